From an optimization exercise on the open Yosys and OpenROAD flow, aimed at small area; shortcuts taken in it are not production practice. At most, simulation tests tie the RTL to the original design; equivalence was not proved. The runs stand in the order in which they began. Some may have run side by side, so a run need not build on the results above it, and the first need not be the original design. The series may have gaps, and a smaller design here may also do less where the tests do not look. No functional check of the RTL was part of run 7. In runs 8 to 27 the design's own scripts or RTL, not TritonCTS, make the clock network. The clock input has no modelled driver; a real chip could not lean on it and would need a root buffer or a full tree.

**design/flow/run.sh**
```bash
#!/bin/bash
# synth_recipe.tcl (not shown) runs the flow's synth.tcl, then flattens the netlist and writes it again
# the make line also repeats each setting of config.mk as NAME=value (left out here)
make -C /OpenROAD-flow-scripts/flow DESIGN_CONFIG=/design/flow/config.mk WORK_HOME=/design/flow/orfs CLKGATE_MAP_FILE= SYNTH_SCRIPT=/design/flow/synth_recipe.tcl finish
```
**design/flow/config.mk**
```make
export PLATFORM = sky130hd
export DESIGN_NAME = fpga_top
export DESIGN_NICKNAME = fpga_top
export VERILOG_FILES = /design/flow/design.v
export SDC_FILE = /design/flow/constraint.sdc
export NUM_CORES = 4
export LEC_CHECK = 0
export CAP_MARGIN = 20
export CORE_MARGIN = 2
export CORE_UTILIZATION = 40
export SLEW_MARGIN = 20
```
**design/flow/constraint.sdc**
```tcl
create_clock -name core_clock -period 10.0 [get_ports {CLOCK_50}]
set_input_delay 2.0000 -clock core_clock [delete_from_list [all_inputs] [get_ports {CLOCK_50}]]
set_output_delay 2.0000 -clock core_clock [all_outputs]
set_load 0.01 [all_outputs]
```
**design/flow/design.v**
```verilog
module fpga_top(SW, KEY, CLOCK_50, LEDR, HEX0, HEX1);
    input [9:0] SW;
    input [3:0] KEY;
    input CLOCK_50;
    output [9:0] LEDR;
    output [6:0] HEX0, HEX1;
    wire resetn;
    wire go;
    wire [7:0] data_result;
    assign go = ~KEY[1];
    assign resetn = KEY[0];
    wrapper u0(
        .clk(CLOCK_50),
        .resetn(resetn),
        .go(go),
        .data_in(SW[7:0]),
        .data_result(data_result)
    );
    assign LEDR[9:0] = {2'b00, data_result};
    hex_decoder H0(
        .hex_digit(data_result[3:0]), 
        .segments(HEX0)
        );
    hex_decoder H1(
        .hex_digit(data_result[7:4]), 
        .segments(HEX1)
        );
endmodule
module wrapper(
    input clk,
    input resetn,
    input go,
    input [7:0] data_in,
    output [7:0] data_result
    );
    wire ld_a, ld_b, ld_c, ld_x, ld_r;
    wire ld_alu_out;
    wire [1:0]  alu_select_a, alu_select_b;
    wire alu_op;
    control C0(
        .clk(clk),
        .resetn(resetn),
        .go(go),
        .ld_alu_out(ld_alu_out), 
        .ld_x(ld_x),
        .ld_a(ld_a),
        .ld_b(ld_b),
        .ld_c(ld_c), 
        .ld_r(ld_r), 
        .alu_select_a(alu_select_a),
        .alu_select_b(alu_select_b),
        .alu_op(alu_op)
    );
    datapath D0(
        .clk(clk),
        .resetn(resetn),
        .ld_alu_out(ld_alu_out), 
        .ld_x(ld_x),
        .ld_a(ld_a),
        .ld_b(ld_b),
        .ld_c(ld_c), 
        .ld_r(ld_r), 
        .alu_select_a(alu_select_a),
        .alu_select_b(alu_select_b),
        .alu_op(alu_op),
        .data_in(data_in),
        .data_result(data_result)
    );
 endmodule        
module control(
    input clk,
    input resetn,
    input go,
    output reg  ld_a, ld_b, ld_c, ld_x, ld_r,
    output reg  ld_alu_out,
    output reg [1:0]  alu_select_a, alu_select_b,
    output reg alu_op
    );
    reg [3:0] current_state, next_state; 
    localparam  S_LOAD_A        = 4'd0,
                S_LOAD_A_WAIT   = 4'd1,
                S_LOAD_B        = 4'd2,
                S_LOAD_B_WAIT   = 4'd3,
                S_LOAD_C        = 4'd4,
                S_LOAD_C_WAIT   = 4'd5,
                S_LOAD_X        = 4'd6,
                S_LOAD_X_WAIT   = 4'd7,
                S_CYCLE_0       = 4'd8,
                S_CYCLE_1       = 4'd9,
                S_CYCLE_2       = 4'd10,
		S_CYCLE_3       = 4'd11,
                S_CYCLE_4       = 4'd12;
    always@(*)
    begin: state_table 
            case (current_state)
                S_LOAD_A: next_state = go ? S_LOAD_A_WAIT : S_LOAD_A;  
                S_LOAD_A_WAIT: next_state = go ? S_LOAD_A_WAIT : S_LOAD_B;  
                S_LOAD_B: next_state = go ? S_LOAD_B_WAIT : S_LOAD_B;  
                S_LOAD_B_WAIT: next_state = go ? S_LOAD_B_WAIT : S_LOAD_C;  
                S_LOAD_C: next_state = go ? S_LOAD_C_WAIT : S_LOAD_C;  
                S_LOAD_C_WAIT: next_state = go ? S_LOAD_C_WAIT : S_LOAD_X;  
                S_LOAD_X: next_state = go ? S_LOAD_X_WAIT : S_LOAD_X;  
                S_LOAD_X_WAIT: next_state = go ? S_LOAD_X_WAIT : S_CYCLE_0;  
                S_CYCLE_0: next_state = S_CYCLE_1;
                S_CYCLE_1: next_state = S_CYCLE_2;
		S_CYCLE_2: next_state = S_CYCLE_3;
		S_CYCLE_3: next_state = S_CYCLE_4;
		S_CYCLE_4: next_state = S_LOAD_A;  
            default:     next_state = S_LOAD_A;
        endcase
    end  
    always @(*)
    begin: enable_signals
        ld_alu_out = 1'b0;
        ld_a = 1'b0;
        ld_b = 1'b0;
        ld_c = 1'b0;
        ld_x = 1'b0;
        ld_r = 1'b0;
        alu_select_a = 2'b00;
        alu_select_b = 2'b00;
        alu_op       = 1'b0;
        case (current_state)
            S_LOAD_A: begin
                ld_a = 1'b1;
                end
            S_LOAD_B: begin
                ld_b = 1'b1;
                end
            S_LOAD_C: begin
                ld_c = 1'b1;
                end
            S_LOAD_X: begin
                ld_x = 1'b1;
                end
            S_CYCLE_0: begin  
                ld_alu_out = 1'b1; ld_a = 1'b1;  
                alu_select_a = 2'b11;  
                alu_select_b = 2'b00;  
                alu_op = 1'b1;  
            end
	    S_CYCLE_1: begin  
                ld_alu_out = 1'b1; ld_a = 1'b1;  
                alu_select_a = 2'b11;  
                alu_select_b = 2'b00;  
                alu_op = 1'b1;  
            end
	    S_CYCLE_2: begin  
                ld_alu_out = 1'b1; ld_b = 1'b1;  
                alu_select_a = 2'b11;  
                alu_select_b = 2'b01;  
                alu_op = 1'b1;  
            end
	    S_CYCLE_3: begin  
                ld_alu_out = 1'b1; ld_b = 1'b1;  
                alu_select_a = 2'b00;  
                alu_select_b = 2'b01;  
                alu_op = 1'b0;  
            end
            S_CYCLE_4: begin 
                ld_r = 1'b1;  
                alu_select_a = 2'b01;  
                alu_select_b = 2'b10;  
                alu_op = 1'b0;  
            end
        endcase
    end  
    always@(posedge clk)
    begin: state_FFs
        if(!resetn)
            current_state <= S_LOAD_A;
        else
            current_state <= next_state;
    end  
endmodule
module datapath(
    input clk,
    input resetn,
    input [7:0] data_in,
    input ld_alu_out, 
    input ld_x, ld_a, ld_b, ld_c,
    input ld_r,
    input alu_op, 
    input [1:0] alu_select_a, alu_select_b,
    output reg [7:0] data_result
    );
    reg [7:0] a, b, c, x;
    reg [7:0] alu_out;
    reg [7:0] alu_a, alu_b;
    always @ (posedge clk) begin
        if (!resetn) begin
            a <= 8'd0; 
            b <= 8'd0; 
            c <= 8'd0; 
            x <= 8'd0; 
        end
        else begin
            if (ld_a)
                a <= ld_alu_out ? alu_out : data_in;  
            if (ld_b)
                b <= ld_alu_out ? alu_out : data_in;  
            if (ld_x)
                x <= data_in;
            if (ld_c)
                c <= data_in;
        end
    end
    always @ (posedge clk) begin
        if (!resetn) begin
            data_result <= 8'd0; 
        end
        else 
            if(ld_r)
                data_result <= alu_out;
    end
    always @(*)
    begin
        case (alu_select_a)
            2'd0:
                alu_a = a;
            2'd1:
                alu_a = b;
            2'd2:
                alu_a = c;
            2'd3:
                alu_a = x;
            default: alu_a = 8'd0;
        endcase
        case (alu_select_b)
            2'd0:
                alu_b = a;
            2'd1:
                alu_b = b;
            2'd2:
                alu_b = c;
            2'd3:
                alu_b = x;
            default: alu_b = 8'd0;
        endcase
    end
    always @(*)
    begin : ALU
        case (alu_op)
            0: begin
                   alu_out = alu_a + alu_b;  
               end
            1: begin
                   alu_out = alu_a * alu_b;  
               end
            default: alu_out = 8'd0;
        endcase
    end
endmodule
module hex_decoder(hex_digit, segments);
    input [3:0] hex_digit;
    output reg [6:0] segments;
    always @(*)
        case (hex_digit)
            4'h0: segments = 7'b100_0000;
            4'h1: segments = 7'b111_1001;
            4'h2: segments = 7'b010_0100;
            4'h3: segments = 7'b011_0000;
            4'h4: segments = 7'b001_1001;
            4'h5: segments = 7'b001_0010;
            4'h6: segments = 7'b000_0010;
            4'h7: segments = 7'b111_1000;
            4'h8: segments = 7'b000_0000;
            4'h9: segments = 7'b001_1000;
            4'hA: segments = 7'b000_1000;
            4'hB: segments = 7'b000_0011;
            4'hC: segments = 7'b100_0110;
            4'hD: segments = 7'b010_0001;
            4'hE: segments = 7'b000_0110;
            4'hF: segments = 7'b000_1110;   
            default: segments = 7'h7f;
        endcase
endmodule
```
==> results.txt, run 1 <==
Worst Hold Class=reg2reg; vias per cell=~5.2; Core Box Area=10900 um^2; CP Launch Point=u0.D0.alu_op; max_cap viols=0; Cell Area, Placed=between 4000 and 5000 um^2; Area Growth Syn to Fin=14.3%; CP Launch Type=register; number of antenna violations at the first check in global routing=0; via count=roughly 3400; Critical Path RT=around 10 ns; Gate Count Post-Synth=487; worst r2r src=u0.D0.alu_op; Max Slew Vio Count=0; PostCTS Resize Cnt=0; dominant cell type by area after synthesis=dfxtp_1; Diodes inserted=0; final non-filler cell total=649; Fin Setup TNS=0 ns; outcome=complete, no violations; synth cell count leaders=67 x dfxtp_1, 60 x nor2_1, 43 x inv_1; unrepaired setup endpoints after global routing=false; Critical Path, Cell by Cell=mux4_2 -> ha_1 -> inv_1 -> fa_1 -> inv_1 -> fa_1 -> ha_1 -> inv_1 -> fa_1 -> inv_1 -> ha_1 -> a21o_1 -> a21oi_1 -> xnor3_1 -> xnor3_1 -> mux2i_4 -> mux2i_4 -> mux2_2 -> o22ai_1; nets=roughly 570; first-pass GRT wire length=roughly 16000 um; Hold-fix buffers, CTS=0; CTS buffer count=9; CP Class=reg2reg; mean post-synth cell area=around 9.3 um^2; Post-synth EDFFs=0; share of cells above drive strength 1=0.102; 1st-pass router iterations=4; Worst setup EP type=register; Post-CTS Setup Bufs=0; port buffer count=32; final wirelength=about 9600 um; Final setup viols=0; Fillers=between 1000 and 1500; utilization after layout=0.474; post-placement cell count=approximately 640; H-tree level count=3; Die Y=111 um; slew at the pin closest to its max-slew limit=about 0.8 ns; R2R Setup Slk=between 3 and 4 ns; GRT Overall Usage=0.163; CTS Sinks=67; top post-synthesis cells by area=dfxtp_1 30%, ha_1 9.1%, mux2i_1 7.9%; root buffer cell=clkbuf_16; Synth async-reset ratio=0; number of global-route vias before repair=between 3000 and 4000; arrival time worst endpoint=6.30 ns; multi-input logic area=2900 um^2; family with the most delay on the worst path=adder cells; Rows=38; Max Fclk=approximately 160 MHz; slowest CP cell=dfxtp_1; sequential element share of the synthesized area=0.295; Antenna Nets Post-Route=0; Layout Skew=approximately 0.0029 ns; fin crit period=~6 ns; Clock Latency Late Sink=between 0.3 and 0.4 ns; Die X=111 um; post-synthesis cell area=about 4500 um^2; fin area=about 5200 um^2; largest net degree at the start of global routing=46; GP Congestion=around 0.85; Yosys top cell area share=0.295; Seq cells post-synth=67; Remaining DRCs=0; full die area=between 10000 and 15000 um^2; clk buf depth=2; Hold Startpoint=u0.D0.a[5]; DP HPWL=around 7200 um; initial drt markers=around 120; crit-path max FO=16; IO Count=39; TritonCTS clock tree=built; most common cell in the netlist=dfxtp_1; Crit path largest cell delay=0.83 ns; CP Buf/Inv Count=4; initial core utilization=0.415; Final Cycle Share=0.607; synth warn=3; post-synthesis cell type count=60; Slew headroom=0.472; crit-path most repeated cell=inv_1; Synth Flop Type=dfxtp_1; DR WL/cell=~15 um; clk slew on worst S/H paths=around 0.05 ns; GR Overflow Total=0; register area=1340 um^2; final hold violations=0
-- path summary, 6_finish.rpt --
path / endpoint / depth (start not counted)
setup / recovery: HEX1[4] / 19
hold / removal: u0.D0.a[5] / 2
setup reg to reg: HEX1[4] / 19
hold reg to reg: u0.D0.a[5] / 2
-- flip-flops by register name (all words and copies together) (netlist names), 2 cells and up --
register,cells
HEX0,7
u0.D0.alu_select_b,2
u0.D0.x,8
u0.D0.a,8
u0.C0.current_state,4
u0.D0.b,8
u0.D0.c,8
HEX1,7
u0.D0.data_result,8
-- logic make-up after synthesis --
group / count (synthesis) / share of synthesized area
compound gates: 81 / 0.120
other cells: 1 / 0.000826
fa+ha+maj: 46 / 0.146
mux: 56 / 0.174
xor+xnor: 22 / 0.0502
buf+inv: 70 / 0.0675
simple gates: 144 / 0.145
flops: 67 / 0.295
-- cell usage in the layout, fill, tap and decap left out, types with 7 or more instances in the layout --
cell	count
a21oi_1	24
and2_1	12
clkbuf_16	9
clkdlybuf4s50_1	32
dfxtp_1	67
fa_1	12
ha_1	33
inv_1	43
mux2i_1	36
mux4_2	15
nand2_1	42
nor2_1	60
o21ai_0	11
o22ai_1	7
xnor2_1	14
-- layout make-up --
class	instances	share of cell area
timing repair buffer	33	0.0632
multi-input combinational	351	0.558
inverter	44	0.0318
sequential	67	0.259
clock buffer	11	0.0468
tap	140	0.0338
clock inverter	3	0.00772
-- worst min-delay path, delay by kind of cell (launching register included) --
family          cells  cell delay (ns)
flops               1             0.31
simple gates        1             0.06
compound gates      1             0.06
-- metrics by stage --
stage | worst slack (ns) | hold slack (ns)
after floorplan | 4.76 | 0.454
after global placement | 3.92 | 0.470
after detailed placement | 3.92 | 0.483
after CTS | 3.86 | 0.493
after global routing | 3.52 | 0.536
final | 3.93 | 0.488
-- routing by layer --
layer,track usage,routed length [um],vias to the layer above,part of all wire
met5,0,0,-,0
li1,-,-,1705,-
met2,0.281,4760,40,0.50
met1,0.210,4490,1627,0.47
met4,0.0450,129,0,0.013
met3,0.0296,229,12,0.024
Power of run 1 is not shown: the default activity estimate is doubtful for this run.
==> inputs of run 2 (changes only) <==
==> design/flow/design.v (replaced) <==
module fpga_top(SW, KEY, CLOCK_50, LEDR, HEX0, HEX1);
    input [9:0] SW;
    input [3:0] KEY;
    input CLOCK_50;
    output [9:0] LEDR;
    output [6:0] HEX0, HEX1;
    wire resetn = KEY[0];
    wire go = ~KEY[1];
    wire [7:0] data_result;
    quad_core u0(
        .clk(CLOCK_50),
        .resetn(resetn),
        .go(go),
        .data_in(SW[7:0]),
        .data_result(data_result)
    );
    assign LEDR[9:0] = {2'b00, data_result};
    hex_decoder H0(.hex_digit(data_result[3:0]), .segments(HEX0));
    hex_decoder H1(.hex_digit(data_result[7:4]), .segments(HEX1));
endmodule
module quad_core(
    input clk,
    input resetn,
    input go,
    input [7:0] data_in,
    output reg [7:0] data_result
    );
    reg [3:0] state;
    wire advance = state[3] | (state[0] ^ go);
    wire last    = (state == 4'd12);
    always @(posedge clk) begin
        if (!resetn)
            state <= 4'd0;
        else if (advance)
            state <= last ? 4'd0 : state + 4'd1;
    end
    wire ld_a  = (state == 4'd0);
    wire ld_b  = (state == 4'd2);
    wire ld_c  = (state == 4'd4);
    wire ld_x  = (state == 4'd6) & go;
    reg [7:0] a, b, c;
    wire [7:0] b_next = (ld_b | ld_x) ? data_in : b;
    wire [7:0] k   = state[3] ? c : b;
    wire [7:0] mac = a * b_next + k;
    always @(posedge clk) begin
        if (ld_a)
            a <= data_in;
        else if (ld_x)
            a <= mac;
        b <= b_next;
        if (ld_c)
            c <= data_in;
    end
    always @(posedge clk) begin
        if (!resetn)
            data_result <= 8'd0;
        else if (last)
            data_result <= mac;
    end
endmodule
module hex_decoder(hex_digit, segments);
    input [3:0] hex_digit;
    output [6:0] segments;
    localparam [15:0] SEG0 = 16'h2812,
                      SEG1 = 16'hd860,
                      SEG2 = 16'hd004,
                      SEG3 = 16'h8692,
                      SEG4 = 16'h02ba,
                      SEG5 = 16'h208e,
                      SEG6 = 16'h1083;
    assign segments = {SEG6[hex_digit], SEG5[hex_digit], SEG4[hex_digit],
                       SEG3[hex_digit], SEG2[hex_digit], SEG1[hex_digit],
                       SEG0[hex_digit]};
endmodule
==> run 2 against run 1 <==
Setup slack worse by 1.3 ns; synthesized area is 33% lower; final cell count fell by 29%; critical path depth unchanged; sequential share of layout area shrank 0.99 points; routed wire length fell by 29%; fmax down 17%; count of clock-buffer cells in the layout down 5; synthesized cell count fell by 31%; clock skew grew 0.0045 ns; critical path type is now in2reg; largest cell class unchanged; highest routed layer unchanged.
==> results.txt, run 2 <==
GRT Overall Usage=0.172; first-pass GRT wire length=11400 um; Cell Area, Placed=between 3000 and 4000 um^2; clk slew on worst S/H paths=about 0.07 ns; clk buf depth=2; IO Count=39; CTS buffer count=5; Die X=between 90 and 100 um; Remaining DRCs=0; Worst Hold Class=reg2reg; Hold Startpoint=u0.b[7]; Hold-fix buffers, CTS=0; sequential element share of the synthesized area=0.288; synth warn=1; via count=~2400; most common cell after layout, fill and taps aside=nand2_1; post-synthesis cell type count=between 40 and 50; post-synthesis cell area=3060 um^2; top post-synthesis cells by area=edfxtp_1 16%, dfxtp_1 13%, ha_1 12%; H-tree level count=2; root buffer cell=clkbuf_8; R2R Setup Slk=4.20 ns; most common cell in the netlist=nand2_1; largest net degree at the start of global routing=22; Critical Path RT=around 10 ns; worst-case reg-to-reg path depth=20; worst r2r src=u0.state[0]; Rows=31; Final setup viols=0; Slew headroom=0.377; Max Slew Vio Count=0; most frequent cells in the layout=53 x nand2_1, 45 x inv_1, 32 x clkdlybuf4s50_1; unrepaired setup endpoints after global routing=false; fin crit period=7.35 ns; GP Congestion=0.820; port buffer count=32; hold depth=1; fin area=approximately 3500 um^2; Fillers=roughly 700; TritonCTS clock tree=built; CP Launch Type=primary input; initial core utilization=0.417; Diodes inserted=0; nets=approximately 430; Post-CTS Setup Bufs=0; 1st-pass router iterations=4; Post-synth EDFFs=16; CP Class=in2reg; Seq cells post-synth=36; register area=between 800 and 900 um^2; Fin Setup TNS=0 ns; Clock Latency Late Sink=0.29 ns; Area Growth Syn to Fin=15.8%; Critical Path, Cell by Cell=clkdlybuf4s50_1 -> nand2_4 -> nand2_2 -> nand2_1 -> nand2_1 -> nand2_1 -> fa_1 -> inv_1 -> fa_1 -> inv_1 -> fa_1 -> fa_1 -> inv_1 -> ha_1 -> a21oi_1 -> xnor3_1 -> xnor3_1 -> xnor3_1 -> o21ai_2; Core Box Area=7330 um^2; dominant cell type by area after synthesis=edfxtp_1; worst r2r dst=u0.a[7]; number of global-route vias before repair=2324; Max Fclk=136 MHz; PnR worst setup slack=2.65 ns; max_cap viols=0; Gate Count Post-Synth=around 330; multi-input logic area=1950 um^2; outcome=complete, no violations; Antenna Nets Post-Route=0; slew at the pin closest to its max-slew limit=between 0.9 and 1 ns; WHS Endpoint=u0.b[7]; DR WL/cell=roughly 15 um; initial drt markers=between 100 and 150; mean post-synth cell area=9.16 um^2; final wirelength=approximately 7000 um; Final Cycle Share=0.735; number of antenna violations at the first check in global routing=0; Yosys top cell area share=0.157; CTS Sinks=36; pre-CTS setup slack=about 2.3 ns; Die Y=91.5 um; full die area=between 8000 and 9000 um^2; final hold violations=0; vias per cell=between 5 and 6; slowest CP cell=clkdlybuf4s50_1; Synth Flop Type=dfxtp_1; Crit path largest cell delay=0.61 ns; arrival time worst endpoint=~7.4 ns; GR Overflow Total=0; crit-path most repeated cell=fa_1; PostCTS Resize Cnt=0; synth cell count leaders=53 x nand2_1, 45 x inv_1, 30 x ha_1; Layout Skew=about 0.0074 ns; crit-path max FO=9; DP HPWL=~5300 um; share of cells above drive strength 1=0.0658; Worst setup EP type=register; Synth async-reset ratio=0
==> run 2: cell count changes after synthesis, sizes merged, moves of 12 or more <==
cell and change:
a21oi -16, nand3 +12, dfxtp -47, edfxtp +16, mux2i -26, mux4 -16
nor2 -47
==> run 2: cell families after synthesis <==
| logic type | Yosys count | synth area share |
|---|---|---|
| AO/OA/AOI/OAI | 50 | 0.101 |
| XOR/XNOR | 15 | 0.0564 |
| adder cells (fa/ha/maj) | 48 | 0.240 |
| buffers and inverters | 57 | 0.0760 |
| flip-flops | 36 | 0.288 |
| multiplexers | 21 | 0.0724 |
| other | 1 | 0.00123 |
| AND/OR/NAND/NOR | 106 | 0.165 |
==> run 2: cell type report <==
class / instances / share of cell area
well taps: 99 / 0.0350
multi-input cells: 242 / 0.550
flip-flops and latches: 36 / 0.249
inverters: 45 / 0.0477
clock inverters: 2 / 0.00318
repair buffers: 34 / 0.0946
clock buffers: 6 / 0.0205
==> run 2: worst max path at each step <==
stage / start / endpoint / slack, ns / depth (start not counted)
6_report: KEY[1] / u0.a[7] / 2.65 / 19
5_1_grt: KEY[1] / u0.a[7] / 2.34 / 19
4_1_cts: KEY[1] / u0.a[7] / 2.61 / 19
3_5_place_dp: KEY[1] / u0.a[7] / 2.31 / 19
3_3_place_gp: KEY[1] / u0.a[7] / 2.40 / 19
2_1_floorplan: KEY[1] / u0.a[7] / 3.37 / 19
==> run 2: routing by layer <==
layer / GRT usage / up-vias / routed length (um)
met1: 0.247 / 1139 / 3340
met4: 0.0429 / 0 / 51
met3: 0.0274 / 4 / 277
met5: 0 / - / 0
met2: 0.268 / 44 / 3180
li1: - / 1165 / -
==> run 2: critical path, delay by kind of cell <==
kind,cells,cell delay (ns)
buffers and inverters,4,0.76
AO/OA/AOI/OAI,2,0.19
AND/OR/NAND/NOR,5,0.81
adder cells (fa/ha/maj),5,2.36
XOR/XNOR,3,1.24
==> run 2: metrics by stage <==
step           utilization  hold slack [ns]  std cells
2_1_floorplan            -            0.460        335
3_3_place_gp         0.472            0.484        456
3_5_place_dp         0.472            0.496        456
4_1_cts              0.483            0.514        464
5_1_grt              0.483            0.537        464
6_report             0.483            0.509        464
Power of run 2 is not shown: the default activity estimate is doubtful for this run.
==> inputs of run 3 (changes only) <==
--- a/design/flow/design.v
+++ b/design/flow/design.v
@@ -41,7 +41,8 @@
     reg [7:0] a, b, c;
     wire [7:0] b_next = (ld_b | ld_x) ? data_in : b;
     wire [7:0] k   = state[3] ? c : b;
-    wire [7:0] mac = a * b_next + k;
+    wire [7:0] mac;
+    mac8 M0(.m(a), .n(b_next), .k(k), .y(mac));
     always @(posedge clk) begin
         if (ld_a)
             a <= data_in;
@@ -72,3 +73,110 @@
                        SEG3[hex_digit], SEG2[hex_digit], SEG1[hex_digit],
                        SEG0[hex_digit]};
 endmodule
+module mac8(
+    input  [7:0] m,
+    input  [7:0] n,
+    input  [7:0] k,
+    output [7:0] y
+    );
+    wire pp0_0 = m[0] & n[0];
+    wire pp0_1 = m[1] & n[0];
+    wire pp0_2 = m[2] & n[0];
+    wire pp0_3 = m[3] & n[0];
+    wire pp0_4 = m[4] & n[0];
+    wire pp0_5 = m[5] & n[0];
+    wire pp0_6 = m[6] & n[0];
+    wire pp0_7 = m[7] & n[0];
+    wire pp1_0 = m[0] & n[1];
+    wire pp1_1 = m[1] & n[1];
+    wire pp1_2 = m[2] & n[1];
+    wire pp1_3 = m[3] & n[1];
+    wire pp1_4 = m[4] & n[1];
+    wire pp1_5 = m[5] & n[1];
+    wire pp1_6 = m[6] & n[1];
+    wire pp2_0 = m[0] & n[2];
+    wire pp2_1 = m[1] & n[2];
+    wire pp2_2 = m[2] & n[2];
+    wire pp2_3 = m[3] & n[2];
+    wire pp2_4 = m[4] & n[2];
+    wire pp2_5 = m[5] & n[2];
+    wire pp3_0 = m[0] & n[3];
+    wire pp3_1 = m[1] & n[3];
+    wire pp3_2 = m[2] & n[3];
+    wire pp3_3 = m[3] & n[3];
+    wire pp3_4 = m[4] & n[3];
+    wire pp4_0 = m[0] & n[4];
+    wire pp4_1 = m[1] & n[4];
+    wire pp4_2 = m[2] & n[4];
+    wire pp4_3 = m[3] & n[4];
+    wire pp5_0 = m[0] & n[5];
+    wire pp5_1 = m[1] & n[5];
+    wire pp5_2 = m[2] & n[5];
+    wire pp6_0 = m[0] & n[6];
+    wire pp6_1 = m[1] & n[6];
+    wire pp7_0 = m[0] & n[7];
+    wire s0 = pp0_0 ^ k[0];
+    wire c0 = pp0_0 & k[0];
+    assign y[0] = s0;
+    wire s1 = pp0_1 ^ pp1_0 ^ k[1];
+    wire c1 = (pp0_1 & pp1_0) | (pp0_1 & k[1]) | (pp1_0 & k[1]);
+    wire s2 = c0 ^ s1;
+    wire c2 = c0 & s1;
+    assign y[1] = s2;
+    wire s3 = pp0_2 ^ pp1_1 ^ pp2_0;
+    wire c3 = (pp0_2 & pp1_1) | (pp0_2 & pp2_0) | (pp1_1 & pp2_0);
+    wire s4 = k[2] ^ c1 ^ c2;
+    wire c4 = (k[2] & c1) | (k[2] & c2) | (c1 & c2);
+    wire s5 = s3 ^ s4;
+    wire c5 = s3 & s4;
+    assign y[2] = s5;
+    wire s6 = pp0_3 ^ pp1_2 ^ pp2_1;
+    wire c6 = (pp0_3 & pp1_2) | (pp0_3 & pp2_1) | (pp1_2 & pp2_1);
+    wire s7 = pp3_0 ^ k[3] ^ c3;
+    wire c7 = (pp3_0 & k[3]) | (pp3_0 & c3) | (k[3] & c3);
+    wire s8 = c4 ^ c5 ^ s6;
+    wire c8 = (c4 & c5) | (c4 & s6) | (c5 & s6);
+    wire s9 = s7 ^ s8;
+    wire c9 = s7 & s8;
+    assign y[3] = s9;
+    wire s10 = pp0_4 ^ pp1_3 ^ pp2_2;
+    wire c10 = (pp0_4 & pp1_3) | (pp0_4 & pp2_2) | (pp1_3 & pp2_2);
+    wire s11 = pp3_1 ^ pp4_0 ^ k[4];
+    wire c11 = (pp3_1 & pp4_0) | (pp3_1 & k[4]) | (pp4_0 & k[4]);
+    wire s12 = c6 ^ c7 ^ c8;
+    wire c12 = (c6 & c7) | (c6 & c8) | (c7 & c8);
+    wire s13 = c9 ^ s10 ^ s11;
+    wire c13 = (c9 & s10) | (c9 & s11) | (s10 & s11);
+    wire s14 = s12 ^ s13;
+    wire c14 = s12 & s13;
+    assign y[4] = s14;
+    wire s15 = pp0_5 ^ pp1_4 ^ pp2_3;
+    wire c15 = (pp0_5 & pp1_4) | (pp0_5 & pp2_3) | (pp1_4 & pp2_3);
+    wire s16 = pp3_2 ^ pp4_1 ^ pp5_0;
+    wire c16 = (pp3_2 & pp4_1) | (pp3_2 & pp5_0) | (pp4_1 & pp5_0);
+    wire s17 = k[5] ^ c10 ^ c11;
+    wire c17 = (k[5] & c10) | (k[5] & c11) | (c10 & c11);
+    wire s18 = c12 ^ c13 ^ c14;
+    wire c18 = (c12 & c13) | (c12 & c14) | (c13 & c14);
+    wire s19 = s15 ^ s16 ^ s17;
+    wire c19 = (s15 & s16) | (s15 & s17) | (s16 & s17);
+    wire s20 = s18 ^ s19;
+    wire c20 = s18 & s19;
+    assign y[5] = s20;
+    wire s21 = pp0_6 ^ pp1_5 ^ pp2_4;
+    wire c21 = (pp0_6 & pp1_5) | (pp0_6 & pp2_4) | (pp1_5 & pp2_4);
+    wire s22 = pp3_3 ^ pp4_2 ^ pp5_1;
+    wire c22 = (pp3_3 & pp4_2) | (pp3_3 & pp5_1) | (pp4_2 & pp5_1);
+    wire s23 = pp6_0 ^ k[6] ^ c15;
+    wire c23 = (pp6_0 & k[6]) | (pp6_0 & c15) | (k[6] & c15);
+    wire s24 = c16 ^ c17 ^ c18;
+    wire c24 = (c16 & c17) | (c16 & c18) | (c17 & c18);
+    wire s25 = c19 ^ c20 ^ s21;
+    wire c25 = (c19 & c20) | (c19 & s21) | (c20 & s21);
+    wire s26 = s22 ^ s23 ^ s24;
+    wire c26 = (s22 & s23) | (s22 & s24) | (s23 & s24);
+    wire s27 = s25 ^ s26;
+    wire c27 = s25 & s26;
+    assign y[6] = s27;
+    assign y[7] = pp0_7 ^ pp1_6 ^ pp2_5 ^ pp3_4 ^ pp4_3 ^ pp5_2 ^ pp6_1 ^ pp7_0 ^ k[7] ^ c21 ^ c22 ^ c23 ^ c24 ^ c25 ^ c26 ^ c27;
+endmodule
--- a/design/flow/config.mk
+++ b/design/flow/config.mk
@@ -5,6 +5,7 @@
 export SDC_FILE = /design/flow/constraint.sdc
 export NUM_CORES = 4
 export LEC_CHECK = 0
+export ABC_AREA = 1
 export CAP_MARGIN = 20
 export CORE_MARGIN = 2
 export CORE_UTILIZATION = 40
==> run 3 against run 2 <==
Still clean; global-route usage increased by 0.54 points; worst hold slack better by 0.011 ns; fmax fell by 15%; setup slack got worse by 1.3 ns; non-clock buffer count down 2; count of clock-buffer cells in the layout shrank 1; sequential share of layout area grew 0.50 points; die area decreased by 2.5%; synthesized area shrank 2.6%; flip-flop and latch count did not move; via count up 7.4%; critical path type unchanged; largest cell class unchanged.
==> results.txt, run 3 <==
outcome=complete, no violations; Die X=about 90 um; Synth Flop Type=dfxtp_1; Critical Path RT=10.04 ns; root buffer cell=clkbuf_8; 1st-pass router iterations=5; Slew headroom=0.420; Die Y=between 90 and 100 um; slew at the pin closest to its max-slew limit=a little under 0.9 ns; Hold-fix buffers, CTS=0; slowest CP cell=clkdlybuf4s50_1; Final Cycle Share=0.864; number of global-route vias before repair=~2500; fin crit period=~8.6 ns; family with the most delay on the worst path=adder cells; post-placement cell count=between 500 and 600; CP Class=in2reg; crit-path most repeated cell=inv_1; synth cell count leaders=80 x nand2_1, 79 x inv_1, 40 x nor2_1; Antenna Nets Post-Route=0; GR Overflow Total=0; Core Box Area=about 7300 um^2; first-pass GRT wire length=approximately 12000 um; GP Congestion=0.864; max_cap viols=0; Post-synth EDFFs=16; Max Slew Vio Count=0; full die area=8160 um^2; Seq cells post-synth=36; unrepaired setup endpoints after global routing=false; GRT Overall Usage=0.177; Worst Hold Class=reg2reg; arrival time worst endpoint=around 8.7 ns; Post-CTS Setup Bufs=0; Clock Latency Late Sink=roughly 0.29 ns; Synth async-reset ratio=0; post-synthesis cell type count=38; post-synthesis cell area=about 3000 um^2; Diodes inserted=0; final wirelength=between 6000 and 7000 um; TritonCTS clock tree=built; Crit path largest cell delay=0.54 ns; PostCTS Resize Cnt=0; final hold violations=0; IO Count=39; most common cell in the netlist=nand2_1; largest net degree at the start of global routing=17; top post-synthesis cells by area=edfxtp_1 16%, fa_1 14%, dfxtp_1 13%; Gate Count Post-Synth=388; final non-filler cell total=between 500 and 600; synth warn=1; Area Growth Syn to Fin=16.5%; Max Fclk=between 100 and 150 MHz; H-tree level count=2; vias per cell=4.85; Yosys top cell area share=0.161; pre-CTS setup slack=between 1 and 1.5 ns; Remaining DRCs=0; sequential element share of the synthesized area=0.296; Rows=31; initial drt markers=137; Layout Skew=0.00746 ns; Final setup viols=0; port buffer count=32; clk slew on worst S/H paths=0.07 ns; Fin Setup TNS=0 ns; DP HPWL=between 5000 and 6000 um; dominant cell type by area after synthesis=edfxtp_1; CP Buf/Inv Count=9; nets=about 480; PnR worst setup slack=about 1.4 ns; DR WL/cell=between 10 and 15 um; crit-path max FO=10; clk buf depth=2; mean post-synth cell area=roughly 7.7 um^2; share of cells above drive strength 1=0.0616; CP Launch Type=primary input; CTS buffer count=5; number of antenna violations at the first check in global routing=0; initial core utilization=0.411; CTS Sinks=36; utilization after layout=0.479; Worst setup EP type=register; most frequent cells in the layout=80 x nand2_1, 79 x inv_1, 40 x nor2_1; most common cell after layout, fill and taps aside=nand2_1; via count=between 2000 and 3000
[run 3: cell count changes after synthesis, sizes merged, moves of 5 or more]
cell,delta
nor2,+30
xnor2,-5
o21ai,+8
nand3,+15
inv,+36
mux2i,-11
nand2,+36
and2,-7
a31oi,-6
ha,-10
mux2,-9
nand2b,-6
[run 3: worst paths after layout]
kind                from      end  slack, ns  depth (start not counted)
min reg2reg      u0.b[7]  u0.b[7]       0.52                          2
max reg2reg  u0.state[3]  u0.a[7]       2.76                         33
min              u0.b[7]  u0.b[7]       0.52                          2
max               KEY[1]  u0.a[7]       1.36                         34
[run 3: logic make-up after synthesis]
group                      share of synthesized area
DFF                                            0.296
adders and majority gates                      0.225
AOI/OAI and AO/OA                             0.0865
and+or+nand+nor                                0.254
muxes                                        0.00336
xor gates and xnor gates                      0.0176
buffers and inverters                          0.116
other                                        0.00126
[run 3: worst reg2reg max path, delay by kind of cell, from the launching register on]
kind | cells | cell delay (ns)
and+or+nand+nor | 12 | 1.38
buffers and inverters | 8 | 0.52
xor gates and xnor gates | 1 | 0.22
adders and majority gates | 12 | 4.06
DFF | 1 | 0.82
[run 3: cell type report]
cell class                      count  area [um^2]
Sequential cell                    36          881
Fill cell                         741         3780
Tap cell                           99          124
Inverter                           81          304
Clock inverter                      3         18.8
Clock buffer                        5         68.8
Multi-Input combinational cell    265         1760
Timing Repair Buffer               32          320
[run 3: layer usage]
layer | routed length [um] | track usage
met4 | 93 | 0.0410
met3 | 307 | 0.0275
met5 | 0 | 0
met2 | 3280 | 0.297
met1 | 3190 | 0.241
[run 3: per-stage QoR]
stage | hold slack, ns | cell area, um^2
6_report | 0.520 | 3470
4_1_cts | 0.517 | 3470
3_3_place_gp | 0.501 | 3390
5_1_grt | 0.544 | 3470
2_1_floorplan | 0.480 | 2980
3_5_place_dp | 0.505 | 3390
Power of run 3 is not shown: the default activity estimate is doubtful for this run.
==> inputs of run 4 (changes only) <==
==> design/flow/design.v (replaced) <==
module fpga_top(SW, KEY, CLOCK_50, LEDR, HEX0, HEX1);
    input [9:0] SW;
    input [3:0] KEY;
    input CLOCK_50;
    output [9:0] LEDR;
    output [6:0] HEX0, HEX1;
    wire resetn = KEY[0];
    wire go = ~KEY[1];
    wire [7:0] data_result;
    quad_core u0(
        .clk(CLOCK_50),
        .resetn(resetn),
        .go(go),
        .data_in(SW[7:0]),
        .data_result(data_result)
    );
    assign LEDR[9:0] = {2'b00, data_result};
    hex_decoder H0(.hex_digit(data_result[3:0]), .segments(HEX0));
    hex_decoder H1(.hex_digit(data_result[7:4]), .segments(HEX1));
endmodule
module quad_core(
    input clk,
    input resetn,
    input go,
    input [7:0] data_in,
    output reg [7:0] data_result
    );
    reg [3:0] state;
    wire advance = state[3] | (state[0] ^ go);
    wire last    = (state == 4'd12);
    always @(posedge clk) begin
        if (!resetn)
            state <= 4'd0;
        else if (advance)
            state <= last ? 4'd0 : state + 4'd1;
    end
    wire ld_a  = (state == 4'd0);
    wire ld_b  = (state == 4'd2);
    wire ld_c  = (state == 4'd4);
    wire ld_x  = (state == 4'd6) & go;
    reg [7:0] a, b, c;
    wire       ld_bx  = ld_b | ld_x;
    wire [7:0] b_next = (data_in & {8{ld_bx}}) | (b & {8{~ld_bx}});
    wire [7:0] k   = state[3] ? c : b;
    wire [7:0] mac_n;
    wire [7:0] mac = ~mac_n;
    mac8 M0(.m(a), .n(b_next), .kn(~k), .yn(mac_n));
    always @(posedge clk) begin
        if (ld_a)
            a <= data_in;
        else if (ld_x)
            a <= mac;
        b <= b_next;
        if (ld_c)
            c <= data_in;
    end
    always @(posedge clk) begin
        if (!resetn)
            data_result <= 8'd0;
        else if (last)
            data_result <= mac;
    end
endmodule
module hex_decoder(hex_digit, segments);
    input [3:0] hex_digit;
    output [6:0] segments;
    localparam [15:0] SEG0 = 16'h2812,
                      SEG1 = 16'hd860,
                      SEG2 = 16'hd004,
                      SEG3 = 16'h8692,
                      SEG4 = 16'h02ba,
                      SEG5 = 16'h208e,
                      SEG6 = 16'h1083;
    assign segments = {SEG6[hex_digit], SEG5[hex_digit], SEG4[hex_digit],
                       SEG3[hex_digit], SEG2[hex_digit], SEG1[hex_digit],
                       SEG0[hex_digit]};
endmodule
module mac8(m, n, kn, yn);
    input [7:0] m, n, kn;
    output [7:0] yn;
    assign yn = ~(m * n + ~kn);
endmodule
==> design/flow/flow/run.sh (new file) <==
#!/bin/bash
# Layout flow: the standard flow, with the multiply-accumulate module
# mac8 taken from a hand-mapped cell netlist (flow/mac8_cells.v) instead of
# being synthesized, and without Yosys's full-adder extraction for the rest.
set -euo pipefail
here=$(pwd)
python3 - "$FLOW_DESIGN" flow/mac8_cells.v design_cells.v > swap_module.log 2>&1 <<'PY'
import re, sys
src = open(sys.argv[1]).read()
cells = open(sys.argv[2]).read()
m = re.search(r'^\s*module\s+mac8\b.*?^\s*endmodule\b', src, re.S | re.M)
assert m, "module mac8 not found"
src = src[:m.start()] + "\n" + cells + "\n" + src[m.end():]
open(sys.argv[3], 'w').write(src)
print("replaced mac8")
PY
bash standard.sh VERILOG_FILES="$here/design_cells.v" ADDER_MAP_FILE= finish > standard_flow.log 2>&1
==> design/flow/flow/mac8_cells.v (new file) <==
module mac8(m, n, kn, yn);
    input [7:0] m, n, kn;
    output [7:0] yn;
    wire ppn1;
    wire ppn3;
    wire ppn5;
    wire ppn7;
    wire ppn9;
    wire ppn11;
    wire ppn13;
    wire ppn15;
    wire ppn17;
    wire ppn19;
    wire ppn21;
    wire ppn23;
    wire ppn25;
    wire ppn27;
    wire ppn29;
    wire ppn31;
    wire ppn33;
    wire ppn35;
    wire ppn37;
    wire ppn39;
    wire ppn41;
    wire ppn43;
    wire ppn45;
    wire ppn47;
    wire ppn49;
    wire ppn51;
    wire ppn53;
    wire ppn55;
    wire ppn57;
    wire ppn59;
    wire ppn61;
    wire ppn63;
    wire ppn65;
    wire ppn67;
    wire ppn69;
    wire ppn71;
    wire s73;
    wire c74;
    wire s77;
    wire c78;
    wire s80;
    wire c81;
    wire s84;
    wire c85;
    wire s87;
    wire c88;
    wire s90;
    wire c91;
    wire s94;
    wire c95;
    wire s97;
    wire c98;
    wire s100;
    wire c101;
    wire s103;
    wire c104;
    wire s107;
    wire c108;
    wire s110;
    wire c111;
    wire s113;
    wire c114;
    wire s116;
    wire c117;
    wire s119;
    wire c120;
    wire s123;
    wire c124;
    wire s126;
    wire c127;
    wire s129;
    wire c130;
    wire s132;
    wire c133;
    wire s135;
    wire c136;
    wire s138;
    wire c139;
    wire s142;
    wire c143;
    wire s145;
    wire c146;
    wire s148;
    wire c149;
    wire s151;
    wire c152;
    wire s154;
    wire c155;
    wire s157;
    wire c158;
    wire s160;
    wire c161;
    wire x164;
    wire x166;
    wire x168;
    wire x170;
    wire x172;
    wire x174;
    wire x176;
    wire x178;
    wire x180;
    wire x182;
    wire x184;
    wire x186;
    wire x188;
    wire x190;
    sky130_fd_sc_hd__nand2_1 g2 (.A(m[0]), .B(n[0]), .Y(ppn1));
    sky130_fd_sc_hd__nand2_1 g4 (.A(m[1]), .B(n[0]), .Y(ppn3));
    sky130_fd_sc_hd__nand2_1 g6 (.A(m[2]), .B(n[0]), .Y(ppn5));
    sky130_fd_sc_hd__nand2_1 g8 (.A(m[3]), .B(n[0]), .Y(ppn7));
    sky130_fd_sc_hd__nand2_1 g10 (.A(m[4]), .B(n[0]), .Y(ppn9));
    sky130_fd_sc_hd__nand2_1 g12 (.A(m[5]), .B(n[0]), .Y(ppn11));
    sky130_fd_sc_hd__nand2_1 g14 (.A(m[6]), .B(n[0]), .Y(ppn13));
    sky130_fd_sc_hd__nand2_1 g16 (.A(m[7]), .B(n[0]), .Y(ppn15));
    sky130_fd_sc_hd__nand2_1 g18 (.A(m[0]), .B(n[1]), .Y(ppn17));
    sky130_fd_sc_hd__nand2_1 g20 (.A(m[1]), .B(n[1]), .Y(ppn19));
    sky130_fd_sc_hd__nand2_1 g22 (.A(m[2]), .B(n[1]), .Y(ppn21));
    sky130_fd_sc_hd__nand2_1 g24 (.A(m[3]), .B(n[1]), .Y(ppn23));
    sky130_fd_sc_hd__nand2_1 g26 (.A(m[4]), .B(n[1]), .Y(ppn25));
    sky130_fd_sc_hd__nand2_1 g28 (.A(m[5]), .B(n[1]), .Y(ppn27));
    sky130_fd_sc_hd__nand2_1 g30 (.A(m[6]), .B(n[1]), .Y(ppn29));
    sky130_fd_sc_hd__nand2_1 g32 (.A(m[0]), .B(n[2]), .Y(ppn31));
    sky130_fd_sc_hd__nand2_1 g34 (.A(m[1]), .B(n[2]), .Y(ppn33));
    sky130_fd_sc_hd__nand2_1 g36 (.A(m[2]), .B(n[2]), .Y(ppn35));
    sky130_fd_sc_hd__nand2_1 g38 (.A(m[3]), .B(n[2]), .Y(ppn37));
    sky130_fd_sc_hd__nand2_1 g40 (.A(m[4]), .B(n[2]), .Y(ppn39));
    sky130_fd_sc_hd__nand2_1 g42 (.A(m[5]), .B(n[2]), .Y(ppn41));
    sky130_fd_sc_hd__nand2_1 g44 (.A(m[0]), .B(n[3]), .Y(ppn43));
    sky130_fd_sc_hd__nand2_1 g46 (.A(m[1]), .B(n[3]), .Y(ppn45));
    sky130_fd_sc_hd__nand2_1 g48 (.A(m[2]), .B(n[3]), .Y(ppn47));
    sky130_fd_sc_hd__nand2_1 g50 (.A(m[3]), .B(n[3]), .Y(ppn49));
    sky130_fd_sc_hd__nand2_1 g52 (.A(m[4]), .B(n[3]), .Y(ppn51));
    sky130_fd_sc_hd__nand2_1 g54 (.A(m[0]), .B(n[4]), .Y(ppn53));
    sky130_fd_sc_hd__nand2_1 g56 (.A(m[1]), .B(n[4]), .Y(ppn55));
    sky130_fd_sc_hd__nand2_1 g58 (.A(m[2]), .B(n[4]), .Y(ppn57));
    sky130_fd_sc_hd__nand2_1 g60 (.A(m[3]), .B(n[4]), .Y(ppn59));
    sky130_fd_sc_hd__nand2_1 g62 (.A(m[0]), .B(n[5]), .Y(ppn61));
    sky130_fd_sc_hd__nand2_1 g64 (.A(m[1]), .B(n[5]), .Y(ppn63));
    sky130_fd_sc_hd__nand2_1 g66 (.A(m[2]), .B(n[5]), .Y(ppn65));
    sky130_fd_sc_hd__nand2_1 g68 (.A(m[0]), .B(n[6]), .Y(ppn67));
    sky130_fd_sc_hd__nand2_1 g70 (.A(m[1]), .B(n[6]), .Y(ppn69));
    sky130_fd_sc_hd__nand2_1 g72 (.A(m[0]), .B(n[7]), .Y(ppn71));
    sky130_fd_sc_hd__xnor2_1 g75 (.A(ppn1), .B(kn[0]), .Y(s73));
    sky130_fd_sc_hd__or2_1 g76 (.A(ppn1), .B(kn[0]), .X(c74));
    assign yn[0] = s73;
    sky130_fd_sc_hd__fa_1 g79 (.A(ppn3), .B(ppn17), .CIN(kn[1]), .COUT(c78), .SUM(s77));
    sky130_fd_sc_hd__xnor2_1 g82 (.A(c74), .B(s77), .Y(s80));
    sky130_fd_sc_hd__or2_1 g83 (.A(c74), .B(s77), .X(c81));
    assign yn[1] = s80;
    sky130_fd_sc_hd__fa_1 g86 (.A(ppn5), .B(ppn19), .CIN(ppn31), .COUT(c85), .SUM(s84));
    sky130_fd_sc_hd__fa_1 g89 (.A(kn[2]), .B(c78), .CIN(c81), .COUT(c88), .SUM(s87));
    sky130_fd_sc_hd__xnor2_1 g92 (.A(s84), .B(s87), .Y(s90));
    sky130_fd_sc_hd__or2_1 g93 (.A(s84), .B(s87), .X(c91));
    assign yn[2] = s90;
    sky130_fd_sc_hd__fa_1 g96 (.A(ppn7), .B(ppn21), .CIN(ppn33), .COUT(c95), .SUM(s94));
    sky130_fd_sc_hd__fa_1 g99 (.A(ppn43), .B(kn[3]), .CIN(c85), .COUT(c98), .SUM(s97));
    sky130_fd_sc_hd__fa_1 g102 (.A(c88), .B(c91), .CIN(s94), .COUT(c101), .SUM(s100));
    sky130_fd_sc_hd__xnor2_1 g105 (.A(s97), .B(s100), .Y(s103));
    sky130_fd_sc_hd__or2_1 g106 (.A(s97), .B(s100), .X(c104));
    assign yn[3] = s103;
    sky130_fd_sc_hd__fa_1 g109 (.A(ppn9), .B(ppn23), .CIN(ppn35), .COUT(c108), .SUM(s107));
    sky130_fd_sc_hd__fa_1 g112 (.A(ppn45), .B(ppn53), .CIN(kn[4]), .COUT(c111), .SUM(s110));
    sky130_fd_sc_hd__fa_1 g115 (.A(c95), .B(c98), .CIN(c101), .COUT(c114), .SUM(s113));
    sky130_fd_sc_hd__fa_1 g118 (.A(c104), .B(s107), .CIN(s110), .COUT(c117), .SUM(s116));
    sky130_fd_sc_hd__xnor2_1 g121 (.A(s113), .B(s116), .Y(s119));
    sky130_fd_sc_hd__or2_1 g122 (.A(s113), .B(s116), .X(c120));
    assign yn[4] = s119;
    sky130_fd_sc_hd__fa_1 g125 (.A(ppn11), .B(ppn25), .CIN(ppn37), .COUT(c124), .SUM(s123));
    sky130_fd_sc_hd__fa_1 g128 (.A(ppn47), .B(ppn55), .CIN(ppn61), .COUT(c127), .SUM(s126));
    sky130_fd_sc_hd__fa_1 g131 (.A(kn[5]), .B(c108), .CIN(c111), .COUT(c130), .SUM(s129));
    sky130_fd_sc_hd__fa_1 g134 (.A(c114), .B(c117), .CIN(c120), .COUT(c133), .SUM(s132));
    sky130_fd_sc_hd__fa_1 g137 (.A(s123), .B(s126), .CIN(s129), .COUT(c136), .SUM(s135));
    sky130_fd_sc_hd__xnor2_1 g140 (.A(s132), .B(s135), .Y(s138));
    sky130_fd_sc_hd__or2_1 g141 (.A(s132), .B(s135), .X(c139));
    assign yn[5] = s138;
    sky130_fd_sc_hd__fa_1 g144 (.A(ppn13), .B(ppn27), .CIN(ppn39), .COUT(c143), .SUM(s142));
    sky130_fd_sc_hd__fa_1 g147 (.A(ppn49), .B(ppn57), .CIN(ppn63), .COUT(c146), .SUM(s145));
    sky130_fd_sc_hd__fa_1 g150 (.A(ppn67), .B(kn[6]), .CIN(c124), .COUT(c149), .SUM(s148));
    sky130_fd_sc_hd__fa_1 g153 (.A(c127), .B(c130), .CIN(c133), .COUT(c152), .SUM(s151));
    sky130_fd_sc_hd__fa_1 g156 (.A(c136), .B(c139), .CIN(s142), .COUT(c155), .SUM(s154));
    sky130_fd_sc_hd__fa_1 g159 (.A(s145), .B(s148), .CIN(s151), .COUT(c158), .SUM(s157));
    sky130_fd_sc_hd__xnor2_1 g162 (.A(s154), .B(s157), .Y(s160));
    sky130_fd_sc_hd__or2_1 g163 (.A(s154), .B(s157), .X(c161));
    assign yn[6] = s160;
    sky130_fd_sc_hd__xor2_1 g165 (.A(ppn15), .B(ppn29), .X(x164));
    sky130_fd_sc_hd__xor2_1 g167 (.A(ppn41), .B(ppn51), .X(x166));
    sky130_fd_sc_hd__xor2_1 g169 (.A(ppn59), .B(ppn65), .X(x168));
    sky130_fd_sc_hd__xor2_1 g171 (.A(ppn69), .B(ppn71), .X(x170));
    sky130_fd_sc_hd__xor2_1 g173 (.A(kn[7]), .B(c143), .X(x172));
    sky130_fd_sc_hd__xor2_1 g175 (.A(c146), .B(c149), .X(x174));
    sky130_fd_sc_hd__xor2_1 g177 (.A(c152), .B(c155), .X(x176));
    sky130_fd_sc_hd__xor2_1 g179 (.A(c158), .B(c161), .X(x178));
    sky130_fd_sc_hd__xor2_1 g181 (.A(x164), .B(x166), .X(x180));
    sky130_fd_sc_hd__xor2_1 g183 (.A(x168), .B(x170), .X(x182));
    sky130_fd_sc_hd__xor2_1 g185 (.A(x172), .B(x174), .X(x184));
    sky130_fd_sc_hd__xor2_1 g187 (.A(x176), .B(x178), .X(x186));
    sky130_fd_sc_hd__xor2_1 g189 (.A(x180), .B(x182), .X(x188));
    sky130_fd_sc_hd__xor2_1 g191 (.A(x184), .B(x186), .X(x190));
    sky130_fd_sc_hd__xnor2_1 g192 (.A(x188), .B(x190), .Y(yn[7]));
endmodule
==> design/flow/standard.sh (new file) <==
#!/bin/bash
# synth_recipe.tcl (not shown) runs the flow's synth.tcl, then flattens the netlist and writes it again
# the make line also repeats each setting of config.mk as NAME=value (left out here)
make -C /OpenROAD-flow-scripts/flow DESIGN_CONFIG=/design/flow/config.mk WORK_HOME=/design/flow/orfs CLKGATE_MAP_FILE= SYNTH_SCRIPT=/design/flow/synth_recipe.tcl "${@:-finish}"
removed: design/flow/run.sh
==> run 4 against run 3 <==
Non-clock buffer count increased by 1; first-iteration DRC count shrank 51%; core utilization rose by 0.47 points; critical path type unchanged; final area down 11%.
==> results.txt, run 4 <==
outcome=complete, no violations; clk slew on worst S/H paths=0.07 ns; hold depth=2; post-synthesis cell area=between 2000 and 3000 um^2; worst-case reg-to-reg path depth=23; IO Count=39; Gate Count Post-Synth=326; Post-synth EDFFs=16; share of cells above drive strength 1=0.0532; most frequent cells in the layout=108 x nand2_1, 35 x nor2_1, 32 x clkdlybuf4s50_1; largest net degree at the start of global routing=18; first-pass GRT wire length=9430 um; hold slack=roughly 0.50 ns; GP Congestion=0.848; R2R Setup Slk=2.70 ns; PnR worst setup slack=~1.2 ns; number of antenna violations at the first check in global routing=0; DR WL/cell=about 13 um; crit-path max FO=10; Clock Latency Late Sink=between 0.2 and 0.3 ns; Hold-fix buffers, CTS=0; post-synthesis cell type count=29; worst r2r dst=u0.a[7]; CP Launch Type=primary input; fin area=a little over 3000 um^2; dominant cell type by area after synthesis=edfxtp_1; root buffer cell=clkbuf_8; H-tree level count=2; fin crit period=just under 9 ns; port buffer count=32; Rows=29; CTS Sinks=36; slew at the pin closest to its max-slew limit=a little under 0.7 ns; Remaining DRCs=0; Diodes inserted=0; Cell Area, Placed=between 3000 and 4000 um^2; Max Fclk=about 110 MHz; Fin Setup TNS=0 ns; crit path to=u0.a[7]; CP Class=in2reg; Area Growth Syn to Fin=15.9%; number of global-route vias before repair=a little under 2000; Seq cells post-synth=36; CP Launch Point=KEY[1]; Synth async-reset ratio=0; PostCTS Resize Cnt=0; GR Overflow Total=0; arrival time worst endpoint=approximately 9 ns; Max Slew Vio Count=0; 1st-pass router iterations=4; Yosys top cell area share=0.180; Worst setup EP type=register; Critical Path RT=10.02 ns; Slew headroom=0.541; full die area=7330 um^2; pre-CTS setup slack=0.874 ns; initial core utilization=0.417; via count=between 2000 and 2500; Post-CTS Setup Bufs=0; final hold violations=0; final wirelength=5440 um; nets=between 300 and 400; sequential element share of the synthesized area=0.331; max_cap viols=0; worst r2r src=u0.state[3]; vias per cell=roughly 4.9; Core Box Area=approximately 6400 um^2; synth cell count leaders=108 x nand2_1, 35 x nor2_1, 24 x nand3_1; mean post-synth cell area=a little over 8 um^2; Worst Hold Class=reg2reg; top post-synthesis cells by area=edfxtp_1 18%, fa_1 16%, nand2_1 15%; Antenna Nets Post-Route=0; unrepaired setup endpoints after global routing=false; Layout Skew=around 0.0071 ns; most common cell after layout, fill and taps aside=nand2_1; clk buf depth=2; Final Cycle Share=0.878; initial drt markers=67; GRT Overall Usage=0.160; Die X=85.6 um; synth warn=1; DP HPWL=~4300 um; Die Y=85.6 um; Synth Flop Type=dfxtp_1; TritonCTS clock tree=built; most common cell in the netlist=nand2_1; CTS buffer count=5; Final setup viols=0
==> run 4: cell count changes in the layout (fill, tap and decap cells not counted), moves of 4 or more <==
cell,change
mux2i_1,+7
nor2_1,-5
or2_1,+7
nand2_2,-6
o21ai_0,-19
nand2_1,+28
inv_1,-65
xnor2_1,+4
xor2_1,+12
ha_1,-20
==> run 4: worst min path at each step <==
stage / from / to / slack [ns]
after detailed placement: u0.b[7] / u0.b[7] / 0.49
after global placement: u0.b[7] / u0.b[7] / 0.49
final: u0.b[7] / u0.b[7] / 0.50
after floorplan: u0.b[7] / u0.b[7] / 0.47
after global routing: u0.b[6] / u0.b[6] / 0.54
after CTS: u0.b[7] / u0.b[7] / 0.50
==> run 4: worst max-delay path, cell delays in order <==
cell,delay (ns)
clkdlybuf4s50_1,0.45
nor2_2,0.14
nand3_2,0.24
nand2_4,0.19
nand2_1,0.06
nand2_1,0.25
nand2_1,0.13
fa_1,0.51
or2_1,0.24
fa_1,0.46
or2_1,0.24
fa_1,0.49
or2_1,0.25
fa_1,0.51
or2_1,0.24
fa_1,0.38
fa_1,0.53
fa_1,0.45
or2_1,0.24
xor2_1,0.17
xor2_1,0.18
xor2_1,0.19
xnor2_1,0.17
a21oi_1,0.09
==> run 4: layout make-up <==
| class | count | area (um^2) |
|---|---|---|
| fillers | 641 | 3300 |
| multi-input cells | 263 | 1640 |
| flip-flops and latches | 36 | 881 |
| repair buffers | 33 | 328 |
| well taps | 77 | 96.3 |
| clock buffers | 7 | 76.3 |
| inverters | 17 | 63.8 |
| clock inverters | 1 | 5.00 |
==> run 4: stage by stage <==
| stage | instances | utilization |
|---|---|---|
| 6_report | 434 | 0.484 |
| 5_1_grt | 434 | 0.484 |
| 4_1_cts | 434 | 0.484 |
| 3_5_place_dp | 426 | 0.471 |
| 3_3_place_gp | 426 | 0.471 |
| 2_1_floorplan | 327 | - |
==> run 4: cell families (layout without fill, tap and decap cells) <==
kind of cell,after synthesis,after routing,share of synthesized area
compound gates,25,25,0.0516
xor+xnor,22,22,0.0723
fa+ha+maj,21,21,0.158
buf+inv,28,58,0.0563
flops,36,36,0.331
mux,8,8,0.0300
other cells,1,2,0.00141
simple gates,185,185,0.300
==> run 4: metal layers <==
metal  vias up  wire [um]  GRT usage  share of wire
met3         5        262     0.0298          0.048
met5         -          0          0              0
met4         0         51     0.0390         0.0094
li1       1101          -          -              -
met2        54       2460      0.261           0.45
met1       976       2660      0.222           0.49
Power of run 4 is not shown: the default activity estimate is doubtful for this run.
==> inputs of run 5 (changes only) <==
==> design/flow/flow/run.sh (replaced) <==
#!/bin/bash
# Layout flow: the standard flow (standard.sh) with three changes to
# synthesis only:
#  - module mac8 (the multiply-accumulate array) is taken from the
#    hand-mapped cell netlist flow/mac8_cells.v instead of being synthesized;
#  - Yosys's full-adder extraction is off for the rest (ADDER_MAP_FILE=);
#  - ABC maps with flow/abc_area_deep.script (area-oriented, no upsizing).
# Registers are inferred from the RTL exactly as in the standard synthesis.
set -euo pipefail
here=$(pwd)
python3 - "$FLOW_DESIGN" flow/mac8_cells.v design_cells.v > swap_module.log 2>&1 <<'PY'
import re, sys
src = open(sys.argv[1]).read()
cells = open(sys.argv[2]).read()
m = re.search(r'^\s*module\s+mac8\b.*?^\s*endmodule\b', src, re.S | re.M)
assert m, "module mac8 not found"
src = src[:m.start()] + "\n" + cells + "\n" + src[m.end():]
open(sys.argv[3], 'w').write(src)
print("replaced mac8")
PY
cp flow/abc_area_deep.script abc_area_deep.script
{
  head -n 1 synth_recipe.tcl
  cat <<TCL
proc abc {args} {
  set i [lsearch -exact \$args -script]
  if {\$i >= 0} { set args [lreplace \$args [expr {\$i+1}] [expr {\$i+1}] $here/abc_area_deep.script] }
  set j [lsearch -exact \$args -D]
  if {\$j >= 0} { set args [lreplace \$args \$j [expr {\$j+1}]] }
  yosys abc {*}\$args
}
TCL
  tail -n +2 synth_recipe.tcl
} > my_synth.tcl
bash standard.sh VERILOG_FILES="$here/design_cells.v" ADDER_MAP_FILE= SYNTH_SCRIPT="$here/my_synth.tcl" finish > standard_flow.log 2>&1
==> design/flow/flow/abc_area_deep.script (new file) <==
strash
&get -n
&deepsyn -T 30
&put
dch
map -a
topo
==> run 5 against run 4 <==
Setup slack worse by 0.13 ns; clock skew down 0.0032 ns; non-clock buffer count up 3; core utilization up 3.6 points; worst hold slack worse by 0.0022 ns; register-to-register slack better by 0.06 ns; synthesized cell count down 25%; highest routed layer unchanged; synthesized area down 12%; critical endpoint unchanged; fmax down 1.4%; final cell count down 17%.
==> results.txt, run 5 <==
clk buf depth=2; H-tree level count=2; post-synthesis cell area=between 2000 and 2500 um^2; top post-synthesis cells by area=edfxtp_1 21%, fa_1 18%, dfxtp_1 17%; hold slack=~0.5 ns; Seq cells post-synth=36; initial core utilization=0.420; arrival time worst endpoint=8.93 ns; CTS buffer count=5; Die X=~80 um; PostCTS Resize Cnt=0; Yosys top cell area share=0.205; Remaining DRCs=0; DR WL/cell=approximately 14 um; Synth async-reset ratio=0; final wirelength=around 5100 um; number of global-route vias before repair=about 1800; final hold violations=0; Post-synth EDFFs=16; slew at the pin closest to its max-slew limit=~0.74 ns; Critical Path, Cell by Cell=clkdlybuf4s50_1 -> clkinv_1 -> o211ai_1 -> mux2_2 -> nand2_1 -> fa_1 -> or2_1 -> fa_1 -> or2_1 -> fa_1 -> or2_1 -> fa_1 -> or2_1 -> fa_1 -> fa_1 -> fa_1 -> or2_1 -> xor2_1 -> xor2_1 -> xor2_1 -> xnor2_1 -> a21oi_1; Gate Count Post-Synth=244; Max Fclk=~110 MHz; root buffer cell=clkbuf_8; Core Box Area=between 5000 and 6000 um^2; vias per cell=roughly 5; dominant cell type by area after synthesis=edfxtp_1; clk slew on worst S/H paths=approximately 0.070 ns; GP Congestion=around 0.76; crit-path max FO=8; most frequent cells in the layout=41 x nor2_1, 41 x nand2_1, 32 x clkdlybuf4s50_1; Fillers=roughly 530; synth warn=1; CP Launch Point=KEY[1]; nets=322; post-synthesis cell type count=23; Crit path largest cell delay=0.54 ns; Diodes inserted=0; CTS Sinks=36; initial drt markers=65; DP HPWL=a little under 4000 um; Hold-fix buffers, CTS=0; fin crit period=around 9 ns; Slew headroom=0.503; Hold Startpoint=u0.state[2]; via count=between 1500 and 2000; slowest CP cell=fa_1; Final Cycle Share=0.891; Rows=27; GRT Overall Usage=0.180; largest net degree at the start of global routing=18; full die area=6480 um^2; share of cells above drive strength 1=0.0801; Clock Latency Late Sink=slightly below 0.3 ns; outcome=complete, no violations; sequential element share of the synthesized area=0.376; CP Class=in2reg; crit-path most repeated cell=fa_1; Max Slew Vio Count=0; Synth Flop Type=dfxtp_1; Worst setup EP type=register; number of antenna violations at the first check in global routing=0; Critical Path RT=~10 ns; TritonCTS clock tree=built; Worst Hold Class=reg2reg; first-pass GRT wire length=8560 um; CP Launch Type=primary input; port buffer count=32; IO Count=39; synth cell count leaders=41 x nand2_1, 41 x nor2_1, 21 x fa_1; GR Overflow Total=0; mean post-synth cell area=9.59 um^2; Final setup viols=0; max_cap viols=0; Layout Skew=just under 0.004 ns; Die Y=80.5 um; Post-CTS Setup Bufs=0; Area Growth Syn to Fin=23.8%; Antenna Nets Post-Route=0; worst r2r src=u0.state[2]; Fin Setup TNS=0 ns; 1st-pass router iterations=4; unrepaired setup endpoints after global routing=false
[run 5: area by class of cell]
cell class	count	area [um^2]	area share
Timing Repair Buffer	36	350	0.121
Inverter	16	60.1	0.0207
Tap cell	72	90.1	0.0311
Multi-Input combinational cell	191	1400	0.481
Clock buffer	8	121	0.0419
Sequential cell	36	881	0.304
[run 5: worst paths after layout]
check	end	slack (ns)	cells after the start
max	u0.a[7]	1.09	22
min	u0.state[3]	0.49	1
max reg2reg	u0.a[7]	2.76	21
min reg2reg	u0.state[3]	0.49	1
[run 5: cell families after synthesis]
logic type / Yosys count / share of synthesized area
compound gates: 34 / 0.0850
xor+xnor: 23 / 0.0861
fa+ha+maj: 21 / 0.180
buf+inv: 18 / 0.0321
flops: 36 / 0.376
mux: 17 / 0.0775
other cells: 1 / 0.00160
simple gates: 94 / 0.162
[run 5: stage by stage]
step | worst slack [ns] | utilization | cells | cell area [um^2]
global placement | 0.795 | 0.498 | 351 | 2780
CTS | 1.07 | 0.520 | 359 | 2900
global route | 0.790 | 0.520 | 359 | 2900
detailed placement | 0.773 | 0.498 | 351 | 2780
finish | 1.09 | 0.520 | 359 | 2900
floorplan | 1.55 | - | 245 | 2340
[run 5: critical path: cells and delay by family]
kind,cells,cell delay (ns)
and+or+nand+nor,6,1.34
xor gates and xnor gates,4,0.73
buffers and inverters,2,0.55
muxes,1,0.48
adders and majority gates,7,3.32
AOI/OAI and AO/OA,2,0.51
[run 5: layer usage]
layer	vias up	routed length (um)	part of all wire	track usage
li1	896	-	-	-
met1	853	2350	0.46	0.231
met2	52	2370	0.47	0.295
met3	9	245	0.048	0.0416
met4	0	101	0.020	0.0661
met5	-	0	0	0
Power of run 5 is not shown: the default activity estimate is doubtful for this run.
==> inputs of run 6 (changes only) <==
--- a/design/flow/flow/run.sh
+++ b/design/flow/flow/run.sh
@@ -32,4 +32,7 @@
 TCL
   tail -n +2 synth_recipe.tcl
 } > my_synth.tcl
-bash standard.sh VERILOG_FILES="$here/design_cells.v" ADDER_MAP_FILE= SYNTH_SCRIPT="$here/my_synth.tcl" finish > standard_flow.log 2>&1
+bash standard.sh VERILOG_FILES="$here/design_cells.v" ADDER_MAP_FILE= SYNTH_SCRIPT="$here/my_synth.tcl" \
+  BUFFER_PORTS_ARGS="-inputs -outputs -buffer_cell sky130_fd_sc_hd__buf_1" \
+  CTS_ARGS="-sink_clustering_enable -repair_clock_nets -dont_use_dummy_load -buf_list sky130_fd_sc_hd__clkbuf_8 -sink_clustering_size 40 -sink_clustering_max_diameter 200" \
+  finish > standard_flow.log 2>&1
==> run 6 against run 5 <==
Flip-flop and latch count unchanged; still clean on timing, DRC and antenna; largest cell class unchanged; non-clock buffer count unchanged; routed wire length down 2.1%; critical endpoint unchanged; final area down 8.7%.
==> results.txt, run 6 <==
outcome=complete, no violations; Die Y=roughly 80 um; Synth Area in Compound Gates=0.0850; GP Congestion=approximately 0.76; DP HPWL=between 3000 and 4000 um; IO Count=39; vias per cell=between 5 and 6; via count=between 1500 and 2000; synth warn=1; CP Launch Type=primary input; sequential element share of the synthesized area=0.376; post-synthesis simple-gate area fraction=0.162; arrival time worst endpoint=8.53 ns; Rows=27; unrepaired setup endpoints after global routing=false; Clock Latency Late Sink=0.30 ns; share of cells above drive strength 1=0.0704; Gate Count Post-Synth=roughly 240; adder-cell share of the synthesized area=0.180; synth cell count leaders=41 x nand2_1, 41 x nor2_1, 21 x fa_1; post-synthesis xor/xnor area fraction=0.0861; Worst setup EP type=register; Crit path largest cell delay=roughly 0.53 ns; slew at the pin closest to its max-slew limit=~0.70 ns; nets=between 300 and 400; Critical Path RT=10.02 ns; GR Overflow Total=0; final hold violations=0; top post-synthesis cells by area=edfxtp_1 21%, fa_1 18%, dfxtp_1 17%; dominant cell type by area after synthesis=edfxtp_1; largest family of logic cells by synthesized area=adder cells; Critical Path, Cell by Cell=buf_1 -> clkinv_1 -> o211ai_1 -> mux2_2 -> nand2_1 -> fa_1 -> or2_1 -> fa_1 -> or2_1 -> fa_1 -> or2_1 -> fa_1 -> or2_1 -> fa_1 -> fa_1 -> fa_1 -> or2_1 -> xor2_1 -> xor2_1 -> xor2_1 -> xnor2_1 -> a21oi_1; CP Class=in2reg; clk buf depth=2; Yosys top cell area share=0.205; GRT Overall Usage=0.173; clk slew on worst S/H paths=roughly 0.080 ns; largest net degree at the start of global routing=18; Remaining DRCs=0; TritonCTS clock tree=built; final wirelength=4960 um; DR WL/cell=approximately 14 um; CTS buffer count=5; Area Growth Syn to Fin=13.0%; crit-path max FO=8; Final Cycle Share=0.851; Post-CTS Setup Bufs=0; CTS Sinks=36; Fillers=~550; Post-synth EDFFs=16; Synth Flop Type=dfxtp_1; Cell Area, Placed=around 2600 um^2; post-synthesis cell area=between 2000 and 2500 um^2; 1st-pass router iterations=4; Max Slew Vio Count=0; mux share of post-synthesis cell area=0.0775; Max Fclk=118 MHz; post-synthesis cell type count=23; full die area=~6500 um^2; port buffer count=32; initial drt markers=130; root buffer cell=clkbuf_8; slowest CP cell=fa_1; Seq cells post-synth=36; Final setup viols=0; first-pass GRT wire length=8430 um; H-tree level count=2; Layout Skew=0.0232 ns; number of antenna violations at the first check in global routing=0; post-placement cell count=~350; Slew headroom=0.529; Core Box Area=approximately 5600 um^2; final non-filler cell total=356; Fin Setup TNS=0 ns; max_cap viols=0; Diodes inserted=0; number of global-route vias before repair=1726; Synth async-reset ratio=0; most frequent cells in the layout=41 x nor2_1, 41 x nand2_1, 32 x buf_1; Die X=between 80 and 90 um; mean post-synth cell area=between 9 and 10 um^2; fin area=2650 um^2; Hold-fix buffers, CTS=0; Antenna Nets Post-Route=0; Worst Hold Class=reg2reg; crit-path most repeated cell=fa_1; initial core utilization=0.420; fin crit period=about 8.5 ns; PostCTS Resize Cnt=0
[run 6: logic make-up after synthesis]
group,after synthesis
AND/OR/NAND/NOR,94
multiplexers,17
other,1
flip-flops,36
AO/OA/AOI/OAI,34
buffers and inverters,18
adder cells (fa/ha/maj),21
XOR/XNOR,23
[run 6: area by class of cell]
cell class / count / area, um^2 / area share
Tap cell: 72 / 90.1 / 0.0341
Inverter: 16 / 60.1 / 0.0227
Timing Repair Buffer: 36 / 150 / 0.0568
Multi-Input combinational cell: 191 / 1400 / 0.527
Sequential cell: 36 / 881 / 0.333
Clock buffer: 5 / 68.8 / 0.0260
[run 6: worst paths after layout]
| path | end | slack (ns) | cells past startpoint | startpoint |
|---|---|---|---|---|
| worst min register to register | u0.state[3] | 0.48 | 1 | u0.state[2] |
| worst max-delay path | u0.a[7] | 1.49 | 22 | KEY[1] |
| worst min-delay path | u0.state[3] | 0.48 | 1 | u0.state[2] |
| worst max register to register | u0.a[7] | 2.80 | 21 | u0.state[2] |
[run 6: worst max-delay path, delay by kind of cell]
kind                       cells  cell delay [ns]
AOI/OAI and AO/OA              2             0.51
adders and majority gates      7             3.28
muxes                          1             0.47
buffers and inverters          2             0.18
and+or+nand+nor                6             1.34
xor gates and xnor gates       4             0.74
[run 6: metal layers]
| metal | GRT usage | up-vias | wire length (um) |
|---|---|---|---|
| met2 | 0.280 | 53 | 2280 |
| li1 | - | 901 | - |
| met5 | 0 | - | 0 |
| met4 | 0.0559 | 0 | 53 |
| met3 | 0.0315 | 7 | 238 |
| met1 | 0.234 | 883 | 2380 |
[run 6: metrics by stage]
| stage | setup slack [ns] | hold slack, ns | utilization |
|---|---|---|---|
| floorplan | 1.55 | 0.439 | - |
| global placement | 1.20 | 0.461 | 0.462 |
| detailed placement | 1.18 | 0.456 | 0.462 |
| CTS | 1.46 | 0.478 | 0.475 |
| global route | 1.15 | 0.544 | 0.475 |
| finish | 1.49 | 0.479 | 0.475 |
Power of run 6 is not shown: the default activity estimate is doubtful for this run.
==> inputs of run 7 (changes only) <==
==> design/flow/design.v (replaced) <==
module fpga_top(SW, KEY, CLOCK_50, LEDR, HEX0, HEX1);
    input [9:0] SW;
    input [3:0] KEY;
    input CLOCK_50;
    output [9:0] LEDR;
    output [6:0] HEX0, HEX1;
    wire [7:0] data_result;
    quad_core u0(
        .clk(CLOCK_50),
        .resetn(KEY[0]),
        .go_n(KEY[1]),
        .data_in(SW[7:0]),
        .data_result(data_result)
    );
    assign LEDR[9:0] = {2'b00, data_result};
    hex_decoder H0(.hex_digit(data_result[3:0]), .segments(HEX0));
    hex_decoder H1(.hex_digit(data_result[7:4]), .segments(HEX1));
endmodule
module quad_core(
    input clk,
    input resetn,
    input go_n,
    input [7:0] data_in,
    output reg [7:0] data_result
    );
    reg [3:0] state;
    reg [7:0] a, b, c;
    wire [3:0] state_next;
    wire ld_a, a_en, bx, bx_n, c_en, ks, ks_n, lr_n, hr;
    ctrl C0(
        .state(state), .go_n(go_n), .resetn(resetn),
        .state_next(state_next),
        .ld_a(ld_a), .a_en(a_en), .bx(bx), .bx_n(bx_n), .c_en(c_en),
        .ks(ks), .ks_n(ks_n), .lr_n(lr_n), .hr(hr)
    );
    wire [7:0] mac_n;      
    wire [7:0] a_d, b_next, k_n, r_d;
    dsel S0(
        .data_in(data_in), .a(a), .b(b), .c(c), .r(data_result), .mac_n(mac_n),
        .ld_a(ld_a), .bx(bx), .bx_n(bx_n), .ks(ks), .ks_n(ks_n),
        .lr_n(lr_n), .hr(hr),
        .a_d(a_d), .b_next(b_next), .k_n(k_n), .r_d(r_d)
    );
    mac8 M0(.m(a), .n(b_next), .kn(k_n), .yn(mac_n));
    always @(posedge clk) begin
        state <= state_next;
        if (a_en)
            a <= a_d;
        b <= b_next;
        if (c_en)
            c <= data_in;
        data_result <= r_d;
    end
endmodule
module ctrl(
    input  [3:0] state,
    input        go_n,
    input        resetn,
    output [3:0] state_next,
    output       ld_a,       
    output       a_en,       
    output       bx,         
    output       bx_n,
    output       c_en,       
    output       ks,         
    output       ks_n,
    output       lr_n,       
    output       hr          
    );
    wire go      = ~go_n;
    wire advance = state[3] | (state[0] ^ go);
    wire last    = (state == 4'd12);
    wire ld_x    = (state == 4'd6) & go;
    assign state_next = (!resetn || (advance && last)) ? 4'd0 :
                        advance ? state + 4'd1 : state;
    assign ld_a = (state == 4'd0);
    assign a_en = ld_a | ld_x;
    assign bx   = (state == 4'd2) | ld_x;
    assign bx_n = ~bx;
    assign c_en = (state == 4'd4);
    assign ks   = state[3];
    assign ks_n = ~state[3];
    assign lr_n = ~(last & resetn);
    assign hr   = ~last & resetn;
endmodule
module dsel(
    input  [7:0] data_in, a, b, c, r, mac_n,
    input        ld_a, bx, bx_n, ks, ks_n, lr_n, hr,
    output [7:0] a_d, b_next, k_n, r_d
    );
    assign a_d    = (data_in & {8{ld_a}}) | (~mac_n & {8{~ld_a}});
    assign b_next = (data_in & {8{bx}}) | (b & {8{bx_n}});
    assign k_n    = ~((c & {8{ks}}) | (b & {8{ks_n}}));
    assign r_d    = (~mac_n & {8{~lr_n}}) | (r & {8{hr}});
endmodule
module mac8(m, n, kn, yn);
    input [7:0] m, n, kn;
    output [7:0] yn;
    assign yn = ~(m * n + ~kn);
endmodule
module hex_decoder(hex_digit, segments);
    input [3:0] hex_digit;
    output [6:0] segments;
    localparam [15:0] SEG0 = 16'h2812,
                      SEG1 = 16'hd860,
                      SEG2 = 16'hd004,
                      SEG3 = 16'h8692,
                      SEG4 = 16'h02ba,
                      SEG5 = 16'h208e,
                      SEG6 = 16'h1083;
    assign segments = {SEG6[hex_digit], SEG5[hex_digit], SEG4[hex_digit],
                       SEG3[hex_digit], SEG2[hex_digit], SEG1[hex_digit],
                       SEG0[hex_digit]};
endmodule
==> design/flow/flow/run.sh (replaced) <==
#!/bin/bash
# Layout flow: the standard flow (standard.sh) with these changes:
#  - synthesis: the purely combinational modules of the design (mac8, dsel,
#    ctrl, hex_decoder) are taken from the hand-mapped cell netlists in
#    flow/cells.v instead of being synthesized from their RTL bodies; the
#    registers stay in the RTL and are inferred as in the standard synthesis.
#    Yosys's full-adder extraction is off and ABC uses an area script.
#  - ports are buffered with sky130_fd_sc_hd__buf_1.
#  - clock tree: no dummy loads, clkbuf_8 only.
set -euo pipefail
here=$(pwd)
python3 - "$FLOW_DESIGN" flow/cells.v design_cells.v > swap_modules.log 2>&1 <<'PY'
import re, sys
src = open(sys.argv[1]).read()
cells = open(sys.argv[2]).read()
for m in re.finditer(r'^\s*module\s+(\w+)\b.*?^\s*endmodule\b', cells, re.S | re.M):
    name = m.group(1)
    mm = re.search(r'^\s*module\s+' + name + r'\b.*?^\s*endmodule\b', src, re.S | re.M)
    assert mm, "module %s not found" % name
    src = src[:mm.start()] + "\n" + m.group(0) + "\n" + src[mm.end():]
    print("replaced", name)
open(sys.argv[3], 'w').write(src)
PY
cp flow/abc_area_deep.script abc_area_deep.script
{
  head -n 1 synth_recipe.tcl
  cat <<TCL
proc abc {args} {
  set i [lsearch -exact \$args -script]
  if {\$i >= 0} { set args [lreplace \$args [expr {\$i+1}] [expr {\$i+1}] $here/abc_area_deep.script] }
  set j [lsearch -exact \$args -D]
  if {\$j >= 0} { set args [lreplace \$args \$j [expr {\$j+1}]] }
  yosys abc {*}\$args
}
TCL
  tail -n +2 synth_recipe.tcl
} > my_synth.tcl
bash standard.sh VERILOG_FILES="$here/design_cells.v" ADDER_MAP_FILE= SYNTH_SCRIPT="$here/my_synth.tcl" \
  BUFFER_PORTS_ARGS="-inputs -outputs -buffer_cell sky130_fd_sc_hd__buf_1" \
  CTS_ARGS="-sink_clustering_enable -repair_clock_nets -dont_use_dummy_load -buf_list sky130_fd_sc_hd__clkbuf_8" \
  finish > standard_flow.log 2>&1
==> design/flow/flow/cells.v (new file) <==
module mac8(m, n, kn, yn);
    input [7:0] m, n, kn;
    output [7:0] yn;
    wire ppn1;
    wire ppn3;
    wire ppn5;
    wire ppn7;
    wire ppn9;
    wire ppn11;
    wire ppn13;
    wire ppn15;
    wire ppn17;
    wire ppn19;
    wire ppn21;
    wire ppn23;
    wire ppn25;
    wire ppn27;
    wire ppn29;
    wire ppn31;
    wire ppn33;
    wire ppn35;
    wire ppn37;
    wire ppn39;
    wire ppn41;
    wire ppn43;
    wire ppn45;
    wire ppn47;
    wire ppn49;
    wire ppn51;
    wire ppn53;
    wire ppn55;
    wire ppn57;
    wire ppn59;
    wire ppn61;
    wire ppn63;
    wire ppn65;
    wire ppn67;
    wire ppn69;
    wire ppn71;
    wire s73;
    wire c74;
    wire s77;
    wire c78;
    wire s80;
    wire c81;
    wire s84;
    wire c85;
    wire s87;
    wire c88;
    wire s90;
    wire c91;
    wire s94;
    wire c95;
    wire s97;
    wire c98;
    wire s100;
    wire c101;
    wire s103;
    wire c104;
    wire s107;
    wire c108;
    wire s110;
    wire c111;
    wire s113;
    wire c114;
    wire s116;
    wire c117;
    wire s119;
    wire c120;
    wire s123;
    wire c124;
    wire s126;
    wire c127;
    wire s129;
    wire c130;
    wire s132;
    wire c133;
    wire s135;
    wire c136;
    wire s138;
    wire c139;
    wire s142;
    wire c143;
    wire s145;
    wire c146;
    wire s148;
    wire c149;
    wire s151;
    wire c152;
    wire s154;
    wire c155;
    wire s157;
    wire c158;
    wire s160;
    wire c161;
    wire x164;
    wire x166;
    wire x168;
    wire x170;
    wire x172;
    wire x174;
    wire x176;
    wire x178;
    wire x180;
    wire x182;
    wire x184;
    wire x186;
    wire x188;
    wire x190;
    sky130_fd_sc_hd__nand2_1 g2 (.A(m[0]), .B(n[0]), .Y(ppn1));
    sky130_fd_sc_hd__nand2_1 g4 (.A(m[1]), .B(n[0]), .Y(ppn3));
    sky130_fd_sc_hd__nand2_1 g6 (.A(m[2]), .B(n[0]), .Y(ppn5));
    sky130_fd_sc_hd__nand2_1 g8 (.A(m[3]), .B(n[0]), .Y(ppn7));
    sky130_fd_sc_hd__nand2_1 g10 (.A(m[4]), .B(n[0]), .Y(ppn9));
    sky130_fd_sc_hd__nand2_1 g12 (.A(m[5]), .B(n[0]), .Y(ppn11));
    sky130_fd_sc_hd__nand2_1 g14 (.A(m[6]), .B(n[0]), .Y(ppn13));
    sky130_fd_sc_hd__nand2_1 g16 (.A(m[7]), .B(n[0]), .Y(ppn15));
    sky130_fd_sc_hd__nand2_1 g18 (.A(m[0]), .B(n[1]), .Y(ppn17));
    sky130_fd_sc_hd__nand2_1 g20 (.A(m[1]), .B(n[1]), .Y(ppn19));
    sky130_fd_sc_hd__nand2_1 g22 (.A(m[2]), .B(n[1]), .Y(ppn21));
    sky130_fd_sc_hd__nand2_1 g24 (.A(m[3]), .B(n[1]), .Y(ppn23));
    sky130_fd_sc_hd__nand2_1 g26 (.A(m[4]), .B(n[1]), .Y(ppn25));
    sky130_fd_sc_hd__nand2_1 g28 (.A(m[5]), .B(n[1]), .Y(ppn27));
    sky130_fd_sc_hd__nand2_1 g30 (.A(m[6]), .B(n[1]), .Y(ppn29));
    sky130_fd_sc_hd__nand2_1 g32 (.A(m[0]), .B(n[2]), .Y(ppn31));
    sky130_fd_sc_hd__nand2_1 g34 (.A(m[1]), .B(n[2]), .Y(ppn33));
    sky130_fd_sc_hd__nand2_1 g36 (.A(m[2]), .B(n[2]), .Y(ppn35));
    sky130_fd_sc_hd__nand2_1 g38 (.A(m[3]), .B(n[2]), .Y(ppn37));
    sky130_fd_sc_hd__nand2_1 g40 (.A(m[4]), .B(n[2]), .Y(ppn39));
    sky130_fd_sc_hd__nand2_1 g42 (.A(m[5]), .B(n[2]), .Y(ppn41));
    sky130_fd_sc_hd__nand2_1 g44 (.A(m[0]), .B(n[3]), .Y(ppn43));
    sky130_fd_sc_hd__nand2_1 g46 (.A(m[1]), .B(n[3]), .Y(ppn45));
    sky130_fd_sc_hd__nand2_1 g48 (.A(m[2]), .B(n[3]), .Y(ppn47));
    sky130_fd_sc_hd__nand2_1 g50 (.A(m[3]), .B(n[3]), .Y(ppn49));
    sky130_fd_sc_hd__nand2_1 g52 (.A(m[4]), .B(n[3]), .Y(ppn51));
    sky130_fd_sc_hd__nand2_1 g54 (.A(m[0]), .B(n[4]), .Y(ppn53));
    sky130_fd_sc_hd__nand2_1 g56 (.A(m[1]), .B(n[4]), .Y(ppn55));
    sky130_fd_sc_hd__nand2_1 g58 (.A(m[2]), .B(n[4]), .Y(ppn57));
    sky130_fd_sc_hd__nand2_1 g60 (.A(m[3]), .B(n[4]), .Y(ppn59));
    sky130_fd_sc_hd__nand2_1 g62 (.A(m[0]), .B(n[5]), .Y(ppn61));
    sky130_fd_sc_hd__nand2_1 g64 (.A(m[1]), .B(n[5]), .Y(ppn63));
    sky130_fd_sc_hd__nand2_1 g66 (.A(m[2]), .B(n[5]), .Y(ppn65));
    sky130_fd_sc_hd__nand2_1 g68 (.A(m[0]), .B(n[6]), .Y(ppn67));
    sky130_fd_sc_hd__nand2_1 g70 (.A(m[1]), .B(n[6]), .Y(ppn69));
    sky130_fd_sc_hd__nand2_1 g72 (.A(m[0]), .B(n[7]), .Y(ppn71));
    sky130_fd_sc_hd__xnor2_1 g75 (.A(ppn1), .B(kn[0]), .Y(s73));
    sky130_fd_sc_hd__or2_1 g76 (.A(ppn1), .B(kn[0]), .X(c74));
    assign yn[0] = s73;
    sky130_fd_sc_hd__fa_1 g79 (.A(ppn3), .B(ppn17), .CIN(kn[1]), .COUT(c78), .SUM(s77));
    sky130_fd_sc_hd__xnor2_1 g82 (.A(c74), .B(s77), .Y(s80));
    sky130_fd_sc_hd__or2_1 g83 (.A(c74), .B(s77), .X(c81));
    assign yn[1] = s80;
    sky130_fd_sc_hd__fa_1 g86 (.A(ppn5), .B(ppn19), .CIN(ppn31), .COUT(c85), .SUM(s84));
    sky130_fd_sc_hd__fa_1 g89 (.A(kn[2]), .B(c78), .CIN(c81), .COUT(c88), .SUM(s87));
    sky130_fd_sc_hd__xnor2_1 g92 (.A(s84), .B(s87), .Y(s90));
    sky130_fd_sc_hd__or2_1 g93 (.A(s84), .B(s87), .X(c91));
    assign yn[2] = s90;
    sky130_fd_sc_hd__fa_1 g96 (.A(ppn7), .B(ppn21), .CIN(ppn33), .COUT(c95), .SUM(s94));
    sky130_fd_sc_hd__fa_1 g99 (.A(ppn43), .B(kn[3]), .CIN(c85), .COUT(c98), .SUM(s97));
    sky130_fd_sc_hd__fa_1 g102 (.A(c88), .B(c91), .CIN(s94), .COUT(c101), .SUM(s100));
    sky130_fd_sc_hd__xnor2_1 g105 (.A(s97), .B(s100), .Y(s103));
    sky130_fd_sc_hd__or2_1 g106 (.A(s97), .B(s100), .X(c104));
    assign yn[3] = s103;
    sky130_fd_sc_hd__fa_1 g109 (.A(ppn9), .B(ppn23), .CIN(ppn35), .COUT(c108), .SUM(s107));
    sky130_fd_sc_hd__fa_1 g112 (.A(ppn45), .B(ppn53), .CIN(kn[4]), .COUT(c111), .SUM(s110));
    sky130_fd_sc_hd__fa_1 g115 (.A(c95), .B(c98), .CIN(c101), .COUT(c114), .SUM(s113));
    sky130_fd_sc_hd__fa_1 g118 (.A(c104), .B(s107), .CIN(s110), .COUT(c117), .SUM(s116));
    sky130_fd_sc_hd__xnor2_1 g121 (.A(s113), .B(s116), .Y(s119));
    sky130_fd_sc_hd__or2_1 g122 (.A(s113), .B(s116), .X(c120));
    assign yn[4] = s119;
    sky130_fd_sc_hd__fa_1 g125 (.A(ppn11), .B(ppn25), .CIN(ppn37), .COUT(c124), .SUM(s123));
    sky130_fd_sc_hd__fa_1 g128 (.A(ppn47), .B(ppn55), .CIN(ppn61), .COUT(c127), .SUM(s126));
    sky130_fd_sc_hd__fa_1 g131 (.A(kn[5]), .B(c108), .CIN(c111), .COUT(c130), .SUM(s129));
    sky130_fd_sc_hd__fa_1 g134 (.A(c114), .B(c117), .CIN(c120), .COUT(c133), .SUM(s132));
    sky130_fd_sc_hd__fa_1 g137 (.A(s123), .B(s126), .CIN(s129), .COUT(c136), .SUM(s135));
    sky130_fd_sc_hd__xnor2_1 g140 (.A(s132), .B(s135), .Y(s138));
    sky130_fd_sc_hd__or2_1 g141 (.A(s132), .B(s135), .X(c139));
    assign yn[5] = s138;
    sky130_fd_sc_hd__fa_1 g144 (.A(ppn13), .B(ppn27), .CIN(ppn39), .COUT(c143), .SUM(s142));
    sky130_fd_sc_hd__fa_1 g147 (.A(ppn49), .B(ppn57), .CIN(ppn63), .COUT(c146), .SUM(s145));
    sky130_fd_sc_hd__fa_1 g150 (.A(ppn67), .B(kn[6]), .CIN(c124), .COUT(c149), .SUM(s148));
    sky130_fd_sc_hd__fa_1 g153 (.A(c127), .B(c130), .CIN(c133), .COUT(c152), .SUM(s151));
    sky130_fd_sc_hd__fa_1 g156 (.A(c136), .B(c139), .CIN(s142), .COUT(c155), .SUM(s154));
    sky130_fd_sc_hd__fa_1 g159 (.A(s145), .B(s148), .CIN(s151), .COUT(c158), .SUM(s157));
    sky130_fd_sc_hd__xnor2_1 g162 (.A(s154), .B(s157), .Y(s160));
    sky130_fd_sc_hd__or2_1 g163 (.A(s154), .B(s157), .X(c161));
    assign yn[6] = s160;
    sky130_fd_sc_hd__xor2_1 g165 (.A(ppn15), .B(ppn29), .X(x164));
    sky130_fd_sc_hd__xor2_1 g167 (.A(ppn41), .B(ppn51), .X(x166));
    sky130_fd_sc_hd__xor2_1 g169 (.A(ppn59), .B(ppn65), .X(x168));
    sky130_fd_sc_hd__xor2_1 g171 (.A(ppn69), .B(ppn71), .X(x170));
    sky130_fd_sc_hd__xor2_1 g173 (.A(kn[7]), .B(c143), .X(x172));
    sky130_fd_sc_hd__xor2_1 g175 (.A(c146), .B(c149), .X(x174));
    sky130_fd_sc_hd__xor2_1 g177 (.A(c152), .B(c155), .X(x176));
    sky130_fd_sc_hd__xor2_1 g179 (.A(c158), .B(c161), .X(x178));
    sky130_fd_sc_hd__xor2_1 g181 (.A(x164), .B(x166), .X(x180));
    sky130_fd_sc_hd__xor2_1 g183 (.A(x168), .B(x170), .X(x182));
    sky130_fd_sc_hd__xor2_1 g185 (.A(x172), .B(x174), .X(x184));
    sky130_fd_sc_hd__xor2_1 g187 (.A(x176), .B(x178), .X(x186));
    sky130_fd_sc_hd__xor2_1 g189 (.A(x180), .B(x182), .X(x188));
    sky130_fd_sc_hd__xor2_1 g191 (.A(x184), .B(x186), .X(x190));
    sky130_fd_sc_hd__xnor2_1 g192 (.A(x188), .B(x190), .Y(yn[7]));
endmodule
module dsel(data_in, a, b, c, r, mac_n, ld_a, bx, bx_n, ks, ks_n, lr_n, hr, a_d, b_next, k_n, r_d);
    input [7:0] data_in, a, b, c, r, mac_n;
    input ld_a, bx, bx_n, ks, ks_n, lr_n, hr;
    output [7:0] a_d, b_next, k_n, r_d;
    sky130_fd_sc_hd__a2bb2o_1 ga0 (.A1_N(ld_a), .A2_N(mac_n[0]), .B1(ld_a), .B2(data_in[0]), .X(a_d[0]));
    sky130_fd_sc_hd__a22o_1 gb0 (.A1(data_in[0]), .A2(bx), .B1(b[0]), .B2(bx_n), .X(b_next[0]));
    sky130_fd_sc_hd__a22oi_1 gk0 (.A1(c[0]), .A2(ks), .B1(b[0]), .B2(ks_n), .Y(k_n[0]));
    sky130_fd_sc_hd__a2bb2o_1 gr0 (.A1_N(lr_n), .A2_N(mac_n[0]), .B1(r[0]), .B2(hr), .X(r_d[0]));
    sky130_fd_sc_hd__a2bb2o_1 ga1 (.A1_N(ld_a), .A2_N(mac_n[1]), .B1(ld_a), .B2(data_in[1]), .X(a_d[1]));
    sky130_fd_sc_hd__a22o_1 gb1 (.A1(data_in[1]), .A2(bx), .B1(b[1]), .B2(bx_n), .X(b_next[1]));
    sky130_fd_sc_hd__a22oi_1 gk1 (.A1(c[1]), .A2(ks), .B1(b[1]), .B2(ks_n), .Y(k_n[1]));
    sky130_fd_sc_hd__a2bb2o_1 gr1 (.A1_N(lr_n), .A2_N(mac_n[1]), .B1(r[1]), .B2(hr), .X(r_d[1]));
    sky130_fd_sc_hd__a2bb2o_1 ga2 (.A1_N(ld_a), .A2_N(mac_n[2]), .B1(ld_a), .B2(data_in[2]), .X(a_d[2]));
    sky130_fd_sc_hd__a22o_1 gb2 (.A1(data_in[2]), .A2(bx), .B1(b[2]), .B2(bx_n), .X(b_next[2]));
    sky130_fd_sc_hd__a22oi_1 gk2 (.A1(c[2]), .A2(ks), .B1(b[2]), .B2(ks_n), .Y(k_n[2]));
    sky130_fd_sc_hd__a2bb2o_1 gr2 (.A1_N(lr_n), .A2_N(mac_n[2]), .B1(r[2]), .B2(hr), .X(r_d[2]));
    sky130_fd_sc_hd__a2bb2o_1 ga3 (.A1_N(ld_a), .A2_N(mac_n[3]), .B1(ld_a), .B2(data_in[3]), .X(a_d[3]));
    sky130_fd_sc_hd__a22o_1 gb3 (.A1(data_in[3]), .A2(bx), .B1(b[3]), .B2(bx_n), .X(b_next[3]));
    sky130_fd_sc_hd__a22oi_1 gk3 (.A1(c[3]), .A2(ks), .B1(b[3]), .B2(ks_n), .Y(k_n[3]));
    sky130_fd_sc_hd__a2bb2o_1 gr3 (.A1_N(lr_n), .A2_N(mac_n[3]), .B1(r[3]), .B2(hr), .X(r_d[3]));
    sky130_fd_sc_hd__a2bb2o_1 ga4 (.A1_N(ld_a), .A2_N(mac_n[4]), .B1(ld_a), .B2(data_in[4]), .X(a_d[4]));
    sky130_fd_sc_hd__a22o_1 gb4 (.A1(data_in[4]), .A2(bx), .B1(b[4]), .B2(bx_n), .X(b_next[4]));
    sky130_fd_sc_hd__a22oi_1 gk4 (.A1(c[4]), .A2(ks), .B1(b[4]), .B2(ks_n), .Y(k_n[4]));
    sky130_fd_sc_hd__a2bb2o_1 gr4 (.A1_N(lr_n), .A2_N(mac_n[4]), .B1(r[4]), .B2(hr), .X(r_d[4]));
    sky130_fd_sc_hd__a2bb2o_1 ga5 (.A1_N(ld_a), .A2_N(mac_n[5]), .B1(ld_a), .B2(data_in[5]), .X(a_d[5]));
    sky130_fd_sc_hd__a22o_1 gb5 (.A1(data_in[5]), .A2(bx), .B1(b[5]), .B2(bx_n), .X(b_next[5]));
    sky130_fd_sc_hd__a22oi_1 gk5 (.A1(c[5]), .A2(ks), .B1(b[5]), .B2(ks_n), .Y(k_n[5]));
    sky130_fd_sc_hd__a2bb2o_1 gr5 (.A1_N(lr_n), .A2_N(mac_n[5]), .B1(r[5]), .B2(hr), .X(r_d[5]));
    sky130_fd_sc_hd__a2bb2o_1 ga6 (.A1_N(ld_a), .A2_N(mac_n[6]), .B1(ld_a), .B2(data_in[6]), .X(a_d[6]));
    sky130_fd_sc_hd__a22o_1 gb6 (.A1(data_in[6]), .A2(bx), .B1(b[6]), .B2(bx_n), .X(b_next[6]));
    sky130_fd_sc_hd__a22oi_1 gk6 (.A1(c[6]), .A2(ks), .B1(b[6]), .B2(ks_n), .Y(k_n[6]));
    sky130_fd_sc_hd__a2bb2o_1 gr6 (.A1_N(lr_n), .A2_N(mac_n[6]), .B1(r[6]), .B2(hr), .X(r_d[6]));
    sky130_fd_sc_hd__a2bb2o_1 ga7 (.A1_N(ld_a), .A2_N(mac_n[7]), .B1(ld_a), .B2(data_in[7]), .X(a_d[7]));
    sky130_fd_sc_hd__a22o_1 gb7 (.A1(data_in[7]), .A2(bx), .B1(b[7]), .B2(bx_n), .X(b_next[7]));
    sky130_fd_sc_hd__a22oi_1 gk7 (.A1(c[7]), .A2(ks), .B1(b[7]), .B2(ks_n), .Y(k_n[7]));
    sky130_fd_sc_hd__a2bb2o_1 gr7 (.A1_N(lr_n), .A2_N(mac_n[7]), .B1(r[7]), .B2(hr), .X(r_d[7]));
endmodule

module ctrl(state, go_n, resetn, state_next, ld_a, a_en, bx, bx_n, c_en, ks, ks_n, lr_n, hr);
  input [3:0] state;
  wire [3:0] state;
  input go_n;
  wire go_n;
  input resetn;
  wire resetn;
  output [3:0] state_next;
  wire [3:0] state_next;
  output ld_a;
  wire ld_a;
  output a_en;
  wire a_en;
  output bx;
  wire bx;
  output bx_n;
  wire bx_n;
  output c_en;
  wire c_en;
  output ks;
  wire ks;
  output ks_n;
  wire ks_n;
  output lr_n;
  wire lr_n;
  output hr;
  wire hr;
  wire _00_;
  wire _01_;
  wire _02_;
  wire _03_;
  wire _04_;
  wire _05_;
  wire _06_;
  wire _07_;
  wire _08_;
  wire _09_;
  wire _10_;
  wire _11_;
  wire _12_;
  wire _13_;
  wire _14_;
  wire _15_;
  wire _16_;
  sky130_fd_sc_hd__clkinv_1 _17_ (
    .A(state[3]),
    .Y(ks_n)
  );
  sky130_fd_sc_hd__clkinv_1 _18_ (
    .A(state[2]),
    .Y(_00_)
  );
  sky130_fd_sc_hd__clkinv_1 _19_ (
    .A(state[0]),
    .Y(_01_)
  );
  sky130_fd_sc_hd__nor2_1 _20_ (
    .A(state[3]),
    .B(go_n),
    .Y(_02_)
  );
  sky130_fd_sc_hd__nor2_1 _21_ (
    .A(_01_),
    .B(_02_),
    .Y(_03_)
  );
  sky130_fd_sc_hd__nand2_1 _22_ (
    .A(_03_),
    .B(state[1]),
    .Y(_04_)
  );
  sky130_fd_sc_hd__clkinv_1 _23_ (
    .A(_04_),
    .Y(_05_)
  );
  sky130_fd_sc_hd__clkinv_1 _24_ (
    .A(resetn),
    .Y(_06_)
  );
  sky130_fd_sc_hd__nor2_1 _25_ (
    .A(_00_),
    .B(_06_),
    .Y(_07_)
  );
  sky130_fd_sc_hd__nand2_1 _26_ (
    .A(_05_),
    .B(_07_),
    .Y(_08_)
  );
  sky130_fd_sc_hd__nor2_1 _27_ (
    .A(state[0]),
    .B(ks_n),
    .Y(_09_)
  );
  sky130_fd_sc_hd__clkinv_1 _28_ (
    .A(state[1]),
    .Y(_10_)
  );
  sky130_fd_sc_hd__a31oi_1 _29_ (
    .A1(_09_),
    .A2(_10_),
    .A3(state[2]),
    .B1(_06_),
    .Y(hr)
  );
  sky130_fd_sc_hd__nand2_1 _30_ (
    .A(_08_),
    .B(hr),
    .Y(_11_)
  );
  sky130_fd_sc_hd__a21oi_1 _31_ (
    .A1(_00_),
    .A2(_04_),
    .B1(_11_),
    .Y(state_next[2])
  );
  sky130_fd_sc_hd__o21ai_0 _32_ (
    .A1(state[1]),
    .A2(_03_),
    .B1(resetn),
    .Y(_12_)
  );
  sky130_fd_sc_hd__nor2_1 _33_ (
    .A(_12_),
    .B(_05_),
    .Y(state_next[1])
  );
  sky130_fd_sc_hd__o21a_1 _34_ (
    .A1(_02_),
    .A2(_09_),
    .B1(hr),
    .X(state_next[0])
  );
  sky130_fd_sc_hd__nand3_1 _35_ (
    .A(_07_),
    .B(_09_),
    .C(_10_),
    .Y(lr_n)
  );
  sky130_fd_sc_hd__nor2_1 _36_ (
    .A(state[3]),
    .B(state[0]),
    .Y(_13_)
  );
  sky130_fd_sc_hd__nand2_1 _37_ (
    .A(_13_),
    .B(_10_),
    .Y(_14_)
  );
  sky130_fd_sc_hd__nor2_1 _38_ (
    .A(_00_),
    .B(_14_),
    .Y(c_en)
  );
  sky130_fd_sc_hd__clkinv_1 _39_ (
    .A(go_n),
    .Y(_15_)
  );
  sky130_fd_sc_hd__o211ai_1 _40_ (
    .A1(_15_),
    .A2(_00_),
    .B1(state[1]),
    .C1(_13_),
    .Y(bx_n)
  );
  sky130_fd_sc_hd__clkinv_1 _41_ (
    .A(bx_n),
    .Y(bx)
  );
  sky130_fd_sc_hd__nor2_1 _42_ (
    .A(state[2]),
    .B(_14_),
    .Y(ld_a)
  );
  sky130_fd_sc_hd__o21bai_1 _43_ (
    .A1(_00_),
    .A2(bx_n),
    .B1_N(ld_a),
    .Y(a_en)
  );
  sky130_fd_sc_hd__nand3_1 _44_ (
    .A(_08_),
    .B(state[3]),
    .C(hr),
    .Y(_16_)
  );
  sky130_fd_sc_hd__o21ai_0 _45_ (
    .A1(state[3]),
    .A2(_08_),
    .B1(_16_),
    .Y(state_next[3])
  );
  assign ks = state[3];
endmodule

module hex_decoder(hex_digit, segments);
  input [3:0] hex_digit;
  wire [3:0] hex_digit;
  output [6:0] segments;
  wire [6:0] segments;
  wire _00_;
  wire _01_;
  wire _02_;
  wire _03_;
  wire _04_;
  wire _05_;
  wire _06_;
  wire _07_;
  wire _08_;
  wire _09_;
  wire _10_;
  wire _11_;
  wire _12_;
  wire _13_;
  wire _14_;
  wire _15_;
  wire _16_;
  wire _17_;
  wire _18_;
  wire _19_;
  wire _20_;
  sky130_fd_sc_hd__clkinv_1 _21_ (
    .A(hex_digit[2]),
    .Y(_00_)
  );
  sky130_fd_sc_hd__nor2_1 _22_ (
    .A(hex_digit[1]),
    .B(_00_),
    .Y(_01_)
  );
  sky130_fd_sc_hd__clkinv_1 _23_ (
    .A(hex_digit[3]),
    .Y(_02_)
  );
  sky130_fd_sc_hd__nand2_1 _24_ (
    .A(_01_),
    .B(_02_),
    .Y(_03_)
  );
  sky130_fd_sc_hd__clkinv_1 _25_ (
    .A(hex_digit[1]),
    .Y(_04_)
  );
  sky130_fd_sc_hd__nor2_1 _26_ (
    .A(hex_digit[2]),
    .B(_04_),
    .Y(_05_)
  );
  sky130_fd_sc_hd__o22ai_1 _27_ (
    .A1(hex_digit[0]),
    .A2(_02_),
    .B1(_01_),
    .B2(_05_),
    .Y(_06_)
  );
  sky130_fd_sc_hd__clkinv_1 _28_ (
    .A(_06_),
    .Y(_07_)
  );
  sky130_fd_sc_hd__o22ai_1 _29_ (
    .A1(hex_digit[0]),
    .A2(_03_),
    .B1(hex_digit[2]),
    .B2(_07_),
    .Y(_08_)
  );
  sky130_fd_sc_hd__clkinv_1 _30_ (
    .A(hex_digit[0]),
    .Y(_09_)
  );
  sky130_fd_sc_hd__a21oi_1 _31_ (
    .A1(_09_),
    .A2(hex_digit[2]),
    .B1(hex_digit[3]),
    .Y(_10_)
  );
  sky130_fd_sc_hd__clkinv_1 _32_ (
    .A(_10_),
    .Y(_11_)
  );
  sky130_fd_sc_hd__clkinv_1 _33_ (
    .A(_01_),
    .Y(_12_)
  );
  sky130_fd_sc_hd__nor2_1 _34_ (
    .A(hex_digit[0]),
    .B(_05_),
    .Y(_13_)
  );
  sky130_fd_sc_hd__a21oi_1 _35_ (
    .A1(_11_),
    .A2(_12_),
    .B1(_13_),
    .Y(_14_)
  );
  sky130_fd_sc_hd__nand2_1 _36_ (
    .A(_14_),
    .B(_03_),
    .Y(_15_)
  );
  sky130_fd_sc_hd__clkinv_1 _37_ (
    .A(_15_),
    .Y(segments[5])
  );
  sky130_fd_sc_hd__nor2_1 _38_ (
    .A(_08_),
    .B(segments[5]),
    .Y(segments[1])
  );
  sky130_fd_sc_hd__nor2_1 _39_ (
    .A(_00_),
    .B(_02_),
    .Y(_16_)
  );
  sky130_fd_sc_hd__a21oi_1 _40_ (
    .A1(hex_digit[1]),
    .A2(hex_digit[3]),
    .B1(_09_),
    .Y(_17_)
  );
  sky130_fd_sc_hd__nor2_1 _41_ (
    .A(_01_),
    .B(_17_),
    .Y(_18_)
  );
  sky130_fd_sc_hd__nor2_1 _42_ (
    .A(_16_),
    .B(_18_),
    .Y(segments[4])
  );
  sky130_fd_sc_hd__o22ai_1 _43_ (
    .A1(hex_digit[0]),
    .A2(_03_),
    .B1(_13_),
    .B2(_07_),
    .Y(segments[3])
  );
  sky130_fd_sc_hd__a21oi_1 _44_ (
    .A1(_12_),
    .A2(_11_),
    .B1(_07_),
    .Y(segments[6])
  );
  sky130_fd_sc_hd__nor2_1 _45_ (
    .A(_16_),
    .B(segments[5]),
    .Y(_19_)
  );
  sky130_fd_sc_hd__nor2_1 _46_ (
    .A(_17_),
    .B(_19_),
    .Y(segments[2])
  );
  sky130_fd_sc_hd__nand2_1 _47_ (
    .A(_08_),
    .B(_14_),
    .Y(_20_)
  );
  sky130_fd_sc_hd__o21ai_0 _48_ (
    .A1(_10_),
    .A2(_06_),
    .B1(_20_),
    .Y(segments[0])
  );
endmodule
removed: design/flow/flow/mac8_cells.v
==> run 7 against run 6 <==
First-iteration DRC count down 63%; critical path type unchanged; die area up 0.31%; register-to-register slack worse by 0.47 ns; core utilization down 0.38 points; global-route usage down 0.51 points; still clean; critical endpoint unchanged; count of clock-buffer cells in the layout unchanged; critical path depth up 2; final area down 0.80%; setup slack worse by 0.36 ns.
==> results.txt, run 7 <==
share of cells above drive strength 1=0.0215; crit-path max FO=10; Antenna Nets Post-Route=0; Max Fclk=approximately 110 MHz; arrival time worst endpoint=roughly 8.9 ns; top post-synthesis cells by area=edfxtp_1 20%, fa_1 18%, dfxtp_1 17%; Final Cycle Share=0.887; dominant cell type by area after synthesis=edfxtp_1; Synth Flop Type=dfxtp_1; DR WL/cell=14.1 um; fin crit period=slightly below 9 ns; DP HPWL=about 4000 um; vias per cell=~5.1; via count=1788; Gate Count Post-Synth=approximately 240; clk slew on worst S/H paths=0.07 ns; multi-input logic area=approximately 1400 um^2; largest net degree at the start of global routing=18; most common cell in the netlist=nand2_1; Fin Setup TNS=0 ns; Max Slew Vio Count=0; port buffer count=32; Seq cells post-synth=36; unrepaired setup endpoints after global routing=false; Area Growth Syn to Fin=11.7%; most common cell after layout, fill and taps aside=nand2_1; post-synthesis cell type count=22; synth cell count leaders=46 x nand2_1, 26 x nor2_1, 24 x clkinv_1; Final setup viols=0; PostCTS Resize Cnt=0; post-synthesis cell area=between 2000 and 2500 um^2; Layout Skew=around 0.013 ns; Critical Path RT=around 10 ns; register area=a little under 900 um^2; Clock Latency Late Sink=roughly 0.29 ns; GP Congestion=roughly 0.84; number of antenna violations at the first check in global routing=0; H-tree level count=2; Worst Hold Class=reg2reg; max_cap viols=0; Synth async-reset ratio=0; slew at the pin closest to its max-slew limit=about 0.86 ns; sequential element share of the synthesized area=0.375; CTS buffer count=5; Die Y=a little over 80 um; most frequent cells in the layout=46 x nand2_1, 32 x buf_1, 26 x nor2_1; Remaining DRCs=0; initial core utilization=0.421; Rows=27; Core Box Area=5570 um^2; first-pass GRT wire length=approximately 8200 um; number of global-route vias before repair=1620; Post-CTS Setup Bufs=0; outcome=complete, no violations; nets=~320; final hold violations=0; Post-synth EDFFs=16; mean post-synth cell area=between 9 and 10 um^2; CP Class=in2reg; full die area=about 6500 um^2; synth warn=1; Slew headroom=0.424; Worst setup EP type=register; 1st-pass router iterations=5; CTS Sinks=36; Diodes inserted=0; Yosys top cell area share=0.205; Fillers=around 550; GRT Overall Usage=0.168; root buffer cell=clkbuf_8; GR Overflow Total=0; CP Launch Type=primary input; final wirelength=slightly below 5000 um; TritonCTS clock tree=built; clk buf depth=2; Hold-fix buffers, CTS=0; initial drt markers=between 40 and 50; IO Count=39; Die X=80.6 um
-- run 7: cell count changes in the layout (fill, tap and decap cells not counted), sizes merged, moves of 2 or more --
cell	delta
a2bb2o	+16
a21oi	-4
o22ai	-4
a22oi	+8
mux2	-9
nor4	-2
buf	-3
mux2i	-8
nand2	+5
nor2	-15
a22o	+8
o21ai	-2
clkinv	+8
-- run 7: area by class of cell --
class                   instances  area share
inverters                      24      0.0343
flip-flops and latches         36       0.336
clock buffers                   5      0.0262
multi-input cells             181       0.521
repair buffers                 33      0.0486
well taps                      72      0.0343
-- run 7: cells by family (layout without fill, tap and decap cells) --
| kind of cell | count (synthesis) | in the layout | synth area share |
|---|---|---|---|
| adders and majority gates | 21 | 21 | 0.179 |
| DFF | 36 | 36 | 0.375 |
| buffers and inverters | 26 | 62 | 0.0448 |
| other | 1 | 2 | 0.00160 |
| AOI/OAI and AO/OA | 55 | 55 | 0.180 |
| and+or+nand+nor | 81 | 81 | 0.138 |
| xor gates and xnor gates | 22 | 22 | 0.0820 |
-- run 7: routing by layer --
metal  track usage  vias to the layer above  share of wire
met5             0                        -              0
met4        0.0407                        0         0.0067
met3        0.0337                        5          0.059
met2         0.244                       55           0.43
met1         0.255                      826           0.51
li1              -                      902              -
-- run 7: worst max-delay path, stage by stage --
cell	delay, ns
buf_1	0.10
clkinv_1	0.07
o211ai_1	0.17
buf_4	0.20
clkinv_1	0.24
a22o_1	0.45
nand2_1	0.16
fa_1	0.42
or2_1	0.24
fa_1	0.47
or2_1	0.25
fa_1	0.48
or2_1	0.25
fa_1	0.51
or2_1	0.24
fa_1	0.39
fa_1	0.51
fa_1	0.44
or2_1	0.24
xor2_1	0.17
xor2_1	0.20
xor2_1	0.20
xnor2_1	0.20
a2bb2o_1	0.31
-- run 7: metrics by stage --
stage / utilization / hold WS [ns] / setup slack (ns) / instance area (um^2) / cells
2_1_floorplan: - / 0.464 / 1.20 / 2350 / 243
3_3_place_gp: 0.458 / 0.496 / 0.876 / 2550 / 346
3_5_place_dp: 0.458 / 0.501 / 0.852 / 2550 / 346
4_1_cts: 0.471 / 0.520 / 1.14 / 2620 / 351
5_1_grt: 0.471 / 0.550 / 0.706 / 2620 / 351
6_report: 0.471 / 0.516 / 1.13 / 2620 / 351
-- run 7: path summary, 6_finish.rpt --
| path | start | endpoint | slack (ns) | cells past startpoint |
|---|---|---|---|---|
| max reg2reg | u0.state[3] | u0.a[7] | 2.33 | 23 |
| min reg2reg | u0.b[7] | u0.b[7] | 0.52 | 1 |
| min | u0.b[7] | u0.b[7] | 0.52 | 1 |
| max | KEY[1] | u0.a[7] | 1.13 | 24 |
Power of run 7 is not shown: the default activity estimate is doubtful for this run.
==> inputs of run 8 (changes only) <==
--- a/design/flow/design.v
+++ b/design/flow/design.v
@@ -26,26 +26,25 @@
     reg [3:0] state;
     reg [7:0] a, b, c;
     wire [3:0] state_next;
-    wire ld_a, a_en, bx, bx_n, c_en, ks, ks_n, lr_n, hr;
+    wire ld_a, ldx_n, a_hold, bx, bx_n, c_en, ks, ks_n, lr_n, hr;
     ctrl C0(
         .state(state), .go_n(go_n), .resetn(resetn),
         .state_next(state_next),
-        .ld_a(ld_a), .a_en(a_en), .bx(bx), .bx_n(bx_n), .c_en(c_en),
+        .ld_a(ld_a), .ldx_n(ldx_n), .a_hold(a_hold), .bx(bx), .bx_n(bx_n), .c_en(c_en),
         .ks(ks), .ks_n(ks_n), .lr_n(lr_n), .hr(hr)
     );
     wire [7:0] mac_n;      
     wire [7:0] a_d, b_next, k_n, r_d;
     dsel S0(
         .data_in(data_in), .a(a), .b(b), .c(c), .r(data_result), .mac_n(mac_n),
-        .ld_a(ld_a), .bx(bx), .bx_n(bx_n), .ks(ks), .ks_n(ks_n),
+        .ld_a(ld_a), .ldx_n(ldx_n), .a_hold(a_hold), .bx(bx), .bx_n(bx_n), .ks(ks), .ks_n(ks_n),
         .lr_n(lr_n), .hr(hr),
         .a_d(a_d), .b_next(b_next), .k_n(k_n), .r_d(r_d)
     );
     mac8 M0(.m(a), .n(b_next), .kn(k_n), .yn(mac_n));
     always @(posedge clk) begin
         state <= state_next;
-        if (a_en)
-            a <= a_d;
+        a <= a_d;
         b <= b_next;
         if (c_en)
             c <= data_in;
@@ -58,7 +57,8 @@
     input        resetn,
     output [3:0] state_next,
     output       ld_a,       
-    output       a_en,       
+    output       ldx_n,      
+    output       a_hold,     
     output       bx,         
     output       bx_n,
     output       c_en,       
@@ -74,7 +74,8 @@
     assign state_next = (!resetn || (advance && last)) ? 4'd0 :
                         advance ? state + 4'd1 : state;
     assign ld_a = (state == 4'd0);
-    assign a_en = ld_a | ld_x;
+    assign ldx_n  = ~ld_x;
+    assign a_hold = ~ld_a & ~ld_x;
     assign bx   = (state == 4'd2) | ld_x;
     assign bx_n = ~bx;
     assign c_en = (state == 4'd4);
@@ -85,10 +86,10 @@
 endmodule
 module dsel(
     input  [7:0] data_in, a, b, c, r, mac_n,
-    input        ld_a, bx, bx_n, ks, ks_n, lr_n, hr,
+    input        ld_a, ldx_n, a_hold, bx, bx_n, ks, ks_n, lr_n, hr,
     output [7:0] a_d, b_next, k_n, r_d
     );
-    assign a_d    = (data_in & {8{ld_a}}) | (~mac_n & {8{~ld_a}});
+    assign a_d    = (data_in & {8{ld_a}}) | (a & {8{a_hold}}) | (~mac_n & {8{~ldx_n}});
     assign b_next = (data_in & {8{bx}}) | (b & {8{bx_n}});
     assign k_n    = ~((c & {8{ks}}) | (b & {8{ks_n}}));
     assign r_d    = (~mac_n & {8{~lr_n}}) | (r & {8{hr}});
--- a/design/flow/flow/run.sh
+++ b/design/flow/flow/run.sh
@@ -6,7 +6,8 @@
 #    registers stay in the RTL and are inferred as in the standard synthesis.
 #    Yosys's full-adder extraction is off and ABC uses an area script.
 #  - ports are buffered with sky130_fd_sc_hd__buf_1.
-#  - clock tree: no dummy loads, clkbuf_8 only.
+#  - clock tree: a single clkbuf_16 driven by the clock port drives every
+#    register clock pin (flow/one_buf.tcl, run in place of TritonCTS).
 set -euo pipefail
 here=$(pwd)
 python3 - "$FLOW_DESIGN" flow/cells.v design_cells.v > swap_modules.log 2>&1 <<'PY'
@@ -35,7 +36,8 @@
 TCL
   tail -n +2 synth_recipe.tcl
 } > my_synth.tcl
+export ONE_CLKBUF=sky130_fd_sc_hd__clkbuf_16
 bash standard.sh VERILOG_FILES="$here/design_cells.v" ADDER_MAP_FILE= SYNTH_SCRIPT="$here/my_synth.tcl" \
   BUFFER_PORTS_ARGS="-inputs -outputs -buffer_cell sky130_fd_sc_hd__buf_1" \
-  CTS_ARGS="-sink_clustering_enable -repair_clock_nets -dont_use_dummy_load -buf_list sky130_fd_sc_hd__clkbuf_8" \
+  PRE_CTS_TCL="$here/flow/one_buf.tcl" \
   finish > standard_flow.log 2>&1
--- a/design/flow/flow/cells.v
+++ b/design/flow/flow/cells.v
@@ -201,45 +201,54 @@
     sky130_fd_sc_hd__xor2_1 g191 (.A(x184), .B(x186), .X(x190));
     sky130_fd_sc_hd__xnor2_1 g192 (.A(x188), .B(x190), .Y(yn[7]));
 endmodule
-module dsel(data_in, a, b, c, r, mac_n, ld_a, bx, bx_n, ks, ks_n, lr_n, hr, a_d, b_next, k_n, r_d);
+module dsel(data_in, a, b, c, r, mac_n, ld_a, ldx_n, a_hold, bx, bx_n, ks, ks_n, lr_n, hr, a_d, b_next, k_n, r_d);
     input [7:0] data_in, a, b, c, r, mac_n;
-    input ld_a, bx, bx_n, ks, ks_n, lr_n, hr;
+    input ld_a, ldx_n, a_hold, bx, bx_n, ks, ks_n, lr_n, hr;
     output [7:0] a_d, b_next, k_n, r_d;
-    sky130_fd_sc_hd__a2bb2o_1 ga0 (.A1_N(ld_a), .A2_N(mac_n[0]), .B1(ld_a), .B2(data_in[0]), .X(a_d[0]));
+    wire [7:0] at;
+    sky130_fd_sc_hd__nor2_1 gt0 (.A(ldx_n), .B(mac_n[0]), .Y(at[0]));
+    sky130_fd_sc_hd__a221o_1 ga0 (.A1(ld_a), .A2(data_in[0]), .B1(a_hold), .B2(a[0]), .C1(at[0]), .X(a_d[0]));
     sky130_fd_sc_hd__a22o_1 gb0 (.A1(data_in[0]), .A2(bx), .B1(b[0]), .B2(bx_n), .X(b_next[0]));
     sky130_fd_sc_hd__a22oi_1 gk0 (.A1(c[0]), .A2(ks), .B1(b[0]), .B2(ks_n), .Y(k_n[0]));
     sky130_fd_sc_hd__a2bb2o_1 gr0 (.A1_N(lr_n), .A2_N(mac_n[0]), .B1(r[0]), .B2(hr), .X(r_d[0]));
-    sky130_fd_sc_hd__a2bb2o_1 ga1 (.A1_N(ld_a), .A2_N(mac_n[1]), .B1(ld_a), .B2(data_in[1]), .X(a_d[1]));
+    sky130_fd_sc_hd__nor2_1 gt1 (.A(ldx_n), .B(mac_n[1]), .Y(at[1]));
+    sky130_fd_sc_hd__a221o_1 ga1 (.A1(ld_a), .A2(data_in[1]), .B1(a_hold), .B2(a[1]), .C1(at[1]), .X(a_d[1]));
     sky130_fd_sc_hd__a22o_1 gb1 (.A1(data_in[1]), .A2(bx), .B1(b[1]), .B2(bx_n), .X(b_next[1]));
     sky130_fd_sc_hd__a22oi_1 gk1 (.A1(c[1]), .A2(ks), .B1(b[1]), .B2(ks_n), .Y(k_n[1]));
     sky130_fd_sc_hd__a2bb2o_1 gr1 (.A1_N(lr_n), .A2_N(mac_n[1]), .B1(r[1]), .B2(hr), .X(r_d[1]));
-    sky130_fd_sc_hd__a2bb2o_1 ga2 (.A1_N(ld_a), .A2_N(mac_n[2]), .B1(ld_a), .B2(data_in[2]), .X(a_d[2]));
+    sky130_fd_sc_hd__nor2_1 gt2 (.A(ldx_n), .B(mac_n[2]), .Y(at[2]));
+    sky130_fd_sc_hd__a221o_1 ga2 (.A1(ld_a), .A2(data_in[2]), .B1(a_hold), .B2(a[2]), .C1(at[2]), .X(a_d[2]));
     sky130_fd_sc_hd__a22o_1 gb2 (.A1(data_in[2]), .A2(bx), .B1(b[2]), .B2(bx_n), .X(b_next[2]));
     sky130_fd_sc_hd__a22oi_1 gk2 (.A1(c[2]), .A2(ks), .B1(b[2]), .B2(ks_n), .Y(k_n[2]));
     sky130_fd_sc_hd__a2bb2o_1 gr2 (.A1_N(lr_n), .A2_N(mac_n[2]), .B1(r[2]), .B2(hr), .X(r_d[2]));
-    sky130_fd_sc_hd__a2bb2o_1 ga3 (.A1_N(ld_a), .A2_N(mac_n[3]), .B1(ld_a), .B2(data_in[3]), .X(a_d[3]));
+    sky130_fd_sc_hd__nor2_1 gt3 (.A(ldx_n), .B(mac_n[3]), .Y(at[3]));
+    sky130_fd_sc_hd__a221o_1 ga3 (.A1(ld_a), .A2(data_in[3]), .B1(a_hold), .B2(a[3]), .C1(at[3]), .X(a_d[3]));
     sky130_fd_sc_hd__a22o_1 gb3 (.A1(data_in[3]), .A2(bx), .B1(b[3]), .B2(bx_n), .X(b_next[3]));
     sky130_fd_sc_hd__a22oi_1 gk3 (.A1(c[3]), .A2(ks), .B1(b[3]), .B2(ks_n), .Y(k_n[3]));
     sky130_fd_sc_hd__a2bb2o_1 gr3 (.A1_N(lr_n), .A2_N(mac_n[3]), .B1(r[3]), .B2(hr), .X(r_d[3]));
-    sky130_fd_sc_hd__a2bb2o_1 ga4 (.A1_N(ld_a), .A2_N(mac_n[4]), .B1(ld_a), .B2(data_in[4]), .X(a_d[4]));
+    sky130_fd_sc_hd__nor2_1 gt4 (.A(ldx_n), .B(mac_n[4]), .Y(at[4]));
+    sky130_fd_sc_hd__a221o_1 ga4 (.A1(ld_a), .A2(data_in[4]), .B1(a_hold), .B2(a[4]), .C1(at[4]), .X(a_d[4]));
     sky130_fd_sc_hd__a22o_1 gb4 (.A1(data_in[4]), .A2(bx), .B1(b[4]), .B2(bx_n), .X(b_next[4]));
     sky130_fd_sc_hd__a22oi_1 gk4 (.A1(c[4]), .A2(ks), .B1(b[4]), .B2(ks_n), .Y(k_n[4]));
     sky130_fd_sc_hd__a2bb2o_1 gr4 (.A1_N(lr_n), .A2_N(mac_n[4]), .B1(r[4]), .B2(hr), .X(r_d[4]));
-    sky130_fd_sc_hd__a2bb2o_1 ga5 (.A1_N(ld_a), .A2_N(mac_n[5]), .B1(ld_a), .B2(data_in[5]), .X(a_d[5]));
+    sky130_fd_sc_hd__nor2_1 gt5 (.A(ldx_n), .B(mac_n[5]), .Y(at[5]));
+    sky130_fd_sc_hd__a221o_1 ga5 (.A1(ld_a), .A2(data_in[5]), .B1(a_hold), .B2(a[5]), .C1(at[5]), .X(a_d[5]));
     sky130_fd_sc_hd__a22o_1 gb5 (.A1(data_in[5]), .A2(bx), .B1(b[5]), .B2(bx_n), .X(b_next[5]));
     sky130_fd_sc_hd__a22oi_1 gk5 (.A1(c[5]), .A2(ks), .B1(b[5]), .B2(ks_n), .Y(k_n[5]));
     sky130_fd_sc_hd__a2bb2o_1 gr5 (.A1_N(lr_n), .A2_N(mac_n[5]), .B1(r[5]), .B2(hr), .X(r_d[5]));
-    sky130_fd_sc_hd__a2bb2o_1 ga6 (.A1_N(ld_a), .A2_N(mac_n[6]), .B1(ld_a), .B2(data_in[6]), .X(a_d[6]));
+    sky130_fd_sc_hd__nor2_1 gt6 (.A(ldx_n), .B(mac_n[6]), .Y(at[6]));
+    sky130_fd_sc_hd__a221o_1 ga6 (.A1(ld_a), .A2(data_in[6]), .B1(a_hold), .B2(a[6]), .C1(at[6]), .X(a_d[6]));
     sky130_fd_sc_hd__a22o_1 gb6 (.A1(data_in[6]), .A2(bx), .B1(b[6]), .B2(bx_n), .X(b_next[6]));
     sky130_fd_sc_hd__a22oi_1 gk6 (.A1(c[6]), .A2(ks), .B1(b[6]), .B2(ks_n), .Y(k_n[6]));
     sky130_fd_sc_hd__a2bb2o_1 gr6 (.A1_N(lr_n), .A2_N(mac_n[6]), .B1(r[6]), .B2(hr), .X(r_d[6]));
-    sky130_fd_sc_hd__a2bb2o_1 ga7 (.A1_N(ld_a), .A2_N(mac_n[7]), .B1(ld_a), .B2(data_in[7]), .X(a_d[7]));
+    sky130_fd_sc_hd__nor2_1 gt7 (.A(ldx_n), .B(mac_n[7]), .Y(at[7]));
+    sky130_fd_sc_hd__a221o_1 ga7 (.A1(ld_a), .A2(data_in[7]), .B1(a_hold), .B2(a[7]), .C1(at[7]), .X(a_d[7]));
     sky130_fd_sc_hd__a22o_1 gb7 (.A1(data_in[7]), .A2(bx), .B1(b[7]), .B2(bx_n), .X(b_next[7]));
     sky130_fd_sc_hd__a22oi_1 gk7 (.A1(c[7]), .A2(ks), .B1(b[7]), .B2(ks_n), .Y(k_n[7]));
     sky130_fd_sc_hd__a2bb2o_1 gr7 (.A1_N(lr_n), .A2_N(mac_n[7]), .B1(r[7]), .B2(hr), .X(r_d[7]));
 endmodule
 
-module ctrl(state, go_n, resetn, state_next, ld_a, a_en, bx, bx_n, c_en, ks, ks_n, lr_n, hr);
+module ctrl(state, go_n, resetn, state_next, ld_a, ldx_n, a_hold, bx, bx_n, c_en, ks, ks_n, lr_n, hr);
   input [3:0] state;
   wire [3:0] state;
   input go_n;
@@ -250,8 +259,10 @@
   wire [3:0] state_next;
   output ld_a;
   wire ld_a;
-  output a_en;
-  wire a_en;
+  output ldx_n;
+  wire ldx_n;
+  output a_hold;
+  wire a_hold;
   output bx;
   wire bx;
   output bx_n;
@@ -283,154 +294,163 @@
   wire _14_;
   wire _15_;
   wire _16_;
-  sky130_fd_sc_hd__clkinv_1 _17_ (
+  wire _17_;
+  sky130_fd_sc_hd__clkinv_1 _18_ (
     .A(state[3]),
     .Y(ks_n)
   );
-  sky130_fd_sc_hd__clkinv_1 _18_ (
-    .A(state[2]),
+  sky130_fd_sc_hd__clkinv_1 _19_ (
+    .A(state[1]),
     .Y(_00_)
   );
-  sky130_fd_sc_hd__clkinv_1 _19_ (
-    .A(state[0]),
+  sky130_fd_sc_hd__clkinv_1 _20_ (
+    .A(go_n),
     .Y(_01_)
   );
-  sky130_fd_sc_hd__nor2_1 _20_ (
-    .A(state[3]),
-    .B(go_n),
+  sky130_fd_sc_hd__nand2_1 _21_ (
+    .A(ks_n),
+    .B(_01_),
     .Y(_02_)
   );
-  sky130_fd_sc_hd__nor2_1 _21_ (
-    .A(_01_),
-    .B(_02_),
+  sky130_fd_sc_hd__nand2_1 _22_ (
+    .A(_02_),
+    .B(state[0]),
     .Y(_03_)
   );
-  sky130_fd_sc_hd__nand2_1 _22_ (
-    .A(_03_),
-    .B(state[1]),
+  sky130_fd_sc_hd__nor2_1 _23_ (
+    .A(_00_),
+    .B(_03_),
     .Y(_04_)
   );
-  sky130_fd_sc_hd__clkinv_1 _23_ (
+  sky130_fd_sc_hd__clkinv_1 _24_ (
     .A(_04_),
     .Y(_05_)
   );
-  sky130_fd_sc_hd__clkinv_1 _24_ (
-    .A(resetn),
+  sky130_fd_sc_hd__nand2_1 _25_ (
+    .A(_05_),
+    .B(resetn),
     .Y(_06_)
   );
-  sky130_fd_sc_hd__nor2_1 _25_ (
-    .A(_00_),
-    .B(_06_),
-    .Y(_07_)
+  sky130_fd_sc_hd__a21oi_1 _26_ (
+    .A1(_00_),
+    .A2(_03_),
+    .B1(_06_),
+    .Y(state_next[1])
   );
-  sky130_fd_sc_hd__nand2_1 _26_ (
-    .A(_05_),
-    .B(_07_),
-    .Y(_08_)
+  sky130_fd_sc_hd__clkinv_1 _27_ (
+    .A(state[2]),
+    .Y(_07_)
   );
-  sky130_fd_sc_hd__nor2_1 _27_ (
+  sky130_fd_sc_hd__or2_2 _28_ (
     .A(state[0]),
     .B(ks_n),
-    .Y(_09_)
+    .X(_08_)
   );
-  sky130_fd_sc_hd__clkinv_1 _28_ (
+  sky130_fd_sc_hd__nor3_1 _29_ (
     .A(state[1]),
-    .Y(_10_)
-  );
-  sky130_fd_sc_hd__a31oi_1 _29_ (
-    .A1(_09_),
-    .A2(_10_),
-    .A3(state[2]),
-    .B1(_06_),
-    .Y(hr)
+    .B(_07_),
+    .C(_08_),
+    .Y(_09_)
   );
   sky130_fd_sc_hd__nand2_1 _30_ (
-    .A(_08_),
-    .B(hr),
+    .A(_09_),
+    .B(resetn),
+    .Y(lr_n)
+  );
+  sky130_fd_sc_hd__clkinv_1 _31_ (
+    .A(_09_),
+    .Y(_10_)
+  );
+  sky130_fd_sc_hd__nand2_1 _32_ (
+    .A(_10_),
+    .B(resetn),
     .Y(_11_)
   );
-  sky130_fd_sc_hd__a21oi_1 _31_ (
-    .A1(_00_),
-    .A2(_04_),
+  sky130_fd_sc_hd__a21oi_1 _33_ (
+    .A1(_02_),
+    .A2(_08_),
     .B1(_11_),
-    .Y(state_next[2])
+    .Y(state_next[0])
   );
-  sky130_fd_sc_hd__o21ai_0 _32_ (
-    .A1(state[1]),
-    .A2(_03_),
-    .B1(resetn),
+  sky130_fd_sc_hd__nor2_1 _34_ (
+    .A(state[3]),
+    .B(state[0]),
     .Y(_12_)
   );
-  sky130_fd_sc_hd__nor2_1 _33_ (
+  sky130_fd_sc_hd__nand2_1 _35_ (
     .A(_12_),
-    .B(_05_),
-    .Y(state_next[1])
-  );
-  sky130_fd_sc_hd__o21a_1 _34_ (
-    .A1(_02_),
-    .A2(_09_),
-    .B1(hr),
-    .X(state_next[0])
-  );
-  sky130_fd_sc_hd__nand3_1 _35_ (
-    .A(_07_),
-    .B(_09_),
-    .C(_10_),
-    .Y(lr_n)
+    .B(_00_),
+    .Y(_13_)
   );
   sky130_fd_sc_hd__nor2_1 _36_ (
-    .A(state[3]),
-    .B(state[0]),
-    .Y(_13_)
+    .A(_07_),
+    .B(_13_),
+    .Y(c_en)
   );
-  sky130_fd_sc_hd__nand2_1 _37_ (
-    .A(_13_),
-    .B(_10_),
+  sky130_fd_sc_hd__clkinv_1 _37_ (
+    .A(_12_),
     .Y(_14_)
   );
   sky130_fd_sc_hd__nor2_1 _38_ (
+    .A(_01_),
+    .B(_07_),
+    .Y(_15_)
+  );
+  sky130_fd_sc_hd__nor3_1 _39_ (
     .A(_00_),
     .B(_14_),
-    .Y(c_en)
-  );
-  sky130_fd_sc_hd__clkinv_1 _39_ (
-    .A(go_n),
-    .Y(_15_)
+    .C(_15_),
+    .Y(bx)
   );
-  sky130_fd_sc_hd__o211ai_1 _40_ (
-    .A1(_15_),
-    .A2(_00_),
-    .B1(state[1]),
-    .C1(_13_),
-    .Y(bx_n)
+  sky130_fd_sc_hd__nand2_1 _40_ (
+    .A(bx),
+    .B(state[2]),
+    .Y(ldx_n)
   );
   sky130_fd_sc_hd__clkinv_1 _41_ (
-    .A(bx_n),
-    .Y(bx)
+    .A(bx),
+    .Y(bx_n)
   );
   sky130_fd_sc_hd__nor2_1 _42_ (
     .A(state[2]),
-    .B(_14_),
+    .B(_13_),
     .Y(ld_a)
   );
-  sky130_fd_sc_hd__o21bai_1 _43_ (
-    .A1(_00_),
-    .A2(bx_n),
-    .B1_N(ld_a),
-    .Y(a_en)
-  );
-  sky130_fd_sc_hd__nand3_1 _44_ (
-    .A(_08_),
-    .B(state[3]),
-    .C(hr),
-    .Y(_16_)
+  sky130_fd_sc_hd__a21oi_1 _43_ (
+    .A1(bx),
+    .A2(state[2]),
+    .B1(ld_a),
+    .Y(a_hold)
+  );
+  sky130_fd_sc_hd__clkinv_1 _44_ (
+    .A(_11_),
+    .Y(hr)
   );
   sky130_fd_sc_hd__o21ai_0 _45_ (
-    .A1(state[3]),
-    .A2(_08_),
-    .B1(_16_),
+    .A1(_07_),
+    .A2(_05_),
+    .B1(hr),
+    .Y(_16_)
+  );
+  sky130_fd_sc_hd__nand4_1 _46_ (
+    .A(_04_),
+    .B(ks_n),
+    .C(state[2]),
+    .D(resetn),
+    .Y(_17_)
+  );
+  sky130_fd_sc_hd__o21ai_0 _47_ (
+    .A1(ks_n),
+    .A2(_16_),
+    .B1(_17_),
     .Y(state_next[3])
   );
+  sky130_fd_sc_hd__a21oi_1 _48_ (
+    .A1(_07_),
+    .A2(_05_),
+    .B1(_16_),
+    .Y(state_next[2])
+  );
   assign ks = state[3];
 endmodule
 
==> design/flow/flow/one_buf.tcl (new file) <==
# Clock tree of a single buffer: the clock port drives one clock buffer,
# placed at the centroid of the registers, which drives every clock pin.
proc clock_tree_synthesis {args} {
  set buf_master $::env(ONE_CLKBUF)
  set block [ord::get_db_block]
  set db [ord::get_db]
  set master [$db findMaster $buf_master]
  set clk_port [$block findBTerm CLOCK_50]
  set clk_net [$clk_port getNet]
  set sinks {}
  set sx 0; set sy 0
  foreach it [$clk_net getITerms] {
    lappend sinks $it
    set inst [$it getInst]
    set bb [$inst getBBox]
    set sx [expr {$sx + ([$bb xMin] + [$bb xMax]) / 2}]
    set sy [expr {$sy + ([$bb yMin] + [$bb yMax]) / 2}]
  }
  set n [llength $sinks]
  puts "one-buffer clock tree: $n sinks, buffer $buf_master"
  set buf [odb::dbInst_create $block $master clkbuf_root]
  set new_net [odb::dbNet_create $block clknet_root]
  $new_net setSigType CLOCK
  $clk_net setSigType CLOCK
  foreach it $sinks {
    $it disconnect
    $it connect $new_net
  }
  [$buf findITerm A] connect $clk_net
  [$buf findITerm X] connect $new_net
  $buf setLocation [expr {$sx / $n}] [expr {$sy / $n}]
  $buf setPlacementStatus PLACED
}
==> run 8 against run 7 <==
Sequential share of layout area shrank 2.0 points; routed wire length is 1.2% higher; setup slack lost 0.11 ns; worst hold slack got worse by 0.0075 ns; clock skew shrank 0.0089 ns; register-to-register slack worse by 0.13 ns; flip-flop and latch count is the same; via count grew 3.1%; first-iteration DRC count is 50% higher; highest routed layer unchanged.
==> results.txt, run 8 <==
Seq cells post-synth=36; Critical Path RT=between 10 and 15 ns; Final setup viols=0; CP Launch Type=primary input; DR WL met3=between 200 and 300 um; GR Overflow Total=0; Remaining DRCs=0; DR WL/cell=about 14 um; Final Cycle Share=0.898; nets=324; DP HPWL=between 3000 and 4000 um; crit-path max FO=8; final non-filler cell total=approximately 360; post-placement cell count=~360; Slew headroom=0.489; port buffer count=32; final hold violations=0; Hold-fix buffers, CTS=0; IO Count=39; met2 wire length=2390 um; final wirelength=5000 um; Antenna Nets Post-Route=0; initial core utilization=0.415; Max Fclk=111 MHz; number of global-route vias before repair=1735; Die Y=approximately 80 um; largest net degree at the start of global routing=37; Gate Count Post-Synth=about 250; Die X=79.8 um; clk slew on worst S/H paths=0.13 ns; number of antenna violations at the first check in global routing=0; Rows=27; top post-synthesis cells by area=dfxtp_1 24%, fa_1 18%, edfxtp_1 10%; Core Box Area=5540 um^2; full die area=between 6000 and 7000 um^2; outcome=complete, no violations; dominant cell type by area after synthesis=dfxtp_1; most frequent cells in the layout=49 x nand2_1, 32 x buf_1, 31 x nor2_1; most common cell after layout, fill and taps aside=nand2_1; share of cells above drive strength 1=0.0140; mean post-synth cell area=9.13 um^2; GP Congestion=~0.8; synth warn=1; CP Class=in2reg; unrepaired setup endpoints after global routing=false; Clock Latency Late Sink=0.18 ns; first-pass GRT wire length=roughly 8600 um; initial drt markers=between 70 and 80; 1st-pass router iterations=4; met1 WL=between 2000 and 2500 um; arrival time worst endpoint=9.07 ns; Synth async-reset ratio=0; PostCTS Resize Cnt=0; via count=~1800; max_cap viols=0; Post-synth EDFFs=8; post-synthesis cell type count=21; sequential element share of the synthesized area=0.348; Yosys top cell area share=0.244; GRT Overall Usage=0.168; Worst Hold Class=reg2reg; most common cell in the netlist=nand2_1; post-synthesis cell area=2300 um^2; fin crit period=8.98 ns; Post-CTS Setup Bufs=0; synth cell count leaders=49 x nand2_1, 31 x nor2_1, 28 x dfxtp_1; Synth Flop Type=dfxtp_1; Area Growth Syn to Fin=10.4%; slew at the pin closest to its max-slew limit=approximately 0.76 ns; top routing layer in use=met4; vias per cell=approximately 5.2; Max Slew Vio Count=0; R2R Setup Slk=between 2 and 2.5 ns; Diodes inserted=0; Worst setup EP type=register; Fin Setup TNS=0 ns; Layout Skew=slightly above 0.004 ns
-- run 8: cell count changes in the layout (fill, tap and decap cells not counted), moves of 2 or more --
cell      delta
edfxtp_1     -8
a21oi_1      +3
a2bb2o_1     -8
nand3_1      -2
nand2_1      +3
nor3_1       +2
a221o_1      +8
nor2_1       +5
clkbuf_8     -5
dfxtp_1      +8
-- run 8: cell type report --
type / instances / area, um^2
well taps: 72 / 90.1
inverters: 25 / 93.8
multi-input cells: 190 / 1400
flip-flops and latches: 36 / 801
repair buffers: 34 / 135
plain buffers: 1 / 25.0
fillers: 572 / 3000
-- run 8: kinds of logic after synthesis --
| group | share of synthesized area |
|---|---|
| adders and majority gates | 0.183 |
| xor gates and xnor gates | 0.0837 |
| buffers and inverters | 0.0473 |
| DFF | 0.348 |
| AOI/OAI and AO/OA | 0.177 |
| other | 0.00163 |
| and+or+nand+nor | 0.159 |
-- run 8: worst max-delay path, cell delays in order --
cell      delay (ns)
buf_1           0.07
clkinv_1        0.05
nor2_1          0.04
nor3_1          0.29
buf_4           0.22
clkinv_1        0.23
a22o_1          0.40
nand2_1         0.14
fa_1            0.44
or2_1           0.24
fa_1            0.47
or2_1           0.24
fa_1            0.49
or2_1           0.26
fa_1            0.51
or2_1           0.24
fa_1            0.39
fa_1            0.51
fa_1            0.44
or2_1           0.23
xor2_1          0.16
xor2_1          0.19
xor2_1          0.25
xnor2_1         0.22
nor2_1          0.07
a221o_1         0.26
-- run 8: path summary, 6_finish.rpt --
path,cells past startpoint,endpoint,from
max,26,u0.a[7],KEY[1]
min,1,u0.a[7],u0.a[7]
max reg2reg,25,u0.a[7],u0.state[3]
min reg2reg,1,u0.a[7],u0.a[7]
-- run 8: metrics by stage --
stage / util / hold slack [ns] / cell area (um^2) / setup WS (ns)
floorplan: - / 0.455 / 2300 / 1.10
detailed placement: 0.454 / 0.474 / 2510 / 0.798
global route: 0.458 / 0.548 / 2540 / 0.565
CTS: 0.458 / 0.482 / 2540 / 0.762
global placement: 0.454 / 0.472 / 2510 / 0.818
finish: 0.458 / 0.509 / 2540 / 1.02
-- run 8: routing by layer --
layer | track usage | up-vias
met4 | 0.00847 | 0
li1 | - | 915
met1 | 0.243 | 882
met5 | 0 | -
met3 | 0.00679 | 2
met2 | 0.296 | 45
Power of run 8 is not shown: the default activity estimate is doubtful for this run.
==> inputs of run 9 (changes only) <==
--- a/design/flow/flow/run.sh
+++ b/design/flow/flow/run.sh
@@ -6,8 +6,9 @@
 #    registers stay in the RTL and are inferred as in the standard synthesis.
 #    Yosys's full-adder extraction is off and ABC uses an area script.
 #  - ports are buffered with sky130_fd_sc_hd__buf_1.
-#  - clock tree: a single clkbuf_16 driven by the clock port drives every
-#    register clock pin (flow/one_buf.tcl, run in place of TritonCTS).
+#  - clock tree: the clock port drives two clkbuf_8, each driving half of
+#    the register clock pins, grouped by position (flow/n_buf.tcl, run in
+#    place of TritonCTS).
 set -euo pipefail
 here=$(pwd)
 python3 - "$FLOW_DESIGN" flow/cells.v design_cells.v > swap_modules.log 2>&1 <<'PY'
@@ -36,8 +37,8 @@
 TCL
   tail -n +2 synth_recipe.tcl
 } > my_synth.tcl
-export ONE_CLKBUF=sky130_fd_sc_hd__clkbuf_16
+export CLKBUF_CELL=sky130_fd_sc_hd__clkbuf_8 CLKBUF_COUNT=2
 bash standard.sh VERILOG_FILES="$here/design_cells.v" ADDER_MAP_FILE= SYNTH_SCRIPT="$here/my_synth.tcl" \
   BUFFER_PORTS_ARGS="-inputs -outputs -buffer_cell sky130_fd_sc_hd__buf_1" \
-  PRE_CTS_TCL="$here/flow/one_buf.tcl" \
+  PRE_CTS_TCL="$here/flow/n_buf.tcl" \
   finish > standard_flow.log 2>&1
==> design/flow/flow/n_buf.tcl (new file) <==
# Clock tree of one level: the clock port drives CLKBUF_COUNT clock buffers
# (cell CLKBUF_CELL); the register clock pins are split into that many groups
# of near-equal size by position (k-means), and each group is driven by one
# buffer placed at the group's centroid. Used in place of TritonCTS.
proc clock_tree_synthesis {args} {
  set master_name $::env(CLKBUF_CELL)
  set nbuf $::env(CLKBUF_COUNT)
  set block [ord::get_db_block]
  set master [[ord::get_db] findMaster $master_name]
  set clk_net [[$block findBTerm CLOCK_50] getNet]
  set pts {}
  foreach it [$clk_net getITerms] {
    set bb [[$it getInst] getBBox]
    lappend pts [list $it [expr {([$bb xMin] + [$bb xMax]) / 2.0}] [expr {([$bb yMin] + [$bb yMax]) / 2.0}]]
  }
  set n [llength $pts]
  # seed centres along x, then balanced k-means (each group gets at most ceil(n/k))
  set sorted [lsort -real -index 1 $pts]
  set cap [expr {int(ceil(double($n) / $nbuf))}]
  set centres {}
  for {set g 0} {$g < $nbuf} {incr g} {
    set p [lindex $sorted [expr {int(($g + 0.5) * $n / $nbuf)}]]
    lappend centres [list [lindex $p 1] [lindex $p 2]]
  }
  for {set iter 0} {$iter < 20} {incr iter} {
    # assign greedily by distance, respecting capacity
    set pairs {}
    set i 0
    foreach p $pts {
      set g 0
      foreach c $centres {
        set d [expr {abs([lindex $p 1] - [lindex $c 0]) + abs([lindex $p 2] - [lindex $c 1])}]
        lappend pairs [list $d $i $g]
        incr g
      }
      incr i
    }
    set pairs [lsort -real -index 0 $pairs]
    set assign [lrepeat $n -1]
    set count [lrepeat $nbuf 0]
    foreach pr $pairs {
      lassign $pr d i g
      if {[lindex $assign $i] >= 0 || [lindex $count $g] >= $cap} continue
      lset assign $i $g
      lset count $g [expr {[lindex $count $g] + 1}]
    }
    set newc {}
    for {set g 0} {$g < $nbuf} {incr g} {
      set sx 0.0; set sy 0.0; set k 0
      for {set i 0} {$i < $n} {incr i} {
        if {[lindex $assign $i] == $g} {
          set p [lindex $pts $i]
          set sx [expr {$sx + [lindex $p 1]}]; set sy [expr {$sy + [lindex $p 2]}]; incr k
        }
      }
      if {$k > 0} { lappend newc [list [expr {$sx / $k}] [expr {$sy / $k}]] } else { lappend newc [lindex $centres $g] }
    }
    set centres $newc
  }
  $clk_net setSigType CLOCK
  for {set g 0} {$g < $nbuf} {incr g} {
    set buf [odb::dbInst_create $block $master clkbuf_$g]
    set net [odb::dbNet_create $block clknet_$g]
    $net setSigType CLOCK
    [$buf findITerm A] connect $clk_net
    [$buf findITerm X] connect $net
    set c [lindex $centres $g]
    $buf setLocation [expr {int([lindex $c 0])}] [expr {int([lindex $c 1])}]
    $buf setPlacementStatus PLACED
    set k 0
    for {set i 0} {$i < $n} {incr i} {
      if {[lindex $assign $i] == $g} {
        set it [lindex [lindex $pts $i] 0]
        $it disconnect
        $it connect $net
        incr k
      }
    }
    puts "clock buffer clkbuf_$g ($master_name) drives $k clock pins"
  }
}
removed: design/flow/flow/one_buf.tcl
==> run 9 against run 8 <==
Flip-flop and latch count unchanged; synthesized cell count unchanged; global-route usage increased by 0.19 points; highest routed layer unchanged.
==> results.txt, run 9 <==
Final Cycle Share=0.900; Gate Count Post-Synth=around 250; outcome=complete, no violations; DR WL/cell=14.0 um; Synth Flop Type=dfxtp_1; Remaining DRCs=0; number of antenna violations at the first check in global routing=0; GRT Overall Usage=0.170; dominant cell type by area after synthesis=dfxtp_1; mean post-synth cell area=around 9.1 um^2; most frequent cells in the layout=49 x nand2_1, 32 x buf_1, 31 x nor2_1; Post-CTS Setup Bufs=0; number of global-route vias before repair=1746; final hold violations=0; initial core utilization=0.415; nets=325; Die Y=between 70 and 80 um; Worst Hold Class=reg2reg; Seq cells post-synth=36; Final setup viols=0; PostCTS Resize Cnt=0; crit-path max FO=8; largest net degree at the start of global routing=19; Clock Latency Late Sink=approximately 0.17 ns; clk slew on worst S/H paths=around 0.12 ns; max_cap viols=0; sequential element share of the synthesized area=0.348; Synth async-reset ratio=0; port buffer count=32; most common cell in the netlist=nand2_1; Yosys top cell area share=0.244; DP HPWL=about 4000 um; initial drt markers=113; Diodes inserted=0; GP Congestion=between 0.8 and 0.9; synth warn=1; first-pass GRT wire length=8650 um; full die area=roughly 6400 um^2; Hold-fix buffers, CTS=0; CP Class=in2reg; share of cells above drive strength 1=0.0174; via count=around 1800; fin crit period=about 9 ns; post-synthesis cell area=approximately 2300 um^2; Layout Skew=0.00811 ns; Rows=27; Worst setup EP type=register; Post-synth EDFFs=8; vias per cell=5.10; Max Slew Vio Count=0; arrival time worst endpoint=between 9 and 10 ns; Area Growth Syn to Fin=10.5%; Die X=between 70 and 80 um; Core Box Area=between 5000 and 6000 um^2; unrepaired setup endpoints after global routing=false; IO Count=39; synth cell count leaders=49 x nand2_1, 31 x nor2_1, 28 x dfxtp_1; top post-synthesis cells by area=dfxtp_1 24%, fa_1 18%, edfxtp_1 10%; post-synthesis cell type count=21; final wirelength=5030 um; most common cell after layout, fill and taps aside=nand2_1; 1st-pass router iterations=4; Fin Setup TNS=0 ns; CP Launch Type=primary input; slew at the pin closest to its max-slew limit=between 0.7 and 0.8 ns; Max Fclk=between 100 and 150 MHz; GR Overflow Total=0; Slew headroom=0.471; Critical Path RT=between 10 and 15 ns; Antenna Nets Post-Route=0
==> run 9: critical path, cell delays in order <==
cell and delay (ns):
buf_1 0.07, clkinv_1 0.05, nor2_1 0.04, nor3_1 0.29, buf_4 0.22, clkinv_1 0.24, a22o_1 0.41, nand2_1 0.14
fa_1 0.44, or2_1 0.24, fa_1 0.47, or2_1 0.24, fa_1 0.49, or2_1 0.26, fa_1 0.51, or2_1 0.24
fa_1 0.39, fa_1 0.51, fa_1 0.44, or2_1 0.23, xor2_1 0.16, xor2_1 0.19, xor2_1 0.26, xnor2_1 0.22
nor2_1 0.07, a221o_1 0.26
==> run 9: routing by layer <==
metal | track usage | routed length [um]
met1 | 0.246 | 2380
met2 | 0.295 | 2340
met3 | 0.0102 | 272
met4 | 0.0102 | 41
met5 | 0 | 0
==> run 9: stage by stage <==
step	hold WS, ns	utilization	cells	worst slack, ns	area [um^2]
2_1_floorplan	0.455	-	253	1.10	2300
3_3_place_gp	0.472	0.454	357	0.818	2510
3_5_place_dp	0.474	0.454	357	0.798	2510
4_1_cts	0.482	0.459	359	0.762	2540
5_1_grt	0.545	0.459	359	0.541	2540
6_report	0.504	0.459	359	0.998	2540
==> run 9: final timing paths <==
check | to | from | cells past startpoint | slack, ns
worst max-delay path | u0.a[7] | KEY[1] | 26 | 1.0
worst min-delay path | u0.a[7] | u0.a[7] | 1 | 0.50
worst max register to register | u0.a[7] | u0.state[3] | 25 | 2.20
worst min register to register | u0.a[7] | u0.a[7] | 1 | 0.50
==> run 9: logic make-up (layout without fill, tap and decap cells) <==
group / Yosys count / after routing / synth area share
buffers and inverters: 27 / 61 / 0.0473
AND/OR/NAND/NOR: 91 / 91 / 0.159
flip-flops: 36 / 36 / 0.348
XOR/XNOR: 22 / 22 / 0.0837
adder cells (fa/ha/maj): 21 / 21 / 0.183
other: 1 / 2 / 0.00163
AO/OA/AOI/OAI: 54 / 54 / 0.177
==> run 9: final cells by class <==
class                   instances  area (um^2)
well taps                      72         90.1
inverters                      25         93.8
fillers                       571         3000
repair buffers                 34          135
plain buffers                   2         27.5
multi-input cells             190         1400
flip-flops and latches         36          801
Power of run 9 is not shown: the default activity estimate is doubtful for this run.
==> inputs of run 10 (changes only) <==
--- a/design/flow/config.mk
+++ b/design/flow/config.mk
@@ -8,5 +8,6 @@
 export ABC_AREA = 1
 export CAP_MARGIN = 20
 export CORE_MARGIN = 2
-export CORE_UTILIZATION = 40
+export CORE_UTILIZATION = 65
+export PLACE_DENSITY = 0.75
 export SLEW_MARGIN = 20
==> run 10 against run 9 <==
Still clean on timing, DRC and antenna; sequential share of layout area up 0.50 points; global-route usage up 9.0 points; final area down 1.6%; core utilization up 29 points; die area down 37%; register-to-register slack better by 0.15 ns; first-iteration DRC count down 15%; fmax up 1.6%; flip-flop and latch count unchanged; clock skew up 0.0051 ns; critical endpoint unchanged; highest routed layer unchanged.
==> results.txt, run 10 <==
Post-CTS Setup Bufs=0; worst r2r dst=u0.a[7]; post-synthesis simple-gate area fraction=0.159; number of antenna violations at the first check in global routing=0; Worst setup EP type=register; synth cell count leaders=49 x nand2_1, 31 x nor2_1, 28 x dfxtp_1; CP Launch Point=KEY[1]; Max Slew Vio Count=0; vias per cell=~5.6; Area Growth Syn to Fin=8.75%; nets=~320; post-synthesis cell area=roughly 2300 um^2; dominant cell type by area after synthesis=dfxtp_1; PostCTS Resize Cnt=0; GP Congestion=about 0.83; share of cells above drive strength 1=0.0140; Synth Flop Type=dfxtp_1; final hold violations=0; most common cell in the netlist=nand2_1; max_cap viols=0; Critical Path RT=slightly above 10 ns; number of global-route vias before repair=around 1900; DP HPWL=between 3000 and 4000 um; CP Launch Type=primary input; final wirelength=4790 um; Rows=21; Fin Setup TNS=0 ns; DR WL/cell=14.4 um; hold slack=about 0.5 ns; GRT Overall Usage=0.260; outcome=complete, no violations; Final setup viols=0; mean post-synth cell area=a little over 9 um^2; Layout Skew=approximately 0.013 ns; full die area=between 4000 and 5000 um^2; Post-synth EDFFs=8; post-synthesis xor/xnor area fraction=0.0837; GR Overflow Total=0; Slew headroom=0.421; port buffer count=32; Hold-fix buffers, CTS=0; most common cell after layout, fill and taps aside=nand2_1; crit path to=u0.a[7]; Diodes inserted=0; post-synthesis cell type count=21; Core Box Area=between 3000 and 4000 um^2; first-pass GRT wire length=8500 um; Die X=between 60 and 70 um; clk slew on worst S/H paths=between 0.1 and 0.15 ns; initial core utilization=0.684; unrepaired setup endpoints after global routing=false; R2R Setup Slk=2.35 ns; synth warn=1; IO Count=39; Fillers=277; largest family of logic cells by synthesized area=adder cells; worst r2r src=u0.state[3]; 1st-pass router iterations=4; initial drt markers=96; Seq cells post-synth=36; Max Fclk=113 MHz; Final Cycle Share=0.886; largest net degree at the start of global routing=19; Synth async-reset ratio=0; sequential element share of the synthesized area=0.348; crit-path max FO=11; adder-cell share of the synthesized area=0.183; CP Class=in2reg; slew at the pin closest to its max-slew limit=roughly 0.87 ns; via count=between 1500 and 2000; fin crit period=roughly 8.9 ns; Synth Area in Compound Gates=0.177; Gate Count Post-Synth=around 250; Worst Hold Class=reg2reg; Remaining DRCs=0; arrival time worst endpoint=8.91 ns; worst-case reg-to-reg path depth=25; mux share of post-synthesis cell area=0; top post-synthesis cells by area=dfxtp_1 24%, fa_1 18%, edfxtp_1 10%; most frequent cells in the layout=49 x nand2_1, 32 x buf_1, 31 x nor2_1; Antenna Nets Post-Route=0; Yosys top cell area share=0.244; Clock Latency Late Sink=between 0.15 and 0.2 ns; Die Y=between 60 and 70 um
[run 10: cell counts after synthesis]
Identical to the previous run, type by type.
[run 10: final cells by class]
class,instances,area [um^2],share of cell area
buffer,2,27.5,0.0110
multi-input combinational,190,1400,0.558
tap,46,57.6,0.0230
sequential,36,801,0.320
timing repair buffer,33,128,0.0510
inverter,25,93.8,0.0375
[run 10: critical path, cell delays in order]
cell      delay (ns)
buf_1           0.07
clkinv_1        0.04
nor2_1          0.04
nor3_1          0.13
buf_4           0.22
clkinv_1        0.25
a22o_1          0.39
nand2_1         0.14
fa_1            0.45
or2_1           0.24
fa_1            0.47
or2_1           0.25
fa_1            0.49
or2_1           0.25
fa_1            0.51
or2_1           0.24
fa_1            0.39
fa_1            0.51
fa_1            0.45
or2_1           0.24
xor2_1          0.17
xor2_1          0.21
xor2_1          0.19
xnor2_1         0.17
nor2_1          0.10
a221o_1         0.28
[run 10: metal layers]
metal,track usage,wire length [um],vias to the layer above,share of wire
met3,0.0125,313,2,0.065
li1,-,-,919,-
met2,0.466,2250,58,0.47
met4,0.0163,27,0,0.0056
met1,0.367,2200,865,0.46
met5,0,0,-,0
[run 10: cells by family after synthesis]
group	count (synthesis)
compound gates	54
xor+xnor	22
fa+ha+maj	21
buf+inv	27
flops	36
other cells	1
simple gates	91
[run 10: worst min path at each step]
stage,start,to,slack [ns],depth (start not counted)
after global placement,u0.a[7],u0.a[7],0.48,1
after CTS,u0.state[1],u0.state[1],0.49,2
after global routing,u0.state[1],u0.state[1],0.54,2
after detailed placement,u0.state[1],u0.state[1],0.49,2
after floorplan,u0.a[7],u0.a[7],0.45,1
final,u0.state[1],u0.state[1],0.50,2
[run 10: stage by stage]
step	cell area (um^2)	std cells	setup slack, ns	utilization
global route	2500	332	0.779	0.744
global placement	2470	330	1.11	0.736
finish	2500	332	1.14	0.744
floorplan	2300	253	1.10	-
CTS	2500	332	0.968	0.744
detailed placement	2470	330	1.00	0.736
Power of run 10 is not shown: the default activity estimate is doubtful for this run.
==> inputs of run 11 (changes only) <==
--- a/design/flow/config.mk
+++ b/design/flow/config.mk
@@ -8,6 +8,6 @@
 export ABC_AREA = 1
 export CAP_MARGIN = 20
 export CORE_MARGIN = 2
-export CORE_UTILIZATION = 65
-export PLACE_DENSITY = 0.75
+export CORE_UTILIZATION = 80
+export PLACE_DENSITY = 0.9
 export SLEW_MARGIN = 20
==> run 11 against run 10 <==
Critical endpoint unchanged; clock skew increased by 0.00097 ns; routed wire length increased by 21%; largest cell class unchanged; still clean on timing, DRC and antenna; synthesized area unchanged; final area decreased by 0.75%.
==> results.txt, run 11 <==
outcome=complete, no violations; Crit path largest cell delay=between 0.5 and 0.6 ns; post-synthesis cell type count=21; Slew headroom=0.525; Fillers=130; utilization after layout=0.908; worst r2r src=u0.state[3]; mean post-synth cell area=slightly above 9 um^2; final non-filler cell total=between 300 and 400; Synth Flop Type=dfxtp_1; via count=2102; initial core utilization=0.842; sequential element share of the synthesized area=0.348; WHS Endpoint=u0.a[7]; slowest CP cell=fa_1; Die Y=slightly below 60 um; Antenna Nets Post-Route=0; GP Congestion=just over 0.9; CP Launch Type=primary input; Post-CTS Setup Bufs=0; largest net degree at the start of global routing=19; Clock Latency Late Sink=around 0.17 ns; arrival time worst endpoint=slightly above 9 ns; number of antenna violations at the first check in global routing=0; Worst setup EP type=register; met2 Usage GRT=0.635; unrepaired setup endpoints after global routing=false; nets=roughly 320; synth cell count leaders=49 x nand2_1, 31 x nor2_1, 28 x dfxtp_1; Fin Setup TNS=0 ns; Remaining DRCs=0; Area Growth Syn to Fin=7.94%; hold depth=1; Die X=between 50 and 60 um; synth warn=1; most frequent cells in the layout=49 x nand2_1, 32 x buf_1, 31 x nor2_1; Yosys top cell area share=0.244; GR Overflow Total=0; Hold-fix buffers, CTS=0; pre-CTS setup slack=1.03 ns; final hold violations=0; max_cap viols=0; crit-path max FO=11; routing usage on met3=0.0491; Core Box Area=between 2000 and 3000 um^2; first-pass GRT wire length=about 9500 um; DR WL/cell=18.3 um; post-placement cell count=about 320; Seq cells post-synth=36; crit-path most repeated cell=fa_1; PnR worst setup slack=about 1 ns; full die area=around 3300 um^2; PostCTS Resize Cnt=0; 1st-pass router iterations=6; R2R Setup Slk=around 2.3 ns; most common cell in the netlist=nand2_1; fin crit period=9.00 ns; GRT met1 Usage=0.458; port buffer count=32; Diodes inserted=0; Max Fclk=~110 MHz; Gate Count Post-Synth=~250; initial drt markers=153; most common cell after layout, fill and taps aside=nand2_1; post-synthesis cell area=2300 um^2; Post-synth EDFFs=8; Final Cycle Share=0.900; final wirelength=about 5800 um; Worst Hold Class=reg2reg; Synth async-reset ratio=0; Final setup viols=0; share of cells above drive strength 1=0.0140; CP Class=in2reg; IO Count=39; number of global-route vias before repair=approximately 2000; Layout Skew=0.0142 ns; slew at the pin closest to its max-slew limit=0.712 ns; clk slew on worst S/H paths=0.11 ns; top post-synthesis cells by area=dfxtp_1 24%, fa_1 18%, edfxtp_1 10%; GRT Overall Usage=0.369; vias per cell=~6.6; Max Slew Vio Count=0; worst r2r dst=u0.a[7]; Hold Startpoint=u0.a[7]; Critical Path RT=about 10 ns; dominant cell type by area after synthesis=dfxtp_1; DP HPWL=4130 um; Rows=19; worst-case reg-to-reg path depth=25; GRT busiest layer=met2
run 11: area by class of cell:
class | count | area, um^2 | area share
Multi-Input combinational cell | 190 | 1400 | 0.562
Sequential cell | 36 | 801 | 0.322
Timing Repair Buffer | 33 | 128 | 0.0514
Inverter | 25 | 93.8 | 0.0378
Tap cell | 31 | 38.8 | 0.0156
Buffer | 2 | 27.5 | 0.0111
run 11: cell families after synthesis:
group | synth area share
buffers and inverters | 0.0473
other | 0.00163
and+or+nand+nor | 0.159
DFF | 0.348
AOI/OAI and AO/OA | 0.177
xor gates and xnor gates | 0.0837
adders and majority gates | 0.183
run 11: worst max path at each step:
stage | start | endpoint | slack [ns] | cells after the start
3_5_place_dp | KEY[1] | u0.a[7] | 1.03 | 26
3_3_place_gp | KEY[1] | u0.a[7] | 1.19 | 26
6_report | KEY[1] | u0.a[7] | 1.0 | 26
2_1_floorplan | KEY[1] | u0.a[7] | 1.10 | 24
4_1_cts | KEY[1] | u0.a[7] | 0.89 | 26
5_1_grt | KEY[1] | u0.a[7] | 0.77 | 26
run 11: metrics by stage:
| step | hold WS (ns) | cell area, um^2 |
|---|---|---|
| CTS | 0.480 | 2480 |
| global route | 0.518 | 2480 |
| global placement | 0.476 | 2460 |
| detailed placement | 0.478 | 2460 |
| floorplan | 0.455 | 2300 |
| finish | 0.511 | 2480 |
run 11: per-layer routing:
layer,vias up,share of wire
li1,920,-
met2,179,0.49
met3,36,0.12
met5,-,0
met1,967,0.34
met4,0,0.054
run 11: critical path: cells and delay by family:
family                     cells  cell delay (ns)
AOI/OAI and AO/OA              2             0.67
adders and majority gates      7             3.40
and+or+nand+nor                9             1.71
buffers and inverters          4             0.54
xor gates and xnor gates       4             0.73
Power of run 11 is not shown: the default activity estimate is doubtful for this run.
==> inputs of run 12 (changes only) <==
--- a/design/flow/design.v
+++ b/design/flow/design.v
@@ -37,7 +37,8 @@
     wire [7:0] a_d, b_next, k_n, r_d;
     dsel S0(
         .data_in(data_in), .a(a), .b(b), .c(c), .r(data_result), .mac_n(mac_n),
-        .ld_a(ld_a), .ldx_n(ldx_n), .a_hold(a_hold), .bx(bx), .bx_n(bx_n), .ks(ks), .ks_n(ks_n),
+        .ld_a(ld_a), .ldx_n(ldx_n), .a_hold(a_hold), .bx(bx), .bx_n(bx_n),
+        .ks(ks), .ks_n(ks_n),
         .lr_n(lr_n), .hr(hr),
         .a_d(a_d), .b_next(b_next), .k_n(k_n), .r_d(r_d)
     );
@@ -67,22 +68,22 @@
     output       lr_n,       
     output       hr          
     );
-    wire go      = ~go_n;
-    wire advance = state[3] | (state[0] ^ go);
-    wire last    = (state == 4'd12);
-    wire ld_x    = (state == 4'd6) & go;
-    assign state_next = (!resetn || (advance && last)) ? 4'd0 :
-                        advance ? state + 4'd1 : state;
-    assign ld_a = (state == 4'd0);
-    assign ldx_n  = ~ld_x;
-    assign a_hold = ~ld_a & ~ld_x;
-    assign bx   = (state == 4'd2) | ld_x;
-    assign bx_n = ~bx;
-    assign c_en = (state == 4'd4);
-    assign ks   = state[3];
-    assign ks_n = ~state[3];
-    assign lr_n = ~(last & resetn);
-    assign hr   = ~last & resetn;
+  wire go = ~go_n;
+  wire nx0_w = (~state[3] & go) | (~state[2] & state[3]) | (~state[1] & state[3]);
+  wire nx1_w = (state[0] & state[3]) | (~state[0] & state[1] & ~state[3]) | (state[0] & ~state[1] & ~go) | (state[0] & state[1] & go);
+  wire nx2_w = (state[2] & ~state[3]) | (state[0] & state[1] & state[3]) | (state[0] & state[1] & ~go);
+  wire nx3_w = (state[0] & state[3]) | (~state[1] & state[3]) | (state[0] & state[1] & state[2] & ~go);
+  wire ld_a_w = (~state[0] & ~state[1] & ~state[2]);
+  wire ldx_w = (~state[0] & state[1] & state[2] & ~state[3] & go);
+  wire bx_w = (~state[0] & state[1] & ~state[2]) | (~state[0] & state[1] & ~state[3] & go);
+  wire c_en_w = (~state[0] & ~state[1] & state[2] & ~state[3]);
+  wire last_w = (~state[0] & state[1] & state[3]);
+  wire ksr_w = (state[3]);
+  assign ld_a = ld_a_w; assign ldx_n = ~ldx_w; assign a_hold = ~ld_a_w & ~ldx_w;
+  assign bx = bx_w; assign bx_n = ~bx_w; assign c_en = c_en_w; assign ks = ksr_w; assign ks_n = ~ksr_w;
+  assign lr_n = ~(last_w & resetn); assign hr = ~last_w & resetn;
+  wire [3:0] nx = {nx3_w, nx2_w, nx1_w, nx0_w};
+  assign state_next = resetn ? nx : 4'd0;
 endmodule
 module dsel(
     input  [7:0] data_in, a, b, c, r, mac_n,
--- a/design/flow/flow/cells.v
+++ b/design/flow/flow/cells.v
@@ -289,168 +289,143 @@
   wire _09_;
   wire _10_;
   wire _11_;
-  wire _12_;
-  wire _13_;
-  wire _14_;
-  wire _15_;
-  wire _16_;
-  wire _17_;
-  sky130_fd_sc_hd__clkinv_1 _18_ (
+  sky130_fd_sc_hd__clkinv_1 _12_ (
     .A(state[3]),
     .Y(ks_n)
   );
-  sky130_fd_sc_hd__clkinv_1 _19_ (
-    .A(state[1]),
+  sky130_fd_sc_hd__clkinv_1 _13_ (
+    .A(resetn),
     .Y(_00_)
   );
-  sky130_fd_sc_hd__clkinv_1 _20_ (
-    .A(go_n),
+  sky130_fd_sc_hd__clkinv_1 _14_ (
+    .A(state[0]),
     .Y(_01_)
   );
-  sky130_fd_sc_hd__nand2_1 _21_ (
-    .A(ks_n),
-    .B(_01_),
+  sky130_fd_sc_hd__nor2_1 _15_ (
+    .A(state[3]),
+    .B(go_n),
     .Y(_02_)
   );
-  sky130_fd_sc_hd__nand2_1 _22_ (
-    .A(_02_),
-    .B(state[0]),
+  sky130_fd_sc_hd__nor2_1 _16_ (
+    .A(_01_),
+    .B(_02_),
     .Y(_03_)
   );
-  sky130_fd_sc_hd__nor2_1 _23_ (
-    .A(_00_),
-    .B(_03_),
+  sky130_fd_sc_hd__a22oi_1 _17_ (
+    .A1(state[2]),
+    .A2(ks_n),
+    .B1(_03_),
+    .B2(state[1]),
     .Y(_04_)
   );
-  sky130_fd_sc_hd__clkinv_1 _24_ (
-    .A(_04_),
+  sky130_fd_sc_hd__nor2_1 _18_ (
+    .A(_00_),
+    .B(_04_),
+    .Y(state_next[2])
+  );
+  sky130_fd_sc_hd__clkinv_1 _19_ (
+    .A(state[1]),
     .Y(_05_)
   );
-  sky130_fd_sc_hd__nand2_1 _25_ (
-    .A(_05_),
-    .B(resetn),
+  sky130_fd_sc_hd__nor4_1 _20_ (
+    .A(state[3]),
+    .B(_05_),
+    .C(_01_),
+    .D(_02_),
     .Y(_06_)
   );
-  sky130_fd_sc_hd__a21oi_1 _26_ (
-    .A1(_00_),
-    .A2(_03_),
-    .B1(_06_),
+  sky130_fd_sc_hd__a21oi_1 _21_ (
+    .A1(ks_n),
+    .A2(state[1]),
+    .B1(_03_),
+    .Y(_07_)
+  );
+  sky130_fd_sc_hd__nor3_1 _22_ (
+    .A(_00_),
+    .B(_06_),
+    .C(_07_),
     .Y(state_next[1])
   );
-  sky130_fd_sc_hd__clkinv_1 _27_ (
+  sky130_fd_sc_hd__clkinv_1 _23_ (
     .A(state[2]),
-    .Y(_07_)
-  );
-  sky130_fd_sc_hd__or2_2 _28_ (
-    .A(state[0]),
-    .B(ks_n),
-    .X(_08_)
+    .Y(_08_)
   );
-  sky130_fd_sc_hd__nor3_1 _29_ (
-    .A(state[1]),
-    .B(_07_),
-    .C(_08_),
+  sky130_fd_sc_hd__nor2_1 _24_ (
+    .A(_08_),
+    .B(_02_),
     .Y(_09_)
   );
-  sky130_fd_sc_hd__nand2_1 _30_ (
-    .A(_09_),
-    .B(resetn),
-    .Y(lr_n)
+  sky130_fd_sc_hd__a221oi_1 _25_ (
+    .A1(ks_n),
+    .A2(go_n),
+    .B1(_09_),
+    .B2(state[1]),
+    .C1(_00_),
+    .Y(state_next[0])
   );
-  sky130_fd_sc_hd__clkinv_1 _31_ (
-    .A(_09_),
+  sky130_fd_sc_hd__nor3_1 _26_ (
+    .A(state[0]),
+    .B(ks_n),
+    .C(_05_),
     .Y(_10_)
   );
-  sky130_fd_sc_hd__nand2_1 _32_ (
+  sky130_fd_sc_hd__nand2_1 _27_ (
     .A(_10_),
     .B(resetn),
-    .Y(_11_)
+    .Y(lr_n)
   );
-  sky130_fd_sc_hd__a21oi_1 _33_ (
-    .A1(_02_),
-    .A2(_08_),
-    .B1(_11_),
-    .Y(state_next[0])
+  sky130_fd_sc_hd__nor3_1 _28_ (
+    .A(state[2]),
+    .B(state[1]),
+    .C(state[0]),
+    .Y(ld_a)
   );
-  sky130_fd_sc_hd__nor2_1 _34_ (
+  sky130_fd_sc_hd__nor4_1 _29_ (
     .A(state[3]),
-    .B(state[0]),
-    .Y(_12_)
-  );
-  sky130_fd_sc_hd__nand2_1 _35_ (
-    .A(_12_),
-    .B(_00_),
-    .Y(_13_)
-  );
-  sky130_fd_sc_hd__nor2_1 _36_ (
-    .A(_07_),
-    .B(_13_),
+    .B(state[1]),
+    .C(state[0]),
+    .D(_08_),
     .Y(c_en)
   );
-  sky130_fd_sc_hd__clkinv_1 _37_ (
-    .A(_12_),
-    .Y(_14_)
+  sky130_fd_sc_hd__nor2_1 _30_ (
+    .A(_00_),
+    .B(_10_),
+    .Y(hr)
   );
-  sky130_fd_sc_hd__nor2_1 _38_ (
-    .A(_01_),
-    .B(_07_),
-    .Y(_15_)
+  sky130_fd_sc_hd__a31oi_1 _31_ (
+    .A1(_03_),
+    .A2(state[2]),
+    .A3(state[1]),
+    .B1(state[3]),
+    .Y(_11_)
   );
-  sky130_fd_sc_hd__nor3_1 _39_ (
+  sky130_fd_sc_hd__nor3_1 _32_ (
     .A(_00_),
-    .B(_14_),
-    .C(_15_),
+    .B(_10_),
+    .C(_11_),
+    .Y(state_next[3])
+  );
+  sky130_fd_sc_hd__nor3_1 _33_ (
+    .A(_05_),
+    .B(state[0]),
+    .C(_09_),
     .Y(bx)
   );
-  sky130_fd_sc_hd__nand2_1 _40_ (
+  sky130_fd_sc_hd__nand2_1 _34_ (
     .A(bx),
     .B(state[2]),
     .Y(ldx_n)
   );
-  sky130_fd_sc_hd__clkinv_1 _41_ (
+  sky130_fd_sc_hd__clkinv_1 _35_ (
     .A(bx),
     .Y(bx_n)
   );
-  sky130_fd_sc_hd__nor2_1 _42_ (
-    .A(state[2]),
-    .B(_13_),
-    .Y(ld_a)
-  );
-  sky130_fd_sc_hd__a21oi_1 _43_ (
+  sky130_fd_sc_hd__a21oi_1 _36_ (
     .A1(bx),
     .A2(state[2]),
     .B1(ld_a),
     .Y(a_hold)
   );
-  sky130_fd_sc_hd__clkinv_1 _44_ (
-    .A(_11_),
-    .Y(hr)
-  );
-  sky130_fd_sc_hd__o21ai_0 _45_ (
-    .A1(_07_),
-    .A2(_05_),
-    .B1(hr),
-    .Y(_16_)
-  );
-  sky130_fd_sc_hd__nand4_1 _46_ (
-    .A(_04_),
-    .B(ks_n),
-    .C(state[2]),
-    .D(resetn),
-    .Y(_17_)
-  );
-  sky130_fd_sc_hd__o21ai_0 _47_ (
-    .A1(ks_n),
-    .A2(_16_),
-    .B1(_17_),
-    .Y(state_next[3])
-  );
-  sky130_fd_sc_hd__a21oi_1 _48_ (
-    .A1(_07_),
-    .A2(_05_),
-    .B1(_16_),
-    .Y(state_next[2])
-  );
   assign ks = state[3];
 endmodule
 
@@ -473,154 +448,120 @@
   wire _11_;
   wire _12_;
   wire _13_;
-  wire _14_;
-  wire _15_;
-  wire _16_;
-  wire _17_;
-  wire _18_;
-  wire _19_;
-  wire _20_;
-  sky130_fd_sc_hd__clkinv_1 _21_ (
+  sky130_fd_sc_hd__clkinv_1 _14_ (
     .A(hex_digit[2]),
     .Y(_00_)
   );
-  sky130_fd_sc_hd__nor2_1 _22_ (
+  sky130_fd_sc_hd__nor3_1 _15_ (
     .A(hex_digit[1]),
-    .B(_00_),
+    .B(hex_digit[3]),
+    .C(_00_),
     .Y(_01_)
   );
-  sky130_fd_sc_hd__clkinv_1 _23_ (
-    .A(hex_digit[3]),
+  sky130_fd_sc_hd__clkinv_1 _16_ (
+    .A(hex_digit[1]),
     .Y(_02_)
   );
-  sky130_fd_sc_hd__nand2_1 _24_ (
-    .A(_01_),
+  sky130_fd_sc_hd__nor2_1 _17_ (
+    .A(hex_digit[2]),
     .B(_02_),
     .Y(_03_)
   );
-  sky130_fd_sc_hd__clkinv_1 _25_ (
-    .A(hex_digit[1]),
+  sky130_fd_sc_hd__nor2_1 _18_ (
+    .A(hex_digit[0]),
+    .B(_03_),
     .Y(_04_)
   );
-  sky130_fd_sc_hd__nor2_1 _26_ (
-    .A(hex_digit[2]),
-    .B(_04_),
+  sky130_fd_sc_hd__clkinv_1 _19_ (
+    .A(hex_digit[3]),
     .Y(_05_)
   );
-  sky130_fd_sc_hd__o22ai_1 _27_ (
-    .A1(hex_digit[0]),
-    .A2(_02_),
-    .B1(_01_),
-    .B2(_05_),
+  sky130_fd_sc_hd__nor2_1 _20_ (
+    .A(hex_digit[1]),
+    .B(_00_),
     .Y(_06_)
   );
-  sky130_fd_sc_hd__clkinv_1 _28_ (
-    .A(_06_),
+  sky130_fd_sc_hd__nor2_1 _21_ (
+    .A(_05_),
+    .B(_06_),
     .Y(_07_)
   );
-  sky130_fd_sc_hd__o22ai_1 _29_ (
+  sky130_fd_sc_hd__nor3_1 _22_ (
+    .A(_01_),
+    .B(_04_),
+    .C(_07_),
+    .Y(segments[5])
+  );
+  sky130_fd_sc_hd__o22ai_1 _23_ (
     .A1(hex_digit[0]),
-    .A2(_03_),
-    .B1(hex_digit[2]),
-    .B2(_07_),
+    .A2(_05_),
+    .B1(_06_),
+    .B2(_03_),
     .Y(_08_)
   );
-  sky130_fd_sc_hd__clkinv_1 _30_ (
-    .A(hex_digit[0]),
+  sky130_fd_sc_hd__clkinv_1 _24_ (
+    .A(_08_),
     .Y(_09_)
   );
-  sky130_fd_sc_hd__a21oi_1 _31_ (
-    .A1(_09_),
-    .A2(hex_digit[2]),
-    .B1(hex_digit[3]),
+  sky130_fd_sc_hd__clkinv_1 _25_ (
+    .A(hex_digit[0]),
     .Y(_10_)
   );
-  sky130_fd_sc_hd__clkinv_1 _32_ (
-    .A(_10_),
+  sky130_fd_sc_hd__nand2_1 _26_ (
+    .A(_01_),
+    .B(_10_),
     .Y(_11_)
   );
-  sky130_fd_sc_hd__clkinv_1 _33_ (
-    .A(_01_),
+  sky130_fd_sc_hd__o21ai_0 _27_ (
+    .A1(_04_),
+    .A2(_09_),
+    .B1(_11_),
+    .Y(segments[3])
+  );
+  sky130_fd_sc_hd__nand2_1 _28_ (
+    .A(segments[3]),
+    .B(_02_),
     .Y(_12_)
   );
-  sky130_fd_sc_hd__nor2_1 _34_ (
-    .A(hex_digit[0]),
-    .B(_05_),
+  sky130_fd_sc_hd__nor2_1 _29_ (
+    .A(_05_),
+    .B(_09_),
     .Y(_13_)
   );
-  sky130_fd_sc_hd__a21oi_1 _35_ (
-    .A1(_11_),
-    .A2(_12_),
+  sky130_fd_sc_hd__a21oi_1 _30_ (
+    .A1(_12_),
+    .A2(_05_),
     .B1(_13_),
-    .Y(_14_)
-  );
-  sky130_fd_sc_hd__nand2_1 _36_ (
-    .A(_14_),
-    .B(_03_),
-    .Y(_15_)
-  );
-  sky130_fd_sc_hd__clkinv_1 _37_ (
-    .A(_15_),
-    .Y(segments[5])
+    .Y(segments[0])
   );
-  sky130_fd_sc_hd__nor2_1 _38_ (
-    .A(_08_),
-    .B(segments[5]),
+  sky130_fd_sc_hd__a221oi_1 _31_ (
+    .A1(_10_),
+    .A2(_00_),
+    .B1(segments[3]),
+    .B2(_02_),
+    .C1(segments[5]),
     .Y(segments[1])
   );
-  sky130_fd_sc_hd__nor2_1 _39_ (
-    .A(_00_),
-    .B(_02_),
-    .Y(_16_)
-  );
-  sky130_fd_sc_hd__a21oi_1 _40_ (
-    .A1(hex_digit[1]),
-    .A2(hex_digit[3]),
-    .B1(_09_),
-    .Y(_17_)
-  );
-  sky130_fd_sc_hd__nor2_1 _41_ (
-    .A(_01_),
-    .B(_17_),
-    .Y(_18_)
-  );
-  sky130_fd_sc_hd__nor2_1 _42_ (
-    .A(_16_),
-    .B(_18_),
-    .Y(segments[4])
-  );
-  sky130_fd_sc_hd__o22ai_1 _43_ (
-    .A1(hex_digit[0]),
-    .A2(_03_),
-    .B1(_13_),
-    .B2(_07_),
-    .Y(segments[3])
-  );
-  sky130_fd_sc_hd__a21oi_1 _44_ (
-    .A1(_12_),
-    .A2(_11_),
+  sky130_fd_sc_hd__a311oi_1 _32_ (
+    .A1(_10_),
+    .A2(hex_digit[2]),
+    .A3(_05_),
     .B1(_07_),
+    .C1(_09_),
     .Y(segments[6])
   );
-  sky130_fd_sc_hd__nor2_1 _45_ (
-    .A(_16_),
-    .B(segments[5]),
-    .Y(_19_)
-  );
-  sky130_fd_sc_hd__nor2_1 _46_ (
-    .A(_17_),
-    .B(_19_),
-    .Y(segments[2])
-  );
-  sky130_fd_sc_hd__nand2_1 _47_ (
-    .A(_08_),
-    .B(_14_),
-    .Y(_20_)
+  sky130_fd_sc_hd__o21ai_0 _33_ (
+    .A1(_10_),
+    .A2(hex_digit[3]),
+    .B1(_12_),
+    .Y(segments[4])
   );
-  sky130_fd_sc_hd__o21ai_0 _48_ (
+  sky130_fd_sc_hd__a32o_1 _34_ (
     .A1(_10_),
-    .A2(_06_),
-    .B1(_20_),
-    .Y(segments[0])
+    .A2(_05_),
+    .A3(_03_),
+    .B1(_13_),
+    .B2(hex_digit[2]),
+    .X(segments[2])
   );
 endmodule
--- a/design/flow/config.mk
+++ b/design/flow/config.mk
@@ -8,6 +8,6 @@
 export ABC_AREA = 1
 export CAP_MARGIN = 20
 export CORE_MARGIN = 2
-export CORE_UTILIZATION = 80
-export PLACE_DENSITY = 0.9
+export CORE_UTILIZATION = 65
+export PLACE_DENSITY = 0.75
 export SLEW_MARGIN = 20
==> run 12 against run 11 <==
Critical path depth did not move; synthesized area is 1.8% lower; routed wire length decreased by 17%; register-to-register slack improved by 0.09 ns; highest routed layer unchanged; clock skew up 0.0043 ns; critical endpoint unchanged; flip-flop and latch count stayed put; core utilization decreased by 17 points; first-iteration DRC count is 39% lower; final cell count is 1.3% lower; die area rose by 19%; via count is 12% lower; fmax grew 0.83%.
==> results.txt, run 12 <==
R2R Setup Slk=around 2.4 ns; Diodes inserted=0; most common cell in the netlist=nand2_1; crit path to=u0.a[7]; Area Growth Syn to Fin=9.25%; arrival time worst endpoint=8.98 ns; Final setup viols=0; Post-CTS Setup Bufs=0; Critical Path RT=between 10 and 15 ns; Die Y=around 63 um; Layout Skew=0.0185 ns; sequential element share of the synthesized area=0.355; GP Congestion=slightly above 0.9; Slew headroom=0.272; max_cap viols=0; GR Overflow Total=0; Antenna Nets Post-Route=0; CP Launch Point=KEY[1]; initial core utilization=0.677; initial drt markers=between 90 and 100; slew at the pin closest to its max-slew limit=1.08 ns; worst-case reg-to-reg path depth=25; via count=around 1900; worst r2r dst=u0.a[7]; synth cell count leaders=42 x nand2_1, 28 x dfxtp_1, 23 x nor2_1; number of antenna violations at the first check in global routing=0; Max Slew Vio Count=0; share of cells above drive strength 1=0.0150; most common cell after layout, fill and taps aside=nand2_1; first-pass GRT wire length=between 8000 and 9000 um; Synth Flop Type=dfxtp_1; dominant cell type by area after synthesis=dfxtp_1; post-synthesis cell type count=24; Yosys top cell area share=0.248; outcome=complete, no violations; top post-synthesis cells by area=dfxtp_1 25%, fa_1 19%, edfxtp_1 11%; CP Launch Type=primary input; worst r2r src=u0.state[3]; IO Count=39; Core Box Area=roughly 3300 um^2; Die X=around 63 um; Worst Hold Class=reg2reg; Worst setup EP type=register; fin crit period=between 8 and 9 ns; Fillers=255; DP HPWL=~3700 um; full die area=just under 4000 um^2; unrepaired setup endpoints after global routing=false; Remaining DRCs=0; GRT Overall Usage=0.260; number of global-route vias before repair=between 1500 and 2000; CP Class=in2reg; most frequent cells in the layout=42 x nand2_1, 32 x buf_1, 28 x dfxtp_1; DR WL/cell=between 15 and 20 um; crit-path max FO=11; clk slew on worst S/H paths=roughly 0.10 ns; 1st-pass router iterations=8; nets=slightly above 300; port buffer count=32; mean post-synth cell area=just under 10 um^2; Fin Setup TNS=0 ns; Gate Count Post-Synth=232; Max Fclk=~110 MHz; final wirelength=4790 um; vias per cell=~5.9; post-synthesis cell area=2260 um^2; Synth async-reset ratio=0; Final Cycle Share=0.893; Seq cells post-synth=36; largest net degree at the start of global routing=19; synth warn=1; PostCTS Resize Cnt=0; final hold violations=0; Post-synth EDFFs=8; Rows=21; Hold-fix buffers, CTS=0; Clock Latency Late Sink=roughly 0.17 ns
[run 12: changes by cell type in the layout (fill, tap and decap cells not counted), sizes merged, moves of 2 or more]
cell / change
clkinv: -9
a21oi: -8
nor2: -8
nand2: -7
nor3: +7
o22ai: -4
a221oi: +3
a311oi: +2
a32o: +2
nor4: +2
[run 12: kinds of logic after synthesis]
group,count (synthesis),synth area share
AOI/OAI and AO/OA,51,0.186
xor gates and xnor gates,22,0.0853
adders and majority gates,21,0.186
buffers and inverters,18,0.0332
DFF,36,0.355
other,1,0.00166
and+or+nand+nor,83,0.153
[run 12: worst min path at each step]
| stage | start | endpoint | slack (ns) | cells past startpoint |
|---|---|---|---|---|
| final | u0.a[7] | u0.a[7] | 0.52 | 1 |
| after global routing | u0.a[7] | u0.a[7] | 0.54 | 1 |
| after CTS | u0.a[7] | u0.a[7] | 0.49 | 1 |
| after detailed placement | u0.a[7] | u0.a[7] | 0.48 | 1 |
| after global placement | u0.a[7] | u0.a[7] | 0.49 | 1 |
| after floorplan | u0.a[7] | u0.a[7] | 0.45 | 1 |
[run 12: metal layers]
layer	up-vias	GRT usage	part of all wire
met2	80	0.436	0.46
met1	878	0.387	0.46
met4	0	0.0278	0.0069
met3	5	0.0144	0.066
li1	894	-	-
met5	-	0	0
[run 12: final cells by class]
cell class                      instances  area [um^2]  area share
Multi-Input combinational cell        179         1390       0.562
Sequential cell                        36          801       0.325
Timing Repair Buffer                   34          135      0.0548
Inverter                               16         60.1      0.0243
Tap cell                               46         57.6      0.0233
Buffer                                  2         27.5      0.0112
[run 12: worst max-delay path, cell delays in order]
cell,delay (ns)
buf_1,0.08
nor2_1,0.16
nor2_1,0.09
nor3_1,0.14
buf_4,0.20
clkinv_1,0.21
a22o_1,0.38
nand2_1,0.15
fa_1,0.42
or2_1,0.24
fa_1,0.47
or2_1,0.24
fa_1,0.50
or2_1,0.25
fa_1,0.52
or2_1,0.25
fa_1,0.39
fa_1,0.51
fa_1,0.44
or2_1,0.23
xor2_1,0.16
xor2_1,0.20
xor2_1,0.19
xnor2_1,0.19
nor2_1,0.10
a221o_1,0.27
[run 12: stage by stage]
stage	utilization	setup slack, ns	cells	hold slack (ns)	cell area, um^2
after floorplan	-	0.960	233	0.455	2260
after global placement	0.731	1.01	311	0.487	2440
after detailed placement	0.731	0.938	311	0.483	2440
after CTS	0.739	0.910	313	0.492	2470
after global routing	0.739	0.625	313	0.535	2470
final	0.739	1.07	313	0.522	2470
Power of run 12 is not shown: the default activity estimate is doubtful for this run.
==> inputs of run 13 (changes only) <==
--- a/design/flow/config.mk
+++ b/design/flow/config.mk
@@ -6,8 +6,8 @@
 export NUM_CORES = 4
 export LEC_CHECK = 0
 export ABC_AREA = 1
-export CAP_MARGIN = 20
+export CAP_MARGIN = 0
 export CORE_MARGIN = 2
 export CORE_UTILIZATION = 65
 export PLACE_DENSITY = 0.75
-export SLEW_MARGIN = 20
+export SLEW_MARGIN = 0
==> run 13 against run 12 <==
Synthesized area unchanged; die area unchanged; sequential share of layout area unchanged; via count unchanged; critical path depth unchanged; first-iteration DRC count unchanged; final cell count unchanged; routed wire length unchanged; core utilization unchanged; clock skew unchanged; critical path type unchanged.
==> results.txt, run 13 <==
outcome=complete, no violations; number of antenna violations at the first check in global routing=0; Yosys top cell area share=0.248; GR Overflow Total=0; Worst setup EP type=register; Clock Latency Late Sink=0.17 ns; mean post-synth cell area=a little under 10 um^2; full die area=a little under 4000 um^2; Critical Path RT=around 10 ns; GRT Overall Usage=0.260; most common cell after layout, fill and taps aside=nand2_1; DP HPWL=about 3700 um; Synth async-reset ratio=0; register area=roughly 800 um^2; Seq cells post-synth=36; Hold-fix buffers, CTS=0; most frequent cells in the layout=42 x nand2_1, 32 x buf_1, 28 x dfxtp_1; fin crit period=8.93 ns; Area Growth Syn to Fin=9.25%; Worst Hold Class=reg2reg; initial core utilization=0.677; port buffer count=32; post-synthesis cell area=2260 um^2; dominant cell type by area after synthesis=dfxtp_1; Max Fclk=between 100 and 150 MHz; Die X=62.9 um; Post-synth EDFFs=8; nets=305; vias per cell=about 5.9; share of cells above drive strength 1=0.0150; max_cap viols=0; CP Class=in2reg; Gate Count Post-Synth=between 200 and 250; Final Cycle Share=0.893; final wirelength=4790 um; Remaining DRCs=0; Die Y=approximately 63 um; Antenna Nets Post-Route=0; synth warn=1; most common cell in the netlist=nand2_1; CP Launch Type=primary input; via count=1857; slew at the pin closest to its max-slew limit=approximately 1.1 ns; first-pass GRT wire length=approximately 8500 um; synth cell count leaders=42 x nand2_1, 28 x dfxtp_1, 23 x nor2_1; DR WL/cell=around 15 um; Core Box Area=3340 um^2; PostCTS Resize Cnt=0; IO Count=39; 1st-pass router iterations=8; clk slew on worst S/H paths=approximately 0.10 ns; Fillers=255; multi-input logic area=between 1000 and 1500 um^2; Synth Flop Type=dfxtp_1; Slew headroom=0.272; GP Congestion=0.916; utilization after layout=0.739; Max Slew Vio Count=0; number of global-route vias before repair=~1800; post-synthesis cell type count=24; Layout Skew=0.0185 ns; sequential element share of the synthesized area=0.355; Rows=21; crit-path max FO=11; largest net degree at the start of global routing=19; initial drt markers=94; top post-synthesis cells by area=dfxtp_1 25%, fa_1 19%, edfxtp_1 11%; Post-CTS Setup Bufs=0; unrepaired setup endpoints after global routing=false; Final setup viols=0; Diodes inserted=0; arrival time worst endpoint=8.98 ns; Fin Setup TNS=0 ns; final hold violations=0
## run 13: cell counts after synthesis
No cell type changed its count.
## run 13: logic make-up (layout without fill, tap and decap cells)
family                   Yosys count  after routing  share of synthesized area
other                              1              2                    0.00166
flip-flops                        36             36                      0.355
AND/OR/NAND/NOR                   83             83                      0.153
AO/OA/AOI/OAI                     51             51                      0.186
buffers and inverters             18             52                     0.0332
adder cells (fa/ha/maj)           21             21                      0.186
XOR/XNOR                          22             22                     0.0853
## run 13: area by class of cell
class | instances | area share
Inverter | 16 | 0.0243
Buffer | 2 | 0.0112
Tap cell | 46 | 0.0233
Timing Repair Buffer | 34 | 0.0548
Sequential cell | 36 | 0.325
Multi-Input combinational cell | 179 | 0.562
## run 13: critical path: stages
cell	delay, ns
buf_1	0.08
nor2_1	0.16
nor2_1	0.09
nor3_1	0.14
buf_4	0.20
clkinv_1	0.21
a22o_1	0.38
nand2_1	0.15
fa_1	0.42
or2_1	0.24
fa_1	0.47
or2_1	0.24
fa_1	0.50
or2_1	0.25
fa_1	0.52
or2_1	0.25
fa_1	0.39
fa_1	0.51
fa_1	0.44
or2_1	0.23
xor2_1	0.16
xor2_1	0.20
xor2_1	0.19
xnor2_1	0.19
nor2_1	0.10
a221o_1	0.27
## run 13: per-layer routing
layer  track usage  part of all wire  vias up
met5             0                 0        -
met4        0.0278            0.0069        0
met3        0.0144             0.066        5
met2         0.436              0.46       80
met1         0.387              0.46      878
li1              -                 -      894
## run 13: path summary, 6_finish.rpt
kind	start	cells past startpoint	slack [ns]	end
worst max-delay path	KEY[1]	26	1.07	u0.a[7]
worst min-delay path	u0.a[7]	1	0.52	u0.a[7]
worst max register to register	u0.state[3]	25	2.37	u0.a[7]
worst min register to register	u0.a[7]	1	0.52	u0.a[7]
## run 13: through the flow
stage,cells,instance area [um^2],setup slack (ns),hold WS [ns]
floorplan,233,2260,0.960,0.455
global placement,311,2440,1.01,0.487
detailed placement,311,2440,0.938,0.483
CTS,313,2470,0.910,0.492
global route,313,2470,0.625,0.535
finish,313,2470,1.07,0.522
Power of run 13 is not shown: the default activity estimate is doubtful for this run.
==> inputs of run 14 (changes only) <==
--- a/design/flow/config.mk
+++ b/design/flow/config.mk
@@ -6,8 +6,9 @@
 export NUM_CORES = 4
 export LEC_CHECK = 0
 export ABC_AREA = 1
-export CAP_MARGIN = 0
+export CAP_MARGIN = 20
 export CORE_MARGIN = 2
 export CORE_UTILIZATION = 65
+export GPL_TIMING_DRIVEN = 0
 export PLACE_DENSITY = 0.75
-export SLEW_MARGIN = 0
+export SLEW_MARGIN = 20
==> run 14 against run 13 <==
Final cell count increased by 0.32%; critical path depth decreased by 1; worst hold slack improved by 0.0047 ns; die area unchanged; critical path type unchanged.
==> results.txt, run 14 <==
outcome=complete, no violations; post-synthesis cell area=between 2000 and 2500 um^2; DR WL met3=around 330 um; unrepaired setup endpoints after global routing=false; share of cells above drive strength 1=0.0261; nets=about 300; clk slew on worst S/H paths=roughly 0.11 ns; Critical Path RT=around 10 ns; final non-filler cell total=between 300 and 400; most common cell after layout, fill and taps aside=nand2_1; Synth Flop Type=dfxtp_1; Post-CTS Setup Bufs=0; CP Class=in2reg; initial core utilization=0.677; post-placement cell count=about 310; initial drt markers=96; met1 WL=approximately 2100 um; synth cell count leaders=42 x nand2_1, 28 x dfxtp_1, 23 x nor2_1; number of antenna violations at the first check in global routing=0; Antenna Nets Post-Route=0; synth warn=1; max_cap viols=0; Die X=about 63 um; Rows=21; Layout Skew=around 0.010 ns; Area Growth Syn to Fin=10.1%; Clock Latency Late Sink=~0.17 ns; Post-synth EDFFs=8; post-synthesis cell type count=24; arrival time worst endpoint=around 9.4 ns; full die area=about 4000 um^2; Yosys top cell area share=0.248; port buffer count=32; 1st-pass router iterations=4; Max Slew Vio Count=0; slew at the pin closest to its max-slew limit=about 1.1 ns; Worst setup EP type=register; largest net degree at the start of global routing=19; fin crit period=9.32 ns; final hold violations=0; CP Launch Type=primary input; register area=about 800 um^2; PostCTS Resize Cnt=0; Hold-fix buffers, CTS=0; number of global-route vias before repair=~1800; first-pass GRT wire length=~8500 um; Remaining DRCs=0; hold slack=between 0.5 and 0.6 ns; GRT Overall Usage=0.263; mean post-synth cell area=around 9.7 um^2; dominant cell type by area after synthesis=dfxtp_1; GP Congestion=about 0.89; IO Count=39; Synth async-reset ratio=0; Final Cycle Share=0.932; multi-input logic area=roughly 1400 um^2; vias per cell=between 6 and 7; top routing layer in use=met4; Max Fclk=107 MHz; Core Box Area=3340 um^2; Fillers=roughly 270; Fin Setup TNS=0 ns; most frequent cells in the layout=42 x nand2_1, 32 x buf_1, 28 x dfxtp_1; via count=approximately 1900; sequential element share of the synthesized area=0.355; Die Y=62.9 um; Diodes inserted=0; met2 wire length=approximately 2200 um; GR Overflow Total=0; crit-path max FO=11; top post-synthesis cells by area=dfxtp_1 25%, fa_1 19%, edfxtp_1 11%; most common cell in the netlist=nand2_1; final wirelength=around 4800 um; Final setup viols=0; DP HPWL=3760 um; Seq cells post-synth=36; Gate Count Post-Synth=approximately 230; Slew headroom=0.267; Worst Hold Class=reg2reg; DR WL/cell=between 15 and 20 um
run 14: changes by cell type in the layout (fill, tap and decap cells not counted), sizes merged:
cell  previous run  this run
buf             34        35
run 14: through the flow:
step / utilization / setup WS (ns) / cell area, um^2
CTS: 0.744 / 0.0121 / 2480
detailed placement: 0.735 / 0.0208 / 2450
global route: 0.745 / 0.182 / 2490
floorplan: - / 0.960 / 2260
global placement: 0.731 / 0.143 / 2440
finish: 0.745 / 0.683 / 2490
run 14: cells by family after synthesis:
logic type	Yosys count	share of synthesized area
AND/OR/NAND/NOR	83	0.153
AO/OA/AOI/OAI	51	0.186
flip-flops	36	0.355
XOR/XNOR	22	0.0853
adder cells (fa/ha/maj)	21	0.186
buffers and inverters	18	0.0332
other	1	0.00166
run 14: final cells by class:
type	instances	share of cell area
plain buffers	4	0.0171
inverters	16	0.0242
multi-input cells	179	0.562
flip-flops and latches	36	0.322
well taps	46	0.0232
repair buffers	33	0.0513
run 14: final timing paths:
path	startpoint	end	slack, ns	cells past startpoint
worst max register to register	u0.state[3]	u0.a[7]	2.04	24
worst max-delay path	KEY[1]	u0.a[7]	0.68	25
worst min-delay path	u0.b[7]	u0.b[7]	0.53	1
worst min register to register	u0.b[7]	u0.b[7]	0.53	1
run 14: per-layer routing:
metal,up-vias,global-route usage
met5,-,0
met4,0,0.0417
met3,7,0.0126
met2,86,0.459
met1,903,0.371
li1,897,-
run 14: critical path, stage by stage:
cell and delay [ns]:
buf_1 0.08, nor2_1 0.16, nor2_1 0.09, nor3_2 0.51
clkinv_1 0.42, a22o_1 0.42, nand2_1 0.14, fa_1 0.46
or2_1 0.24, fa_1 0.46, or2_1 0.24, fa_1 0.49
or2_1 0.25, fa_1 0.51, or2_1 0.24, fa_1 0.38
fa_1 0.50, fa_1 0.44, or2_1 0.23, xor2_1 0.16
xor2_1 0.19, xor2_1 0.19, xnor2_1 0.19, nor2_1 0.09
a221o_1 0.29
Power of run 14 is not shown: the default activity estimate is doubtful for this run.
==> inputs of run 15 (changes only) <==
--- a/design/flow/flow/run.sh
+++ b/design/flow/flow/run.sh
@@ -38,7 +38,7 @@
   tail -n +2 synth_recipe.tcl
 } > my_synth.tcl
 export CLKBUF_CELL=sky130_fd_sc_hd__clkbuf_8 CLKBUF_COUNT=2
-bash standard.sh VERILOG_FILES="$here/design_cells.v" ADDER_MAP_FILE= SYNTH_SCRIPT="$here/my_synth.tcl" \
+bash standard.sh VERILOG_FILES="$here/design_cells.v" ADDER_MAP_FILE= SYNTH_INSBUF=0 SYNTH_SCRIPT="$here/my_synth.tcl" \
   BUFFER_PORTS_ARGS="-inputs -outputs -buffer_cell sky130_fd_sc_hd__buf_1" \
   PRE_CTS_TCL="$here/flow/n_buf.tcl" \
   finish > standard_flow.log 2>&1
--- a/design/flow/config.mk
+++ b/design/flow/config.mk
@@ -9,6 +9,5 @@
 export CAP_MARGIN = 20
 export CORE_MARGIN = 2
 export CORE_UTILIZATION = 65
-export GPL_TIMING_DRIVEN = 0
 export PLACE_DENSITY = 0.75
 export SLEW_MARGIN = 20
==> run 15 against run 14 <==
Flip-flop and latch count is the same; core utilization shrank 0.56 points; critical path depth grew 1; worst hold slack lost 0.025 ns; still clean; setup slack gained 0.45 ns; critical path type unchanged; first-iteration DRC count shrank 3.1%; clock skew is essentially flat; register-to-register slack gained 0.42 ns; critical endpoint unchanged.
==> results.txt, run 15 <==
most common cell after layout, fill and taps aside=nand2_1; number of antenna violations at the first check in global routing=0; clk slew on worst S/H paths=0.10 ns; GR Overflow Total=0; top post-synthesis cells by area=dfxtp_1 25%, fa_1 19%, edfxtp_1 11%; 1st-pass router iterations=4; outcome=complete, no violations; CP Class=in2reg; Die Y=around 63 um; port buffer count=32; Critical Path RT=approximately 10 ns; share of cells above drive strength 1=0.0150; Hold-fix buffers, CTS=0; GP Congestion=0.851; Core Box Area=about 3300 um^2; largest family of logic cells by synthesized area=compound AO/OA/AOI/OAI gates; PostCTS Resize Cnt=0; post-synthesis cell area=about 2200 um^2; largest net degree at the start of global routing=19; WHS Endpoint=u0.a[7]; dominant cell type by area after synthesis=dfxtp_1; synth warn=1; family with the most delay on the worst path=adder cells; slowest CP cell=fa_1; Worst setup EP type=register; crit-path most repeated cell=fa_1; sequential element share of the synthesized area=0.357; Final setup viols=0; arrival time worst endpoint=~9 ns; Post-CTS Setup Bufs=0; Yosys top cell area share=0.250; Rows=21; fin crit period=8.86 ns; most common cell in the netlist=nand2_1; final hold violations=0; CP Launch Type=primary input; slew at the pin closest to its max-slew limit=1.05 ns; CP Buf/Inv Count=3; R2R Setup Slk=~2.5 ns; via count=around 1900; hold depth=1; worst r2r src=u0.state[3]; worst-case reg-to-reg path depth=25; Diodes inserted=0; adder-cell share of the synthesized area=0.187; Post-synth EDFFs=8; unrepaired setup endpoints after global routing=false; initial core utilization=0.672; worst r2r dst=u0.a[7]; Seq cells post-synth=36; most frequent cells in the layout=42 x nand2_1, 32 x buf_1, 28 x dfxtp_1; mean post-synth cell area=between 9 and 10 um^2; Area Growth Syn to Fin=9.98%; GRT Overall Usage=0.265; post-synthesis simple-gate area fraction=0.154; number of global-route vias before repair=between 1500 and 2000; Antenna Nets Post-Route=0; Gate Count Post-Synth=230; full die area=approximately 3900 um^2; max_cap viols=0; Synth Area in Compound Gates=0.187; mux share of post-synthesis cell area=0; nets=approximately 300; Clock Latency Late Sink=around 0.16 ns; Synth async-reset ratio=0; Fillers=266; Die X=between 60 and 70 um; Cell Area, Placed=roughly 2400 um^2; initial drt markers=93; Max Slew Vio Count=0; DP HPWL=about 3800 um; first-pass GRT wire length=8450 um; Remaining DRCs=0; post-synthesis cell type count=23; synth cell count leaders=42 x nand2_1, 28 x dfxtp_1, 23 x nor2_1; Worst Hold Class=reg2reg; final wirelength=4790 um; post-synthesis xor/xnor area fraction=0.0859; IO Count=39; Layout Skew=~0.011 ns; Max Fclk=roughly 110 MHz; Crit path largest cell delay=~0.5 ns; Fin Setup TNS=0 ns; Synth Flop Type=dfxtp_1; Hold Startpoint=u0.a[7]; DR WL/cell=~15 um; vias per cell=around 6.0; crit-path max FO=11; Slew headroom=0.292; fin area=around 2500 um^2; Final Cycle Share=0.886
[run 15: changes by cell type in the layout (fill, tap and decap cells not counted)]
| cell | delta |
|---|---|
| buf_4 | -1 |
| nor3_1 | +1 |
| nor3_2 | -1 |
| nor4_1 | +1 |
| nor4_2 | -1 |
[run 15: per-stage QoR]
stage	util	hold WS [ns]	instances	setup WS [ns]
finish	0.739	0.502	313	1.14
detailed placement	0.731	0.467	311	0.976
CTS	0.739	0.478	313	0.931
floorplan	-	0.455	231	0.960
global placement	0.731	0.482	311	1.02
global route	0.739	0.529	313	0.660
[run 15: area by class of cell]
class	count	area (um^2)	share of cell area
flip-flops and latches	36	801	0.325
well taps	46	57.6	0.0233
multi-input cells	179	1390	0.562
plain buffers	2	27.5	0.0112
inverters	16	60.1	0.0243
repair buffers	34	135	0.0548
[run 15: worst max path at each step]
stage,start,end,cells after the start,slack (ns)
6_report,KEY[1],u0.a[7],26,1.14
5_1_grt,KEY[1],u0.a[7],26,0.66
4_1_cts,KEY[1],u0.a[7],26,0.93
3_5_place_dp,KEY[1],u0.a[7],26,0.98
3_3_place_gp,KEY[1],u0.a[7],26,1.02
2_1_floorplan,KEY[1],u0.a[7],24,0.96
[run 15: worst register-to-register path, stage by stage, from the launching register on]
cell and delay [ns]:
dfxtp_1 0.64, nor2_1 0.14, nor2_1 0.15, nor3_1 0.06
buf_4 0.17, clkinv_1 0.16, a22o_1 0.39, nand2_1 0.15
fa_1 0.51, or2_1 0.24, fa_1 0.47, or2_1 0.25
fa_1 0.50, or2_1 0.26, fa_1 0.50, or2_1 0.24
fa_1 0.38, fa_1 0.51, fa_1 0.43, or2_1 0.24
xor2_1 0.17, xor2_1 0.19, xor2_1 0.19, xnor2_1 0.16
nor2_1 0.07, a221o_1 0.26
[run 15: kinds of logic (layout without fill, tap and decap cells)]
| family | after synthesis | after routing |
|---|---|---|
| simple gates | 83 | 83 |
| compound gates | 51 | 51 |
| flops | 36 | 36 |
| xor+xnor | 22 | 22 |
| fa+ha+maj | 21 | 21 |
| buf+inv | 16 | 52 |
| other cells | 1 | 2 |
[run 15: layer usage]
metal | wire [um] | track usage | share of wire | up-vias
li1 | - | - | - | 895
met1 | 2160 | 0.398 | 0.45 | 888
met2 | 2200 | 0.445 | 0.46 | 81
met3 | 352 | 0.00721 | 0.074 | 8
met4 | 73 | 0.0389 | 0.015 | 0
met5 | 0 | 0 | 0 | -
Power of run 15 is not shown: the default activity estimate is doubtful for this run.
==> inputs of run 16 (changes only) <==
--- a/design/flow/config.mk
+++ b/design/flow/config.mk
@@ -9,5 +9,6 @@
 export CAP_MARGIN = 20
 export CORE_MARGIN = 2
 export CORE_UTILIZATION = 65
+export GPL_TIMING_DRIVEN = 0
 export PLACE_DENSITY = 0.75
 export SLEW_MARGIN = 20
==> run 16 against run 15 <==
Final cell count is 0.32% lower; die area unchanged; final area about the same; fmax decreased by 4.9%; critical path depth decreased by 1; global-route usage is 0.52 points higher; synthesized area unchanged; register-to-register slack got worse by 0.44 ns; flip-flop and latch count unchanged; worst hold slack better by 0.0094 ns; core utilization hardly changed; clock skew increased by 0.0051 ns; highest routed layer unchanged.
==> results.txt, run 16 <==
Rows=21; CP Class=in2reg; slew at the pin closest to its max-slew limit=around 1.1 ns; CP Launch Type=primary input; Synth async-reset ratio=0; CP Buf/Inv Count=2; Diodes inserted=0; post-synthesis cell type count=23; DP HPWL=3790 um; Slew headroom=0.284; synth cell count leaders=42 x nand2_1, 28 x dfxtp_1, 23 x nor2_1; nets=approximately 300; Fin Setup TNS=0 ns; full die area=3940 um^2; mean post-synth cell area=9.75 um^2; IO Count=39; DR WL/cell=roughly 16 um; Yosys top cell area share=0.250; Synth Flop Type=dfxtp_1; Layout Skew=around 0.016 ns; initial drt markers=125; Critical Path RT=~10 ns; initial core utilization=0.672; slowest CP cell=nor3_2; number of global-route vias before repair=around 1800; Seq cells post-synth=36; hold depth=1; family with the most delay on the worst path=adder cells; GP Congestion=between 0.8 and 0.9; worst r2r dst=u0.a[7]; max_cap viols=0; via count=1878; PostCTS Resize Cnt=0; final hold violations=0; Area Growth Syn to Fin=10.0%; number of antenna violations at the first check in global routing=0; Worst setup EP type=register; vias per cell=6.02; Post-CTS Setup Bufs=0; sequential element share of the synthesized area=0.357; Remaining DRCs=0; Max Fclk=107 MHz; worst r2r src=u0.state[3]; first-pass GRT wire length=8660 um; Max Slew Vio Count=0; Crit path largest cell delay=between 0.5 and 0.6 ns; dominant cell type by area after synthesis=dfxtp_1; clk slew on worst S/H paths=0.10 ns; crit-path most repeated cell=fa_1; final wirelength=around 4900 um; Worst Hold Class=reg2reg; Final setup viols=0; synth warn=1; fin crit period=approximately 9.3 ns; GRT Overall Usage=0.270; Clock Latency Late Sink=0.17 ns; unrepaired setup endpoints after global routing=false; Hold Startpoint=u0.a[7]; worst-case reg-to-reg path depth=24; Die X=~63 um; arrival time worst endpoint=9.37 ns; crit-path max FO=11; R2R Setup Slk=~2.0 ns; largest net degree at the start of global routing=19; port buffer count=32; Post-synth EDFFs=8; most common cell in the netlist=nand2_1; most frequent cells in the layout=42 x nand2_1, 32 x buf_1, 28 x dfxtp_1; top post-synthesis cells by area=dfxtp_1 25%, fa_1 19%, edfxtp_1 11%; most common cell after layout, fill and taps aside=nand2_1; Final Cycle Share=0.932; GR Overflow Total=0; post-synthesis cell area=between 2000 and 2500 um^2; Hold-fix buffers, CTS=0; WHS Endpoint=u0.a[7]; Gate Count Post-Synth=230; Core Box Area=~3300 um^2; share of cells above drive strength 1=0.0188; outcome=complete, no violations; Antenna Nets Post-Route=0; Die Y=around 63 um; 1st-pass router iterations=4
## run 16: cell counts after synthesis
No cell type changed its count.
## run 16: final cells by class
cell class	instances	area, um^2
multi-input combinational	179	1400
fill	289	868
sequential	36	801
timing repair buffer	33	125
inverter	16	60.1
tap	46	57.6
buffer	2	27.5
## run 16: kinds of logic after synthesis
kind of cell	after synthesis	share of synthesized area
AOI/OAI and AO/OA	51	0.187
DFF	36	0.357
buffers and inverters	16	0.0268
other	1	0.00167
and+or+nand+nor	83	0.154
xor gates and xnor gates	22	0.0859
adders and majority gates	21	0.187
## run 16: routing by layer
layer	up-vias	routed length, um	track usage
met3	2	177	0.00901
met2	55	2350	0.464
met5	-	0	0
li1	892	-	-
met1	929	2350	0.405
met4	0	16	0.0222
## run 16: worst max-delay path by stage
stage,from,end,slack (ns),depth (start not counted)
floorplan,KEY[1],u0.a[7],0.96,24
global placement,KEY[1],u0.a[7],0.16,25
detailed placement,KEY[1],u0.a[7],0.11,25
CTS,KEY[1],u0.a[7],0.09,25
global route,KEY[1],u0.a[7],0.22,25
finish,KEY[1],u0.a[7],0.68,25
## run 16: stage by stage
stage	utilization	cell area (um^2)	cells	worst slack (ns)	hold slack, ns
after detailed placement	0.730	2440	310	0.109	0.477
after global routing	0.740	2470	312	0.216	0.534
after floorplan	-	2250	231	0.960	0.455
final	0.740	2470	312	0.681	0.512
after global placement	0.727	2420	309	0.162	0.482
after CTS	0.738	2460	312	0.0881	0.484
Power of run 16 is not shown: the default activity estimate is doubtful for this run.
==> inputs of run 17 (changes only) <==
--- a/design/flow/design.v
+++ b/design/flow/design.v
@@ -26,29 +26,28 @@
     reg [3:0] state;
     reg [7:0] a, b, c;
     wire [3:0] state_next;
-    wire ld_a, ldx_n, a_hold, bx, bx_n, c_en, ks, ks_n, lr_n, hr;
+    wire ld_a, ldx_n, a_hold, bx, bx_n, c_en, c_en_n, ks, ks_n, lr_n, hr;
     ctrl C0(
         .state(state), .go_n(go_n), .resetn(resetn),
         .state_next(state_next),
-        .ld_a(ld_a), .ldx_n(ldx_n), .a_hold(a_hold), .bx(bx), .bx_n(bx_n), .c_en(c_en),
+        .ld_a(ld_a), .ldx_n(ldx_n), .a_hold(a_hold), .bx(bx), .bx_n(bx_n), .c_en(c_en), .c_en_n(c_en_n),
         .ks(ks), .ks_n(ks_n), .lr_n(lr_n), .hr(hr)
     );
     wire [7:0] mac_n;      
-    wire [7:0] a_d, b_next, k_n, r_d;
+    wire [7:0] a_d, b_next, c_d, k_n, r_d;
     dsel S0(
         .data_in(data_in), .a(a), .b(b), .c(c), .r(data_result), .mac_n(mac_n),
         .ld_a(ld_a), .ldx_n(ldx_n), .a_hold(a_hold), .bx(bx), .bx_n(bx_n),
-        .ks(ks), .ks_n(ks_n),
+        .c_en(c_en), .c_en_n(c_en_n), .ks(ks), .ks_n(ks_n),
         .lr_n(lr_n), .hr(hr),
-        .a_d(a_d), .b_next(b_next), .k_n(k_n), .r_d(r_d)
+        .a_d(a_d), .b_next(b_next), .c_d(c_d), .k_n(k_n), .r_d(r_d)
     );
     mac8 M0(.m(a), .n(b_next), .kn(k_n), .yn(mac_n));
     always @(posedge clk) begin
         state <= state_next;
         a <= a_d;
         b <= b_next;
-        if (c_en)
-            c <= data_in;
+        c <= c_d;
         data_result <= r_d;
     end
 endmodule
@@ -63,6 +62,7 @@
     output       bx,         
     output       bx_n,
     output       c_en,       
+    output       c_en_n,
     output       ks,         
     output       ks_n,
     output       lr_n,       
@@ -80,19 +80,20 @@
   wire last_w = (~state[0] & state[1] & state[3]);
   wire ksr_w = (state[3]);
   assign ld_a = ld_a_w; assign ldx_n = ~ldx_w; assign a_hold = ~ld_a_w & ~ldx_w;
-  assign bx = bx_w; assign bx_n = ~bx_w; assign c_en = c_en_w; assign ks = ksr_w; assign ks_n = ~ksr_w;
+  assign bx = bx_w; assign bx_n = ~bx_w; assign c_en = c_en_w; assign c_en_n = ~c_en_w; assign ks = ksr_w; assign ks_n = ~ksr_w;
   assign lr_n = ~(last_w & resetn); assign hr = ~last_w & resetn;
   wire [3:0] nx = {nx3_w, nx2_w, nx1_w, nx0_w};
   assign state_next = resetn ? nx : 4'd0;
 endmodule
 module dsel(
     input  [7:0] data_in, a, b, c, r, mac_n,
-    input        ld_a, ldx_n, a_hold, bx, bx_n, ks, ks_n, lr_n, hr,
-    output [7:0] a_d, b_next, k_n, r_d
+    input        ld_a, ldx_n, a_hold, bx, bx_n, c_en, c_en_n, ks, ks_n, lr_n, hr,
+    output [7:0] a_d, b_next, c_d, k_n, r_d
     );
     assign a_d    = (data_in & {8{ld_a}}) | (a & {8{a_hold}}) | (~mac_n & {8{~ldx_n}});
     assign b_next = (data_in & {8{bx}}) | (b & {8{bx_n}});
-    assign k_n    = ~((c & {8{ks}}) | (b & {8{ks_n}}));
+    assign c_d    = (data_in & {8{c_en}}) | (c & {8{c_en_n}});
+    assign k_n    = ~((c_d & {8{ks}}) | (b & {8{ks_n}}));
     assign r_d    = (~mac_n & {8{~lr_n}}) | (r & {8{hr}});
 endmodule
 module mac8(m, n, kn, yn);
--- a/design/flow/flow/run.sh
+++ b/design/flow/flow/run.sh
@@ -38,7 +38,7 @@
   tail -n +2 synth_recipe.tcl
 } > my_synth.tcl
 export CLKBUF_CELL=sky130_fd_sc_hd__clkbuf_8 CLKBUF_COUNT=2
-bash standard.sh VERILOG_FILES="$here/design_cells.v" ADDER_MAP_FILE= SYNTH_INSBUF=0 SYNTH_SCRIPT="$here/my_synth.tcl" \
+bash standard.sh VERILOG_FILES="$here/design_cells.v" ADDER_MAP_FILE= SYNTH_SCRIPT="$here/my_synth.tcl" \
   BUFFER_PORTS_ARGS="-inputs -outputs -buffer_cell sky130_fd_sc_hd__buf_1" \
   PRE_CTS_TCL="$here/flow/n_buf.tcl" \
   finish > standard_flow.log 2>&1
--- a/design/flow/flow/cells.v
+++ b/design/flow/flow/cells.v
@@ -201,54 +201,62 @@
     sky130_fd_sc_hd__xor2_1 g191 (.A(x184), .B(x186), .X(x190));
     sky130_fd_sc_hd__xnor2_1 g192 (.A(x188), .B(x190), .Y(yn[7]));
 endmodule
-module dsel(data_in, a, b, c, r, mac_n, ld_a, ldx_n, a_hold, bx, bx_n, ks, ks_n, lr_n, hr, a_d, b_next, k_n, r_d);
+module dsel(data_in, a, b, c, r, mac_n, ld_a, ldx_n, a_hold, bx, bx_n, c_en, c_en_n, ks, ks_n, lr_n, hr, a_d, b_next, c_d, k_n, r_d);
     input [7:0] data_in, a, b, c, r, mac_n;
-    input ld_a, ldx_n, a_hold, bx, bx_n, ks, ks_n, lr_n, hr;
-    output [7:0] a_d, b_next, k_n, r_d;
+    input ld_a, ldx_n, a_hold, bx, bx_n, c_en, c_en_n, ks, ks_n, lr_n, hr;
+    output [7:0] a_d, b_next, c_d, k_n, r_d;
     wire [7:0] at;
     sky130_fd_sc_hd__nor2_1 gt0 (.A(ldx_n), .B(mac_n[0]), .Y(at[0]));
     sky130_fd_sc_hd__a221o_1 ga0 (.A1(ld_a), .A2(data_in[0]), .B1(a_hold), .B2(a[0]), .C1(at[0]), .X(a_d[0]));
     sky130_fd_sc_hd__a22o_1 gb0 (.A1(data_in[0]), .A2(bx), .B1(b[0]), .B2(bx_n), .X(b_next[0]));
-    sky130_fd_sc_hd__a22oi_1 gk0 (.A1(c[0]), .A2(ks), .B1(b[0]), .B2(ks_n), .Y(k_n[0]));
+    sky130_fd_sc_hd__a22o_1 gc0 (.A1(data_in[0]), .A2(c_en), .B1(c[0]), .B2(c_en_n), .X(c_d[0]));
+    sky130_fd_sc_hd__a22oi_1 gk0 (.A1(c_d[0]), .A2(ks), .B1(b[0]), .B2(ks_n), .Y(k_n[0]));
     sky130_fd_sc_hd__a2bb2o_1 gr0 (.A1_N(lr_n), .A2_N(mac_n[0]), .B1(r[0]), .B2(hr), .X(r_d[0]));
     sky130_fd_sc_hd__nor2_1 gt1 (.A(ldx_n), .B(mac_n[1]), .Y(at[1]));
     sky130_fd_sc_hd__a221o_1 ga1 (.A1(ld_a), .A2(data_in[1]), .B1(a_hold), .B2(a[1]), .C1(at[1]), .X(a_d[1]));
     sky130_fd_sc_hd__a22o_1 gb1 (.A1(data_in[1]), .A2(bx), .B1(b[1]), .B2(bx_n), .X(b_next[1]));
-    sky130_fd_sc_hd__a22oi_1 gk1 (.A1(c[1]), .A2(ks), .B1(b[1]), .B2(ks_n), .Y(k_n[1]));
+    sky130_fd_sc_hd__a22o_1 gc1 (.A1(data_in[1]), .A2(c_en), .B1(c[1]), .B2(c_en_n), .X(c_d[1]));
+    sky130_fd_sc_hd__a22oi_1 gk1 (.A1(c_d[1]), .A2(ks), .B1(b[1]), .B2(ks_n), .Y(k_n[1]));
     sky130_fd_sc_hd__a2bb2o_1 gr1 (.A1_N(lr_n), .A2_N(mac_n[1]), .B1(r[1]), .B2(hr), .X(r_d[1]));
     sky130_fd_sc_hd__nor2_1 gt2 (.A(ldx_n), .B(mac_n[2]), .Y(at[2]));
     sky130_fd_sc_hd__a221o_1 ga2 (.A1(ld_a), .A2(data_in[2]), .B1(a_hold), .B2(a[2]), .C1(at[2]), .X(a_d[2]));
     sky130_fd_sc_hd__a22o_1 gb2 (.A1(data_in[2]), .A2(bx), .B1(b[2]), .B2(bx_n), .X(b_next[2]));
-    sky130_fd_sc_hd__a22oi_1 gk2 (.A1(c[2]), .A2(ks), .B1(b[2]), .B2(ks_n), .Y(k_n[2]));
+    sky130_fd_sc_hd__a22o_1 gc2 (.A1(data_in[2]), .A2(c_en), .B1(c[2]), .B2(c_en_n), .X(c_d[2]));
+    sky130_fd_sc_hd__a22oi_1 gk2 (.A1(c_d[2]), .A2(ks), .B1(b[2]), .B2(ks_n), .Y(k_n[2]));
     sky130_fd_sc_hd__a2bb2o_1 gr2 (.A1_N(lr_n), .A2_N(mac_n[2]), .B1(r[2]), .B2(hr), .X(r_d[2]));
     sky130_fd_sc_hd__nor2_1 gt3 (.A(ldx_n), .B(mac_n[3]), .Y(at[3]));
     sky130_fd_sc_hd__a221o_1 ga3 (.A1(ld_a), .A2(data_in[3]), .B1(a_hold), .B2(a[3]), .C1(at[3]), .X(a_d[3]));
     sky130_fd_sc_hd__a22o_1 gb3 (.A1(data_in[3]), .A2(bx), .B1(b[3]), .B2(bx_n), .X(b_next[3]));
-    sky130_fd_sc_hd__a22oi_1 gk3 (.A1(c[3]), .A2(ks), .B1(b[3]), .B2(ks_n), .Y(k_n[3]));
+    sky130_fd_sc_hd__a22o_1 gc3 (.A1(data_in[3]), .A2(c_en), .B1(c[3]), .B2(c_en_n), .X(c_d[3]));
+    sky130_fd_sc_hd__a22oi_1 gk3 (.A1(c_d[3]), .A2(ks), .B1(b[3]), .B2(ks_n), .Y(k_n[3]));
     sky130_fd_sc_hd__a2bb2o_1 gr3 (.A1_N(lr_n), .A2_N(mac_n[3]), .B1(r[3]), .B2(hr), .X(r_d[3]));
     sky130_fd_sc_hd__nor2_1 gt4 (.A(ldx_n), .B(mac_n[4]), .Y(at[4]));
     sky130_fd_sc_hd__a221o_1 ga4 (.A1(ld_a), .A2(data_in[4]), .B1(a_hold), .B2(a[4]), .C1(at[4]), .X(a_d[4]));
     sky130_fd_sc_hd__a22o_1 gb4 (.A1(data_in[4]), .A2(bx), .B1(b[4]), .B2(bx_n), .X(b_next[4]));
-    sky130_fd_sc_hd__a22oi_1 gk4 (.A1(c[4]), .A2(ks), .B1(b[4]), .B2(ks_n), .Y(k_n[4]));
+    sky130_fd_sc_hd__a22o_1 gc4 (.A1(data_in[4]), .A2(c_en), .B1(c[4]), .B2(c_en_n), .X(c_d[4]));
+    sky130_fd_sc_hd__a22oi_1 gk4 (.A1(c_d[4]), .A2(ks), .B1(b[4]), .B2(ks_n), .Y(k_n[4]));
     sky130_fd_sc_hd__a2bb2o_1 gr4 (.A1_N(lr_n), .A2_N(mac_n[4]), .B1(r[4]), .B2(hr), .X(r_d[4]));
     sky130_fd_sc_hd__nor2_1 gt5 (.A(ldx_n), .B(mac_n[5]), .Y(at[5]));
     sky130_fd_sc_hd__a221o_1 ga5 (.A1(ld_a), .A2(data_in[5]), .B1(a_hold), .B2(a[5]), .C1(at[5]), .X(a_d[5]));
     sky130_fd_sc_hd__a22o_1 gb5 (.A1(data_in[5]), .A2(bx), .B1(b[5]), .B2(bx_n), .X(b_next[5]));
-    sky130_fd_sc_hd__a22oi_1 gk5 (.A1(c[5]), .A2(ks), .B1(b[5]), .B2(ks_n), .Y(k_n[5]));
+    sky130_fd_sc_hd__a22o_1 gc5 (.A1(data_in[5]), .A2(c_en), .B1(c[5]), .B2(c_en_n), .X(c_d[5]));
+    sky130_fd_sc_hd__a22oi_1 gk5 (.A1(c_d[5]), .A2(ks), .B1(b[5]), .B2(ks_n), .Y(k_n[5]));
     sky130_fd_sc_hd__a2bb2o_1 gr5 (.A1_N(lr_n), .A2_N(mac_n[5]), .B1(r[5]), .B2(hr), .X(r_d[5]));
     sky130_fd_sc_hd__nor2_1 gt6 (.A(ldx_n), .B(mac_n[6]), .Y(at[6]));
     sky130_fd_sc_hd__a221o_1 ga6 (.A1(ld_a), .A2(data_in[6]), .B1(a_hold), .B2(a[6]), .C1(at[6]), .X(a_d[6]));
     sky130_fd_sc_hd__a22o_1 gb6 (.A1(data_in[6]), .A2(bx), .B1(b[6]), .B2(bx_n), .X(b_next[6]));
-    sky130_fd_sc_hd__a22oi_1 gk6 (.A1(c[6]), .A2(ks), .B1(b[6]), .B2(ks_n), .Y(k_n[6]));
+    sky130_fd_sc_hd__a22o_1 gc6 (.A1(data_in[6]), .A2(c_en), .B1(c[6]), .B2(c_en_n), .X(c_d[6]));
+    sky130_fd_sc_hd__a22oi_1 gk6 (.A1(c_d[6]), .A2(ks), .B1(b[6]), .B2(ks_n), .Y(k_n[6]));
     sky130_fd_sc_hd__a2bb2o_1 gr6 (.A1_N(lr_n), .A2_N(mac_n[6]), .B1(r[6]), .B2(hr), .X(r_d[6]));
     sky130_fd_sc_hd__nor2_1 gt7 (.A(ldx_n), .B(mac_n[7]), .Y(at[7]));
     sky130_fd_sc_hd__a221o_1 ga7 (.A1(ld_a), .A2(data_in[7]), .B1(a_hold), .B2(a[7]), .C1(at[7]), .X(a_d[7]));
     sky130_fd_sc_hd__a22o_1 gb7 (.A1(data_in[7]), .A2(bx), .B1(b[7]), .B2(bx_n), .X(b_next[7]));
-    sky130_fd_sc_hd__a22oi_1 gk7 (.A1(c[7]), .A2(ks), .B1(b[7]), .B2(ks_n), .Y(k_n[7]));
+    sky130_fd_sc_hd__a22o_1 gc7 (.A1(data_in[7]), .A2(c_en), .B1(c[7]), .B2(c_en_n), .X(c_d[7]));
+    sky130_fd_sc_hd__a22oi_1 gk7 (.A1(c_d[7]), .A2(ks), .B1(b[7]), .B2(ks_n), .Y(k_n[7]));
     sky130_fd_sc_hd__a2bb2o_1 gr7 (.A1_N(lr_n), .A2_N(mac_n[7]), .B1(r[7]), .B2(hr), .X(r_d[7]));
 endmodule
 
-module ctrl(state, go_n, resetn, state_next, ld_a, ldx_n, a_hold, bx, bx_n, c_en, ks, ks_n, lr_n, hr);
+module ctrl(state, go_n, resetn, state_next, ld_a, ldx_n, a_hold, bx, bx_n, c_en, c_en_n, ks, ks_n, lr_n, hr);
   input [3:0] state;
   wire [3:0] state;
   input go_n;
@@ -269,6 +277,8 @@
   wire bx_n;
   output c_en;
   wire c_en;
+  output c_en_n;
+  wire c_en_n;
   output ks;
   wire ks;
   output ks_n;
@@ -364,68 +374,72 @@
     .Y(state_next[0])
   );
   sky130_fd_sc_hd__nor3_1 _26_ (
+    .A(_05_),
+    .B(state[0]),
+    .C(_09_),
+    .Y(bx)
+  );
+  sky130_fd_sc_hd__nand2_1 _27_ (
+    .A(bx),
+    .B(state[2]),
+    .Y(ldx_n)
+  );
+  sky130_fd_sc_hd__clkinv_1 _28_ (
+    .A(bx),
+    .Y(bx_n)
+  );
+  sky130_fd_sc_hd__nor3_1 _29_ (
+    .A(state[2]),
+    .B(state[1]),
+    .C(state[0]),
+    .Y(ld_a)
+  );
+  sky130_fd_sc_hd__nor3_1 _30_ (
     .A(state[0]),
     .B(ks_n),
     .C(_05_),
     .Y(_10_)
   );
-  sky130_fd_sc_hd__nand2_1 _27_ (
+  sky130_fd_sc_hd__nand2_1 _31_ (
     .A(_10_),
     .B(resetn),
     .Y(lr_n)
   );
-  sky130_fd_sc_hd__nor3_1 _28_ (
-    .A(state[2]),
-    .B(state[1]),
-    .C(state[0]),
-    .Y(ld_a)
+  sky130_fd_sc_hd__nor2_1 _32_ (
+    .A(_00_),
+    .B(_10_),
+    .Y(hr)
   );
-  sky130_fd_sc_hd__nor4_1 _29_ (
+  sky130_fd_sc_hd__nor4_1 _33_ (
     .A(state[3]),
     .B(state[1]),
     .C(state[0]),
     .D(_08_),
     .Y(c_en)
   );
-  sky130_fd_sc_hd__nor2_1 _30_ (
-    .A(_00_),
-    .B(_10_),
-    .Y(hr)
-  );
-  sky130_fd_sc_hd__a31oi_1 _31_ (
+  sky130_fd_sc_hd__a31oi_1 _34_ (
     .A1(_03_),
     .A2(state[2]),
     .A3(state[1]),
     .B1(state[3]),
     .Y(_11_)
   );
-  sky130_fd_sc_hd__nor3_1 _32_ (
+  sky130_fd_sc_hd__nor3_1 _35_ (
     .A(_00_),
     .B(_10_),
     .C(_11_),
     .Y(state_next[3])
   );
-  sky130_fd_sc_hd__nor3_1 _33_ (
-    .A(_05_),
-    .B(state[0]),
-    .C(_09_),
-    .Y(bx)
-  );
-  sky130_fd_sc_hd__nand2_1 _34_ (
-    .A(bx),
-    .B(state[2]),
-    .Y(ldx_n)
-  );
-  sky130_fd_sc_hd__clkinv_1 _35_ (
-    .A(bx),
-    .Y(bx_n)
-  );
   sky130_fd_sc_hd__a21oi_1 _36_ (
     .A1(bx),
     .A2(state[2]),
     .B1(ld_a),
     .Y(a_hold)
   );
+  sky130_fd_sc_hd__clkinv_1 _37_ (
+    .A(c_en),
+    .Y(c_en_n)
+  );
   assign ks = state[3];
 endmodule
 
--- a/design/flow/config.mk
+++ b/design/flow/config.mk
@@ -9,6 +9,5 @@
 export CAP_MARGIN = 20
 export CORE_MARGIN = 2
 export CORE_UTILIZATION = 65
-export GPL_TIMING_DRIVEN = 0
 export PLACE_DENSITY = 0.75
 export SLEW_MARGIN = 20
==> run 17 against run 16 <==
Still clean on timing, DRC and antenna; fmax up 3.1%; setup slack improved by 0.28 ns; via count rose by 2.3%; synthesized area up 0.39%; clock skew is 0.0031 ns lower; first-iteration DRC count fell by 18%; register-to-register slack better by 0.32 ns; sequential share of layout area decreased by 3.2 points; core utilization unchanged; final area unchanged.
==> results.txt, run 17 <==
fin crit period=9.04 ns; Diodes inserted=0; sequential element share of the synthesized area=0.320; Area Growth Syn to Fin=9.61%; largest family of logic cells by synthesized area=compound AO/OA/AOI/OAI gates; DR WL/cell=between 15 and 20 um; post-synthesis cell type count=23; Core Box Area=~3300 um^2; top post-synthesis cells by area=dfxtp_1 32%, fa_1 19%, nand2_1 7.0%; Slew headroom=0.290; most frequent cells in the layout=42 x nand2_1, 36 x dfxtp_1, 32 x buf_1; full die area=slightly below 4000 um^2; Fin Setup TNS=0 ns; initial core utilization=0.675; CP Class=in2reg; 1st-pass router iterations=4; Gate Count Post-Synth=roughly 240; Hold-fix buffers, CTS=0; Antenna Nets Post-Route=0; mux share of post-synthesis cell area=0; Worst Hold Class=reg2reg; GP Congestion=just over 0.8; CP Launch Type=primary input; Yosys top cell area share=0.320; share of cells above drive strength 1=0.0181; Crit path largest cell delay=~0.51 ns; final hold violations=0; post-synthesis cell area=between 2000 and 2500 um^2; synth cell count leaders=42 x nand2_1, 36 x dfxtp_1, 23 x nor2_1; PostCTS Resize Cnt=0; Remaining DRCs=0; DP HPWL=4000 um; most common cell after layout, fill and taps aside=nand2_1; synth warn=1; clk slew on worst S/H paths=0.10 ns; final wirelength=between 5000 and 6000 um; Final Cycle Share=0.904; GRT Overall Usage=0.277; Critical Path RT=just over 10 ns; IO Count=39; outcome=complete, no violations; Worst setup EP type=register; Max Slew Vio Count=0; Layout Skew=around 0.013 ns; adder-cell share of the synthesized area=0.187; via count=around 1900; initial drt markers=between 100 and 150; Post-CTS Setup Bufs=0; number of global-route vias before repair=1906; post-synthesis xor/xnor area fraction=0.0856; largest net degree at the start of global routing=19; Synth async-reset ratio=0; crit-path max FO=11; Die Y=~63 um; mean post-synth cell area=around 9.3 um^2; Max Fclk=approximately 110 MHz; first-pass GRT wire length=about 9000 um; Post-synth EDFFs=0; crit-path most repeated cell=fa_1; GR Overflow Total=0; most common cell in the netlist=nand2_1; arrival time worst endpoint=a little over 9 ns; unrepaired setup endpoints after global routing=false; Rows=21; Synth Flop Type=dfxtp_1; Synth Area in Compound Gates=0.218; Seq cells post-synth=36; vias per cell=roughly 6.0; post-synthesis simple-gate area fraction=0.153; dominant cell type by area after synthesis=dfxtp_1; nets=between 300 and 400; number of antenna violations at the first check in global routing=0; slew at the pin closest to its max-slew limit=between 1 and 1.5 ns; Clock Latency Late Sink=approximately 0.17 ns; port buffer count=32; Final setup viols=0; Die X=around 63 um; max_cap viols=0; slowest CP cell=fa_1
[run 17: cell types whose count changed after synthesis, sizes merged]
| cell | before | now |
|---|---|---|
| dfxtp | 28 | 36 |
| edfxtp | 8 | 0 |
| clkinv | 16 | 17 |
| buf | 0 | 2 |
| a22o | 8 | 16 |
[run 17: final cells by class]
cell class | count | area (um^2)
multi-input combinational | 187 | 1460
inverter | 17 | 63.8
timing repair buffer | 35 | 143
tap | 46 | 57.6
fill | 286 | 868
buffer | 2 | 27.5
sequential | 36 | 721
[run 17: critical path, delay by kind of cell]
| kind | cells | cell delay (ns) |
|---|---|---|
| buffers and inverters | 3 | 0.55 |
| adder cells (fa/ha/maj) | 7 | 3.28 |
| AND/OR/NAND/NOR | 10 | 1.82 |
| XOR/XNOR | 4 | 0.78 |
| AO/OA/AOI/OAI | 2 | 0.66 |
[run 17: logic make-up (layout without fill, tap and decap cells)]
group,Yosys count,in the layout
AOI/OAI and AO/OA,59,59
xor gates and xnor gates,22,22
adders and majority gates,21,21
buffers and inverters,19,54
DFF,36,36
other,1,2
and+or+nand+nor,83,83
[run 17: final timing paths]
check / startpoint / endpoint / slack [ns] / cells past startpoint
worst min register to register: u0.c[4] / u0.c[4] / 0.49 / 1
worst max register to register: u0.state[3] / u0.a[7] / 2.34 / 25
worst max-delay path: KEY[1] / u0.a[7] / 0.96 / 26
worst min-delay path: u0.c[4] / u0.c[4] / 0.49 / 1
[run 17: metal layers]
metal | track usage | routed length [um] | up-vias
met5 | 0 | 0 | -
met4 | 0.0250 | 55 | 0
met3 | 0.0126 | 374 | 4
met2 | 0.480 | 2540 | 84
met1 | 0.402 | 2260 | 910
li1 | - | - | 924
[run 17: metrics by stage]
stage / hold WS [ns] / std cells / instance area, um^2 / utilization / worst slack (ns)
4_1_cts: 0.461 / 323 / 2470 / 0.740 / 0.800
3_5_place_dp: 0.455 / 321 / 2440 / 0.732 / 0.848
6_report: 0.486 / 323 / 2470 / 0.740 / 0.964
5_1_grt: 0.500 / 323 / 2470 / 0.740 / 0.598
3_3_place_gp: 0.452 / 321 / 2440 / 0.732 / 0.845
2_1_floorplan: 0.440 / 242 / 2260 / - / 0.960
Power of run 17 is not shown: the default activity estimate is doubtful for this run.
==> inputs of run 18 (changes only) <==
--- a/design/flow/flow/run.sh
+++ b/design/flow/flow/run.sh
@@ -38,7 +38,7 @@
   tail -n +2 synth_recipe.tcl
 } > my_synth.tcl
 export CLKBUF_CELL=sky130_fd_sc_hd__clkbuf_8 CLKBUF_COUNT=2
-bash standard.sh VERILOG_FILES="$here/design_cells.v" ADDER_MAP_FILE= SYNTH_SCRIPT="$here/my_synth.tcl" \
+bash standard.sh VERILOG_FILES="$here/design_cells.v" ADDER_MAP_FILE= SYNTH_INSBUF=0 SYNTH_SCRIPT="$here/my_synth.tcl" \
   BUFFER_PORTS_ARGS="-inputs -outputs -buffer_cell sky130_fd_sc_hd__buf_1" \
   PRE_CTS_TCL="$here/flow/n_buf.tcl" \
   finish > standard_flow.log 2>&1
--- a/design/flow/config.mk
+++ b/design/flow/config.mk
@@ -9,5 +9,6 @@
 export CAP_MARGIN = 20
 export CORE_MARGIN = 2
 export CORE_UTILIZATION = 65
+export GPL_TIMING_DRIVEN = 0
 export PLACE_DENSITY = 0.75
 export SLEW_MARGIN = 20
==> run 18 against run 17 <==
Still clean on timing, DRC and antenna; final area barely moved; global-route usage rose by 0.27 points; worst hold slack got worse by 0.0031 ns; via count rose by 1.3%; clock skew fell by 0.0055 ns; synthesized cell count fell by 0.83%; final cell count fell by 0.62%; sequential share of layout area barely moved; largest cell class unchanged.
==> results.txt, run 18 <==
outcome=complete, no violations; Final Cycle Share=0.957; arrival time worst endpoint=around 9.6 ns; worst r2r src=u0.state[3]; 1st-pass router iterations=4; Synth Area in Compound Gates=0.219; GRT Overall Usage=0.280; max_cap viols=0; largest net degree at the start of global routing=19; Clock Latency Late Sink=between 0.15 and 0.2 ns; Hold-fix buffers, CTS=0; Post-synth EDFFs=0; Worst Hold Class=reg2reg; worst r2r dst=u0.a[7]; most common cell in the netlist=nand2_1; unrepaired setup endpoints after global routing=false; Antenna Nets Post-Route=0; full die area=around 3900 um^2; Area Growth Syn to Fin=10.3%; crit-path max FO=11; Hold Startpoint=u0.c[7]; post-synthesis xor/xnor area fraction=0.0861; synth cell count leaders=42 x nand2_1, 36 x dfxtp_1, 23 x nor2_1; Synth async-reset ratio=0; CP Class=in2reg; initial core utilization=0.676; number of antenna violations at the first check in global routing=0; CP Buf/Inv Count=2; GR Overflow Total=0; hold depth=1; Fillers=259; Yosys top cell area share=0.322; post-synthesis simple-gate area fraction=0.154; Synth Flop Type=dfxtp_1; most frequent cells in the layout=42 x nand2_1, 36 x dfxtp_1, 32 x buf_1; clk slew on worst S/H paths=~0.10 ns; adder-cell share of the synthesized area=0.188; fin crit period=about 9.6 ns; mean post-synth cell area=about 9.4 um^2; Post-CTS Setup Bufs=0; multi-input logic area=roughly 1500 um^2; first-pass GRT wire length=between 8000 and 9000 um; Final setup viols=0; final hold violations=0; DR WL/cell=~16 um; GP Congestion=0.815; initial drt markers=138; R2R Setup Slk=about 1.8 ns; Max Slew Vio Count=0; Critical Path RT=roughly 10 ns; port buffer count=32; Fin Setup TNS=0 ns; IO Count=39; register area=a little over 700 um^2; crit-path most repeated cell=fa_1; Slew headroom=0.494; final wirelength=5250 um; worst-case reg-to-reg path depth=24; Worst setup EP type=register; number of global-route vias before repair=between 1500 and 2000; WHS Endpoint=u0.c[7]; slew at the pin closest to its max-slew limit=about 0.76 ns; DP HPWL=roughly 4000 um; Diodes inserted=0; hold slack=0.483 ns; nets=about 310; share of cells above drive strength 1=0.0218; Remaining DRCs=0; Die X=roughly 63 um; via count=between 1500 and 2000; PostCTS Resize Cnt=0; most common cell after layout, fill and taps aside=nand2_1; slowest CP cell=nor3_2; Seq cells post-synth=36; utilization after layout=0.745; vias per cell=between 6 and 7; mux share of post-synthesis cell area=0; sequential element share of the synthesized area=0.322; Layout Skew=~0.0074 ns; Gate Count Post-Synth=about 240; post-synthesis cell type count=22; Rows=21; top post-synthesis cells by area=dfxtp_1 32%, fa_1 19%, nand2_1 7.0%; Core Box Area=between 3000 and 4000 um^2; Die Y=roughly 63 um; post-synthesis cell area=2240 um^2; dominant cell type by area after synthesis=dfxtp_1; largest family of logic cells by synthesized area=compound AO/OA/AOI/OAI gates; CP Launch Type=primary input; Max Fclk=around 100 MHz; synth warn=1; family with the most delay on the worst path=adder cells; Crit path largest cell delay=0.57 ns
[run 18: metrics by stage]
step,instances,worst slack [ns],cell area [um^2]
6_report,321,0.428,2470
3_5_place_dp,319,0.291,2430
4_1_cts,321,0.286,2460
5_1_grt,321,0.0693,2470
2_1_floorplan,240,0.960,2240
3_3_place_gp,318,-0.162,2420
[run 18: area by class of cell]
type                    instances  area share
inverters                      17      0.0259
repair buffers                 33      0.0507
multi-input cells             187       0.597
flip-flops and latches         36       0.292
plain buffers                   2      0.0112
well taps                      46      0.0233
[run 18: layer usage]
layer  track usage  up-vias  part of all wire
met5             0        -                 0
met3        0.0216       16             0.066
met2         0.480       88              0.47
li1              -      919                 -
met1         0.370      924              0.43
met4         0.111        0             0.033
[run 18: worst max-delay path by stage]
stage	startpoint	endpoint	depth (start not counted)
after floorplan	KEY[1]	u0.a[7]	24
after global placement	KEY[1]	u0.a[7]	25
after detailed placement	KEY[1]	u0.a[7]	25
after CTS	KEY[1]	u0.a[7]	25
after global routing	KEY[1]	u0.a[7]	25
final	KEY[1]	u0.a[7]	25
[run 18: cell families after synthesis]
group | Yosys count
simple gates | 83
other cells | 1
buf+inv | 17
compound gates | 59
fa+ha+maj | 21
flops | 36
xor+xnor | 22
[run 18: worst register-to-register path: stages (launching register included)]
cell and delay (ns):
dfxtp_1 0.49, nor2_1 0.26, nor2_1 0.09, nor3_2 0.57
clkinv_1 0.47, a22o_1 0.45, nand2_1 0.15, fa_1 0.42
or2_1 0.24, fa_1 0.48, or2_1 0.26, fa_1 0.51
or2_1 0.26, fa_1 0.51, or2_1 0.24, fa_1 0.41
fa_1 0.51, fa_1 0.43, or2_1 0.24, xor2_1 0.16
xor2_1 0.19, xor2_1 0.23, xnor2_1 0.23, nor2_1 0.07
a221o_1 0.26
Power of run 18 is not shown: the default activity estimate is doubtful for this run.
==> inputs of run 19 (changes only) <==
--- a/design/flow/config.mk
+++ b/design/flow/config.mk
@@ -6,9 +6,9 @@
 export NUM_CORES = 4
 export LEC_CHECK = 0
 export ABC_AREA = 1
-export CAP_MARGIN = 20
+export CAP_MARGIN = 0
 export CORE_MARGIN = 2
 export CORE_UTILIZATION = 65
 export GPL_TIMING_DRIVEN = 0
 export PLACE_DENSITY = 0.75
-export SLEW_MARGIN = 20
+export SLEW_MARGIN = 0
==> run 19 against run 18 <==
Still clean on timing, DRC and antenna; final cell count shrank 0.31%; critical path depth is the same; worst hold slack better by 0.0015 ns; clock skew is essentially flat; synthesized cell count did not move; global-route usage up 0.067 points; synthesized area is the same; critical endpoint unchanged.
==> results.txt, run 19 <==
sequential element share of the synthesized area=0.322; Core Box Area=between 3000 and 4000 um^2; port buffer count=32; Final setup viols=0; vias per cell=between 5 and 6; slowest CP cell=fa_1; Final Cycle Share=0.932; top routing layer in use=met4; Layout Skew=about 0.0076 ns; number of global-route vias before repair=about 1900; Synth async-reset ratio=0; CP Launch Type=primary input; nets=312; GRT Overall Usage=0.281; Antenna Nets Post-Route=0; worst-case reg-to-reg path depth=22; final hold violations=0; CP Launch Point=KEY[1]; number of antenna violations at the first check in global routing=0; Diodes inserted=0; synth warn=1; Hold-fix buffers, CTS=0; arrival time worst endpoint=~9.4 ns; Yosys top cell area share=0.322; outcome=complete, no violations; IO Count=39; first-pass GRT wire length=8900 um; Die Y=approximately 63 um; max_cap viols=0; largest net degree at the start of global routing=19; Gate Count Post-Synth=239; Synth Flop Type=dfxtp_1; worst r2r dst=u0.a[7]; Remaining DRCs=0; Max Fclk=roughly 110 MHz; unrepaired setup endpoints after global routing=false; met1 WL=between 2000 and 2500 um; DR WL/cell=between 15 and 20 um; GR Overflow Total=0; Max Slew Vio Count=0; worst r2r src=u0.state[3]; clk slew on worst S/H paths=0.10 ns; DR WL met3=292 um; Worst Hold Class=reg2reg; Seq cells post-synth=36; Critical Path RT=roughly 10 ns; full die area=a little under 4000 um^2; crit path to=u0.a[7]; share of cells above drive strength 1=0.0146; crit-path most repeated cell=fa_1; Slew headroom=0.201; Area Growth Syn to Fin=10.1%; Rows=21; Crit path largest cell delay=~0.51 ns; most frequent cells in the layout=42 x nand2_1, 36 x dfxtp_1, 32 x buf_1; R2R Setup Slk=roughly 1.6 ns; final wirelength=between 5000 and 6000 um; fin crit period=between 9 and 10 ns; Die X=approximately 63 um; 1st-pass router iterations=5; Post-synth EDFFs=0; post-synthesis cell type count=22; most common cell in the netlist=nand2_1; GP Congestion=~0.8; via count=approximately 1900; DP HPWL=slightly below 4000 um; post-synthesis cell area=2240 um^2; Clock Latency Late Sink=0.16 ns; hold slack=0.485 ns; dominant cell type by area after synthesis=dfxtp_1; CP Class=in2reg; slew at the pin closest to its max-slew limit=between 1 and 1.5 ns; Post-CTS Setup Bufs=0; initial core utilization=0.676; top post-synthesis cells by area=dfxtp_1 32%, fa_1 19%, nand2_1 7.0%; mean post-synth cell area=9.36 um^2; met2 wire length=about 2500 um; most common cell after layout, fill and taps aside=nand2_1; crit-path max FO=11; synth cell count leaders=42 x nand2_1, 36 x dfxtp_1, 23 x nor2_1; Worst setup EP type=register; initial drt markers=roughly 130
==> run 19: cell counts after synthesis <==
No cell type changed its count.
==> run 19: kinds of logic (layout without fill, tap and decap cells) <==
group	after synthesis	after routing	synth area share
XOR/XNOR	22	22	0.0861
AND/OR/NAND/NOR	83	83	0.154
adder cells (fa/ha/maj)	21	21	0.188
flip-flops	36	36	0.322
buffers and inverters	17	51	0.0285
other	1	2	0.00168
AO/OA/AOI/OAI	59	59	0.219
==> run 19: worst min path at each step <==
stage	to	slack, ns	cells past startpoint	startpoint
after floorplan	u0.c[0]	0.44	1	u0.c[0]
after global placement	u0.c[2]	0.45	1	u0.c[2]
after detailed placement	u0.c[0]	0.46	1	u0.c[0]
after CTS	u0.c[0]	0.46	1	u0.c[0]
after global routing	u0.c[6]	0.51	1	u0.c[6]
final	u0.c[0]	0.48	1	u0.c[0]
==> run 19: area by class of cell <==
cell class                      instances  area (um^2)
Multi-Input combinational cell        187         1470
Inverter                               17         63.8
Tap cell                               46         57.6
Buffer                                  2         27.5
Sequential cell                        36          721
Fill cell                             266          847
Timing Repair Buffer                   32          120
==> run 19: per-layer routing <==
metal / vias to the layer above / global-route usage
li1: 914 / -
met1: 909 / 0.386
met2: 75 / 0.493
met3: 10 / 0.0144
met4: 0 / 0.0611
met5: - / 0
==> run 19: metrics by stage <==
stage	std cells	util	cell area (um^2)	TNS (ns)	setup WS [ns]
after detailed placement	318	0.732	2420	-0.420	-0.224
after global routing	320	0.744	2460	0	0.286
after global placement	318	0.731	2420	-0.307	-0.162
final	320	0.744	2460	0	0.676
after CTS	320	0.742	2460	0	0.283
after floorplan	240	-	2240	0	0.960
==> run 19: critical path, delay by kind of cell <==
family,cells,cell delay (ns)
buffers and inverters,2,0.46
and+or+nand+nor,10,2.14
xor gates and xnor gates,4,0.81
adders and majority gates,7,3.26
AOI/OAI and AO/OA,2,0.70
==> run 19: repair_timing <==
| item | 4_1_cts | 5_1_grt |
|---|---|---|
| resized for setup | 1 | 1 |
| endpoints found under the setup margin | 2 | 1 |
| pin swaps | 0 | 0 |
Power of run 19 is not shown: the default activity estimate is doubtful for this run.
==> inputs of run 20 (changes only) <==
--- a/design/flow/flow/run.sh
+++ b/design/flow/flow/run.sh
@@ -4,7 +4,8 @@
 #    ctrl, hex_decoder) are taken from the hand-mapped cell netlists in
 #    flow/cells.v instead of being synthesized from their RTL bodies; the
 #    registers stay in the RTL and are inferred as in the standard synthesis.
-#    Yosys's full-adder extraction is off and ABC uses an area script.
+#    Yosys's full-adder extraction and pass-through buffering are off and
+#    ABC uses an area script.
 #  - ports are buffered with sky130_fd_sc_hd__buf_1.
 #  - clock tree: the clock port drives two clkbuf_8, each driving half of
 #    the register clock pins, grouped by position (flow/n_buf.tcl, run in
==> run 20 against run 19 <==
Clock skew unchanged; critical path depth unchanged; sequential share of layout area unchanged; routed wire length unchanged; first-iteration DRC count unchanged; global-route usage unchanged; synthesized area unchanged; flip-flop and latch count unchanged; die area unchanged; highest routed layer unchanged.
==> results.txt, run 20 <==
outcome=complete, no violations; met2 Usage GRT=0.493; Gate Count Post-Synth=between 200 and 250; Worst Hold Class=reg2reg; Max Slew Vio Count=0; Core Box Area=between 3000 and 4000 um^2; Remaining DRCs=0; crit-path most repeated cell=fa_1; initial drt markers=about 130; number of antenna violations at the first check in global routing=0; Fillers=266; full die area=~4000 um^2; top post-synthesis cells by area=dfxtp_1 32%, fa_1 19%, nand2_1 7.0%; port buffer count=32; CP Class=in2reg; fin area=between 2000 and 2500 um^2; Diodes inserted=0; nets=about 310; Yosys top cell area share=0.322; Critical Path RT=~10 ns; Final Cycle Share=0.932; unrepaired setup endpoints after global routing=false; post-synthesis cell type count=22; slowest CP cell=fa_1; Area Growth Syn to Fin=10.1%; GRT Overall Usage=0.281; first-pass GRT wire length=8900 um; synth warn=1; Layout Skew=0.00764 ns; final wirelength=approximately 5200 um; Rows=21; Antenna Nets Post-Route=0; Hold-fix buffers, CTS=0; most common cell in the netlist=nand2_1; largest net degree at the start of global routing=19; Hold Startpoint=u0.c[0]; most common cell after layout, fill and taps aside=nand2_1; post-synthesis cell area=2240 um^2; most frequent cells in the layout=42 x nand2_1, 36 x dfxtp_1, 32 x buf_1; vias per cell=~6; IO Count=39; initial core utilization=0.676; Die Y=between 60 and 70 um; GR Overflow Total=0; Seq cells post-synth=36; R2R Setup Slk=1.58 ns; Clock Latency Late Sink=approximately 0.16 ns; hold slack=0.485 ns; Max Fclk=107 MHz; share of cells above drive strength 1=0.0146; DP HPWL=3940 um; Final setup viols=0; worst r2r src=u0.state[3]; Post-CTS Setup Bufs=0; DR WL/cell=between 15 and 20 um; GRT busiest layer=met2; Synth async-reset ratio=0; final hold violations=0; GRT met1 Usage=0.386; Crit path largest cell delay=roughly 0.5 ns; number of global-route vias before repair=around 1900; fin crit period=slightly above 9 ns; 1st-pass router iterations=5; sequential element share of the synthesized area=0.322; GP Congestion=approximately 0.8; slew at the pin closest to its max-slew limit=1.19 ns; arrival time worst endpoint=9.38 ns; CP Launch Type=primary input; Die X=approximately 63 um; routing usage on met3=0.0144; synth cell count leaders=42 x nand2_1, 36 x dfxtp_1, 23 x nor2_1; via count=1908; Synth Flop Type=dfxtp_1; Slew headroom=0.201; CP Launch Point=KEY[1]; Worst setup EP type=register; crit-path max FO=11; dominant cell type by area after synthesis=dfxtp_1; Cell Area, Placed=2420 um^2; clk slew on worst S/H paths=~0.10 ns; mean post-synth cell area=9.36 um^2; Post-synth EDFFs=0; max_cap viols=0
## run 20: cell counts after synthesis
Identical to the previous run, type by type.
## run 20: worst max-delay path, delay by kind of cell
kind / cells / cell delay (ns)
buffers and inverters: 2 / 0.46
XOR/XNOR: 4 / 0.81
AND/OR/NAND/NOR: 10 / 2.14
adder cells (fa/ha/maj): 7 / 3.26
AO/OA/AOI/OAI: 2 / 0.70
## run 20: per-stage QoR
step	util	std cells	setup WS (ns)	TNS [ns]
finish	0.744	320	0.676	0
global route	0.744	320	0.286	0
CTS	0.742	320	0.283	0
detailed placement	0.732	318	-0.224	-0.420
global placement	0.731	318	-0.162	-0.307
floorplan	-	240	0.960	0
## run 20: final timing paths
kind	cells past startpoint	to
worst max-delay path	25	u0.a[7]
worst min-delay path	1	u0.c[0]
worst max register to register	22	u0.a[7]
worst min register to register	1	u0.c[0]
## run 20: routing by layer
metal,share of wire,vias up
met5,0,-
met4,0.022,0
met3,0.056,10
met2,0.48,75
met1,0.44,909
li1,-,914
## run 20: cell type report
type / count / area (um^2) / share of cell area
timing repair buffer: 32 / 120 / 0.0488
multi-input combinational: 187 / 1470 / 0.598
inverter: 17 / 63.8 / 0.0259
buffer: 2 / 27.5 / 0.0112
sequential: 36 / 721 / 0.293
tap: 46 / 57.6 / 0.0234
## run 20: kinds of logic after synthesis
group | Yosys count | synth area share
other | 1 | 0.00168
buffers and inverters | 17 | 0.0285
XOR/XNOR | 22 | 0.0861
adder cells (fa/ha/maj) | 21 | 0.188
flip-flops | 36 | 0.322
AND/OR/NAND/NOR | 83 | 0.154
AO/OA/AOI/OAI | 59 | 0.219
## run 20: what timing repair did
action / in CTS / in global routing
pin swaps: 0 / 0
setup endpoints to repair: 2 / 1
resized for setup: 1 / 1
endpoints found under the hold margin: 0 / 0
Power of run 20 is not shown: the default activity estimate is doubtful for this run.
==> inputs of run 21 (changes only) <==
==> design/flow/design.v (replaced) <==
module fpga_top(SW, KEY, CLOCK_50, LEDR, HEX0, HEX1);
    input [9:0] SW;
    input [3:0] KEY;
    input CLOCK_50;
    output [9:0] LEDR;
    output [6:0] HEX0, HEX1;
    wire [7:0] data_result;
    quad_core u0(
        .clk(CLOCK_50),
        .resetn(KEY[0]),
        .go_n(KEY[1]),
        .data_in(SW[7:0]),
        .data_result(data_result)
    );
    assign LEDR[9:0] = {2'b00, data_result};
    hex_decoder H0(.hex_digit(data_result[3:0]), .segments(HEX0));
    hex_decoder H1(.hex_digit(data_result[7:4]), .segments(HEX1));
endmodule
module quad_core(
    input clk,
    input resetn,
    input go_n,
    input [7:0] data_in,
    output reg [7:0] data_result
    );
    reg [3:0] state;
    reg [7:0] a, p, q;
    wire [3:0] state_next;
    wire ld_a, ldx_n, a_hold, shp, shp_n, shq, lr_n, hr;
    ctrl C0(
        .state(state), .go_n(go_n), .resetn(resetn),
        .state_next(state_next),
        .ld_a(ld_a), .ldx_n(ldx_n), .a_hold(a_hold),
        .shp(shp), .shp_n(shp_n), .shq(shq), .lr_n(lr_n), .hr(hr)
    );
    wire [7:0] mac_n;      
    wire [7:0] a_d, p_next, r_d;
    dsel S0(
        .data_in(data_in), .a(a), .p(p), .q(q), .r(data_result), .mac_n(mac_n),
        .ld_a(ld_a), .ldx_n(ldx_n), .a_hold(a_hold),
        .shp(shp), .shp_n(shp_n), .lr_n(lr_n), .hr(hr),
        .a_d(a_d), .p_next(p_next), .r_d(r_d)
    );
    mac8 M0(.m(a), .n(p_next), .k(q), .yn(mac_n));
    always @(posedge clk) begin
        state <= state_next;
        a <= a_d;
        p <= p_next;
        if (shq)
            q <= p;
        data_result <= r_d;
    end
endmodule
module ctrl(
    input  [3:0] state,
    input        go_n,
    input        resetn,
    output [3:0] state_next,
    output       ld_a,       
    output       ldx_n,      
    output       a_hold,     
    output       shp,        
    output       shp_n,
    output       shq,        
    output       lr_n,       
    output       hr          
    );
  wire go = ~go_n;
  wire nx0_w = (~state[3] & go) | (~state[2] & state[3]) | (~state[1] & state[3]);
  wire nx1_w = (state[0] & state[3]) | (~state[0] & state[1] & ~state[3]) | (state[0] & ~state[1] & ~go) | (state[0] & state[1] & go);
  wire nx2_w = (state[2] & ~state[3]) | (state[0] & state[1] & state[3]) | (state[0] & state[1] & ~go);
  wire nx3_w = (state[0] & state[3]) | (~state[1] & state[3]) | (state[0] & state[1] & state[2] & ~go);
  wire ld_a_w = (~state[0] & ~state[1] & ~state[2]);
  wire ldx_w = (~state[0] & state[1] & state[2] & ~state[3] & go);
  wire shp_w = (~state[0] & state[1] & ~state[3] & go) | (~state[0] & state[2] & ~state[3] & go);
  wire shq_w = (~state[0] & state[2] & ~state[3] & go);
  wire last_w = (~state[0] & state[1] & state[3]);
  assign ld_a = ld_a_w; assign ldx_n = ~ldx_w; assign a_hold = ~ld_a_w & ~ldx_w;
  assign shp = shp_w; assign shp_n = ~shp_w; assign shq = shq_w;
  assign lr_n = ~(last_w & resetn); assign hr = ~last_w & resetn;
  wire [3:0] nx = {nx3_w, nx2_w, nx1_w, nx0_w};
  assign state_next = resetn ? nx : 4'd0;
endmodule
module dsel(
    input  [7:0] data_in, a, p, q, r, mac_n,
    input        ld_a, ldx_n, a_hold, shp, shp_n, lr_n, hr,
    output [7:0] a_d, p_next, r_d
    );
    assign a_d    = (data_in & {8{ld_a}}) | (a & {8{a_hold}}) | (~mac_n & {8{~ldx_n}});
    assign p_next = (data_in & {8{shp}}) | (p & {8{shp_n}});
    assign r_d    = (~mac_n & {8{~lr_n}}) | (r & {8{hr}});
endmodule
module mac8(m, n, k, yn);
    input [7:0] m, n, k;
    output [7:0] yn;
    assign yn = ~(m * n + k);
endmodule
module hex_decoder(hex_digit, segments);
    input [3:0] hex_digit;
    output [6:0] segments;
    localparam [15:0] SEG0 = 16'h2812,
                      SEG1 = 16'hd860,
                      SEG2 = 16'hd004,
                      SEG3 = 16'h8692,
                      SEG4 = 16'h02ba,
                      SEG5 = 16'h208e,
                      SEG6 = 16'h1083;
    assign segments = {SEG6[hex_digit], SEG5[hex_digit], SEG4[hex_digit],
                       SEG3[hex_digit], SEG2[hex_digit], SEG1[hex_digit],
                       SEG0[hex_digit]};
endmodule
==> design/flow/flow/cells.v (replaced) <==
module mac8(m, n, k, yn);
    input [7:0] m, n, k;
    output [7:0] yn;
    wire ppn1;
    wire ppn3;
    wire ppn5;
    wire ppn7;
    wire ppn9;
    wire ppn11;
    wire ppn13;
    wire ppn15;
    wire ppn17;
    wire ppn19;
    wire ppn21;
    wire ppn23;
    wire ppn25;
    wire ppn27;
    wire ppn29;
    wire ppn31;
    wire ppn33;
    wire ppn35;
    wire ppn37;
    wire ppn39;
    wire ppn41;
    wire ppn43;
    wire ppn45;
    wire ppn47;
    wire ppn49;
    wire ppn51;
    wire ppn53;
    wire ppn55;
    wire ppn57;
    wire ppn59;
    wire ppn61;
    wire ppn63;
    wire ppn65;
    wire ppn67;
    wire ppn69;
    wire ppn71;
    wire c73;
    wire s76;
    wire c77;
    wire c79;
    wire s82;
    wire c83;
    wire s85;
    wire c86;
    wire c88;
    wire s91;
    wire c92;
    wire s94;
    wire c95;
    wire s97;
    wire c98;
    wire c100;
    wire s103;
    wire c104;
    wire s106;
    wire c107;
    wire s109;
    wire c110;
    wire s112;
    wire c113;
    wire c115;
    wire s118;
    wire c119;
    wire s121;
    wire c122;
    wire s124;
    wire c125;
    wire s127;
    wire c128;
    wire s130;
    wire c131;
    wire c133;
    wire s136;
    wire c137;
    wire s139;
    wire c140;
    wire s142;
    wire c143;
    wire s145;
    wire c146;
    wire s148;
    wire c149;
    wire s151;
    wire c152;
    wire c154;
    wire x157;
    wire x159;
    wire x161;
    wire x163;
    wire x165;
    wire x167;
    wire x169;
    wire x171;
    wire x173;
    wire x175;
    wire x177;
    wire x179;
    wire x181;
    wire x183;
    sky130_fd_sc_hd__nand2_1 g2 (.A(m[0]), .B(n[0]), .Y(ppn1));
    sky130_fd_sc_hd__nand2_1 g4 (.A(m[1]), .B(n[0]), .Y(ppn3));
    sky130_fd_sc_hd__nand2_1 g6 (.A(m[2]), .B(n[0]), .Y(ppn5));
    sky130_fd_sc_hd__nand2_1 g8 (.A(m[3]), .B(n[0]), .Y(ppn7));
    sky130_fd_sc_hd__nand2_1 g10 (.A(m[4]), .B(n[0]), .Y(ppn9));
    sky130_fd_sc_hd__nand2_1 g12 (.A(m[5]), .B(n[0]), .Y(ppn11));
    sky130_fd_sc_hd__nand2_1 g14 (.A(m[6]), .B(n[0]), .Y(ppn13));
    sky130_fd_sc_hd__nand2_1 g16 (.A(m[7]), .B(n[0]), .Y(ppn15));
    sky130_fd_sc_hd__nand2_1 g18 (.A(m[0]), .B(n[1]), .Y(ppn17));
    sky130_fd_sc_hd__nand2_1 g20 (.A(m[1]), .B(n[1]), .Y(ppn19));
    sky130_fd_sc_hd__nand2_1 g22 (.A(m[2]), .B(n[1]), .Y(ppn21));
    sky130_fd_sc_hd__nand2_1 g24 (.A(m[3]), .B(n[1]), .Y(ppn23));
    sky130_fd_sc_hd__nand2_1 g26 (.A(m[4]), .B(n[1]), .Y(ppn25));
    sky130_fd_sc_hd__nand2_1 g28 (.A(m[5]), .B(n[1]), .Y(ppn27));
    sky130_fd_sc_hd__nand2_1 g30 (.A(m[6]), .B(n[1]), .Y(ppn29));
    sky130_fd_sc_hd__nand2_1 g32 (.A(m[0]), .B(n[2]), .Y(ppn31));
    sky130_fd_sc_hd__nand2_1 g34 (.A(m[1]), .B(n[2]), .Y(ppn33));
    sky130_fd_sc_hd__nand2_1 g36 (.A(m[2]), .B(n[2]), .Y(ppn35));
    sky130_fd_sc_hd__nand2_1 g38 (.A(m[3]), .B(n[2]), .Y(ppn37));
    sky130_fd_sc_hd__nand2_1 g40 (.A(m[4]), .B(n[2]), .Y(ppn39));
    sky130_fd_sc_hd__nand2_1 g42 (.A(m[5]), .B(n[2]), .Y(ppn41));
    sky130_fd_sc_hd__nand2_1 g44 (.A(m[0]), .B(n[3]), .Y(ppn43));
    sky130_fd_sc_hd__nand2_1 g46 (.A(m[1]), .B(n[3]), .Y(ppn45));
    sky130_fd_sc_hd__nand2_1 g48 (.A(m[2]), .B(n[3]), .Y(ppn47));
    sky130_fd_sc_hd__nand2_1 g50 (.A(m[3]), .B(n[3]), .Y(ppn49));
    sky130_fd_sc_hd__nand2_1 g52 (.A(m[4]), .B(n[3]), .Y(ppn51));
    sky130_fd_sc_hd__nand2_1 g54 (.A(m[0]), .B(n[4]), .Y(ppn53));
    sky130_fd_sc_hd__nand2_1 g56 (.A(m[1]), .B(n[4]), .Y(ppn55));
    sky130_fd_sc_hd__nand2_1 g58 (.A(m[2]), .B(n[4]), .Y(ppn57));
    sky130_fd_sc_hd__nand2_1 g60 (.A(m[3]), .B(n[4]), .Y(ppn59));
    sky130_fd_sc_hd__nand2_1 g62 (.A(m[0]), .B(n[5]), .Y(ppn61));
    sky130_fd_sc_hd__nand2_1 g64 (.A(m[1]), .B(n[5]), .Y(ppn63));
    sky130_fd_sc_hd__nand2_1 g66 (.A(m[2]), .B(n[5]), .Y(ppn65));
    sky130_fd_sc_hd__nand2_1 g68 (.A(m[0]), .B(n[6]), .Y(ppn67));
    sky130_fd_sc_hd__nand2_1 g70 (.A(m[1]), .B(n[6]), .Y(ppn69));
    sky130_fd_sc_hd__nand2_1 g72 (.A(m[0]), .B(n[7]), .Y(ppn71));
    sky130_fd_sc_hd__xor2_1 g74 (.A(ppn1), .B(k[0]), .X(yn[0]));
    sky130_fd_sc_hd__or2b_1 g75 (.A(ppn1), .B_N(k[0]), .X(c73));
    sky130_fd_sc_hd__fa_1 g78 (.A(ppn3), .B(ppn17), .CIN(c73), .COUT(c77), .SUM(s76));
    sky130_fd_sc_hd__xor2_1 g80 (.A(s76), .B(k[1]), .X(yn[1]));
    sky130_fd_sc_hd__or2b_1 g81 (.A(s76), .B_N(k[1]), .X(c79));
    sky130_fd_sc_hd__fa_1 g84 (.A(ppn5), .B(ppn19), .CIN(ppn31), .COUT(c83), .SUM(s82));
    sky130_fd_sc_hd__fa_1 g87 (.A(c77), .B(c79), .CIN(s82), .COUT(c86), .SUM(s85));
    sky130_fd_sc_hd__xor2_1 g89 (.A(s85), .B(k[2]), .X(yn[2]));
    sky130_fd_sc_hd__or2b_1 g90 (.A(s85), .B_N(k[2]), .X(c88));
    sky130_fd_sc_hd__fa_1 g93 (.A(ppn7), .B(ppn21), .CIN(ppn33), .COUT(c92), .SUM(s91));
    sky130_fd_sc_hd__fa_1 g96 (.A(ppn43), .B(c83), .CIN(c86), .COUT(c95), .SUM(s94));
    sky130_fd_sc_hd__fa_1 g99 (.A(c88), .B(s91), .CIN(s94), .COUT(c98), .SUM(s97));
    sky130_fd_sc_hd__xor2_1 g101 (.A(s97), .B(k[3]), .X(yn[3]));
    sky130_fd_sc_hd__or2b_1 g102 (.A(s97), .B_N(k[3]), .X(c100));
    sky130_fd_sc_hd__fa_1 g105 (.A(ppn9), .B(ppn23), .CIN(ppn35), .COUT(c104), .SUM(s103));
    sky130_fd_sc_hd__fa_1 g108 (.A(ppn45), .B(ppn53), .CIN(c92), .COUT(c107), .SUM(s106));
    sky130_fd_sc_hd__fa_1 g111 (.A(c95), .B(c98), .CIN(c100), .COUT(c110), .SUM(s109));
    sky130_fd_sc_hd__fa_1 g114 (.A(s103), .B(s106), .CIN(s109), .COUT(c113), .SUM(s112));
    sky130_fd_sc_hd__xor2_1 g116 (.A(s112), .B(k[4]), .X(yn[4]));
    sky130_fd_sc_hd__or2b_1 g117 (.A(s112), .B_N(k[4]), .X(c115));
    sky130_fd_sc_hd__fa_1 g120 (.A(ppn11), .B(ppn25), .CIN(ppn37), .COUT(c119), .SUM(s118));
    sky130_fd_sc_hd__fa_1 g123 (.A(ppn47), .B(ppn55), .CIN(ppn61), .COUT(c122), .SUM(s121));
    sky130_fd_sc_hd__fa_1 g126 (.A(c104), .B(c107), .CIN(c110), .COUT(c125), .SUM(s124));
    sky130_fd_sc_hd__fa_1 g129 (.A(c113), .B(c115), .CIN(s118), .COUT(c128), .SUM(s127));
    sky130_fd_sc_hd__fa_1 g132 (.A(s121), .B(s124), .CIN(s127), .COUT(c131), .SUM(s130));
    sky130_fd_sc_hd__xor2_1 g134 (.A(s130), .B(k[5]), .X(yn[5]));
    sky130_fd_sc_hd__or2b_1 g135 (.A(s130), .B_N(k[5]), .X(c133));
    sky130_fd_sc_hd__fa_1 g138 (.A(ppn13), .B(ppn27), .CIN(ppn39), .COUT(c137), .SUM(s136));
    sky130_fd_sc_hd__fa_1 g141 (.A(ppn49), .B(ppn57), .CIN(ppn63), .COUT(c140), .SUM(s139));
    sky130_fd_sc_hd__fa_1 g144 (.A(ppn67), .B(c119), .CIN(c122), .COUT(c143), .SUM(s142));
    sky130_fd_sc_hd__fa_1 g147 (.A(c125), .B(c128), .CIN(c131), .COUT(c146), .SUM(s145));
    sky130_fd_sc_hd__fa_1 g150 (.A(c133), .B(s136), .CIN(s139), .COUT(c149), .SUM(s148));
    sky130_fd_sc_hd__fa_1 g153 (.A(s142), .B(s145), .CIN(s148), .COUT(c152), .SUM(s151));
    sky130_fd_sc_hd__xor2_1 g155 (.A(s151), .B(k[6]), .X(yn[6]));
    sky130_fd_sc_hd__or2b_1 g156 (.A(s151), .B_N(k[6]), .X(c154));
    sky130_fd_sc_hd__xor2_1 g158 (.A(ppn15), .B(ppn29), .X(x157));
    sky130_fd_sc_hd__xor2_1 g160 (.A(ppn41), .B(ppn51), .X(x159));
    sky130_fd_sc_hd__xor2_1 g162 (.A(ppn59), .B(ppn65), .X(x161));
    sky130_fd_sc_hd__xor2_1 g164 (.A(ppn69), .B(ppn71), .X(x163));
    sky130_fd_sc_hd__xor2_1 g166 (.A(c137), .B(c140), .X(x165));
    sky130_fd_sc_hd__xor2_1 g168 (.A(c143), .B(c146), .X(x167));
    sky130_fd_sc_hd__xor2_1 g170 (.A(c149), .B(c152), .X(x169));
    sky130_fd_sc_hd__xor2_1 g172 (.A(c154), .B(k[7]), .X(x171));
    sky130_fd_sc_hd__xor2_1 g174 (.A(x157), .B(x159), .X(x173));
    sky130_fd_sc_hd__xor2_1 g176 (.A(x161), .B(x163), .X(x175));
    sky130_fd_sc_hd__xor2_1 g178 (.A(x165), .B(x167), .X(x177));
    sky130_fd_sc_hd__xor2_1 g180 (.A(x169), .B(x171), .X(x179));
    sky130_fd_sc_hd__xor2_1 g182 (.A(x173), .B(x175), .X(x181));
    sky130_fd_sc_hd__xor2_1 g184 (.A(x177), .B(x179), .X(x183));
    sky130_fd_sc_hd__xor2_1 g185 (.A(x181), .B(x183), .X(yn[7]));
endmodule
module dsel(data_in, a, p, q, r, mac_n, ld_a, ldx_n, a_hold, shp, shp_n, lr_n, hr, a_d, p_next, r_d);
    input [7:0] data_in, a, p, q, r, mac_n;
    input ld_a, ldx_n, a_hold, shp, shp_n, lr_n, hr;
    output [7:0] a_d, p_next, r_d;
    wire [7:0] at;
    sky130_fd_sc_hd__nor2_1 gt0 (.A(ldx_n), .B(mac_n[0]), .Y(at[0]));
    sky130_fd_sc_hd__a221o_1 ga0 (.A1(ld_a), .A2(data_in[0]), .B1(a_hold), .B2(a[0]), .C1(at[0]), .X(a_d[0]));
    sky130_fd_sc_hd__a22o_1 gp0 (.A1(data_in[0]), .A2(shp), .B1(p[0]), .B2(shp_n), .X(p_next[0]));
    sky130_fd_sc_hd__a2bb2o_1 gr0 (.A1_N(lr_n), .A2_N(mac_n[0]), .B1(r[0]), .B2(hr), .X(r_d[0]));
    sky130_fd_sc_hd__nor2_1 gt1 (.A(ldx_n), .B(mac_n[1]), .Y(at[1]));
    sky130_fd_sc_hd__a221o_1 ga1 (.A1(ld_a), .A2(data_in[1]), .B1(a_hold), .B2(a[1]), .C1(at[1]), .X(a_d[1]));
    sky130_fd_sc_hd__a22o_1 gp1 (.A1(data_in[1]), .A2(shp), .B1(p[1]), .B2(shp_n), .X(p_next[1]));
    sky130_fd_sc_hd__a2bb2o_1 gr1 (.A1_N(lr_n), .A2_N(mac_n[1]), .B1(r[1]), .B2(hr), .X(r_d[1]));
    sky130_fd_sc_hd__nor2_1 gt2 (.A(ldx_n), .B(mac_n[2]), .Y(at[2]));
    sky130_fd_sc_hd__a221o_1 ga2 (.A1(ld_a), .A2(data_in[2]), .B1(a_hold), .B2(a[2]), .C1(at[2]), .X(a_d[2]));
    sky130_fd_sc_hd__a22o_1 gp2 (.A1(data_in[2]), .A2(shp), .B1(p[2]), .B2(shp_n), .X(p_next[2]));
    sky130_fd_sc_hd__a2bb2o_1 gr2 (.A1_N(lr_n), .A2_N(mac_n[2]), .B1(r[2]), .B2(hr), .X(r_d[2]));
    sky130_fd_sc_hd__nor2_1 gt3 (.A(ldx_n), .B(mac_n[3]), .Y(at[3]));
    sky130_fd_sc_hd__a221o_1 ga3 (.A1(ld_a), .A2(data_in[3]), .B1(a_hold), .B2(a[3]), .C1(at[3]), .X(a_d[3]));
    sky130_fd_sc_hd__a22o_1 gp3 (.A1(data_in[3]), .A2(shp), .B1(p[3]), .B2(shp_n), .X(p_next[3]));
    sky130_fd_sc_hd__a2bb2o_1 gr3 (.A1_N(lr_n), .A2_N(mac_n[3]), .B1(r[3]), .B2(hr), .X(r_d[3]));
    sky130_fd_sc_hd__nor2_1 gt4 (.A(ldx_n), .B(mac_n[4]), .Y(at[4]));
    sky130_fd_sc_hd__a221o_1 ga4 (.A1(ld_a), .A2(data_in[4]), .B1(a_hold), .B2(a[4]), .C1(at[4]), .X(a_d[4]));
    sky130_fd_sc_hd__a22o_1 gp4 (.A1(data_in[4]), .A2(shp), .B1(p[4]), .B2(shp_n), .X(p_next[4]));
    sky130_fd_sc_hd__a2bb2o_1 gr4 (.A1_N(lr_n), .A2_N(mac_n[4]), .B1(r[4]), .B2(hr), .X(r_d[4]));
    sky130_fd_sc_hd__nor2_1 gt5 (.A(ldx_n), .B(mac_n[5]), .Y(at[5]));
    sky130_fd_sc_hd__a221o_1 ga5 (.A1(ld_a), .A2(data_in[5]), .B1(a_hold), .B2(a[5]), .C1(at[5]), .X(a_d[5]));
    sky130_fd_sc_hd__a22o_1 gp5 (.A1(data_in[5]), .A2(shp), .B1(p[5]), .B2(shp_n), .X(p_next[5]));
    sky130_fd_sc_hd__a2bb2o_1 gr5 (.A1_N(lr_n), .A2_N(mac_n[5]), .B1(r[5]), .B2(hr), .X(r_d[5]));
    sky130_fd_sc_hd__nor2_1 gt6 (.A(ldx_n), .B(mac_n[6]), .Y(at[6]));
    sky130_fd_sc_hd__a221o_1 ga6 (.A1(ld_a), .A2(data_in[6]), .B1(a_hold), .B2(a[6]), .C1(at[6]), .X(a_d[6]));
    sky130_fd_sc_hd__a22o_1 gp6 (.A1(data_in[6]), .A2(shp), .B1(p[6]), .B2(shp_n), .X(p_next[6]));
    sky130_fd_sc_hd__a2bb2o_1 gr6 (.A1_N(lr_n), .A2_N(mac_n[6]), .B1(r[6]), .B2(hr), .X(r_d[6]));
    sky130_fd_sc_hd__nor2_1 gt7 (.A(ldx_n), .B(mac_n[7]), .Y(at[7]));
    sky130_fd_sc_hd__a221o_1 ga7 (.A1(ld_a), .A2(data_in[7]), .B1(a_hold), .B2(a[7]), .C1(at[7]), .X(a_d[7]));
    sky130_fd_sc_hd__a22o_1 gp7 (.A1(data_in[7]), .A2(shp), .B1(p[7]), .B2(shp_n), .X(p_next[7]));
    sky130_fd_sc_hd__a2bb2o_1 gr7 (.A1_N(lr_n), .A2_N(mac_n[7]), .B1(r[7]), .B2(hr), .X(r_d[7]));
endmodule
module ctrl(state, go_n, resetn, state_next, ld_a, ldx_n, a_hold, shp, shp_n, shq, lr_n, hr);
  input [3:0] state;
  wire [3:0] state;
  input go_n;
  wire go_n;
  input resetn;
  wire resetn;
  output [3:0] state_next;
  wire [3:0] state_next;
  output ld_a;
  wire ld_a;
  output ldx_n;
  wire ldx_n;
  output a_hold;
  wire a_hold;
  output shp;
  wire shp;
  output shp_n;
  wire shp_n;
  output shq;
  wire shq;
  output lr_n;
  wire lr_n;
  output hr;
  wire hr;
  wire _00_;
  wire _01_;
  wire _02_;
  wire _03_;
  wire _04_;
  wire _05_;
  wire _06_;
  wire _07_;
  wire _08_;
  wire _09_;
  wire _10_;
  wire _11_;
  wire _12_;
  wire _13_;
  sky130_fd_sc_hd__clkinv_1 _14_ (
    .A(state[2]),
    .Y(_00_)
  );
  sky130_fd_sc_hd__clkinv_1 _15_ (
    .A(resetn),
    .Y(_01_)
  );
  sky130_fd_sc_hd__clkinv_1 _16_ (
    .A(state[1]),
    .Y(_02_)
  );
  sky130_fd_sc_hd__nor2_1 _17_ (
    .A(state[3]),
    .B(go_n),
    .Y(_03_)
  );
  sky130_fd_sc_hd__clkinv_1 _18_ (
    .A(_03_),
    .Y(_04_)
  );
  sky130_fd_sc_hd__nand2_1 _19_ (
    .A(_04_),
    .B(state[0]),
    .Y(_05_)
  );
  sky130_fd_sc_hd__nor3_1 _20_ (
    .A(_02_),
    .B(_01_),
    .C(_05_),
    .Y(_06_)
  );
  sky130_fd_sc_hd__clkinv_1 _21_ (
    .A(_06_),
    .Y(_07_)
  );
  sky130_fd_sc_hd__o31ai_1 _22_ (
    .A1(_00_),
    .A2(state[3]),
    .A3(_01_),
    .B1(_07_),
    .Y(state_next[2])
  );
  sky130_fd_sc_hd__clkinv_1 _23_ (
    .A(state[3]),
    .Y(_08_)
  );
  sky130_fd_sc_hd__nor2_1 _24_ (
    .A(state[0]),
    .B(_08_),
    .Y(_09_)
  );
  sky130_fd_sc_hd__nand3_1 _25_ (
    .A(_09_),
    .B(state[1]),
    .C(resetn),
    .Y(lr_n)
  );
  sky130_fd_sc_hd__nand2_1 _26_ (
    .A(lr_n),
    .B(resetn),
    .Y(_10_)
  );
  sky130_fd_sc_hd__a221oi_1 _27_ (
    .A1(_02_),
    .A2(_05_),
    .B1(_06_),
    .B2(_08_),
    .C1(_10_),
    .Y(state_next[1])
  );
  sky130_fd_sc_hd__o21ai_0 _28_ (
    .A1(_00_),
    .A2(_02_),
    .B1(state[3]),
    .Y(_11_)
  );
  sky130_fd_sc_hd__a21oi_1 _29_ (
    .A1(_11_),
    .A2(_04_),
    .B1(_01_),
    .Y(state_next[0])
  );
  sky130_fd_sc_hd__nor3_1 _30_ (
    .A(state[2]),
    .B(state[0]),
    .C(state[1]),
    .Y(ld_a)
  );
  sky130_fd_sc_hd__clkinv_1 _31_ (
    .A(_10_),
    .Y(hr)
  );
  sky130_fd_sc_hd__nor2_1 _32_ (
    .A(state[0]),
    .B(_04_),
    .Y(_12_)
  );
  sky130_fd_sc_hd__clkinv_1 _33_ (
    .A(_12_),
    .Y(_13_)
  );
  sky130_fd_sc_hd__nor2_1 _34_ (
    .A(_00_),
    .B(_13_),
    .Y(shq)
  );
  sky130_fd_sc_hd__o22ai_1 _35_ (
    .A1(_08_),
    .A2(_10_),
    .B1(_00_),
    .B2(_07_),
    .Y(state_next[3])
  );
  sky130_fd_sc_hd__a21oi_1 _36_ (
    .A1(_00_),
    .A2(_02_),
    .B1(_13_),
    .Y(shp)
  );
  sky130_fd_sc_hd__nand2_1 _37_ (
    .A(shq),
    .B(state[1]),
    .Y(ldx_n)
  );
  sky130_fd_sc_hd__clkinv_1 _38_ (
    .A(shp),
    .Y(shp_n)
  );
  sky130_fd_sc_hd__a21oi_1 _39_ (
    .A1(shq),
    .A2(state[1]),
    .B1(ld_a),
    .Y(a_hold)
  );
endmodule

module hex_decoder(hex_digit, segments);
  input [3:0] hex_digit;
  wire [3:0] hex_digit;
  output [6:0] segments;
  wire [6:0] segments;
  wire _00_;
  wire _01_;
  wire _02_;
  wire _03_;
  wire _04_;
  wire _05_;
  wire _06_;
  wire _07_;
  wire _08_;
  wire _09_;
  wire _10_;
  wire _11_;
  wire _12_;
  wire _13_;
  sky130_fd_sc_hd__clkinv_1 _14_ (
    .A(hex_digit[2]),
    .Y(_00_)
  );
  sky130_fd_sc_hd__nor3_1 _15_ (
    .A(hex_digit[1]),
    .B(hex_digit[3]),
    .C(_00_),
    .Y(_01_)
  );
  sky130_fd_sc_hd__clkinv_1 _16_ (
    .A(hex_digit[1]),
    .Y(_02_)
  );
  sky130_fd_sc_hd__nor2_1 _17_ (
    .A(hex_digit[2]),
    .B(_02_),
    .Y(_03_)
  );
  sky130_fd_sc_hd__nor2_1 _18_ (
    .A(hex_digit[0]),
    .B(_03_),
    .Y(_04_)
  );
  sky130_fd_sc_hd__clkinv_1 _19_ (
    .A(hex_digit[3]),
    .Y(_05_)
  );
  sky130_fd_sc_hd__nor2_1 _20_ (
    .A(hex_digit[1]),
    .B(_00_),
    .Y(_06_)
  );
  sky130_fd_sc_hd__nor2_1 _21_ (
    .A(_05_),
    .B(_06_),
    .Y(_07_)
  );
  sky130_fd_sc_hd__nor3_1 _22_ (
    .A(_01_),
    .B(_04_),
    .C(_07_),
    .Y(segments[5])
  );
  sky130_fd_sc_hd__o22ai_1 _23_ (
    .A1(hex_digit[0]),
    .A2(_05_),
    .B1(_06_),
    .B2(_03_),
    .Y(_08_)
  );
  sky130_fd_sc_hd__clkinv_1 _24_ (
    .A(_08_),
    .Y(_09_)
  );
  sky130_fd_sc_hd__clkinv_1 _25_ (
    .A(hex_digit[0]),
    .Y(_10_)
  );
  sky130_fd_sc_hd__nand2_1 _26_ (
    .A(_01_),
    .B(_10_),
    .Y(_11_)
  );
  sky130_fd_sc_hd__o21ai_0 _27_ (
    .A1(_04_),
    .A2(_09_),
    .B1(_11_),
    .Y(segments[3])
  );
  sky130_fd_sc_hd__nand2_1 _28_ (
    .A(segments[3]),
    .B(_02_),
    .Y(_12_)
  );
  sky130_fd_sc_hd__nor2_1 _29_ (
    .A(_05_),
    .B(_09_),
    .Y(_13_)
  );
  sky130_fd_sc_hd__a21oi_1 _30_ (
    .A1(_12_),
    .A2(_05_),
    .B1(_13_),
    .Y(segments[0])
  );
  sky130_fd_sc_hd__a221oi_1 _31_ (
    .A1(_10_),
    .A2(_00_),
    .B1(segments[3]),
    .B2(_02_),
    .C1(segments[5]),
    .Y(segments[1])
  );
  sky130_fd_sc_hd__a311oi_1 _32_ (
    .A1(_10_),
    .A2(hex_digit[2]),
    .A3(_05_),
    .B1(_07_),
    .C1(_09_),
    .Y(segments[6])
  );
  sky130_fd_sc_hd__o21ai_0 _33_ (
    .A1(_10_),
    .A2(hex_digit[3]),
    .B1(_12_),
    .Y(segments[4])
  );
  sky130_fd_sc_hd__a32o_1 _34_ (
    .A1(_10_),
    .A2(_05_),
    .A3(_03_),
    .B1(_13_),
    .B2(hex_digit[2]),
    .X(segments[2])
  );
endmodule
==> run 21 against run 20 <==
Now fails the layout checks on setup timing; first-iteration DRC count is 10% lower; synthesized cell count fell by 6.7%; global-route usage shrank 3.1 points; critical endpoint unchanged; largest cell class unchanged; highest routed layer unchanged.
==> results.txt, run 21 <==
Remaining DRCs=0; post-synthesis cell type count=21; Seq cells post-synth=36; largest net degree at the start of global routing=19; CP Launch Point=KEY[1]; via count=about 1800; vias per cell=between 5 and 6; 1st-pass router iterations=4; Clock Latency Late Sink=about 0.16 ns; Synth async-reset ratio=0; Fillers=between 200 and 250; Diodes inserted=0; Rows=21; post-synthesis cell area=between 2000 and 2500 um^2; top post-synthesis cells by area=dfxtp_1 26%, fa_1 19%, edfxtp_1 11%; CP Class=in2reg; final wirelength=about 4600 um; Max Slew Vio Count=0; Yosys top cell area share=0.256; GR Overflow Total=0; Layout Skew=between 0.003 and 0.004 ns; Die Y=62.1 um; nets=313; most frequent cells in the layout=42 x nand2_1, 31 x buf_1, 28 x dfxtp_1; Final setup viols=2; dominant cell type by area after synthesis=dfxtp_1; Antenna Nets Post-Route=0; Critical Path RT=10.06 ns; outcome=failed layout checks; number of global-route vias before repair=roughly 1500; Hold Startpoint=u0.p[2]; worst-case reg-to-reg path depth=30; port buffer count=32; SO Faults=setup timing; synth warn=1; worst r2r src=u0.state[3]; number of antenna violations at the first check in global routing=0; DP HPWL=around 3500 um; unrepaired setup endpoints after global routing=true; most common cell in the netlist=nand2_1; initial drt markers=between 100 and 150; final hold violations=0; crit-path most repeated cell=fa_1; Worst Hold Class=reg2reg; GP Congestion=a little under 0.9; Area Growth Syn to Fin=19.1%; CP Launch Type=primary input; clk slew on worst S/H paths=0.11 ns; full die area=between 3000 and 4000 um^2; Crit path largest cell delay=0.52 ns; most common cell after layout, fill and taps aside=nand2_1; DR WL/cell=14.4 um; crit-path max FO=3; hold slack=approximately 0.45 ns; Post-synth EDFFs=8; Gate Count Post-Synth=roughly 220; first-pass GRT wire length=a little over 7000 um; multi-input logic area=between 1000 and 1500 um^2; register area=801 um^2; Max Fclk=99.0 MHz; Final Cycle Share=1.01; Slew headroom=0.340; worst r2r dst=u0.a[7]; slew at the pin closest to its max-slew limit=a little under 1 ns; max_cap viols=0; GRT Overall Usage=0.250; Core Box Area=around 3300 um^2; WHS Endpoint=u0.q[2]; PnR worst setup slack=-0.102 ns; share of cells above drive strength 1=0.113; hold depth=0; Hold-fix buffers, CTS=0; Synth Flop Type=dfxtp_1; initial core utilization=0.667; R2R Setup Slk=~1.4 ns; sequential element share of the synthesized area=0.366; arrival time worst endpoint=~10 ns; fin crit period=10.10 ns; synth cell count leaders=43 x nand2_1, 28 x dfxtp_1, 22 x nor2_1, 22 x xor2_1, 21 x fa_1; mean post-synth cell area=9.82 um^2; IO Count=39; Die X=62.1 um; slowest CP cell=fa_1; Worst setup EP type=register
[run 21: cell types whose count changed after synthesis, moves of 2 or more]
| cell | before | now |
|---|---|---|
| a22oi_1 | 9 | 0 |
| a22o_1 | 16 | 8 |
| dfxtp_1 | 36 | 28 |
| edfxtp_1 | 0 | 8 |
| xnor2_1 | 8 | 0 |
| xor2_1 | 14 | 22 |
| or2_1 | 7 | 0 |
| or2b_1 | 0 | 7 |
| nor3_1 | 9 | 6 |
| clkinv_1 | 17 | 19 |
| nor4_1 | 2 | 0 |
[run 21: how the worst max path moves through the flow]
stage | to | slack (ns) | depth (start not counted)
2_1_floorplan | u0.a[7] | -0.04 | 30
3_3_place_gp | u0.a[7] | -0.70 | 31
4_1_cts | u0.data_result[7] | -0.33 | 31
5_1_grt | u0.a[7] | -0.34 | 31
6_report | u0.a[7] | -0.10 | 31
3_5_place_dp | u0.a[7] | -0.73 | 31
[run 21: timing repair]
item                       CTS  global route
setup buffers               14             3
pin swaps                    9             2
resized for setup            7             2
setup endpoints to repair    3             2
[run 21: layout make-up]
class | count | share of cell area
flip-flops and latches | 36 | 0.307
repair buffers | 49 | 0.103
plain buffers | 2 | 0.0106
multi-input cells | 169 | 0.527
inverters | 19 | 0.0312
well taps | 46 | 0.0221
[run 21: per-layer routing]
metal	up-vias	wire length [um]	global-route usage
met2	47	2170	0.433
met4	0	37	0.0152
li1	879	-	-
met1	835	2220	0.361
met3	3	196	0.0228
met5	-	0	0
[run 21: metrics by stage]
stage,util,cell area [um^2],setup slack [ns],cells,TNS (ns)
6_report,0.794,2610,-0.102,321,-0.201
5_1_grt,0.794,2610,-0.339,321,-0.676
4_1_cts,0.787,2580,-0.331,318,-0.660
3_5_place_dp,0.734,2410,-0.728,302,-1.41
3_3_place_gp,0.734,2410,-0.702,302,-1.37
2_1_floorplan,-,2230,-0.0389,224,-0.0621
[run 21: critical path: cells and delay by family]
family	cells	cell delay, ns
simple gates	10	1.85
fa+ha+maj	10	4.58
buf+inv	4	0.33
xor+xnor	4	0.80
compound gates	3	0.61
[run 21: kinds of logic after synthesis]
logic type / after synthesis / share of synthesized area
AO/OA/AOI/OAI: 45 / 0.169
XOR/XNOR: 22 / 0.0879
adder cells (fa/ha/maj): 21 / 0.192
buffers and inverters: 19 / 0.0326
flip-flops: 36 / 0.366
other: 1 / 0.00171
AND/OR/NAND/NOR: 79 / 0.151
Power of run 21 is not shown: the default activity estimate is doubtful for this run.
==> inputs of run 22 (changes only) <==
--- a/design/flow/design.v
+++ b/design/flow/design.v
@@ -34,20 +34,20 @@
         .shp(shp), .shp_n(shp_n), .shq(shq), .lr_n(lr_n), .hr(hr)
     );
     wire [7:0] mac_n;      
-    wire [7:0] a_d, p_next, r_d;
+    wire [7:0] a_d, p_next, p_n, r_d;
     dsel S0(
         .data_in(data_in), .a(a), .p(p), .q(q), .r(data_result), .mac_n(mac_n),
         .ld_a(ld_a), .ldx_n(ldx_n), .a_hold(a_hold),
         .shp(shp), .shp_n(shp_n), .lr_n(lr_n), .hr(hr),
-        .a_d(a_d), .p_next(p_next), .r_d(r_d)
+        .a_d(a_d), .p_next(p_next), .p_n(p_n), .r_d(r_d)
     );
-    mac8 M0(.m(a), .n(p_next), .k(q), .yn(mac_n));
+    mac8 M0(.m(a), .n(p_next), .kn(q), .yn(mac_n));
     always @(posedge clk) begin
         state <= state_next;
         a <= a_d;
         p <= p_next;
         if (shq)
-            q <= p;
+            q <= p_n;
         data_result <= r_d;
     end
 endmodule
@@ -84,16 +84,17 @@
 module dsel(
     input  [7:0] data_in, a, p, q, r, mac_n,
     input        ld_a, ldx_n, a_hold, shp, shp_n, lr_n, hr,
-    output [7:0] a_d, p_next, r_d
+    output [7:0] a_d, p_next, p_n, r_d
     );
     assign a_d    = (data_in & {8{ld_a}}) | (a & {8{a_hold}}) | (~mac_n & {8{~ldx_n}});
     assign p_next = (data_in & {8{shp}}) | (p & {8{shp_n}});
+    assign p_n    = ~p;
     assign r_d    = (~mac_n & {8{~lr_n}}) | (r & {8{hr}});
 endmodule
-module mac8(m, n, k, yn);
-    input [7:0] m, n, k;
+module mac8(m, n, kn, yn);
+    input [7:0] m, n, kn;
     output [7:0] yn;
-    assign yn = ~(m * n + k);
+    assign yn = ~(m * n + ~kn);
 endmodule
 module hex_decoder(hex_digit, segments);
     input [3:0] hex_digit;
--- a/design/flow/flow/cells.v
+++ b/design/flow/flow/cells.v
@@ -1,5 +1,5 @@
-module mac8(m, n, k, yn);
-    input [7:0] m, n, k;
+module mac8(m, n, kn, yn);
+    input [7:0] m, n, kn;
     output [7:0] yn;
     wire ppn1;
     wire ppn3;
@@ -37,46 +37,48 @@
     wire ppn67;
     wire ppn69;
     wire ppn71;
-    wire c73;
-    wire s76;
-    wire c77;
-    wire c79;
-    wire s82;
-    wire c83;
-    wire s85;
-    wire c86;
+    wire s73;
+    wire c74;
+    wire s77;
+    wire c78;
+    wire s80;
+    wire c81;
+    wire s84;
+    wire c85;
+    wire s87;
     wire c88;
-    wire s91;
-    wire c92;
+    wire s90;
+    wire c91;
     wire s94;
     wire c95;
     wire s97;
     wire c98;
-    wire c100;
+    wire s100;
+    wire c101;
     wire s103;
     wire c104;
-    wire s106;
-    wire c107;
-    wire s109;
-    wire c110;
-    wire s112;
-    wire c113;
-    wire c115;
-    wire s118;
-    wire c119;
-    wire s121;
-    wire c122;
-    wire s124;
-    wire c125;
-    wire s127;
-    wire c128;
-    wire s130;
-    wire c131;
+    wire s107;
+    wire c108;
+    wire s110;
+    wire c111;
+    wire s113;
+    wire c114;
+    wire s116;
+    wire c117;
+    wire s119;
+    wire c120;
+    wire s123;
+    wire c124;
+    wire s126;
+    wire c127;
+    wire s129;
+    wire c130;
+    wire s132;
     wire c133;
-    wire s136;
-    wire c137;
-    wire s139;
-    wire c140;
+    wire s135;
+    wire c136;
+    wire s138;
+    wire c139;
     wire s142;
     wire c143;
     wire s145;
@@ -85,21 +87,26 @@
     wire c149;
     wire s151;
     wire c152;
-    wire c154;
-    wire x157;
-    wire x159;
-    wire x161;
-    wire x163;
-    wire x165;
-    wire x167;
-    wire x169;
-    wire x171;
-    wire x173;
-    wire x175;
-    wire x177;
-    wire x179;
-    wire x181;
-    wire x183;
+    wire s154;
+    wire c155;
+    wire s157;
+    wire c158;
+    wire s160;
+    wire c161;
+    wire x164;
+    wire x166;
+    wire x168;
+    wire x170;
+    wire x172;
+    wire x174;
+    wire x176;
+    wire x178;
+    wire x180;
+    wire x182;
+    wire x184;
+    wire x186;
+    wire x188;
+    wire x190;
     sky130_fd_sc_hd__nand2_1 g2 (.A(m[0]), .B(n[0]), .Y(ppn1));
     sky130_fd_sc_hd__nand2_1 g4 (.A(m[1]), .B(n[0]), .Y(ppn3));
     sky130_fd_sc_hd__nand2_1 g6 (.A(m[2]), .B(n[0]), .Y(ppn5));
@@ -136,95 +143,111 @@
     sky130_fd_sc_hd__nand2_1 g68 (.A(m[0]), .B(n[6]), .Y(ppn67));
     sky130_fd_sc_hd__nand2_1 g70 (.A(m[1]), .B(n[6]), .Y(ppn69));
     sky130_fd_sc_hd__nand2_1 g72 (.A(m[0]), .B(n[7]), .Y(ppn71));
-    sky130_fd_sc_hd__xor2_1 g74 (.A(ppn1), .B(k[0]), .X(yn[0]));
-    sky130_fd_sc_hd__or2b_1 g75 (.A(ppn1), .B_N(k[0]), .X(c73));
-    sky130_fd_sc_hd__fa_1 g78 (.A(ppn3), .B(ppn17), .CIN(c73), .COUT(c77), .SUM(s76));
-    sky130_fd_sc_hd__xor2_1 g80 (.A(s76), .B(k[1]), .X(yn[1]));
-    sky130_fd_sc_hd__or2b_1 g81 (.A(s76), .B_N(k[1]), .X(c79));
-    sky130_fd_sc_hd__fa_1 g84 (.A(ppn5), .B(ppn19), .CIN(ppn31), .COUT(c83), .SUM(s82));
-    sky130_fd_sc_hd__fa_1 g87 (.A(c77), .B(c79), .CIN(s82), .COUT(c86), .SUM(s85));
-    sky130_fd_sc_hd__xor2_1 g89 (.A(s85), .B(k[2]), .X(yn[2]));
-    sky130_fd_sc_hd__or2b_1 g90 (.A(s85), .B_N(k[2]), .X(c88));
-    sky130_fd_sc_hd__fa_1 g93 (.A(ppn7), .B(ppn21), .CIN(ppn33), .COUT(c92), .SUM(s91));
-    sky130_fd_sc_hd__fa_1 g96 (.A(ppn43), .B(c83), .CIN(c86), .COUT(c95), .SUM(s94));
-    sky130_fd_sc_hd__fa_1 g99 (.A(c88), .B(s91), .CIN(s94), .COUT(c98), .SUM(s97));
-    sky130_fd_sc_hd__xor2_1 g101 (.A(s97), .B(k[3]), .X(yn[3]));
-    sky130_fd_sc_hd__or2b_1 g102 (.A(s97), .B_N(k[3]), .X(c100));
-    sky130_fd_sc_hd__fa_1 g105 (.A(ppn9), .B(ppn23), .CIN(ppn35), .COUT(c104), .SUM(s103));
-    sky130_fd_sc_hd__fa_1 g108 (.A(ppn45), .B(ppn53), .CIN(c92), .COUT(c107), .SUM(s106));
-    sky130_fd_sc_hd__fa_1 g111 (.A(c95), .B(c98), .CIN(c100), .COUT(c110), .SUM(s109));
-    sky130_fd_sc_hd__fa_1 g114 (.A(s103), .B(s106), .CIN(s109), .COUT(c113), .SUM(s112));
-    sky130_fd_sc_hd__xor2_1 g116 (.A(s112), .B(k[4]), .X(yn[4]));
-    sky130_fd_sc_hd__or2b_1 g117 (.A(s112), .B_N(k[4]), .X(c115));
-    sky130_fd_sc_hd__fa_1 g120 (.A(ppn11), .B(ppn25), .CIN(ppn37), .COUT(c119), .SUM(s118));
-    sky130_fd_sc_hd__fa_1 g123 (.A(ppn47), .B(ppn55), .CIN(ppn61), .COUT(c122), .SUM(s121));
-    sky130_fd_sc_hd__fa_1 g126 (.A(c104), .B(c107), .CIN(c110), .COUT(c125), .SUM(s124));
-    sky130_fd_sc_hd__fa_1 g129 (.A(c113), .B(c115), .CIN(s118), .COUT(c128), .SUM(s127));
-    sky130_fd_sc_hd__fa_1 g132 (.A(s121), .B(s124), .CIN(s127), .COUT(c131), .SUM(s130));
-    sky130_fd_sc_hd__xor2_1 g134 (.A(s130), .B(k[5]), .X(yn[5]));
-    sky130_fd_sc_hd__or2b_1 g135 (.A(s130), .B_N(k[5]), .X(c133));
-    sky130_fd_sc_hd__fa_1 g138 (.A(ppn13), .B(ppn27), .CIN(ppn39), .COUT(c137), .SUM(s136));
-    sky130_fd_sc_hd__fa_1 g141 (.A(ppn49), .B(ppn57), .CIN(ppn63), .COUT(c140), .SUM(s139));
-    sky130_fd_sc_hd__fa_1 g144 (.A(ppn67), .B(c119), .CIN(c122), .COUT(c143), .SUM(s142));
-    sky130_fd_sc_hd__fa_1 g147 (.A(c125), .B(c128), .CIN(c131), .COUT(c146), .SUM(s145));
-    sky130_fd_sc_hd__fa_1 g150 (.A(c133), .B(s136), .CIN(s139), .COUT(c149), .SUM(s148));
-    sky130_fd_sc_hd__fa_1 g153 (.A(s142), .B(s145), .CIN(s148), .COUT(c152), .SUM(s151));
-    sky130_fd_sc_hd__xor2_1 g155 (.A(s151), .B(k[6]), .X(yn[6]));
-    sky130_fd_sc_hd__or2b_1 g156 (.A(s151), .B_N(k[6]), .X(c154));
-    sky130_fd_sc_hd__xor2_1 g158 (.A(ppn15), .B(ppn29), .X(x157));
-    sky130_fd_sc_hd__xor2_1 g160 (.A(ppn41), .B(ppn51), .X(x159));
-    sky130_fd_sc_hd__xor2_1 g162 (.A(ppn59), .B(ppn65), .X(x161));
-    sky130_fd_sc_hd__xor2_1 g164 (.A(ppn69), .B(ppn71), .X(x163));
-    sky130_fd_sc_hd__xor2_1 g166 (.A(c137), .B(c140), .X(x165));
-    sky130_fd_sc_hd__xor2_1 g168 (.A(c143), .B(c146), .X(x167));
-    sky130_fd_sc_hd__xor2_1 g170 (.A(c149), .B(c152), .X(x169));
-    sky130_fd_sc_hd__xor2_1 g172 (.A(c154), .B(k[7]), .X(x171));
-    sky130_fd_sc_hd__xor2_1 g174 (.A(x157), .B(x159), .X(x173));
-    sky130_fd_sc_hd__xor2_1 g176 (.A(x161), .B(x163), .X(x175));
-    sky130_fd_sc_hd__xor2_1 g178 (.A(x165), .B(x167), .X(x177));
-    sky130_fd_sc_hd__xor2_1 g180 (.A(x169), .B(x171), .X(x179));
-    sky130_fd_sc_hd__xor2_1 g182 (.A(x173), .B(x175), .X(x181));
-    sky130_fd_sc_hd__xor2_1 g184 (.A(x177), .B(x179), .X(x183));
-    sky130_fd_sc_hd__xor2_1 g185 (.A(x181), .B(x183), .X(yn[7]));
+    sky130_fd_sc_hd__xnor2_1 g75 (.A(ppn1), .B(kn[0]), .Y(s73));
+    sky130_fd_sc_hd__or2_1 g76 (.A(ppn1), .B(kn[0]), .X(c74));
+    assign yn[0] = s73;
+    sky130_fd_sc_hd__fa_1 g79 (.A(ppn3), .B(ppn17), .CIN(kn[1]), .COUT(c78), .SUM(s77));
+    sky130_fd_sc_hd__xnor2_1 g82 (.A(c74), .B(s77), .Y(s80));
+    sky130_fd_sc_hd__or2_1 g83 (.A(c74), .B(s77), .X(c81));
+    assign yn[1] = s80;
+    sky130_fd_sc_hd__fa_1 g86 (.A(ppn5), .B(ppn19), .CIN(ppn31), .COUT(c85), .SUM(s84));
+    sky130_fd_sc_hd__fa_1 g89 (.A(kn[2]), .B(c78), .CIN(c81), .COUT(c88), .SUM(s87));
+    sky130_fd_sc_hd__xnor2_1 g92 (.A(s84), .B(s87), .Y(s90));
+    sky130_fd_sc_hd__or2_1 g93 (.A(s84), .B(s87), .X(c91));
+    assign yn[2] = s90;
+    sky130_fd_sc_hd__fa_1 g96 (.A(ppn7), .B(ppn21), .CIN(ppn33), .COUT(c95), .SUM(s94));
+    sky130_fd_sc_hd__fa_1 g99 (.A(ppn43), .B(kn[3]), .CIN(c85), .COUT(c98), .SUM(s97));
+    sky130_fd_sc_hd__fa_1 g102 (.A(c88), .B(c91), .CIN(s94), .COUT(c101), .SUM(s100));
+    sky130_fd_sc_hd__xnor2_1 g105 (.A(s97), .B(s100), .Y(s103));
+    sky130_fd_sc_hd__or2_1 g106 (.A(s97), .B(s100), .X(c104));
+    assign yn[3] = s103;
+    sky130_fd_sc_hd__fa_1 g109 (.A(ppn9), .B(ppn23), .CIN(ppn35), .COUT(c108), .SUM(s107));
+    sky130_fd_sc_hd__fa_1 g112 (.A(ppn45), .B(ppn53), .CIN(kn[4]), .COUT(c111), .SUM(s110));
+    sky130_fd_sc_hd__fa_1 g115 (.A(c95), .B(c98), .CIN(c101), .COUT(c114), .SUM(s113));
+    sky130_fd_sc_hd__fa_1 g118 (.A(c104), .B(s107), .CIN(s110), .COUT(c117), .SUM(s116));
+    sky130_fd_sc_hd__xnor2_1 g121 (.A(s113), .B(s116), .Y(s119));
+    sky130_fd_sc_hd__or2_1 g122 (.A(s113), .B(s116), .X(c120));
+    assign yn[4] = s119;
+    sky130_fd_sc_hd__fa_1 g125 (.A(ppn11), .B(ppn25), .CIN(ppn37), .COUT(c124), .SUM(s123));
+    sky130_fd_sc_hd__fa_1 g128 (.A(ppn47), .B(ppn55), .CIN(ppn61), .COUT(c127), .SUM(s126));
+    sky130_fd_sc_hd__fa_1 g131 (.A(kn[5]), .B(c108), .CIN(c111), .COUT(c130), .SUM(s129));
+    sky130_fd_sc_hd__fa_1 g134 (.A(c114), .B(c117), .CIN(c120), .COUT(c133), .SUM(s132));
+    sky130_fd_sc_hd__fa_1 g137 (.A(s123), .B(s126), .CIN(s129), .COUT(c136), .SUM(s135));
+    sky130_fd_sc_hd__xnor2_1 g140 (.A(s132), .B(s135), .Y(s138));
+    sky130_fd_sc_hd__or2_1 g141 (.A(s132), .B(s135), .X(c139));
+    assign yn[5] = s138;
+    sky130_fd_sc_hd__fa_1 g144 (.A(ppn13), .B(ppn27), .CIN(ppn39), .COUT(c143), .SUM(s142));
+    sky130_fd_sc_hd__fa_1 g147 (.A(ppn49), .B(ppn57), .CIN(ppn63), .COUT(c146), .SUM(s145));
+    sky130_fd_sc_hd__fa_1 g150 (.A(ppn67), .B(kn[6]), .CIN(c124), .COUT(c149), .SUM(s148));
+    sky130_fd_sc_hd__fa_1 g153 (.A(c127), .B(c130), .CIN(c133), .COUT(c152), .SUM(s151));
+    sky130_fd_sc_hd__fa_1 g156 (.A(c136), .B(c139), .CIN(s142), .COUT(c155), .SUM(s154));
+    sky130_fd_sc_hd__fa_1 g159 (.A(s145), .B(s148), .CIN(s151), .COUT(c158), .SUM(s157));
+    sky130_fd_sc_hd__xnor2_1 g162 (.A(s154), .B(s157), .Y(s160));
+    sky130_fd_sc_hd__or2_1 g163 (.A(s154), .B(s157), .X(c161));
+    assign yn[6] = s160;
+    sky130_fd_sc_hd__xor2_1 g165 (.A(ppn15), .B(ppn29), .X(x164));
+    sky130_fd_sc_hd__xor2_1 g167 (.A(ppn41), .B(ppn51), .X(x166));
+    sky130_fd_sc_hd__xor2_1 g169 (.A(ppn59), .B(ppn65), .X(x168));
+    sky130_fd_sc_hd__xor2_1 g171 (.A(ppn69), .B(ppn71), .X(x170));
+    sky130_fd_sc_hd__xor2_1 g173 (.A(kn[7]), .B(c143), .X(x172));
+    sky130_fd_sc_hd__xor2_1 g175 (.A(c146), .B(c149), .X(x174));
+    sky130_fd_sc_hd__xor2_1 g177 (.A(c152), .B(c155), .X(x176));
+    sky130_fd_sc_hd__xor2_1 g179 (.A(c158), .B(c161), .X(x178));
+    sky130_fd_sc_hd__xor2_1 g181 (.A(x164), .B(x166), .X(x180));
+    sky130_fd_sc_hd__xor2_1 g183 (.A(x168), .B(x170), .X(x182));
+    sky130_fd_sc_hd__xor2_1 g185 (.A(x172), .B(x174), .X(x184));
+    sky130_fd_sc_hd__xor2_1 g187 (.A(x176), .B(x178), .X(x186));
+    sky130_fd_sc_hd__xor2_1 g189 (.A(x180), .B(x182), .X(x188));
+    sky130_fd_sc_hd__xor2_1 g191 (.A(x184), .B(x186), .X(x190));
+    sky130_fd_sc_hd__xnor2_1 g192 (.A(x188), .B(x190), .Y(yn[7]));
 endmodule
-module dsel(data_in, a, p, q, r, mac_n, ld_a, ldx_n, a_hold, shp, shp_n, lr_n, hr, a_d, p_next, r_d);
+module dsel(data_in, a, p, q, r, mac_n, ld_a, ldx_n, a_hold, shp, shp_n, lr_n, hr, a_d, p_next, p_n, r_d);
     input [7:0] data_in, a, p, q, r, mac_n;
     input ld_a, ldx_n, a_hold, shp, shp_n, lr_n, hr;
-    output [7:0] a_d, p_next, r_d;
+    output [7:0] a_d, p_next, p_n, r_d;
     wire [7:0] at;
     sky130_fd_sc_hd__nor2_1 gt0 (.A(ldx_n), .B(mac_n[0]), .Y(at[0]));
     sky130_fd_sc_hd__a221o_1 ga0 (.A1(ld_a), .A2(data_in[0]), .B1(a_hold), .B2(a[0]), .C1(at[0]), .X(a_d[0]));
     sky130_fd_sc_hd__a22o_1 gp0 (.A1(data_in[0]), .A2(shp), .B1(p[0]), .B2(shp_n), .X(p_next[0]));
+    sky130_fd_sc_hd__inv_1 gq0 (.A(p[0]), .Y(p_n[0]));
     sky130_fd_sc_hd__a2bb2o_1 gr0 (.A1_N(lr_n), .A2_N(mac_n[0]), .B1(r[0]), .B2(hr), .X(r_d[0]));
     sky130_fd_sc_hd__nor2_1 gt1 (.A(ldx_n), .B(mac_n[1]), .Y(at[1]));
     sky130_fd_sc_hd__a221o_1 ga1 (.A1(ld_a), .A2(data_in[1]), .B1(a_hold), .B2(a[1]), .C1(at[1]), .X(a_d[1]));
     sky130_fd_sc_hd__a22o_1 gp1 (.A1(data_in[1]), .A2(shp), .B1(p[1]), .B2(shp_n), .X(p_next[1]));
+    sky130_fd_sc_hd__inv_1 gq1 (.A(p[1]), .Y(p_n[1]));
     sky130_fd_sc_hd__a2bb2o_1 gr1 (.A1_N(lr_n), .A2_N(mac_n[1]), .B1(r[1]), .B2(hr), .X(r_d[1]));
     sky130_fd_sc_hd__nor2_1 gt2 (.A(ldx_n), .B(mac_n[2]), .Y(at[2]));
     sky130_fd_sc_hd__a221o_1 ga2 (.A1(ld_a), .A2(data_in[2]), .B1(a_hold), .B2(a[2]), .C1(at[2]), .X(a_d[2]));
     sky130_fd_sc_hd__a22o_1 gp2 (.A1(data_in[2]), .A2(shp), .B1(p[2]), .B2(shp_n), .X(p_next[2]));
+    sky130_fd_sc_hd__inv_1 gq2 (.A(p[2]), .Y(p_n[2]));
     sky130_fd_sc_hd__a2bb2o_1 gr2 (.A1_N(lr_n), .A2_N(mac_n[2]), .B1(r[2]), .B2(hr), .X(r_d[2]));
     sky130_fd_sc_hd__nor2_1 gt3 (.A(ldx_n), .B(mac_n[3]), .Y(at[3]));
     sky130_fd_sc_hd__a221o_1 ga3 (.A1(ld_a), .A2(data_in[3]), .B1(a_hold), .B2(a[3]), .C1(at[3]), .X(a_d[3]));
     sky130_fd_sc_hd__a22o_1 gp3 (.A1(data_in[3]), .A2(shp), .B1(p[3]), .B2(shp_n), .X(p_next[3]));
+    sky130_fd_sc_hd__inv_1 gq3 (.A(p[3]), .Y(p_n[3]));
     sky130_fd_sc_hd__a2bb2o_1 gr3 (.A1_N(lr_n), .A2_N(mac_n[3]), .B1(r[3]), .B2(hr), .X(r_d[3]));
     sky130_fd_sc_hd__nor2_1 gt4 (.A(ldx_n), .B(mac_n[4]), .Y(at[4]));
     sky130_fd_sc_hd__a221o_1 ga4 (.A1(ld_a), .A2(data_in[4]), .B1(a_hold), .B2(a[4]), .C1(at[4]), .X(a_d[4]));
     sky130_fd_sc_hd__a22o_1 gp4 (.A1(data_in[4]), .A2(shp), .B1(p[4]), .B2(shp_n), .X(p_next[4]));
+    sky130_fd_sc_hd__inv_1 gq4 (.A(p[4]), .Y(p_n[4]));
     sky130_fd_sc_hd__a2bb2o_1 gr4 (.A1_N(lr_n), .A2_N(mac_n[4]), .B1(r[4]), .B2(hr), .X(r_d[4]));
     sky130_fd_sc_hd__nor2_1 gt5 (.A(ldx_n), .B(mac_n[5]), .Y(at[5]));
     sky130_fd_sc_hd__a221o_1 ga5 (.A1(ld_a), .A2(data_in[5]), .B1(a_hold), .B2(a[5]), .C1(at[5]), .X(a_d[5]));
     sky130_fd_sc_hd__a22o_1 gp5 (.A1(data_in[5]), .A2(shp), .B1(p[5]), .B2(shp_n), .X(p_next[5]));
+    sky130_fd_sc_hd__inv_1 gq5 (.A(p[5]), .Y(p_n[5]));
     sky130_fd_sc_hd__a2bb2o_1 gr5 (.A1_N(lr_n), .A2_N(mac_n[5]), .B1(r[5]), .B2(hr), .X(r_d[5]));
     sky130_fd_sc_hd__nor2_1 gt6 (.A(ldx_n), .B(mac_n[6]), .Y(at[6]));
     sky130_fd_sc_hd__a221o_1 ga6 (.A1(ld_a), .A2(data_in[6]), .B1(a_hold), .B2(a[6]), .C1(at[6]), .X(a_d[6]));
     sky130_fd_sc_hd__a22o_1 gp6 (.A1(data_in[6]), .A2(shp), .B1(p[6]), .B2(shp_n), .X(p_next[6]));
+    sky130_fd_sc_hd__inv_1 gq6 (.A(p[6]), .Y(p_n[6]));
     sky130_fd_sc_hd__a2bb2o_1 gr6 (.A1_N(lr_n), .A2_N(mac_n[6]), .B1(r[6]), .B2(hr), .X(r_d[6]));
     sky130_fd_sc_hd__nor2_1 gt7 (.A(ldx_n), .B(mac_n[7]), .Y(at[7]));
     sky130_fd_sc_hd__a221o_1 ga7 (.A1(ld_a), .A2(data_in[7]), .B1(a_hold), .B2(a[7]), .C1(at[7]), .X(a_d[7]));
     sky130_fd_sc_hd__a22o_1 gp7 (.A1(data_in[7]), .A2(shp), .B1(p[7]), .B2(shp_n), .X(p_next[7]));
+    sky130_fd_sc_hd__inv_1 gq7 (.A(p[7]), .Y(p_n[7]));
     sky130_fd_sc_hd__a2bb2o_1 gr7 (.A1_N(lr_n), .A2_N(mac_n[7]), .B1(r[7]), .B2(hr), .X(r_d[7]));
 endmodule
+
 module ctrl(state, go_n, resetn, state_next, ld_a, ldx_n, a_hold, shp, shp_n, shq, lr_n, hr);
   input [3:0] state;
   wire [3:0] state;
==> run 22 against run 21 <==
Now clean on timing, DRC and antenna; via count down 2.0%; first-iteration DRC count grew 0.88%; worst hold slack better by 0.0069 ns; critical path depth fell by 4; final cell count is 2.8% lower; final area down 7.1%; critical path type unchanged; highest routed layer unchanged; sequential share of layout area is 2.3 points higher.
==> results.txt, run 22 <==
outcome=complete, no violations; final non-filler cell total=about 310; Rows=21; post-synthesis cell area=roughly 2200 um^2; post-synthesis xor/xnor area fraction=0.0871; Core Box Area=3310 um^2; synth warn=1; multi-input logic area=1320 um^2; Area Growth Syn to Fin=9.62%; largest net degree at the start of global routing=19; share of cells above drive strength 1=0.0113; Die Y=about 62 um; 1st-pass router iterations=4; most common cell after layout, fill and taps aside=nand2_1; Yosys top cell area share=0.253; CP Class=in2reg; final wirelength=4490 um; top post-synthesis cells by area=dfxtp_1 25%, fa_1 19%, edfxtp_1 11%; Post-synth EDFFs=8; initial core utilization=0.668; register area=801 um^2; DP HPWL=between 3000 and 4000 um; Remaining DRCs=0; Critical Path RT=just over 10 ns; CP Launch Type=primary input; post-synthesis simple-gate area fraction=0.146; Synth Flop Type=dfxtp_1; synth cell count leaders=43 x nand2_1, 28 x dfxtp_1, 22 x nor2_1; Clock Latency Late Sink=0.16 ns; sequential element share of the synthesized area=0.362; Seq cells post-synth=36; Layout Skew=about 0.0064 ns; IO Count=39; Final Cycle Share=0.933; number of global-route vias before repair=1670; GR Overflow Total=0; most frequent cells in the layout=43 x nand2_1, 32 x buf_1, 28 x dfxtp_1; Worst Hold Class=reg2reg; mux share of post-synthesis cell area=0; adder-cell share of the synthesized area=0.190; number of antenna violations at the first check in global routing=0; Hold-fix buffers, CTS=0; DR WL/cell=approximately 14 um; post-placement cell count=between 300 and 400; Fin Setup TNS=0 ns; most common cell in the netlist=nand2_1; Max Slew Vio Count=0; post-synthesis cell type count=23; nets=about 300; slew at the pin closest to its max-slew limit=roughly 1 ns; dominant cell type by area after synthesis=dfxtp_1; Final setup viols=0; GP Congestion=approximately 0.8; first-pass GRT wire length=just under 8000 um; full die area=3890 um^2; via count=about 1700; arrival time worst endpoint=between 9 and 10 ns; fin crit period=a little over 9 ns; Antenna Nets Post-Route=0; clk slew on worst S/H paths=0.11 ns; Synth async-reset ratio=0; Die X=around 62 um; mean post-synth cell area=9.58 um^2; Worst setup EP type=register; max_cap viols=0; crit-path max FO=9; port buffer count=32; unrepaired setup endpoints after global routing=false; vias per cell=roughly 5.5; Slew headroom=0.328; final hold violations=0; GRT Overall Usage=0.247; Synth Area in Compound Gates=0.167; Post-CTS Setup Bufs=0; Max Fclk=107 MHz; Fillers=about 280; Diodes inserted=0; initial drt markers=between 100 and 150; largest family of logic cells by synthesized area=adder cells; Gate Count Post-Synth=between 200 and 250
==> run 22: changes by cell type after synthesis, sizes merged <==
cell / before / now
inv: 0 / 8
or2: 0 / 7
or2b: 7 / 0
xnor2: 0 / 8
xor2: 22 / 14
==> run 22: logic make-up (layout without fill, tap and decap cells) <==
family	after synthesis	count (layout)
AOI/OAI and AO/OA	45	45
xor gates and xnor gates	22	22
adders and majority gates	21	21
buffers and inverters	27	61
DFF	36	36
other	1	2
and+or+nand+nor	79	79
==> run 22: through the flow <==
stage	area, um^2	hold WS (ns)	worst slack [ns]	util
after floorplan	2220	0.428	1.15	-
after global placement	2390	0.433	0.179	0.723
after detailed placement	2390	0.436	0.147	0.723
after CTS	2420	0.437	0.102	0.731
after global routing	2420	0.478	0.344	0.732
final	2420	0.454	0.672	0.732
==> run 22: layer usage <==
metal | GRT usage | vias up | wire, um | part of all wire
li1 | - | 855 | - | -
met1 | 0.355 | 819 | 2040 | 0.46
met2 | 0.440 | 52 | 2200 | 0.49
met3 | 0.0127 | 2 | 218 | 0.049
met4 | 0.0139 | 0 | 32 | 0.0071
met5 | 0 | - | 0 | 0
==> run 22: what timing repair did <==
item / in CTS / in global routing
endpoints found under the hold margin: 0 / 0
resized for setup: 0 / 1
endpoints found under the setup margin: 0 / 1
==> run 22: final cells by class <==
class | instances | area share
Inverter | 27 | 0.0418
Multi-Input combinational cell | 169 | 0.543
Timing Repair Buffer | 32 | 0.0495
Tap cell | 46 | 0.0237
Buffer | 2 | 0.0114
Sequential cell | 36 | 0.330
==> run 22: final timing paths <==
| check | from | to | slack (ns) | cells after the start |
|---|---|---|---|---|
| max reg2reg | u0.state[3] | u0.a[7] | 2.21 | 26 |
| min | u0.p[3] | u0.q[3] | 0.45 | 1 |
| min reg2reg | u0.p[3] | u0.q[3] | 0.45 | 1 |
| max | KEY[1] | u0.a[7] | 0.67 | 27 |
==> run 22: critical path: stages <==
cell and delay, ns:
buf_1 0.07, nor2_1 0.09, clkinv_1 0.10, nor2_1 0.11, clkinv_1 0.10, a21oi_2 0.39
clkinv_1 0.39, a22o_1 0.43, nand2_1 0.15, fa_1 0.42, or2_1 0.24, fa_1 0.47
or2_1 0.25, fa_1 0.49, or2_1 0.25, fa_1 0.51, or2_1 0.24, fa_1 0.39
fa_1 0.52, fa_1 0.45, or2_1 0.24, xor2_1 0.17, xor2_1 0.20, xor2_1 0.21
xnor2_1 0.21, nor2_1 0.08, a221o_1 0.26
Power of run 22 is not shown: the default activity estimate is doubtful for this run.
==> inputs of run 23 (changes only) <==
--- a/design/flow/design.v
+++ b/design/flow/design.v
@@ -34,20 +34,20 @@
         .shp(shp), .shp_n(shp_n), .shq(shq), .lr_n(lr_n), .hr(hr)
     );
     wire [7:0] mac_n;      
-    wire [7:0] a_d, p_next, p_n, r_d;
+    wire [7:0] a_d, p_next, r_d;
     dsel S0(
         .data_in(data_in), .a(a), .p(p), .q(q), .r(data_result), .mac_n(mac_n),
         .ld_a(ld_a), .ldx_n(ldx_n), .a_hold(a_hold),
         .shp(shp), .shp_n(shp_n), .lr_n(lr_n), .hr(hr),
-        .a_d(a_d), .p_next(p_next), .p_n(p_n), .r_d(r_d)
+        .a_d(a_d), .p_next(p_next), .r_d(r_d)
     );
-    mac8 M0(.m(a), .n(p_next), .kn(q), .yn(mac_n));
+    mac8 M0(.m(a), .n(p_next), .k(q), .yn(mac_n));
     always @(posedge clk) begin
         state <= state_next;
         a <= a_d;
         p <= p_next;
         if (shq)
-            q <= p_n;
+            q <= p;
         data_result <= r_d;
     end
 endmodule
@@ -84,17 +84,16 @@
 module dsel(
     input  [7:0] data_in, a, p, q, r, mac_n,
     input        ld_a, ldx_n, a_hold, shp, shp_n, lr_n, hr,
-    output [7:0] a_d, p_next, p_n, r_d
+    output [7:0] a_d, p_next, r_d
     );
     assign a_d    = (data_in & {8{ld_a}}) | (a & {8{a_hold}}) | (~mac_n & {8{~ldx_n}});
     assign p_next = (data_in & {8{shp}}) | (p & {8{shp_n}});
-    assign p_n    = ~p;
     assign r_d    = (~mac_n & {8{~lr_n}}) | (r & {8{hr}});
 endmodule
-module mac8(m, n, kn, yn);
-    input [7:0] m, n, kn;
+module mac8(m, n, k, yn);
+    input [7:0] m, n, k;
     output [7:0] yn;
-    assign yn = ~(m * n + ~kn);
+    assign yn = ~(m * n + k);
 endmodule
 module hex_decoder(hex_digit, segments);
     input [3:0] hex_digit;
--- a/design/flow/flow/cells.v
+++ b/design/flow/flow/cells.v
@@ -1,5 +1,5 @@
-module mac8(m, n, kn, yn);
-    input [7:0] m, n, kn;
+module mac8(m, n, k, yn);
+    input [7:0] m, n, k;
     output [7:0] yn;
     wire ppn1;
     wire ppn3;
@@ -41,58 +41,58 @@
     wire c74;
     wire s77;
     wire c78;
-    wire s80;
-    wire c81;
+    wire s81;
+    wire c82;
     wire s84;
     wire c85;
-    wire s87;
-    wire c88;
-    wire s90;
-    wire c91;
+    wire s88;
+    wire c89;
+    wire s91;
+    wire c92;
     wire s94;
     wire c95;
-    wire s97;
-    wire c98;
-    wire s100;
-    wire c101;
-    wire s103;
-    wire c104;
+    wire s98;
+    wire c99;
+    wire s101;
+    wire c102;
+    wire s104;
+    wire c105;
     wire s107;
     wire c108;
-    wire s110;
-    wire c111;
-    wire s113;
-    wire c114;
-    wire s116;
-    wire c117;
-    wire s119;
-    wire c120;
+    wire s111;
+    wire c112;
+    wire s114;
+    wire c115;
+    wire s117;
+    wire c118;
+    wire s120;
+    wire c121;
     wire s123;
     wire c124;
-    wire s126;
-    wire c127;
-    wire s129;
-    wire c130;
-    wire s132;
-    wire c133;
-    wire s135;
-    wire c136;
-    wire s138;
-    wire c139;
+    wire s127;
+    wire c128;
+    wire s130;
+    wire c131;
+    wire s133;
+    wire c134;
+    wire s136;
+    wire c137;
+    wire s139;
+    wire c140;
     wire s142;
     wire c143;
-    wire s145;
-    wire c146;
-    wire s148;
-    wire c149;
-    wire s151;
-    wire c152;
-    wire s154;
-    wire c155;
-    wire s157;
-    wire c158;
-    wire s160;
-    wire c161;
+    wire s146;
+    wire c147;
+    wire s149;
+    wire c150;
+    wire s152;
+    wire c153;
+    wire s155;
+    wire c156;
+    wire s158;
+    wire c159;
+    wire s161;
+    wire c162;
     wire x164;
     wire x166;
     wire x168;
@@ -143,111 +143,102 @@
     sky130_fd_sc_hd__nand2_1 g68 (.A(m[0]), .B(n[6]), .Y(ppn67));
     sky130_fd_sc_hd__nand2_1 g70 (.A(m[1]), .B(n[6]), .Y(ppn69));
     sky130_fd_sc_hd__nand2_1 g72 (.A(m[0]), .B(n[7]), .Y(ppn71));
-    sky130_fd_sc_hd__xnor2_1 g75 (.A(ppn1), .B(kn[0]), .Y(s73));
-    sky130_fd_sc_hd__or2_1 g76 (.A(ppn1), .B(kn[0]), .X(c74));
+    sky130_fd_sc_hd__xor2_1 g75 (.A(ppn1), .B(k[0]), .X(s73));
+    sky130_fd_sc_hd__or2b_1 g76 (.A(ppn1), .B_N(k[0]), .X(c74));
     assign yn[0] = s73;
-    sky130_fd_sc_hd__fa_1 g79 (.A(ppn3), .B(ppn17), .CIN(kn[1]), .COUT(c78), .SUM(s77));
-    sky130_fd_sc_hd__xnor2_1 g82 (.A(c74), .B(s77), .Y(s80));
-    sky130_fd_sc_hd__or2_1 g83 (.A(c74), .B(s77), .X(c81));
-    assign yn[1] = s80;
-    sky130_fd_sc_hd__fa_1 g86 (.A(ppn5), .B(ppn19), .CIN(ppn31), .COUT(c85), .SUM(s84));
-    sky130_fd_sc_hd__fa_1 g89 (.A(kn[2]), .B(c78), .CIN(c81), .COUT(c88), .SUM(s87));
-    sky130_fd_sc_hd__xnor2_1 g92 (.A(s84), .B(s87), .Y(s90));
-    sky130_fd_sc_hd__or2_1 g93 (.A(s84), .B(s87), .X(c91));
-    assign yn[2] = s90;
-    sky130_fd_sc_hd__fa_1 g96 (.A(ppn7), .B(ppn21), .CIN(ppn33), .COUT(c95), .SUM(s94));
-    sky130_fd_sc_hd__fa_1 g99 (.A(ppn43), .B(kn[3]), .CIN(c85), .COUT(c98), .SUM(s97));
-    sky130_fd_sc_hd__fa_1 g102 (.A(c88), .B(c91), .CIN(s94), .COUT(c101), .SUM(s100));
-    sky130_fd_sc_hd__xnor2_1 g105 (.A(s97), .B(s100), .Y(s103));
-    sky130_fd_sc_hd__or2_1 g106 (.A(s97), .B(s100), .X(c104));
-    assign yn[3] = s103;
-    sky130_fd_sc_hd__fa_1 g109 (.A(ppn9), .B(ppn23), .CIN(ppn35), .COUT(c108), .SUM(s107));
-    sky130_fd_sc_hd__fa_1 g112 (.A(ppn45), .B(ppn53), .CIN(kn[4]), .COUT(c111), .SUM(s110));
-    sky130_fd_sc_hd__fa_1 g115 (.A(c95), .B(c98), .CIN(c101), .COUT(c114), .SUM(s113));
-    sky130_fd_sc_hd__fa_1 g118 (.A(c104), .B(s107), .CIN(s110), .COUT(c117), .SUM(s116));
-    sky130_fd_sc_hd__xnor2_1 g121 (.A(s113), .B(s116), .Y(s119));
-    sky130_fd_sc_hd__or2_1 g122 (.A(s113), .B(s116), .X(c120));
-    assign yn[4] = s119;
-    sky130_fd_sc_hd__fa_1 g125 (.A(ppn11), .B(ppn25), .CIN(ppn37), .COUT(c124), .SUM(s123));
-    sky130_fd_sc_hd__fa_1 g128 (.A(ppn47), .B(ppn55), .CIN(ppn61), .COUT(c127), .SUM(s126));
-    sky130_fd_sc_hd__fa_1 g131 (.A(kn[5]), .B(c108), .CIN(c111), .COUT(c130), .SUM(s129));
-    sky130_fd_sc_hd__fa_1 g134 (.A(c114), .B(c117), .CIN(c120), .COUT(c133), .SUM(s132));
-    sky130_fd_sc_hd__fa_1 g137 (.A(s123), .B(s126), .CIN(s129), .COUT(c136), .SUM(s135));
-    sky130_fd_sc_hd__xnor2_1 g140 (.A(s132), .B(s135), .Y(s138));
-    sky130_fd_sc_hd__or2_1 g141 (.A(s132), .B(s135), .X(c139));
-    assign yn[5] = s138;
-    sky130_fd_sc_hd__fa_1 g144 (.A(ppn13), .B(ppn27), .CIN(ppn39), .COUT(c143), .SUM(s142));
-    sky130_fd_sc_hd__fa_1 g147 (.A(ppn49), .B(ppn57), .CIN(ppn63), .COUT(c146), .SUM(s145));
-    sky130_fd_sc_hd__fa_1 g150 (.A(ppn67), .B(kn[6]), .CIN(c124), .COUT(c149), .SUM(s148));
-    sky130_fd_sc_hd__fa_1 g153 (.A(c127), .B(c130), .CIN(c133), .COUT(c152), .SUM(s151));
-    sky130_fd_sc_hd__fa_1 g156 (.A(c136), .B(c139), .CIN(s142), .COUT(c155), .SUM(s154));
-    sky130_fd_sc_hd__fa_1 g159 (.A(s145), .B(s148), .CIN(s151), .COUT(c158), .SUM(s157));
-    sky130_fd_sc_hd__xnor2_1 g162 (.A(s154), .B(s157), .Y(s160));
-    sky130_fd_sc_hd__or2_1 g163 (.A(s154), .B(s157), .X(c161));
-    assign yn[6] = s160;
-    sky130_fd_sc_hd__xor2_1 g165 (.A(ppn15), .B(ppn29), .X(x164));
-    sky130_fd_sc_hd__xor2_1 g167 (.A(ppn41), .B(ppn51), .X(x166));
-    sky130_fd_sc_hd__xor2_1 g169 (.A(ppn59), .B(ppn65), .X(x168));
-    sky130_fd_sc_hd__xor2_1 g171 (.A(ppn69), .B(ppn71), .X(x170));
-    sky130_fd_sc_hd__xor2_1 g173 (.A(kn[7]), .B(c143), .X(x172));
-    sky130_fd_sc_hd__xor2_1 g175 (.A(c146), .B(c149), .X(x174));
-    sky130_fd_sc_hd__xor2_1 g177 (.A(c152), .B(c155), .X(x176));
-    sky130_fd_sc_hd__xor2_1 g179 (.A(c158), .B(c161), .X(x178));
-    sky130_fd_sc_hd__xor2_1 g181 (.A(x164), .B(x166), .X(x180));
-    sky130_fd_sc_hd__xor2_1 g183 (.A(x168), .B(x170), .X(x182));
-    sky130_fd_sc_hd__xor2_1 g185 (.A(x172), .B(x174), .X(x184));
-    sky130_fd_sc_hd__xor2_1 g187 (.A(x176), .B(x178), .X(x186));
-    sky130_fd_sc_hd__xor2_1 g189 (.A(x180), .B(x182), .X(x188));
-    sky130_fd_sc_hd__xor2_1 g191 (.A(x184), .B(x186), .X(x190));
-    sky130_fd_sc_hd__xnor2_1 g192 (.A(x188), .B(x190), .Y(yn[7]));
+    sky130_fd_sc_hd__xor2_1 g79 (.A(ppn3), .B(k[1]), .X(s77));
+    sky130_fd_sc_hd__or2b_1 g80 (.A(ppn3), .B_N(k[1]), .X(c78));
+    sky130_fd_sc_hd__fa_1 g83 (.A(ppn17), .B(c74), .CIN(s77), .COUT(c82), .SUM(s81));
+    assign yn[1] = s81;
+    sky130_fd_sc_hd__xor2_1 g86 (.A(ppn5), .B(k[2]), .X(s84));
+    sky130_fd_sc_hd__or2b_1 g87 (.A(ppn5), .B_N(k[2]), .X(c85));
+    sky130_fd_sc_hd__fa_1 g90 (.A(ppn19), .B(ppn31), .CIN(c78), .COUT(c89), .SUM(s88));
+    sky130_fd_sc_hd__fa_1 g93 (.A(s84), .B(c82), .CIN(s88), .COUT(c92), .SUM(s91));
+    assign yn[2] = s91;
+    sky130_fd_sc_hd__xor2_1 g96 (.A(ppn7), .B(k[3]), .X(s94));
+    sky130_fd_sc_hd__or2b_1 g97 (.A(ppn7), .B_N(k[3]), .X(c95));
+    sky130_fd_sc_hd__fa_1 g100 (.A(ppn21), .B(ppn33), .CIN(ppn43), .COUT(c99), .SUM(s98));
+    sky130_fd_sc_hd__fa_1 g103 (.A(c85), .B(s94), .CIN(s98), .COUT(c102), .SUM(s101));
+    sky130_fd_sc_hd__fa_1 g106 (.A(c89), .B(s101), .CIN(c92), .COUT(c105), .SUM(s104));
+    assign yn[3] = s104;
+    sky130_fd_sc_hd__xor2_1 g109 (.A(ppn9), .B(k[4]), .X(s107));
+    sky130_fd_sc_hd__or2b_1 g110 (.A(ppn9), .B_N(k[4]), .X(c108));
+    sky130_fd_sc_hd__fa_1 g113 (.A(ppn23), .B(ppn35), .CIN(ppn45), .COUT(c112), .SUM(s111));
+    sky130_fd_sc_hd__fa_1 g116 (.A(ppn53), .B(c95), .CIN(s107), .COUT(c115), .SUM(s114));
+    sky130_fd_sc_hd__fa_1 g119 (.A(c99), .B(s111), .CIN(s114), .COUT(c118), .SUM(s117));
+    sky130_fd_sc_hd__fa_1 g122 (.A(c102), .B(s117), .CIN(c105), .COUT(c121), .SUM(s120));
+    assign yn[4] = s120;
+    sky130_fd_sc_hd__xor2_1 g125 (.A(ppn11), .B(k[5]), .X(s123));
+    sky130_fd_sc_hd__or2b_1 g126 (.A(ppn11), .B_N(k[5]), .X(c124));
+    sky130_fd_sc_hd__fa_1 g129 (.A(ppn25), .B(ppn37), .CIN(ppn47), .COUT(c128), .SUM(s127));
+    sky130_fd_sc_hd__fa_1 g132 (.A(ppn55), .B(ppn61), .CIN(c108), .COUT(c131), .SUM(s130));
+    sky130_fd_sc_hd__fa_1 g135 (.A(s123), .B(c112), .CIN(s127), .COUT(c134), .SUM(s133));
+    sky130_fd_sc_hd__fa_1 g138 (.A(c115), .B(s130), .CIN(s133), .COUT(c137), .SUM(s136));
+    sky130_fd_sc_hd__fa_1 g141 (.A(c118), .B(s136), .CIN(c121), .COUT(c140), .SUM(s139));
+    assign yn[5] = s139;
+    sky130_fd_sc_hd__xor2_1 g144 (.A(ppn13), .B(k[6]), .X(s142));
+    sky130_fd_sc_hd__or2b_1 g145 (.A(ppn13), .B_N(k[6]), .X(c143));
+    sky130_fd_sc_hd__fa_1 g148 (.A(ppn27), .B(ppn39), .CIN(ppn49), .COUT(c147), .SUM(s146));
+    sky130_fd_sc_hd__fa_1 g151 (.A(ppn57), .B(ppn63), .CIN(ppn67), .COUT(c150), .SUM(s149));
+    sky130_fd_sc_hd__fa_1 g154 (.A(c124), .B(s142), .CIN(c128), .COUT(c153), .SUM(s152));
+    sky130_fd_sc_hd__fa_1 g157 (.A(s146), .B(s149), .CIN(c131), .COUT(c156), .SUM(s155));
+    sky130_fd_sc_hd__fa_1 g160 (.A(c134), .B(s152), .CIN(s155), .COUT(c159), .SUM(s158));
+    sky130_fd_sc_hd__fa_1 g163 (.A(c137), .B(s158), .CIN(c140), .COUT(c162), .SUM(s161));
+    assign yn[6] = s161;
+    sky130_fd_sc_hd__xor2_1 g165 (.A(k[7]), .B(ppn15), .X(x164));
+    sky130_fd_sc_hd__xor2_1 g167 (.A(ppn29), .B(ppn41), .X(x166));
+    sky130_fd_sc_hd__xor2_1 g169 (.A(ppn51), .B(ppn59), .X(x168));
+    sky130_fd_sc_hd__xor2_1 g171 (.A(ppn65), .B(ppn69), .X(x170));
+    sky130_fd_sc_hd__xor2_1 g173 (.A(ppn71), .B(x164), .X(x172));
+    sky130_fd_sc_hd__xor2_1 g175 (.A(x166), .B(x168), .X(x174));
+    sky130_fd_sc_hd__xor2_1 g177 (.A(x170), .B(c143), .X(x176));
+    sky130_fd_sc_hd__xor2_1 g179 (.A(c147), .B(c150), .X(x178));
+    sky130_fd_sc_hd__xor2_1 g181 (.A(x172), .B(x174), .X(x180));
+    sky130_fd_sc_hd__xor2_1 g183 (.A(x176), .B(x178), .X(x182));
+    sky130_fd_sc_hd__xor2_1 g185 (.A(x180), .B(x182), .X(x184));
+    sky130_fd_sc_hd__xor2_1 g187 (.A(c153), .B(x184), .X(x186));
+    sky130_fd_sc_hd__xor2_1 g189 (.A(c156), .B(x186), .X(x188));
+    sky130_fd_sc_hd__xor2_1 g191 (.A(x188), .B(c159), .X(x190));
+    sky130_fd_sc_hd__xor2_1 g192 (.A(x190), .B(c162), .X(yn[7]));
 endmodule
-module dsel(data_in, a, p, q, r, mac_n, ld_a, ldx_n, a_hold, shp, shp_n, lr_n, hr, a_d, p_next, p_n, r_d);
+module dsel(data_in, a, p, q, r, mac_n, ld_a, ldx_n, a_hold, shp, shp_n, lr_n, hr, a_d, p_next, r_d);
     input [7:0] data_in, a, p, q, r, mac_n;
     input ld_a, ldx_n, a_hold, shp, shp_n, lr_n, hr;
-    output [7:0] a_d, p_next, p_n, r_d;
+    output [7:0] a_d, p_next, r_d;
     wire [7:0] at;
     sky130_fd_sc_hd__nor2_1 gt0 (.A(ldx_n), .B(mac_n[0]), .Y(at[0]));
     sky130_fd_sc_hd__a221o_1 ga0 (.A1(ld_a), .A2(data_in[0]), .B1(a_hold), .B2(a[0]), .C1(at[0]), .X(a_d[0]));
     sky130_fd_sc_hd__a22o_1 gp0 (.A1(data_in[0]), .A2(shp), .B1(p[0]), .B2(shp_n), .X(p_next[0]));
-    sky130_fd_sc_hd__inv_1 gq0 (.A(p[0]), .Y(p_n[0]));
     sky130_fd_sc_hd__a2bb2o_1 gr0 (.A1_N(lr_n), .A2_N(mac_n[0]), .B1(r[0]), .B2(hr), .X(r_d[0]));
     sky130_fd_sc_hd__nor2_1 gt1 (.A(ldx_n), .B(mac_n[1]), .Y(at[1]));
     sky130_fd_sc_hd__a221o_1 ga1 (.A1(ld_a), .A2(data_in[1]), .B1(a_hold), .B2(a[1]), .C1(at[1]), .X(a_d[1]));
     sky130_fd_sc_hd__a22o_1 gp1 (.A1(data_in[1]), .A2(shp), .B1(p[1]), .B2(shp_n), .X(p_next[1]));
-    sky130_fd_sc_hd__inv_1 gq1 (.A(p[1]), .Y(p_n[1]));
     sky130_fd_sc_hd__a2bb2o_1 gr1 (.A1_N(lr_n), .A2_N(mac_n[1]), .B1(r[1]), .B2(hr), .X(r_d[1]));
     sky130_fd_sc_hd__nor2_1 gt2 (.A(ldx_n), .B(mac_n[2]), .Y(at[2]));
     sky130_fd_sc_hd__a221o_1 ga2 (.A1(ld_a), .A2(data_in[2]), .B1(a_hold), .B2(a[2]), .C1(at[2]), .X(a_d[2]));
     sky130_fd_sc_hd__a22o_1 gp2 (.A1(data_in[2]), .A2(shp), .B1(p[2]), .B2(shp_n), .X(p_next[2]));
-    sky130_fd_sc_hd__inv_1 gq2 (.A(p[2]), .Y(p_n[2]));
     sky130_fd_sc_hd__a2bb2o_1 gr2 (.A1_N(lr_n), .A2_N(mac_n[2]), .B1(r[2]), .B2(hr), .X(r_d[2]));
     sky130_fd_sc_hd__nor2_1 gt3 (.A(ldx_n), .B(mac_n[3]), .Y(at[3]));
     sky130_fd_sc_hd__a221o_1 ga3 (.A1(ld_a), .A2(data_in[3]), .B1(a_hold), .B2(a[3]), .C1(at[3]), .X(a_d[3]));
     sky130_fd_sc_hd__a22o_1 gp3 (.A1(data_in[3]), .A2(shp), .B1(p[3]), .B2(shp_n), .X(p_next[3]));
-    sky130_fd_sc_hd__inv_1 gq3 (.A(p[3]), .Y(p_n[3]));
     sky130_fd_sc_hd__a2bb2o_1 gr3 (.A1_N(lr_n), .A2_N(mac_n[3]), .B1(r[3]), .B2(hr), .X(r_d[3]));
     sky130_fd_sc_hd__nor2_1 gt4 (.A(ldx_n), .B(mac_n[4]), .Y(at[4]));
     sky130_fd_sc_hd__a221o_1 ga4 (.A1(ld_a), .A2(data_in[4]), .B1(a_hold), .B2(a[4]), .C1(at[4]), .X(a_d[4]));
     sky130_fd_sc_hd__a22o_1 gp4 (.A1(data_in[4]), .A2(shp), .B1(p[4]), .B2(shp_n), .X(p_next[4]));
-    sky130_fd_sc_hd__inv_1 gq4 (.A(p[4]), .Y(p_n[4]));
     sky130_fd_sc_hd__a2bb2o_1 gr4 (.A1_N(lr_n), .A2_N(mac_n[4]), .B1(r[4]), .B2(hr), .X(r_d[4]));
     sky130_fd_sc_hd__nor2_1 gt5 (.A(ldx_n), .B(mac_n[5]), .Y(at[5]));
     sky130_fd_sc_hd__a221o_1 ga5 (.A1(ld_a), .A2(data_in[5]), .B1(a_hold), .B2(a[5]), .C1(at[5]), .X(a_d[5]));
     sky130_fd_sc_hd__a22o_1 gp5 (.A1(data_in[5]), .A2(shp), .B1(p[5]), .B2(shp_n), .X(p_next[5]));
-    sky130_fd_sc_hd__inv_1 gq5 (.A(p[5]), .Y(p_n[5]));
     sky130_fd_sc_hd__a2bb2o_1 gr5 (.A1_N(lr_n), .A2_N(mac_n[5]), .B1(r[5]), .B2(hr), .X(r_d[5]));
     sky130_fd_sc_hd__nor2_1 gt6 (.A(ldx_n), .B(mac_n[6]), .Y(at[6]));
     sky130_fd_sc_hd__a221o_1 ga6 (.A1(ld_a), .A2(data_in[6]), .B1(a_hold), .B2(a[6]), .C1(at[6]), .X(a_d[6]));
     sky130_fd_sc_hd__a22o_1 gp6 (.A1(data_in[6]), .A2(shp), .B1(p[6]), .B2(shp_n), .X(p_next[6]));
-    sky130_fd_sc_hd__inv_1 gq6 (.A(p[6]), .Y(p_n[6]));
     sky130_fd_sc_hd__a2bb2o_1 gr6 (.A1_N(lr_n), .A2_N(mac_n[6]), .B1(r[6]), .B2(hr), .X(r_d[6]));
     sky130_fd_sc_hd__nor2_1 gt7 (.A(ldx_n), .B(mac_n[7]), .Y(at[7]));
     sky130_fd_sc_hd__a221o_1 ga7 (.A1(ld_a), .A2(data_in[7]), .B1(a_hold), .B2(a[7]), .C1(at[7]), .X(a_d[7]));
     sky130_fd_sc_hd__a22o_1 gp7 (.A1(data_in[7]), .A2(shp), .B1(p[7]), .B2(shp_n), .X(p_next[7]));
-    sky130_fd_sc_hd__inv_1 gq7 (.A(p[7]), .Y(p_n[7]));
     sky130_fd_sc_hd__a2bb2o_1 gr7 (.A1_N(lr_n), .A2_N(mac_n[7]), .B1(r[7]), .B2(hr), .X(r_d[7]));
 endmodule
-
 module ctrl(state, go_n, resetn, state_next, ld_a, ldx_n, a_hold, shp, shp_n, shq, lr_n, hr);
   input [3:0] state;
   wire [3:0] state;
==> run 23 against run 22 <==
Fmax up 29%; synthesized cell count is 3.5% lower; still clean; setup slack improved by 2.1 ns; synthesized area decreased by 0.96%; final area is 1.0% lower; final cell count shrank 2.6%; routed wire length grew 0.13%; global-route usage up 0.053 points; worst hold slack worse by 0.020 ns; die area fell by 0.90%; core utilization shrank 0.18 points; register-to-register slack improved by 2.1 ns.
==> results.txt, run 23 <==
Gate Count Post-Synth=223; Post-CTS Setup Bufs=0; Hold Startpoint=u0.p[1]; hold depth=0; max_cap viols=0; crit-path max FO=9; synth warn=1; top post-synthesis cells by area=dfxtp_1 26%, fa_1 19%, edfxtp_1 11%; PnR worst setup slack=about 2.7 ns; Diodes inserted=0; number of global-route vias before repair=about 1500; 1st-pass router iterations=4; Clock Latency Late Sink=0.17 ns; initial drt markers=99; Synth Flop Type=dfxtp_1; Fin Setup TNS=0 ns; initial core utilization=0.667; full die area=3850 um^2; Cell Area, Placed=roughly 2400 um^2; IO Count=39; PostCTS Resize Cnt=0; Core Box Area=about 3300 um^2; worst-case reg-to-reg path depth=18; Fillers=256; sequential element share of the synthesized area=0.366; Area Growth Syn to Fin=9.54%; GR Overflow Total=0; GP Congestion=roughly 0.79; most common cell in the netlist=nand2_1; Layout Skew=about 0.012 ns; pre-CTS setup slack=2.60 ns; Max Fclk=approximately 140 MHz; Yosys top cell area share=0.256; clk slew on worst S/H paths=around 0.11 ns; number of antenna violations at the first check in global routing=0; DP HPWL=about 3500 um; fin area=around 2400 um^2; Die Y=62.1 um; Final Cycle Share=0.726; first-pass GRT wire length=7020 um; worst r2r src=u0.state[3]; Seq cells post-synth=36; slew at the pin closest to its max-slew limit=1.02 ns; share of cells above drive strength 1=0.00775; arrival time worst endpoint=between 7 and 8 ns; via count=1727; unrepaired setup endpoints after global routing=false; GRT Overall Usage=0.247; post-synthesis cell area=~2200 um^2; Die X=about 62 um; final wirelength=between 4000 and 5000 um; synth cell count leaders=43 x nand2_1, 28 x dfxtp_1, 22 x nor2_1, 22 x xor2_1, 21 x fa_1; most common cell after layout, fill and taps aside=nand2_1; Hold-fix buffers, CTS=0; nets=~300; mean post-synth cell area=approximately 9.8 um^2; dominant cell type by area after synthesis=dfxtp_1; final hold violations=0; Final setup viols=0; Critical Path RT=between 10 and 15 ns; largest net degree at the start of global routing=19; post-synthesis cell type count=21; Remaining DRCs=0; port buffer count=32; vias per cell=~5.7; Max Slew Vio Count=0; Antenna Nets Post-Route=0; Slew headroom=0.318; CP Launch Type=primary input; CP Class=in2reg; Synth async-reset ratio=0; DR WL/cell=between 10 and 15 um; Post-synth EDFFs=8; Worst Hold Class=reg2reg; fin crit period=slightly above 7 ns; CP Launch Point=KEY[1]; most frequent cells in the layout=43 x nand2_1, 32 x buf_1, 28 x dfxtp_1; outcome=complete, no violations; Worst setup EP type=register; Rows=21
run 23: worst paths after layout:
| kind | slack (ns) | endpoint |
|---|---|---|
| setup / recovery | 2.74 | u0.a[7] |
| hold reg to reg | 0.43 | u0.q[1] |
| hold / removal | 0.43 | u0.q[1] |
| setup reg to reg | 4.28 | u0.a[7] |
run 23: cells by family (layout without fill, tap and decap cells):
kind of cell	count (synthesis)	count (layout)	synth area share
AND/OR/NAND/NOR	79	79	0.151
AO/OA/AOI/OAI	45	45	0.169
XOR/XNOR	22	22	0.0879
other	1	2	0.00171
buffers and inverters	19	53	0.0326
flip-flops	36	36	0.366
adder cells (fa/ha/maj)	21	21	0.192
run 23: metal layers:
layer	GRT usage	part of all wire	wire, um
met1	0.355	0.43	1940
met2	0.423	0.48	2160
met3	0.0269	0.076	344
met4	0.0274	0.011	49
met5	0	0	0
run 23: worst max-delay path, cell delays in order:
cell and delay [ns]:
buf_1 0.07, nor2_1 0.09, clkinv_1 0.10, nor2_1 0.10, clkinv_1 0.08, a21oi_1 0.63, clkinv_1 0.50, a22o_1 0.45
nand2_1 0.16, or2b_1 0.12, fa_1 0.42, fa_1 0.40, fa_1 0.39, fa_1 0.41, fa_1 0.40, fa_1 0.38
xor2_1 0.23, nor2_1 0.10, a221o_1 0.27
run 23: layout make-up:
type,count,area [um^2],area share
inverter,19,71.3,0.0297
timing repair buffer,32,120,0.0501
tap,46,57.6,0.0240
buffer,2,27.5,0.0115
multi-input combinational,169,1320,0.551
sequential,36,801,0.334
run 23: metrics by stage:
stage	hold WS (ns)	util	std cells
after detailed placement	0.421	0.722	302
after global placement	0.414	0.722	302
after CTS	0.421	0.731	304
final	0.434	0.731	304
after floorplan	0.409	-	224
after global routing	0.428	0.731	304
Power of run 23 is not shown: the default activity estimate is doubtful for this run.
==> inputs of run 24 (changes only) <==
--- a/design/flow/design.v
+++ b/design/flow/design.v
@@ -65,21 +65,24 @@
     output       lr_n,       
     output       hr          
     );
-  wire go = ~go_n;
-  wire nx0_w = (~state[3] & go) | (~state[2] & state[3]) | (~state[1] & state[3]);
-  wire nx1_w = (state[0] & state[3]) | (~state[0] & state[1] & ~state[3]) | (state[0] & ~state[1] & ~go) | (state[0] & state[1] & go);
-  wire nx2_w = (state[2] & ~state[3]) | (state[0] & state[1] & state[3]) | (state[0] & state[1] & ~go);
-  wire nx3_w = (state[0] & state[3]) | (~state[1] & state[3]) | (state[0] & state[1] & state[2] & ~go);
-  wire ld_a_w = (~state[0] & ~state[1] & ~state[2]);
-  wire ldx_w = (~state[0] & state[1] & state[2] & ~state[3] & go);
-  wire shp_w = (~state[0] & state[1] & ~state[3] & go) | (~state[0] & state[2] & ~state[3] & go);
-  wire shq_w = (~state[0] & state[2] & ~state[3] & go);
-  wire last_w = (~state[0] & state[1] & state[3]);
-  assign ld_a = ld_a_w; assign ldx_n = ~ldx_w; assign a_hold = ~ld_a_w & ~ldx_w;
-  assign shp = shp_w; assign shp_n = ~shp_w; assign shq = shq_w;
-  assign lr_n = ~(last_w & resetn); assign hr = ~last_w & resetn;
-  wire [3:0] nx = {nx3_w, nx2_w, nx1_w, nx0_w};
-  assign state_next = resetn ? nx : 4'd0;
+    wire s0 = state[0], s1 = state[1], s2 = state[2], s3 = state[3];
+    wire go = ~go_n;
+    wire u    = ~s3 & go & ~s0;           
+    wire ldx  = u & s2 & s1;              
+    wire last = s3 & s1 & ~s0;            
+    assign shq    = u & s2;               
+    assign shp    = u & (s2 | s1);        
+    assign shp_n  = ~shp;
+    assign ldx_n  = ~ldx;
+    assign ld_a   = ~s2 & ~s1 & ~s0;      
+    assign a_hold = ~ld_a & ~ldx;
+    assign lr_n   = ~(last & resetn);
+    assign hr     = ~last & resetn;
+    wire leave = s0 & go_n;
+    assign state_next[0] = resetn & (s3 ? ~(s2 & s1) : go);
+    assign state_next[1] = resetn & (s3 ? s0 : s1 ^ leave);
+    assign state_next[2] = resetn & (s3 ? (s1 & s0) : (s2 | (s1 & leave)));
+    assign state_next[3] = resetn & (s3 ? ~(s2 & s1 & ~s0) : (s2 & s1 & leave));
 endmodule
 module dsel(
     input  [7:0] data_in, a, p, q, r, mac_n,
--- a/design/flow/flow/cells.v
+++ b/design/flow/flow/cells.v
@@ -275,144 +275,130 @@
   wire _08_;
   wire _09_;
   wire _10_;
-  wire _11_;
-  wire _12_;
-  wire _13_;
-  sky130_fd_sc_hd__clkinv_1 _14_ (
+  sky130_fd_sc_hd__clkinv_1 _11_ (
     .A(state[2]),
     .Y(_00_)
   );
-  sky130_fd_sc_hd__clkinv_1 _15_ (
-    .A(resetn),
+  sky130_fd_sc_hd__clkinv_1 _12_ (
+    .A(state[0]),
     .Y(_01_)
   );
-  sky130_fd_sc_hd__clkinv_1 _16_ (
-    .A(state[1]),
+  sky130_fd_sc_hd__clkinv_1 _13_ (
+    .A(resetn),
     .Y(_02_)
   );
-  sky130_fd_sc_hd__nor2_1 _17_ (
-    .A(state[3]),
-    .B(go_n),
+  sky130_fd_sc_hd__nor2_1 _14_ (
+    .A(go_n),
+    .B(state[3]),
     .Y(_03_)
   );
-  sky130_fd_sc_hd__clkinv_1 _18_ (
-    .A(_03_),
+  sky130_fd_sc_hd__nor3_1 _15_ (
+    .A(_01_),
+    .B(_02_),
+    .C(_03_),
     .Y(_04_)
   );
-  sky130_fd_sc_hd__nand2_1 _19_ (
+  sky130_fd_sc_hd__nand2_1 _16_ (
     .A(_04_),
-    .B(state[0]),
+    .B(state[1]),
     .Y(_05_)
   );
-  sky130_fd_sc_hd__nor3_1 _20_ (
-    .A(_02_),
-    .B(_01_),
-    .C(_05_),
+  sky130_fd_sc_hd__clkinv_1 _17_ (
+    .A(state[1]),
     .Y(_06_)
   );
-  sky130_fd_sc_hd__clkinv_1 _21_ (
-    .A(_06_),
+  sky130_fd_sc_hd__o211ai_1 _18_ (
+    .A1(_06_),
+    .A2(_00_),
+    .B1(state[3]),
+    .C1(resetn),
     .Y(_07_)
   );
-  sky130_fd_sc_hd__o31ai_1 _22_ (
+  sky130_fd_sc_hd__o21ai_0 _19_ (
     .A1(_00_),
-    .A2(state[3]),
-    .A3(_01_),
+    .A2(_05_),
     .B1(_07_),
+    .Y(state_next[3])
+  );
+  sky130_fd_sc_hd__o31ai_1 _20_ (
+    .A1(_00_),
+    .A2(state[3]),
+    .A3(_02_),
+    .B1(_05_),
     .Y(state_next[2])
   );
-  sky130_fd_sc_hd__clkinv_1 _23_ (
+  sky130_fd_sc_hd__nor3_1 _21_ (
     .A(state[3]),
+    .B(_06_),
+    .C(_02_),
     .Y(_08_)
   );
-  sky130_fd_sc_hd__nor2_1 _24_ (
-    .A(state[0]),
-    .B(_08_),
-    .Y(_09_)
-  );
-  sky130_fd_sc_hd__nand3_1 _25_ (
-    .A(_09_),
-    .B(state[1]),
-    .C(resetn),
-    .Y(lr_n)
+  sky130_fd_sc_hd__xor2_1 _22_ (
+    .A(_08_),
+    .B(_04_),
+    .X(state_next[1])
   );
-  sky130_fd_sc_hd__nand2_1 _26_ (
-    .A(lr_n),
+  sky130_fd_sc_hd__nand2_1 _23_ (
+    .A(_03_),
     .B(resetn),
-    .Y(_10_)
-  );
-  sky130_fd_sc_hd__a221oi_1 _27_ (
-    .A1(_02_),
-    .A2(_05_),
-    .B1(_06_),
-    .B2(_08_),
-    .C1(_10_),
-    .Y(state_next[1])
-  );
-  sky130_fd_sc_hd__o21ai_0 _28_ (
-    .A1(_00_),
-    .A2(_02_),
-    .B1(state[3]),
-    .Y(_11_)
+    .Y(_09_)
   );
-  sky130_fd_sc_hd__a21oi_1 _29_ (
-    .A1(_11_),
-    .A2(_04_),
-    .B1(_01_),
+  sky130_fd_sc_hd__nand2_1 _24_ (
+    .A(_07_),
+    .B(_09_),
     .Y(state_next[0])
   );
-  sky130_fd_sc_hd__nor3_1 _30_ (
-    .A(state[2]),
-    .B(state[0]),
-    .C(state[1]),
-    .Y(ld_a)
-  );
-  sky130_fd_sc_hd__clkinv_1 _31_ (
-    .A(_10_),
+  sky130_fd_sc_hd__a31oi_1 _25_ (
+    .A1(_01_),
+    .A2(state[1]),
+    .A3(state[3]),
+    .B1(_02_),
     .Y(hr)
   );
-  sky130_fd_sc_hd__nor2_1 _32_ (
-    .A(state[0]),
-    .B(_04_),
-    .Y(_12_)
+  sky130_fd_sc_hd__nand4_1 _26_ (
+    .A(_01_),
+    .B(state[1]),
+    .C(state[3]),
+    .D(resetn),
+    .Y(lr_n)
   );
-  sky130_fd_sc_hd__clkinv_1 _33_ (
-    .A(_12_),
-    .Y(_13_)
+  sky130_fd_sc_hd__nand2_1 _27_ (
+    .A(_03_),
+    .B(_01_),
+    .Y(_10_)
   );
-  sky130_fd_sc_hd__nor2_1 _34_ (
+  sky130_fd_sc_hd__nor2_1 _28_ (
     .A(_00_),
-    .B(_13_),
+    .B(_10_),
     .Y(shq)
   );
-  sky130_fd_sc_hd__o22ai_1 _35_ (
-    .A1(_08_),
-    .A2(_10_),
-    .B1(_00_),
-    .B2(_07_),
-    .Y(state_next[3])
-  );
-  sky130_fd_sc_hd__a21oi_1 _36_ (
-    .A1(_00_),
-    .A2(_02_),
-    .B1(_13_),
-    .Y(shp)
-  );
-  sky130_fd_sc_hd__nand2_1 _37_ (
+  sky130_fd_sc_hd__nand2_1 _29_ (
     .A(shq),
     .B(state[1]),
     .Y(ldx_n)
   );
-  sky130_fd_sc_hd__clkinv_1 _38_ (
-    .A(shp),
-    .Y(shp_n)
+  sky130_fd_sc_hd__nor3_1 _30_ (
+    .A(state[1]),
+    .B(state[2]),
+    .C(state[0]),
+    .Y(ld_a)
   );
-  sky130_fd_sc_hd__a21oi_1 _39_ (
+  sky130_fd_sc_hd__a21oi_1 _31_ (
     .A1(shq),
     .A2(state[1]),
     .B1(ld_a),
     .Y(a_hold)
   );
+  sky130_fd_sc_hd__a21oi_1 _32_ (
+    .A1(_06_),
+    .A2(_00_),
+    .B1(_10_),
+    .Y(shp)
+  );
+  sky130_fd_sc_hd__clkinv_1 _33_ (
+    .A(shp),
+    .Y(shp_n)
+  );
 endmodule
 
 module hex_decoder(hex_digit, segments);
==> run 24 against run 23 <==
Register-to-register slack improved by 0.05 ns; sequential share of layout area increased by 0.087 points; clock skew barely moved; synthesized area fell by 0.29%; worst hold slack better by 0.013 ns; setup slack improved by 0.052 ns; critical path depth down 2; synthesized cell count shrank 1.3%.
==> results.txt, run 24 <==
largest family of logic cells by synthesized area=adder cells; family with the most delay on the worst path=adder cells; top post-synthesis cells by area=dfxtp_1 26%, fa_1 19%, edfxtp_1 11%; Synth Area in Compound Gates=0.167; Core Box Area=~3300 um^2; Slew headroom=0.310; IO Count=39; Synth async-reset ratio=0; most common cell after layout, fill and taps aside=nand2_1; number of antenna violations at the first check in global routing=0; post-synthesis cell area=2180 um^2; DR WL/cell=14.8 um; largest net degree at the start of global routing=19; CP Class=in2reg; slew at the pin closest to its max-slew limit=between 1 and 1.5 ns; Fin Setup TNS=0 ns; adder-cell share of the synthesized area=0.192; CP Launch Point=KEY[1]; Die Y=62.0 um; Die X=~62 um; PostCTS Resize Cnt=0; CP Buf/Inv Count=2; critical path depth=17; post-synthesis cell type count=23; final wirelength=approximately 4400 um; worst r2r src=u0.state[3]; crit-path max FO=9; Clock Latency Late Sink=about 0.16 ns; worst r2r dst=u0.a[7]; post-synthesis simple-gate area fraction=0.155; Diodes inserted=0; final hold violations=0; mean post-synth cell area=9.93 um^2; Synth Flop Type=dfxtp_1; crit path to=u0.a[7]; R2R Setup Slk=between 4 and 5 ns; most common cell in the netlist=nand2_1; Max Fclk=approximately 140 MHz; share of cells above drive strength 1=0.00784; Yosys top cell area share=0.257; Final setup viols=0; outcome=complete, no violations; Hold-fix buffers, CTS=0; Antenna Nets Post-Route=0; Worst Hold Class=reg2reg; number of global-route vias before repair=approximately 1600; arrival time worst endpoint=7.26 ns; Crit path largest cell delay=between 0.6 and 0.7 ns; initial drt markers=76; full die area=slightly below 4000 um^2; Seq cells post-synth=36; GP Congestion=roughly 0.82; CP Launch Type=primary input; vias per cell=roughly 5.8; Fillers=approximately 270; Max Slew Vio Count=0; nets=293; GRT Overall Usage=0.251; Worst setup EP type=register; port buffer count=32; synth cell count leaders=45 x nand2_1, 28 x dfxtp_1, 23 x xor2_1; Hold Startpoint=u0.p[7]; initial core utilization=0.665; Final Cycle Share=0.720; Critical Path RT=10.05 ns; post-synthesis xor/xnor area fraction=0.0922; GR Overflow Total=0; mux share of post-synthesis cell area=0; slowest CP cell=a21oi_1; max_cap viols=0; most frequent cells in the layout=45 x nand2_1, 32 x buf_1, 28 x dfxtp_1; synth warn=1; fin crit period=a little over 7 ns; dominant cell type by area after synthesis=dfxtp_1; Gate Count Post-Synth=220; Area Growth Syn to Fin=9.56%; Post-synth EDFFs=8; Rows=21; worst-case reg-to-reg path depth=16; Post-CTS Setup Bufs=0; clk slew on worst S/H paths=0.10 ns; Critical Path, Cell by Cell=buf_1 -> nor2_1 -> nand2_1 -> a21oi_1 -> clkinv_1 -> a22o_1 -> nand2_1 -> or2b_1 -> fa_1 -> fa_1 -> fa_1 -> fa_1 -> fa_1 -> fa_1 -> xor2_1 -> nor2_1 -> a221o_1; sequential element share of the synthesized area=0.367; via count=1736; Remaining DRCs=0; Layout Skew=between 0.01 and 0.015 ns; DP HPWL=3540 um; unrepaired setup endpoints after global routing=false; crit-path most repeated cell=fa_1; 1st-pass router iterations=4; first-pass GRT wire length=about 7000 um
==> run 24: metrics by stage <==
stage | cell area [um^2] | setup WS (ns) | utilization | std cells | hold slack, ns
2_1_floorplan | 2190 | 3.65 | - | 221 | 0.409
3_3_place_gp | 2370 | 2.68 | 0.720 | 299 | 0.413
3_5_place_dp | 2370 | 2.65 | 0.720 | 299 | 0.419
4_1_cts | 2390 | 2.62 | 0.729 | 301 | 0.419
5_1_grt | 2390 | 2.47 | 0.729 | 301 | 0.452
6_report | 2390 | 2.80 | 0.729 | 301 | 0.447
==> run 24: cells by family (layout without fill, tap and decap cells) <==
| logic type | after synthesis | in the layout |
|---|---|---|
| simple gates | 80 | 80 |
| fa+ha+maj | 21 | 21 |
| flops | 36 | 36 |
| buf+inv | 15 | 49 |
| other cells | 1 | 2 |
| xor+xnor | 23 | 23 |
| compound gates | 44 | 44 |
==> run 24: worst min-delay path by stage <==
stage / end / slack, ns / cells after the start
floorplan: u0.q[0] / 0.41 / 0
global placement: u0.q[7] / 0.41 / 0
detailed placement: u0.q[1] / 0.42 / 0
CTS: u0.q[1] / 0.42 / 0
global route: u0.q[7] / 0.45 / 0
finish: u0.q[7] / 0.45 / 0
==> run 24: area by class of cell <==
type	instances	area, um^2	share of cell area
repair buffers	32	120	0.0502
plain buffers	2	27.5	0.0115
inverters	15	56.3	0.0235
multi-input cells	170	1330	0.556
well taps	46	57.6	0.0240
flip-flops and latches	36	801	0.335
==> run 24: metal layers <==
metal / up-vias / part of all wire / track usage
met2: 48 / 0.49 / 0.458
met1: 843 / 0.44 / 0.329
met4: 0 / 0.016 / 0.0547
met3: 4 / 0.048 / 0.0124
met5: - / 0 / 0
li1: 841 / - / -
Power of run 24 is not shown: the default activity estimate is doubtful for this run.
==> inputs of run 25 (changes only) <==
--- a/design/flow/flow/run.sh
+++ b/design/flow/flow/run.sh
@@ -38,7 +38,7 @@
 TCL
   tail -n +2 synth_recipe.tcl
 } > my_synth.tcl
-export CLKBUF_CELL=sky130_fd_sc_hd__clkbuf_8 CLKBUF_COUNT=2
+export CLKBUF_CELL=sky130_fd_sc_hd__clkbuf_16 CLKBUF_COUNT=1
 bash standard.sh VERILOG_FILES="$here/design_cells.v" ADDER_MAP_FILE= SYNTH_INSBUF=0 SYNTH_SCRIPT="$here/my_synth.tcl" \
   BUFFER_PORTS_ARGS="-inputs -outputs -buffer_cell sky130_fd_sc_hd__buf_1" \
   PRE_CTS_TCL="$here/flow/n_buf.tcl" \
==> run 25 against run 24 <==
Critical path type unchanged; setup slack worse by 0.0047 ns; final area shrank 0.10%; highest routed layer unchanged; synthesized cell count is the same; worst hold slack better by 0.0041 ns; die area unchanged; flip-flop and latch count did not move; synthesized area is the same; global-route usage fell by 0.17 points.
==> results.txt, run 25 <==
outcome=complete, no violations; hold slack=0.451 ns; unrepaired setup endpoints after global routing=false; number of antenna violations at the first check in global routing=0; DP HPWL=approximately 3500 um; Worst Hold Class=reg2reg; Yosys top cell area share=0.257; vias per cell=approximately 5.8; IO Count=39; Diodes inserted=0; most common cell after layout, fill and taps aside=nand2_1; Fin Setup TNS=0 ns; hold depth=0; sequential element share of the synthesized area=0.367; CP Class=in2reg; post-placement cell count=~300; Die X=between 60 and 70 um; synth cell count leaders=45 x nand2_1, 28 x dfxtp_1, 23 x xor2_1; final wirelength=approximately 4500 um; crit-path max FO=9; via count=roughly 1800; max_cap viols=0; share of cells above drive strength 1=0.00394; arrival time worst endpoint=about 7.3 ns; dominant cell type by area after synthesis=dfxtp_1; worst-case reg-to-reg path depth=16; GP Congestion=0.825; first-pass GRT wire length=7050 um; Max Fclk=139 MHz; top post-synthesis cells by area=dfxtp_1 26%, fa_1 19%, edfxtp_1 11%; final non-filler cell total=300; fin crit period=7.21 ns; nets=between 200 and 300; most frequent cells in the layout=45 x nand2_1, 32 x buf_1, 28 x dfxtp_1; Final setup viols=0; post-synthesis cell area=around 2200 um^2; slew at the pin closest to its max-slew limit=1.03 ns; port buffer count=32; Final Cycle Share=0.721; PostCTS Resize Cnt=0; Layout Skew=0.0125 ns; post-synthesis cell type count=23; GRT Overall Usage=0.249; synth warn=1; Core Box Area=approximately 3300 um^2; most common cell in the netlist=nand2_1; Remaining DRCs=0; Critical Path RT=~10 ns; Synth Flop Type=dfxtp_1; Synth async-reset ratio=0; Rows=21; GRT met1 Usage=0.332; met2 Usage GRT=0.457; Worst setup EP type=register; initial drt markers=92; mean post-synth cell area=slightly below 10 um^2; Hold-fix buffers, CTS=0; routing usage on met3=0.00828; Clock Latency Late Sink=around 0.18 ns; 1st-pass router iterations=4; initial core utilization=0.665; clk slew on worst S/H paths=0.12 ns; Post-CTS Setup Bufs=0; DR WL/cell=14.8 um; Seq cells post-synth=36; Post-synth EDFFs=8; final hold violations=0; pre-CTS setup slack=approximately 2.7 ns; Die Y=just over 60 um; Area Growth Syn to Fin=9.45%; GR Overflow Total=0; full die area=between 3000 and 4000 um^2; Gate Count Post-Synth=220; largest net degree at the start of global routing=37; PnR worst setup slack=2.79 ns; CP Launch Type=primary input; GRT busiest layer=met2; Max Slew Vio Count=0; Antenna Nets Post-Route=0; Slew headroom=0.309; number of global-route vias before repair=~1600
==> run 25: cell types whose count changed in the layout (fill, tap and decap cells not counted) <==
cell,change
clkbuf_16,+1
clkbuf_8,-2
==> run 25: worst paths after layout <==
check / start / end / slack, ns
min reg2reg: u0.p[1] / u0.q[1] / 0.45
max reg2reg: u0.state[3] / u0.a[7] / 4.30
min: u0.p[1] / u0.q[1] / 0.45
max: KEY[1] / u0.a[7] / 2.79
==> run 25: logic make-up after synthesis <==
| group | Yosys count | share of synthesized area |
|---|---|---|
| AO/OA/AOI/OAI | 44 | 0.167 |
| AND/OR/NAND/NOR | 80 | 0.155 |
| flip-flops | 36 | 0.367 |
| buffers and inverters | 15 | 0.0258 |
| other | 1 | 0.00172 |
| adder cells (fa/ha/maj) | 21 | 0.192 |
| XOR/XNOR | 23 | 0.0922 |
==> run 25: critical path, stage by stage <==
cell and delay, ns:
buf_1 0.07, nor2_1 0.17, nand2_1 0.09, a21oi_1 0.67, clkinv_1 0.50, a22o_1 0.47, nand2_1 0.15, or2b_1 0.13
fa_1 0.45, fa_1 0.42, fa_1 0.40, fa_1 0.39, fa_1 0.39, fa_1 0.39, xor2_1 0.22, nor2_1 0.10
a221o_1 0.27
==> run 25: final cells by class <==
cell class / instances / area [um^2]
repair buffers: 32 / 120
well taps: 46 / 57.6
fillers: 264 / 893
plain buffers: 1 / 25.0
flip-flops and latches: 36 / 801
inverters: 15 / 56.3
multi-input cells: 170 / 1330
==> run 25: routing by layer <==
metal / vias up / share of wire
li1: 835 / -
met1: 838 / 0.44
met2: 67 / 0.48
met3: 12 / 0.053
met4: 0 / 0.024
met5: - / 0
==> run 25: metrics by stage <==
stage | util | cell area [um^2]
3_3_place_gp | 0.720 | 2370
2_1_floorplan | - | 2190
4_1_cts | 0.728 | 2390
5_1_grt | 0.728 | 2390
6_report | 0.728 | 2390
3_5_place_dp | 0.720 | 2370
Power of run 25 is not shown: the default activity estimate is doubtful for this run.
==> inputs of run 26 (changes only) <==
--- a/design/flow/flow/run.sh
+++ b/design/flow/flow/run.sh
@@ -38,8 +38,8 @@
 TCL
   tail -n +2 synth_recipe.tcl
 } > my_synth.tcl
-export CLKBUF_CELL=sky130_fd_sc_hd__clkbuf_16 CLKBUF_COUNT=1
-bash standard.sh VERILOG_FILES="$here/design_cells.v" ADDER_MAP_FILE= SYNTH_INSBUF=0 SYNTH_SCRIPT="$here/my_synth.tcl" \
+export CLKBUF_CELL=sky130_fd_sc_hd__clkbuf_8 CLKBUF_COUNT=2
+bash standard.sh VERILOG_FILES="$here/design_cells.v" ADDER_MAP_FILE= SYNTH_INSBUF=0 SKIP_REPAIR_TIE_FANOUT=1 SYNTH_SCRIPT="$here/my_synth.tcl" \
   BUFFER_PORTS_ARGS="-inputs -outputs -buffer_cell sky130_fd_sc_hd__buf_1" \
   PRE_CTS_TCL="$here/flow/n_buf.tcl" \
   finish > standard_flow.log 2>&1
==> run 26 against run 25 <==
Core utilization barely moved; via count rose by 1.1%; final cell count did not move; synthesized cell count did not move; synthesized area did not move; clock skew rose by 0.0045 ns; die area did not move; final area barely moved; sequential share of layout area barely moved; fmax fell by 0.59%; largest cell class unchanged; highest routed layer unchanged.
==> results.txt, run 26 <==
outcome=complete, no violations; post-placement cell count=298; DP HPWL=approximately 3500 um; Area Growth Syn to Fin=9.39%; synth cell count leaders=45 x nand2_1, 28 x dfxtp_1, 23 x xor2_1; number of global-route vias before repair=between 1500 and 2000; number of antenna violations at the first check in global routing=0; port buffer count=32; Rows=21; final wirelength=~4800 um; sequential element share of the synthesized area=0.367; GR Overflow Total=0; Final setup viols=0; final hold violations=0; dominant cell type by area after synthesis=dfxtp_1; arrival time worst endpoint=7.30 ns; initial core utilization=0.665; vias per cell=roughly 6; Post-synth EDFFs=8; Post-CTS Setup Bufs=0; mean post-synth cell area=a little under 10 um^2; top post-synthesis cells by area=dfxtp_1 26%, fa_1 19%, edfxtp_1 11%; crit-path most repeated cell=fa_1; 1st-pass router iterations=4; max_cap viols=0; Hold-fix buffers, CTS=0; unrepaired setup endpoints after global routing=false; post-synthesis cell type count=23; utilization after layout=0.728; Fillers=263; Layout Skew=approximately 0.017 ns; Antenna Nets Post-Route=0; via count=1772; Clock Latency Late Sink=0.17 ns; PnR worst setup slack=approximately 2.7 ns; Crit path largest cell delay=0.66 ns; Synth Flop Type=dfxtp_1; CP Launch Type=primary input; GP Congestion=roughly 0.82; synth warn=1; fin crit period=about 7.3 ns; Remaining DRCs=0; most frequent cells in the layout=45 x nand2_1, 32 x buf_1, 28 x dfxtp_1; Max Slew Vio Count=0; full die area=approximately 3800 um^2; CP Class=in2reg; IO Count=39; Max Fclk=138 MHz; Slew headroom=0.306; Final Cycle Share=0.725; Critical Path RT=10.05 ns; Critical Path, Cell by Cell=buf_1 -> nor2_1 -> nand2_1 -> a21oi_1 -> clkinv_1 -> a22o_1 -> nand2_1 -> or2b_1 -> fa_1 -> fa_1 -> fa_1 -> fa_1 -> fa_1 -> fa_1 -> xor2_1 -> nor2_1 -> a221o_1; slowest CP cell=a21oi_1; initial drt markers=~110; hold depth=0; Seq cells post-synth=36; worst-case reg-to-reg path depth=15; Worst Hold Class=reg2reg; largest net degree at the start of global routing=19; clk slew on worst S/H paths=between 0.1 and 0.15 ns; DR WL/cell=around 16 um; post-synthesis cell area=~2200 um^2; final non-filler cell total=300; Worst setup EP type=register; share of cells above drive strength 1=0.00787; Fin Setup TNS=0 ns; slew at the pin closest to its max-slew limit=1.03 ns; Gate Count Post-Synth=220; crit-path max FO=9; Diodes inserted=0; Die X=between 60 and 70 um; GRT Overall Usage=0.251; Core Box Area=roughly 3300 um^2; pre-CTS setup slack=roughly 2.7 ns; Synth async-reset ratio=0; Yosys top cell area share=0.257; Die Y=~62 um; first-pass GRT wire length=7140 um; most common cell after layout, fill and taps aside=nand2_1; PostCTS Resize Cnt=0; most common cell in the netlist=nand2_1; nets=292
run 26: through the flow:
step | hold slack [ns] | cell area [um^2]
finish | 0.438 | 2390
global route | 0.449 | 2390
CTS | 0.425 | 2390
detailed placement | 0.418 | 2360
global placement | 0.413 | 2360
floorplan | 0.409 | 2180
run 26: kinds of logic after synthesis:
logic type / share of synthesized area
compound gates: 0.167
fa+ha+maj: 0.192
flops: 0.367
simple gates: 0.155
other cells: 0.00172
xor+xnor: 0.0922
buf+inv: 0.0258
run 26: cell type report:
type	instances	area (um^2)	share of cell area
inverters	15	56.3	0.0236
plain buffers	2	27.5	0.0115
flip-flops and latches	36	801	0.335
multi-input cells	169	1330	0.555
repair buffers	32	120	0.0503
well taps	46	57.6	0.0241
run 26: layer usage:
metal | track usage | vias up | share of wire
met3 | 0.0124 | 4 | 0.063
met4 | 0.0334 | 0 | 0.010
met5 | 0 | - | 0
met2 | 0.448 | 63 | 0.49
met1 | 0.349 | 875 | 0.43
li1 | - | 830 | -
run 26: path summary, 6_finish.rpt:
path                                  start  slack, ns  endpoint
worst max-delay path                 KEY[1]       2.75   u0.a[7]
worst min-delay path                u0.p[3]       0.44   u0.q[3]
worst max register to register  u0.state[1]       4.28   u0.a[7]
worst min register to register      u0.p[3]       0.44   u0.q[3]
run 26: worst max-delay path, delay by kind of cell:
kind / cells / cell delay (ns)
buf+inv: 2 / 0.56
xor+xnor: 1 / 0.25
compound gates: 3 / 1.39
fa+ha+maj: 6 / 2.42
simple gates: 5 / 0.66
Power of run 26 is not shown: the default activity estimate is doubtful for this run.
==> inputs of run 27 (changes only) <==
--- a/design/flow/flow/run.sh
+++ b/design/flow/flow/run.sh
@@ -6,6 +6,7 @@
 #    registers stay in the RTL and are inferred as in the standard synthesis.
 #    Yosys's full-adder extraction and pass-through buffering are off and
 #    ABC uses an area script.
+#  - the two constant outputs (LEDR[9:8]) share one tie cell.
 #  - ports are buffered with sky130_fd_sc_hd__buf_1.
 #  - clock tree: the clock port drives two clkbuf_8, each driving half of
 #    the register clock pins, grouped by position (flow/n_buf.tcl, run in
==> run 27 against run 26 <==
Flip-flop and latch count stayed put; worst hold slack stayed put; final area stayed put; setup slack stayed put; register-to-register slack hardly changed; sequential share of layout area stayed put; synthesized cell count stayed put; clock skew stayed put; die area stayed put; routed wire length stayed put; critical endpoint unchanged.
==> results.txt, run 27 <==
outcome=complete, no violations; Synth async-reset ratio=0; Remaining DRCs=0; Hold-fix buffers, CTS=0; initial core utilization=0.665; Seq cells post-synth=36; first-pass GRT wire length=7140 um; Final Cycle Share=0.725; Core Box Area=3280 um^2; 1st-pass router iterations=4; Worst Hold Class=reg2reg; port buffer count=32; fin crit period=7.25 ns; IO Count=39; nets=approximately 290; via count=1772; Critical Path RT=between 10 and 15 ns; dominant cell type by area after synthesis=dfxtp_1; GRT Overall Usage=0.251; initial drt markers=between 100 and 150; post-synthesis cell area=between 2000 and 2500 um^2; CP Launch Type=primary input; full die area=between 3000 and 4000 um^2; sequential element share of the synthesized area=0.367; Slew headroom=0.306; number of global-route vias before repair=1560; PostCTS Resize Cnt=0; Post-CTS Setup Bufs=0; max_cap viols=0; number of antenna violations at the first check in global routing=0; Yosys top cell area share=0.257; Diodes inserted=0; Synth Flop Type=dfxtp_1; Fin Setup TNS=0 ns; Clock Latency Late Sink=0.17 ns; most common cell after layout, fill and taps aside=nand2_1; synth cell count leaders=45 x nand2_1, 28 x dfxtp_1, 23 x xor2_1; Worst setup EP type=register; post-synthesis cell type count=23; Die X=between 60 and 70 um; met1 WL=~2100 um; share of cells above drive strength 1=0.00787; met2 wire length=about 2400 um; mean post-synth cell area=9.93 um^2; Max Slew Vio Count=0; vias per cell=5.91; Max Fclk=between 100 and 150 MHz; Die Y=62.0 um; Post-synth EDFFs=8; most frequent cells in the layout=45 x nand2_1, 32 x buf_1, 28 x dfxtp_1; synth warn=1; most common cell in the netlist=nand2_1; arrival time worst endpoint=7.30 ns; final wirelength=~4800 um; utilization after layout=0.728; largest net degree at the start of global routing=19; unrepaired setup endpoints after global routing=false; final hold violations=0; DR WL met3=around 300 um; GP Congestion=0.818; DR WL/cell=15.8 um; clk slew on worst S/H paths=around 0.12 ns; top routing layer in use=met4; Gate Count Post-Synth=220; crit-path max FO=9; Rows=21; DP HPWL=between 3000 and 4000 um; GR Overflow Total=0; Layout Skew=roughly 0.017 ns; slew at the pin closest to its max-slew limit=between 1 and 1.5 ns; top post-synthesis cells by area=dfxtp_1 26%, fa_1 19%, edfxtp_1 11%; Final setup viols=0; Antenna Nets Post-Route=0; Area Growth Syn to Fin=9.39%; CP Class=in2reg
-- run 27: cell counts in the layout (fill, tap and decap cells not counted) --
Identical to the previous run, type by type.
-- run 27: worst paths after layout --
path / start / endpoint / slack, ns / depth (start not counted)
setup / recovery: KEY[1] / u0.a[7] / 2.75 / 17
setup reg to reg: u0.state[1] / u0.a[7] / 4.28 / 15
hold / removal: u0.p[3] / u0.q[3] / 0.44 / 0
hold reg to reg: u0.p[3] / u0.q[3] / 0.44 / 0
-- run 27: final cells by class --
class                           count  area (um^2)
Multi-Input combinational cell    169         1330
Timing Repair Buffer               32          120
Sequential cell                    36          801
Buffer                              2         27.5
Tap cell                           46         57.6
Fill cell                         263          895
Inverter                           15         56.3
-- run 27: metrics by stage --
stage | area (um^2) | cells | setup slack, ns | hold WS, ns
6_report | 2390 | 300 | 2.75 | 0.438
5_1_grt | 2390 | 300 | 2.48 | 0.449
4_1_cts | 2390 | 300 | 2.61 | 0.425
3_5_place_dp | 2360 | 298 | 2.68 | 0.418
3_3_place_gp | 2360 | 298 | 2.70 | 0.413
2_1_floorplan | 2180 | 220 | 3.65 | 0.409
-- run 27: critical path, cell delays in order --
cell	delay, ns
buf_1	0.07
nor2_1	0.17
nand2_1	0.09
a21oi_1	0.66
clkinv_1	0.49
a22o_1	0.45
nand2_1	0.16
or2b_1	0.14
fa_1	0.45
fa_1	0.41
fa_1	0.40
fa_1	0.39
fa_1	0.39
fa_1	0.38
xor2_1	0.25
nor2_1	0.10
a221o_1	0.28
-- run 27: cells by family after synthesis --
| logic type | after synthesis | share of synthesized area |
|---|---|---|
| flops | 36 | 0.367 |
| buf+inv | 15 | 0.0258 |
| simple gates | 80 | 0.155 |
| other cells | 1 | 0.00172 |
| fa+ha+maj | 21 | 0.192 |
| compound gates | 44 | 0.167 |
| xor+xnor | 23 | 0.0922 |
-- run 27: metal layers --
layer,vias up,global-route usage
met5,-,0
met2,63,0.448
met3,4,0.0124
li1,830,-
met4,0,0.0334
met1,875,0.349
Power of run 27 is not shown: the default activity estimate is doubtful for this run.

-- afterwards: timing with drivers on the ports --
How much do the figures lean on ideal ports? The routed layouts below were timed once more, with nothing changed but the port constraints. Step 1: set_driving_cell puts a clkbuf_16 on CLOCK_50 and a buf_2 on each other input, an assumption about the parent block. Step 2 moves the port delays by t, midway between the first and last clock arrival at a register: inputs arrive t later, outputs are due t later. That takes back most of the time a late clock gives input paths. a / b / c = ideal / step 1 / step 2; a / b = the first two.
run | t, ns | setup slack, ns | hold WS [ns] | clock arrival spread, ns | cell pins on the clock port's net
run 1 | 0.357 | 3.930 / 3.930 / 3.930 | 0.488 / 0.488 / 0.488 | 0.003 / 0.003 | 1
run 2 | 0.313 | 2.647 / 2.654 / 2.341 | 0.509 / 0.509 / 0.509 | 0.008 / 0.008 | 1
run 3 | 0.315 | 1.365 / 1.370 / 1.055 | 0.520 / 0.520 / 0.520 | 0.008 / 0.008 | 1
run 4 | 0.307 | 1.215 / 1.221 / 0.913 | 0.496 / 0.496 / 0.496 | 0.007 / 0.007 | 1
run 5 | 0.314 | 1.088 / 1.091 / 0.777 | 0.493 / 0.493 / 0.493 | 0.004 / 0.004 | 1
run 6 | 0.311 | 1.490 / 1.496 / 1.184 | 0.479 / 0.479 / 0.479 | 0.023 / 0.023 | 1
run 7 | 0.307 | 1.134 / 1.137 / 0.830 | 0.516 / 0.516 / 0.516 | 0.013 / 0.013 | 1
run 8 | 0.212 | 1.021 / 1.028 / 0.816 | 0.509 / 0.509 / 0.509 | 0.004 / 0.004 | 1
run 9 | 0.206 | 0.998 / 1.013 / 0.807 | 0.504 / 0.504 / 0.504 | 0.009 / 0.008 | 2
run 10 | 0.193 | 1.141 / 1.158 / 0.966 | 0.499 / 0.499 / 0.499 | 0.013 / 0.013 | 2
run 11 | 0.199 | 0.999 / 0.995 / 0.796 | 0.511 / 0.511 / 0.511 | 0.014 / 0.014 | 2
run 12 | 0.197 | 1.073 / 1.088 / 0.891 | 0.522 / 0.522 / 0.522 | 0.018 / 0.018 | 2
run 13 | 0.197 | 1.073 / 1.088 / 0.891 | 0.522 / 0.522 / 0.522 | 0.018 / 0.018 | 2
run 14 | 0.201 | 0.683 / 0.701 / 0.500 | 0.527 / 0.527 / 0.527 | 0.011 / 0.011 | 2
run 15 | 0.193 | 1.136 / 1.152 / 0.960 | 0.502 / 0.502 / 0.502 | 0.011 / 0.011 | 2
run 16 | 0.193 | 0.681 / 0.695 / 0.502 | 0.512 / 0.512 / 0.512 | 0.016 / 0.016 | 2
run 17 | 0.201 | 0.964 / 0.981 / 0.781 | 0.486 / 0.486 / 0.486 | 0.013 / 0.013 | 2
run 18 | 0.200 | 0.428 / 0.447 / 0.247 | 0.483 / 0.483 / 0.483 | 0.007 / 0.008 | 2
run 19 | 0.197 | 0.676 / 0.693 / 0.496 | 0.485 / 0.485 / 0.485 | 0.008 / 0.008 | 2
run 20 | 0.197 | 0.676 / 0.693 / 0.496 | 0.485 / 0.485 / 0.485 | 0.008 / 0.008 | 2
run 21 | 0.199 | -0.102 / -0.099 / -0.297 | 0.448 / 0.448 / 0.448 | 0.004 / 0.003 | 2
run 22 | 0.196 | 0.672 / 0.687 / 0.492 | 0.454 / 0.454 / 0.454 | 0.007 / 0.007 | 2
run 23 | 0.200 | 2.743 / 2.763 / 2.564 | 0.434 / 0.434 / 0.434 | 0.012 / 0.013 | 2
run 24 | 0.196 | 2.796 / 2.814 / 2.618 | 0.447 / 0.447 / 0.447 | 0.014 / 0.014 | 2
run 25 | 0.206 | 2.791 / 2.800 / 2.595 | 0.451 / 0.451 / 0.451 | 0.012 / 0.013 | 1
run 26 | 0.198 | 2.748 / 2.763 / 2.566 | 0.438 / 0.438 / 0.438 | 0.017 / 0.017 | 2
run 27 | 0.198 | 2.748 / 2.763 / 2.566 | 0.438 / 0.438 / 0.438 | 0.017 / 0.017 | 2
For run 5, which loses most, drivers alone change the setup slack by +0.003 ns; drivers and shift together by -0.311 ns.
